Context: an optimization exercise on an open-source flow, tuned for small area and a short achievable clock period. The choices shown serve that exercise and are no tape-out recipe. At most, simulation tests tie the RTL to the original design; equivalence was not proved. Runs are listed by start time; runs that overlapped did not see each other's results, and the first one shown may already differ from the original design. Not every run is shown, and edits may drop behaviour that the tests do not exercise. No functional check of the RTL was part of runs 2, 4, 8, 9, 11 to 14, 17, 20 and 30.

**config.mk**
```make
export PLATFORM = sky130hd
export DESIGN_NAME = image_enhance
export DESIGN_NICKNAME = image_enhance
export VERILOG_FILES = /design/flow/design.v
export SDC_FILE = /design/flow/constraint.sdc
export NUM_CORES = 4
export LEC_CHECK = 0
export CAP_MARGIN = 20
export CORE_MARGIN = 2
export CORE_UTILIZATION = 30
export SLEW_MARGIN = 20
```
**constraint.sdc**
```tcl
create_clock -name core_clock -period 20.0 [get_ports {clk}]
set_input_delay 4.0000 -clock core_clock [delete_from_list [all_inputs] [get_ports {clk}]]
set_output_delay 4.0000 -clock core_clock [all_outputs]
set_load 0.01 [all_outputs]
```
**design.v**
```verilog
module sharpening(
    input reset,
    input clk,
    input stall,
    input  [80:0] img_flat,  
    input  [71:0] fil_flat,  
    output logic signed [20:0] out  
);
    logic signed [8:0] img[8:0];  
    logic signed [7:0] fil[0:2][0:2];
    genvar k;
    generate
        for (k = 0; k < 9; k = k + 1) begin : g_unpack
            assign img[k] = img_flat[9*k +: 9];
            assign fil[k/3][k%3] = fil_flat[8*k +: 8];
        end
    endgenerate
    logic signed [16:0] temp[0:8];   
    always_ff @(posedge clk) begin
       if(reset) out<=0;
       else begin
       if(stall) out<=out;
       else begin
        temp[0] = (fil[0][0]) * img[0];
        temp[1] = (fil[0][1]) * img[1];
        temp[2] = (fil[0][2]) * img[2];
        temp[3] = (fil[1][0]) * img[3];
        temp[4] = (fil[1][1]) * img[4];
        temp[5] = (fil[1][2]) * img[5];
        temp[6] = (fil[2][0]) * img[6];
        temp[7] = (fil[2][1]) * img[7];
        temp[8] = (fil[2][2]) * img[8];
        out <= temp[0] + temp[1] + temp[2] + temp[3] + temp[4] + temp[5] + temp[6] + temp[7] + temp[8];
        end
        end
    end
endmodule
`timescale 1ns / 1ps
module addition(
    input reset,
    input [8:0] img,
    input stall,
    input clk,
    input signed [20:0] sharpened_image,
    output logic signed [20:0] out);
    always_ff@(posedge clk)begin
    if (reset) out<=0;
    else begin
    if(stall) out<=out;
    else begin
    out<=sharpened_image+img;
    end
    end
    end
endmodule
`timescale 1ns / 1ps
parameter norm_width = 21;
module Normalization(A, out, clk ,reset,stall);
    input clk;
    input reset;
    input stall;
    input logic signed  [norm_width:0]A;
    output logic signed [norm_width+8:0]out;  
    localparam integer signed max=1530;
    localparam integer signed min=-510;
    logic signed [norm_width+8:0]temp;
    logic signed [norm_width+8:0]temp_out;
    always_ff@(posedge clk)begin
        if(reset) temp<=0;
        else begin
        if(stall) temp<=temp;
        else begin
            temp <= 255*(A - min); 
            end  
        end 
    end
    always_ff@(posedge clk)begin
        if(reset) temp_out<=0;
        else begin
        if(stall) temp_out<=temp_out;
        else temp_out <= temp /(max-min);
        end
    end
    assign   out = temp_out;
endmodule
module image_enhance (
    input  logic        clk,
    input  logic        reset,
    input  logic        stall,
    input  logic [80:0] img,       
    input  logic [71:0] fil,       
    input  logic [8:0]  add_img,   
    output logic [29:0] out        
);
    logic signed [20:0] sharpened_image;
    logic signed [20:0] addition_out;
    logic signed [29:0] normalized_img;
    sharpening ar1(reset, clk, stall, img, fil, sharpened_image);
    addition ad1(reset, add_img, stall, clk, sharpened_image, addition_out);
    Normalization nr1({addition_out[20], addition_out}, normalized_img, clk, reset, stall);
    assign out = normalized_img;
endmodule
```
**run.sh**
```bash
#!/bin/bash
# synth_recipe.tcl (not shown) runs the flow's synth.tcl, then flattens the netlist and writes it again
# the make line also repeats each setting of config.mk as NAME=value (left out here)
make -C /OpenROAD-flow-scripts/flow DESIGN_CONFIG=/design/flow/config.mk WORK_HOME=/design/flow/orfs CLKGATE_MAP_FILE= SYNTH_SCRIPT=/design/flow/synth_recipe.tcl finish
```
==> notes.md, run 1 <==
sequential area share after synthesis 4.80%; first-pass GRT wire length 184000 um; DRT antenna net count 0; DP Wirelength 99500 um; Register Area 0.00204 mm2; Max Fclk 0.0585 GHz; Critical Path AT 17.34 ns; die span in x 380 um; asr flop ratio synth 0%; crit path max fanout 11; #FFs+latches synth 102; Slew @ Worst Pin 0.935 ns; share of post-route cells with drive strength above 1 2.06%; Netlist Area Pre-Place 0.0425 mm2; root buf cell clkbuf_16; Max Cap Viol 0; TritonRoute pass-1 iters 6; # setup viols final 0; DR vias/cell 4.71; setup_tns 0 ns; fillcell total 14695; First DRT Iteration DRCs 2038; Max-Slew Margin vs Limit 35.9%; Worst setup SP type flip-flop; CP delay by family, top compound AO/OA/AOI/OAI gates; crit end category flip-flop; CP max-delay cell nor4b_1; Cells after Synth 4757; fraction of synthesized area in multiplexers 0.892%; Setup Buffers After CTS 0; Non-Filler Instances 6775; PostCTS Resize Cnt 0; Synth Area per Inst 8.94 um2; Simple-Gate Fraction of Synth Area 15.5%; IO Port Bufs 194; CTS Hold Bufs 0; die area 0.145 mm2; RSZ-0062 raised after global routing false; Most common cell on crit path a21oi_1; final hold vios 0; CTS Buf Count 9; antenna violations before repair 42; Slew Limit Fails 0; Compound-Gate Fraction of Synth Area 9.76%; H-tree depth 3; status complete, no violations; slowest stage delay, CP 0.79 ns; CP Class flip-flop to flip-flop; Area growth, synth to finish 10.1%; CTS max path bufs 2; Remaining DRCs 0; Hold WC Path Type flip-flop to flip-flop; Clock Latency Late Sink 0.39 ns; final WL 110000 um; Multi-input gate area 0.0357 mm2; Post-Synth XOR/XNOR Area 4.32%; Cell variety after synth 118; syn_nets 6179; wire length per cell 16.3 um; Crit path required time 20.23 ns; Cells after DPL 6736; grt ovf 0; Final min period 17.11 ns; Worst-path clk slew 0.09 ns; fin nets 6279; Post-Synth Adder-Cell Area 53.6%; CTS tree built; die height 380 um; period utilisation layout 85.5%; largest family of logic cells by synthesized area adder cells; WP buf/inv 0; Ports 195; Vias 31890; pin count of the biggest net entering global routing 69; YS warnings 6; core area 0.141 mm2; Row Count 138; Post-synth EDFFs 0; top_reg_cell synth dfxtp_1; gpl congestion 0.942; Setup Skew 0.0146 ns; vias in the first global route 34192; Clock Sinks 102; Initial Util 30.1%; Total GRT Usage 15.7%
## path summary, 6_finish.rpt
| kind | from | depth (start not counted) | end | slack, ns |
|---|---|---|---|---|
| worst max register to register | nr1.temp[8] | 49 | nr1.temp_out[18] | 2.89 |
| worst min register to register | nr1.temp_out[27] | 1 | nr1.temp_out[27] | 0.45 |
| worst min-delay path | nr1.temp_out[27] | 1 | nr1.temp_out[27] | 0.45 |
| worst max-delay path | nr1.temp[8] | 49 | nr1.temp_out[18] | 2.89 |
## synthesized netlist by cell type (all sizes together), types with 19 or more instances
| cell | count | share of area [%] |
|---|---|---|
| nor3 | 48 | 0.58 |
| a211oi | 27 | 0.53 |
| o31ai | 27 | 0.55 |
| o21bai | 38 | 0.67 |
| o211ai | 27 | 0.49 |
| nand2b | 72 | 1.1 |
| nand2 | 493 | 4.4 |
| and2 | 279 | 4.1 |
| o21ai | 81 | 0.97 |
| a21o | 37 | 0.65 |
| ha | 317 | 9.3 |
| xor2 | 67 | 1.4 |
| fa | 940 | 44 |
| nand4 | 28 | 0.45 |
| clkbuf | 90 | 0.79 |
| a21oi | 193 | 2.3 |
| nor2 | 183 | 1.6 |
| or3 | 20 | 0.29 |
| nand3 | 45 | 0.54 |
| or4 | 22 | 0.40 |
| and3 | 23 | 0.35 |
| buf | 22 | 0.25 |
| nor4 | 24 | 0.54 |
| or2 | 19 | 0.28 |
| inv | 1144 | 10 |
| xnor2 | 140 | 2.9 |
| mux2i | 26 | 0.67 |
| dfxtp | 102 | 4.8 |
## placed cells by master (no fill, tap or decap), types with 9 or more instances in the layout
cell type        count
nand3_1             44
a21o_1              37
xnor2_1            140
or4_1               21
nor2b_1             18
and2_1             278
a21oi_1            190
xor2_1              67
o22ai_1             10
nor3_1              47
or2_2               12
o21ai_1             13
nand2b_1            72
and3_1              22
clkdlybuf4s50_1    192
o211ai_1            26
a211o_1             11
a31oi_1             13
o21bai_1            38
o211a_1             11
dfxtp_1            101
o21a_1              14
mux2i_1             24
a211oi_1            24
clkbuf_16            9
o31ai_1             24
or3_1               20
nor4_1              18
ha_1               317
o21ai_0             66
buf_4                9
fa_1               940
inv_1             1144
nand2_1            492
nand4_1             27
diode_2             23
nor2_1             182
## area by class of cell
type	count	area share, %
multi-input combinational	3396	76.3
inverter	1147	9.20
tap	1890	5.05
sequential	102	4.37
timing repair buffer	201	4.25
clock buffer	9	0.481
clock inverter	7	0.182
antenna	23	0.123
## metal layers
metal | up-vias | share of wire, % | track usage [%] | wire length, um
met1 | 16044 | 42 | 20.0 | 46400
met3 | 164 | 4.1 | 1.58 | 4580
li1 | 14898 | - | - | -
met5 | - | 0.17 | 0 | 193
met2 | 754 | 51 | 27.9 | 55900
met4 | 30 | 3.0 | 4.85 | 3370
## state kept, by name (all words and copies together) (netlist names)
signal	flops
nr1.temp	30
nr1.temp_out	30
ad1.out	21
ar1.out	21
## cell families (layout without fill, tap and decap cells)
family,count (synthesis),count (layout)
AOI/OAI and AO/OA,595,595
xor gates and xnor gates,208,208
adders and majority gates,1257,1257
buffers and inverters,1259,1364
DFF,102,102
muxes,33,33
other,0,23
and+or+nand+nor,1303,1303
## through the flow
step	worst slack (ns)	instance area [um2]	util [%]	hold WS (ns)
3_3_place_gp	3.19	46400	32.9	0.435
5_1_grt	1.52	46800	33.2	0.488
3_5_place_dp	3.16	46400	32.9	0.439
6_report	2.89	46800	33.2	0.453
2_1_floorplan	4.90	42500	-	0.445
4_1_cts	3.14	46700	33.1	0.456
Power of run 1 is not shown: default switching activity piles up to over one toggle a cycle in this logic, so the estimate is an artifact.
--- run 2: outline of the changes from run 1 ---
design.v: 102 -> 3931 lines; modules unchanged: 0
  image_enhance: edited, 17 -> 3931 lines, shown in part
  removed: sharpening, addition, Normalization
  code outside the modules changed too, not shown
==> module image_enhance, changes in run 2, first 74 of 3942 lines <==
@@ -2,16 +2,3930 @@
     input  logic        clk,
     input  logic        reset,
     input  logic        stall,
-    input  logic [80:0] img,       
-    input  logic [71:0] fil,       
-    input  logic [8:0]  add_img,   
-    output logic [29:0] out        
+    input  logic [80:0] img,
+    input  logic [71:0] fil,
+    input  logic [8:0]  add_img,
+    output logic [29:0] out
 );
-    logic signed [20:0] sharpened_image;
-    logic signed [20:0] addition_out;
-    logic signed [29:0] normalized_img;
-    sharpening ar1(reset, clk, stall, img, fil, sharpened_image);
-    addition ad1(reset, add_img, stall, clk, sharpened_image, addition_out);
-    Normalization nr1({addition_out[20], addition_out}, normalized_img, clk, reset, stall);
-    assign out = normalized_img;
+    logic [80:0] g_r;
+    logic [71:0] f_r;
+    logic        v1;
+    always_ff @(posedge clk) begin
+        if (!stall) begin
+            g_r <= img;
+            f_r <= fil;
+        end
+    end
+    always_ff @(posedge clk) begin
+        if (reset) v1 <= 1'b0;
+        else if (!stall) v1 <= 1'b1;
+    end
+    logic pp1;
+    logic pp2;
+    logic pp3;
+    logic pp4;
+    logic pp5;
+    logic pp6;
+    logic pp7;
+    logic pp8;
+    logic pp9;
+    logic pp10;
+    logic pp11;
+    logic pp12;
+    logic pp13;
+    logic pp14;
+    logic pp15;
+    logic pp16;
+    logic pp17;
+    logic pp18;
+    logic pp19;
+    logic pp20;
+    logic pp21;
+    logic pp22;
+    logic pp23;
+    logic pp24;
+    logic pp25;
+    logic pp26;
+    logic pp27;
+    logic pp28;
+    logic pp29;
+    logic pp30;
+    logic pp31;
+    logic pp32;
+    logic pp33;
+    logic pp34;
+    logic pp35;
+    logic pp36;
+    logic pp37;
+    logic pp38;
+    logic pp39;
+    logic pp40;
+    logic pp41;
==> notes.md, run 2 <==
CP Capture Point cs_r[32]; root buf cell clkbuf_16; Remaining DRCs 0 (unchanged); asr flop ratio synth 0% (unchanged); syn_nets 3477 (-44%); max reg flops 81; Max Cap Viol 0 (unchanged); DR vias/cell 4.60 (-2.3%); largest family of logic cells by synthesized area adder cells; Hold WC Path Type flip-flop to flip-flop; Critical path origin f_r[4]; share of post-route cells with drive strength above 1 2.25% (+0.20 points); top_reg_cell synth edfxtp_1; Max-Slew Margin vs Limit 34.0% (-1.9 points); fillcell total 9126 (-38%); Setup Skew 0.0146 ns (-0.0000151 ns); grt ovf 0 (unchanged); RSZ-0062 raised after global routing false; Largest regs g_r: 81 flops, f_r: 72 flops, cs_r: 40 flops; IO Port Bufs 194 (unchanged); CTS max path bufs 3 (+1); #FFs+latches synth 238 (+130%); top cells by area, synth fa_1 (45%), edfxtp_1 (17%), inv_1 (8.6%); Critical Path, Cell by Cell and2_1 -> fa_1 -> fa_1 -> inv_1 -> fa_1 -> fa_1 -> fa_1 -> fa_1 -> inv_1 -> fa_1 -> inv_1 -> fa_1 -> fa_1 -> fa_1 -> nor2_1 -> a21oi_1 -> nor2_1; CP max-delay cell fa_1; fraction of synthesized area in multiplexers 0.692% (-0.20 points); Slew Limit Fails 0 (unchanged); top-area cell type share of the netlist area 45.2% (+0.95 points); flop2flop setup slack 13.80 ns (+10.91 ns); DP Wirelength 73700 um (-26%); Netlist Area Pre-Place 0.0275 mm2 (-35%); sequential area share after synthesis 22.9% (+18 points); crit end category flip-flop; period utilisation layout 31.0% (-55 points); Post-synth EDFFs 153 (+153); fin util 34.5% (+1.3 points); core area 0.0912 mm2 (-35%); most common cell after layout, fill and taps aside inv_1; WP depth 17 (-65%); Final min period 6.20 ns (-10.91 ns); Cells after DPL 3932 (-42%); Area growth, synth to finish 14.5%; Synth Area per Inst 10.5 um2 (+17%); Synth area leader fa_1; die span in x 307 um (-19%); top post-synthesis cells by count inv_1 (629), fa_1 (621), nand2_1 (376), and2_1 (310), edfxtp_1 (153); Most flops, register g_r; Max Fclk 0.161 GHz (+180%); Simple-Gate Fraction of Synth Area 14.6% (-0.89 points); hold_sp xh_r[11]; Compound-Gate Fraction of Synth Area 3.10% (-6.7 points); most frequent cell after synthesis inv_1; die area 0.0941 mm2 (-35%); first-pass GRT wire length 130000 um (-29%); Cells after Synth 2630 (-45%); die height 307 um (-19%); Most common cell on crit path fa_1; Post-Synth XOR/XNOR Area 0.796% (-3.5 points); WP buf/inv 3 (+3); Crit path required time 20.44 ns (+0.21 ns); Post-Synth Adder-Cell Area 48.0% (-5.6 points); crit path max fanout 9 (-2); antenna violations before repair 5 (-88%); slowest stage delay, CP 0.56 ns (-0.23 ns); PostCTS Resize Cnt 0 (unchanged); Ports 195 (unchanged); gpl congestion 0.967 (+2.6%); Initial Util 30.1% (about the same); R2R depth 17 (-65%); final WL 87900 um (-20%); status complete, no violations; CTS Buf Count 28 (+19); Critical Path AT 6.64 ns (-10.70 ns); CP delay by family, top adder cells; CTS Hold Bufs 0 (unchanged); TritonRoute pass-1 iters 6 (unchanged); Worst-path clk slew 0.06 ns (-0.03 ns); Total GRT Usage 19.0% (+3.3 points); Non-Filler Instances 3984 (-41%); Cell variety after synth 57 (-52%); R2R Path End cs_r[32]; Row Count 111 (-20%); CTS tree built; Clock Sinks 238 (+130%); setup_tns 0 ns (unchanged); Worst setup SP type flip-flop; RR Startpoint f_r[4]; CP Class flip-flop to flip-flop; Clock Latency Late Sink 0.60 ns (+0.21 ns); vias in the first global route 19553 (-43%); Setup Buffers After CTS 0 (unchanged); fin nets 3623 (-42%); H-tree depth 1 (-2); YS warnings 1 (-5); First DRT Iteration DRCs 1611 (-21%); Vias 18317 (-43%); final hold vios 0 (unchanged); Slew @ Worst Pin 0.988 ns (+0.0525 ns); wire length per cell 22.1 um (+35%); most frequent cells in the layout inv_1 (629), fa_1 (621), nand2_1 (376); # setup viols final 0 (unchanged); pin count of the biggest net entering global routing 76 (+10%); DRT antenna net count 0 (unchanged)
run 2: worst min path at each step:
stage	to	slack [ns]	cells after the start
2_1_floorplan	xh_r[11]	0.43	2
3_3_place_gp	xh_r[11]	0.44	2
3_5_place_dp	xh_r[11]	0.44	2
4_1_cts	xh_r[11]	0.45	2
5_1_grt	xh_r[11]	0.46	2
6_report	xh_r[11]	0.44	2
run 2: cell families (layout without fill, tap and decap cells):
kind of cell    count (synthesis)  in the layout
xor+xnor                       25             25
mux                            19             19
other cells                     0              1
flops                         238            238
fa+ha+maj                     682            682
compound gates                122            122
buf+inv                       713            880
simple gates                  831            831
run 2: cell type report:
cell class / instances / area (um2) / share of cell area, %
flip-flops and latches: 238 / 6300 / 20.0
inverters: 630 / 2370 / 7.54
multi-input cells: 1679 / 18500 / 58.6
well taps: 1186 / 1480 / 4.71
clock inverters: 13 / 116 / 0.370
clock buffers: 38 / 779 / 2.48
diodes: 1 / 2.50 / 0.00795
repair buffers: 199 / 1970 / 6.26
run 2: per-stage QoR:
step	area [um2]	setup slack [ns]	hold slack, ns
final	31500	13.80	0.443
after global routing	31500	13.55	0.463
after CTS	31500	13.79	0.447
after detailed placement	30600	13.57	0.438
after global placement	30600	13.58	0.435
after floorplan	27500	10.67	0.425
run 2: tightest hold or removal path, delay by kind of cell, from the launching register on:
family	cells	cell delay, ns
AND/OR/NAND/NOR	1	0.05
flip-flops	1	0.31
AO/OA/AOI/OAI	1	0.05
run 2: routing by layer:
layer	track usage, %	share of wire [%]	wire length (um)	vias to the layer above
li1	-	-	-	8000
met1	24.0	39	34500	9466
met2	31.8	48	42600	695
met3	4.10	7.4	6520	154
met4	7.51	4.8	4180	2
met5	0	0.013	11	-
Power of run 2 is left out for the same reason.
==> run 3, diff against run 2 <==
--- a/design.v
+++ b/design.v
@@ -9,17 +9,13 @@
 );
     logic [80:0] g_r;
     logic [71:0] f_r;
-    logic        v1;
+    logic        v1;      
     always_ff @(posedge clk) begin
         if (!stall) begin
             g_r <= img;
             f_r <= fil;
         end
     end
-    always_ff @(posedge clk) begin
-        if (reset) v1 <= 1'b0;
-        else if (!stall) v1 <= 1'b1;
-    end
     logic pp1;
     logic pp2;
     logic pp3;
@@ -1958,6 +1954,42 @@
     logic c1936;
     logic s1937;
     logic c1938;
+    logic s1939;
+    logic c1940;
+    logic s1941;
+    logic c1942;
+    logic s1943;
+    logic c1944;
+    logic s1945;
+    logic c1946;
+    logic s1947;
+    logic c1948;
+    logic s1949;
+    logic c1950;
+    logic s1951;
+    logic c1952;
+    logic s1953;
+    logic c1954;
+    logic s1955;
+    logic c1956;
+    logic s1957;
+    logic c1958;
+    logic s1959;
+    logic c1960;
+    logic s1961;
+    logic c1962;
+    logic s1963;
+    logic c1964;
+    logic s1965;
+    logic c1966;
+    logic s1967;
+    logic c1968;
+    logic s1969;
+    logic c1970;
+    logic s1971;
+    logic c1972;
+    logic s1973;
+    logic c1974;
     assign pp1 = f_r[0] & g_r[0];
     assign pp2 = f_r[0] & g_r[1];
     assign pp3 = f_r[0] & g_r[2];
@@ -3820,104 +3852,137 @@
     assign c1860 = (1'b1 & c1692) | (c1788 & (1'b1 ^ c1692));
     assign s1861 = c1790 ^ c1792;
     assign c1862 = c1790 & c1792;
-    assign s1863 = pp577 ^ s1693;
-    assign c1864 = pp577 & s1693;
-    assign s1865 = s1701 ^ c1794 ^ s1795;
-    assign c1866 = (s1701 & c1794) | (s1795 & (s1701 ^ c1794));
-    assign s1867 = c1796 ^ c1798 ^ s1799;
-    assign c1868 = (c1796 & c1798) | (s1799 & (c1796 ^ c1798));
-    assign s1869 = c1800 ^ c1802 ^ s1803;
-    assign c1870 = (c1800 & c1802) | (s1803 & (c1800 ^ c1802));
-    assign s1871 = c1804 ^ c1806 ^ s1807;
-    assign c1872 = (c1804 & c1806) | (s1807 & (c1804 ^ c1806));
-    assign s1873 = c1808 ^ c1810 ^ s1811;
-    assign c1874 = (c1808 & c1810) | (s1811 & (c1808 ^ c1810));
-    assign s1875 = c1812 ^ c1814 ^ s1815;
-    assign c1876 = (c1812 & c1814) | (s1815 & (c1812 ^ c1814));
-    assign s1877 = c1816 ^ c1818 ^ s1819;
-    assign c1878 = (c1816 & c1818) | (s1819 & (c1816 ^ c1818));
-    assign s1879 = c1820 ^ c1822 ^ s1823;
-    assign c1880 = (c1820 & c1822) | (s1823 & (c1820 ^ c1822));
-    assign s1881 = c1824 ^ c1826 ^ s1827;
-    assign c1882 = (c1824 & c1826) | (s1827 & (c1824 ^ c1826));
-    assign s1883 = c1828 ^ c1830 ^ s1831;
-    assign c1884 = (c1828 & c1830) | (s1831 & (c1828 ^ c1830));
-    assign s1885 = c1832 ^ c1834 ^ s1835;
-    assign c1886 = (c1832 & c1834) | (s1835 & (c1832 ^ c1834));
-    assign s1887 = c1836 ^ c1838 ^ s1839;
-    assign c1888 = (c1836 & c1838) | (s1839 & (c1836 ^ c1838));
-    assign s1889 = c1840 ^ c1842 ^ s1843;
-    assign c1890 = (c1840 & c1842) | (s1843 & (c1840 ^ c1842));
-    assign s1891 = c1844 ^ c1846 ^ s1847;
-    assign c1892 = (c1844 & c1846) | (s1847 & (c1844 ^ c1846));
-    assign s1893 = c1848 ^ c1850 ^ s1851;
-    assign c1894 = (c1848 & c1850) | (s1851 & (c1848 ^ c1850));
-    assign s1895 = c1852 ^ c1854 ^ s1855;
-    assign c1896 = (c1852 & c1854) | (s1855 & (c1852 ^ c1854));
-    assign s1897 = c1856 ^ c1858 ^ s1859;
-    assign c1898 = (c1856 & c1858) | (s1859 & (c1856 ^ c1858));
-    assign s1899 = 1'b1 ^ c1860;
-    assign c1900 = 1'b1 & c1860;
-    assign s1901 = s1695 ^ s1793;
-    assign c1902 = s1695 & s1793;
-    assign s1903 = s1797 ^ c1864 ^ s1865;
-    assign c1904 = (s1797 & c1864) | (s1865 & (s1797 ^ c1864));
-    assign s1905 = s1801 ^ c1866 ^ s1867;
-    assign c1906 = (s1801 & c1866) | (s1867 & (s1801 ^ c1866));
-    assign s1907 = s1805 ^ c1868 ^ s1869;
-    assign c1908 = (s1805 & c1868) | (s1869 & (s1805 ^ c1868));
-    assign s1909 = s1809 ^ c1870 ^ s1871;
-    assign c1910 = (s1809 & c1870) | (s1871 & (s1809 ^ c1870));
-    assign s1911 = s1813 ^ c1872 ^ s1873;
-    assign c1912 = (s1813 & c1872) | (s1873 & (s1813 ^ c1872));
-    assign s1913 = s1817 ^ c1874 ^ s1875;
-    assign c1914 = (s1817 & c1874) | (s1875 & (s1817 ^ c1874));
-    assign s1915 = s1821 ^ c1876 ^ s1877;
-    assign c1916 = (s1821 & c1876) | (s1877 & (s1821 ^ c1876));
-    assign s1917 = s1825 ^ c1878 ^ s1879;
-    assign c1918 = (s1825 & c1878) | (s1879 & (s1825 ^ c1878));
-    assign s1919 = s1829 ^ c1880 ^ s1881;
-    assign c1920 = (s1829 & c1880) | (s1881 & (s1829 ^ c1880));
-    assign s1921 = s1833 ^ c1882 ^ s1883;
-    assign c1922 = (s1833 & c1882) | (s1883 & (s1833 ^ c1882));
-    assign s1923 = s1837 ^ c1884 ^ s1885;
-    assign c1924 = (s1837 & c1884) | (s1885 & (s1837 ^ c1884));
-    assign s1925 = s1841 ^ c1886 ^ s1887;
-    assign c1926 = (s1841 & c1886) | (s1887 & (s1841 ^ c1886));
-    assign s1927 = s1845 ^ c1888 ^ s1889;
-    assign c1928 = (s1845 & c1888) | (s1889 & (s1845 ^ c1888));
-    assign s1929 = s1849 ^ c1890 ^ s1891;
-    assign c1930 = (s1849 & c1890) | (s1891 & (s1849 ^ c1890));
-    assign s1931 = s1853 ^ c1892 ^ s1893;
-    assign c1932 = (s1853 & c1892) | (s1893 & (s1853 ^ c1892));
-    assign s1933 = s1857 ^ c1894 ^ s1895;
-    assign c1934 = (s1857 & c1894) | (s1895 & (s1857 ^ c1894));
-    assign s1935 = s1861 ^ c1896 ^ s1897;
-    assign c1936 = (s1861 & c1896) | (s1897 & (s1861 ^ c1896));
-    assign s1937 = c1862 ^ c1898 ^ s1899;
-    assign c1938 = (c1862 & c1898) | (s1899 & (c1862 ^ c1898));
-    logic [39:0] cs_r;
+    logic [74:0] cs_r;
     logic [8:0] a_r;
-    logic [39:0] cs_d;
-    assign cs_d = v1 ? {c1900, s1937, s1935, s1933, s1931, s1929, s1927, s1925, s1923, s1921, s1919, s1917, s1915, s1913, s1911, s1909, s1907, s1905, s1903, s1863, c1938, c1936, c1934, c1932, c1930, c1928, c1926, c1924, c1922, c1920, c1918, c1916, c1914, c1912, c1910, c1908, c1906, c1904, c1902, s1901} : 40'd510;
+    logic       s2;       
+    logic       d2;       
     always_ff @(posedge clk) begin
-        if (reset) begin
-            cs_r <= 40'd510;
-            a_r <= 9'd0;
-        end else if (!stall) begin
-            cs_r <= cs_d;
+        if (!stall) begin
+            cs_r <= {1'b1, c1862, c1860, s1861, s1859, c1858, c1856, s1857, s1855, c1854, c1852, s1853, s1851, c1850, c1848, s1849, s1847, c1846, c1844, s1845, s1843, c1842, c1840, s1841, s1839, c1838, c1836, s1837, s1835, c1834, c1832, s1833, s1831, c1830, c1828, s1829, s1827, c1826, c1824, s1825, s1823, c1822, c1820, s1821, s1819, c1818, c1816, s1817, s1815, c1814, c1812, s1813, s1811, c1810, c1808, s1809, s1807, c1806, c1804, s1805, s1803, c1802, c1800, s1801, s1799, c1798, c1796, s1701, s1797, s1795, c1794, s1695, s1693, pp577, s1793};
             a_r <= add_img;
         end
     end
-    logic [19:0] x;
-    assign x = 20'({cs_r[19], cs_r[18], cs_r[17], cs_r[16], cs_r[15], cs_r[14], cs_r[13], cs_r[12], cs_r[11], cs_r[10], cs_r[9], cs_r[8], cs_r[7], cs_r[6], cs_r[5], cs_r[4], cs_r[3], cs_r[2], cs_r[1], cs_r[0]}) + 20'({cs_r[39], cs_r[38], cs_r[37], cs_r[36], cs_r[35], cs_r[34], cs_r[33], cs_r[32], cs_r[31], cs_r[30], cs_r[29], cs_r[28], cs_r[27], cs_r[26], cs_r[25], cs_r[24], cs_r[23], cs_r[22], cs_r[21], cs_r[20]}) + 20'(a_r);
+    assign s1863 = cs_r[0] ^ cs_r[1];
+    assign c1864 = cs_r[0] & cs_r[1];
+    assign s1865 = cs_r[4] ^ cs_r[5] ^ cs_r[6];
+    assign c1866 = (cs_r[4] & cs_r[5]) | (cs_r[6] & (cs_r[4] ^ cs_r[5]));
+    assign s1867 = cs_r[8] ^ cs_r[9] ^ cs_r[10];
+    assign c1868 = (cs_r[8] & cs_r[9]) | (cs_r[10] & (cs_r[8] ^ cs_r[9]));
+    assign s1869 = cs_r[12] ^ cs_r[13] ^ cs_r[14];
+    assign c1870 = (cs_r[12] & cs_r[13]) | (cs_r[14] & (cs_r[12] ^ cs_r[13]));
+    assign s1871 = cs_r[16] ^ cs_r[17] ^ cs_r[18];
+    assign c1872 = (cs_r[16] & cs_r[17]) | (cs_r[18] & (cs_r[16] ^ cs_r[17]));
+    assign s1873 = cs_r[20] ^ cs_r[21] ^ cs_r[22];
+    assign c1874 = (cs_r[20] & cs_r[21]) | (cs_r[22] & (cs_r[20] ^ cs_r[21]));
+    assign s1875 = cs_r[24] ^ cs_r[25] ^ cs_r[26];
+    assign c1876 = (cs_r[24] & cs_r[25]) | (cs_r[26] & (cs_r[24] ^ cs_r[25]));
+    assign s1877 = cs_r[28] ^ cs_r[29] ^ cs_r[30];
+    assign c1878 = (cs_r[28] & cs_r[29]) | (cs_r[30] & (cs_r[28] ^ cs_r[29]));
+    assign s1879 = cs_r[32] ^ cs_r[33] ^ cs_r[34];
+    assign c1880 = (cs_r[32] & cs_r[33]) | (cs_r[34] & (cs_r[32] ^ cs_r[33]));
+    assign s1881 = cs_r[36] ^ cs_r[37];
+    assign c1882 = cs_r[36] & cs_r[37];
+    assign s1883 = cs_r[40] ^ cs_r[41];
+    assign c1884 = cs_r[40] & cs_r[41];
+    assign s1885 = cs_r[44] ^ cs_r[45];
+    assign c1886 = cs_r[44] & cs_r[45];
+    assign s1887 = cs_r[48] ^ cs_r[49];
+    assign c1888 = cs_r[48] & cs_r[49];
+    assign s1889 = cs_r[52] ^ cs_r[53];
+    assign c1890 = cs_r[52] & cs_r[53];
+    assign s1891 = cs_r[56] ^ cs_r[57];
+    assign c1892 = cs_r[56] & cs_r[57];
+    assign s1893 = cs_r[60] ^ cs_r[61];
+    assign c1894 = cs_r[60] & cs_r[61];
+    assign s1895 = cs_r[64] ^ cs_r[65];
+    assign c1896 = cs_r[64] & cs_r[65];
+    assign s1897 = cs_r[68] ^ cs_r[69];
+    assign c1898 = cs_r[68] & cs_r[69];
+    assign s1899 = cs_r[2] ^ cs_r[3];
+    assign c1900 = cs_r[2] & cs_r[3];
+    assign s1901 = cs_r[7] ^ a_r[1] ^ c1864;
+    assign c1902 = (cs_r[7] & a_r[1]) | (c1864 & (cs_r[7] ^ a_r[1]));
+    assign s1903 = cs_r[11] ^ a_r[2] ^ c1866;
+    assign c1904 = (cs_r[11] & a_r[2]) | (c1866 & (cs_r[11] ^ a_r[2]));
+    assign s1905 = cs_r[15] ^ a_r[3] ^ c1868;
+    assign c1906 = (cs_r[15] & a_r[3]) | (c1868 & (cs_r[15] ^ a_r[3]));
+    assign s1907 = cs_r[19] ^ a_r[4] ^ c1870;
+    assign c1908 = (cs_r[19] & a_r[4]) | (c1870 & (cs_r[19] ^ a_r[4]));
+    assign s1909 = cs_r[23] ^ a_r[5] ^ c1872;
+    assign c1910 = (cs_r[23] & a_r[5]) | (c1872 & (cs_r[23] ^ a_r[5]));
+    assign s1911 = cs_r[27] ^ a_r[6] ^ c1874;
+    assign c1912 = (cs_r[27] & a_r[6]) | (c1874 & (cs_r[27] ^ a_r[6]));
+    assign s1913 = cs_r[31] ^ a_r[7] ^ c1876;
+    assign c1914 = (cs_r[31] & a_r[7]) | (c1876 & (cs_r[31] ^ a_r[7]));
+    assign s1915 = cs_r[35] ^ a_r[8] ^ c1878;
+    assign c1916 = (cs_r[35] & a_r[8]) | (c1878 & (cs_r[35] ^ a_r[8]));
+    assign s1917 = cs_r[38] ^ cs_r[39] ^ c1880;
+    assign c1918 = (cs_r[38] & cs_r[39]) | (c1880 & (cs_r[38] ^ cs_r[39]));
+    assign s1919 = cs_r[42] ^ cs_r[43] ^ c1882;
+    assign c1920 = (cs_r[42] & cs_r[43]) | (c1882 & (cs_r[42] ^ cs_r[43]));
+    assign s1921 = cs_r[46] ^ cs_r[47] ^ c1884;
+    assign c1922 = (cs_r[46] & cs_r[47]) | (c1884 & (cs_r[46] ^ cs_r[47]));
+    assign s1923 = cs_r[50] ^ cs_r[51] ^ c1886;
+    assign c1924 = (cs_r[50] & cs_r[51]) | (c1886 & (cs_r[50] ^ cs_r[51]));
+    assign s1925 = cs_r[54] ^ cs_r[55] ^ c1888;
+    assign c1926 = (cs_r[54] & cs_r[55]) | (c1888 & (cs_r[54] ^ cs_r[55]));
+    assign s1927 = cs_r[58] ^ cs_r[59] ^ c1890;
+    assign c1928 = (cs_r[58] & cs_r[59]) | (c1890 & (cs_r[58] ^ cs_r[59]));
+    assign s1929 = cs_r[62] ^ cs_r[63] ^ c1892;
+    assign c1930 = (cs_r[62] & cs_r[63]) | (c1892 & (cs_r[62] ^ cs_r[63]));
+    assign s1931 = cs_r[66] ^ cs_r[67] ^ c1894;
+    assign c1932 = (cs_r[66] & cs_r[67]) | (c1894 & (cs_r[66] ^ cs_r[67]));
+    assign s1933 = cs_r[70] ^ cs_r[71] ^ c1896;
+    assign c1934 = (cs_r[70] & cs_r[71]) | (c1896 & (cs_r[70] ^ cs_r[71]));
+    assign s1935 = cs_r[72] ^ cs_r[73] ^ cs_r[74];
+    assign c1936 = (cs_r[72] & cs_r[73]) | (cs_r[74] & (cs_r[72] ^ cs_r[73]));
+    assign s1937 = a_r[0] ^ s1863;
+    assign c1938 = a_r[0] & s1863;
+    assign s1939 = s1865 ^ c1900 ^ s1901;
+    assign c1940 = (s1865 & c1900) | (s1901 & (s1865 ^ c1900));
+    assign s1941 = s1867 ^ c1902 ^ s1903;
+    assign c1942 = (s1867 & c1902) | (s1903 & (s1867 ^ c1902));
+    assign s1943 = s1869 ^ c1904 ^ s1905;
+    assign c1944 = (s1869 & c1904) | (s1905 & (s1869 ^ c1904));
+    assign s1945 = s1871 ^ c1906 ^ s1907;
+    assign c1946 = (s1871 & c1906) | (s1907 & (s1871 ^ c1906));
+    assign s1947 = s1873 ^ c1908 ^ s1909;
+    assign c1948 = (s1873 & c1908) | (s1909 & (s1873 ^ c1908));
+    assign s1949 = s1875 ^ c1910 ^ s1911;
+    assign c1950 = (s1875 & c1910) | (s1911 & (s1875 ^ c1910));
+    assign s1951 = s1877 ^ c1912 ^ s1913;
+    assign c1952 = (s1877 & c1912) | (s1913 & (s1877 ^ c1912));
+    assign s1953 = s1879 ^ c1914 ^ s1915;
+    assign c1954 = (s1879 & c1914) | (s1915 & (s1879 ^ c1914));
+    assign s1955 = s1881 ^ c1916 ^ s1917;
+    assign c1956 = (s1881 & c1916) | (s1917 & (s1881 ^ c1916));
+    assign s1957 = s1883 ^ c1918 ^ s1919;
+    assign c1958 = (s1883 & c1918) | (s1919 & (s1883 ^ c1918));
+    assign s1959 = s1885 ^ c1920 ^ s1921;
+    assign c1960 = (s1885 & c1920) | (s1921 & (s1885 ^ c1920));
+    assign s1961 = s1887 ^ c1922 ^ s1923;
+    assign c1962 = (s1887 & c1922) | (s1923 & (s1887 ^ c1922));
+    assign s1963 = s1889 ^ c1924 ^ s1925;
+    assign c1964 = (s1889 & c1924) | (s1925 & (s1889 ^ c1924));
+    assign s1965 = s1891 ^ c1926 ^ s1927;
+    assign c1966 = (s1891 & c1926) | (s1927 & (s1891 ^ c1926));
+    assign s1967 = s1893 ^ c1928 ^ s1929;
+    assign c1968 = (s1893 & c1928) | (s1929 & (s1893 ^ c1928));
+    assign s1969 = s1895 ^ c1930 ^ s1931;
+    assign c1970 = (s1895 & c1930) | (s1931 & (s1895 ^ c1930));
+    assign s1971 = s1897 ^ c1932 ^ s1933;
+    assign c1972 = (s1897 & c1932) | (s1933 & (s1897 ^ c1932));
+    assign s1973 = c1898 ^ c1934 ^ s1935;
+    assign c1974 = (c1898 & c1934) | (s1935 & (c1898 ^ c1934));
+    logic [19:0] x1, x0, x;
+    assign x1 = {c1974, c1972, c1970, c1968, c1966, c1964, c1962, c1960, c1958, c1956, c1954, c1952, c1950, c1948, c1946, c1944, c1942, c1940, c1938, s1937} + {c1936, s1973, s1971, s1969, s1967, s1965, s1963, s1961, s1959, s1957, s1955, s1953, s1951, s1949, s1947, s1945, s1943, s1941, s1939, s1899};
+    assign x0 = 20'd510 + 20'(d2 ? a_r : 9'd0);
+    assign x = (s2 & d2) ? x1 : x0;
     logic [16:0] xh_r;
     logic        xn_r;
+    logic        d3;      
     always_ff @(posedge clk) begin
-        if (reset) begin
-            xh_r <= 17'd0;
-            xn_r <= 1'b0;
-        end else if (!stall) begin
+        if (!stall) begin
             xh_r <= x[19:3];
             xn_r <= x[19] & (|x[2:0]);
         end
@@ -3925,7 +3990,20 @@
     logic signed [16:0] o_r;
     always_ff @(posedge clk) begin
         if (reset) o_r <= 17'd0;
-        else if (!stall) o_r <= xh_r + {16'd0, xn_r};
+        else if (!stall) o_r <= d3 ? xh_r + {16'd0, xn_r} : 17'd0;
     end
     assign out = {{13{o_r[16]}}, o_r};
+    always_ff @(posedge clk) begin
+        if (reset) begin
+            v1 <= 1'b0;
+            s2 <= 1'b0;
+            d2 <= 1'b0;
+            d3 <= 1'b0;
+        end else if (!stall) begin
+            v1 <= 1'b1;
+            s2 <= v1;
+            d2 <= 1'b1;
+            d3 <= 1'b1;
+        end
+    end
 endmodule
==> notes.md, run 3 <==
status complete, no violations; met3 GRT Util 3.61% (-0.49 points); Post-Synth XOR/XNOR Area 0.903% (+0.11 points); gr busiest metal met2; flop2flop setup slack 14.74 ns (+0.94 ns); WHS Endpoint o_r[15]; Post-synth EDFFs 254 (+66%); cell count of the worst hold path 2 (unchanged); Vias 17578 (-4.0%); WP buf/inv 5 (+2); Remaining DRCs 0 (unchanged); hold_sp o_r[15]; setup_tns 0 ns (unchanged); antenna cell count 0 (-1); largest family of logic cells by synthesized area adder cells; Slew @ Worst Pin 1.03 ns (+0.0457 ns); Worst-path clk slew 0.05 ns (about the same); Critical Path, Cell by Cell clkdlybuf4s50_1 -> buf_4 -> inv_8 -> buf_4 -> buf_4; Max Cap Viol 0 (unchanged); gpl congestion 0.905 (-6.3%); crit end category flip-flop; RSZ-0062 raised after global routing false; most common cell after layout, fill and taps aside fa_1; root buf cell clkbuf_16; Critical Path AT 7.17 ns (+0.53 ns); Crit path required time 20.18 ns (-0.26 ns); CTS Hold Bufs 0 (unchanged); Largest regs g_r: 81 flops, cs_r: 74 flops, f_r: 72 flops; period utilisation layout 35.0% (+4.0 points); fraction of synthesized area in multiplexers 0.254% (-0.44 points); asr flop ratio synth 0% (unchanged); final WL 85200 um (-3.0%); First DRT Iteration DRCs 1176 (-27%); # setup viols final 0 (unchanged); Synth Area per Inst 11.7 um2 (+12%); Area growth, synth to finish 15.5%; most frequent cell after synthesis fa_1; IO Port Bufs 194 (unchanged); Hold WC Path Type flip-flop to flip-flop; Ports 195 (unchanged); Cell variety after synth 48 (-16%); final hold vios 0 (unchanged); top-area cell type share of the netlist area 44.1% (-1.1 points); slowest stage delay, CP 0.90 ns (+0.34 ns); Synth area leader fa_1; Compound-Gate Fraction of Synth Area 1.93% (-1.2 points); top_reg_cell synth edfxtp_1; CTS tree built; grt ovf 0 (unchanged); DRT antenna net count 0 (unchanged); vias in the first global route 19640 (+0.44%); YS warnings 1 (unchanged); CP Class primary input to flip-flop; first-pass GRT wire length 126000 um (-2.7%); DR vias/cell 4.56 (-0.80%); core area 0.0932 mm2 (+2.1%); Max-Slew Margin vs Limit 31.1% (-2.9 points); Setup Skew 0.0124 ns (-0.00223 ns); CTS max path bufs 3 (unchanged); Total GRT Usage 18.4% (-0.62 points); most frequent cells in the layout fa_1 (620), inv_1 (493), and2_1 (360); sequential area share after synthesis 28.5% (+5.6 points); die span in x 310 um (+1.1%); TritonRoute pass-1 iters 5 (-1); Cells after Synth 2402 (-8.7%); Post-Synth Adder-Cell Area 47.0% (-1.0 points); Initial Util 30.2% (+0.051 points); share of post-route cells with drive strength above 1 2.38% (+0.13 points); Clock Latency Late Sink 0.56 ns (-0.04 ns); Final min period 6.99 ns (+0.792 ns); Slew Limit Fails 0 (unchanged); PostCTS Resize Cnt 0 (unchanged); top post-synthesis cells by count fa_1 (620), inv_1 (494), and2_1 (360), nand2_1 (325), edfxtp_1 (254); Netlist Area Pre-Place 0.0281 mm2 (+2.3%); pin count of the biggest net entering global routing 114 (+50%); CP delay by family, top buffers and inverters; syn_nets 3251 (-6.5%); fin nets 3425 (-5.5%); antenna violations before repair 4 (-1); crit path max fanout 113 (+104); wire length per cell 22.1 um (+0.24%); Setup Buffers After CTS 0 (unchanged); die height 310 um (+1.1%); met1 Usage GRT 22.6% (-1.4 points); Most common cell on crit path buf_4; Row Count 112 (+0.90%); Worst setup SP type primary input; CP max-delay cell buf_4; met2 Usage GRT 31.7% (-0.17 points); H-tree depth 2 (+1); RR Startpoint g_r[26]; max reg flops 81 (unchanged); R2R depth 12 (-5); die area 0.0962 mm2 (+2.3%); WP depth 5 (-12); Most flops, register g_r; #FFs+latches synth 273 (+15%); Max Fclk 0.143 GHz (-11%); R2R Path End cs_r[47]; Clock Sinks 273 (+15%); Simple-Gate Fraction of Synth Area 13.9% (-0.67 points); CTS Buf Count 35 (+25%); top cells by area, synth fa_1 (44%), edfxtp_1 (27%), and2_1 (8.0%); DP Wirelength 71800 um (-2.6%)
==> run 3: metrics by stage <==
step	cells	area, um2	util (%)	hold WS (ns)	setup WS, ns
after floorplan	2402	28100	-	0.486	10.29
after global placement	3793	31400	33.7	0.460	12.46
after detailed placement	3793	31400	33.7	0.458	12.43
after CTS	3854	32500	34.9	0.464	13.03
after global routing	3854	32500	34.9	0.491	12.79
final	3854	32500	34.9	0.462	13.01
==> run 3: cell type report <==
type / count / area (um2)
timing repair buffer: 197 / 1960
clock buffer: 40 / 895
inverter: 494 / 1860
multi-input combinational: 1575 / 18000
clock inverter: 21 / 201
tap: 1254 / 1570
fill: 9234 / 60700
sequential: 273 / 8010
==> run 3: kinds of logic after synthesis <==
kind of cell	after synthesis
xor gates and xnor gates	29
and+or+nand+nor	772
AOI/OAI and AO/OA	83
DFF	273
adders and majority gates	684
buffers and inverters	554
muxes	7
==> run 3: per-layer routing <==
layer,share of wire [%],vias to the layer above
met2,50,725
met5,0.015,-
met3,7.5,160
li1,-,7551
met1,38,9140
met4,4.7,2
==> run 3: worst max path at each step <==
| stage | start | endpoint | slack, ns |
|---|---|---|---|
| 6_report | stall | g_r[32] | 13.01 |
| 5_1_grt | stall | g_r[35] | 12.79 |
| 4_1_cts | stall | g_r[35] | 13.03 |
| 3_5_place_dp | stall | g_r[35] | 12.43 |
| 3_3_place_gp | stall | g_r[35] | 12.46 |
| 2_1_floorplan | stall | o_r[0] | 10.29 |
==> run 3: worst min-delay path, stage by stage (launching register included) <==
cell and delay (ns):
dfxtp_1 0.31, nand2_1 0.06, a21oi_1 0.05
Power of run 3 is left out for the same reason.
==> run 4, diff against run 3 <==
--- a/design.v
+++ b/design.v
@@ -1988,8 +1988,6 @@
     logic c1970;
     logic s1971;
     logic c1972;
-    logic s1973;
-    logic c1974;
     assign pp1 = f_r[0] & g_r[0];
     assign pp2 = f_r[0] & g_r[1];
     assign pp3 = f_r[0] & g_r[2];
@@ -3782,200 +3780,198 @@
     assign c1790 = (c1576 & c1684) | (c1686 & (c1576 ^ c1684));
     assign s1791 = c1688 ^ c1690 ^ s1691;
     assign c1792 = (c1688 & c1690) | (s1691 & (c1688 ^ c1690));
-    assign s1793 = pp361 ^ pp433 ^ pp505;
-    assign c1794 = (pp361 & pp433) | (pp505 & (pp361 ^ pp433));
-    assign s1795 = s1579 ^ c1694 ^ c1696;
-    assign c1796 = (s1579 & c1694) | (c1696 & (s1579 ^ c1694));
-    assign s1797 = s1697 ^ s1699;
-    assign c1798 = s1697 & s1699;
-    assign s1799 = c1698 ^ c1700 ^ c1702;
-    assign c1800 = (c1698 & c1700) | (c1702 & (c1698 ^ c1700));
-    assign s1801 = s1703 ^ s1705 ^ s1707;
-    assign c1802 = (s1703 & s1705) | (s1707 & (s1703 ^ s1705));
-    assign s1803 = c1704 ^ c1706 ^ c1708;
-    assign c1804 = (c1704 & c1706) | (c1708 & (c1704 ^ c1706));
-    assign s1805 = s1709 ^ s1711 ^ s1713;
-    assign c1806 = (s1709 & s1711) | (s1713 & (s1709 ^ s1711));
-    assign s1807 = c1710 ^ c1712 ^ c1714;
-    assign c1808 = (c1710 & c1712) | (c1714 & (c1710 ^ c1712));
-    assign s1809 = s1715 ^ s1717 ^ s1719;
-    assign c1810 = (s1715 & s1717) | (s1719 & (s1715 ^ s1717));
-    assign s1811 = c1716 ^ c1718 ^ c1720;
-    assign c1812 = (c1716 & c1718) | (c1720 & (c1716 ^ c1718));
-    assign s1813 = s1721 ^ s1723 ^ s1725;
-    assign c1814 = (s1721 & s1723) | (s1725 & (s1721 ^ s1723));
-    assign s1815 = c1722 ^ c1724 ^ c1726;
-    assign c1816 = (c1722 & c1724) | (c1726 & (c1722 ^ c1724));
-    assign s1817 = s1727 ^ s1729 ^ s1731;
-    assign c1818 = (s1727 & s1729) | (s1731 & (s1727 ^ s1729));
-    assign s1819 = c1728 ^ c1730 ^ c1732;
-    assign c1820 = (c1728 & c1730) | (c1732 & (c1728 ^ c1730));
-    assign s1821 = s1733 ^ s1735 ^ s1737;
-    assign c1822 = (s1733 & s1735) | (s1737 & (s1733 ^ s1735));
-    assign s1823 = c1734 ^ c1736 ^ c1738;
-    assign c1824 = (c1734 & c1736) | (c1738 & (c1734 ^ c1736));
-    assign s1825 = s1739 ^ s1741 ^ s1743;
-    assign c1826 = (s1739 & s1741) | (s1743 & (s1739 ^ s1741));
-    assign s1827 = c1740 ^ c1742 ^ c1744;
-    assign c1828 = (c1740 & c1742) | (c1744 & (c1740 ^ c1742));
-    assign s1829 = s1745 ^ s1747 ^ s1749;
-    assign c1830 = (s1745 & s1747) | (s1749 & (s1745 ^ s1747));
-    assign s1831 = c1746 ^ c1748 ^ c1750;
-    assign c1832 = (c1746 & c1748) | (c1750 & (c1746 ^ c1748));
-    assign s1833 = s1751 ^ s1753 ^ s1755;
-    assign c1834 = (s1751 & s1753) | (s1755 & (s1751 ^ s1753));
-    assign s1835 = c1752 ^ c1754 ^ c1756;
-    assign c1836 = (c1752 & c1754) | (c1756 & (c1752 ^ c1754));
-    assign s1837 = s1757 ^ s1759 ^ s1761;
-    assign c1838 = (s1757 & s1759) | (s1761 & (s1757 ^ s1759));
-    assign s1839 = c1758 ^ c1760 ^ c1762;
-    assign c1840 = (c1758 & c1760) | (c1762 & (c1758 ^ c1760));
-    assign s1841 = s1763 ^ s1765 ^ s1767;
-    assign c1842 = (s1763 & s1765) | (s1767 & (s1763 ^ s1765));
-    assign s1843 = c1764 ^ c1766 ^ c1768;
-    assign c1844 = (c1764 & c1766) | (c1768 & (c1764 ^ c1766));
-    assign s1845 = s1769 ^ s1771 ^ s1773;
-    assign c1846 = (s1769 & s1771) | (s1773 & (s1769 ^ s1771));
-    assign s1847 = c1770 ^ c1772 ^ c1774;
-    assign c1848 = (c1770 & c1772) | (c1774 & (c1770 ^ c1772));
-    assign s1849 = s1775 ^ s1777 ^ s1779;
-    assign c1850 = (s1775 & s1777) | (s1779 & (s1775 ^ s1777));
-    assign s1851 = c1776 ^ c1778 ^ c1780;
-    assign c1852 = (c1776 & c1778) | (c1780 & (c1776 ^ c1778));
-    assign s1853 = s1781 ^ s1783 ^ s1785;
-    assign c1854 = (s1781 & s1783) | (s1785 & (s1781 ^ s1783));
-    assign s1855 = c1782 ^ c1784 ^ c1786;
-    assign c1856 = (c1782 & c1784) | (c1786 & (c1782 ^ c1784));
-    assign s1857 = s1787 ^ s1789 ^ s1791;
-    assign c1858 = (s1787 & s1789) | (s1791 & (s1787 ^ s1789));
-    assign s1859 = 1'b1 ^ c1692 ^ c1788;
-    assign c1860 = (1'b1 & c1692) | (c1788 & (1'b1 ^ c1692));
-    assign s1861 = c1790 ^ c1792;
-    assign c1862 = c1790 & c1792;
-    logic [74:0] cs_r;
+    logic [107:0] cs_r;
     logic [8:0] a_r;
     logic       s2;       
     logic       d2;       
     always_ff @(posedge clk) begin
         if (!stall) begin
-            cs_r <= {1'b1, c1862, c1860, s1861, s1859, c1858, c1856, s1857, s1855, c1854, c1852, s1853, s1851, c1850, c1848, s1849, s1847, c1846, c1844, s1845, s1843, c1842, c1840, s1841, s1839, c1838, c1836, s1837, s1835, c1834, c1832, s1833, s1831, c1830, c1828, s1829, s1827, c1826, c1824, s1825, s1823, c1822, c1820, s1821, s1819, c1818, c1816, s1817, s1815, c1814, c1812, s1813, s1811, c1810, c1808, s1809, s1807, c1806, c1804, s1805, s1803, c1802, c1800, s1801, s1799, c1798, c1796, s1701, s1797, s1795, c1794, s1695, s1693, pp577, s1793};
+            cs_r <= {1'b1, c1692, 1'b1, c1792, c1790, c1788, s1791, s1789, s1787, c1786, c1784, c1782, s1785, s1783, s1781, c1780, c1778, c1776, s1779, s1777, s1775, c1774, c1772, c1770, s1773, s1771, s1769, c1768, c1766, c1764, s1767, s1765, s1763, c1762, c1760, c1758, s1761, s1759, s1757, c1756, c1754, c1752, s1755, s1753, s1751, c1750, c1748, c1746, s1749, s1747, s1745, c1744, c1742, c1740, s1743, s1741, s1739, c1738, c1736, c1734, s1737, s1735, s1733, c1732, c1730, c1728, s1731, s1729, s1727, c1726, c1724, c1722, s1725, s1723, s1721, c1720, c1718, c1716, s1719, s1717, s1715, c1714, c1712, c1710, s1713, s1711, s1709, c1708, c1706, c1704, s1707, s1705, s1703, c1702, c1700, c1698, s1579, s1701, s1699, s1697, c1696, c1694, pp577, pp505, pp433, pp361, s1695, s1693};
             a_r <= add_img;
         end
     end
-    assign s1863 = cs_r[0] ^ cs_r[1];
-    assign c1864 = cs_r[0] & cs_r[1];
-    assign s1865 = cs_r[4] ^ cs_r[5] ^ cs_r[6];
-    assign c1866 = (cs_r[4] & cs_r[5]) | (cs_r[6] & (cs_r[4] ^ cs_r[5]));
-    assign s1867 = cs_r[8] ^ cs_r[9] ^ cs_r[10];
-    assign c1868 = (cs_r[8] & cs_r[9]) | (cs_r[10] & (cs_r[8] ^ cs_r[9]));
-    assign s1869 = cs_r[12] ^ cs_r[13] ^ cs_r[14];
-    assign c1870 = (cs_r[12] & cs_r[13]) | (cs_r[14] & (cs_r[12] ^ cs_r[13]));
-    assign s1871 = cs_r[16] ^ cs_r[17] ^ cs_r[18];
-    assign c1872 = (cs_r[16] & cs_r[17]) | (cs_r[18] & (cs_r[16] ^ cs_r[17]));
-    assign s1873 = cs_r[20] ^ cs_r[21] ^ cs_r[22];
-    assign c1874 = (cs_r[20] & cs_r[21]) | (cs_r[22] & (cs_r[20] ^ cs_r[21]));
-    assign s1875 = cs_r[24] ^ cs_r[25] ^ cs_r[26];
-    assign c1876 = (cs_r[24] & cs_r[25]) | (cs_r[26] & (cs_r[24] ^ cs_r[25]));
-    assign s1877 = cs_r[28] ^ cs_r[29] ^ cs_r[30];
-    assign c1878 = (cs_r[28] & cs_r[29]) | (cs_r[30] & (cs_r[28] ^ cs_r[29]));
-    assign s1879 = cs_r[32] ^ cs_r[33] ^ cs_r[34];
-    assign c1880 = (cs_r[32] & cs_r[33]) | (cs_r[34] & (cs_r[32] ^ cs_r[33]));
-    assign s1881 = cs_r[36] ^ cs_r[37];
-    assign c1882 = cs_r[36] & cs_r[37];
-    assign s1883 = cs_r[40] ^ cs_r[41];
-    assign c1884 = cs_r[40] & cs_r[41];
-    assign s1885 = cs_r[44] ^ cs_r[45];
-    assign c1886 = cs_r[44] & cs_r[45];
-    assign s1887 = cs_r[48] ^ cs_r[49];
-    assign c1888 = cs_r[48] & cs_r[49];
-    assign s1889 = cs_r[52] ^ cs_r[53];
-    assign c1890 = cs_r[52] & cs_r[53];
-    assign s1891 = cs_r[56] ^ cs_r[57];
-    assign c1892 = cs_r[56] & cs_r[57];
-    assign s1893 = cs_r[60] ^ cs_r[61];
-    assign c1894 = cs_r[60] & cs_r[61];
-    assign s1895 = cs_r[64] ^ cs_r[65];
-    assign c1896 = cs_r[64] & cs_r[65];
-    assign s1897 = cs_r[68] ^ cs_r[69];
-    assign c1898 = cs_r[68] & cs_r[69];
-    assign s1899 = cs_r[2] ^ cs_r[3];
-    assign c1900 = cs_r[2] & cs_r[3];
-    assign s1901 = cs_r[7] ^ a_r[1] ^ c1864;
-    assign c1902 = (cs_r[7] & a_r[1]) | (c1864 & (cs_r[7] ^ a_r[1]));
-    assign s1903 = cs_r[11] ^ a_r[2] ^ c1866;
-    assign c1904 = (cs_r[11] & a_r[2]) | (c1866 & (cs_r[11] ^ a_r[2]));
-    assign s1905 = cs_r[15] ^ a_r[3] ^ c1868;
-    assign c1906 = (cs_r[15] & a_r[3]) | (c1868 & (cs_r[15] ^ a_r[3]));
-    assign s1907 = cs_r[19] ^ a_r[4] ^ c1870;
-    assign c1908 = (cs_r[19] & a_r[4]) | (c1870 & (cs_r[19] ^ a_r[4]));
-    assign s1909 = cs_r[23] ^ a_r[5] ^ c1872;
-    assign c1910 = (cs_r[23] & a_r[5]) | (c1872 & (cs_r[23] ^ a_r[5]));
-    assign s1911 = cs_r[27] ^ a_r[6] ^ c1874;
-    assign c1912 = (cs_r[27] & a_r[6]) | (c1874 & (cs_r[27] ^ a_r[6]));
-    assign s1913 = cs_r[31] ^ a_r[7] ^ c1876;
-    assign c1914 = (cs_r[31] & a_r[7]) | (c1876 & (cs_r[31] ^ a_r[7]));
-    assign s1915 = cs_r[35] ^ a_r[8] ^ c1878;
-    assign c1916 = (cs_r[35] & a_r[8]) | (c1878 & (cs_r[35] ^ a_r[8]));
-    assign s1917 = cs_r[38] ^ cs_r[39] ^ c1880;
-    assign c1918 = (cs_r[38] & cs_r[39]) | (c1880 & (cs_r[38] ^ cs_r[39]));
-    assign s1919 = cs_r[42] ^ cs_r[43] ^ c1882;
-    assign c1920 = (cs_r[42] & cs_r[43]) | (c1882 & (cs_r[42] ^ cs_r[43]));
-    assign s1921 = cs_r[46] ^ cs_r[47] ^ c1884;
-    assign c1922 = (cs_r[46] & cs_r[47]) | (c1884 & (cs_r[46] ^ cs_r[47]));
-    assign s1923 = cs_r[50] ^ cs_r[51] ^ c1886;
-    assign c1924 = (cs_r[50] & cs_r[51]) | (c1886 & (cs_r[50] ^ cs_r[51]));
-    assign s1925 = cs_r[54] ^ cs_r[55] ^ c1888;
-    assign c1926 = (cs_r[54] & cs_r[55]) | (c1888 & (cs_r[54] ^ cs_r[55]));
-    assign s1927 = cs_r[58] ^ cs_r[59] ^ c1890;
-    assign c1928 = (cs_r[58] & cs_r[59]) | (c1890 & (cs_r[58] ^ cs_r[59]));
-    assign s1929 = cs_r[62] ^ cs_r[63] ^ c1892;
-    assign c1930 = (cs_r[62] & cs_r[63]) | (c1892 & (cs_r[62] ^ cs_r[63]));
-    assign s1931 = cs_r[66] ^ cs_r[67] ^ c1894;
-    assign c1932 = (cs_r[66] & cs_r[67]) | (c1894 & (cs_r[66] ^ cs_r[67]));
-    assign s1933 = cs_r[70] ^ cs_r[71] ^ c1896;
-    assign c1934 = (cs_r[70] & cs_r[71]) | (c1896 & (cs_r[70] ^ cs_r[71]));
-    assign s1935 = cs_r[72] ^ cs_r[73] ^ cs_r[74];
-    assign c1936 = (cs_r[72] & cs_r[73]) | (cs_r[74] & (cs_r[72] ^ cs_r[73]));
-    assign s1937 = a_r[0] ^ s1863;
-    assign c1938 = a_r[0] & s1863;
-    assign s1939 = s1865 ^ c1900 ^ s1901;
-    assign c1940 = (s1865 & c1900) | (s1901 & (s1865 ^ c1900));
-    assign s1941 = s1867 ^ c1902 ^ s1903;
-    assign c1942 = (s1867 & c1902) | (s1903 & (s1867 ^ c1902));
-    assign s1943 = s1869 ^ c1904 ^ s1905;
-    assign c1944 = (s1869 & c1904) | (s1905 & (s1869 ^ c1904));
-    assign s1945 = s1871 ^ c1906 ^ s1907;
-    assign c1946 = (s1871 & c1906) | (s1907 & (s1871 ^ c1906));
-    assign s1947 = s1873 ^ c1908 ^ s1909;
-    assign c1948 = (s1873 & c1908) | (s1909 & (s1873 ^ c1908));
-    assign s1949 = s1875 ^ c1910 ^ s1911;
-    assign c1950 = (s1875 & c1910) | (s1911 & (s1875 ^ c1910));
-    assign s1951 = s1877 ^ c1912 ^ s1913;
-    assign c1952 = (s1877 & c1912) | (s1913 & (s1877 ^ c1912));
-    assign s1953 = s1879 ^ c1914 ^ s1915;
-    assign c1954 = (s1879 & c1914) | (s1915 & (s1879 ^ c1914));
-    assign s1955 = s1881 ^ c1916 ^ s1917;
-    assign c1956 = (s1881 & c1916) | (s1917 & (s1881 ^ c1916));
-    assign s1957 = s1883 ^ c1918 ^ s1919;
-    assign c1958 = (s1883 & c1918) | (s1919 & (s1883 ^ c1918));
-    assign s1959 = s1885 ^ c1920 ^ s1921;
-    assign c1960 = (s1885 & c1920) | (s1921 & (s1885 ^ c1920));
-    assign s1961 = s1887 ^ c1922 ^ s1923;
-    assign c1962 = (s1887 & c1922) | (s1923 & (s1887 ^ c1922));
-    assign s1963 = s1889 ^ c1924 ^ s1925;
-    assign c1964 = (s1889 & c1924) | (s1925 & (s1889 ^ c1924));
-    assign s1965 = s1891 ^ c1926 ^ s1927;
-    assign c1966 = (s1891 & c1926) | (s1927 & (s1891 ^ c1926));
-    assign s1967 = s1893 ^ c1928 ^ s1929;
-    assign c1968 = (s1893 & c1928) | (s1929 & (s1893 ^ c1928));
+    assign s1793 = cs_r[0] ^ cs_r[1];
+    assign c1794 = cs_r[0] & cs_r[1];
+    assign s1795 = cs_r[6] ^ cs_r[7] ^ cs_r[8];
+    assign c1796 = (cs_r[6] & cs_r[7]) | (cs_r[8] & (cs_r[6] ^ cs_r[7]));
+    assign s1797 = cs_r[12] ^ cs_r[13] ^ cs_r[14];
+    assign c1798 = (cs_r[12] & cs_r[13]) | (cs_r[14] & (cs_r[12] ^ cs_r[13]));
+    assign s1799 = cs_r[18] ^ cs_r[19] ^ cs_r[20];
+    assign c1800 = (cs_r[18] & cs_r[19]) | (cs_r[20] & (cs_r[18] ^ cs_r[19]));
+    assign s1801 = cs_r[24] ^ cs_r[25] ^ cs_r[26];
+    assign c1802 = (cs_r[24] & cs_r[25]) | (cs_r[26] & (cs_r[24] ^ cs_r[25]));
+    assign s1803 = cs_r[30] ^ cs_r[31] ^ cs_r[32];
+    assign c1804 = (cs_r[30] & cs_r[31]) | (cs_r[32] & (cs_r[30] ^ cs_r[31]));
+    assign s1805 = cs_r[36] ^ cs_r[37] ^ cs_r[38];
+    assign c1806 = (cs_r[36] & cs_r[37]) | (cs_r[38] & (cs_r[36] ^ cs_r[37]));
+    assign s1807 = cs_r[42] ^ cs_r[43] ^ cs_r[44];
+    assign c1808 = (cs_r[42] & cs_r[43]) | (cs_r[44] & (cs_r[42] ^ cs_r[43]));
+    assign s1809 = cs_r[48] ^ cs_r[49] ^ cs_r[50];
+    assign c1810 = (cs_r[48] & cs_r[49]) | (cs_r[50] & (cs_r[48] ^ cs_r[49]));
+    assign s1811 = cs_r[54] ^ cs_r[55];
+    assign c1812 = cs_r[54] & cs_r[55];
+    assign s1813 = cs_r[60] ^ cs_r[61];
+    assign c1814 = cs_r[60] & cs_r[61];
+    assign s1815 = cs_r[66] ^ cs_r[67];
+    assign c1816 = cs_r[66] & cs_r[67];
+    assign s1817 = cs_r[72] ^ cs_r[73];
+    assign c1818 = cs_r[72] & cs_r[73];
+    assign s1819 = cs_r[78] ^ cs_r[79];
+    assign c1820 = cs_r[78] & cs_r[79];
+    assign s1821 = cs_r[84] ^ cs_r[85];
+    assign c1822 = cs_r[84] & cs_r[85];
+    assign s1823 = cs_r[90] ^ cs_r[91];
+    assign c1824 = cs_r[90] & cs_r[91];
+    assign s1825 = cs_r[96] ^ cs_r[97];
+    assign c1826 = cs_r[96] & cs_r[97];
+    assign s1827 = cs_r[2] ^ cs_r[3] ^ cs_r[4];
+    assign c1828 = (cs_r[2] & cs_r[3]) | (cs_r[4] & (cs_r[2] ^ cs_r[3]));
+    assign s1829 = cs_r[9] ^ cs_r[10] ^ cs_r[11];
+    assign c1830 = (cs_r[9] & cs_r[10]) | (cs_r[11] & (cs_r[9] ^ cs_r[10]));
+    assign s1831 = a_r[1] ^ c1794;
+    assign c1832 = a_r[1] & c1794;
+    assign s1833 = cs_r[15] ^ cs_r[16] ^ cs_r[17];
+    assign c1834 = (cs_r[15] & cs_r[16]) | (cs_r[17] & (cs_r[15] ^ cs_r[16]));
+    assign s1835 = a_r[2] ^ c1796 ^ s1797;
+    assign c1836 = (a_r[2] & c1796) | (s1797 & (a_r[2] ^ c1796));
+    assign s1837 = cs_r[21] ^ cs_r[22] ^ cs_r[23];
+    assign c1838 = (cs_r[21] & cs_r[22]) | (cs_r[23] & (cs_r[21] ^ cs_r[22]));
+    assign s1839 = a_r[3] ^ c1798 ^ s1799;
+    assign c1840 = (a_r[3] & c1798) | (s1799 & (a_r[3] ^ c1798));
+    assign s1841 = cs_r[27] ^ cs_r[28] ^ cs_r[29];
+    assign c1842 = (cs_r[27] & cs_r[28]) | (cs_r[29] & (cs_r[27] ^ cs_r[28]));
+    assign s1843 = a_r[4] ^ c1800 ^ s1801;
+    assign c1844 = (a_r[4] & c1800) | (s1801 & (a_r[4] ^ c1800));
+    assign s1845 = cs_r[33] ^ cs_r[34] ^ cs_r[35];
+    assign c1846 = (cs_r[33] & cs_r[34]) | (cs_r[35] & (cs_r[33] ^ cs_r[34]));
+    assign s1847 = a_r[5] ^ c1802 ^ s1803;
+    assign c1848 = (a_r[5] & c1802) | (s1803 & (a_r[5] ^ c1802));
+    assign s1849 = cs_r[39] ^ cs_r[40] ^ cs_r[41];
+    assign c1850 = (cs_r[39] & cs_r[40]) | (cs_r[41] & (cs_r[39] ^ cs_r[40]));
+    assign s1851 = a_r[6] ^ c1804 ^ s1805;
+    assign c1852 = (a_r[6] & c1804) | (s1805 & (a_r[6] ^ c1804));
+    assign s1853 = cs_r[45] ^ cs_r[46] ^ cs_r[47];
+    assign c1854 = (cs_r[45] & cs_r[46]) | (cs_r[47] & (cs_r[45] ^ cs_r[46]));
+    assign s1855 = a_r[7] ^ c1806 ^ s1807;
+    assign c1856 = (a_r[7] & c1806) | (s1807 & (a_r[7] ^ c1806));
+    assign s1857 = cs_r[51] ^ cs_r[52] ^ cs_r[53];
+    assign c1858 = (cs_r[51] & cs_r[52]) | (cs_r[53] & (cs_r[51] ^ cs_r[52]));
+    assign s1859 = a_r[8] ^ c1808 ^ s1809;
+    assign c1860 = (a_r[8] & c1808) | (s1809 & (a_r[8] ^ c1808));
+    assign s1861 = cs_r[56] ^ cs_r[57] ^ cs_r[58];
+    assign c1862 = (cs_r[56] & cs_r[57]) | (cs_r[58] & (cs_r[56] ^ cs_r[57]));
+    assign s1863 = cs_r[59] ^ c1810 ^ s1811;
+    assign c1864 = (cs_r[59] & c1810) | (s1811 & (cs_r[59] ^ c1810));
+    assign s1865 = cs_r[62] ^ cs_r[63] ^ cs_r[64];
+    assign c1866 = (cs_r[62] & cs_r[63]) | (cs_r[64] & (cs_r[62] ^ cs_r[63]));
+    assign s1867 = cs_r[65] ^ c1812 ^ s1813;
+    assign c1868 = (cs_r[65] & c1812) | (s1813 & (cs_r[65] ^ c1812));
+    assign s1869 = cs_r[68] ^ cs_r[69] ^ cs_r[70];
+    assign c1870 = (cs_r[68] & cs_r[69]) | (cs_r[70] & (cs_r[68] ^ cs_r[69]));
+    assign s1871 = cs_r[71] ^ c1814 ^ s1815;
+    assign c1872 = (cs_r[71] & c1814) | (s1815 & (cs_r[71] ^ c1814));
+    assign s1873 = cs_r[74] ^ cs_r[75] ^ cs_r[76];
+    assign c1874 = (cs_r[74] & cs_r[75]) | (cs_r[76] & (cs_r[74] ^ cs_r[75]));
+    assign s1875 = cs_r[77] ^ c1816 ^ s1817;
+    assign c1876 = (cs_r[77] & c1816) | (s1817 & (cs_r[77] ^ c1816));
+    assign s1877 = cs_r[80] ^ cs_r[81] ^ cs_r[82];
+    assign c1878 = (cs_r[80] & cs_r[81]) | (cs_r[82] & (cs_r[80] ^ cs_r[81]));
+    assign s1879 = cs_r[83] ^ c1818 ^ s1819;
+    assign c1880 = (cs_r[83] & c1818) | (s1819 & (cs_r[83] ^ c1818));
+    assign s1881 = cs_r[86] ^ cs_r[87] ^ cs_r[88];
+    assign c1882 = (cs_r[86] & cs_r[87]) | (cs_r[88] & (cs_r[86] ^ cs_r[87]));
+    assign s1883 = cs_r[89] ^ c1820 ^ s1821;
+    assign c1884 = (cs_r[89] & c1820) | (s1821 & (cs_r[89] ^ c1820));
+    assign s1885 = cs_r[92] ^ cs_r[93] ^ cs_r[94];
+    assign c1886 = (cs_r[92] & cs_r[93]) | (cs_r[94] & (cs_r[92] ^ cs_r[93]));
+    assign s1887 = cs_r[95] ^ c1822 ^ s1823;
+    assign c1888 = (cs_r[95] & c1822) | (s1823 & (cs_r[95] ^ c1822));
+    assign s1889 = cs_r[98] ^ cs_r[99] ^ cs_r[100];
+    assign c1890 = (cs_r[98] & cs_r[99]) | (cs_r[100] & (cs_r[98] ^ cs_r[99]));
+    assign s1891 = cs_r[101] ^ c1824 ^ s1825;
+    assign c1892 = (cs_r[101] & c1824) | (s1825 & (cs_r[101] ^ c1824));
+    assign s1893 = cs_r[102] ^ cs_r[103] ^ cs_r[104];
+    assign c1894 = (cs_r[102] & cs_r[103]) | (cs_r[104] & (cs_r[102] ^ cs_r[103]));
+    assign s1895 = cs_r[105] ^ cs_r[106] ^ c1826;
+    assign c1896 = (cs_r[105] & cs_r[106]) | (c1826 & (cs_r[105] ^ cs_r[106]));
+    assign s1897 = cs_r[5] ^ a_r[0];
+    assign c1898 = cs_r[5] & a_r[0];
+    assign s1899 = s1795 ^ c1828 ^ s1829;
+    assign c1900 = (s1795 & c1828) | (s1829 & (s1795 ^ c1828));
+    assign s1901 = c1830 ^ c1832 ^ s1833;
+    assign c1902 = (c1830 & c1832) | (s1833 & (c1830 ^ c1832));
+    assign s1903 = c1834 ^ c1836 ^ s1837;
+    assign c1904 = (c1834 & c1836) | (s1837 & (c1834 ^ c1836));
+    assign s1905 = c1838 ^ c1840 ^ s1841;
+    assign c1906 = (c1838 & c1840) | (s1841 & (c1838 ^ c1840));
+    assign s1907 = c1842 ^ c1844 ^ s1845;
+    assign c1908 = (c1842 & c1844) | (s1845 & (c1842 ^ c1844));
+    assign s1909 = c1846 ^ c1848 ^ s1849;
+    assign c1910 = (c1846 & c1848) | (s1849 & (c1846 ^ c1848));
+    assign s1911 = c1850 ^ c1852 ^ s1853;
+    assign c1912 = (c1850 & c1852) | (s1853 & (c1850 ^ c1852));
+    assign s1913 = c1854 ^ c1856 ^ s1857;
+    assign c1914 = (c1854 & c1856) | (s1857 & (c1854 ^ c1856));
+    assign s1915 = c1858 ^ c1860 ^ s1861;
+    assign c1916 = (c1858 & c1860) | (s1861 & (c1858 ^ c1860));
+    assign s1917 = c1862 ^ c1864 ^ s1865;
+    assign c1918 = (c1862 & c1864) | (s1865 & (c1862 ^ c1864));
+    assign s1919 = c1866 ^ c1868 ^ s1869;
+    assign c1920 = (c1866 & c1868) | (s1869 & (c1866 ^ c1868));
+    assign s1921 = c1870 ^ c1872 ^ s1873;
+    assign c1922 = (c1870 & c1872) | (s1873 & (c1870 ^ c1872));
+    assign s1923 = c1874 ^ c1876 ^ s1877;
+    assign c1924 = (c1874 & c1876) | (s1877 & (c1874 ^ c1876));
+    assign s1925 = c1878 ^ c1880 ^ s1881;
+    assign c1926 = (c1878 & c1880) | (s1881 & (c1878 ^ c1880));
+    assign s1927 = c1882 ^ c1884 ^ s1885;
+    assign c1928 = (c1882 & c1884) | (s1885 & (c1882 ^ c1884));
+    assign s1929 = c1886 ^ c1888 ^ s1889;
+    assign c1930 = (c1886 & c1888) | (s1889 & (c1886 ^ c1888));
+    assign s1931 = c1890 ^ c1892 ^ s1893;
+    assign c1932 = (c1890 & c1892) | (s1893 & (c1890 ^ c1892));
+    assign s1933 = cs_r[107] ^ c1894;
+    assign c1934 = cs_r[107] & c1894;
+    assign s1935 = s1793 ^ s1827;
+    assign c1936 = s1793 & s1827;
+    assign s1937 = s1831 ^ c1898 ^ s1899;
+    assign c1938 = (s1831 & c1898) | (s1899 & (s1831 ^ c1898));
+    assign s1939 = s1835 ^ c1900 ^ s1901;
+    assign c1940 = (s1835 & c1900) | (s1901 & (s1835 ^ c1900));
+    assign s1941 = s1839 ^ c1902 ^ s1903;
+    assign c1942 = (s1839 & c1902) | (s1903 & (s1839 ^ c1902));
+    assign s1943 = s1843 ^ c1904 ^ s1905;
+    assign c1944 = (s1843 & c1904) | (s1905 & (s1843 ^ c1904));
+    assign s1945 = s1847 ^ c1906 ^ s1907;
+    assign c1946 = (s1847 & c1906) | (s1907 & (s1847 ^ c1906));
+    assign s1947 = s1851 ^ c1908 ^ s1909;
+    assign c1948 = (s1851 & c1908) | (s1909 & (s1851 ^ c1908));
+    assign s1949 = s1855 ^ c1910 ^ s1911;
+    assign c1950 = (s1855 & c1910) | (s1911 & (s1855 ^ c1910));
+    assign s1951 = s1859 ^ c1912 ^ s1913;
+    assign c1952 = (s1859 & c1912) | (s1913 & (s1859 ^ c1912));
+    assign s1953 = s1863 ^ c1914 ^ s1915;
+    assign c1954 = (s1863 & c1914) | (s1915 & (s1863 ^ c1914));
+    assign s1955 = s1867 ^ c1916 ^ s1917;
+    assign c1956 = (s1867 & c1916) | (s1917 & (s1867 ^ c1916));
+    assign s1957 = s1871 ^ c1918 ^ s1919;
+    assign c1958 = (s1871 & c1918) | (s1919 & (s1871 ^ c1918));
+    assign s1959 = s1875 ^ c1920 ^ s1921;
+    assign c1960 = (s1875 & c1920) | (s1921 & (s1875 ^ c1920));
+    assign s1961 = s1879 ^ c1922 ^ s1923;
+    assign c1962 = (s1879 & c1922) | (s1923 & (s1879 ^ c1922));
+    assign s1963 = s1883 ^ c1924 ^ s1925;
+    assign c1964 = (s1883 & c1924) | (s1925 & (s1883 ^ c1924));
+    assign s1965 = s1887 ^ c1926 ^ s1927;
+    assign c1966 = (s1887 & c1926) | (s1927 & (s1887 ^ c1926));
+    assign s1967 = s1891 ^ c1928 ^ s1929;
+    assign c1968 = (s1891 & c1928) | (s1929 & (s1891 ^ c1928));
     assign s1969 = s1895 ^ c1930 ^ s1931;
     assign c1970 = (s1895 & c1930) | (s1931 & (s1895 ^ c1930));
-    assign s1971 = s1897 ^ c1932 ^ s1933;
-    assign c1972 = (s1897 & c1932) | (s1933 & (s1897 ^ c1932));
-    assign s1973 = c1898 ^ c1934 ^ s1935;
-    assign c1974 = (c1898 & c1934) | (s1935 & (c1898 ^ c1934));
+    assign s1971 = c1896 ^ c1932 ^ s1933;
+    assign c1972 = (c1896 & c1932) | (s1933 & (c1896 ^ c1932));
     logic [19:0] x1, x0, x;
-    assign x1 = {c1974, c1972, c1970, c1968, c1966, c1964, c1962, c1960, c1958, c1956, c1954, c1952, c1950, c1948, c1946, c1944, c1942, c1940, c1938, s1937} + {c1936, s1973, s1971, s1969, s1967, s1965, s1963, s1961, s1959, s1957, s1955, s1953, s1951, s1949, s1947, s1945, s1943, s1941, s1939, s1899};
+    assign x1 = {c1972, c1970, c1968, c1966, c1964, c1962, c1960, c1958, c1956, c1954, c1952, c1950, c1948, c1946, c1944, c1942, c1940, c1938, c1936, s1935} + {c1934, s1971, s1969, s1967, s1965, s1963, s1961, s1959, s1957, s1955, s1953, s1951, s1949, s1947, s1945, s1943, s1941, s1939, s1937, s1897};
     assign x0 = 20'd510 + 20'(d2 ? a_r : 9'd0);
     assign x = (s2 & d2) ? x1 : x0;
     logic [16:0] xh_r;
==> notes.md, run 4 <==
Row Count 115 (+2.7%); syn_nets 3352 (+3.1%); top cells by area, synth fa_1 (42%), edfxtp_1 (29%), and2_1 (10%); Max Cap Viol 0 (unchanged); Cells after Synth 2505 (+4.3%); Final min period 6.57 ns (-0.422 ns); TritonRoute pass-1 iters 5 (unchanged); Clock Latency Late Sink 0.57 ns (about the same); Post-synth EDFFs 286 (+13%); crit end category flip-flop; IO Port Bufs 194 (unchanged); CTS Buf Count 36 (+2.9%); Total GRT Usage 19.2% (+0.76 points); status complete, no violations; Netlist Area Pre-Place 0.0296 mm2 (+5.1%); Placed Area 0.0330 mm2 (+5.1%); Remaining DRCs 0 (unchanged); #FFs+latches synth 305 (+12%); CTS max path bufs 3 (unchanged); max reg flops 106 (+31%); root buf cell clkbuf_16; setup_tns 0 ns (unchanged); period utilisation layout 32.9% (-2.1 points); Most flops, register cs_r; die height 318 um (+2.5%); Crit path required time 20.19 ns (about the same); Area growth, synth to finish 15.5% (about the same); Ports 195 (unchanged); Compound-Gate Fraction of Synth Area 1.65% (-0.28 points); most frequent cells in the layout fa_1 (621), inv_1 (616), and2_1 (473); wire length per cell 23.3 um (+5.6%); Post-Synth Adder-Cell Area 44.6% (-2.4 points); sequential area share after synthesis 30.3% (+1.9 points); DR vias/cell 4.48 (-1.8%); Max-Slew Margin vs Limit 37.7% (+6.5 points); core area 0.0980 mm2 (+5.1%); Worst setup SP type primary input; crit path max fanout 73 (-35%); First DRT Iteration DRCs 1300 (+11%); die area 0.101 mm2 (+5.1%); Post-Synth XOR/XNOR Area 1.07% (+0.16 points); largest family of logic cells by synthesized area adder cells; Initial Util 30.2% (about the same); final hold vios 0 (unchanged); YS warnings 1 (unchanged); top-area cell type share of the netlist area 42.0% (-2.1 points); fraction of synthesized area in multiplexers 0.0338% (-0.22 points); top_reg_cell synth edfxtp_1; CTS Hold Bufs 0 (unchanged); first-pass GRT wire length 138000 um (+9.1%); Critical Path AT 6.76 ns (-0.41 ns); asr flop ratio synth 0% (unchanged); antenna cell count 0 (unchanged); post-route cell area 0.0342 mm2 (+5.2%); top post-synthesis cells by count fa_1 (621), inv_1 (617), and2_1 (473), edfxtp_1 (286), nand2_1 (212); H-tree depth 2 (unchanged); Setup Buffers After CTS 0 (unchanged); Worst-path clk slew 0.06 ns (about the same); Synth Area per Inst 11.8 um2 (+0.81%); share of post-route cells with drive strength above 1 2.05% (-0.33 points); Synth area leader fa_1; most frequent cell after synthesis fa_1; vias in the first global route 20149 (+2.6%); Vias 17989 (+2.3%); CP Class primary input to flip-flop; # setup viols final 0 (unchanged); Max Fclk 0.152 GHz (+6.4%); Setup Skew 0.0177 ns (+0.00531 ns); die span in x 318 um (+2.5%); Hold WC Path Type flip-flop to flip-flop; Largest regs cs_r: 106 flops, g_r: 81 flops, f_r: 72 flops; RSZ-0062 raised after global routing false; DRT antenna net count 0 (unchanged); grt ovf 0 (unchanged); Clock Sinks 305 (+12%); Slew Limit Fails 0 (unchanged); CTS tree built; Simple-Gate Fraction of Synth Area 13.9% (+0.028 points); Cell variety after synth 43 (-10%); most common cell after layout, fill and taps aside fa_1; PostCTS Resize Cnt 0 (unchanged); gpl congestion 0.965 (+6.6%); Slew @ Worst Pin 0.935 ns (-0.0982 ns); fin nets 3557 (+3.9%); DP Wirelength 78600 um (+9.5%); pin count of the biggest net entering global routing 74 (-35%); final WL 93800 um (+10%); antenna violations before repair 4 (unchanged)
## run 4: cell types whose count changed in the layout (fill, tap and decap cells not counted), moves of 5 or more
cell / change
nand3_1: -7
clkinv_2: -5
a21oi_1: -7
nor2_1: +5
mux2i_1: -5
inv_1: +123
edfxtp_1: +32
and2_1: +113
nand2_1: -113
o21ai_0: -5
## run 4: logic make-up (layout without fill, tap and decap cells)
kind of cell    count (synthesis)  count (layout)
simple gates                  760             760
fa+ha+maj                     682             682
buf+inv                       648             874
flops                         305             305
compound gates                 73              73
xor+xnor                       36              36
mux                             1               1
## run 4: final cells by class
class | instances | area (um2)
clock buffers | 43 | 927
clock inverters | 16 | 240
fillers | 9768 | 63800
inverters | 617 | 2320
multi-input cells | 1552 | 18100
flip-flops and latches | 305 | 8970
well taps | 1287 | 1610
repair buffers | 198 | 1970
## run 4: worst max-delay path, stage by stage
cell and delay [ns]:
clkdlybuf4s50_1 0.41, buf_4 0.22, inv_8 0.36, buf_4 0.80, buf_4 0.82
## run 4: metal layers
| metal | up-vias | part of all wire, % | global-route usage (%) |
|---|---|---|---|
| li1 | 7828 | - | - |
| met1 | 9387 | 40 | 24.1 |
| met2 | 636 | 47 | 31.6 |
| met3 | 138 | 7.8 | 4.27 |
| met4 | 0 | 5.0 | 8.55 |
| met5 | - | 0 | 0 |
## run 4: final timing paths
kind / endpoint / slack (ns) / startpoint / cells past startpoint
setup reg to reg: cs_r[71] / 15.23 / f_r[3] / 10
hold / removal: o_r[15] / 0.47 / o_r[15] / 2
setup / recovery: f_r[25] / 13.43 / stall / 5
hold reg to reg: o_r[15] / 0.47 / o_r[15] / 2
## run 4: stage by stage
stage                     worst slack [ns]  util (%)  cells  hold slack (ns)
after floorplan                       9.28         -   2505            0.472
after global placement               12.79      33.7   3959            0.452
after detailed placement             12.79      33.7   3959            0.460
after CTS                            13.38      34.9   4018            0.466
after global routing                 13.18      34.9   4018            0.494
final                                13.43      34.9   4018            0.465
Power of run 4 is left out for the same reason.
==> run 5, diff against run 4 <==
==> design.v: back to that of run 3 <==
--- a/config.mk
+++ b/config.mk
@@ -5,7 +5,7 @@
 export SDC_FILE = /design/flow/constraint.sdc
 export NUM_CORES = 4
 export LEC_CHECK = 0
-export CAP_MARGIN = 20
+export CAP_MARGIN = 50
 export CORE_MARGIN = 2
 export CORE_UTILIZATION = 30
-export SLEW_MARGIN = 20
+export SLEW_MARGIN = 80
==> notes.md, run 5 <==
status complete, no violations; Cell variety after synth 48 (+12%); fin nets 3705 (+4.2%); first-pass GRT wire length 132000 um (-4.4%); final hold vios 0 (unchanged); fillcell total 9012 (-7.7%); CTS tree built; IO Port Bufs 194 (unchanged); Clock Sinks 273 (-10%); Placed Area 0.0339 mm2 (+2.7%); Synth Area per Inst 11.7 um2 (-0.81%); DR vias/cell 4.52 (+0.90%); YS warnings 1 (unchanged); CP Class primary input to flip-flop; Setup Buffers After CTS 0 (unchanged); share of post-route cells with drive strength above 1 12.4% (+10 points); syn_nets 3251 (-3.0%); RSZ-0062 raised after global routing false; CTS Buf Count 34 (-5.6%); # setup viols final 0 (unchanged); Most flops, register g_r; cell count of the worst hold path 2 (unchanged); most common cell after layout, fill and taps aside fa_1; Max Cap Viol 0 (unchanged); CP max-delay cell clkdlybuf4s50_1; WHS Endpoint o_r[14]; gr busiest metal met2; top post-synthesis cells by count fa_1 (620), inv_1 (494), and2_1 (360), nand2_1 (325), edfxtp_1 (254); Max-Slew Margin vs Limit 80.0% (+42 points); Ports 195 (unchanged); top-area cell type share of the netlist area 44.1% (+2.1 points); Total GRT Usage 18.9% (-0.26 points); Remaining DRCs 0 (unchanged); Worst setup SP type primary input; antenna cell count 0 (unchanged); grt ovf 0 (unchanged); die span in x 310 um (-2.4%); Post-synth EDFFs 254 (-11%); CTS max path bufs 3 (unchanged); Crit path required time 20.26 ns (+0.07 ns); DRT antenna net count 0 (unchanged); DP Wirelength 76500 um (-2.6%); top_reg_cell synth edfxtp_1; Final min period 5.79 ns (-0.778 ns); met2 Usage GRT 32.6% (+1.0 points); Initial Util 30.2% (about the same); slowest stage delay, CP 0.44 ns (-0.38 ns); gpl congestion 0.905 (-6.2%); Slew @ Worst Pin 0.299 ns (-0.636 ns); Largest regs g_r: 81 flops, cs_r: 74 flops, f_r: 72 flops; wire length per cell 21.0 um (-9.9%); Critical path origin stall; period utilisation layout 29.0% (-3.9 points); Area growth, synth to finish 24.5%; hold_sp o_r[14]; CTS Hold Bufs 0 (unchanged); die height 310 um (-2.4%); Setup Skew 0.0273 ns (+0.00958 ns); Register Area 0.00802 mm2 (-11%); Slew Limit Fails 0 (unchanged); top cells by area, synth fa_1 (44%), edfxtp_1 (27%), and2_1 (8.0%); PostCTS Resize Cnt 0 (unchanged); Clock Latency Late Sink 0.57 ns (about the same); Max Fclk 0.173 GHz (+13%); TritonRoute pass-1 iters 5 (unchanged); Multi-input gate area 0.0181 mm2 (about the same); flop2flop setup slack 14.54 ns (-0.69 ns); #FFs+latches synth 273 (-10%); Critical Path, Cell by Cell clkdlybuf4s50_1 -> buf_6 -> inv_16 -> buf_12 -> buf_8 -> buf_8 -> buf_12 -> buf_12; Cells after Synth 2402 (-4.1%); core area 0.0932 mm2 (-4.9%); Netlist Area Pre-Place 0.0281 mm2 (-4.9%); pin count of the biggest net entering global routing 45 (-39%); die area 0.0962 mm2 (-4.8%); antenna violations before repair 1 (-3); Synth area leader fa_1; Worst-path clk slew 0.05 ns (about the same); Critical Path AT 6.05 ns (-0.71 ns); met1 Usage GRT 23.7% (-0.48 points); max reg flops 81 (-24%); Vias 18675 (+3.8%); crit end category flip-flop; crit path max fanout 36 (-51%); vias in the first global route 21107 (+4.8%); sequential area share after synthesis 28.5% (-1.9 points); First DRT Iteration DRCs 1429 (+9.9%); Hold WC Path Type flip-flop to flip-flop; final WL 87000 um (-7.3%); met3 GRT Util 2.81% (-1.5 points); most frequent cell after synthesis fa_1; post-route cell area 0.0350 mm2 (+2.5%); most frequent cells in the layout fa_1 (618), inv_1 (493), and2_1 (359); R2R depth 14 (+4); Row Count 112 (-2.6%); root buf cell clkbuf_16; H-tree depth 2 (unchanged); R2R Path End cs_r[47]; Most common cell on crit path buf_12; setup_tns 0 ns (unchanged); RR Startpoint f_r[5]; asr flop ratio synth 0% (unchanged)
run 5: critical path: cells and delay by family:
kind | cells | cell delay [ns]
buf+inv | 8 | 1.94
run 5: worst max path at each step:
stage	endpoint	slack [ns]	depth (start not counted)
finish	g_r[35]	14.21	8
global placement	g_r[35]	12.46	5
CTS	f_r[21]	14.22	8
floorplan	o_r[0]	10.29	4
detailed placement	g_r[35]	13.64	8
global route	g_r[7]	14.11	8
run 5: per-layer routing:
metal | wire length [um] | up-vias
met2 | 43300 | 759
met3 | 5740 | 166
met1 | 33700 | 9632
met5 | 0 | -
met4 | 4160 | 0
li1 | - | 8118
run 5: layout make-up:
| cell class | instances | share of cell area [%] |
|---|---|---|
| Inverter | 494 | 5.34 |
| Sequential cell | 273 | 22.9 |
| Timing Repair Buffer | 478 | 12.5 |
| Tap cell | 1254 | 4.48 |
| Clock buffer | 44 | 2.54 |
| Multi-Input combinational cell | 1575 | 51.7 |
| Clock inverter | 16 | 0.518 |
run 5: logic make-up after synthesis:
| kind of cell | after synthesis | synth area share, % |
|---|---|---|
| AOI/OAI and AO/OA | 83 | 1.93 |
| and+or+nand+nor | 772 | 13.9 |
| muxes | 7 | 0.254 |
| DFF | 273 | 28.5 |
| xor gates and xnor gates | 29 | 0.903 |
| adders and majority gates | 684 | 47.0 |
| buffers and inverters | 554 | 7.58 |
run 5: stage by stage:
step	cells	util, %	setup slack, ns	hold slack (ns)
3_5_place_dp	4072	36.4	13.64	0.459
2_1_floorplan	2402	-	10.29	0.486
6_report	4134	37.6	14.21	0.469
3_3_place_gp	3793	33.7	12.46	0.460
4_1_cts	4132	37.5	14.22	0.473
5_1_grt	4134	37.6	14.11	0.493
Power of run 5 is left out for the same reason.
==> run 6, diff against run 5 <==
==> flow/run.sh (new file) <==
#!/bin/bash
# Layout flow: the standard synthesis, then a netlist pass that removes
# inverters around the full-adder cells (flow/invopt.py), then the standard
# ORFS flow from floorplan to finish with the settings in flow/settings.txt.
set -euo pipefail
R=orfs/results/sky130hd/image_enhance/base
bash standard.sh synth > synth.log 2>&1
python3 flow/invopt.py $R/1_2_yosys.v $R/1_2_yosys_invopt.v > invopt.log 2>&1
cp $R/1_2_yosys.v $R/1_2_yosys_orig.v
cp $R/1_2_yosys_invopt.v $R/1_2_yosys.v
rm -f $R/1_synth.odb $R/1_synth.sdc
mapfile -t EXTRA < flow/settings.txt
bash standard.sh "${EXTRA[@]}" finish > finish.log 2>&1
==> flow/invopt.py (new file) <==
#!/usr/bin/env python3
"""Remove inverters around full-adder cells in a mapped sky130hd netlist.

A full adder is self-dual: FA(~a,~b,~c) = (~sum, ~cout).  Each fa cell may
therefore be "flipped" (fed the complements of its inputs, giving the
complements of its outputs) without changing the function.  This picks a
flip for every fa cell, greedily, to minimise the inverters needed, then
rebuilds the inverters: at most one per driven signal.

Usage: invopt.py IN.v OUT.v
"""
import re, sys
from collections import defaultdict

src = open(sys.argv[1]).read()
OUTP = {"X", "Y", "Q", "Q_N", "SUM", "COUT", "HI", "LO", "GCLK"}
inst_re = re.compile(r'^(\s*)(sky130_fd_sc_hd__\w+)\s+(\S+)\s*\((.*?)\);\n', re.S | re.M)
pin_re = re.compile(r'\.(\w+)\(\s*((?:\\\S+\s)|[^()\s]+(?:\[\d+\])?)\s*\)')

cells = []
pieces = []
last = 0
for m in inst_re.finditer(src):
    pieces.append(src[last:m.start()])
    pins = [(p, n.strip()) for p, n in pin_re.findall(m.group(4))]
    cells.append({"type": m.group(2), "name": m.group(3), "pins": pins, "ind": m.group(1)})
    pieces.append(len(cells) - 1)
    last = m.end()
pieces.append(src[last:])

# special nets: ports and anything in assign statements stay as they are
header_text = "".join(p for p in pieces if isinstance(p, str))
special = set()
for m in re.finditer(r'^\s*(input|output|inout)\s+(\[[^\]]*\]\s*)?(\S+?)\s*;', header_text, re.M):
    special.add(m.group(3))
for m in re.finditer(r'^\s*assign\s+(.*?);', header_text, re.M | re.S):
    for t in re.findall(r'\\\S+|[A-Za-z_][\w$]*', m.group(1)):
        special.add(t)

def base(n):
    n = n.strip()
    if n.startswith("\\"):
        return n
    return re.sub(r'\[\d+\]$', '', n)

def is_special(n):
    return n in special or base(n) in special

driver = {}
loads = defaultdict(list)
for i, c in enumerate(cells):
    for p, n in c["pins"]:
        if p in OUTP:
            driver[n] = (i, p)
        else:
            loads[n].append((i, p))

def is_inv(c):
    return re.match(r'sky130_fd_sc_hd__(clk)?inv_\d+$', c["type"]) is not None

def is_fa(c):
    return re.match(r'sky130_fd_sc_hd__fa_\d+$', c["type"]) is not None

# root of each net through inverter chains
def root_of(n):
    par = 0
    seen = 0
    while n in driver and is_inv(cells[driver[n][0]]) and seen < 100:
        ci = driver[n][0]
        n = dict(cells[ci]["pins"])["A"]
        par ^= 1
        seen += 1
    return n, par

# build trees: root -> list of (cell, pin, parity), frozen flag
trees = {}
inv_cells = set()
for i, c in enumerate(cells):
    if is_inv(c):
        inv_cells.add(i)
netroot = {}
allnets = set(driver) | set(loads)
for n in allnets:
    netroot[n] = root_of(n)
for n, (r, par) in netroot.items():
    t = trees.setdefault(r, {"loads": [], "frozen": False, "nets": []})
    t["nets"].append((n, par))
    if is_special(n) and (n != r):
        t["frozen"] = True
    for (ci, p) in loads[n]:
        if ci in inv_cells:
            continue
        t["loads"].append((ci, p, par))
# a special root net itself is fine (it keeps its value if its driver is fixed)
for r, t in trees.items():
    if is_special(r):
        t["special_root"] = True

flip = defaultdict(int)
fixed = set()
for r, t in trees.items():
    if t["frozen"] or t.get("special_root"):
        if r in driver:
            fixed.add(driver[r][0])
        if t["frozen"]:
            for (ci, p, par) in t["loads"]:
                fixed.add(ci)
# output-inverting swaps for simple gates: type -> (other type, old pin, new pin, area delta)
AREA = {"and2_1": 6.256, "nand2_1": 3.7536, "or2_1": 6.256, "nor2_1": 3.7536,
        "xor2_1": 8.7584, "xnor2_1": 8.7584, "and3_1": 6.256, "nand3_1": 5.0048,
        "or3_1": 6.256, "nor3_1": 5.0048, "a21oi_1": 5.0048, "a21o_1": 7.5072,
        "o21ai_0": 5.0048, "o21a_1": 7.5072, "and4_1": 8.7584, "nand4_1": 6.256,
        "a22oi_1": 7.5072, "a22o_1": 8.7584, "o22ai_1": 6.256, "o22a_1": 8.7584,
        "a31oi_1": 6.256, "a31o_1": 8.7584}
PAIRS = [("and2_1", "nand2_1"), ("or2_1", "nor2_1"), ("xor2_1", "xnor2_1"),
         ("and3_1", "nand3_1"), ("or3_1", "nor3_1"), ("a21o_1", "a21oi_1"),
         ("o21a_1", "o21ai_0"), ("and4_1", "nand4_1"), ("a22o_1", "a22oi_1"),
         ("o22a_1", "o22ai_1"), ("a31o_1", "a31oi_1")]
SWAP = {}
for a, b in PAIRS:
    SWAP["sky130_fd_sc_hd__" + a] = "sky130_fd_sc_hd__" + b
    SWAP["sky130_fd_sc_hd__" + b] = "sky130_fd_sc_hd__" + a
def outpin(t):
    n = t[len("sky130_fd_sc_hd__"):]
    return "X" if n.split("_")[0] in ("and2", "or2", "and3", "or3", "a21o", "o21a", "and4", "a22o", "o22a", "a31o") else "Y"
def swap_delta(c):
    a = AREA[c["type"][len("sky130_fd_sc_hd__"):]]
    b = AREA[SWAP[c["type"]][len("sky130_fd_sc_hd__"):]]
    return b - a
flippable = [i for i, c in enumerate(cells) if (is_fa(c) or c["type"] in SWAP) and i not in fixed]
flipset = set(flippable)
isfa = {i: is_fa(cells[i]) for i in flippable}
INV = 3.7536

def drv_cell(r):
    return driver[r][0] if r in driver else None

def tree_cost(r):
    t = trees[r]
    if t["frozen"]:
        return 0
    dc = drv_cell(r)
    pd = flip[dc] if dc is not None else 0
    need = False
    for (ci, p, par) in t["loads"]:
        if par ^ pd ^ (flip[ci] if (ci in flipset and isfa[ci]) else 0):
            need = True
            break
    return INV if need else 0

def own(ci):
    return 0 if isfa[ci] or not flip[ci] else swap_delta(cells[ci])

cell_roots = defaultdict(set)
for r, t in trees.items():
    dc = drv_cell(r)
    if dc is not None:
        cell_roots[dc].add(r)
    for (ci, p, par) in t["loads"]:
        cell_roots[ci].add(r)

import random, math
random.seed(1)
def total():
    return sum(tree_cost(r) for r in trees) + sum(own(c) for c in flippable)
def delta_flip(ci):
    rs = cell_roots[ci]
    c0 = sum(tree_cost(r) for r in rs) + own(ci)
    flip[ci] ^= 1
    c1 = sum(tree_cost(r) for r in rs) + own(ci)
    flip[ci] ^= 1
    return c1 - c0
before = total()
best = before
bestflip = dict(flip)
T = 4.0
steps = 200 * len(flippable)
for s_ in range(steps):
    ci = random.choice(flippable)
    dl = delta_flip(ci)
    if dl < 0 or (T > 0.01 and random.random() < math.exp(-dl / T)):
        flip[ci] ^= 1
    T = 4.0 * (1 - s_ / steps)
changed = True
passes = 0
while changed and passes < 50:
    changed = False
    passes += 1
    for ci in flippable:
        if delta_flip(ci) < 0:
            flip[ci] ^= 1
            changed = True
after = total()
print(f"inverters: {len(inv_cells)} cells; cost {before:.1f} -> {after:.1f}; "
      f"flipped {sum(flip[c] for c in flippable)} of {len(flippable)} cells, {passes} passes",
      file=sys.stderr)

# rebuild
remove = set()
for r, t in trees.items():
    if t["frozen"]:
        continue
    for (n, par) in t["nets"]:
        if n in driver and driver[n][0] in inv_cells:
            remove.add(driver[n][0])
new_cells = []
new_wires = []
k = 0
for r, t in trees.items():
    if t["frozen"]:
        continue
    dc = drv_cell(r)
    pd = flip[dc] if dc is not None else 0
    invnet = None
    for (ci, p, par) in t["loads"]:
        needinv = par ^ pd ^ (flip[ci] if (ci in flipset and isfa[ci]) else 0)
        target = r
        if needinv:
            if invnet is None:
                k += 1
                invnet = f"_invopt_n{k}_"
                new_wires.append(invnet)
                new_cells.append({"type": "sky130_fd_sc_hd__inv_1", "name": f"_invopt_{k}_",
                                  "pins": [("A", r), ("Y", invnet)], "ind": "  "})
            target = invnet
        c = cells[ci]
        c["pins"] = [(pp, target if pp == p else nn) for (pp, nn) in c["pins"]]

for ci in flippable:
    if flip[ci] and not isfa[ci]:
        c = cells[ci]
        op, nt = outpin(c["type"]), SWAP[c["type"]]
        np_ = outpin(nt)
        c["type"] = nt
        c["pins"] = [((np_ if pp == op else pp), nn) for (pp, nn) in c["pins"]]

def fmt_net(n):
    return n + " " if n.startswith("\\") else n

def fmt(c):
    pins = ",\n".join(f"    .{p}({fmt_net(n)})" for p, n in c["pins"])
    return f"{c['ind']}{c['type']} {c['name']} (\n{pins}\n  );\n"

used = set()
for i, c in enumerate(cells):
    if i in remove:
        continue
    for p, n in c["pins"]:
        used.add(n)
for c in new_cells:
    for p, n in c["pins"]:
        used.add(n)

out = []
for p in pieces:
    if isinstance(p, str):
        # drop declarations of wires that are no longer used
        def keep(m):
            n = m.group(1)
            if n in used or is_special(n) or n.startswith("["):
                return m.group(0)
            return ""
        p = re.sub(r'^\s*wire\s+(\\\S+|[\w$]+)\s*;\n', keep, p, flags=re.M)
        out.append(p)
    elif p not in remove:
        out.append(fmt(cells[p]))
text = "".join(out)
decl = "".join(f"  wire {w};\n" for w in new_wires)
newc = "".join(fmt(c) for c in new_cells)
i = text.rfind("endmodule")
text = text[:i] + newc + text[i:]
m = re.search(r'^\s*wire\s', text, re.M)
text = text[:m.start()] + "\n" + decl + text[m.start():]
open(sys.argv[2], "w").write(text)
print(f"removed {len(remove)} inverters, added {len(new_cells)}", file=sys.stderr)
==> flow/settings.txt (new file) <==
SETUP_SLACK_MARGIN=14.5
BUFFER_PORTS_ARGS=-buffer_cell sky130_fd_sc_hd__buf_4
==> standard.sh (new file) <==
#!/bin/bash
# synth_recipe.tcl (not shown) runs the flow's synth.tcl, then flattens the netlist and writes it again
# the make line also repeats each setting of config.mk as NAME=value (left out here)
make -C /OpenROAD-flow-scripts/flow DESIGN_CONFIG=/design/flow/config.mk WORK_HOME=/design/flow/orfs CLKGATE_MAP_FILE= SYNTH_SCRIPT=/design/flow/synth_recipe.tcl "${@:-finish}"
--- a/config.mk
+++ b/config.mk
@@ -5,7 +5,7 @@
 export SDC_FILE = /design/flow/constraint.sdc
 export NUM_CORES = 4
 export LEC_CHECK = 0
-export CAP_MARGIN = 50
+export CAP_MARGIN = 20
 export CORE_MARGIN = 2
 export CORE_UTILIZATION = 30
-export SLEW_MARGIN = 80
+export SLEW_MARGIN = 20
removed: run.sh
==> notes.md, run 6 <==
# setup viols final 0 (unchanged); Slew @ Worst Pin 0.998 ns (+0.699 ns); Row Count 108 (-3.6%); root buf cell clkbuf_16; Crit path required time 20.27 ns (about the same); grt ovf 0 (unchanged); die area 0.0899 mm2 (-6.6%); crit end category flip-flop; Vias 16612 (-11%); met1 Usage GRT 24.6% (+0.96 points); Area growth, synth to finish 13.8%; Netlist Area Pre-Place 0.0262 mm2 (-6.7%); Remaining DRCs 0 (unchanged); IO Port Bufs 194 (unchanged); YS warnings 1 (unchanged); die height 300 um (-3.4%); Max Fclk 0.189 GHz (+9.4%); core area 0.0868 mm2 (-6.9%); CTS max path bufs 3 (unchanged); fin util 34.4% (-3.2 points); Worst-path clk slew 0.06 ns (about the same); TritonRoute pass-1 iters 5 (unchanged); DRT antenna net count 0 (unchanged); vias in the first global route 17715 (-16%); Cells after Synth 2037 (-15%); gr busiest metal met2; Critical path origin stall; Setup Buffers After CTS 0 (unchanged); CTS Hold Bufs 0 (unchanged); period utilisation layout 26.5% (-2.5 points); fillcell total 8591 (-4.7%); gpl congestion 1.02 (+13%); Critical Path AT 5.57 ns (-0.48 ns); RR Startpoint f_r[3]; Synth Area per Inst 12.9 um2 (+10%); met3 GRT Util 4.13% (+1.3 points); R2R depth 10 (-4); R2R Path End cs_r[43]; hold_sp o_r[14]; Slew Limit Fails 0 (unchanged); Setup WS post-layout 14.70 ns (+0.496 ns); crit path max fanout 78 (+120%); Initial Util 30.3% (+0.069 points); CP Capture Point f_r[17]; max reg flops 81 (unchanged); CP Class primary input to flip-flop; antenna violations before repair 2 (+1); most common cell after layout, fill and taps aside fa_1; Max Cap Viol 0 (unchanged); status complete, no violations; final WL 82600 um (-5.1%); Max-Slew Margin vs Limit 33.4% (-47 points); Final min period 5.30 ns (-0.496 ns); Hold WC Path Type flip-flop to flip-flop; antenna cell count 0 (unchanged); Worst setup SP type primary input; CTS tree built; met2 Usage GRT 29.2% (-3.4 points); syn_nets 2886 (-11%); most frequent cells in the layout fa_1 (620), nand2_1 (530), edfxtp_1 (254); share of post-route cells with drive strength above 1 11.2% (-1.1 points); Setup Skew 0.0467 ns (+0.0194 ns); Most flops, register g_r; Largest regs g_r: 81 flops, cs_r: 74 flops, f_r: 72 flops; H-tree depth 1 (-1); First DRT Iteration DRCs 1575 (+10%); flop2flop setup slack 14.87 ns (+0.33 ns); fin nets 3057 (-17%); pin count of the biggest net entering global routing 79 (+76%); Ports 195 (unchanged); wire length per cell 24.4 um (+16%); Min Hold Slack 0.479 ns (+0.00988 ns); RSZ-0062 raised after global routing false; DP Wirelength 68800 um (-10%); DP Worst Slack 12.98 ns (-0.658 ns); DR vias/cell 4.90 (+8.6%); Clock Latency Late Sink 0.64 ns (+0.07 ns); die span in x 300 um (-3.4%); Total GRT Usage 18.5% (-0.39 points); CTS Buf Count 31 (-8.8%); first-pass GRT wire length 121000 um (-8.4%); Clock Sinks 273 (unchanged); setup_tns 0 ns (unchanged); final hold vios 0 (unchanged)
==> run 6: what timing repair did <==
| item | 4_1_cts | 5_1_grt |
|---|---|---|
| gates cloned | 1 | 0 |
| gates resized for setup | 3 | 4 |
| endpoints found under the setup margin | 77 | 77 |
==> run 6: area by class of cell <==
| class | instances | area (um2) | area share [%] |
|---|---|---|---|
| clock buffer | 34 | 787 | 2.63 |
| clock inverter | 23 | 160 | 0.536 |
| inverter | 129 | 488 | 1.63 |
| multi-input combinational | 1575 | 17500 | 58.5 |
| sequential | 273 | 8010 | 26.8 |
| tap | 1155 | 1450 | 4.84 |
| timing repair buffer | 197 | 1500 | 5.02 |
| timing repair inverter | 1 | 5.00 | 0.0168 |
==> run 6: critical path, stage by stage <==
cell and delay (ns):
buf_4 0.20, clkinvlp_4 0.36, buf_12 0.40, buf_8 0.43
==> run 6: how the worst min path moves through the flow <==
stage,to,slack [ns],cells past startpoint
finish,o_r[14],0.48,2
global route,o_r[14],0.50,2
global placement,o_r[14],0.49,2
detailed placement,o_r[14],0.47,2
floorplan,o_r[13],0.49,2
CTS,o_r[14],0.48,2
==> run 6: per-layer routing <==
| metal | share of wire [%] | up-vias |
|---|---|---|
| met5 | 0.012 | - |
| met3 | 9.7 | 176 |
| li1 | - | 6809 |
| met1 | 39 | 8702 |
| met2 | 46 | 923 |
| met4 | 5.2 | 2 |
==> run 6: stage by stage <==
step / cell area [um2] / cells
finish: 29900 / 3387
global route: 29900 / 3387
CTS: 29900 / 3387
detailed placement: 28900 / 3329
global placement: 28900 / 3329
floorplan: 26300 / 2037
Power of run 6 is left out for the same reason.
==> run 7, diff against run 6 <==
==> flow/settings.txt (replaced) <==
SETUP_SLACK_MARGIN=15.3
BUFFER_PORTS_ARGS=-buffer_cell sky130_fd_sc_hd__buf_1
==> notes.md, run 7 <==
Critical path origin o_r[16]; IO Port Bufs 194 (unchanged); fillcell total 8475 (-1.4%); slowest stage delay, CP 0.41 ns (-0.02 ns); met3 WL 8000 um (+0.46%); die area 0.0899 mm2 (unchanged); CTS tree built; Total GRT Usage 19.7% (+1.2 points); DP Wirelength 69600 um (+1.3%); Final min period 5.14 ns (-0.162 ns); TritonRoute pass-1 iters 6 (+1); Initial Util 30.3% (unchanged); Worst-path clk slew 0.06 ns (about the same); Most flops, register g_r; Ports 195 (unchanged); Synth Area per Inst 12.9 um2 (unchanged); die span in x 300 um (unchanged); Cells after DPL 3330 (+0.030%); hold_sp o_r[14]; DR vias/cell 4.91 (+0.16%); final hold vios 0 (unchanged); antenna violations before repair 7 (+5); period utilisation layout 25.7% (-0.81 points); gpl congestion 0.967 (-5.5%); core area 0.0868 mm2 (unchanged); Routed met2 length 40600 um (+6.5%); first-pass GRT wire length 128000 um (+5.5%); Non-Filler Instances 3556 (+5.0%); # setup viols final 0 (unchanged); most frequent cells in the layout fa_1 (530), nand2_1 (520), edfxtp_1 (254); Clock Sinks 273 (unchanged); H-tree depth 2 (+1); Vias 17468 (+5.2%); CP max-delay cell dfxtp_4; Worst setup SP type flip-flop; die height 300 um (unchanged); RSZ-0062 raised after global routing true; RR Startpoint f_r[5]; crit end category primary output; R2R Path End cs_r[43]; max reg flops 81 (unchanged); Critical Path AT 1.14 ns (-4.43 ns); Netlist Area Pre-Place 0.0262 mm2 (unchanged); Setup Skew 0.0416 ns (-0.00508 ns); Remaining DRCs 0 (unchanged); antenna cell count 0 (unchanged); grt ovf 0 (unchanged); Cells after Synth 2037 (unchanged); most common cell after layout, fill and taps aside fa_1; Slew @ Worst Pin 0.862 ns (-0.136 ns); share of post-route cells with drive strength above 1 16.0% (+4.7 points); Largest regs g_r: 81 flops, cs_r: 74 flops, f_r: 72 flops; First DRT Iteration DRCs 1952 (+24%); Row Count 108 (unchanged); Hold WC Path Type flip-flop to flip-flop; cell count of the worst hold path 2 (unchanged); Clock Latency Late Sink 0.59 ns (-0.05 ns); status complete, no violations; CTS Buf Count 34 (+9.7%); Crit path required time 16.00 ns (-4.27 ns); WHS Endpoint o_r[14]; WP depth 1 (-3); fin nets 3226 (+5.5%); crit path max fanout 15 (-81%); top layer reached by signal wires met5; CTS max path bufs 3 (unchanged); Slew Limit Fails 0 (unchanged); Multi-input gate area 0.0178 mm2 (+1.6%); Critical Path, Cell by Cell buf_2; WP buf/inv 1 (-3); CTS Hold Bufs 0 (unchanged); root buf cell clkbuf_16; Register Area 0.00803 mm2 (+0.28%); Max Fclk 0.195 GHz (+3.2%); Max Cap Viol 0 (unchanged); CP Class flip-flop to primary output; M1 wire length 34300 um (+6.7%); pin count of the biggest net entering global routing 82 (+3.8%); vias in the first global route 18712 (+5.6%); DRT antenna net count 0 (unchanged); R2R depth 10 (unchanged); YS warnings 1 (unchanged); flop2flop setup slack 15.15 ns (+0.28 ns); final WL 87900 um (+6.4%); setup_tns 0 ns (unchanged); wire length per cell 24.7 um (+1.4%); CP delay by family, top flip-flops; Max-Slew Margin vs Limit 42.5% (+9.1 points); syn_nets 2886 (unchanged); Area growth, synth to finish 19.4%
==> run 7: changes by cell type in the layout (fill, tap and decap cells not counted), sizes merged <==
cell,change
bufbuf,+3
buf,+161
clkinv,-11
bufinv,+4
clkbuf,+8
clkinvlp,+4
==> run 7: worst max-delay path by stage <==
stage,endpoint
final,out[23]
after global routing,out[26]
after CTS,out[23]
after detailed placement,f_r[17]
after global placement,f_r[17]
after floorplan,o_r[0]
==> run 7: per-layer routing <==
metal  vias to the layer above  GRT usage, %
met3                       206          4.44
li1                       7156             -
met2                       960          31.2
met5                         -         0.212
met4                         6          9.30
met1                      9140          25.7
==> run 7: repair_timing <==
action / 4_1_cts / 5_1_grt
setup buffers: 128 / 29
pin swaps: 38 / 50
gates resized for setup: 139 / 61
gates cloned: 7 / 2
setup endpoints to repair: 316 / 152
==> run 7: layout make-up <==
| class | instances | area share (%) |
|---|---|---|
| Clock inverter | 20 | 1.00 |
| Timing Repair Buffer | 363 | 7.74 |
| Timing Repair inverter | 1 | 0.0240 |
| Clock buffer | 40 | 2.79 |
| Multi-Input combinational cell | 1575 | 56.7 |
| Sequential cell | 273 | 25.6 |
| Inverter | 129 | 1.56 |
| Tap cell | 1155 | 4.61 |
==> run 7: metrics by stage <==
step	util (%)	cell area, um2	hold WS (ns)	setup WS (ns)
after floorplan	-	26300	0.490	11.70
after global placement	32.5	28200	0.478	13.02
after detailed placement	32.5	28200	0.482	12.93
after CTS	35.6	30900	0.490	14.84
after global routing	36.1	31300	0.509	14.81
final	36.1	31300	0.485	14.86
==> run 7: worst reg2reg max path: cells and delay by family, from the launching register on <==
kind                     cells  cell delay (ns)
AND/OR/NAND/NOR              1             0.13
flip-flops                   1             0.49
buffers and inverters        1             0.04
adder cells (fa/ha/maj)      8             3.95
Power of run 7 is left out for the same reason.
==> run 8, diff against run 7 <==
--- a/design.v
+++ b/design.v
@@ -3988,11 +3988,17 @@
         end
     end
     logic signed [16:0] o_r;
+    logic               o_s;
     always_ff @(posedge clk) begin
-        if (reset) o_r <= 17'd0;
-        else if (!stall) o_r <= d3 ? xh_r + {16'd0, xn_r} : 17'd0;
+        if (reset) begin
+            o_r <= 17'd0;
+            o_s <= 1'b0;
+        end else if (!stall) begin
+            o_r <= d3 ? xh_r + {16'd0, xn_r} : 17'd0;
+            o_s <= d3 & xh_r[16] & ~(xn_r & (&xh_r[15:0]));
+        end
     end
-    assign out = {{13{o_r[16]}}, o_r};
+    assign out = {{7{o_s}}, {7{o_r[16]}}, o_r[15:0]};
     always_ff @(posedge clk) begin
         if (reset) begin
             v1 <= 1'b0;
==> flow/settings.txt (replaced) <==
SETUP_SLACK_MARGIN=15.0
BUFFER_PORTS_ARGS=-buffer_cell sky130_fd_sc_hd__buf_1
==> notes.md, run 8 <==
Vias 17210 (-1.5%); root buf cell clkbuf_16; core area 0.0870 mm2 (+0.31%); fin nets 3179 (-1.5%); CTS tree built; Crit path required time 16.00 ns (about the same); TritonRoute pass-1 iters 5 (-1); Synth Area per Inst 12.8 um2 (-0.42%); slowest stage delay, CP 0.42 ns (about the same); Largest regs g_r: 81 flops, cs_r: 74 flops, f_r: 72 flops; final hold vios 0 (unchanged); die height 301 um (+0.35%); Remaining DRCs 0 (unchanged); Clock Sinks 274 (+0.37%); first-pass GRT wire length 128000 um (+0.57%); Slew @ Worst Pin 0.741 ns (-0.121 ns); DRT antenna net count 0 (unchanged); Worst-path clk slew 0.06 ns (about the same); DP Wirelength 72700 um (+4.4%); Hold WC Path Type flip-flop to flip-flop; CTS max path bufs 3 (unchanged); Max-Slew Margin vs Limit 50.4% (+7.9 points); vias in the first global route 18444 (-1.4%); setup_tns 0 ns (unchanged); final WL 88600 um (+0.80%); die area 0.0905 mm2 (+0.69%); period utilisation layout 25.8% (+0.12 points); First DRT Iteration DRCs 1663 (-15%); die span in x 301 um (+0.35%); syn_nets 2909 (+0.80%); YS warnings 1 (unchanged); Critical Path AT 1.16 ns (+0.02 ns); Worst setup SP type flip-flop; # setup viols final 0 (unchanged); fillcell total 8650 (+2.1%); Row Count 108 (unchanged); Setup Skew 0.0322 ns (-0.00934 ns); Initial Util 30.4% (+0.12 points); antenna violations before repair 3 (-4); CP max-delay cell dfxtp_4; Area growth, synth to finish 15.4%; share of post-route cells with drive strength above 1 9.81% (-6.2 points); pin count of the biggest net entering global routing 75 (-8.5%); H-tree depth 1 (-1); Slew Limit Fails 0 (unchanged); gpl congestion 0.951 (-1.7%); Most flops, register g_r; crit end category primary output; Cells after Synth 2060 (+1.1%); WP buf/inv 1 (unchanged); CTS Buf Count 31 (-8.8%); wire length per cell 25.2 um (+2.1%); max reg flops 81 (unchanged); IO Port Bufs 194 (unchanged); Critical Path, Cell by Cell buf_6; Final min period 5.16 ns (+0.0232 ns); Ports 195 (unchanged); status complete, no violations; Clock Latency Late Sink 0.64 ns (+0.05 ns); Netlist Area Pre-Place 0.0264 mm2 (+0.70%); Max Cap Viol 0 (unchanged); grt ovf 0 (unchanged); most frequent cells in the layout fa_1 (610), nand2_1 (536), edfxtp_1 (254); CP delay by family, top flip-flops; Max Fclk 0.194 GHz (-0.45%); most common cell after layout, fill and taps aside fa_1; Total GRT Usage 19.8% (+0.14 points); RSZ-0062 raised after global routing true; Register Area 0.00806 mm2 (+0.30%); crit path max fanout 8 (-7); Multi-input gate area 0.0176 mm2 (-0.61%); DR vias/cell 4.90 (-0.21%); CP Class flip-flop to primary output
==> run 8: timing repair <==
item | 4_1_cts | 5_1_grt
cloned | 3 | 0
endpoints found under the setup margin | 303 | 172
buffers inserted | 52 | 42
gates resized for setup | 88 | 15
endpoints found under the hold margin | 0 | 0
hold buffers | 0 | 0
pin swaps | 0 | 2
==> run 8: worst register-to-register path: cells and delay by family (launching register included) <==
kind | cells | cell delay, ns
adder cells (fa/ha/maj) | 7 | 3.71
buffers and inverters | 1 | 0.07
AND/OR/NAND/NOR | 1 | 0.15
flip-flops | 1 | 0.73
==> run 8: per-stage QoR <==
stage / hold slack (ns) / setup slack [ns] / cell area [um2] / instances / util (%)
detailed placement: 0.447 / 12.55 / 28400 / 3355 / 32.6
CTS: 0.463 / 14.82 / 30100 / 3468 / 34.6
floorplan: 0.479 / 11.55 / 26500 / 2060 / -
global route: 0.485 / 14.79 / 30500 / 3510 / 35.0
finish: 0.458 / 14.84 / 30500 / 3511 / 35.0
global placement: 0.453 / 12.62 / 28400 / 3355 / 32.6
==> run 8: worst paths after layout <==
kind / from / to / slack (ns) / cells after the start
worst min-delay path: o_r[13] / o_r[13] / 0.46 / 2
worst min register to register: o_r[13] / o_r[13] / 0.46 / 2
worst max register to register: f_r[34] / cs_r[35] / 15.05 / 9
worst max-delay path: o_s / out[28] / 14.84 / 1
==> run 8: area by class of cell <==
cell class / instances / share of cell area, %
Inverter: 137 / 1.70
Clock buffer: 34 / 2.58
Timing Repair inverter: 2 / 0.0410
Clock inverter: 24 / 0.862
Antenna cell: 1 / 0.00820
Timing Repair Buffer: 292 / 5.80
Sequential cell: 274 / 26.4
Multi-Input combinational cell: 1592 / 57.9
Tap cell: 1155 / 4.74
==> run 8: per-layer routing <==
| layer | vias to the layer above | global-route usage [%] | share of wire, % |
|---|---|---|---|
| li1 | 7089 | - | - |
| met1 | 9084 | 27.2 | 41 |
| met2 | 888 | 30.2 | 45 |
| met3 | 149 | 4.47 | 9.1 |
| met4 | 0 | 8.58 | 4.9 |
| met5 | - | 0 | 0 |
Power of run 8 is left out for the same reason.
==> run 9, diff against run 8 <==
--- a/config.mk
+++ b/config.mk
@@ -7,5 +7,6 @@
 export LEC_CHECK = 0
 export CAP_MARGIN = 20
 export CORE_MARGIN = 2
-export CORE_UTILIZATION = 30
+export CORE_UTILIZATION = 50
+export CTS_BUF_LIST = sky130_fd_sc_hd__clkbuf_8 sky130_fd_sc_hd__clkbuf_4
 export SLEW_MARGIN = 20
==> notes.md, run 9 <==
status complete, no violations; antenna violations before repair 1 (-2); Max-Slew Margin vs Limit 51.3% (+0.83 points); Clock Latency Late Sink 0.67 ns (+0.03 ns); # setup viols final 0 (unchanged); Clock Sinks 274 (unchanged); Vias 17170 (-0.23%); YS warnings 1 (unchanged); Synth Area per Inst 12.8 um2 (unchanged); Area growth, synth to finish 12.4%; Slew Limit Fails 0 (unchanged); Hold WC Path Type flip-flop to flip-flop; slowest stage delay, CP 0.39 ns (-0.03 ns); CP delay by family, top flip-flops; Setup Skew 0.0618 ns (+0.0295 ns); vias in the first global route 18566 (+0.66%); Critical Path AT 1.20 ns (+0.04 ns); Cells after Synth 2060 (unchanged); setup_tns 0 ns (unchanged); DRT antenna net count 0 (unchanged); Most flops, register g_r; Crit path required time 16.00 ns (about the same); CTS tree built; first-pass GRT wire length 117000 um (-8.7%); CTS Buf Count 48 (+55%); fillcell total 4425 (-49%); Multi-input gate area 0.0176 mm2 (about the same); RSZ-0062 raised after global routing true; Netlist Area Pre-Place 0.0264 mm2 (unchanged); die height 234 um (-22%); share of post-route cells with drive strength above 1 9.74% (-0.073 points); CP max-delay cell dfxtp_4; final WL 80400 um (-9.2%); Slew @ Worst Pin 0.731 ns (-0.00966 ns); IO Port Bufs 194 (unchanged); Remaining DRCs 0 (unchanged); most common cell after layout, fill and taps aside fa_1; DP Worst Slack 12.80 ns (+0.246 ns); die span in x 234 um (-22%); CTS max path bufs 3 (unchanged); crit path max fanout 8 (unchanged); Max Cap Viol 0 (unchanged); final hold vios 0 (unchanged); Worst setup SP type flip-flop; wire length per cell 26.4 um (+4.8%); Final min period 5.20 ns (+0.0435 ns); most frequent cells in the layout fa_1 (613), nand2_1 (532), edfxtp_1 (254); fin nets 3162 (-0.53%); period utilisation layout 26.0% (+0.22 points); Min Hold Slack 0.463 ns (+0.00487 ns); flop2flop setup slack 15.07 ns (+0.02 ns); Largest regs g_r: 81 flops, cs_r: 74 flops, f_r: 72 flops; DP Wirelength 66800 um (-8.2%); root buf cell clkbuf_8; Register Area 0.00806 mm2 (unchanged); CTS Hold Bufs 0 (unchanged); gpl congestion 0.979 (+3.0%); Critical Path, Cell by Cell buf_2; Row Count 84 (-22%); Worst-path clk slew 0.07 ns (about the same); die area 0.0547 mm2 (-40%); core area 0.0524 mm2 (-40%); grt ovf 0 (unchanged); max reg flops 81 (unchanged); pin count of the biggest net entering global routing 74 (-1.3%); TritonRoute pass-1 iters 6 (+1); Setup WS post-layout 14.80 ns (-0.0435 ns); Total GRT Usage 30.6% (+11 points); DR vias/cell 5.65 (+15%); Initial Util 50.4% (+20 points); First DRT Iteration DRCs 1497 (-10%); H-tree depth 2 (+1); Ports 195 (unchanged); crit end category primary output; fin util 56.6% (+22 points); Max Fclk 0.192 GHz (-0.83%); WP buf/inv 1 (unchanged); syn_nets 2909 (unchanged); CP Class flip-flop to primary output
## run 9: final cells by class
cell class              instances  share of cell area [%]
multi-input cells            1592                    59.4
flip-flops and latches        274                    27.1
repair buffers                259                    4.92
well taps                     688                    2.90
clock buffers                  57                    2.45
inverters                     137                    1.74
clock inverters                32                    1.42
repair inverters                1                  0.0169
diodes                          1                 0.00843
## run 9: stage by stage
step / std cells / area, um2
2_1_floorplan: 2060 / 26500
4_1_cts: 2999 / 29400
5_1_grt: 3040 / 29700
3_3_place_gp: 2888 / 27800
6_report: 3041 / 29700
3_5_place_dp: 2888 / 27800
## run 9: layer usage
layer / wire (um) / GRT usage, % / up-vias
met5: 0 / 0 / -
met4: 4160 / 14.0 / 0
met3: 7930 / 8.07 / 175
met2: 37900 / 47.7 / 914
met1: 30500 / 40.5 / 9026
li1: - / - / 7055
## run 9: final timing paths
check,endpoint,startpoint,cells past startpoint
worst max-delay path,out[23],o_s,1
worst min-delay path,o_r[13],o_r[13],2
worst min register to register,o_r[13],o_r[13],2
worst max register to register,cs_r[31],f_r[25],9
## run 9: tightest hold or removal path, cell delays in order (launching register included)
cell and delay [ns]:
dfxtp_2 0.33, nand2_1 0.04, o21ai_0 0.05
## run 9: repair_timing
| item | CTS | global route |
|---|---|---|
| setup buffers | 19 | 41 |
| endpoints found under the setup margin | 277 | 134 |
| resized for setup | 80 | 15 |
| gates cloned | 3 | 0 |
Power of run 9 is left out for the same reason.
==> run 10, diff against run 9 <==
--- a/design.v
+++ b/design.v
@@ -3988,17 +3988,11 @@
         end
     end
     logic signed [16:0] o_r;
-    logic               o_s;
     always_ff @(posedge clk) begin
-        if (reset) begin
-            o_r <= 17'd0;
-            o_s <= 1'b0;
-        end else if (!stall) begin
-            o_r <= d3 ? xh_r + {16'd0, xn_r} : 17'd0;
-            o_s <= d3 & xh_r[16] & ~(xn_r & (&xh_r[15:0]));
-        end
+        if (reset) o_r <= 17'd0;
+        else if (!stall) o_r <= d3 ? xh_r + {16'd0, xn_r} : 17'd0;
     end
-    assign out = {{7{o_s}}, {7{o_r[16]}}, o_r[15:0]};
+    assign out = {{13{o_r[16]}}, o_r};
     always_ff @(posedge clk) begin
         if (reset) begin
             v1 <= 1'b0;
--- a/config.mk
+++ b/config.mk
@@ -7,6 +7,5 @@
 export LEC_CHECK = 0
 export CAP_MARGIN = 20
 export CORE_MARGIN = 2
-export CORE_UTILIZATION = 50
-export CTS_BUF_LIST = sky130_fd_sc_hd__clkbuf_8 sky130_fd_sc_hd__clkbuf_4
+export CORE_UTILIZATION = 30
 export SLEW_MARGIN = 20
==> notes.md, run 10 <==
CTS Hold Bufs 0 (unchanged); die height 300 um (+28%); TritonRoute pass-1 iters 7 (+1); fin util 34.9% (-22 points); RSZ-0062 raised after global routing true; pin count of the biggest net entering global routing 75 (+1.4%); Setup Skew 0.0494 ns (-0.0123 ns); grt ovf 0 (unchanged); max reg flops 81 (unchanged); IO Port Bufs 194 (unchanged); Cells after DPL 3330 (+15%); Worst-path clk slew 0.06 ns (about the same); Max Fclk 0.194 GHz (+0.95%); crit end category primary output; syn_nets 2886 (-0.79%); vias in the first global route 18289 (-1.5%); Non-Filler Instances 3486 (+15%); Area growth, synth to finish 15.2%; Total GRT Usage 19.1% (-11 points); final hold vios 0 (unchanged); Most flops, register g_r; most common cell after layout, fill and taps aside fa_1; DP Wirelength 69400 um (+3.9%); H-tree depth 1 (-1); CTS tree built; WHS Endpoint o_r[13]; most frequent cells in the layout fa_1 (610), nand2_1 (526), edfxtp_1 (254); CP max-delay cell dfxtp_4; status complete, no violations; R2R depth 10 (+1); slowest stage delay, CP 0.40 ns (about the same); DP Worst Slack 12.77 ns (-0.0291 ns); Crit path required time 16.00 ns (about the same); RR Startpoint g_r[17]; period utilisation layout 25.8% (-0.24 points); Ports 195 (unchanged); Setup WS post-layout 14.85 ns (+0.0489 ns); Max Cap Viol 0 (unchanged); Critical Path, Cell by Cell buf_2; Worst setup SP type flip-flop; Critical Path AT 1.15 ns (-0.05 ns); setup_tns 0 ns (unchanged); core area 0.0868 mm2 (+65%); Netlist Area Pre-Place 0.0262 mm2 (-0.70%); first-pass GRT wire length 124000 um (+5.4%); Clock Sinks 273 (-0.36%); Remaining DRCs 0 (unchanged); die span in x 300 um (+28%); DR vias/cell 4.83 (-15%); cell count of the worst hold path 2 (unchanged); Final min period 5.15 ns (-0.0489 ns); Slew @ Worst Pin 0.847 ns (+0.116 ns); Synth Area per Inst 12.9 um2 (+0.43%); die area 0.0899 mm2 (+64%); wire length per cell 24.4 um (-7.9%); crit path max fanout 15 (+7); root buf cell clkbuf_16; First DRT Iteration DRCs 1660 (+11%); flop2flop setup slack 15.04 ns (-0.03 ns); YS warnings 1 (unchanged); DRT antenna net count 0 (unchanged); WP buf/inv 1 (unchanged); Slew Limit Fails 0 (unchanged); CTS max path bufs 3 (unchanged); antenna violations before repair 2 (+1); Initial Util 30.3% (-20 points); CTS Buf Count 31 (-35%); hold_sp o_r[13]; CP Class flip-flop to primary output; Row Count 108 (+29%); Hold WC Path Type flip-flop to flip-flop; R2R Path End cs_r[47]; Clock Latency Late Sink 0.65 ns (-0.02 ns); Largest regs g_r: 81 flops, cs_r: 74 flops, f_r: 72 flops; fin nets 3153 (-0.28%); CP delay by family, top flip-flops; gpl congestion 0.993 (+1.5%); Max-Slew Margin vs Limit 43.5% (-7.7 points); final WL 84900 um (+5.6%); # setup viols final 0 (unchanged); Cells after Synth 2037 (-1.1%); share of post-route cells with drive strength above 1 9.53% (-0.20 points); Vias 16826 (-2.0%)
## run 10: cell type report
type                       count  area (um2)
inverter                     129         488
timing repair buffer         292        1670
timing repair inverter         2        12.5
clock buffer                  38         853
clock inverter                20         223
sequential                   273        8030
tap                         1155        1450
fill                        8554       56500
multi-input combinational   1575       17500
antenna                        2        5.00
## run 10: worst max-delay path by stage
stage                        from  endpoint  slack, ns  depth (start not counted)
final                     o_r[16]   out[20]      14.85                          1
after global routing      o_r[16]   out[24]      14.76                          1
after CTS                 o_r[16]   out[22]      14.80                          1
after detailed placement    stall    g_r[9]      12.77                          5
after global placement      stall   f_r[16]      12.83                          5
after floorplan             stall    o_r[0]      11.70                          4
## run 10: layer usage
| metal | vias to the layer above | GRT usage [%] | part of all wire, % |
|---|---|---|---|
| li1 | 7012 | - | - |
| met2 | 839 | 30.2 | 46 |
| met3 | 174 | 5.63 | 10 |
| met5 | - | 0 | 0 |
| met4 | 0 | 8.85 | 5.7 |
| met1 | 8801 | 24.1 | 38 |
## run 10: stage by stage
step / cell area, um2 / hold slack, ns
2_1_floorplan: 26300 / 0.490
3_3_place_gp: 28200 / 0.479
3_5_place_dp: 28200 / 0.478
4_1_cts: 29900 / 0.487
5_1_grt: 30200 / 0.512
6_report: 30200 / 0.488
## run 10: repair_timing
action                                  4_1_cts  5_1_grt
gates cloned                                  3        0
pin swaps                                     0        8
endpoints found under the hold margin         0        0
gates resized for setup                      74       14
endpoints found under the setup margin      298      112
buffers inserted                             57       36
Power of run 10 is left out for the same reason.
==> run 11, diff against run 10 <==
--- a/design.v
+++ b/design.v
@@ -3988,11 +3988,17 @@
         end
     end
     logic signed [16:0] o_r;
+    logic               o_s;
     always_ff @(posedge clk) begin
-        if (reset) o_r <= 17'd0;
-        else if (!stall) o_r <= d3 ? xh_r + {16'd0, xn_r} : 17'd0;
+        if (reset) begin
+            o_r <= 17'd0;
+            o_s <= 1'b0;
+        end else if (!stall) begin
+            o_r <= d3 ? xh_r + {16'd0, xn_r} : 17'd0;
+            o_s <= d3 & xh_r[16] & ~(xn_r & (&xh_r[15:0]));
+        end
     end
-    assign out = {{13{o_r[16]}}, o_r};
+    assign out = {{7{o_s}}, {7{o_r[16]}}, o_r[15:0]};
     always_ff @(posedge clk) begin
         if (reset) begin
             v1 <= 1'b0;
--- a/flow/run.sh
+++ b/flow/run.sh
@@ -1,6 +1,6 @@
 #!/bin/bash
 # Layout flow: the standard synthesis, then a netlist pass that removes
-# inverters around the full-adder cells (flow/invopt.py), then the standard
+# inverters around the full-adder cells (flow/invopt.py: cell polarities chosen so fewer inverters are needed), then the standard
 # ORFS flow from floorplan to finish with the settings in flow/settings.txt.
 set -euo pipefail
 R=orfs/results/sky130hd/image_enhance/base
==> flow/invopt.py (replaced) <==
#!/usr/bin/env python3
"""Remove inverters around adder cells in a mapped sky130hd netlist.

The netlist's logic is kept; only the polarity in which signals are carried
changes:
  * fa cells are self-dual, FA(~a,~b,~c) = (~sum, ~cout), so each may work
    on complemented inputs and give complemented outputs;
  * 2-input AND/OR-type gates (and2, nand2, or2, nor2 and their b-variants)
    and xor2/xnor2 take their inputs in either polarity and give their output
    in either polarity, by choice of cell;
  * ha cells are split into an xor gate and an AND-type gate when that helps.
Every other cell, and every port, keeps the polarity it has.  The choice is
made by simulated annealing on total cell area, then every inverter is
rebuilt: at most one per driven signal.

Usage: invopt2.py IN.v OUT.v
"""
import re, sys, random, math, os
from collections import defaultdict

src = open(sys.argv[1]).read()
OUTP = {"X", "Y", "Q", "Q_N", "SUM", "COUT", "HI", "LO", "GCLK"}
PFX = "sky130_fd_sc_hd__"
inst_re = re.compile(r'^(\s*)(sky130_fd_sc_hd__\w+)\s+(\S+)\s*\((.*?)\);\n', re.S | re.M)
pin_re = re.compile(r'\.(\w+)\(\s*((?:\\\S+\s)|[^()\s]+)\s*\)')

cells, pieces, last = [], [], 0
for m in inst_re.finditer(src):
    pieces.append(src[last:m.start()])
    pins = [(p, n.strip()) for p, n in pin_re.findall(m.group(4))]
    cells.append({"type": m.group(2), "name": m.group(3), "pins": pins, "ind": m.group(1)})
    pieces.append(len(cells) - 1)
    last = m.end()
pieces.append(src[last:])

header_text = "".join(p for p in pieces if isinstance(p, str))
special = set()
for m in re.finditer(r'^\s*(input|output|inout)\s+(\[[^\]]*\]\s*)?(\S+?)\s*;', header_text, re.M):
    special.add(m.group(3))
for m in re.finditer(r'^\s*assign\s+(.*?);', header_text, re.M | re.S):
    for t in re.findall(r'\\\S+|[A-Za-z_][\w$]*', m.group(1)):
        special.add(t)

def base(n):
    return n if n.startswith("\\") else re.sub(r'\[\d+\]$', '', n)

def is_special(n):
    return n in special or base(n) in special or "'" in n

driver, loads = {}, defaultdict(list)
for i, c in enumerate(cells):
    for p, n in c["pins"]:
        if p in OUTP:
            driver[n] = (i, p)
        else:
            loads[n].append((i, p))

def kind_of(t):
    if not t.startswith(PFX):
        return None
    return t[len(PFX):]

INVRE = re.compile(r'(clk)?inv_\d+$')
inv_cells = {i for i, c in enumerate(cells) if INVRE.match(kind_of(c["type"]))}

# AND-type cells: name -> (pinA, pinB, out, ia, ib, io): out = AND(A^ia, B^ib) ^ io
ANDT = {
    "and2_1": ("A", "B", "X", 0, 0, 0), "and2_0": ("A", "B", "X", 0, 0, 0),
    "nand2_1": ("A", "B", "Y", 0, 0, 1),
    "or2_1": ("A", "B", "X", 1, 1, 1), "or2_0": ("A", "B", "X", 1, 1, 1),
    "nor2_1": ("A", "B", "Y", 1, 1, 0),
    "and2b_1": ("A_N", "B", "X", 1, 0, 0),
    "nand2b_1": ("A_N", "B", "Y", 1, 0, 1),
    "or2b_1": ("A", "B_N", "X", 1, 0, 1),
    "nor2b_1": ("A", "B_N", "Y", 1, 0, 0),
}
XORT = {"xor2_1": ("A", "B", "X", 0), "xnor2_1": ("A", "B", "Y", 1)}
A = {"and2": 6.256, "nand2": 3.7536, "nor2": 3.7536, "or2": 6.256,
     "nor2b": 6.256, "nand2b": 6.256, "xor2": 8.7584, "ha": 12.512}
INV = 3.7536

def root_of(n):
    par, k = 0, 0
    while n in driver and driver[n][0] in inv_cells and k < 100:
        n = dict(cells[driver[n][0]]["pins"])["A"]
        par ^= 1
        k += 1
    return n, par

netroot = {n: root_of(n) for n in set(driver) | set(loads)}
trees = {}
for n, (r, par) in netroot.items():
    t = trees.setdefault(r, {"nets": [], "loads": [], "frozen": False})
    t["nets"].append((n, par))
    if is_special(n) and n != r:
        t["frozen"] = True
    for (ci, p) in loads[n]:
        if ci not in inv_cells:
            t["loads"].append((ci, p, par))

# node kinds
kind = {}
for i, c in enumerate(cells):
    k = kind_of(c["type"])
    if i in inv_cells:
        kind[i] = "inv"
    elif re.match(r'fa_1$', k):
        kind[i] = "fa"
    elif k == "ha_1":
        kind[i] = "ha"
    elif k in ANDT:
        kind[i] = "and"
    elif k in XORT:
        kind[i] = "xor"
    else:
        kind[i] = "fixed"

# cells touching frozen trees or driving special roots are fixed
for r, t in trees.items():
    if t["frozen"] or is_special(r):
        if r in driver:
            kind[driver[r][0]] = "fixed" if kind[driver[r][0]] != "inv" else "inv"
        if t["frozen"]:
            for (ci, p, par) in t["loads"]:
                kind[ci] = "fixed"

# per node: input literals (root, lp) and output roots
pinmap = {i: dict(c["pins"]) for i, c in enumerate(cells)}
node_in = {}
for i, c in enumerate(cells):
    k = kind[i]
    if k in ("and", "xor", "ha"):
        pm = pinmap[i]
        if k == "and":
            pa, pb, po, ia, ib, io = ANDT[kind_of(c["type"])]
        elif k == "xor":
            pa, pb, po, io = XORT[kind_of(c["type"])]
            ia = ib = 0
        else:
            pa, pb, ia, ib, io = "A", "B", 0, 0, 0
        ra, par_a = netroot[pm[pa]]
        rb, par_b = netroot[pm[pb]]
        node_in[i] = (ra, par_a ^ ia, rb, par_b ^ ib, io)

# variables: fa -> [f]; and/xor -> [o]; ha -> [o_s, o_c]
pol = defaultdict(int)       # (cell, outpin) -> output polarity
def outpol(r):
    if r not in driver:
        return 0
    ci, p = driver[r]
    return pol[(ci, p)]

def and_cell(pa, pb, oo):
    if pa == pb:
        return {(0, 0): "and2", (0, 1): "nand2", (1, 0): "nor2", (1, 1): "or2"}[(pa, oo)]
    return "nand2b" if oo else "nor2b"

def node_cost(i):
    k = kind[i]
    if k not in ("and", "xor", "ha"):
        return 0.0
    ra, la, rb, lb, io = node_in[i]
    pa, pb = la ^ outpol(ra), lb ^ outpol(rb)
    if k == "and":
        oo = io ^ pol[(i, ANDT[kind_of(cells[i]["type"])][2])]
        return A[and_cell(pa, pb, oo)]
    if k == "xor":
        return A["xor2"]
    os_, oc = pol[(i, "SUM")], pol[(i, "COUT")]
    if pa == 0 and pb == 0 and os_ == 0 and oc == 0:
        return A["ha"]
    return A["xor2"] + A[and_cell(pa, pb, oc)]

def load_need(ci, p, par, pd):
    """1 if this load pin needs the complement of the root net."""
    k = kind[ci]
    if k in ("and", "xor", "ha"):
        return 0
    if k == "fa":
        return par ^ pd ^ pol[(ci, "SUM")]
    return par ^ pd

def root_cost(r):
    t = trees[r]
    if t["frozen"]:
        return 0.0
    pd = outpol(r)
    for (ci, p, par) in t["loads"]:
        if load_need(ci, p, par, pd):
            return INV
    return 0.0

# variables
var_cells = [i for i in range(len(cells)) if kind[i] in ("fa", "and", "xor", "ha")]
out_roots = defaultdict(set)
in_roots = defaultdict(set)
for r, t in trees.items():
    if r in driver:
        out_roots[driver[r][0]].add(r)
    for (ci, p, par) in t["loads"]:
        in_roots[ci].add(r)
abs_loads = defaultdict(set)     # root -> absorbing nodes loading it
for r, t in trees.items():
    for (ci, p, par) in t["loads"]:
        if kind[ci] in ("and", "xor", "ha"):
            abs_loads[r].add(ci)

def flip_var(i, which):
    k = kind[i]
    if k == "fa":
        pol[(i, "SUM")] ^= 1
        pol[(i, "COUT")] ^= 1
    elif k in ("and", "xor"):
        o = ANDT[kind_of(cells[i]["type"])][2] if k == "and" else XORT[kind_of(cells[i]["type"])][2]
        pol[(i, o)] ^= 1
    else:
        pol[(i, "SUM" if which == 0 else "COUT")] ^= 1

def affected(i):
    rs = set(out_roots[i]) | set(in_roots[i])
    ns = {i}
    for r in out_roots[i]:
        ns |= abs_loads[r]
    return rs, ns

aff_cache = {i: affected(i) for i in var_cells}

def local(i):
    rs, ns = aff_cache[i]
    return sum(root_cost(r) for r in rs) + sum(node_cost(n) for n in ns)

def total():
    return sum(root_cost(r) for r in trees) + sum(node_cost(n) for n in range(len(cells)))

moves = [(i, 0) for i in var_cells] + [(i, 1) for i in var_cells if kind[i] == "ha"]
random.seed(1)
before = total() + INV * 0
inv_before = len(inv_cells) * INV
T0 = float(os.environ.get("T0", "4.0"))
steps = int(os.environ.get("SA", "300")) * len(moves)
for s_ in range(steps):
    i, w = moves[random.randrange(len(moves))]
    c0 = local(i)
    flip_var(i, w)
    dl = local(i) - c0
    T = T0 * (1 - s_ / steps)
    if not (dl < 0 or (T > 0.01 and random.random() < math.exp(-dl / T))):
        flip_var(i, w)
changed, passes = True, 0
while changed and passes < 50:
    changed, passes = False, passes + 1
    for (i, w) in moves:
        c0 = local(i)
        flip_var(i, w)
        if local(i) - c0 < -1e-9:
            changed = True
        else:
            flip_var(i, w)
after = total()
print(f"cost (gate area of the flexible cells + inverters): {before:.1f} -> {after:.1f}", file=sys.stderr)

# ---- rebuild ----
remove = set()
for r, t in trees.items():
    if not t["frozen"]:
        for (n, par) in t["nets"]:
            if n in driver and driver[n][0] in inv_cells:
                remove.add(driver[n][0])
new_cells, new_wires = [], []
cnt = [0]
invnet = {}
def get_inv(r):
    if r not in invnet:
        cnt[0] += 1
        n = f"_invopt_n{cnt[0]}_"
        new_wires.append(n)
        new_cells.append({"type": PFX + "inv_1", "name": f"_invopt_{cnt[0]}_",
                          "pins": [("A", r), ("Y", n)], "ind": "  "})
        invnet[r] = n
    return invnet[r]

# reconnect fixed and fa loads
for r, t in trees.items():
    if t["frozen"]:
        continue
    pd = outpol(r)
    for (ci, p, par) in t["loads"]:
        if kind[ci] in ("and", "xor", "ha"):
            continue
        tgt = get_inv(r) if load_need(ci, p, par, pd) else r
        cells[ci]["pins"] = [(pp, tgt if pp == p else nn) for (pp, nn) in cells[ci]["pins"]]

AND_PINS = {"and2": ("A", "B", "X"), "nand2": ("A", "B", "Y"), "nor2": ("A", "B", "Y"),
            "or2": ("A", "B", "X")}
def make_and(pa, pb, oo, ra, rb, outnet):
    t = and_cell(pa, pb, oo)
    if t in AND_PINS:
        a, b, o = AND_PINS[t]
        return PFX + t + "_1", [(a, ra), (b, rb), (o, outnet)]
    # mixed: inverted-literal input goes to A_N (nand2b) / A (nor2b)
    inv_in, true_in = (ra, rb) if pa else (rb, ra)
    if t == "nand2b":
        return PFX + "nand2b_1", [("A_N", inv_in), ("B", true_in), ("Y", outnet)]
    return PFX + "nor2b_1", [("A", inv_in), ("B_N", true_in), ("Y", outnet)]

def make_xor(pa, pb, want_func_inv, ra, rb, outnet):
    # pins see a^pa, b^pb; output must be a^b^want_func_inv
    if pa ^ pb ^ want_func_inv:
        return PFX + "xnor2_1", [("A", ra), ("B", rb), ("Y", outnet)]
    return PFX + "xor2_1", [("A", ra), ("B", rb), ("X", outnet)]

hx = [0]
for i in var_cells:
    k = kind[i]
    if k not in ("and", "xor", "ha"):
        continue
    c = cells[i]
    ra, la, rb, lb, io = node_in[i]
    pa, pb = la ^ outpol(ra), lb ^ outpol(rb)
    pm = pinmap[i]
    if k == "and":
        o = ANDT[kind_of(c["type"])][2]
        c["type"], c["pins"] = make_and(pa, pb, io ^ pol[(i, o)], ra, rb, pm[o])
    elif k == "xor":
        o = XORT[kind_of(c["type"])][2]
        c["type"], c["pins"] = make_xor(pa, pb, io ^ pol[(i, o)], ra, rb, pm[o])
    else:
        os_, oc = pol[(i, "SUM")], pol[(i, "COUT")]
        if pa == 0 and pb == 0 and os_ == 0 and oc == 0:
            c["pins"] = [("A", ra), ("B", rb), ("COUT", pm["COUT"]), ("SUM", pm["SUM"])]
        else:
            hx[0] += 1
            t1, p1 = make_xor(pa, pb, os_, ra, rb, pm["SUM"])
            new_cells.append({"type": t1, "name": f"_haxor_{hx[0]}_", "pins": p1, "ind": "  "})
            c["type"], c["pins"] = make_and(pa, pb, oc, ra, rb, pm["COUT"])

def fmt_net(n):
    return n + " " if n.startswith("\\") else n

def fmt(c):
    pins = ",\n".join(f"    .{p}({fmt_net(n)})" for p, n in c["pins"])
    return f"{c['ind']}{c['type']} {c['name']} (\n{pins}\n  );\n"

used = set()
for i, c in enumerate(cells):
    if i not in remove:
        used.update(n for p, n in c["pins"])
for c in new_cells:
    used.update(n for p, n in c["pins"])

out = []
for p in pieces:
    if isinstance(p, str):
        def keep(m):
            n = m.group(1)
            return m.group(0) if (n in used or is_special(n)) else ""
        out.append(re.sub(r'^\s*wire\s+(\\\S+|[\w$]+)\s*;\n', keep, p, flags=re.M))
    elif p not in remove:
        out.append(fmt(cells[p]))
text = "".join(out)
i = text.rfind("endmodule")
text = text[:i] + "".join(fmt(c) for c in new_cells) + text[i:]
m = re.search(r'^\s*wire\s', text, re.M)
text = text[:m.start()] + "\n" + "".join(f"  wire {w};\n" for w in new_wires) + text[m.start():]
open(sys.argv[2], "w").write(text)
from collections import Counter
print(f"removed {len(remove)} inverters, added {sum(1 for c in new_cells if 'inv_1' in c['type'])}, "
      f"split {hx[0]} half adders", file=sys.stderr)
==> notes.md, run 11 <==
status complete, no violations; WP buf/inv 1 (unchanged); die span in x 299 um (-0.10%); Clock Sinks 274 (+0.37%); setup_tns 0 ns (unchanged); hold_sp o_r[12]; RSZ-0062 raised after global routing true; H-tree depth 1 (unchanged); Row Count 108 (unchanged); Remaining DRCs 0 (unchanged); Worst setup SP type flip-flop; final WL 82700 um (-2.6%); TritonRoute pass-1 iters 5 (-2); syn_nets 2858 (-0.97%); IO Port Bufs 194 (unchanged); Area growth, synth to finish 14.9%; cell count of the worst hold path 2 (unchanged); Critical Path, Cell by Cell buf_2; CTS Hold Bufs 0 (unchanged); YS warnings 1 (unchanged); Vias 16765 (-0.36%); Slew @ Worst Pin 0.718 ns (-0.130 ns); DR vias/cell 4.84 (+0.27%); Worst-path clk slew 0.06 ns (about the same); wire length per cell 23.9 um (-2.0%); R2R depth 11 (+1); grt ovf 0 (unchanged); share of post-route cells with drive strength above 1 9.74% (+0.21 points); Non-Filler Instances 3464 (-0.63%); antenna cell count 0 (-2); flop2flop setup slack 15.06 ns (+0.02 ns); period utilisation layout 25.6% (-0.16 points); most common cell after layout, fill and taps aside fa_1; CP max-delay cell dfxtp_4; Most flops, register g_r; most frequent cells in the layout fa_1 (598), nand2_1 (574), edfxtp_1 (254); RR Startpoint g_r[11]; gpl congestion 0.936 (-5.8%); Max Cap Viol 0 (unchanged); CTS Buf Count 31 (unchanged); WHS Endpoint o_r[12]; root buf cell clkbuf_16; Hold WC Path Type flip-flop to flip-flop; Critical Path AT 1.12 ns (-0.03 ns); first-pass GRT wire length 122000 um (-1.1%); Total GRT Usage 18.7% (-0.44 points); Netlist Area Pre-Place 0.0262 mm2 (-0.20%); DRT antenna net count 0 (unchanged); max reg flops 81 (unchanged); Setup Skew 0.0423 ns (-0.00716 ns); Placed Area 0.0281 mm2 (-0.13%); Cells after Synth 2032 (-0.25%); Cells after DPL 3327 (-0.090%); Max-Slew Margin vs Limit 52.1% (+8.5 points); First DRT Iteration DRCs 1391 (-16%); core area 0.0866 mm2 (-0.16%); final hold vios 0 (unchanged); fillcell total 8480 (-0.87%); die area 0.0897 mm2 (-0.20%); pin count of the biggest net entering global routing 89 (+19%); Final min period 5.12 ns (-0.0314 ns); Max Fclk 0.195 GHz (+0.61%); CP delay by family, top flip-flops; Synth Area per Inst 12.9 um2 (about the same); Clock Latency Late Sink 0.62 ns (-0.03 ns); DP Wirelength 68400 um (-1.4%); slowest stage delay, CP 0.39 ns (about the same); Crit path required time 16.00 ns (about the same); CTS tree built; post-route cell area 0.0301 mm2 (-0.47%); CTS max path bufs 3 (unchanged); CP Class flip-flop to primary output; Slew Limit Fails 0 (unchanged); Initial Util 30.2% (about the same); fin nets 3113 (-1.3%); Ports 195 (unchanged); vias in the first global route 18658 (+2.0%); # setup viols final 0 (unchanged); crit path max fanout 8 (-7); Largest regs g_r: 81 flops, cs_r: 74 flops, f_r: 72 flops; die height 299 um (-0.10%); antenna violations before repair 2 (unchanged); crit end category primary output; R2R Path End cs_r[43]
[run 11: cell count changes in the layout (fill, tap and decap cells not counted), sizes merged, moves of 9 or more]
cell	before	now
inv	133	86
nand2	530	576
and2	156	115
ha	64	41
buf	291	275
or2	0	14
xnor2	15	29
xor2	14	24
nor2	36	45
[run 11: repair_timing]
action / in CTS / in global routing
endpoints found under the setup margin: 121 / 122
gates resized for setup: 76 / 25
hold endpoints to repair: 0 / 0
pin swaps: 3 / 14
cloned: 1 / 1
setup buffers: 54 / 26
[run 11: cell type report]
type,instances,area (um2),share of cell area [%]
clock buffers,37,798,2.65
clock inverters,18,216,0.719
inverters,86,327,1.08
multi-input cells,1615,17600,58.6
flip-flops and latches,274,8060,26.8
well taps,1155,1450,4.80
repair buffers,279,1620,5.37
[run 11: metrics by stage]
stage	hold slack, ns	utilization, %	worst slack (ns)
global route	0.465	34.7	14.83
floorplan	0.470	-	11.56
global placement	0.441	32.5	13.55
CTS	0.454	34.4	14.87
finish	0.451	34.7	14.88
detailed placement	0.442	32.5	13.53
[run 11: worst max-delay path by stage]
stage	startpoint	endpoint	slack (ns)	cells past startpoint
floorplan	stall	o_r[0]	11.56	5
global placement	stall	g_r[15]	13.55	5
detailed placement	stall	f_r[13]	13.53	5
CTS	o_r[16]	out[16]	14.87	1
global route	o_s	out[24]	14.83	1
finish	o_s	out[24]	14.88	1
[run 11: per-layer routing]
layer,share of wire (%),global-route usage (%),vias to the layer above,wire length [um]
met4,3.9,6.11,2,3240
met1,39,23.6,8804,32200
met2,49,32.0,760,40800
met3,7.7,3.77,193,6360
li1,-,-,7006,-
met5,0.017,0,-,14
Power of run 11 is not shown: the default activity estimate is doubtful for this run.
==> run 12, diff against run 11 <==
--- a/config.mk
+++ b/config.mk
@@ -8,4 +8,5 @@
 export CAP_MARGIN = 20
 export CORE_MARGIN = 2
 export CORE_UTILIZATION = 30
+export CTS_BUF_LIST = sky130_fd_sc_hd__clkbuf_8
 export SLEW_MARGIN = 20
==> notes.md, run 12 <==
status complete, no violations; WHS Endpoint o_r[14]; most common cell after layout, fill and taps aside fa_1; CTS Hold Bufs 0 (unchanged); fin nets 3126 (+0.42%); setup_tns 0 ns (unchanged); cell count of the worst hold path 2 (unchanged); vias in the first global route 18558 (-0.54%); gpl congestion 0.917 (-2.1%); Setup Skew 0.0369 ns (-0.00534 ns); root buf cell clkbuf_8; final hold vios 0 (unchanged); final WL 84100 um (+1.8%); die span in x 299 um (unchanged); # setup viols final 0 (unchanged); R2R depth 11 (unchanged); Max-Slew Margin vs Limit 49.6% (-2.5 points); max reg flops 81 (unchanged); die height 299 um (unchanged); CP Class flip-flop to primary output; Critical Path, Cell by Cell buf_2; antenna violations before repair 1 (-1); WP buf/inv 1 (unchanged); Vias 17095 (+2.0%); Cells after Synth 2032 (unchanged); Remaining DRCs 0 (unchanged); first-pass GRT wire length 124000 um (+1.3%); DR vias/cell 4.89 (+0.98%); RR Startpoint f_r[7]; core area 0.0866 mm2 (unchanged); Ports 195 (unchanged); TritonRoute pass-1 iters 5 (unchanged); hold_sp o_r[14]; IO Port Bufs 194 (unchanged); Clock Latency Late Sink 0.67 ns (+0.05 ns); pin count of the biggest net entering global routing 83 (-6.7%); die area 0.0897 mm2 (unchanged); YS warnings 1 (unchanged); DP Wirelength 68800 um (+0.66%); CP max-delay cell dfxtp_4; slowest stage delay, CP 0.38 ns (about the same); Slew Limit Fails 0 (unchanged); Most flops, register g_r; CP delay by family, top flip-flops; Synth Area per Inst 12.9 um2 (unchanged); CTS max path bufs 3 (unchanged); syn_nets 2858 (unchanged); Max Fclk 0.193 GHz (-1.2%); WP depth 1 (unchanged); H-tree depth 2 (+1); antenna cell count 0 (unchanged); First DRT Iteration DRCs 1428 (+2.7%); Max Cap Viol 0 (unchanged); Total GRT Usage 19.0% (+0.39 points); CTS Buf Count 51 (+65%); Critical Path AT 1.19 ns (+0.07 ns); Worst-path clk slew 0.06 ns (about the same); Netlist Area Pre-Place 0.0262 mm2 (unchanged); Crit path required time 16.00 ns (about the same); Hold WC Path Type flip-flop to flip-flop; Clock Sinks 274 (unchanged); Final min period 5.19 ns (+0.0648 ns); Area growth, synth to finish 15.0% (about the same); wire length per cell 24.0 um (+0.79%); share of post-route cells with drive strength above 1 10.2% (+0.46 points); Initial Util 30.2% (unchanged); RSZ-0062 raised after global routing true; R2R Path End cs_r[55]; flop2flop setup slack 15.05 ns (about the same); crit end category primary output; Slew @ Worst Pin 0.755 ns (+0.0372 ns); Largest regs g_r: 81 flops, cs_r: 74 flops, f_r: 72 flops; most frequent cells in the layout fa_1 (605), nand2_1 (572), edfxtp_1 (254); Worst setup SP type flip-flop; grt ovf 0 (unchanged); Row Count 108 (unchanged); crit path max fanout 8 (unchanged); CTS tree built; period utilisation layout 25.9% (+0.32 points); DRT antenna net count 0 (unchanged)
## run 12: per-stage QoR
| stage | hold slack [ns] | instances | utilization (%) | area [um2] | setup WS [ns] |
|---|---|---|---|---|---|
| 2_1_floorplan | 0.470 | 2032 | - | 26200 | 11.56 |
| 3_5_place_dp | 0.442 | 3326 | 32.5 | 28100 | 13.07 |
| 4_1_cts | 0.455 | 3466 | 34.4 | 29800 | 14.76 |
| 6_report | 0.454 | 3498 | 34.8 | 30100 | 14.81 |
| 5_1_grt | 0.477 | 3498 | 34.8 | 30100 | 14.75 |
| 3_3_place_gp | 0.436 | 3326 | 32.5 | 28100 | 13.12 |
## run 12: metal layers
layer	track usage (%)	part of all wire, %
met3	3.85	7.8
met4	5.74	3.3
met1	24.3	39
met2	32.7	50
met5	0	0
## run 12: area by class of cell
type,count,area (um2)
Sequential cell,274,8060
Multi-Input combinational cell,1615,17600
Clock buffer,53,729
Tap cell,1155,1450
Clock inverter,43,347
Timing Repair Buffer,272,1600
Fill cell,8543,56500
Inverter,86,327
## run 12: repair_timing
| item | CTS | global route |
|---|---|---|
| setup buffers | 41 | 32 |
| gates resized for setup | 76 | 19 |
| hold endpoints to repair | 0 | 0 |
| endpoints found under the setup margin | 278 | 43 |
| pin swaps | 0 | 2 |
| cloned | 3 | 0 |
## run 12: worst max path at each step
| stage | startpoint | end | slack [ns] |
|---|---|---|---|
| finish | o_r[16] | out[21] | 14.81 |
| global placement | stall | f_r[26] | 13.12 |
| CTS | o_r[16] | out[16] | 14.76 |
| floorplan | stall | o_r[0] | 11.56 |
| detailed placement | stall | f_r[26] | 13.07 |
| global route | o_s | out[27] | 14.75 |
Power of run 12 is not shown: the default activity estimate is doubtful for this run.
==> run 13, diff against run 12 <==
--- a/design.v
+++ b/design.v
@@ -3980,25 +3980,29 @@
     assign x = (s2 & d2) ? x1 : x0;
     logic [16:0] xh_r;
     logic        xn_r;
+    logic        on_r;    
     logic        d3;      
     always_ff @(posedge clk) begin
         if (!stall) begin
             xh_r <= x[19:3];
             xn_r <= x[19] & (|x[2:0]);
+            on_r <= x[19] & ~((&x[18:3]) & (|x[2:0]));
         end
     end
     logic signed [16:0] o_r;
-    logic               o_s;
+    logic               o_s, o_t;
     always_ff @(posedge clk) begin
         if (reset) begin
             o_r <= 17'd0;
             o_s <= 1'b0;
+            o_t <= 1'b0;
         end else if (!stall) begin
             o_r <= d3 ? xh_r + {16'd0, xn_r} : 17'd0;
             o_s <= d3 & xh_r[16] & ~(xn_r & (&xh_r[15:0]));
+            o_t <= d3 & on_r;
         end
     end
-    assign out = {{7{o_s}}, {7{o_r[16]}}, o_r[15:0]};
+    assign out = {{4{o_t}}, {5{o_s}}, {5{o_r[16]}}, o_r[15:0]};
     always_ff @(posedge clk) begin
         if (reset) begin
             v1 <= 1'b0;
--- a/config.mk
+++ b/config.mk
@@ -8,5 +8,4 @@
 export CAP_MARGIN = 20
 export CORE_MARGIN = 2
 export CORE_UTILIZATION = 30
-export CTS_BUF_LIST = sky130_fd_sc_hd__clkbuf_8
 export SLEW_MARGIN = 20
==> notes.md, run 13 <==
vias in the first global route 18776 (+1.2%); status complete, no violations; IO Port Bufs 194 (unchanged); core area 0.0869 mm2 (+0.31%); met2 Usage GRT 30.3% (-2.4 points); Synth Area per Inst 12.9 um2 (+0.43%); pin count of the biggest net entering global routing 74 (-11%); Netlist Area Pre-Place 0.0263 mm2 (+0.43%); R2R depth 9 (-2); Vias 17291 (+1.1%); Slew @ Worst Pin 0.887 ns (+0.132 ns); grt ovf 0 (unchanged); Max-Slew Margin vs Limit 40.9% (-8.7 points); Ports 195 (unchanged); CTS tree built; antenna violations before repair 1 (unchanged); die span in x 300 um (+0.21%); CTS max path bufs 3 (unchanged); R2R Path End cs_r[47]; cell count of the worst hold path 2 (unchanged); RSZ-0062 raised after global routing true; die area 0.0901 mm2 (+0.42%); setup_tns 0 ns (unchanged); CP Class flip-flop to primary output; Max Cap Viol 0 (unchanged); slowest stage delay, CP 0.37 ns (about the same); Critical Path AT 1.11 ns (-0.08 ns); Area growth, synth to finish 16.0%; die height 300 um (+0.21%); met1 Usage GRT 25.3% (+1.0 points); Cells after Synth 2032 (unchanged); Clock Sinks 276 (+0.73%); final hold vios 0 (unchanged); H-tree depth 2 (unchanged); # setup viols final 0 (unchanged); period utilisation layout 25.5% (-0.40 points); Most flops, register g_r; Final min period 5.11 ns (-0.0797 ns); gpl congestion 0.933 (+1.8%); WHS Endpoint o_r[1]; Initial Util 30.3% (+0.036 points); CTS Buf Count 34 (-33%); Critical Path, Cell by Cell buf_2; CTS Hold Bufs 0 (unchanged); antenna cell count 0 (unchanged); met3 GRT Util 4.21% (+0.36 points); Largest regs g_r: 81 flops, cs_r: 74 flops, f_r: 72 flops; crit path max fanout 5 (-3); first-pass GRT wire length 124000 um (about the same); TritonRoute pass-1 iters 5 (unchanged); Row Count 108 (unchanged); gr busiest metal met2; Max Fclk 0.196 GHz (+1.6%); CP max-delay cell dfxtp_4; final WL 83700 um (-0.54%); syn_nets 2856 (-0.070%); most frequent cells in the layout fa_1 (611), nand2_1 (564), edfxtp_1 (255); First DRT Iteration DRCs 1546 (+8.3%); YS warnings 1 (unchanged); Slew Limit Fails 0 (unchanged); Clock Latency Late Sink 0.60 ns (-0.07 ns); share of post-route cells with drive strength above 1 9.49% (-0.71 points); Hold WC Path Type flip-flop to flip-flop; hold_sp o_r[1]; fillcell total 8542 (-0.012%); Crit path required time 16.00 ns (about the same); CP delay by family, top flip-flops; RR Startpoint g_r[58]; flop2flop setup slack 15.04 ns (about the same); wire length per cell 23.9 um (-0.43%); Setup Skew 0.0376 ns (+0.000702 ns); max reg flops 81 (unchanged); Total GRT Usage 18.9% (-0.098 points); DR vias/cell 4.95 (+1.3%); Worst setup SP type flip-flop; fin nets 3138 (+0.38%); WP buf/inv 1 (unchanged); DRT antenna net count 0 (unchanged); Remaining DRCs 0 (unchanged); root buf cell clkbuf_16; crit end category primary output; Worst-path clk slew 0.06 ns (about the same); DP Wirelength 67300 um (-2.2%); most common cell after layout, fill and taps aside fa_1
run 13: layout make-up:
type | count | area [um2] | share of cell area, %
timing repair buffer | 290 | 1830 | 5.98
clock buffer | 38 | 866 | 2.84
tap | 1155 | 1450 | 4.73
sequential | 276 | 8110 | 26.6
multi-input combinational | 1621 | 17700 | 57.9
clock inverter | 23 | 245 | 0.803
inverter | 91 | 345 | 1.13
run 13: through the flow:
| step | instances | utilization, % | setup slack, ns | instance area [um2] | hold WS (ns) |
|---|---|---|---|---|---|
| floorplan | 2032 | - | 11.72 | 26300 | 0.525 |
| global placement | 3342 | 32.6 | 13.00 | 28300 | 0.483 |
| detailed placement | 3342 | 32.6 | 12.94 | 28300 | 0.479 |
| CTS | 3455 | 34.7 | 14.86 | 30100 | 0.494 |
| global route | 3494 | 35.1 | 14.86 | 30500 | 0.551 |
| finish | 3494 | 35.1 | 14.89 | 30500 | 0.495 |
run 13: worst max path at each step:
stage                from  cells after the start  endpoint  slack [ns]
floorplan           stall                      4    o_r[0]       11.72
global placement    stall                      6    g_r[7]       13.00
detailed placement  stall                      6   f_r[13]       12.94
CTS                   o_t                      1   out[27]       14.86
global route          o_t                      1   out[29]       14.86
finish                o_t                      1   out[27]       14.89
run 13: repair_timing:
item | in CTS | in global routing
setup endpoints to repair | 232 | 152
pin swaps | 0 | 9
cloned | 3 | 0
setup buffers | 49 | 39
resized for setup | 92 | 14
run 13: per-layer routing:
metal / vias to the layer above / part of all wire [%] / wire (um)
li1: 7115 / - / -
met1: 9009 / 38 / 31800
met2: 976 / 48 / 39900
met3: 189 / 10 / 8640
met4: 2 / 4.0 / 3310
met5: - / 0.019 / 16
Power of run 13 is not shown: default switching activity piles up to over one toggle a cycle in this logic, so the estimate is an artifact.
==> run 14: too many edits to list; what changed since run 13 <==
design.v: 4019 -> 3923 lines; modules unchanged: 0
  image_enhance: edited, 4019 -> 3923 lines, shown in part
==> module image_enhance as of run 14, first 103 of 3923 lines <==
module image_enhance (
    input  logic        clk,
    input  logic        reset,
    input  logic        stall,
    input  logic [80:0] img,
    input  logic [71:0] fil,
    input  logic [8:0]  add_img,
    output logic [29:0] out
);
    logic [80:0] g_r;
    logic [71:0] f_r;
    logic        v1;      
    always_ff @(posedge clk) begin
        if (!stall) begin
            g_r <= img;
            f_r <= fil;
        end
    end
    logic pp1;
    logic pp2;
    logic pp3;
    logic pp4;
    logic pp5;
    logic pp6;
    logic pp7;
    logic pp8;
    logic pp9;
    logic pp10;
    logic pp11;
    logic pp12;
    logic pp13;
    logic pp14;
    logic pp15;
    logic pp16;
    logic pp17;
    logic pp18;
    logic pp19;
    logic pp20;
    logic pp21;
    logic pp22;
    logic pp23;
    logic pp24;
    logic pp25;
    logic pp26;
    logic pp27;
    logic pp28;
    logic pp29;
    logic pp30;
    logic pp31;
    logic pp32;
    logic pp33;
    logic pp34;
    logic pp35;
    logic pp36;
    logic pp37;
    logic pp38;
    logic pp39;
    logic pp40;
    logic pp41;
    logic pp42;
    logic pp43;
    logic pp44;
    logic pp45;
    logic pp46;
    logic pp47;
    logic pp48;
    logic pp49;
    logic pp50;
    logic pp51;
    logic pp52;
    logic pp53;
    logic pp54;
    logic pp55;
    logic pp56;
    logic pp57;
    logic pp58;
    logic pp59;
    logic pp60;
    logic pp61;
    logic pp62;
    logic pp63;
    logic pp64;
    logic pp65;
    logic pp66;
    logic pp67;
    logic pp68;
    logic pp69;
    logic pp70;
    logic pp71;
    logic pp72;
    logic pp73;
    logic pp74;
    logic pp75;
    logic pp76;
    logic pp77;
    logic pp78;
    logic pp79;
    logic pp80;
    logic pp81;
    logic pp82;
    logic pp83;
    logic pp84;
    logic pp85;
==> notes.md, run 14 <==
YS warnings 1 (unchanged); Cells after Synth 1960 (-3.5%); Clock Sinks 247 (-11%); Max-Slew Margin vs Limit 43.6% (+2.7 points); Worst-path clk slew 0.06 ns (about the same); Clock Latency Late Sink 0.59 ns (about the same); crit path max fanout 6 (+1); gpl congestion 0.951 (+1.9%); CP max-delay cell dfxtp_4; fillcell total 7943 (-7.0%); RSZ-0062 raised after global routing true; grt ovf 0 (unchanged); first-pass GRT wire length 126000 um (+2.1%); antenna violations before repair 3 (+2); DP Worst Slack 13.39 ns (+0.454 ns); CTS Buf Count 28 (-18%); fin nets 3204 (+2.1%); share of post-route cells with drive strength above 1 24.4% (+15 points); crit end category primary output; Slew @ Worst Pin 0.846 ns (-0.0407 ns); slowest stage delay, CP 0.38 ns (about the same); Setup WS post-layout 14.90 ns (+0.0115 ns); DP Wirelength 69600 um (+3.5%); CTS tree built; wire length per cell 25.0 um (+4.6%); Hold WC Path Type flip-flop to flip-flop; Synth Area per Inst 12.8 um2 (-1.5%); H-tree depth 1 (-1); final WL 87200 um (+4.2%); cell count of the worst hold path 2 (unchanged); core area 0.0822 mm2 (-5.3%); CP delay by family, top flip-flops; Multi-input gate area 0.0175 mm2 (-1.2%); pin count of the biggest net entering global routing 73 (-1.4%); post-route cell area 0.0309 mm2 (+1.4%); Max Fclk 0.196 GHz (+0.23%); Crit path required time 16.00 ns (about the same); # setup viols final 0 (unchanged); Setup Skew 0.0235 ns (-0.0141 ns); TritonRoute pass-1 iters 5 (unchanged); Netlist Area Pre-Place 0.0250 mm2 (-5.0%); Critical Path, Cell by Cell buf_2; vias in the first global route 18848 (+0.38%); most frequent cells in the layout nand2_1 (549), fa_1 (484), buf_4 (265); Register Area 0.00724 mm2 (-11%); WP depth 1 (unchanged); max reg flops 81 (unchanged); Row Count 105 (-2.8%); status complete, no violations; most common cell after layout, fill and taps aside nand2_1; root buf cell clkbuf_16; CP Class flip-flop to primary output; Final min period 5.10 ns (-0.0115 ns); Worst setup SP type flip-flop; Vias 17084 (-1.2%); Initial Util 30.4% (+0.12 points); Placed Area 0.0266 mm2 (-6.0%); Ports 195 (unchanged); Area growth, synth to finish 23.8%; Max Cap Viol 0 (unchanged); period utilisation layout 25.5% (-0.057 points); CTS max path bufs 3 (unchanged); WP buf/inv 1 (unchanged); Total GRT Usage 20.6% (+1.6 points); First DRT Iteration DRCs 1886 (+22%); Largest regs g_r: 81 flops, f_r: 72 flops, cs_r: 45 flops; Remaining DRCs 0 (unchanged); Most flops, register g_r; antenna cell count 0 (unchanged); DRT antenna net count 0 (unchanged); Critical Path AT 1.10 ns (about the same); R2R depth 10 (+1); die height 293 um (-2.5%); DR vias/cell 4.91 (-0.80%); die area 0.0857 mm2 (-4.9%); final hold vios 0 (unchanged); Slew Limit Fails 0 (unchanged); syn_nets 2776 (-2.8%); IO Port Bufs 194 (unchanged); die span in x 293 um (-2.5%); setup_tns 0 ns (unchanged); flop2flop setup slack 14.99 ns (-0.05 ns)
run 14: worst paths after layout:
check	startpoint	end
worst max-delay path	o_s	out[23]
worst min-delay path	o_r[1]	o_r[1]
worst max register to register	g_r[63]	cs_r[24]
worst min register to register	o_r[1]	o_r[1]
run 14: final cells by class:
class	count	share of cell area, %
sequential	247	23.4
multi-input combinational	1531	56.5
clock inverter	19	0.675
timing repair buffer	512	12.0
tap	1070	4.33
inverter	67	0.825
timing repair inverter	1	0.0162
clock buffer	33	2.33
run 14: timing repair:
item                       CTS  global route
buffers inserted           268            45
setup endpoints to repair  265           165
pin swaps                   60            78
gates resized for setup    185            96
hold buffers                 0             0
cloned                       1             1
run 14: layer usage:
metal | up-vias | part of all wire [%] | GRT usage, %
li1 | 7035 | - | -
met1 | 9046 | 40 | 27.4
met2 | 846 | 47 | 33.6
met3 | 155 | 7.6 | 3.04
met4 | 2 | 5.4 | 9.06
met5 | - | 0.015 | 0
run 14: through the flow:
stage / instances / hold slack, ns / util, %
4_1_cts: 3434 / 0.500 / 36.8
3_3_place_gp: 3113 / 0.481 / 32.3
2_1_floorplan: 1960 / 0.525 / -
3_5_place_dp: 3113 / 0.484 / 32.3
6_report: 3480 / 0.520 / 37.6
5_1_grt: 3480 / 0.545 / 37.6
Power of run 14 is left out for the same reason.
## Run 15: large edit since run 14, in outline
design.v: 3923 -> 3923 lines; modules unchanged: 0
  image_enhance: edited, 3923 -> 3923 lines, shown in part
==> module image_enhance as of run 15, first 103 of 3923 lines <==
module image_enhance (
    input  logic        clk,
    input  logic        reset,
    input  logic        stall,
    input  logic [80:0] img,
    input  logic [71:0] fil,
    input  logic [8:0]  add_img,
    output logic [29:0] out
);
    logic [80:0] g_r;
    logic [71:0] f_r;
    logic        v1;      
    always_ff @(posedge clk) begin
        if (!stall) begin
            g_r <= img;
            f_r <= fil;
        end
    end
    logic pp1;
    logic pp2;
    logic pp3;
    logic pp4;
    logic pp5;
    logic pp6;
    logic pp7;
    logic pp8;
    logic pp9;
    logic pp10;
    logic pp11;
    logic pp12;
    logic pp13;
    logic pp14;
    logic pp15;
    logic pp16;
    logic pp17;
    logic pp18;
    logic pp19;
    logic pp20;
    logic pp21;
    logic pp22;
    logic pp23;
    logic pp24;
    logic pp25;
    logic pp26;
    logic pp27;
    logic pp28;
    logic pp29;
    logic pp30;
    logic pp31;
    logic pp32;
    logic pp33;
    logic pp34;
    logic pp35;
    logic pp36;
    logic pp37;
    logic pp38;
    logic pp39;
    logic pp40;
    logic pp41;
    logic pp42;
    logic pp43;
    logic pp44;
    logic pp45;
    logic pp46;
    logic pp47;
    logic pp48;
    logic pp49;
    logic pp50;
    logic pp51;
    logic pp52;
    logic pp53;
    logic pp54;
    logic pp55;
    logic pp56;
    logic pp57;
    logic pp58;
    logic pp59;
    logic pp60;
    logic pp61;
    logic pp62;
    logic pp63;
    logic pp64;
    logic pp65;
    logic pp66;
    logic pp67;
    logic pp68;
    logic pp69;
    logic pp70;
    logic pp71;
    logic pp72;
    logic pp73;
    logic pp74;
    logic pp75;
    logic pp76;
    logic pp77;
    logic pp78;
    logic pp79;
    logic pp80;
    logic pp81;
    logic pp82;
    logic pp83;
    logic pp84;
    logic pp85;
==> notes.md, run 15 <==
status complete, no violations; crit end category primary output; fin nets 2914 (-9.1%); Hold WC Path Type flip-flop to flip-flop; met3 GRT Util 3.29% (+0.26 points); IO Port Bufs 194 (unchanged); First DRT Iteration DRCs 1667 (-12%); grt ovf 0 (unchanged); Vias 15913 (-6.9%); Slew Limit Fails 0 (unchanged); pin count of the biggest net entering global routing 75 (+2.7%); Total GRT Usage 19.7% (-0.87 points); Most flops, register g_r; Netlist Area Pre-Place 0.0249 mm2 (-0.29%); DRT antenna net count 0 (unchanged); Worst setup SP type flip-flop; # setup viols final 0 (unchanged); Ports 195 (unchanged); Cells after DPL 3122 (+0.29%); antenna violations before repair 0 (-3); setup_tns 0 ns (unchanged); wire length per cell 25.9 um (+3.4%); hold_sp o_r[2]; Clock Latency Late Sink 0.60 ns (about the same); core area 0.0821 mm2 (-0.16%); Setup Skew 0.0233 ns (-0.000210 ns); met1 Usage GRT 25.3% (-2.1 points); TritonRoute pass-1 iters 5 (unchanged); Max Fclk 0.196 GHz (about the same); slowest stage delay, CP 0.40 ns (+0.02 ns); most frequent cells in the layout fa_1 (627), nand2_1 (564), edfxtp_1 (238); root buf cell clkbuf_16; Area growth, synth to finish 13.4%; Remaining DRCs 0 (unchanged); syn_nets 2701 (-2.7%); CTS tree built; Synth Area per Inst 13.2 um2 (+3.6%); Max Cap Viol 0 (unchanged); DP Wirelength 69500 um (-0.17%); WP buf/inv 1 (unchanged); Slew @ Worst Pin 0.979 ns (+0.132 ns); gr busiest metal met2; Initial Util 30.4% (-0.040 points); CTS Hold Bufs 0 (unchanged); DR vias/cell 4.98 (+1.5%); Cells after Synth 1886 (-3.8%); Crit path required time 16.00 ns (about the same); die height 292 um (-0.14%); CP max-delay cell dfxtp_4; CTS Buf Count 30 (+7.1%); Row Count 105 (unchanged); antenna cell count 0 (unchanged); H-tree depth 1 (unchanged); Worst-path clk slew 0.07 ns (about the same); CTS max path bufs 3 (unchanged); vias in the first global route 17912 (-5.0%); max reg flops 81 (unchanged); crit path max fanout 6 (unchanged); Max-Slew Margin vs Limit 34.3% (-9.3 points); CP Class flip-flop to primary output; Non-Filler Instances 3193 (-8.2%); RSZ-0062 raised after global routing true; Largest regs g_r: 81 flops, f_r: 72 flops, cs_r: 57 flops; die area 0.0854 mm2 (-0.29%); first-pass GRT wire length 122000 um (-3.6%); Critical Path AT 1.10 ns (about the same); Critical Path, Cell by Cell buf_6; Final min period 5.10 ns (+0.00290 ns); met2 Usage GRT 33.6% (+0.051 points); Critical path origin o_s; Clock Sinks 259 (+4.9%); period utilisation layout 25.5% (about the same); most common cell after layout, fill and taps aside fa_1; gpl congestion 0.934 (-1.7%); CP delay by family, top flip-flops; die span in x 292 um (-0.14%); final hold vios 0 (unchanged); RR Startpoint f_r[66]; share of post-route cells with drive strength above 1 6.22% (-18 points); fillcell total 7939 (-0.050%); final WL 82700 um (-5.1%); YS warnings 1 (unchanged)
-- run 15: cell type report --
| type | instances | area [um2] | area share [%] |
|---|---|---|---|
| Tap cell | 1070 | 1340 | 4.74 |
| Multi-Input combinational cell | 1520 | 16900 | 59.8 |
| Timing Repair inverter | 1 | 7.51 | 0.0266 |
| Inverter | 75 | 285 | 1.01 |
| Sequential cell | 259 | 7600 | 26.9 |
| Clock inverter | 26 | 246 | 0.872 |
| Clock buffer | 30 | 751 | 2.66 |
| Timing Repair Buffer | 212 | 1140 | 4.02 |
-- run 15: worst paths after layout --
kind | endpoint | slack, ns | cells past startpoint
setup / recovery | out[24] | 14.90 | 1
hold / removal | o_r[2] | 0.53 | 2
setup reg to reg | cs_r[10] | 15.10 | 9
hold reg to reg | o_r[2] | 0.53 | 2
-- run 15: what timing repair did --
action,4_1_cts,5_1_grt
setup endpoints to repair,257,121
gates resized for setup,92,3
gates cloned,1,1
setup buffers,10,3
-- run 15: through the flow --
stage | cell area (um2) | worst slack (ns) | hold slack (ns) | util [%]
floorplan | 25000 | 11.94 | 0.455 | -
global placement | 26900 | 13.23 | 0.509 | 32.7
detailed placement | 26900 | 13.06 | 0.506 | 32.7
CTS | 28200 | 14.86 | 0.530 | 34.4
global route | 28300 | 14.85 | 0.565 | 34.4
finish | 28300 | 14.90 | 0.528 | 34.4
-- run 15: per-layer routing --
| layer | wire [um] | share of wire, % |
|---|---|---|
| met4 | 3650 | 4.4 |
| met3 | 6070 | 7.3 |
| met1 | 31700 | 38 |
| met2 | 41300 | 50 |
| met5 | 0 | 0 |
Power of run 15 is not shown: the default activity estimate is doubtful for this run.
==> run 16, diff against run 15 <==
--- a/design.v
+++ b/design.v
@@ -2706,8 +2706,8 @@
     assign c762 = (s747 & s749) | (s751 & (s747 ^ s749));
     assign s763 = s753 ^ c708 ^ c710;
     assign c764 = (s753 & c708) | (c710 & (s753 ^ c708));
-    assign s765 = c712 ^ s755 ^ s757;
-    assign c766 = (c712 & s755) | (s757 & (c712 ^ s755));
+    assign s765 = s755 ^ c712 ^ s757;
+    assign c766 = (s755 & c712) | (s757 & (s755 ^ c712));
     assign s767 = s759 ^ s761 ^ c714;
     assign c768 = (s759 & s761) | (c714 & (s759 ^ s761));
     assign s769 = s763 ^ s765 ^ c716;
@@ -2772,14 +2772,14 @@
     assign c828 = (s809 & s811) | (s813 & (s809 ^ s811));
     assign s829 = s815 ^ s817 ^ c756;
     assign c830 = (s815 & s817) | (c756 & (s815 ^ s817));
-    assign s831 = c758 ^ c760 ^ c762;
-    assign c832 = (c758 & c760) | (c762 & (c758 ^ c760));
-    assign s833 = s819 ^ s821 ^ s823;
-    assign c834 = (s819 & s821) | (s823 & (s819 ^ s821));
+    assign s831 = c758 ^ c760 ^ s819;
+    assign c832 = (c758 & c760) | (s819 & (c758 ^ c760));
+    assign s833 = c762 ^ s821 ^ s823;
+    assign c834 = (c762 & s821) | (s823 & (c762 ^ s821));
     assign s835 = s825 ^ s827 ^ c764;
     assign c836 = (s825 & s827) | (c764 & (s825 ^ s827));
-    assign s837 = c766 ^ s829 ^ s831;
-    assign c838 = (c766 & s829) | (s831 & (c766 ^ s829));
+    assign s837 = s829 ^ c766 ^ s831;
+    assign c838 = (s829 & c766) | (s831 & (s829 ^ c766));
     assign s839 = s833 ^ c768 ^ s835;
     assign c840 = (s833 & c768) | (s835 & (s833 ^ c768));
     assign s841 = s837 ^ c770 ^ s839;
@@ -2858,8 +2858,8 @@
     assign c914 = (s895 & s897) | (s899 & (s895 ^ s897));
     assign s915 = c820 ^ c822 ^ c824;
     assign c916 = (c820 & c822) | (c824 & (c820 ^ c822));
-    assign s917 = c826 ^ c828 ^ s901;
-    assign c918 = (c826 & c828) | (s901 & (c826 ^ c828));
+    assign s917 = c826 ^ s901 ^ c828;
+    assign c918 = (c826 & s901) | (c828 & (c826 ^ s901));
     assign s919 = s903 ^ s905 ^ s907;
     assign c920 = (s903 & s905) | (s907 & (s903 ^ s905));
     assign s921 = s909 ^ s911 ^ s913;
@@ -2960,18 +2960,18 @@
     assign c1016 = (s997 & c902) | (c904 & (s997 ^ c902));
     assign s1017 = c906 ^ c908 ^ c910;
     assign c1018 = (c906 & c908) | (c910 & (c906 ^ c908));
-    assign s1019 = c912 ^ c914 ^ s999;
-    assign c1020 = (c912 & c914) | (s999 & (c912 ^ c914));
-    assign s1021 = s1001 ^ s1003 ^ s1005;
-    assign c1022 = (s1001 & s1003) | (s1005 & (s1001 ^ s1003));
+    assign s1019 = s999 ^ s1001 ^ c912;
+    assign c1020 = (s999 & s1001) | (c912 & (s999 ^ s1001));
+    assign s1021 = c914 ^ s1003 ^ s1005;
+    assign c1022 = (c914 & s1003) | (s1005 & (c914 ^ s1003));
     assign s1023 = s1007 ^ s1009 ^ s1011;
     assign c1024 = (s1007 & s1009) | (s1011 & (s1007 ^ s1009));
     assign s1025 = s1013 ^ c916 ^ c918;
     assign c1026 = (s1013 & c916) | (c918 & (s1013 ^ c916));
-    assign s1027 = c920 ^ c922 ^ s1015;
-    assign c1028 = (c920 & c922) | (s1015 & (c920 ^ c922));
-    assign s1029 = s1017 ^ s1019 ^ s1021;
-    assign c1030 = (s1017 & s1019) | (s1021 & (s1017 ^ s1019));
+    assign s1027 = c920 ^ s1015 ^ s1017;
+    assign c1028 = (c920 & s1015) | (s1017 & (c920 ^ s1015));
+    assign s1029 = c922 ^ s1019 ^ s1021;
+    assign c1030 = (c922 & s1019) | (s1021 & (c922 ^ s1019));
     assign s1031 = s1023 ^ c924 ^ c926;
     assign c1032 = (s1023 & c924) | (c926 & (s1023 ^ c924));
     assign s1033 = s1025 ^ s1027 ^ s1029;
@@ -3078,28 +3078,28 @@
     assign c1134 = (s1113 & c1000) | (c1002 & (s1113 ^ c1000));
     assign s1135 = c1004 ^ c1006 ^ c1008;
     assign c1136 = (c1004 & c1006) | (c1008 & (c1004 ^ c1006));
-    assign s1137 = c1010 ^ c1012 ^ c1014;
-    assign c1138 = (c1010 & c1012) | (c1014 & (c1010 ^ c1012));
-    assign s1139 = s1115 ^ s1117 ^ s1119;
-    assign c1140 = (s1115 & s1117) | (s1119 & (s1115 ^ s1117));
+    assign s1137 = c1010 ^ s1115 ^ s1117;
+    assign c1138 = (c1010 & s1115) | (s1117 & (c1010 ^ s1115));
+    assign s1139 = c1012 ^ c1014 ^ s1119;
+    assign c1140 = (c1012 & c1014) | (s1119 & (c1012 ^ c1014));
     assign s1141 = s1121 ^ s1123 ^ s1125;
     assign c1142 = (s1121 & s1123) | (s1125 & (s1121 ^ s1123));
     assign s1143 = s1127 ^ s1129 ^ s1131;
     assign c1144 = (s1127 & s1129) | (s1131 & (s1127 ^ s1129));
-    assign s1145 = c1016 ^ c1018 ^ c1020;
-    assign c1146 = (c1016 & c1018) | (c1020 & (c1016 ^ c1018));
-    assign s1147 = c1022 ^ c1024 ^ s1133;
-    assign c1148 = (c1022 & c1024) | (s1133 & (c1022 ^ c1024));
-    assign s1149 = s1135 ^ s1137 ^ s1139;
-    assign c1150 = (s1135 & s1137) | (s1139 & (s1135 ^ s1137));
+    assign s1145 = c1016 ^ c1018 ^ s1133;
+    assign c1146 = (c1016 & c1018) | (s1133 & (c1016 ^ c1018));
+    assign s1147 = c1020 ^ c1022 ^ s1135;
+    assign c1148 = (c1020 & c1022) | (s1135 & (c1020 ^ c1022));
+    assign s1149 = s1137 ^ c1024 ^ s1139;
+    assign c1150 = (s1137 & c1024) | (s1139 & (s1137 ^ c1024));
     assign s1151 = s1141 ^ s1143 ^ c1026;
     assign c1152 = (s1141 & s1143) | (c1026 & (s1141 ^ s1143));
-    assign s1153 = c1028 ^ c1030 ^ s1145;
-    assign c1154 = (c1028 & c1030) | (s1145 & (c1028 ^ c1030));
+    assign s1153 = c1028 ^ s1145 ^ c1030;
+    assign c1154 = (c1028 & s1145) | (c1030 & (c1028 ^ s1145));
     assign s1155 = s1147 ^ s1149 ^ c1032;
     assign c1156 = (s1147 & s1149) | (c1032 & (s1147 ^ s1149));
-    assign s1157 = c1034 ^ s1151 ^ s1153;
-    assign c1158 = (c1034 & s1151) | (s1153 & (c1034 ^ s1151));
+    assign s1157 = s1151 ^ c1034 ^ s1153;
+    assign c1158 = (s1151 & c1034) | (s1153 & (s1151 ^ c1034));
     assign s1159 = pp9 ^ pp17 ^ pp25;
     assign c1160 = (pp9 & pp17) | (pp25 & (pp9 ^ pp17));
     assign s1161 = pp33 ^ pp41 ^ pp49;
@@ -3204,28 +3204,28 @@
     assign c1260 = (s1235 & s1237) | (c1116 & (s1235 ^ s1237));
     assign s1261 = c1118 ^ c1120 ^ c1122;
     assign c1262 = (c1118 & c1120) | (c1122 & (c1118 ^ c1120));
-    assign s1263 = c1124 ^ c1126 ^ c1128;
-    assign c1264 = (c1124 & c1126) | (c1128 & (c1124 ^ c1126));
-    assign s1265 = c1130 ^ c1132 ^ s1239;
-    assign c1266 = (c1130 & c1132) | (s1239 & (c1130 ^ c1132));
-    assign s1267 = s1241 ^ s1243 ^ s1245;
-    assign c1268 = (s1241 & s1243) | (s1245 & (s1241 ^ s1243));
+    assign s1263 = c1124 ^ c1126 ^ s1239;
+    assign c1264 = (c1124 & c1126) | (s1239 & (c1124 ^ c1126));
+    assign s1265 = s1241 ^ c1128 ^ c1130;
+    assign c1266 = (s1241 & c1128) | (c1130 & (s1241 ^ c1128));
+    assign s1267 = c1132 ^ s1243 ^ s1245;
+    assign c1268 = (c1132 & s1243) | (s1245 & (c1132 ^ s1243));
     assign s1269 = s1247 ^ s1249 ^ s1251;
     assign c1270 = (s1247 & s1249) | (s1251 & (s1247 ^ s1249));
     assign s1271 = s1253 ^ s1255 ^ s1257;
     assign c1272 = (s1253 & s1255) | (s1257 & (s1253 ^ s1255));
     assign s1273 = c1134 ^ c1136 ^ c1138;
     assign c1274 = (c1134 & c1136) | (c1138 & (c1134 ^ c1136));
-    assign s1275 = c1140 ^ c1142 ^ c1144;
-    assign c1276 = (c1140 & c1142) | (c1144 & (c1140 ^ c1142));
-    assign s1277 = s1259 ^ s1261 ^ s1263;
-    assign c1278 = (s1259 & s1261) | (s1263 & (s1259 ^ s1261));
+    assign s1275 = s1259 ^ c1140 ^ c1142;
+    assign c1276 = (s1259 & c1140) | (c1142 & (s1259 ^ c1140));
+    assign s1277 = s1261 ^ s1263 ^ c1144;
+    assign c1278 = (s1261 & s1263) | (c1144 & (s1261 ^ s1263));
     assign s1279 = s1265 ^ s1267 ^ s1269;
     assign c1280 = (s1265 & s1267) | (s1269 & (s1265 ^ s1267));
     assign s1281 = s1271 ^ c1146 ^ c1148;
     assign c1282 = (s1271 & c1146) | (c1148 & (s1271 ^ c1146));
-    assign s1283 = c1150 ^ s1273 ^ s1275;
-    assign c1284 = (c1150 & s1273) | (s1275 & (c1150 ^ s1273));
+    assign s1283 = s1273 ^ c1150 ^ s1275;
+    assign c1284 = (s1273 & c1150) | (s1275 & (s1273 ^ c1150));
     assign s1285 = s1277 ^ s1279 ^ c1152;
     assign c1286 = (s1277 & s1279) | (c1152 & (s1277 ^ s1279));
     assign s1287 = c1154 ^ s1281 ^ s1283;
@@ -3328,558 +3328,558 @@
     assign c1384 = (c1242 & c1244) | (c1246 & (c1242 ^ c1244));
     assign s1385 = c1248 ^ c1250 ^ c1252;
     assign c1386 = (c1248 & c1250) | (c1252 & (c1248 ^ c1250));
-    assign s1387 = c1254 ^ c1256 ^ c1258;
-    assign c1388 = (c1254 & c1256) | (c1258 & (c1254 ^ c1256));
-    assign s1389 = s1361 ^ s1363 ^ s1365;
-    assign c1390 = (s1361 & s1363) | (s1365 & (s1361 ^ s1363));
+    assign s1387 = c1254 ^ s1361 ^ s1363;
+    assign c1388 = (c1254 & s1361) | (s1363 & (c1254 ^ s1361));
+    assign s1389 = s1365 ^ c1256 ^ c1258;
+    assign c1390 = (s1365 & c1256) | (c1258 & (s1365 ^ c1256));
     assign s1391 = s1367 ^ s1369 ^ s1371;
     assign c1392 = (s1367 & s1369) | (s1371 & (s1367 ^ s1369));
     assign s1393 = s1373 ^ s1375 ^ s1377;
     assign c1394 = (s1373 & s1375) | (s1377 & (s1373 ^ s1375));
     assign s1395 = s1379 ^ c1260 ^ c1262;
     assign c1396 = (s1379 & c1260) | (c1262 & (s1379 ^ c1260));
-    assign s1397 = c1264 ^ c1266 ^ c1268;
-    assign c1398 = (c1264 & c1266) | (c1268 & (c1264 ^ c1266));
-    assign s1399 = c1270 ^ c1272 ^ s1381;
-    assign c1400 = (c1270 & c1272) | (s1381 & (c1270 ^ c1272));
-    assign s1401 = s1383 ^ s1385 ^ s1387;
-    assign c1402 = (s1383 & s1385) | (s1387 & (s1383 ^ s1385));
+    assign s1397 = c1264 ^ s1381 ^ c1266;
+    assign c1398 = (c1264 & s1381) | (c1266 & (c1264 ^ s1381));
+    assign s1399 = c1268 ^ c1270 ^ s1383;
+    assign c1400 = (c1268 & c1270) | (s1383 & (c1268 ^ c1270));
+    assign s1401 = s1385 ^ s1387 ^ c1272;
+    assign c1402 = (s1385 & s1387) | (c1272 & (s1385 ^ s1387));
     assign s1403 = s1389 ^ s1391 ^ s1393;
     assign c1404 = (s1389 & s1391) | (s1393 & (s1389 ^ s1391));
-    assign s1405 = c1274 ^ c1276 ^ c1278;
-    assign c1406 = (c1274 & c1276) | (c1278 & (c1274 ^ c1276));
-    assign s1407 = c1280 ^ s1395 ^ s1397;
-    assign c1408 = (c1280 & s1395) | (s1397 & (c1280 ^ s1395));
+    assign s1405 = c1274 ^ c1276 ^ s1395;
+    assign c1406 = (c1274 & c1276) | (s1395 & (c1274 ^ c1276));
+    assign s1407 = c1278 ^ c1280 ^ s1397;
+    assign c1408 = (c1278 & c1280) | (s1397 & (c1278 ^ c1280));
     assign s1409 = s1399 ^ s1401 ^ s1403;
     assign c1410 = (s1399 & s1401) | (s1403 & (s1399 ^ s1401));
     assign s1411 = c1282 ^ c1284 ^ s1405;
     assign c1412 = (c1282 & c1284) | (s1405 & (c1282 ^ c1284));
-    assign s1413 = pp27 ^ pp35 ^ pp43;
-    assign c1414 = (pp27 & pp35) | (pp43 & (pp27 ^ pp35));
-    assign s1415 = pp51 ^ pp59 ^ pp67;
-    assign c1416 = (pp51 & pp59) | (pp67 & (pp51 ^ pp59));
-    assign s1417 = pp99 ^ pp107 ^ pp115;
-    assign c1418 = (pp99 & pp107) | (pp115 & (pp99 ^ pp107));
-    assign s1419 = pp123 ^ pp131 ^ pp139;
-    assign c1420 = (pp123 & pp131) | (pp139 & (pp123 ^ pp131));
-    assign s1421 = pp171 ^ pp179 ^ pp187;
-    assign c1422 = (pp171 & pp179) | (pp187 & (pp171 ^ pp179));
-    assign s1423 = pp195 ^ pp203 ^ pp211;
-    assign c1424 = (pp195 & pp203) | (pp211 & (pp195 ^ pp203));
-    assign s1425 = pp243 ^ pp251 ^ pp259;
-    assign c1426 = (pp243 & pp251) | (pp259 & (pp243 ^ pp251));
-    assign s1427 = pp267 ^ pp275 ^ pp283;
-    assign c1428 = (pp267 & pp275) | (pp283 & (pp267 ^ pp275));
-    assign s1429 = pp315 ^ pp323 ^ pp331;
-    assign c1430 = (pp315 & pp323) | (pp331 & (pp315 ^ pp323));
-    assign s1431 = pp339 ^ pp347 ^ pp355;
-    assign c1432 = (pp339 & pp347) | (pp355 & (pp339 ^ pp347));
-    assign s1433 = pp387 ^ pp395 ^ pp403;
-    assign c1434 = (pp387 & pp395) | (pp403 & (pp387 ^ pp395));
-    assign s1435 = pp411 ^ pp419 ^ pp427;
-    assign c1436 = (pp411 & pp419) | (pp427 & (pp411 ^ pp419));
-    assign s1437 = pp459 ^ pp467 ^ pp475;
-    assign c1438 = (pp459 & pp467) | (pp475 & (pp459 ^ pp467));
-    assign s1439 = pp483 ^ pp491 ^ pp499;
-    assign c1440 = (pp483 & pp491) | (pp499 & (pp483 ^ pp491));
-    assign s1441 = pp531 ^ pp539 ^ pp547;
-    assign c1442 = (pp531 & pp539) | (pp547 & (pp531 ^ pp539));
-    assign s1443 = pp555 ^ pp563 ^ pp571;
-    assign c1444 = (pp555 & pp563) | (pp571 & (pp555 ^ pp563));
-    assign s1445 = pp603 ^ pp611 ^ pp619;
-    assign c1446 = (pp603 & pp611) | (pp619 & (pp603 ^ pp611));
-    assign s1447 = pp627 ^ pp635 ^ pp643;
-    assign c1448 = (pp627 & pp635) | (pp643 & (pp627 ^ pp635));
-    assign s1449 = 1'b1 ^ c1290 ^ c1292;
-    assign c1450 = (1'b1 & c1290) | (c1292 & (1'b1 ^ c1290));
-    assign s1451 = c1294 ^ c1296 ^ c1298;
-    assign c1452 = (c1294 & c1296) | (c1298 & (c1294 ^ c1296));
-    assign s1453 = c1300 ^ c1302 ^ c1304;
-    assign c1454 = (c1300 & c1302) | (c1304 & (c1300 ^ c1302));
-    assign s1455 = c1306 ^ c1308 ^ c1310;
-    assign c1456 = (c1306 & c1308) | (c1310 & (c1306 ^ c1308));
-    assign s1457 = c1312 ^ c1314 ^ c1316;
-    assign c1458 = (c1312 & c1314) | (c1316 & (c1312 ^ c1314));
-    assign s1459 = c1318 ^ c1320 ^ c1322;
-    assign c1460 = (c1318 & c1320) | (c1322 & (c1318 ^ c1320));
-    assign s1461 = c1324 ^ c1326 ^ c1328;
-    assign c1462 = (c1324 & c1326) | (c1328 & (c1324 ^ c1326));
-    assign s1463 = c1330 ^ s1413 ^ s1415;
-    assign c1464 = (c1330 & s1413) | (s1415 & (c1330 ^ s1413));
-    assign s1465 = s1417 ^ s1419 ^ s1421;
-    assign c1466 = (s1417 & s1419) | (s1421 & (s1417 ^ s1419));
-    assign s1467 = s1423 ^ s1425 ^ s1427;
-    assign c1468 = (s1423 & s1425) | (s1427 & (s1423 ^ s1425));
-    assign s1469 = s1429 ^ s1431 ^ s1433;
-    assign c1470 = (s1429 & s1431) | (s1433 & (s1429 ^ s1431));
-    assign s1471 = s1435 ^ s1437 ^ s1439;
-    assign c1472 = (s1435 & s1437) | (s1439 & (s1435 ^ s1437));
-    assign s1473 = s1441 ^ s1443 ^ s1445;
-    assign c1474 = (s1441 & s1443) | (s1445 & (s1441 ^ s1443));
-    assign s1475 = s1447 ^ c1332 ^ c1334;
-    assign c1476 = (s1447 & c1332) | (c1334 & (s1447 ^ c1332));
-    assign s1477 = c1336 ^ c1338 ^ c1340;
-    assign c1478 = (c1336 & c1338) | (c1340 & (c1336 ^ c1338));
-    assign s1479 = c1342 ^ c1344 ^ c1346;
-    assign c1480 = (c1342 & c1344) | (c1346 & (c1342 ^ c1344));
-    assign s1481 = c1348 ^ c1350 ^ c1352;
-    assign c1482 = (c1348 & c1350) | (c1352 & (c1348 ^ c1350));
-    assign s1483 = c1354 ^ c1356 ^ c1358;
-    assign c1484 = (c1354 & c1356) | (c1358 & (c1354 ^ c1356));
-    assign s1485 = c1360 ^ s1449 ^ s1451;
-    assign c1486 = (c1360 & s1449) | (s1451 & (c1360 ^ s1449));
-    assign s1487 = s1453 ^ s1455 ^ s1457;
-    assign c1488 = (s1453 & s1455) | (s1457 & (s1453 ^ s1455));
-    assign s1489 = s1459 ^ s1461 ^ s1463;
-    assign c1490 = (s1459 & s1461) | (s1463 & (s1459 ^ s1461));
-    assign s1491 = s1465 ^ s1467 ^ s1469;
-    assign c1492 = (s1465 & s1467) | (s1469 & (s1465 ^ s1467));
-    assign s1493 = s1471 ^ s1473 ^ c1362;
-    assign c1494 = (s1471 & s1473) | (c1362 & (s1471 ^ s1473));
-    assign s1495 = c1364 ^ c1366 ^ c1368;
-    assign c1496 = (c1364 & c1366) | (c1368 & (c1364 ^ c1366));
-    assign s1497 = c1370 ^ c1372 ^ c1374;
-    assign c1498 = (c1370 & c1372) | (c1374 & (c1370 ^ c1372));
-    assign s1499 = c1376 ^ c1378 ^ c1380;
-    assign c1500 = (c1376 & c1378) | (c1380 & (c1376 ^ c1378));
-    assign s1501 = s1475 ^ s1477 ^ s1479;
-    assign c1502 = (s1475 & s1477) | (s1479 & (s1475 ^ s1477));
-    assign s1503 = s1481 ^ s1483 ^ s1485;
-    assign c1504 = (s1481 & s1483) | (s1485 & (s1481 ^ s1483));
-    assign s1505 = s1487 ^ s1489 ^ s1491;
-    assign c1506 = (s1487 & s1489) | (s1491 & (s1487 ^ s1489));
-    assign s1507 = c1382 ^ c1384 ^ c1386;
-    assign c1508 = (c1382 & c1384) | (c1386 & (c1382 ^ c1384));
-    assign s1509 = c1388 ^ c1390 ^ c1392;
-    assign c1510 = (c1388 & c1390) | (c1392 & (c1388 ^ c1390));
-    assign s1511 = c1394 ^ s1493 ^ s1495;
-    assign c1512 = (c1394 & s1493) | (s1495 & (c1394 ^ s1493));
-    assign s1513 = s1497 ^ s1499 ^ s1501;
-    assign c1514 = (s1497 & s1499) | (s1501 & (s1497 ^ s1499));
-    assign s1515 = s1503 ^ s1505 ^ c1396;
-    assign c1516 = (s1503 & s1505) | (c1396 & (s1503 ^ s1505));
-    assign s1517 = c1398 ^ c1400 ^ c1402;
-    assign c1518 = (c1398 & c1400) | (c1402 & (c1398 ^ c1400));
-    assign s1519 = c1404 ^ s1507 ^ s1509;
-    assign c1520 = (c1404 & s1507) | (s1509 & (c1404 ^ s1507));
-    assign s1521 = s1511 ^ s1513 ^ c1406;
-    assign c1522 = (s1511 & s1513) | (c1406 & (s1511 ^ s1513));
-    assign s1523 = c1408 ^ c1410 ^ s1515;
-    assign c1524 = (c1408 & c1410) | (s1515 & (c1408 ^ c1410));
-    assign s1525 = pp36 ^ pp44 ^ pp52;
-    assign c1526 = (pp36 & pp44) | (pp52 & (pp36 ^ pp44));
-    assign s1527 = pp60 ^ pp68 ^ pp108;
-    assign c1528 = (pp60 & pp68) | (pp108 & (pp60 ^ pp68));
-    assign s1529 = pp116 ^ pp124 ^ pp132;
-    assign c1530 = (pp116 & pp124) | (pp132 & (pp116 ^ pp124));
-    assign s1531 = pp140 ^ pp180 ^ pp188;
-    assign c1532 = (pp140 & pp180) | (pp188 & (pp140 ^ pp180));
-    assign s1533 = pp196 ^ pp204 ^ pp212;
-    assign c1534 = (pp196 & pp204) | (pp212 & (pp196 ^ pp204));
-    assign s1535 = pp252 ^ pp260 ^ pp268;
-    assign c1536 = (pp252 & pp260) | (pp268 & (pp252 ^ pp260));
-    assign s1537 = pp276 ^ pp284 ^ pp324;
-    assign c1538 = (pp276 & pp284) | (pp324 & (pp276 ^ pp284));
-    assign s1539 = pp332 ^ pp340 ^ pp348;
-    assign c1540 = (pp332 & pp340) | (pp348 & (pp332 ^ pp340));
-    assign s1541 = pp356 ^ pp396 ^ pp404;
-    assign c1542 = (pp356 & pp396) | (pp404 & (pp356 ^ pp396));
-    assign s1543 = pp412 ^ pp420 ^ pp428;
-    assign c1544 = (pp412 & pp420) | (pp428 & (pp412 ^ pp420));
-    assign s1545 = pp468 ^ pp476 ^ pp484;
-    assign c1546 = (pp468 & pp476) | (pp484 & (pp468 ^ pp476));
-    assign s1547 = pp492 ^ pp500 ^ pp540;
-    assign c1548 = (pp492 & pp500) | (pp540 & (pp492 ^ pp500));
-    assign s1549 = pp548 ^ pp556 ^ pp564;
-    assign c1550 = (pp548 & pp556) | (pp564 & (pp548 ^ pp556));
-    assign s1551 = pp572 ^ pp612 ^ pp620;
-    assign c1552 = (pp572 & pp612) | (pp620 & (pp572 ^ pp612));
-    assign s1553 = pp628 ^ pp636 ^ pp644;
-    assign c1554 = (pp628 & pp636) | (pp644 & (pp628 ^ pp636));
-    assign s1555 = 1'b1 ^ c1414 ^ c1416;
-    assign c1556 = (1'b1 & c1414) | (c1416 & (1'b1 ^ c1414));
-    assign s1557 = c1418 ^ c1420 ^ c1422;
-    assign c1558 = (c1418 & c1420) | (c1422 & (c1418 ^ c1420));
-    assign s1559 = c1424 ^ c1426 ^ c1428;
-    assign c1560 = (c1424 & c1426) | (c1428 & (c1424 ^ c1426));
-    assign s1561 = c1430 ^ c1432 ^ c1434;
-    assign c1562 = (c1430 & c1432) | (c1434 & (c1430 ^ c1432));
-    assign s1563 = c1436 ^ c1438 ^ c1440;
-    assign c1564 = (c1436 & c1438) | (c1440 & (c1436 ^ c1438));
-    assign s1565 = c1442 ^ c1444 ^ c1446;
-    assign c1566 = (c1442 & c1444) | (c1446 & (c1442 ^ c1444));
-    assign s1567 = c1448 ^ s1525 ^ s1527;
-    assign c1568 = (c1448 & s1525) | (s1527 & (c1448 ^ s1525));
-    assign s1569 = s1529 ^ s1531 ^ s1533;
-    assign c1570 = (s1529 & s1531) | (s1533 & (s1529 ^ s1531));
-    assign s1571 = s1535 ^ s1537 ^ s1539;
-    assign c1572 = (s1535 & s1537) | (s1539 & (s1535 ^ s1537));
-    assign s1573 = s1541 ^ s1543 ^ s1545;
-    assign c1574 = (s1541 & s1543) | (s1545 & (s1541 ^ s1543));
-    assign s1575 = s1547 ^ s1549 ^ s1551;
-    assign c1576 = (s1547 & s1549) | (s1551 & (s1547 ^ s1549));
-    assign s1577 = s1553 ^ c1450 ^ c1452;
-    assign c1578 = (s1553 & c1450) | (c1452 & (s1553 ^ c1450));
-    assign s1579 = c1454 ^ c1456 ^ c1458;
-    assign c1580 = (c1454 & c1456) | (c1458 & (c1454 ^ c1456));
-    assign s1581 = c1460 ^ c1462 ^ c1464;
-    assign c1582 = (c1460 & c1462) | (c1464 & (c1460 ^ c1462));
-    assign s1583 = c1466 ^ c1468 ^ c1470;
-    assign c1584 = (c1466 & c1468) | (c1470 & (c1466 ^ c1468));
-    assign s1585 = c1472 ^ c1474 ^ s1555;
-    assign c1586 = (c1472 & c1474) | (s1555 & (c1472 ^ c1474));
-    assign s1587 = s1557 ^ s1559 ^ s1561;
-    assign c1588 = (s1557 & s1559) | (s1561 & (s1557 ^ s1559));
-    assign s1589 = s1563 ^ s1565 ^ s1567;
-    assign c1590 = (s1563 & s1565) | (s1567 & (s1563 ^ s1565));
-    assign s1591 = s1569 ^ s1571 ^ s1573;
-    assign c1592 = (s1569 & s1571) | (s1573 & (s1569 ^ s1571));
-    assign s1593 = s1575 ^ c1476 ^ c1478;
-    assign c1594 = (s1575 & c1476) | (c1478 & (s1575 ^ c1476));
-    assign s1595 = c1480 ^ c1482 ^ c1484;
-    assign c1596 = (c1480 & c1482) | (c1484 & (c1480 ^ c1482));
-    assign s1597 = c1486 ^ c1488 ^ c1490;
-    assign c1598 = (c1486 & c1488) | (c1490 & (c1486 ^ c1488));
-    assign s1599 = c1492 ^ s1577 ^ s1579;
-    assign c1600 = (c1492 & s1577) | (s1579 & (c1492 ^ s1577));
-    assign s1601 = s1581 ^ s1583 ^ s1585;
-    assign c1602 = (s1581 & s1583) | (s1585 & (s1581 ^ s1583));
-    assign s1603 = s1587 ^ s1589 ^ s1591;
-    assign c1604 = (s1587 & s1589) | (s1591 & (s1587 ^ s1589));
-    assign s1605 = c1494 ^ c1496 ^ c1498;
-    assign c1606 = (c1494 & c1496) | (c1498 & (c1494 ^ c1496));
-    assign s1607 = c1500 ^ c1502 ^ c1504;
-    assign c1608 = (c1500 & c1502) | (c1504 & (c1500 ^ c1502));
-    assign s1609 = c1506 ^ s1593 ^ s1595;
-    assign c1610 = (c1506 & s1593) | (s1595 & (c1506 ^ s1593));
-    assign s1611 = s1597 ^ s1599 ^ s1601;
-    assign c1612 = (s1597 & s1599) | (s1601 & (s1597 ^ s1599));
-    assign s1613 = s1603 ^ c1508 ^ c1510;
-    assign c1614 = (s1603 & c1508) | (c1510 & (s1603 ^ c1508));
-    assign s1615 = c1512 ^ c1514 ^ s1605;
-    assign c1616 = (c1512 & c1514) | (s1605 & (c1512 ^ c1514));
-    assign s1617 = s1607 ^ s1609 ^ s1611;
-    assign c1618 = (s1607 & s1609) | (s1611 & (s1607 ^ s1609));
-    assign s1619 = c1516 ^ c1518 ^ c1520;
-    assign c1620 = (c1516 & c1518) | (c1520 & (c1516 ^ c1518));
-    assign s1621 = s1613 ^ s1615 ^ s1617;
-    assign c1622 = (s1613 & s1615) | (s1617 & (s1613 ^ s1615));
-    assign s1623 = pp45 ^ pp53 ^ pp61;
-    assign c1624 = (pp45 & pp53) | (pp61 & (pp45 ^ pp53));
-    assign s1625 = pp69 ^ pp117 ^ pp125;
-    assign c1626 = (pp69 & pp117) | (pp125 & (pp69 ^ pp117));
-    assign s1627 = pp133 ^ pp141 ^ pp189;
-    assign c1628 = (pp133 & pp141) | (pp189 & (pp133 ^ pp141));
-    assign s1629 = pp197 ^ pp205 ^ pp213;
-    assign c1630 = (pp197 & pp205) | (pp213 & (pp197 ^ pp205));
-    assign s1631 = pp261 ^ pp269 ^ pp277;
-    assign c1632 = (pp261 & pp269) | (pp277 & (pp261 ^ pp269));
-    assign s1633 = pp285 ^ pp333 ^ pp341;
-    assign c1634 = (pp285 & pp333) | (pp341 & (pp285 ^ pp333));
-    assign s1635 = pp349 ^ pp357 ^ pp405;
-    assign c1636 = (pp349 & pp357) | (pp405 & (pp349 ^ pp357));
-    assign s1637 = pp413 ^ pp421 ^ pp429;
-    assign c1638 = (pp413 & pp421) | (pp429 & (pp413 ^ pp421));
-    assign s1639 = pp477 ^ pp485 ^ pp493;
-    assign c1640 = (pp477 & pp485) | (pp493 & (pp477 ^ pp485));
-    assign s1641 = pp501 ^ pp549 ^ pp557;
-    assign c1642 = (pp501 & pp549) | (pp557 & (pp501 ^ pp549));
-    assign s1643 = pp565 ^ pp573 ^ pp621;
-    assign c1644 = (pp565 & pp573) | (pp621 & (pp565 ^ pp573));
-    assign s1645 = pp629 ^ pp637 ^ pp645;
-    assign c1646 = (pp629 & pp637) | (pp645 & (pp629 ^ pp637));
-    assign s1647 = c1526 ^ c1528 ^ c1530;
-    assign c1648 = (c1526 & c1528) | (c1530 & (c1526 ^ c1528));
-    assign s1649 = c1532 ^ c1534 ^ c1536;
-    assign c1650 = (c1532 & c1534) | (c1536 & (c1532 ^ c1534));
-    assign s1651 = c1538 ^ c1540 ^ c1542;
-    assign c1652 = (c1538 & c1540) | (c1542 & (c1538 ^ c1540));
-    assign s1653 = c1544 ^ c1546 ^ c1548;
-    assign c1654 = (c1544 & c1546) | (c1548 & (c1544 ^ c1546));
-    assign s1655 = c1550 ^ c1552 ^ c1554;
-    assign c1656 = (c1550 & c1552) | (c1554 & (c1550 ^ c1552));
-    assign s1657 = s1623 ^ s1625 ^ s1627;
-    assign c1658 = (s1623 & s1625) | (s1627 & (s1623 ^ s1625));
-    assign s1659 = s1629 ^ s1631 ^ s1633;
-    assign c1660 = (s1629 & s1631) | (s1633 & (s1629 ^ s1631));
-    assign s1661 = s1635 ^ s1637 ^ s1639;
-    assign c1662 = (s1635 & s1637) | (s1639 & (s1635 ^ s1637));
-    assign s1663 = s1641 ^ s1643 ^ s1645;
-    assign c1664 = (s1641 & s1643) | (s1645 & (s1641 ^ s1643));
-    assign s1665 = c1556 ^ c1558 ^ c1560;
-    assign c1666 = (c1556 & c1558) | (c1560 & (c1556 ^ c1558));
-    assign s1667 = c1562 ^ c1564 ^ c1566;
-    assign c1668 = (c1562 & c1564) | (c1566 & (c1562 ^ c1564));
-    assign s1669 = c1568 ^ c1570 ^ c1572;
-    assign c1670 = (c1568 & c1570) | (c1572 & (c1568 ^ c1570));
-    assign s1671 = c1574 ^ c1576 ^ s1647;
-    assign c1672 = (c1574 & c1576) | (s1647 & (c1574 ^ c1576));
-    assign s1673 = s1649 ^ s1651 ^ s1653;
-    assign c1674 = (s1649 & s1651) | (s1653 & (s1649 ^ s1651));
-    assign s1675 = s1655 ^ s1657 ^ s1659;
-    assign c1676 = (s1655 & s1657) | (s1659 & (s1655 ^ s1657));
-    assign s1677 = s1661 ^ s1663 ^ c1578;
-    assign c1678 = (s1661 & s1663) | (c1578 & (s1661 ^ s1663));
-    assign s1679 = c1580 ^ c1582 ^ c1584;
-    assign c1680 = (c1580 & c1582) | (c1584 & (c1580 ^ c1582));
-    assign s1681 = c1586 ^ c1588 ^ c1590;
-    assign c1682 = (c1586 & c1588) | (c1590 & (c1586 ^ c1588));
-    assign s1683 = c1592 ^ s1665 ^ s1667;
-    assign c1684 = (c1592 & s1665) | (s1667 & (c1592 ^ s1665));
-    assign s1685 = s1669 ^ s1671 ^ s1673;
-    assign c1686 = (s1669 & s1671) | (s1673 & (s1669 ^ s1671));
-    assign s1687 = s1675 ^ c1594 ^ c1596;
-    assign c1688 = (s1675 & c1594) | (c1596 & (s1675 ^ c1594));
-    assign s1689 = c1598 ^ c1600 ^ c1602;
-    assign c1690 = (c1598 & c1600) | (c1602 & (c1598 ^ c1600));
-    assign s1691 = c1604 ^ s1677 ^ s1679;
-    assign c1692 = (c1604 & s1677) | (s1679 & (c1604 ^ s1677));
-    assign s1693 = s1681 ^ s1683 ^ s1685;
-    assign c1694 = (s1681 & s1683) | (s1685 & (s1681 ^ s1683));
-    assign s1695 = c1606 ^ c1608 ^ c1610;
-    assign c1696 = (c1606 & c1608) | (c1610 & (c1606 ^ c1608));
-    assign s1697 = c1612 ^ s1687 ^ s1689;
-    assign c1698 = (c1612 & s1687) | (s1689 & (c1612 ^ s1687));
-    assign s1699 = s1691 ^ s1693 ^ c1614;
-    assign c1700 = (s1691 & s1693) | (c1614 & (s1691 ^ s1693));
-    assign s1701 = c1616 ^ c1618 ^ s1695;
-    assign c1702 = (c1616 & c1618) | (s1695 & (c1616 ^ c1618));
-    assign s1703 = pp54 ^ pp62 ^ pp70;
-    assign c1704 = (pp54 & pp62) | (pp70 & (pp54 ^ pp62));
-    assign s1705 = pp126 ^ pp134 ^ pp142;
-    assign c1706 = (pp126 & pp134) | (pp142 & (pp126 ^ pp134));
-    assign s1707 = pp198 ^ pp206 ^ pp214;
-    assign c1708 = (pp198 & pp206) | (pp214 & (pp198 ^ pp206));
-    assign s1709 = pp270 ^ pp278 ^ pp286;
-    assign c1710 = (pp270 & pp278) | (pp286 & (pp270 ^ pp278));
-    assign s1711 = pp342 ^ pp350 ^ pp358;
-    assign c1712 = (pp342 & pp350) | (pp358 & (pp342 ^ pp350));
-    assign s1713 = pp414 ^ pp422 ^ pp430;
-    assign c1714 = (pp414 & pp422) | (pp430 & (pp414 ^ pp422));
-    assign s1715 = pp486 ^ pp494 ^ pp502;
-    assign c1716 = (pp486 & pp494) | (pp502 & (pp486 ^ pp494));
-    assign s1717 = pp558 ^ pp566 ^ pp574;
-    assign c1718 = (pp558 & pp566) | (pp574 & (pp558 ^ pp566));
-    assign s1719 = pp630 ^ pp638 ^ pp646;
-    assign c1720 = (pp630 & pp638) | (pp646 & (pp630 ^ pp638));
-    assign s1721 = c1624 ^ c1626 ^ c1628;
-    assign c1722 = (c1624 & c1626) | (c1628 & (c1624 ^ c1626));
-    assign s1723 = c1630 ^ c1632 ^ c1634;
-    assign c1724 = (c1630 & c1632) | (c1634 & (c1630 ^ c1632));
-    assign s1725 = c1636 ^ c1638 ^ c1640;
-    assign c1726 = (c1636 & c1638) | (c1640 & (c1636 ^ c1638));
-    assign s1727 = c1642 ^ c1644 ^ c1646;
-    assign c1728 = (c1642 & c1644) | (c1646 & (c1642 ^ c1644));
-    assign s1729 = s1703 ^ s1705 ^ s1707;
-    assign c1730 = (s1703 & s1705) | (s1707 & (s1703 ^ s1705));
-    assign s1731 = s1709 ^ s1711 ^ s1713;
-    assign c1732 = (s1709 & s1711) | (s1713 & (s1709 ^ s1711));
-    assign s1733 = s1715 ^ s1717 ^ s1719;
-    assign c1734 = (s1715 & s1717) | (s1719 & (s1715 ^ s1717));
-    assign s1735 = c1648 ^ c1650 ^ c1652;
-    assign c1736 = (c1648 & c1650) | (c1652 & (c1648 ^ c1650));
-    assign s1737 = c1654 ^ c1656 ^ c1658;
-    assign c1738 = (c1654 & c1656) | (c1658 & (c1654 ^ c1656));
-    assign s1739 = c1660 ^ c1662 ^ c1664;
-    assign c1740 = (c1660 & c1662) | (c1664 & (c1660 ^ c1662));
-    assign s1741 = s1721 ^ s1723 ^ s1725;
-    assign c1742 = (s1721 & s1723) | (s1725 & (s1721 ^ s1723));
-    assign s1743 = s1727 ^ s1729 ^ s1731;
-    assign c1744 = (s1727 & s1729) | (s1731 & (s1727 ^ s1729));
-    assign s1745 = s1733 ^ c1666 ^ c1668;
-    assign c1746 = (s1733 & c1666) | (c1668 & (s1733 ^ c1666));
-    assign s1747 = c1670 ^ c1672 ^ c1674;
-    assign c1748 = (c1670 & c1672) | (c1674 & (c1670 ^ c1672));
-    assign s1749 = c1676 ^ s1735 ^ s1737;
-    assign c1750 = (c1676 & s1735) | (s1737 & (c1676 ^ s1735));
-    assign s1751 = s1739 ^ s1741 ^ s1743;
-    assign c1752 = (s1739 & s1741) | (s1743 & (s1739 ^ s1741));
-    assign s1753 = c1678 ^ c1680 ^ c1682;
-    assign c1754 = (c1678 & c1680) | (c1682 & (c1678 ^ c1680));
-    assign s1755 = c1684 ^ c1686 ^ s1745;
-    assign c1756 = (c1684 & c1686) | (s1745 & (c1684 ^ c1686));
-    assign s1757 = s1747 ^ s1749 ^ s1751;
-    assign c1758 = (s1747 & s1749) | (s1751 & (s1747 ^ s1749));
-    assign s1759 = c1688 ^ c1690 ^ c1692;
-    assign c1760 = (c1688 & c1690) | (c1692 & (c1688 ^ c1690));
-    assign s1761 = c1694 ^ s1753 ^ s1755;
-    assign c1762 = (c1694 & s1753) | (s1755 & (c1694 ^ s1753));
-    assign s1763 = s1757 ^ c1696 ^ c1698;
-    assign c1764 = (s1757 & c1696) | (c1698 & (s1757 ^ c1696));
-    assign s1765 = pp63 ^ pp71 ^ pp135;
-    assign c1766 = (pp63 & pp71) | (pp135 & (pp63 ^ pp71));
-    assign s1767 = pp143 ^ pp207 ^ pp215;
-    assign c1768 = (pp143 & pp207) | (pp215 & (pp143 ^ pp207));
-    assign s1769 = pp279 ^ pp287 ^ pp351;
-    assign c1770 = (pp279 & pp287) | (pp351 & (pp279 ^ pp287));
-    assign s1771 = pp359 ^ pp423 ^ pp431;
-    assign c1772 = (pp359 & pp423) | (pp431 & (pp359 ^ pp423));
-    assign s1773 = pp495 ^ pp503 ^ pp567;
-    assign c1774 = (pp495 & pp503) | (pp567 & (pp495 ^ pp503));
-    assign s1775 = pp575 ^ pp639 ^ pp647;
-    assign c1776 = (pp575 & pp639) | (pp647 & (pp575 ^ pp639));
-    assign s1777 = c1704 ^ c1706 ^ c1708;
-    assign c1778 = (c1704 & c1706) | (c1708 & (c1704 ^ c1706));
-    assign s1779 = c1710 ^ c1712 ^ c1714;
-    assign c1780 = (c1710 & c1712) | (c1714 & (c1710 ^ c1712));
-    assign s1781 = c1716 ^ c1718 ^ c1720;
-    assign c1782 = (c1716 & c1718) | (c1720 & (c1716 ^ c1718));
-    assign s1783 = s1765 ^ s1767 ^ s1769;
-    assign c1784 = (s1765 & s1767) | (s1769 & (s1765 ^ s1767));
-    assign s1785 = s1771 ^ s1773 ^ s1775;
-    assign c1786 = (s1771 & s1773) | (s1775 & (s1771 ^ s1773));
-    assign s1787 = c1722 ^ c1724 ^ c1726;
-    assign c1788 = (c1722 & c1724) | (c1726 & (c1722 ^ c1724));
-    assign s1789 = c1728 ^ c1730 ^ c1732;
-    assign c1790 = (c1728 & c1730) | (c1732 & (c1728 ^ c1730));
-    assign s1791 = c1734 ^ s1777 ^ s1779;
-    assign c1792 = (c1734 & s1777) | (s1779 & (c1734 ^ s1777));
-    assign s1793 = s1781 ^ s1783 ^ s1785;
-    assign c1794 = (s1781 & s1783) | (s1785 & (s1781 ^ s1783));
-    assign s1795 = c1736 ^ c1738 ^ c1740;
-    assign c1796 = (c1736 & c1738) | (c1740 & (c1736 ^ c1738));
-    assign s1797 = c1742 ^ c1744 ^ s1787;
-    assign c1798 = (c1742 & c1744) | (s1787 & (c1742 ^ c1744));
-    assign s1799 = s1789 ^ s1791 ^ s1793;
-    assign c1800 = (s1789 & s1791) | (s1793 & (s1789 ^ s1791));
-    assign s1801 = c1746 ^ c1748 ^ c1750;
-    assign c1802 = (c1746 & c1748) | (c1750 & (c1746 ^ c1748));
-    assign s1803 = c1752 ^ s1795 ^ s1797;
-    assign c1804 = (c1752 & s1795) | (s1797 & (c1752 ^ s1795));
-    assign s1805 = s1799 ^ c1754 ^ c1756;
-    assign c1806 = (s1799 & c1754) | (c1756 & (s1799 ^ c1754));
-    assign s1807 = c1758 ^ s1801 ^ s1803;
-    assign c1808 = (c1758 & s1801) | (s1803 & (c1758 ^ s1801));
-    assign s1809 = c1760 ^ c1762 ^ s1805;
-    assign c1810 = (c1760 & c1762) | (s1805 & (c1760 ^ c1762));
-    assign s1811 = pp72 ^ pp144 ^ pp216;
-    assign c1812 = (pp72 & pp144) | (pp216 & (pp72 ^ pp144));
-    assign s1813 = pp288 ^ pp360 ^ pp432;
-    assign c1814 = (pp288 & pp360) | (pp432 & (pp288 ^ pp360));
-    assign s1815 = pp504 ^ pp576 ^ pp648;
-    assign c1816 = (pp504 & pp576) | (pp648 & (pp504 ^ pp576));
-    assign s1817 = c1766 ^ c1768 ^ c1770;
-    assign c1818 = (c1766 & c1768) | (c1770 & (c1766 ^ c1768));
-    assign s1819 = c1772 ^ c1774 ^ c1776;
-    assign c1820 = (c1772 & c1774) | (c1776 & (c1772 ^ c1774));
-    assign s1821 = s1811 ^ s1813 ^ s1815;
-    assign c1822 = (s1811 & s1813) | (s1815 & (s1811 ^ s1813));
-    assign s1823 = c1778 ^ c1780 ^ c1782;
-    assign c1824 = (c1778 & c1780) | (c1782 & (c1778 ^ c1780));
-    assign s1825 = c1784 ^ c1786 ^ s1817;
-    assign c1826 = (c1784 & c1786) | (s1817 & (c1784 ^ c1786));
-    assign s1827 = s1819 ^ s1821 ^ c1788;
-    assign c1828 = (s1819 & s1821) | (c1788 & (s1819 ^ s1821));
-    assign s1829 = c1790 ^ c1792 ^ c1794;
-    assign c1830 = (c1790 & c1792) | (c1794 & (c1790 ^ c1792));
-    assign s1831 = s1823 ^ s1825 ^ c1796;
-    assign c1832 = (s1823 & s1825) | (c1796 & (s1823 ^ s1825));
-    assign s1833 = c1798 ^ c1800 ^ s1827;
-    assign c1834 = (c1798 & c1800) | (s1827 & (c1798 ^ c1800));
-    assign s1835 = s1829 ^ c1802 ^ c1804;
-    assign c1836 = (s1829 & c1802) | (c1804 & (s1829 ^ c1802));
-    assign s1837 = s1831 ^ s1833 ^ c1806;
-    assign c1838 = (s1831 & s1833) | (c1806 & (s1831 ^ s1833));
-    assign s1839 = 1'b1 ^ c1812 ^ c1814;
-    assign c1840 = (1'b1 & c1812) | (c1814 & (1'b1 ^ c1812));
-    assign s1841 = c1816 ^ c1818 ^ c1820;
-    assign c1842 = (c1816 & c1818) | (c1820 & (c1816 ^ c1818));
-    assign s1843 = c1822 ^ s1839 ^ c1824;
-    assign c1844 = (c1822 & s1839) | (c1824 & (c1822 ^ s1839));
-    assign s1845 = c1826 ^ s1841 ^ c1828;
-    assign c1846 = (c1826 & s1841) | (c1828 & (c1826 ^ s1841));
-    assign s1847 = c1830 ^ s1843 ^ c1832;
-    assign c1848 = (c1830 & s1843) | (c1832 & (c1830 ^ s1843));
-    assign s1849 = c1834 ^ s1845 ^ c1836;
-    assign c1850 = (c1834 & s1845) | (c1836 & (c1834 ^ s1845));
-    assign s1851 = 1'b1 ^ c1840 ^ c1842;
-    assign c1852 = (1'b1 & c1840) | (c1842 & (1'b1 ^ c1840));
-    assign s1853 = c1844 ^ s1851 ^ c1846;
-    assign c1854 = (c1844 & s1851) | (c1846 & (c1844 ^ s1851));
-    assign s1855 = 1'b1 ^ c1852 ^ c1854;
-    assign c1856 = (1'b1 & c1852) | (c1854 & (1'b1 ^ c1852));
-    logic [56:0] cs_r;
+    assign s1413 = s1407 ^ c1286 ^ s1409;
+    assign c1414 = (s1407 & c1286) | (s1409 & (s1407 ^ c1286));
+    assign s1415 = pp27 ^ pp35 ^ pp43;
+    assign c1416 = (pp27 & pp35) | (pp43 & (pp27 ^ pp35));
+    assign s1417 = pp51 ^ pp59 ^ pp67;
+    assign c1418 = (pp51 & pp59) | (pp67 & (pp51 ^ pp59));
+    assign s1419 = pp99 ^ pp107 ^ pp115;
+    assign c1420 = (pp99 & pp107) | (pp115 & (pp99 ^ pp107));
+    assign s1421 = pp123 ^ pp131 ^ pp139;
+    assign c1422 = (pp123 & pp131) | (pp139 & (pp123 ^ pp131));
+    assign s1423 = pp171 ^ pp179 ^ pp187;
+    assign c1424 = (pp171 & pp179) | (pp187 & (pp171 ^ pp179));
+    assign s1425 = pp195 ^ pp203 ^ pp211;
+    assign c1426 = (pp195 & pp203) | (pp211 & (pp195 ^ pp203));
+    assign s1427 = pp243 ^ pp251 ^ pp259;
+    assign c1428 = (pp243 & pp251) | (pp259 & (pp243 ^ pp251));
+    assign s1429 = pp267 ^ pp275 ^ pp283;
+    assign c1430 = (pp267 & pp275) | (pp283 & (pp267 ^ pp275));
+    assign s1431 = pp315 ^ pp323 ^ pp331;
+    assign c1432 = (pp315 & pp323) | (pp331 & (pp315 ^ pp323));
+    assign s1433 = pp339 ^ pp347 ^ pp355;
+    assign c1434 = (pp339 & pp347) | (pp355 & (pp339 ^ pp347));
+    assign s1435 = pp387 ^ pp395 ^ pp403;
+    assign c1436 = (pp387 & pp395) | (pp403 & (pp387 ^ pp395));
+    assign s1437 = pp411 ^ pp419 ^ pp427;
+    assign c1438 = (pp411 & pp419) | (pp427 & (pp411 ^ pp419));
+    assign s1439 = pp459 ^ pp467 ^ pp475;
+    assign c1440 = (pp459 & pp467) | (pp475 & (pp459 ^ pp467));
+    assign s1441 = pp483 ^ pp491 ^ pp499;
+    assign c1442 = (pp483 & pp491) | (pp499 & (pp483 ^ pp491));
+    assign s1443 = pp531 ^ pp539 ^ pp547;
+    assign c1444 = (pp531 & pp539) | (pp547 & (pp531 ^ pp539));
+    assign s1445 = pp555 ^ pp563 ^ pp571;
+    assign c1446 = (pp555 & pp563) | (pp571 & (pp555 ^ pp563));
+    assign s1447 = pp603 ^ pp611 ^ pp619;
+    assign c1448 = (pp603 & pp611) | (pp619 & (pp603 ^ pp611));
+    assign s1449 = pp627 ^ pp635 ^ pp643;
+    assign c1450 = (pp627 & pp635) | (pp643 & (pp627 ^ pp635));
+    assign s1451 = 1'b1 ^ c1290 ^ c1292;
+    assign c1452 = (1'b1 & c1290) | (c1292 & (1'b1 ^ c1290));
+    assign s1453 = c1294 ^ c1296 ^ c1298;
+    assign c1454 = (c1294 & c1296) | (c1298 & (c1294 ^ c1296));
+    assign s1455 = c1300 ^ c1302 ^ c1304;
+    assign c1456 = (c1300 & c1302) | (c1304 & (c1300 ^ c1302));
+    assign s1457 = c1306 ^ c1308 ^ c1310;
+    assign c1458 = (c1306 & c1308) | (c1310 & (c1306 ^ c1308));
+    assign s1459 = c1312 ^ c1314 ^ c1316;
+    assign c1460 = (c1312 & c1314) | (c1316 & (c1312 ^ c1314));
+    assign s1461 = c1318 ^ c1320 ^ c1322;
+    assign c1462 = (c1318 & c1320) | (c1322 & (c1318 ^ c1320));
+    assign s1463 = c1324 ^ c1326 ^ c1328;
+    assign c1464 = (c1324 & c1326) | (c1328 & (c1324 ^ c1326));
+    assign s1465 = c1330 ^ s1415 ^ s1417;
+    assign c1466 = (c1330 & s1415) | (s1417 & (c1330 ^ s1415));
+    assign s1467 = s1419 ^ s1421 ^ s1423;
+    assign c1468 = (s1419 & s1421) | (s1423 & (s1419 ^ s1421));
+    assign s1469 = s1425 ^ s1427 ^ s1429;
+    assign c1470 = (s1425 & s1427) | (s1429 & (s1425 ^ s1427));
+    assign s1471 = s1431 ^ s1433 ^ s1435;
+    assign c1472 = (s1431 & s1433) | (s1435 & (s1431 ^ s1433));
+    assign s1473 = s1437 ^ s1439 ^ s1441;
+    assign c1474 = (s1437 & s1439) | (s1441 & (s1437 ^ s1439));
+    assign s1475 = s1443 ^ s1445 ^ s1447;
+    assign c1476 = (s1443 & s1445) | (s1447 & (s1443 ^ s1445));
+    assign s1477 = s1449 ^ c1332 ^ c1334;
+    assign c1478 = (s1449 & c1332) | (c1334 & (s1449 ^ c1332));
+    assign s1479 = c1336 ^ c1338 ^ c1340;
+    assign c1480 = (c1336 & c1338) | (c1340 & (c1336 ^ c1338));
+    assign s1481 = c1342 ^ c1344 ^ c1346;
+    assign c1482 = (c1342 & c1344) | (c1346 & (c1342 ^ c1344));
+    assign s1483 = c1348 ^ c1350 ^ c1352;
+    assign c1484 = (c1348 & c1350) | (c1352 & (c1348 ^ c1350));
+    assign s1485 = c1354 ^ c1356 ^ c1358;
+    assign c1486 = (c1354 & c1356) | (c1358 & (c1354 ^ c1356));
+    assign s1487 = c1360 ^ s1451 ^ s1453;
+    assign c1488 = (c1360 & s1451) | (s1453 & (c1360 ^ s1451));
+    assign s1489 = s1455 ^ s1457 ^ s1459;
+    assign c1490 = (s1455 & s1457) | (s1459 & (s1455 ^ s1457));
+    assign s1491 = s1461 ^ s1463 ^ s1465;
+    assign c1492 = (s1461 & s1463) | (s1465 & (s1461 ^ s1463));
+    assign s1493 = s1467 ^ s1469 ^ s1471;
+    assign c1494 = (s1467 & s1469) | (s1471 & (s1467 ^ s1469));
+    assign s1495 = s1473 ^ s1475 ^ c1362;
+    assign c1496 = (s1473 & s1475) | (c1362 & (s1473 ^ s1475));
+    assign s1497 = c1364 ^ c1366 ^ c1368;
+    assign c1498 = (c1364 & c1366) | (c1368 & (c1364 ^ c1366));
+    assign s1499 = c1370 ^ c1372 ^ c1374;
+    assign c1500 = (c1370 & c1372) | (c1374 & (c1370 ^ c1372));
+    assign s1501 = c1376 ^ s1477 ^ s1479;
+    assign c1502 = (c1376 & s1477) | (s1479 & (c1376 ^ s1477));
+    assign s1503 = s1481 ^ c1378 ^ c1380;
+    assign c1504 = (s1481 & c1378) | (c1380 & (s1481 ^ c1378));
+    assign s1505 = s1483 ^ s1485 ^ s1487;
+    assign c1506 = (s1483 & s1485) | (s1487 & (s1483 ^ s1485));
+    assign s1507 = s1489 ^ s1491 ^ s1493;
+    assign c1508 = (s1489 & s1491) | (s1493 & (s1489 ^ s1491));
+    assign s1509 = c1382 ^ c1384 ^ c1386;
+    assign c1510 = (c1382 & c1384) | (c1386 & (c1382 ^ c1384));
+    assign s1511 = c1388 ^ s1495 ^ c1390;
+    assign c1512 = (c1388 & s1495) | (c1390 & (c1388 ^ s1495));
+    assign s1513 = c1392 ^ s1497 ^ s1499;
+    assign c1514 = (c1392 & s1497) | (s1499 & (c1392 ^ s1497));
+    assign s1515 = s1501 ^ c1394 ^ s1503;
+    assign c1516 = (s1501 & c1394) | (s1503 & (s1501 ^ c1394));
+    assign s1517 = s1505 ^ s1507 ^ c1396;
+    assign c1518 = (s1505 & s1507) | (c1396 & (s1505 ^ s1507));
+    assign s1519 = c1398 ^ c1400 ^ s1509;
+    assign c1520 = (c1398 & c1400) | (s1509 & (c1398 ^ c1400));
+    assign s1521 = c1402 ^ s1511 ^ s1513;
+    assign c1522 = (c1402 & s1511) | (s1513 & (c1402 ^ s1511));
+    assign s1523 = c1404 ^ s1515 ^ c1406;
+    assign c1524 = (c1404 & s1515) | (c1406 & (c1404 ^ s1515));
+    assign s1525 = s1517 ^ c1408 ^ s1519;
+    assign c1526 = (s1517 & c1408) | (s1519 & (s1517 ^ c1408));
+    assign s1527 = pp36 ^ pp44 ^ pp52;
+    assign c1528 = (pp36 & pp44) | (pp52 & (pp36 ^ pp44));
+    assign s1529 = pp60 ^ pp68 ^ pp108;
+    assign c1530 = (pp60 & pp68) | (pp108 & (pp60 ^ pp68));
+    assign s1531 = pp116 ^ pp124 ^ pp132;
+    assign c1532 = (pp116 & pp124) | (pp132 & (pp116 ^ pp124));
+    assign s1533 = pp140 ^ pp180 ^ pp188;
+    assign c1534 = (pp140 & pp180) | (pp188 & (pp140 ^ pp180));
+    assign s1535 = pp196 ^ pp204 ^ pp212;
+    assign c1536 = (pp196 & pp204) | (pp212 & (pp196 ^ pp204));
+    assign s1537 = pp252 ^ pp260 ^ pp268;
+    assign c1538 = (pp252 & pp260) | (pp268 & (pp252 ^ pp260));
+    assign s1539 = pp276 ^ pp284 ^ pp324;
+    assign c1540 = (pp276 & pp284) | (pp324 & (pp276 ^ pp284));
+    assign s1541 = pp332 ^ pp340 ^ pp348;
+    assign c1542 = (pp332 & pp340) | (pp348 & (pp332 ^ pp340));
+    assign s1543 = pp356 ^ pp396 ^ pp404;
+    assign c1544 = (pp356 & pp396) | (pp404 & (pp356 ^ pp396));
+    assign s1545 = pp412 ^ pp420 ^ pp428;
+    assign c1546 = (pp412 & pp420) | (pp428 & (pp412 ^ pp420));
+    assign s1547 = pp468 ^ pp476 ^ pp484;
+    assign c1548 = (pp468 & pp476) | (pp484 & (pp468 ^ pp476));
+    assign s1549 = pp492 ^ pp500 ^ pp540;
+    assign c1550 = (pp492 & pp500) | (pp540 & (pp492 ^ pp500));
+    assign s1551 = pp548 ^ pp556 ^ pp564;
+    assign c1552 = (pp548 & pp556) | (pp564 & (pp548 ^ pp556));
+    assign s1553 = pp572 ^ pp612 ^ pp620;
+    assign c1554 = (pp572 & pp612) | (pp620 & (pp572 ^ pp612));
+    assign s1555 = pp628 ^ pp636 ^ pp644;
+    assign c1556 = (pp628 & pp636) | (pp644 & (pp628 ^ pp636));
+    assign s1557 = 1'b1 ^ c1416 ^ c1418;
+    assign c1558 = (1'b1 & c1416) | (c1418 & (1'b1 ^ c1416));
+    assign s1559 = c1420 ^ c1422 ^ c1424;
+    assign c1560 = (c1420 & c1422) | (c1424 & (c1420 ^ c1422));
+    assign s1561 = c1426 ^ c1428 ^ c1430;
+    assign c1562 = (c1426 & c1428) | (c1430 & (c1426 ^ c1428));
+    assign s1563 = c1432 ^ c1434 ^ c1436;
+    assign c1564 = (c1432 & c1434) | (c1436 & (c1432 ^ c1434));
+    assign s1565 = c1438 ^ c1440 ^ c1442;
+    assign c1566 = (c1438 & c1440) | (c1442 & (c1438 ^ c1440));
+    assign s1567 = c1444 ^ c1446 ^ c1448;
+    assign c1568 = (c1444 & c1446) | (c1448 & (c1444 ^ c1446));
+    assign s1569 = c1450 ^ s1527 ^ s1529;
+    assign c1570 = (c1450 & s1527) | (s1529 & (c1450 ^ s1527));
+    assign s1571 = s1531 ^ s1533 ^ s1535;
+    assign c1572 = (s1531 & s1533) | (s1535 & (s1531 ^ s1533));
+    assign s1573 = s1537 ^ s1539 ^ s1541;
+    assign c1574 = (s1537 & s1539) | (s1541 & (s1537 ^ s1539));
+    assign s1575 = s1543 ^ s1545 ^ s1547;
+    assign c1576 = (s1543 & s1545) | (s1547 & (s1543 ^ s1545));
+    assign s1577 = s1549 ^ s1551 ^ s1553;
+    assign c1578 = (s1549 & s1551) | (s1553 & (s1549 ^ s1551));
+    assign s1579 = s1555 ^ c1452 ^ c1454;
+    assign c1580 = (s1555 & c1452) | (c1454 & (s1555 ^ c1452));
+    assign s1581 = c1456 ^ c1458 ^ c1460;
+    assign c1582 = (c1456 & c1458) | (c1460 & (c1456 ^ c1458));
+    assign s1583 = c1462 ^ c1464 ^ c1466;
+    assign c1584 = (c1462 & c1464) | (c1466 & (c1462 ^ c1464));
+    assign s1585 = c1468 ^ c1470 ^ c1472;
+    assign c1586 = (c1468 & c1470) | (c1472 & (c1468 ^ c1470));
+    assign s1587 = c1474 ^ c1476 ^ s1557;
+    assign c1588 = (c1474 & c1476) | (s1557 & (c1474 ^ c1476));
+    assign s1589 = s1559 ^ s1561 ^ s1563;
+    assign c1590 = (s1559 & s1561) | (s1563 & (s1559 ^ s1561));
+    assign s1591 = s1565 ^ s1567 ^ s1569;
+    assign c1592 = (s1565 & s1567) | (s1569 & (s1565 ^ s1567));
+    assign s1593 = s1571 ^ s1573 ^ s1575;
+    assign c1594 = (s1571 & s1573) | (s1575 & (s1571 ^ s1573));
+    assign s1595 = s1577 ^ c1478 ^ c1480;
+    assign c1596 = (s1577 & c1478) | (c1480 & (s1577 ^ c1478));
+    assign s1597 = c1482 ^ c1484 ^ c1486;
+    assign c1598 = (c1482 & c1484) | (c1486 & (c1482 ^ c1484));
+    assign s1599 = c1488 ^ c1490 ^ s1579;
+    assign c1600 = (c1488 & c1490) | (s1579 & (c1488 ^ c1490));
+    assign s1601 = s1581 ^ c1492 ^ c1494;
+    assign c1602 = (s1581 & c1492) | (c1494 & (s1581 ^ c1492));
+    assign s1603 = s1583 ^ s1585 ^ s1587;
+    assign c1604 = (s1583 & s1585) | (s1587 & (s1583 ^ s1585));
+    assign s1605 = s1589 ^ s1591 ^ s1593;
+    assign c1606 = (s1589 & s1591) | (s1593 & (s1589 ^ s1591));
+    assign s1607 = c1496 ^ c1498 ^ c1500;
+    assign c1608 = (c1496 & c1498) | (c1500 & (c1496 ^ c1498));
+    assign s1609 = c1502 ^ s1595 ^ c1504;
+    assign c1610 = (c1502 & s1595) | (c1504 & (c1502 ^ s1595));
+    assign s1611 = c1506 ^ s1597 ^ s1599;
+    assign c1612 = (c1506 & s1597) | (s1599 & (c1506 ^ s1597));
+    assign s1613 = c1508 ^ s1601 ^ s1603;
+    assign c1614 = (c1508 & s1601) | (s1603 & (c1508 ^ s1601));
+    assign s1615 = s1605 ^ c1510 ^ c1512;
+    assign c1616 = (s1605 & c1510) | (c1512 & (s1605 ^ c1510));
+    assign s1617 = c1514 ^ s1607 ^ c1516;
+    assign c1618 = (c1514 & s1607) | (c1516 & (c1514 ^ s1607));
+    assign s1619 = s1609 ^ s1611 ^ s1613;
+    assign c1620 = (s1609 & s1611) | (s1613 & (s1609 ^ s1611));
+    assign s1621 = c1518 ^ c1520 ^ c1522;
+    assign c1622 = (c1518 & c1520) | (c1522 & (c1518 ^ c1520));
+    assign s1623 = s1615 ^ s1617 ^ s1619;
+    assign c1624 = (s1615 & s1617) | (s1619 & (s1615 ^ s1617));
+    assign s1625 = pp45 ^ pp53 ^ pp61;
+    assign c1626 = (pp45 & pp53) | (pp61 & (pp45 ^ pp53));
+    assign s1627 = pp69 ^ pp117 ^ pp125;
+    assign c1628 = (pp69 & pp117) | (pp125 & (pp69 ^ pp117));
+    assign s1629 = pp133 ^ pp141 ^ pp189;
+    assign c1630 = (pp133 & pp141) | (pp189 & (pp133 ^ pp141));
+    assign s1631 = pp197 ^ pp205 ^ pp213;
+    assign c1632 = (pp197 & pp205) | (pp213 & (pp197 ^ pp205));
+    assign s1633 = pp261 ^ pp269 ^ pp277;
+    assign c1634 = (pp261 & pp269) | (pp277 & (pp261 ^ pp269));
+    assign s1635 = pp285 ^ pp333 ^ pp341;
+    assign c1636 = (pp285 & pp333) | (pp341 & (pp285 ^ pp333));
+    assign s1637 = pp349 ^ pp357 ^ pp405;
+    assign c1638 = (pp349 & pp357) | (pp405 & (pp349 ^ pp357));
+    assign s1639 = pp413 ^ pp421 ^ pp429;
+    assign c1640 = (pp413 & pp421) | (pp429 & (pp413 ^ pp421));
+    assign s1641 = pp477 ^ pp485 ^ pp493;
+    assign c1642 = (pp477 & pp485) | (pp493 & (pp477 ^ pp485));
+    assign s1643 = pp501 ^ pp549 ^ pp557;
+    assign c1644 = (pp501 & pp549) | (pp557 & (pp501 ^ pp549));
+    assign s1645 = pp565 ^ pp573 ^ pp621;
+    assign c1646 = (pp565 & pp573) | (pp621 & (pp565 ^ pp573));
+    assign s1647 = pp629 ^ pp637 ^ pp645;
+    assign c1648 = (pp629 & pp637) | (pp645 & (pp629 ^ pp637));
+    assign s1649 = c1528 ^ c1530 ^ c1532;
+    assign c1650 = (c1528 & c1530) | (c1532 & (c1528 ^ c1530));
+    assign s1651 = c1534 ^ c1536 ^ c1538;
+    assign c1652 = (c1534 & c1536) | (c1538 & (c1534 ^ c1536));
+    assign s1653 = c1540 ^ c1542 ^ c1544;
+    assign c1654 = (c1540 & c1542) | (c1544 & (c1540 ^ c1542));
+    assign s1655 = c1546 ^ c1548 ^ c1550;
+    assign c1656 = (c1546 & c1548) | (c1550 & (c1546 ^ c1548));
+    assign s1657 = c1552 ^ c1554 ^ c1556;
+    assign c1658 = (c1552 & c1554) | (c1556 & (c1552 ^ c1554));
+    assign s1659 = s1625 ^ s1627 ^ s1629;
+    assign c1660 = (s1625 & s1627) | (s1629 & (s1625 ^ s1627));
+    assign s1661 = s1631 ^ s1633 ^ s1635;
+    assign c1662 = (s1631 & s1633) | (s1635 & (s1631 ^ s1633));
+    assign s1663 = s1637 ^ s1639 ^ s1641;
+    assign c1664 = (s1637 & s1639) | (s1641 & (s1637 ^ s1639));
+    assign s1665 = s1643 ^ s1645 ^ s1647;
+    assign c1666 = (s1643 & s1645) | (s1647 & (s1643 ^ s1645));
+    assign s1667 = c1558 ^ c1560 ^ c1562;
+    assign c1668 = (c1558 & c1560) | (c1562 & (c1558 ^ c1560));
+    assign s1669 = c1564 ^ c1566 ^ c1568;
+    assign c1670 = (c1564 & c1566) | (c1568 & (c1564 ^ c1566));
+    assign s1671 = c1570 ^ c1572 ^ c1574;
+    assign c1672 = (c1570 & c1572) | (c1574 & (c1570 ^ c1572));
+    assign s1673 = c1576 ^ c1578 ^ s1649;
+    assign c1674 = (c1576 & c1578) | (s1649 & (c1576 ^ c1578));
+    assign s1675 = s1651 ^ s1653 ^ s1655;
+    assign c1676 = (s1651 & s1653) | (s1655 & (s1651 ^ s1653));
+    assign s1677 = s1657 ^ s1659 ^ s1661;
+    assign c1678 = (s1657 & s1659) | (s1661 & (s1657 ^ s1659));
+    assign s1679 = s1663 ^ s1665 ^ c1580;
+    assign c1680 = (s1663 & s1665) | (c1580 & (s1663 ^ s1665));
+    assign s1681 = c1582 ^ c1584 ^ c1586;
+    assign c1682 = (c1582 & c1584) | (c1586 & (c1582 ^ c1584));
+    assign s1683 = c1588 ^ c1590 ^ s1667;
+    assign c1684 = (c1588 & c1590) | (s1667 & (c1588 ^ c1590));
+    assign s1685 = s1669 ^ c1592 ^ c1594;
+    assign c1686 = (s1669 & c1592) | (c1594 & (s1669 ^ c1592));
+    assign s1687 = s1671 ^ s1673 ^ s1675;
+    assign c1688 = (s1671 & s1673) | (s1675 & (s1671 ^ s1673));
+    assign s1689 = s1677 ^ c1596 ^ c1598;
+    assign c1690 = (s1677 & c1596) | (c1598 & (s1677 ^ c1596));
+    assign s1691 = c1600 ^ s1679 ^ c1602;
+    assign c1692 = (c1600 & s1679) | (c1602 & (c1600 ^ s1679));
+    assign s1693 = c1604 ^ s1681 ^ s1683;
+    assign c1694 = (c1604 & s1681) | (s1683 & (c1604 ^ s1681));
+    assign s1695 = c1606 ^ s1685 ^ s1687;
+    assign c1696 = (c1606 & s1685) | (s1687 & (c1606 ^ s1685));
+    assign s1697 = c1608 ^ c1610 ^ c1612;
+    assign c1698 = (c1608 & c1610) | (c1612 & (c1608 ^ c1610));
+    assign s1699 = s1689 ^ c1614 ^ s1691;
+    assign c1700 = (s1689 & c1614) | (s1691 & (s1689 ^ c1614));
+    assign s1701 = s1693 ^ s1695 ^ c1616;
+    assign c1702 = (s1693 & s1695) | (c1616 & (s1693 ^ s1695));
+    assign s1703 = c1618 ^ s1697 ^ c1620;
+    assign c1704 = (c1618 & s1697) | (c1620 & (c1618 ^ s1697));
+    assign s1705 = pp54 ^ pp62 ^ pp70;
+    assign c1706 = (pp54 & pp62) | (pp70 & (pp54 ^ pp62));
+    assign s1707 = pp126 ^ pp134 ^ pp142;
+    assign c1708 = (pp126 & pp134) | (pp142 & (pp126 ^ pp134));
+    assign s1709 = pp198 ^ pp206 ^ pp214;
+    assign c1710 = (pp198 & pp206) | (pp214 & (pp198 ^ pp206));
+    assign s1711 = pp270 ^ pp278 ^ pp286;
+    assign c1712 = (pp270 & pp278) | (pp286 & (pp270 ^ pp278));
+    assign s1713 = pp342 ^ pp350 ^ pp358;
+    assign c1714 = (pp342 & pp350) | (pp358 & (pp342 ^ pp350));
+    assign s1715 = pp414 ^ pp422 ^ pp430;
+    assign c1716 = (pp414 & pp422) | (pp430 & (pp414 ^ pp422));
+    assign s1717 = pp486 ^ pp494 ^ pp502;
+    assign c1718 = (pp486 & pp494) | (pp502 & (pp486 ^ pp494));
+    assign s1719 = pp558 ^ pp566 ^ pp574;
+    assign c1720 = (pp558 & pp566) | (pp574 & (pp558 ^ pp566));
+    assign s1721 = pp630 ^ pp638 ^ pp646;
+    assign c1722 = (pp630 & pp638) | (pp646 & (pp630 ^ pp638));
+    assign s1723 = c1626 ^ c1628 ^ c1630;
+    assign c1724 = (c1626 & c1628) | (c1630 & (c1626 ^ c1628));
+    assign s1725 = c1632 ^ c1634 ^ c1636;
+    assign c1726 = (c1632 & c1634) | (c1636 & (c1632 ^ c1634));
+    assign s1727 = c1638 ^ c1640 ^ c1642;
+    assign c1728 = (c1638 & c1640) | (c1642 & (c1638 ^ c1640));
+    assign s1729 = c1644 ^ c1646 ^ c1648;
+    assign c1730 = (c1644 & c1646) | (c1648 & (c1644 ^ c1646));
+    assign s1731 = s1705 ^ s1707 ^ s1709;
+    assign c1732 = (s1705 & s1707) | (s1709 & (s1705 ^ s1707));
+    assign s1733 = s1711 ^ s1713 ^ s1715;
+    assign c1734 = (s1711 & s1713) | (s1715 & (s1711 ^ s1713));
+    assign s1735 = s1717 ^ s1719 ^ s1721;
+    assign c1736 = (s1717 & s1719) | (s1721 & (s1717 ^ s1719));
+    assign s1737 = c1650 ^ c1652 ^ c1654;
+    assign c1738 = (c1650 & c1652) | (c1654 & (c1650 ^ c1652));
+    assign s1739 = c1656 ^ c1658 ^ c1660;
+    assign c1740 = (c1656 & c1658) | (c1660 & (c1656 ^ c1658));
+    assign s1741 = c1662 ^ c1664 ^ c1666;
+    assign c1742 = (c1662 & c1664) | (c1666 & (c1662 ^ c1664));
+    assign s1743 = s1723 ^ s1725 ^ s1727;
+    assign c1744 = (s1723 & s1725) | (s1727 & (s1723 ^ s1725));
+    assign s1745 = s1729 ^ s1731 ^ s1733;
+    assign c1746 = (s1729 & s1731) | (s1733 & (s1729 ^ s1731));
+    assign s1747 = s1735 ^ c1668 ^ c1670;
+    assign c1748 = (s1735 & c1668) | (c1670 & (s1735 ^ c1668));
+    assign s1749 = c1672 ^ c1674 ^ c1676;
+    assign c1750 = (c1672 & c1674) | (c1676 & (c1672 ^ c1674));
+    assign s1751 = s1737 ^ c1678 ^ s1739;
+    assign c1752 = (s1737 & c1678) | (s1739 & (s1737 ^ c1678));
+    assign s1753 = s1741 ^ s1743 ^ s1745;
+    assign c1754 = (s1741 & s1743) | (s1745 & (s1741 ^ s1743));
+    assign s1755 = c1680 ^ c1682 ^ c1684;
+    assign c1756 = (c1680 & c1682) | (c1684 & (c1680 ^ c1682));
+    assign s1757 = s1747 ^ c1686 ^ c1688;
+    assign c1758 = (s1747 & c1686) | (c1688 & (s1747 ^ c1686));
+    assign s1759 = s1749 ^ s1751 ^ s1753;
+    assign c1760 = (s1749 & s1751) | (s1753 & (s1749 ^ s1751));
+    assign s1761 = c1690 ^ c1692 ^ c1694;
+    assign c1762 = (c1690 & c1692) | (c1694 & (c1690 ^ c1692));
+    assign s1763 = s1755 ^ c1696 ^ s1757;
+    assign c1764 = (s1755 & c1696) | (s1757 & (s1755 ^ c1696));
+    assign s1765 = s1759 ^ c1698 ^ c1700;
+    assign c1766 = (s1759 & c1698) | (c1700 & (s1759 ^ c1698));
+    assign s1767 = s1761 ^ s1763 ^ c1702;
+    assign c1768 = (s1761 & s1763) | (c1702 & (s1761 ^ s1763));
+    assign s1769 = pp63 ^ pp71 ^ pp135;
+    assign c1770 = (pp63 & pp71) | (pp135 & (pp63 ^ pp71));
+    assign s1771 = pp143 ^ pp207 ^ pp215;
+    assign c1772 = (pp143 & pp207) | (pp215 & (pp143 ^ pp207));
+    assign s1773 = pp279 ^ pp287 ^ pp351;
+    assign c1774 = (pp279 & pp287) | (pp351 & (pp279 ^ pp287));
+    assign s1775 = pp359 ^ pp423 ^ pp431;
+    assign c1776 = (pp359 & pp423) | (pp431 & (pp359 ^ pp423));
+    assign s1777 = pp495 ^ pp503 ^ pp567;
+    assign c1778 = (pp495 & pp503) | (pp567 & (pp495 ^ pp503));
+    assign s1779 = pp575 ^ pp639 ^ pp647;
+    assign c1780 = (pp575 & pp639) | (pp647 & (pp575 ^ pp639));
+    assign s1781 = c1706 ^ c1708 ^ c1710;
+    assign c1782 = (c1706 & c1708) | (c1710 & (c1706 ^ c1708));
+    assign s1783 = c1712 ^ c1714 ^ c1716;
+    assign c1784 = (c1712 & c1714) | (c1716 & (c1712 ^ c1714));
+    assign s1785 = c1718 ^ c1720 ^ c1722;
+    assign c1786 = (c1718 & c1720) | (c1722 & (c1718 ^ c1720));
+    assign s1787 = s1769 ^ s1771 ^ s1773;
+    assign c1788 = (s1769 & s1771) | (s1773 & (s1769 ^ s1771));
+    assign s1789 = s1775 ^ s1777 ^ s1779;
+    assign c1790 = (s1775 & s1777) | (s1779 & (s1775 ^ s1777));
+    assign s1791 = c1724 ^ c1726 ^ c1728;
+    assign c1792 = (c1724 & c1726) | (c1728 & (c1724 ^ c1726));
+    assign s1793 = c1730 ^ c1732 ^ c1734;
+    assign c1794 = (c1730 & c1732) | (c1734 & (c1730 ^ c1732));
+    assign s1795 = c1736 ^ s1781 ^ s1783;
+    assign c1796 = (c1736 & s1781) | (s1783 & (c1736 ^ s1781));
+    assign s1797 = s1785 ^ s1787 ^ s1789;
+    assign c1798 = (s1785 & s1787) | (s1789 & (s1785 ^ s1787));
+    assign s1799 = c1738 ^ c1740 ^ c1742;
+    assign c1800 = (c1738 & c1740) | (c1742 & (c1738 ^ c1740));
+    assign s1801 = c1744 ^ s1791 ^ c1746;
+    assign c1802 = (c1744 & s1791) | (c1746 & (c1744 ^ s1791));
+    assign s1803 = s1793 ^ s1795 ^ s1797;
+    assign c1804 = (s1793 & s1795) | (s1797 & (s1793 ^ s1795));
+    assign s1805 = c1748 ^ c1750 ^ c1752;
+    assign c1806 = (c1748 & c1750) | (c1752 & (c1748 ^ c1750));
+    assign s1807 = s1799 ^ c1754 ^ s1801;
+    assign c1808 = (s1799 & c1754) | (s1801 & (s1799 ^ c1754));
+    assign s1809 = s1803 ^ c1756 ^ c1758;
+    assign c1810 = (s1803 & c1756) | (c1758 & (s1803 ^ c1756));
+    assign s1811 = s1805 ^ c1760 ^ s1807;
+    assign c1812 = (s1805 & c1760) | (s1807 & (s1805 ^ c1760));
+    assign s1813 = c1762 ^ c1764 ^ s1809;
+    assign c1814 = (c1762 & c1764) | (s1809 & (c1762 ^ c1764));
+    assign s1815 = pp72 ^ pp144 ^ pp216;
+    assign c1816 = (pp72 & pp144) | (pp216 & (pp72 ^ pp144));
+    assign s1817 = pp288 ^ pp360 ^ pp432;
+    assign c1818 = (pp288 & pp360) | (pp432 & (pp288 ^ pp360));
+    assign s1819 = pp504 ^ pp576 ^ pp648;
+    assign c1820 = (pp504 & pp576) | (pp648 & (pp504 ^ pp576));
+    assign s1821 = c1770 ^ c1772 ^ c1774;
+    assign c1822 = (c1770 & c1772) | (c1774 & (c1770 ^ c1772));
+    assign s1823 = c1776 ^ c1778 ^ c1780;
+    assign c1824 = (c1776 & c1778) | (c1780 & (c1776 ^ c1778));
+    assign s1825 = s1815 ^ s1817 ^ s1819;
+    assign c1826 = (s1815 & s1817) | (s1819 & (s1815 ^ s1817));
+    assign s1827 = c1782 ^ c1784 ^ c1786;
+    assign c1828 = (c1782 & c1784) | (c1786 & (c1782 ^ c1784));
+    assign s1829 = c1788 ^ c1790 ^ s1821;
+    assign c1830 = (c1788 & c1790) | (s1821 & (c1788 ^ c1790));
+    assign s1831 = s1823 ^ s1825 ^ c1792;
+    assign c1832 = (s1823 & s1825) | (c1792 & (s1823 ^ s1825));
+    assign s1833 = c1794 ^ c1796 ^ s1827;
+    assign c1834 = (c1794 & c1796) | (s1827 & (c1794 ^ c1796));
+    assign s1835 = c1798 ^ s1829 ^ c1800;
+    assign c1836 = (c1798 & s1829) | (c1800 & (c1798 ^ s1829));
+    assign s1837 = s1831 ^ c1802 ^ s1833;
+    assign c1838 = (s1831 & c1802) | (s1833 & (s1831 ^ c1802));
+    assign s1839 = c1804 ^ c1806 ^ s1835;
+    assign c1840 = (c1804 & c1806) | (s1835 & (c1804 ^ c1806));
+    assign s1841 = c1808 ^ s1837 ^ c1810;
+    assign c1842 = (c1808 & s1837) | (c1810 & (c1808 ^ s1837));
+    assign s1843 = 1'b1 ^ c1816 ^ c1818;
+    assign c1844 = (1'b1 & c1816) | (c1818 & (1'b1 ^ c1816));
+    assign s1845 = c1820 ^ c1822 ^ c1824;
+    assign c1846 = (c1820 & c1822) | (c1824 & (c1820 ^ c1822));
+    assign s1847 = c1826 ^ s1843 ^ c1828;
+    assign c1848 = (c1826 & s1843) | (c1828 & (c1826 ^ s1843));
+    assign s1849 = c1830 ^ s1845 ^ c1832;
+    assign c1850 = (c1830 & s1845) | (c1832 & (c1830 ^ s1845));
+    assign s1851 = c1834 ^ s1847 ^ c1836;
+    assign c1852 = (c1834 & s1847) | (c1836 & (c1834 ^ s1847));
+    assign s1853 = s1849 ^ c1838 ^ c1840;
+    assign c1854 = (s1849 & c1838) | (c1840 & (s1849 ^ c1838));
+    assign s1855 = 1'b1 ^ c1844 ^ c1846;
+    assign c1856 = (1'b1 & c1844) | (c1846 & (1'b1 ^ c1844));
+    assign s1857 = c1848 ^ s1855 ^ c1850;
+    assign c1858 = (c1848 & s1855) | (c1850 & (c1848 ^ s1855));
+    assign s1859 = c1852 ^ s1857 ^ c1854;
+    assign c1860 = (c1852 & s1857) | (c1854 & (c1852 ^ s1857));
+    assign s1861 = 1'b1 ^ c1856 ^ c1858;
+    assign c1862 = (1'b1 & c1856) | (c1858 & (1'b1 ^ c1856));
+    logic [53:0] cs_r;
     logic [8:0] a_r;
     logic       s2;       
     logic       d2;       
     always_ff @(posedge clk) begin
         if (!stall) begin
-            cs_r <= {c1856, s1855, c1850, s1853, c1848, s1849, c1838, s1847, s1837, c1810, s1835, c1808, s1809, c1764, s1807, s1763, c1702, c1700, s1761, s1759, s1701, s1699, c1622, c1620, s1697, s1621, s1619, c1524, c1522, s1523, s1521, c1412, s1519, s1517, s1411, c1288, c1286, s1409, s1407, s1287, s1285, c1158, c1156, s1157, s1155, c1036, s1035, c930, s929, c842, s927, s841, s769, s767, s715, s677, s655};
+            cs_r <= {c1862, c1860, s1861, s1859, s1853, c1842, s1851, s1841, c1814, c1812, s1839, c1768, s1813, c1766, s1811, s1767, s1765, c1704, s1703, c1624, s1701, c1622, s1699, s1623, s1621, c1526, c1524, c1414, s1525, s1523, c1412, c1410, s1521, s1413, s1411, c1288, s1287, c1158, s1285, c1156, s1157, c1036, s1155, s1035, c930, s929, c842, s927, s841, s769, s767, s715, s677, s655};
             a_r <= add_img;
         end
     end
-    assign s1857 = cs_r[3] ^ cs_r[4] ^ a_r[3];
-    assign c1858 = (cs_r[3] & cs_r[4]) | (a_r[3] & (cs_r[3] ^ cs_r[4]));
-    assign s1859 = cs_r[5] ^ a_r[4] ^ c1858;
-    assign c1860 = (cs_r[5] & a_r[4]) | (c1858 & (cs_r[5] ^ a_r[4]));
-    assign s1861 = cs_r[6] ^ cs_r[7] ^ cs_r[8];
-    assign c1862 = (cs_r[6] & cs_r[7]) | (cs_r[8] & (cs_r[6] ^ cs_r[7]));
-    assign s1863 = a_r[5] ^ s1861 ^ c1860;
-    assign c1864 = (a_r[5] & s1861) | (c1860 & (a_r[5] ^ s1861));
-    assign s1865 = cs_r[9] ^ cs_r[10] ^ a_r[6];
-    assign c1866 = (cs_r[9] & cs_r[10]) | (a_r[6] & (cs_r[9] ^ cs_r[10]));
-    assign s1867 = c1862 ^ s1865 ^ c1864;
-    assign c1868 = (c1862 & s1865) | (c1864 & (c1862 ^ s1865));
-    assign s1869 = cs_r[11] ^ cs_r[12] ^ cs_r[13];
-    assign c1870 = (cs_r[11] & cs_r[12]) | (cs_r[13] & (cs_r[11] ^ cs_r[12]));
-    assign s1871 = a_r[7] ^ c1866 ^ s1869;
-    assign c1872 = (a_r[7] & c1866) | (s1869 & (a_r[7] ^ c1866));
-    assign s1873 = cs_r[14] ^ cs_r[15] ^ cs_r[16];
-    assign c1874 = (cs_r[14] & cs_r[15]) | (cs_r[16] & (cs_r[14] ^ cs_r[15]));
-    assign s1875 = cs_r[17] ^ a_r[8] ^ c1870;
-    assign c1876 = (cs_r[17] & a_r[8]) | (c1870 & (cs_r[17] ^ a_r[8]));
-    assign s1877 = s1873 ^ c1872 ^ s1875;
-    assign c1878 = (s1873 & c1872) | (s1875 & (s1873 ^ c1872));
-    assign s1879 = cs_r[18] ^ cs_r[19] ^ cs_r[20];
-    assign c1880 = (cs_r[18] & cs_r[19]) | (cs_r[20] & (cs_r[18] ^ cs_r[19]));
-    assign s1881 = cs_r[21] ^ cs_r[22] ^ c1874;
-    assign c1882 = (cs_r[21] & cs_r[22]) | (c1874 & (cs_r[21] ^ cs_r[22]));
-    assign s1883 = s1879 ^ c1876 ^ s1881;
-    assign c1884 = (s1879 & c1876) | (s1881 & (s1879 ^ c1876));
-    assign s1885 = cs_r[23] ^ cs_r[24] ^ cs_r[25];
-    assign c1886 = (cs_r[23] & cs_r[24]) | (cs_r[25] & (cs_r[23] ^ cs_r[24]));
-    assign s1887 = cs_r[26] ^ cs_r[27] ^ c1880;
-    assign c1888 = (cs_r[26] & cs_r[27]) | (c1880 & (cs_r[26] ^ cs_r[27]));
-    assign s1889 = s1885 ^ c1882 ^ s1887;
-    assign c1890 = (s1885 & c1882) | (s1887 & (s1885 ^ c1882));
-    assign s1891 = cs_r[28] ^ cs_r[29] ^ cs_r[30];
-    assign c1892 = (cs_r[28] & cs_r[29]) | (cs_r[30] & (cs_r[28] ^ cs_r[29]));
-    assign s1893 = cs_r[31] ^ c1886 ^ s1891;
-    assign c1894 = (cs_r[31] & c1886) | (s1891 & (cs_r[31] ^ c1886));
-    assign s1895 = c1888 ^ s1893 ^ c1890;
-    assign c1896 = (c1888 & s1893) | (c1890 & (c1888 ^ s1893));
-    assign s1897 = cs_r[32] ^ cs_r[33] ^ cs_r[34];
-    assign c1898 = (cs_r[32] & cs_r[33]) | (cs_r[34] & (cs_r[32] ^ cs_r[33]));
-    assign s1899 = cs_r[35] ^ cs_r[36] ^ c1892;
-    assign c1900 = (cs_r[35] & cs_r[36]) | (c1892 & (cs_r[35] ^ cs_r[36]));
-    assign s1901 = s1897 ^ c1894 ^ s1899;
-    assign c1902 = (s1897 & c1894) | (s1899 & (s1897 ^ c1894));
-    assign s1903 = cs_r[37] ^ cs_r[38] ^ cs_r[39];
-    assign c1904 = (cs_r[37] & cs_r[38]) | (cs_r[39] & (cs_r[37] ^ cs_r[38]));
-    assign s1905 = cs_r[40] ^ cs_r[41] ^ c1898;
-    assign c1906 = (cs_r[40] & cs_r[41]) | (c1898 & (cs_r[40] ^ cs_r[41]));
-    assign s1907 = s1903 ^ c1900 ^ s1905;
-    assign c1908 = (s1903 & c1900) | (s1905 & (s1903 ^ c1900));
-    assign s1909 = cs_r[42] ^ cs_r[43] ^ cs_r[44];
-    assign c1910 = (cs_r[42] & cs_r[43]) | (cs_r[44] & (cs_r[42] ^ cs_r[43]));
-    assign s1911 = c1904 ^ s1909 ^ c1906;
-    assign c1912 = (c1904 & s1909) | (c1906 & (c1904 ^ s1909));
-    assign s1913 = cs_r[45] ^ cs_r[46] ^ cs_r[47];
-    assign c1914 = (cs_r[45] & cs_r[46]) | (cs_r[47] & (cs_r[45] ^ cs_r[46]));
-    assign s1915 = cs_r[48] ^ c1910 ^ s1913;
-    assign c1916 = (cs_r[48] & c1910) | (s1913 & (cs_r[48] ^ c1910));
-    assign s1917 = cs_r[49] ^ cs_r[50] ^ cs_r[51];
-    assign c1918 = (cs_r[49] & cs_r[50]) | (cs_r[51] & (cs_r[49] ^ cs_r[50]));
-    assign s1919 = c1914 ^ s1917 ^ c1916;
-    assign c1920 = (c1914 & s1917) | (c1916 & (c1914 ^ s1917));
-    assign s1921 = cs_r[52] ^ cs_r[53] ^ cs_r[54];
-    assign c1922 = (cs_r[52] & cs_r[53]) | (cs_r[54] & (cs_r[52] ^ cs_r[53]));
-    assign s1923 = c1918 ^ s1921 ^ c1920;
-    assign c1924 = (c1918 & s1921) | (c1920 & (c1918 ^ s1921));
-    assign s1925 = cs_r[55] ^ c1922 ^ c1924;
-    assign c1926 = (cs_r[55] & c1922) | (c1924 & (cs_r[55] ^ c1922));
+    assign s1863 = cs_r[3] ^ cs_r[4] ^ a_r[3];
+    assign c1864 = (cs_r[3] & cs_r[4]) | (a_r[3] & (cs_r[3] ^ cs_r[4]));
+    assign s1865 = cs_r[5] ^ a_r[4] ^ c1864;
+    assign c1866 = (cs_r[5] & a_r[4]) | (c1864 & (cs_r[5] ^ a_r[4]));
+    assign s1867 = cs_r[6] ^ cs_r[7] ^ cs_r[8];
+    assign c1868 = (cs_r[6] & cs_r[7]) | (cs_r[8] & (cs_r[6] ^ cs_r[7]));
+    assign s1869 = a_r[5] ^ s1867 ^ c1866;
+    assign c1870 = (a_r[5] & s1867) | (c1866 & (a_r[5] ^ s1867));
+    assign s1871 = cs_r[9] ^ cs_r[10] ^ a_r[6];
+    assign c1872 = (cs_r[9] & cs_r[10]) | (a_r[6] & (cs_r[9] ^ cs_r[10]));
+    assign s1873 = c1868 ^ s1871 ^ c1870;
+    assign c1874 = (c1868 & s1871) | (c1870 & (c1868 ^ s1871));
+    assign s1875 = cs_r[11] ^ cs_r[12] ^ cs_r[13];
+    assign c1876 = (cs_r[11] & cs_r[12]) | (cs_r[13] & (cs_r[11] ^ cs_r[12]));
+    assign s1877 = a_r[7] ^ c1872 ^ s1875;
+    assign c1878 = (a_r[7] & c1872) | (s1875 & (a_r[7] ^ c1872));
+    assign s1879 = cs_r[14] ^ cs_r[15] ^ cs_r[16];
+    assign c1880 = (cs_r[14] & cs_r[15]) | (cs_r[16] & (cs_r[14] ^ cs_r[15]));
+    assign s1881 = cs_r[17] ^ a_r[8] ^ c1876;
+    assign c1882 = (cs_r[17] & a_r[8]) | (c1876 & (cs_r[17] ^ a_r[8]));
+    assign s1883 = s1879 ^ c1878 ^ s1881;
+    assign c1884 = (s1879 & c1878) | (s1881 & (s1879 ^ c1878));
+    assign s1885 = cs_r[18] ^ cs_r[19] ^ cs_r[20];
+    assign c1886 = (cs_r[18] & cs_r[19]) | (cs_r[20] & (cs_r[18] ^ cs_r[19]));
+    assign s1887 = c1880 ^ s1885 ^ c1882;
+    assign c1888 = (c1880 & s1885) | (c1882 & (c1880 ^ s1885));
+    assign s1889 = cs_r[21] ^ cs_r[22] ^ cs_r[23];
+    assign c1890 = (cs_r[21] & cs_r[22]) | (cs_r[23] & (cs_r[21] ^ cs_r[22]));
+    assign s1891 = cs_r[24] ^ cs_r[25] ^ cs_r[26];
+    assign c1892 = (cs_r[24] & cs_r[25]) | (cs_r[26] & (cs_r[24] ^ cs_r[25]));
+    assign s1893 = c1886 ^ s1889 ^ s1891;
+    assign c1894 = (c1886 & s1889) | (s1891 & (c1886 ^ s1889));
+    assign s1895 = cs_r[27] ^ cs_r[28] ^ cs_r[29];
+    assign c1896 = (cs_r[27] & cs_r[28]) | (cs_r[29] & (cs_r[27] ^ cs_r[28]));
+    assign s1897 = cs_r[30] ^ c1890 ^ c1892;
+    assign c1898 = (cs_r[30] & c1890) | (c1892 & (cs_r[30] ^ c1890));
+    assign s1899 = s1895 ^ c1894 ^ s1897;
+    assign c1900 = (s1895 & c1894) | (s1897 & (s1895 ^ c1894));
+    assign s1901 = cs_r[31] ^ cs_r[32] ^ cs_r[33];
+    assign c1902 = (cs_r[31] & cs_r[32]) | (cs_r[33] & (cs_r[31] ^ cs_r[32]));
+    assign s1903 = cs_r[34] ^ cs_r[35] ^ c1896;
+    assign c1904 = (cs_r[34] & cs_r[35]) | (c1896 & (cs_r[34] ^ cs_r[35]));
+    assign s1905 = s1901 ^ c1898 ^ s1903;
+    assign c1906 = (s1901 & c1898) | (s1903 & (s1901 ^ c1898));
+    assign s1907 = cs_r[36] ^ cs_r[37] ^ cs_r[38];
+    assign c1908 = (cs_r[36] & cs_r[37]) | (cs_r[38] & (cs_r[36] ^ cs_r[37]));
+    assign s1909 = c1902 ^ s1907 ^ c1904;
+    assign c1910 = (c1902 & s1907) | (c1904 & (c1902 ^ s1907));
+    assign s1911 = cs_r[39] ^ cs_r[40] ^ cs_r[41];
+    assign c1912 = (cs_r[39] & cs_r[40]) | (cs_r[41] & (cs_r[39] ^ cs_r[40]));
+    assign s1913 = cs_r[42] ^ c1908 ^ s1911;
+    assign c1914 = (cs_r[42] & c1908) | (s1911 & (cs_r[42] ^ c1908));
+    assign s1915 = cs_r[43] ^ cs_r[44] ^ cs_r[45];
+    assign c1916 = (cs_r[43] & cs_r[44]) | (cs_r[45] & (cs_r[43] ^ cs_r[44]));
+    assign s1917 = cs_r[46] ^ c1912 ^ s1915;
+    assign c1918 = (cs_r[46] & c1912) | (s1915 & (cs_r[46] ^ c1912));
+    assign s1919 = cs_r[47] ^ cs_r[48] ^ cs_r[49];
+    assign c1920 = (cs_r[47] & cs_r[48]) | (cs_r[49] & (cs_r[47] ^ cs_r[48]));
+    assign s1921 = c1916 ^ s1919 ^ c1918;
+    assign c1922 = (c1916 & s1919) | (c1918 & (c1916 ^ s1919));
+    assign s1923 = cs_r[50] ^ c1920 ^ c1922;
+    assign c1924 = (cs_r[50] & c1920) | (c1922 & (cs_r[50] ^ c1920));
+    assign s1925 = cs_r[51] ^ cs_r[52] ^ c1924;
+    assign c1926 = (cs_r[51] & cs_r[52]) | (c1924 & (cs_r[51] ^ cs_r[52]));
     logic [19:0] x1, x0, x;
-    assign x1 = {cs_r[56], s1925, s1923, s1919, s1915, c1908, c1902, s1901, s1895, c1884, c1878, s1877, s1871, s1867, s1863, s1859, s1857, cs_r[2], cs_r[1], cs_r[0]} + {c1926, 1'b0, 1'b0, 1'b0, c1912, s1911, s1907, c1896, 1'b0, s1889, s1883, 1'b0, c1868, 1'b0, 1'b0, 1'b0, 1'b0, a_r[2], a_r[1], a_r[0]};
+    assign x1 = {cs_r[53], s1925, s1923, s1921, c1914, s1913, c1906, c1900, s1899, s1893, c1884, s1883, s1877, s1873, s1869, s1865, s1863, cs_r[2], cs_r[1], cs_r[0]} + {c1926, 1'b0, 1'b0, 1'b0, s1917, c1910, s1909, s1905, 1'b0, c1888, s1887, 1'b0, c1874, 1'b0, 1'b0, 1'b0, 1'b0, a_r[2], a_r[1], a_r[0]};
     assign x0 = 20'd510 + 20'(d2 ? a_r : 9'd0);
     assign x = (s2 & d2) ? x1 : x0;
     logic [16:0] xh_r;
--- a/flow/invopt.py
+++ b/flow/invopt.py
@@ -334,6 +334,54 @@
             new_cells.append({"type": t1, "name": f"_haxor_{hx[0]}_", "pins": p1, "ind": "  "})
             c["type"], c["pins"] = make_and(pa, pb, oc, ra, rb, pm["COUT"])
 
+# ---- full-adder input order: latest-arriving input on CIN ----
+# (fa_1 is fastest from CIN, then B, then A; the inputs are interchangeable)
+allc = [c for i, c in enumerate(cells) if i not in remove] + new_cells
+drv2 = {}
+for c in allc:
+    for p, n in c["pins"]:
+        if p in OUTP:
+            drv2[n] = c
+SEQ = re.compile(r'(e?dfx|dfr|dfs|sdf|dlx|dlr)')
+arr = {}
+def arrival(n, depth=0):
+    if n in arr:
+        return arr[n]
+    c = drv2.get(n)
+    if c is None or SEQ.match(kind_of(c["type"]) or "") or depth > 400:
+        arr[n] = 0.0
+        return 0.0
+    ins = [(p, nn) for p, nn in c["pins"] if p not in OUTP]
+    k = kind_of(c["type"])
+    if k.startswith("fa_"):
+        tin = {p: arrival(nn, depth + 1) for p, nn in ins}
+        outp = [p for p, nn in c["pins"] if nn == n][0]
+        if outp == "SUM":
+            t = max(tin["A"] + 0.55, tin["B"] + 0.53, tin["CIN"] + 0.49)
+        else:
+            t = max(tin["A"] + 0.45, tin["B"] + 0.43, tin["CIN"] + 0.39)
+    else:
+        d = 0.06 if "inv" in k else 0.2
+        t = max([arrival(nn, depth + 1) for p, nn in ins] or [0.0]) + d
+    arr[n] = t
+    return t
+sys.setrecursionlimit(100000)
+# topological order over fa cells: process by increasing input arrival
+fas = [c for c in allc if kind_of(c["type"]).startswith("fa_")]
+def fa_in_arr(c):
+    return max(arrival(nn) for p, nn in c["pins"] if p not in OUTP)
+nperm = 0
+for c in sorted(fas, key=fa_in_arr):
+    pm = dict(c["pins"])
+    ins = sorted([pm["A"], pm["B"], pm["CIN"]], key=arrival)
+    if [pm["A"], pm["B"], pm["CIN"]] != ins:
+        nperm += 1
+        c["pins"] = [("A", ins[0]), ("B", ins[1]), ("CIN", ins[2]),
+                     ("COUT", pm["COUT"]), ("SUM", pm["SUM"])]
+        # outputs of this cell change: forget arrivals downstream
+        arr.clear()
+print(f"reordered the inputs of {nperm} of {len(fas)} full adders", file=sys.stderr)
+
 def fmt_net(n):
     return n + " " if n.startswith("\\") else n
 
==> notes.md, run 16 <==
Clock Sinks 256 (-1.2%); final hold vios 0 (unchanged); CTS Hold Bufs 0 (unchanged); grt ovf 0 (unchanged); most common cell after layout, fill and taps aside fa_1; TritonRoute pass-1 iters 5 (unchanged); Largest regs g_r: 81 flops, f_r: 72 flops, cs_r: 54 flops; period utilisation layout 25.5% (about the same); Worst setup SP type flip-flop; Row Count 105 (unchanged); crit path max fanout 5 (-1); Synth Area per Inst 13.2 um2 (-0.14%); CP delay by family, top flip-flops; die area 0.0854 mm2 (about the same); Total GRT Usage 19.3% (-0.40 points); Setup Skew 0.0260 ns (+0.00275 ns); CTS max path bufs 3 (unchanged); Max Cap Viol 0 (unchanged); fin nets 2909 (-0.17%); Initial Util 30.3% (about the same); Max Fclk 0.196 GHz (about the same); met2 Usage GRT 33.4% (-0.27 points); Hold WC Path Type flip-flop to flip-flop; crit end category primary output; gpl congestion 0.951 (+1.8%); H-tree depth 1 (unchanged); DR vias/cell 5.01 (+0.55%); Critical Path, Cell by Cell buf_6; antenna violations before repair 0 (unchanged); met1 Usage GRT 24.1% (-1.2 points); Area growth, synth to finish 13.4% (about the same); post-route cell area 0.0283 mm2 (about the same); fillcell total 7987 (+0.60%); RSZ-0062 raised after global routing true; met3 GRT Util 3.61% (+0.32 points); status complete, no violations; Cells after Synth 1888 (+0.11%); vias in the first global route 17915 (+0.017%); Worst-path clk slew 0.06 ns (about the same); Final min period 5.09 ns (-0.00460 ns); Most flops, register g_r; WP buf/inv 1 (unchanged); share of post-route cells with drive strength above 1 6.09% (-0.13 points); antenna cell count 0 (unchanged); die span in x 292 um (about the same); Slew Limit Fails 0 (unchanged); die height 292 um (about the same); Crit path required time 16.00 ns (about the same); CTS Buf Count 30 (unchanged); IO Port Bufs 194 (unchanged); final WL 81100 um (-1.9%); DRT antenna net count 0 (unchanged); pin count of the biggest net entering global routing 77 (+2.7%); Netlist Area Pre-Place 0.0249 mm2 (about the same); First DRT Iteration DRCs 1531 (-8.2%); slowest stage delay, CP 0.40 ns (about the same); Clock Latency Late Sink 0.59 ns (about the same); Ports 195 (unchanged); Max-Slew Margin vs Limit 39.8% (+5.5 points); CTS tree built; first-pass GRT wire length 119000 um (-1.9%); setup_tns 0 ns (unchanged); max reg flops 81 (unchanged); # setup viols final 0 (unchanged); root buf cell clkbuf_16; wire length per cell 25.4 um (-1.8%); CP max-delay cell dfxtp_4; Placed Area 0.0268 mm2 (about the same); CP Class flip-flop to primary output; Slew @ Worst Pin 0.904 ns (-0.0751 ns); Critical Path AT 1.09 ns (about the same); YS warnings 1 (unchanged); Remaining DRCs 0 (unchanged); Vias 15981 (+0.43%); DP Wirelength 68400 um (-1.6%); syn_nets 2702 (+0.037%); gr busiest metal met2; core area 0.0821 mm2 (unchanged); most frequent cells in the layout fa_1 (627), nand2_1 (557), edfxtp_1 (235)
## run 16: per-stage QoR
step                      worst slack, ns  utilization [%]  hold WS, ns  cells
final                               14.91             34.4        0.521   3189
after global routing                14.86             34.4        0.556   3189
after CTS                           14.86             34.3        0.526   3183
after detailed placement            13.26             32.7        0.493   3117
after global placement              13.38             32.7        0.497   3117
after floorplan                     12.01                -        0.525   1888
## run 16: path summary, 6_finish.rpt
path / cells past startpoint / startpoint / end / slack, ns
hold / removal: 2 / o_r[4] / o_r[4] / 0.52
hold reg to reg: 2 / o_r[4] / o_r[4] / 0.52
setup reg to reg: 10 / f_r[7] / cs_r[38] / 15.09
setup / recovery: 1 / o_t / out[28] / 14.91
## run 16: per-layer routing
metal	vias to the layer above	part of all wire, %
met3	163	8.0
met5	-	0
met2	848	50
met4	0	4.7
met1	8500	37
li1	6470	-
## run 16: repair_timing
item,CTS,global route
hold endpoints to repair,0,0
resized for setup,89,3
endpoints found under the setup margin,254,177
buffers inserted,10,5
cloned,0,1
## run 16: layout make-up
type | instances | area [um2] | area share, %
Timing Repair Buffer | 214 | 1160 | 4.09
Tap cell | 1070 | 1340 | 4.74
Clock buffer | 35 | 791 | 2.80
Multi-Input combinational cell | 1525 | 17000 | 60.1
Inverter | 68 | 259 | 0.917
Clock inverter | 21 | 209 | 0.739
Sequential cell | 256 | 7510 | 26.6
## run 16: worst min-delay path, cell delays in order (launching register included)
cell and delay, ns:
dfxtp_2 0.33, a22oi_1 0.08, nor2_1 0.08
Power of run 16 is not shown: the default activity estimate is doubtful for this run.
## Run 17: large edit since run 16, in outline
design.v: 3923 -> 3923 lines; modules unchanged: 0
  image_enhance: edited, 3923 -> 3923 lines, shown in part
==> module image_enhance as of run 17, first 103 of 3923 lines <==
module image_enhance (
    input  logic        clk,
    input  logic        reset,
    input  logic        stall,
    input  logic [80:0] img,
    input  logic [71:0] fil,
    input  logic [8:0]  add_img,
    output logic [29:0] out
);
    logic [80:0] g_r;
    logic [71:0] f_r;
    logic        v1;      
    always_ff @(posedge clk) begin
        if (!stall) begin
            g_r <= img;
            f_r <= fil;
        end
    end
    logic pp1;
    logic pp2;
    logic pp3;
    logic pp4;
    logic pp5;
    logic pp6;
    logic pp7;
    logic pp8;
    logic pp9;
    logic pp10;
    logic pp11;
    logic pp12;
    logic pp13;
    logic pp14;
    logic pp15;
    logic pp16;
    logic pp17;
    logic pp18;
    logic pp19;
    logic pp20;
    logic pp21;
    logic pp22;
    logic pp23;
    logic pp24;
    logic pp25;
    logic pp26;
    logic pp27;
    logic pp28;
    logic pp29;
    logic pp30;
    logic pp31;
    logic pp32;
    logic pp33;
    logic pp34;
    logic pp35;
    logic pp36;
    logic pp37;
    logic pp38;
    logic pp39;
    logic pp40;
    logic pp41;
    logic pp42;
    logic pp43;
    logic pp44;
    logic pp45;
    logic pp46;
    logic pp47;
    logic pp48;
    logic pp49;
    logic pp50;
    logic pp51;
    logic pp52;
    logic pp53;
    logic pp54;
    logic pp55;
    logic pp56;
    logic pp57;
    logic pp58;
    logic pp59;
    logic pp60;
    logic pp61;
    logic pp62;
    logic pp63;
    logic pp64;
    logic pp65;
    logic pp66;
    logic pp67;
    logic pp68;
    logic pp69;
    logic pp70;
    logic pp71;
    logic pp72;
    logic pp73;
    logic pp74;
    logic pp75;
    logic pp76;
    logic pp77;
    logic pp78;
    logic pp79;
    logic pp80;
    logic pp81;
    logic pp82;
    logic pp83;
    logic pp84;
    logic pp85;
==> notes.md, run 17 <==
Final min period 5.10 ns (+0.00960 ns); antenna violations before repair 2 (+2); Worst setup SP type flip-flop; slowest stage delay, CP 0.38 ns (-0.02 ns); DP Wirelength 68800 um (+0.50%); CTS max path bufs 3 (unchanged); final WL 84300 um (+3.9%); Remaining DRCs 0 (unchanged); Max Cap Viol 0 (unchanged); WP buf/inv 1 (unchanged); grt ovf 0 (unchanged); Ports 195 (unchanged); period utilisation layout 25.5% (+0.048 points); Row Count 105 (unchanged); DR vias/cell 4.99 (-0.42%); Synth Area per Inst 12.8 um2 (-2.7%); WHS Endpoint o_r[6]; gpl congestion 0.969 (+1.9%); YS warnings 1 (unchanged); Largest regs g_r: 81 flops, f_r: 72 flops, cs_r: 49 flops; CP Class flip-flop to primary output; CP delay by family, top flip-flops; die span in x 293 um (+0.20%); RSZ-0062 raised after global routing true; antenna cell count 0 (unchanged); final hold vios 0 (unchanged); hold_sp o_r[6]; Critical path origin o_r[16]; R2R depth 11 (+1); Critical Path AT 1.10 ns (about the same); Total GRT Usage 19.8% (+0.49 points); flop2flop setup slack 15.04 ns (-0.05 ns); Critical Path, Cell by Cell buf_2; die area 0.0857 mm2 (+0.40%); First DRT Iteration DRCs 1557 (+1.7%); post-route cell area 0.0296 mm2 (+4.7%); Slew Limit Fails 0 (unchanged); fin nets 3076 (+5.7%); pin count of the biggest net entering global routing 74 (-3.9%); Setup WS post-layout 14.90 ns (-0.00960 ns); CTS Buf Count 28 (-6.7%); Cells after Synth 1949 (+3.2%); first-pass GRT wire length 122000 um (+2.2%); Max-Slew Margin vs Limit 44.2% (+4.4 points); Initial Util 30.4% (about the same); cell count of the worst hold path 2 (unchanged); Crit path required time 16.00 ns (about the same); crit path max fanout 6 (+1); Most flops, register g_r; most frequent cells in the layout fa_1 (598), nand2_1 (551), edfxtp_1 (230); H-tree depth 1 (unchanged); Placed Area 0.0267 mm2 (-0.55%); Area growth, synth to finish 18.2%; Slew @ Worst Pin 0.837 ns (-0.0665 ns); syn_nets 2762 (+2.2%); Vias 16742 (+4.8%); root buf cell clkbuf_16; vias in the first global route 17946 (+0.17%); Setup Skew 0.0254 ns (-0.000622 ns); IO Port Bufs 194 (unchanged); most common cell after layout, fill and taps aside fa_1; TritonRoute pass-1 iters 7 (+2); setup_tns 0 ns (unchanged); wire length per cell 25.1 um (-1.2%); die height 293 um (+0.20%); Clock Latency Late Sink 0.61 ns (+0.02 ns); Netlist Area Pre-Place 0.0250 mm2 (+0.41%); Max Fclk 0.196 GHz (-0.19%); # setup viols final 0 (unchanged); R2R Path End cs_r[31]; crit end category primary output; CTS tree built; DRT antenna net count 0 (unchanged); status complete, no violations; DP Worst Slack 12.47 ns (-0.790 ns); core area 0.0824 mm2 (+0.32%); Hold WC Path Type flip-flop to flip-flop; share of post-route cells with drive strength above 1 14.3% (+8.2 points); Worst-path clk slew 0.06 ns (about the same); Clock Sinks 251 (-2.0%); RR Startpoint f_r[35]; fin util 35.9% (+1.5 points); max reg flops 81 (unchanged); CP max-delay cell dfxtp_4
==> run 17: layout make-up <==
class	count	area [um2]
fillers	7912	52800
repair inverters	2	12.5
inverters	69	263
multi-input cells	1528	17100
flip-flops and latches	251	7360
clock inverters	19	228
clock buffers	33	719
repair buffers	383	2570
well taps	1070	1340
==> run 17: per-layer routing <==
| layer | GRT usage, % | vias up | wire length (um) |
|---|---|---|---|
| met5 | 0 | - | 8 |
| li1 | - | 6788 | - |
| met3 | 3.57 | 154 | 6920 |
| met4 | 6.88 | 2 | 3750 |
| met1 | 26.6 | 8876 | 33500 |
| met2 | 32.3 | 922 | 40100 |
==> run 17: timing repair <==
item                                    CTS  global route
buffers inserted                         70           115
hold buffers                              0             0
endpoints found under the setup margin  282            38
pin swaps                                 1             6
gates cloned                              2             0
gates resized for setup                  92            38
==> run 17: worst max path at each step <==
stage / slack, ns / cells past startpoint / end
finish: 14.90 / 1 / out[16]
global route: 14.86 / 1 / out[23]
CTS: 14.87 / 1 / out[25]
detailed placement: 12.47 / 4 / f_r[24]
global placement: 12.70 / 4 / f_r[25]
floorplan: 12.09 / 4 / o_r[0]
==> run 17: worst register-to-register path: stages, from the launching register on <==
cell      delay [ns]
edfxtp_1        0.57
buf_4           0.18
nand2_1         0.06
fa_1            0.48
fa_1            0.65
fa_1            0.50
fa_1            0.40
fa_1            0.41
fa_2            0.43
fa_1            0.42
fa_1            0.56
inv_1           0.06
==> run 17: per-stage QoR <==
stage                     hold WS, ns  cells
after CTS                       0.507   3239
after floorplan                 0.525   1949
after global routing            0.527   3355
final                           0.513   3355
after detailed placement        0.502   3115
after global placement          0.494   3115
Power of run 17 is not shown: default switching activity piles up to over one toggle a cycle in this logic, so the estimate is an artifact.
==> run 18, diff against run 17 <==
==> design.v: back to that of run 16 <==
--- a/config.mk
+++ b/config.mk
@@ -7,5 +7,5 @@
 export LEC_CHECK = 0
 export CAP_MARGIN = 20
 export CORE_MARGIN = 2
-export CORE_UTILIZATION = 30
+export CORE_UTILIZATION = 55
 export SLEW_MARGIN = 20
==> notes.md, run 18 <==
root buf cell clkbuf_16; grt ovf 0 (unchanged); period utilisation layout 25.4% (-0.097 points); Worst setup SP type flip-flop; top layer reached by signal wires met4; CP delay by family, top flip-flops; wire length per cell 26.3 um (+4.8%); Critical Path, Cell by Cell buf_6; cell count of the worst hold path 2 (unchanged); fillcell total 3540 (-55%); status complete, no violations; most common cell after layout, fill and taps aside fa_1; final hold vios 0 (unchanged); share of post-route cells with drive strength above 1 5.86% (-8.4 points); Worst-path clk slew 0.06 ns (about the same); DRT antenna net count 0 (unchanged); vias in the first global route 17502 (-2.5%); die area 0.0470 mm2 (-45%); # setup viols final 0 (unchanged); setup_tns 0 ns (unchanged); final WL 71400 um (-15%); Remaining DRCs 0 (unchanged); hold_sp o_r[1]; Crit path required time 16.00 ns (about the same); DR vias/cell 5.89 (+18%); R2R depth 10 (-1); Synth Area per Inst 13.2 um2 (+2.8%); IO Port Bufs 194 (unchanged); antenna cell count 0 (unchanged); Multi-input gate area 0.0170 mm2 (-0.50%); Min Hold Slack 0.494 ns (-0.0192 ns); Cells after Synth 1888 (-3.1%); Setup Skew 0.0215 ns (-0.00393 ns); M1 wire length 27000 um (-20%); slowest stage delay, CP 0.39 ns (about the same); flop2flop setup slack 15.12 ns (+0.08 ns); Initial Util 56.0% (+26 points); WP depth 1 (unchanged); core area 0.0445 mm2 (-46%); first-pass GRT wire length 108000 um (-11%); Ports 195 (unchanged); Hold WC Path Type flip-flop to flip-flop; H-tree depth 1 (unchanged); WP buf/inv 1 (unchanged); met3 WL 6710 um (-3.1%); Row Count 77 (-27%); YS warnings 1 (unchanged); Most flops, register g_r; max reg flops 81 (unchanged); Register Area 0.00751 mm2 (+2.0%); pin count of the biggest net entering global routing 43 (-42%); Critical Path AT 1.08 ns (-0.02 ns); CTS max path bufs 3 (unchanged); CP max-delay cell dfxtp_4; Slew @ Worst Pin 0.899 ns (+0.0619 ns); Max-Slew Margin vs Limit 40.1% (-4.1 points); syn_nets 2702 (-2.2%); CP Class flip-flop to primary output; crit end category primary output; die height 217 um (-26%); RR Startpoint f_r[71]; Routed met2 length 34000 um (-15%); Clock Latency Late Sink 0.58 ns (-0.03 ns); CTS Hold Bufs 0 (unchanged); Area growth, synth to finish 11.0%; die span in x 217 um (-26%); WHS Endpoint o_r[1]; R2R Path End cs_r[38]; antenna violations before repair 0 (-2); Final min period 5.08 ns (-0.0195 ns); Max Fclk 0.197 GHz (+0.38%); TritonRoute pass-1 iters 6 (-1); gpl congestion 0.948 (-2.1%); fin nets 2911 (-5.4%); Largest regs g_r: 81 flops, f_r: 72 flops, cs_r: 54 flops; Vias 15946 (-4.8%); Critical path origin o_r[16]; RSZ-0062 raised after global routing true; most frequent cells in the layout fa_1 (627), nand2_1 (557), edfxtp_1 (235); Clock Sinks 256 (+2.0%); First DRT Iteration DRCs 1679 (+7.8%); Slew Limit Fails 0 (unchanged); DP Wirelength 60200 um (-12%); Max Cap Viol 0 (unchanged); Netlist Area Pre-Place 0.0249 mm2 (-0.41%); CTS Buf Count 29 (+3.6%); Total GRT Usage 32.0% (+12 points); CTS tree built; crit path max fanout 6 (unchanged)
[run 18: changes by cell type in the layout (fill, tap and decap cells not counted), moves of 4 or more]
cell      previous run  this run
and2_4               6         0
a21oi_1             13        17
and2_1             115       111
fa_1               598       627
edfxtp_1           230       235
buf_12              17         3
nand2_1            551       557
fa_2                29         0
buf_4              170        14
nor3_1              11         5
xor2_1              22        17
or3_1                6         2
[run 18: per-layer routing]
layer,track usage (%),up-vias
met2,50.0,961
met5,0,-
met4,14.1,0
li1,-,6472
met3,5.65,155
met1,44.7,8358
[run 18: stage by stage]
step | std cells | setup WS [ns] | util [%] | instance area, um2
2_1_floorplan | 1888 | 12.01 | - | 24900
3_3_place_gp | 2639 | 13.29 | 58.9 | 26200
6_report | 2709 | 14.92 | 62.1 | 27700
5_1_grt | 2709 | 14.88 | 62.1 | 27700
4_1_cts | 2695 | 14.88 | 61.8 | 27500
3_5_place_dp | 2639 | 13.17 | 58.9 | 26200
[run 18: worst max path at each step]
stage | to | slack, ns
finish | out[20] | 14.92
global placement | f_r[18] | 13.29
CTS | out[22] | 14.88
detailed placement | f_r[12] | 13.17
global route | out[18] | 14.88
floorplan | o_r[0] | 12.01
[run 18: layout make-up]
type	instances	area share, %
multi-input combinational	1525	61.5
sequential	256	27.2
timing repair buffer	217	4.64
clock buffer	35	2.71
tap	592	2.68
inverter	68	0.937
clock inverter	16	0.403
[run 18: timing repair]
item / CTS / global route
cloned: 3 / 0
resized for setup: 95 / 3
setup buffers: 2 / 14
endpoints found under the setup margin: 284 / 114
Power of run 18 is left out for the same reason.
==> run 19, diff against run 18 <==
--- a/config.mk
+++ b/config.mk
@@ -8,4 +8,6 @@
 export CAP_MARGIN = 20
 export CORE_MARGIN = 2
 export CORE_UTILIZATION = 55
+export CTS_CLUSTER_DIAMETER = 80
+export CTS_CLUSTER_SIZE = 30
 export SLEW_MARGIN = 20
==> notes.md, run 19 <==
cell count of the worst hold path 2 (unchanged); vias in the first global route 17444 (-0.33%); period utilisation layout 25.5% (+0.056 points); crit path max fanout 6 (unchanged); CTS Buf Count 18 (-38%); antenna violations before repair 0 (unchanged); R2R Path End cs_r[38]; Clock Sinks 256 (unchanged); WP buf/inv 1 (unchanged); RSZ-0062 raised after global routing true; CTS tree built; Remaining DRCs 0 (unchanged); Slew Limit Fails 0 (unchanged); fin nets 2892 (-0.65%); CP Class flip-flop to primary output; Final min period 5.09 ns (+0.0112 ns); DRT antenna net count 0 (unchanged); Slew @ Worst Pin 0.888 ns (-0.0106 ns); Netlist Area Pre-Place 0.0249 mm2 (unchanged); die area 0.0470 mm2 (unchanged); pin count of the biggest net entering global routing 74 (+72%); root buf cell clkbuf_16; first-pass GRT wire length 109000 um (+0.97%); # setup viols final 0 (unchanged); grt ovf 0 (unchanged); Setup Skew 0.0242 ns (+0.00272 ns); gpl congestion 0.955 (+0.67%); CTS Hold Bufs 0 (unchanged); TritonRoute pass-1 iters 5 (-1); Worst-path clk slew 0.09 ns (+0.03 ns); Initial Util 56.0% (unchanged); Clock Latency Late Sink 0.56 ns (-0.02 ns); Max-Slew Margin vs Limit 40.8% (+0.71 points); Critical Path, Cell by Cell buf_6; Hold WC Path Type flip-flop to flip-flop; Register Area 0.00751 mm2 (unchanged); R2R depth 10 (unchanged); most frequent cells in the layout fa_1 (627), nand2_1 (557), edfxtp_1 (235); crit end category primary output; die height 217 um (unchanged); syn_nets 2702 (unchanged); Crit path required time 16.00 ns (about the same); most common cell after layout, fill and taps aside fa_1; Total GRT Usage 32.3% (+0.31 points); hold_sp o_r[1]; Multi-input gate area 0.0170 mm2 (about the same); Cells after Synth 1888 (unchanged); H-tree depth 1 (unchanged); WHS Endpoint o_r[1]; DP Wirelength 60800 um (+0.87%); YS warnings 1 (unchanged); final hold vios 0 (unchanged); flop2flop setup slack 15.11 ns (about the same); Row Count 77 (unchanged); Largest regs g_r: 81 flops, f_r: 72 flops, cs_r: 54 flops; IO Port Bufs 194 (unchanged); CTS max path bufs 3 (unchanged); CP delay by family, top flip-flops; Max Cap Viol 0 (unchanged); Most flops, register g_r; slowest stage delay, CP 0.41 ns (+0.02 ns); final WL 71700 um (+0.45%); DR vias/cell 5.92 (+0.51%); die span in x 217 um (unchanged); Critical Path AT 1.09 ns (about the same); First DRT Iteration DRCs 1453 (-13%); wire length per cell 26.7 um (+1.5%); share of post-route cells with drive strength above 1 5.22% (-0.64 points); Vias 15867 (-0.50%); CP max-delay cell dfxtp_4; status complete, no violations; Area growth, synth to finish 9.86%; Max Fclk 0.196 GHz (-0.22%); core area 0.0445 mm2 (unchanged); RR Startpoint f_r[7]; Synth Area per Inst 13.2 um2 (unchanged); setup_tns 0 ns (unchanged); antenna cell count 0 (unchanged); max reg flops 81 (unchanged); Ports 195 (unchanged); fillcell total 3614 (+2.1%); Worst setup SP type flip-flop
==> run 19: how the worst max path moves through the flow <==
stage / slack (ns) / depth (start not counted) / endpoint / from
2_1_floorplan: 12.01 / 4 / o_r[0] / stall
3_3_place_gp: 13.27 / 4 / f_r[26] / stall
3_5_place_dp: 13.17 / 4 / g_r[29] / stall
4_1_cts: 14.89 / 1 / out[17] / o_r[16]
5_1_grt: 14.86 / 1 / out[17] / o_r[16]
6_report: 14.91 / 1 / out[17] / o_r[16]
==> run 19: timing repair <==
| action | in CTS | in global routing |
|---|---|---|
| resized for setup | 98 | 4 |
| hold endpoints to repair | 0 | 0 |
| setup buffers | 3 | 6 |
| setup endpoints to repair | 284 | 124 |
| pin swaps | 0 | 0 |
| gates cloned | 2 | 0 |
==> run 19: stage by stage <==
stage | cell area (um2) | instances | utilization, % | setup slack [ns] | hold slack (ns)
after global routing | 27400 | 2682 | 61.5 | 14.86 | 0.531
after floorplan | 24900 | 1888 | - | 12.01 | 0.525
after detailed placement | 26200 | 2639 | 58.9 | 13.17 | 0.483
final | 27400 | 2682 | 61.5 | 14.91 | 0.504
after global placement | 26200 | 2639 | 58.9 | 13.27 | 0.477
after CTS | 27300 | 2676 | 61.3 | 14.89 | 0.505
==> run 19: layer usage <==
metal  vias to the layer above  wire [um]  GRT usage, %
met5                         -          0             0
met4                         0       4050          14.8
met3                       161       6890          5.38
met2                       909      34100          50.0
met1                      8369      26600          45.6
li1                       6428          -             -
==> run 19: layout make-up <==
cell class                      count  area share, %
Timing Repair Buffer              209           4.40
Tap cell                          592           2.71
Inverter                           68          0.946
Multi-Input combinational cell   1525           62.1
Clock inverter                     14          0.745
Clock buffer                       18           1.65
Sequential cell                   256           27.4
Power of run 19 is left out for the same reason.
==> run 20, diff against run 19 <==
==> design.v: back to that of run 17 <==
==> flow/settings.txt (replaced) <==
SETUP_SLACK_MARGIN=14.9
BUFFER_PORTS_ARGS=-buffer_cell sky130_fd_sc_hd__buf_1
==> notes.md, run 20 <==
# setup viols final 0 (unchanged); R2R Path End cs_r[23]; Slew @ Worst Pin 1.01 ns (+0.122 ns); CP Class flip-flop to primary output; Worst setup SP type flip-flop; Largest regs g_r: 81 flops, f_r: 72 flops, cs_r: 49 flops; flop2flop setup slack 14.95 ns (-0.16 ns); max reg flops 81 (unchanged); Critical Path AT 1.10 ns (about the same); Critical Path, Cell by Cell buf_6; Synth Area per Inst 12.8 um2 (-2.7%); fin nets 2891 (-0.035%); die area 0.0472 mm2 (+0.40%); syn_nets 2762 (+2.2%); CTS max path bufs 3 (unchanged); antenna cell count 0 (unchanged); Remaining DRCs 0 (unchanged); hold_sp o_r[0]; slowest stage delay, CP 0.43 ns (+0.02 ns); Setup WS post-layout 14.90 ns (-0.00240 ns); share of post-route cells with drive strength above 1 4.07% (-1.1 points); CP max-delay cell dfxtp_4; RR Startpoint f_r[68]; setup_tns 0 ns (unchanged); antenna violations before repair 0 (unchanged); most common cell after layout, fill and taps aside fa_1; final WL 71400 um (-0.40%); DR vias/cell 5.85 (-1.1%); crit end category primary output; Slew Limit Fails 0 (unchanged); wire length per cell 26.6 um (-0.63%); WP buf/inv 1 (unchanged); gpl congestion 0.921 (-3.5%); Crit path required time 16.00 ns (about the same); Netlist Area Pre-Place 0.0250 mm2 (+0.41%); Hold WC Path Type flip-flop to flip-flop; Row Count 78 (+1.3%); Most flops, register g_r; Max Cap Viol 0 (unchanged); IO Port Bufs 194 (unchanged); Max-Slew Margin vs Limit 32.5% (-8.2 points); R2R depth 10 (unchanged); RSZ-0062 raised after global routing true; H-tree depth 1 (unchanged); core area 0.0452 mm2 (+1.5%); Vias 15734 (-0.84%); First DRT Iteration DRCs 1592 (+9.6%); Setup Skew 0.0355 ns (+0.0113 ns); YS warnings 1 (unchanged); period utilisation layout 25.5% (about the same); Max Fclk 0.196 GHz (about the same); cell count of the worst hold path 2 (unchanged); Cells after Synth 1949 (+3.2%); die span in x 217 um (+0.20%); CTS tree built; Initial Util 55.4% (-0.61 points); die height 217 um (+0.20%); first-pass GRT wire length 107000 um (-1.5%); final hold vios 0 (unchanged); Worst-path clk slew 0.11 ns (+0.02 ns); CP delay by family, top flip-flops; Clock Sinks 251 (-2.0%); crit path max fanout 6 (unchanged); DP Worst Slack 13.22 ns (+0.0551 ns); Ports 195 (unchanged); Clock Latency Late Sink 0.56 ns (about the same); DP Wirelength 60900 um (+0.30%); vias in the first global route 17373 (-0.41%); TritonRoute pass-1 iters 5 (unchanged); status complete, no violations; Total GRT Usage 31.9% (-0.36 points); root buf cell clkbuf_16; pin count of the biggest net entering global routing 77 (+4.1%); grt ovf 0 (unchanged); Final min period 5.10 ns (+0.00240 ns); DRT antenna net count 0 (unchanged); most frequent cells in the layout fa_1 (627), nand2_1 (551), edfxtp_1 (230); CTS Buf Count 16 (-2); Area growth, synth to finish 8.23%; WHS Endpoint o_r[0]
## run 20: worst max-delay path by stage
stage	start	to	slack, ns	depth (start not counted)
floorplan	stall	o_r[0]	12.09	4
global placement	stall	g_r[14]	13.30	4
detailed placement	stall	f_r[14]	13.22	4
CTS	o_s	out[22]	14.89	1
global route	o_s	out[23]	14.87	1
finish	o_s	out[23]	14.90	1
## run 20: through the flow
step | util, % | std cells | hold slack, ns | instance area (um2)
6_report | 59.9 | 2688 | 0.505 | 27100
5_1_grt | 59.9 | 2688 | 0.537 | 27100
4_1_cts | 59.5 | 2675 | 0.512 | 26900
3_5_place_dp | 57.7 | 2645 | 0.484 | 26100
3_3_place_gp | 57.7 | 2645 | 0.496 | 26100
2_1_floorplan | - | 1949 | 0.525 | 25000
## run 20: metal layers
layer / global-route usage, % / routed length, um / share of wire [%]
met1: 43.3 / 26800 / 38
met2: 52.3 / 35300 / 49
met3: 4.05 / 5430 / 7.6
met4: 14.5 / 3880 / 5.4
met5: 0 / 0 / 0
## run 20: cell type report
type                            instances  area [um2]
Inverter                               69         263
Multi-Input combinational cell       1528       17000
Timing Repair Buffer                  212        1130
Fill cell                            3714       18100
Clock inverter                         11         169
Tap cell                              600         751
Sequential cell                       251        7340
Clock buffer                           17         425
## run 20: timing repair
item | CTS | global route
gates resized for setup | 38 | 15
hold buffers | 0 | 0
endpoints found under the setup margin | 264 | 25
buffers inserted | 0 | 13
gates cloned | 2 | 0
## run 20: tightest hold or removal path: stages (launching register included)
cell and delay, ns:
dfxtp_1 0.34, a21oi_1 0.07, nor2_1 0.07
Power of run 20 is left out for the same reason.
==> run 21, diff against run 20 <==
==> design.v: back to that of run 16 <==
==> flow/settings.txt (replaced) <==
SETUP_SLACK_MARGIN=14.7
BUFFER_PORTS_ARGS=-buffer_cell sky130_fd_sc_hd__buf_1
==> notes.md, run 21 <==
Row Count 77 (-1.3%); CP Class primary input to flip-flop; First DRT Iteration DRCs 1446 (-9.2%); crit end category flip-flop; first-pass GRT wire length 106000 um (-1.2%); pin count of the biggest net entering global routing 86 (+12%); DP Wirelength 60200 um (-1.1%); Netlist Area Pre-Place 0.0249 mm2 (-0.41%); WHS Endpoint o_r[1]; Worst setup SP type primary input; flop2flop setup slack 15.02 ns (+0.07 ns); root buf cell clkbuf_16; antenna violations before repair 0 (unchanged); top layer reached by signal wires met4; period utilisation layout 26.1% (+0.60 points); RSZ-0062 raised after global routing false; fin nets 2883 (-0.28%); Max-Slew Margin vs Limit 41.4% (+8.9 points); CTS tree built; die area 0.0470 mm2 (-0.40%); die height 217 um (-0.20%); gpl congestion 0.960 (+4.3%); Max Fclk 0.192 GHz (-2.3%); Worst-path clk slew 0.09 ns (-0.02 ns); Cells after DPL 2639 (-0.23%); Cells after Synth 1888 (-3.1%); Crit path required time 20.25 ns (+4.25 ns); antenna cell count 0 (unchanged); YS warnings 1 (unchanged); Vias 15718 (-0.10%); # setup viols final 0 (unchanged); Final min period 5.22 ns (+0.121 ns); setup_tns 0 ns (unchanged); Multi-input gate area 0.0170 mm2 (about the same); R2R Path End cs_r[20]; Area growth, synth to finish 8.48%; Clock Latency Late Sink 0.58 ns (+0.02 ns); Slew @ Worst Pin 0.879 ns (-0.131 ns); CTS max path bufs 3 (unchanged); hold_sp o_r[1]; vias in the first global route 17195 (-1.0%); most common cell after layout, fill and taps aside fa_1; most frequent cells in the layout fa_1 (627), nand2_1 (557), edfxtp_1 (235); post-route cell area 0.0270 mm2 (-0.18%); Setup Skew 0.0485 ns (+0.0130 ns); Placed Area 0.0262 mm2 (+0.52%); max reg flops 81 (unchanged); final WL 70600 um (-1.1%); IO Port Bufs 194 (unchanged); CTS Buf Count 19 (+3); Hold WC Path Type flip-flop to flip-flop; fillcell total 3638 (-2.0%); met3 WL 6050 um (+11%); crit path max fanout 72 (+66); Initial Util 56.0% (+0.61 points); R2R depth 10 (unchanged); DRT antenna net count 0 (unchanged); Largest regs g_r: 81 flops, f_r: 72 flops, cs_r: 54 flops; RR Startpoint f_r[67]; Remaining DRCs 0 (unchanged); Register Area 0.00748 mm2 (+1.9%); Routed met2 length 33800 um (-4.3%); grt ovf 0 (unchanged); TritonRoute pass-1 iters 5 (unchanged); Critical Path AT 5.46 ns (+4.36 ns); Most flops, register g_r; Max Cap Viol 0 (unchanged); core area 0.0445 mm2 (-1.5%); syn_nets 2702 (-2.2%); DR vias/cell 5.88 (+0.42%); Non-Filler Instances 2674 (-0.52%); Ports 195 (unchanged); status complete, no violations; wire length per cell 26.4 um (-0.56%); M1 wire length 27000 um (+0.51%); H-tree depth 1 (unchanged); Slew Limit Fails 0 (unchanged); Total GRT Usage 31.5% (-0.43 points); share of post-route cells with drive strength above 1 2.50% (-1.6 points); cell count of the worst hold path 2 (unchanged); Clock Sinks 256 (+2.0%); die span in x 217 um (-0.20%); final hold vios 0 (unchanged); Synth Area per Inst 13.2 um2 (+2.8%)
[run 21: changes by cell type in the layout (fill, tap and decap cells not counted), moves of 6 or more]
cell	previous run	this run
nand2_1	551	557
buf_6	7	0
buf_12	7	0
and2_1	121	111
clkbuf_2	11	1
nor3_1	11	5
buf_2	6	0
buf_1	170	193
[run 21: area by class of cell]
class                           instances  share of cell area (%)
Timing Repair Buffer                  199                    3.15
Inverter                               68                   0.958
Sequential cell                       256                    27.7
Clock inverter                         14                   0.847
Multi-Input combinational cell       1525                    62.9
Clock buffer                           20                    1.78
Tap cell                              592                    2.74
[run 21: routing by layer]
layer / global-route usage, % / up-vias
met1: 44.6 / 8292
met2: 49.4 / 860
li1: - / 6402
met5: 0 / -
met3: 4.53 / 164
met4: 14.0 / 0
[run 21: repair_timing]
action / CTS / global route
hold buffers: 0 / 0
setup buffers: 0 / 0
endpoints found under the setup margin: 158 / 155
resized for setup: 11 / 3
cloned: 0 / 1
pin swaps: 0 / 0
[run 21: worst max-delay path: stages]
cell,delay (ns)
clkdlybuf4s15_2,0.52
clkinvlp_4,0.32
buf_16,0.27
buf_16,0.24
[run 21: per-stage QoR]
| step | hold slack [ns] | setup slack, ns | utilization, % |
|---|---|---|---|
| after global routing | 0.531 | 14.70 | 60.7 |
| after floorplan | 0.525 | 12.01 | - |
| final | 0.497 | 14.78 | 60.7 |
| after CTS | 0.500 | 14.74 | 60.6 |
| after detailed placement | 0.477 | 13.15 | 58.9 |
| after global placement | 0.481 | 13.25 | 58.9 |
[run 21: worst max path at each step]
stage,to,depth (start not counted),from
floorplan,o_r[0],4,stall
global placement,f_r[26],4,stall
detailed placement,f_r[18],4,stall
CTS,g_r[29],4,stall
global route,f_r[16],4,stall
finish,g_r[5],4,stall
Power of run 21 is left out for the same reason.
==> run 22, diff against run 21 <==
==> flow/settings.txt (replaced) <==
SETUP_SLACK_MARGIN=14.9
BUFFER_PORTS_ARGS=-buffer_cell sky130_fd_sc_hd__buf_1
==> notes.md, run 22 <==
CTS tree built; Worst setup SP type flip-flop; core area 0.0445 mm2 (unchanged); CTS max path bufs 3 (unchanged); antenna cell count 0 (unchanged); fillcell total 3627 (-0.30%); crit end category primary output; crit path max fanout 2 (-97%); Initial Util 56.0% (unchanged); Max-Slew Margin vs Limit 41.3% (-0.093 points); vias in the first global route 17345 (+0.87%); antenna violations before repair 0 (unchanged); First DRT Iteration DRCs 1589 (+9.9%); WP buf/inv 1 (-3); H-tree depth 1 (unchanged); Slew @ Worst Pin 0.880 ns (+0.00140 ns); Clock Latency Late Sink 0.56 ns (-0.02 ns); first-pass GRT wire length 108000 um (+1.4%); Setup Buffers After CTS 0 (unchanged); Hold WC Path Type flip-flop to flip-flop; Total GRT Usage 31.7% (+0.23 points); R2R Path End cs_r[38]; # setup viols final 0 (unchanged); CP Class flip-flop to primary output; die height 217 um (unchanged); status complete, no violations; RR Startpoint f_r[66]; DP Wirelength 60300 um (+0.16%); IO Port Bufs 194 (unchanged); final hold vios 0 (unchanged); Row Count 77 (unchanged); Clock Sinks 256 (unchanged); WHS Endpoint o_r[1]; die area 0.0470 mm2 (unchanged); most frequent cells in the layout fa_1 (627), nand2_1 (557), edfxtp_1 (235); max reg flops 81 (unchanged); final WL 70600 um (about the same); grt ovf 0 (unchanged); root buf cell clkbuf_16; Critical Path, Cell by Cell buf_2; CTS Hold Bufs 0 (unchanged); share of post-route cells with drive strength above 1 3.56% (+1.1 points); Netlist Area Pre-Place 0.0249 mm2 (unchanged); Final min period 5.07 ns (-0.148 ns); slowest stage delay, CP 0.38 ns (-0.14 ns); die span in x 217 um (unchanged); Synth Area per Inst 13.2 um2 (unchanged); YS warnings 1 (unchanged); TritonRoute pass-1 iters 5 (unchanged); R2R depth 10 (unchanged); setup_tns 0 ns (unchanged); CP max-delay cell dfxtp_1; Slew Limit Fails 0 (unchanged); CTS Buf Count 18 (-1); DRT antenna net count 0 (unchanged); Critical Path AT 1.07 ns (-4.39 ns); fin util 60.7% (about the same); flop2flop setup slack 15.10 ns (+0.08 ns); syn_nets 2702 (unchanged); Cells after Synth 1888 (unchanged); Max Fclk 0.197 GHz (+2.9%); Crit path required time 16.00 ns (-4.25 ns); CP delay by family, top flip-flops; most common cell after layout, fill and taps aside fa_1; Area growth, synth to finish 8.47% (about the same); Ports 195 (unchanged); Worst-path clk slew 0.08 ns (about the same); period utilisation layout 25.4% (-0.74 points); Vias 15859 (+0.90%); fin nets 2883 (unchanged); DR vias/cell 5.93 (+0.93%); Remaining DRCs 0 (unchanged); Setup Skew 0.0369 ns (-0.0115 ns); RSZ-0062 raised after global routing false; pin count of the biggest net entering global routing 74 (-14%); gpl congestion 0.957 (-0.34%); Max Cap Viol 0 (unchanged); Largest regs g_r: 81 flops, f_r: 72 flops, cs_r: 54 flops; wire length per cell 26.4 um (about the same); cell count of the worst hold path 2 (unchanged); hold_sp o_r[1]; Most flops, register g_r
## run 22: cell count changes in the layout (fill, tap and decap cells not counted), moves of 2 or more
cell	previous run	this run
buf_1	193	173
clkbuf_2	1	5
dfxtp_2	0	3
inv_8	2	0
inv_16	3	1
clkinv_1	0	2
bufbuf_16	0	2
dfxtp_4	0	2
buf_2	0	15
dfxtp_1	21	16
## run 22: metrics by stage
| step | hold WS [ns] | area, um2 | std cells | worst slack [ns] |
|---|---|---|---|---|
| 6_report | 0.505 | 27000 | 2673 | 14.93 |
| 5_1_grt | 0.546 | 27000 | 2673 | 14.90 |
| 4_1_cts | 0.504 | 27000 | 2673 | 14.90 |
| 3_5_place_dp | 0.483 | 26200 | 2639 | 13.14 |
| 3_3_place_gp | 0.480 | 26200 | 2639 | 13.24 |
| 2_1_floorplan | 0.525 | 24900 | 1888 | 12.01 |
## run 22: layer usage
layer	track usage, %	vias to the layer above	wire length, um
met5	0	-	0
met2	50.5	912	34000
met1	45.1	8398	26700
met3	4.72	137	6620
met4	11.8	0	3250
li1	-	6412	-
## run 22: timing repair
item / in CTS / in global routing
setup endpoints to repair: 272 / 100
cloned: 2 / 0
pin swaps: 0 / 0
gates resized for setup: 34 / 11
## run 22: final cells by class
cell class	instances	area, um2	area share, %
Clock buffer	20	479	1.77
Clock inverter	12	149	0.551
Inverter	68	259	0.958
Multi-Input combinational cell	1525	17000	62.9
Sequential cell	256	7490	27.7
Tap cell	592	741	2.74
Timing Repair Buffer	200	912	3.37
## run 22: worst max path at each step
| stage | start | to | slack (ns) | cells after the start |
|---|---|---|---|---|
| 2_1_floorplan | stall | o_r[0] | 12.01 | 4 |
| 3_3_place_gp | stall | g_r[29] | 13.24 | 4 |
| 3_5_place_dp | stall | f_r[18] | 13.14 | 4 |
| 4_1_cts | o_r[16] | out[18] | 14.90 | 1 |
| 5_1_grt | o_s | out[22] | 14.90 | 1 |
| 6_report | o_r[2] | out[2] | 14.93 | 1 |
Power of run 22 is left out for the same reason.
==> run 23, diff against run 22 <==
--- a/config.mk
+++ b/config.mk
@@ -7,7 +7,7 @@
 export LEC_CHECK = 0
 export CAP_MARGIN = 20
 export CORE_MARGIN = 2
-export CORE_UTILIZATION = 55
+export CORE_UTILIZATION = 70
 export CTS_CLUSTER_DIAMETER = 80
 export CTS_CLUSTER_SIZE = 30
 export SLEW_MARGIN = 20
==> notes.md, run 23 <==
root buf cell clkbuf_16; DP Worst Slack 13.14 ns (-0.00780 ns); setup_tns 0 ns (unchanged); Clock Sinks 256 (unchanged); slowest stage delay, CP 0.38 ns (about the same); Initial Util 70.6% (+15 points); status complete, no violations; final hold vios 0 (unchanged); CP max-delay cell dfxtp_2; WP buf/inv 1 (unchanged); # setup viols final 0 (unchanged); Max Cap Viol 0 (unchanged); DRT antenna net count 0 (unchanged); Largest regs g_r: 81 flops, f_r: 72 flops, cs_r: 54 flops; antenna violations before repair 0 (unchanged); First DRT Iteration DRCs 1713 (+7.8%); Worst setup SP type flip-flop; RR Startpoint f_r[66]; max reg flops 81 (unchanged); Total GRT Usage 39.4% (+7.7 points); TritonRoute pass-1 iters 5 (unchanged); H-tree depth 1 (unchanged); Max-Slew Margin vs Limit 43.2% (+1.9 points); die height 193 um (-11%); most common cell after layout, fill and taps aside fa_1; Crit path required time 16.00 ns (about the same); CTS Hold Bufs 0 (unchanged); Setup Skew 0.0314 ns (-0.00553 ns); Slew Limit Fails 0 (unchanged); Hold WC Path Type flip-flop to flip-flop; wire length per cell 26.7 um (+1.2%); antenna cell count 0 (unchanged); met3 WL 7870 um (+19%); Final min period 5.07 ns (+0.000100 ns); Critical Path AT 1.07 ns (about the same); pin count of the biggest net entering global routing 83 (+12%); period utilisation layout 25.4% (about the same); CTS Buf Count 17 (-1); Max Fclk 0.197 GHz (about the same); M1 wire length 23100 um (-13%); top layer reached by signal wires met4; CTS max path bufs 3 (unchanged); CP delay by family, top flip-flops; YS warnings 1 (unchanged); hold_sp o_r[1]; Synth Area per Inst 13.2 um2 (unchanged); most frequent cells in the layout fa_1 (627), nand2_1 (557), edfxtp_1 (235); grt ovf 0 (unchanged); Row Count 69 (-10%); die area 0.0371 mm2 (-21%); Area growth, synth to finish 7.36%; Routed met2 length 31700 um (-6.8%); Most flops, register g_r; crit end category primary output; IO Port Bufs 194 (unchanged); Clock Latency Late Sink 0.54 ns (-0.02 ns); Critical path origin o_t; syn_nets 2702 (unchanged); die span in x 193 um (-11%); Netlist Area Pre-Place 0.0249 mm2 (unchanged); Ports 195 (unchanged); Worst-path clk slew 0.10 ns (+0.02 ns); Slew @ Worst Pin 0.851 ns (-0.0291 ns); CP Class flip-flop to primary output; DP Wirelength 57400 um (-4.9%); core area 0.0353 mm2 (-21%); Setup WS post-layout 14.93 ns (-0.000100 ns); Cells after Synth 1888 (unchanged); first-pass GRT wire length 103000 um (-4.0%); Vias 16153 (+1.9%); gpl congestion 0.991 (+3.6%); DR vias/cell 6.36 (+7.2%); CTS tree built; Critical Path, Cell by Cell buf_1; fin nets 2884 (+0.035%); RSZ-0062 raised after global routing false; share of post-route cells with drive strength above 1 2.84% (-0.72 points); Remaining DRCs 0 (unchanged); vias in the first global route 17775 (+2.5%); crit path max fanout 5 (+3); final WL 67900 um (-3.8%)
run 23: cell types whose count changed in the layout (fill, tap and decap cells not counted), moves of 3 or more:
cell    before  now
buf_1      173  187
buf_2       15    1
buf_16       3    0
buf_4        1    4
inv_16       1    4
run 23: layer usage:
layer,track usage [%],vias to the layer above
met5,0,-
met4,24.6,0
met3,8.42,237
met2,59.5,1257
met1,53.4,8251
li1,-,6408
run 23: through the flow:
stage                     hold slack [ns]  std cells  utilization [%]  instance area (um2)
after floorplan                     0.525       1888                -                24900
after global placement              0.469       2508             73.8                26100
after detailed placement            0.476       2508             73.8                26100
after CTS                           0.500       2540             75.7                26700
after global routing                0.557       2540             75.8                26800
final                               0.496       2540             75.8                26800
run 23: layout make-up:
cell class / count / area, um2
Clock inverter: 10 / 171
Timing Repair inverter: 1 / 7.51
Multi-Input combinational cell: 1525 / 17000
Sequential cell: 256 / 7480
Inverter: 68 / 259
Clock buffer: 18 / 429
Fill cell: 2286 / 8560
Timing Repair Buffer: 201 / 818
Tap cell: 461 / 577
run 23: worst reg2reg max path: stages (launching register included):
cell      delay [ns]
edfxtp_1        0.79
nand2_1         0.18
fa_1            0.50
fa_1            0.46
fa_1            0.51
fa_1            0.47
fa_1            0.41
fa_1            0.42
fa_1            0.40
fa_1            0.51
inv_1           0.04
run 23: worst paths after layout:
path	end	slack (ns)	cells past startpoint
setup / recovery	out[27]	14.93	1
hold / removal	o_r[1]	0.50	2
setup reg to reg	cs_r[38]	15.10	10
hold reg to reg	o_r[1]	0.50	2
run 23: what timing repair did:
item,in CTS,in global routing
gates cloned,1,0
pin swaps,0,0
resized for setup,11,9
buffers inserted,3,0
endpoints found under the hold margin,0,0
endpoints found under the setup margin,220,33
Power of run 23 is left out for the same reason.
==> run 24, diff against run 23 <==
==> flow/run.sh (replaced) <==
#!/bin/bash
# Layout flow:
#  1. the standard synthesis (standard.sh synth), unchanged;
#  2. flow/invopt.py on its netlist: picks the polarity in which each
#     full adder and 2-input AND/OR/XOR gate works, so that fewer inverters
#     are needed, and puts each full adder's latest input on its fastest pin
#     (the logic and the registers are left as they are);
#  3. the standard ORFS flow from floorplan to finish, with the make settings
#     in flow/settings.txt, one per line: ports buffered with buf_1, and
#     timing repair asked for 14.9 ns of setup slack (a 5.1 ns period), at
#     the design's clock period and constraints.
# Each step's output goes to its own log file in the work folder.
set -euo pipefail
R=orfs/results/sky130hd/image_enhance/base
bash standard.sh synth > synth.log 2>&1
python3 flow/invopt.py $R/1_2_yosys.v $R/1_2_yosys_invopt.v > invopt.log 2>&1
cp $R/1_2_yosys.v $R/1_2_yosys_orig.v
cp $R/1_2_yosys_invopt.v $R/1_2_yosys.v
rm -f $R/1_synth.odb $R/1_synth.sdc
mapfile -t EXTRA < flow/settings.txt
bash standard.sh "${EXTRA[@]}" finish > finish.log 2>&1
==> notes.md, run 24 <==
RR Startpoint f_r[66]; Hold WC Path Type flip-flop to flip-flop; Final min period 5.09 ns (+0.0170 ns); First DRT Iteration DRCs 1693 (-1.2%); Clock Latency Late Sink 0.55 ns (about the same); setup_tns 0 ns (unchanged); WP buf/inv 1 (unchanged); max reg flops 81 (unchanged); Critical Path AT 1.09 ns (+0.02 ns); core area 0.0353 mm2 (unchanged); Max Cap Viol 0 (unchanged); Synth Area per Inst 13.2 um2 (unchanged); CTS tree built; Critical path origin o_r[15]; wire length per cell 26.7 um (-0.16%); Max Fclk 0.197 GHz (-0.33%); Total GRT Usage 39.4% (-0.085 points); most frequent cells in the layout fa_1 (627), nand2_1 (557), edfxtp_1 (235); CP Class flip-flop to primary output; pin count of the biggest net entering global routing 84 (+1.2%); R2R Path End cs_r[38]; die height 193 um (unchanged); final WL 67700 um (-0.24%); antenna cell count 0 (unchanged); period utilisation layout 25.4% (+0.085 points); fillcell total 2334 (+2.1%); crit path max fanout 2 (-3); Largest regs g_r: 81 flops, f_r: 72 flops, cs_r: 54 flops; Ports 195 (unchanged); status complete, no violations; Initial Util 70.6% (unchanged); hold_sp o_r[0]; most common cell after layout, fill and taps aside fa_1; CP delay by family, top flip-flops; Slew Limit Fails 0 (unchanged); # setup viols final 0 (unchanged); final hold vios 0 (unchanged); crit end category primary output; antenna violations before repair 0 (unchanged); YS warnings 1 (unchanged); Area growth, synth to finish 7.54%; grt ovf 0 (unchanged); Worst setup SP type flip-flop; CTS max path bufs 3 (unchanged); Vias 16096 (-0.35%); Crit path required time 16.00 ns (about the same); fin nets 2880 (-0.14%); H-tree depth 1 (unchanged); DRT antenna net count 0 (unchanged); RSZ-0062 raised after global routing true; root buf cell clkbuf_16; DP Wirelength 57200 um (-0.22%); DR vias/cell 6.34 (-0.27%); IO Port Bufs 194 (unchanged); die area 0.0371 mm2 (unchanged); CP Capture Point out[15]; Cells after Synth 1888 (unchanged); Clock Sinks 256 (unchanged); Worst-path clk slew 0.10 ns (about the same); WP depth 1 (unchanged); TritonRoute pass-1 iters 6 (+1); share of post-route cells with drive strength above 1 3.08% (+0.24 points); R2R depth 10 (unchanged); CP max-delay cell dfxtp_1; Row Count 69 (unchanged); first-pass GRT wire length 104000 um (+0.36%); gpl congestion 0.987 (-0.40%); Setup Skew 0.0238 ns (-0.00760 ns); CTS Buf Count 17 (unchanged); syn_nets 2702 (unchanged); slowest stage delay, CP 0.38 ns (about the same); die span in x 193 um (unchanged); Remaining DRCs 0 (unchanged); Most flops, register g_r; flop2flop setup slack 15.06 ns (-0.04 ns); Critical Path, Cell by Cell clkbuf_2; Slew @ Worst Pin 1.09 ns (+0.239 ns); vias in the first global route 17589 (-1.0%); Netlist Area Pre-Place 0.0249 mm2 (unchanged); Max-Slew Margin vs Limit 26.4% (-17 points)
-- run 24: stage by stage --
step	util [%]	worst slack, ns	cell area [um2]	hold slack, ns	cells
global route	75.9	14.86	26800	0.534	2538
finish	75.9	14.91	26800	0.499	2538
detailed placement	73.8	13.51	26100	0.481	2508
global placement	73.8	13.63	26100	0.472	2508
CTS	75.7	14.90	26700	0.505	2538
floorplan	-	12.01	24900	0.525	1888
-- run 24: repair_timing --
item / in CTS / in global routing
gates resized for setup: 24 / 17
hold buffers: 0 / 0
pin swaps: 0 / 0
endpoints found under the setup margin: 180 / 151
setup buffers: 0 / 0
-- run 24: worst min path at each step --
| stage | end | cells after the start |
|---|---|---|
| floorplan | o_r[0] | 2 |
| global placement | o_r[1] | 2 |
| detailed placement | o_r[0] | 2 |
| CTS | o_r[0] | 2 |
| global route | o_r[0] | 2 |
| finish | o_r[0] | 2 |
-- run 24: layout make-up --
| cell class | instances | area, um2 | share of cell area, % |
|---|---|---|---|
| clock buffer | 17 | 425 | 1.59 |
| tap | 461 | 577 | 2.15 |
| timing repair buffer | 198 | 872 | 3.25 |
| inverter | 68 | 259 | 0.966 |
| clock inverter | 13 | 174 | 0.649 |
| multi-input combinational | 1525 | 17000 | 63.4 |
| sequential | 256 | 7490 | 27.9 |
-- run 24: per-layer routing --
| layer | vias to the layer above | GRT usage [%] | wire [um] |
|---|---|---|---|
| li1 | 6394 | - | - |
| met1 | 8298 | 54.4 | 23600 |
| met2 | 1162 | 59.6 | 31800 |
| met3 | 242 | 7.67 | 7510 |
| met4 | 0 | 22.8 | 4880 |
| met5 | - | 0 | 0 |
Power of run 24 is left out for the same reason.
==> run 25, diff against run 24 <==
==> flow/settings.txt (replaced) <==
SETUP_SLACK_MARGIN=14.95
BUFFER_PORTS_ARGS=-buffer_cell sky130_fd_sc_hd__buf_1
==> notes.md, run 25 <==
fin util 76.5% (+0.65 points); TritonRoute pass-1 iters 6 (unchanged); hold_sp o_r[1]; Area growth, synth to finish 8.46%; root buf cell clkbuf_16; Critical Path AT 1.07 ns (-0.02 ns); Vias 16246 (+0.93%); die span in x 193 um (unchanged); # setup viols final 0 (unchanged); CTS Hold Bufs 0 (unchanged); RR Startpoint f_r[65]; vias in the first global route 17668 (+0.45%); CP delay by family, top flip-flops; Largest regs g_r: 81 flops, f_r: 72 flops, cs_r: 54 flops; antenna violations before repair 0 (unchanged); Clock Sinks 256 (unchanged); Worst-path clk slew 0.10 ns (about the same); most common cell after layout, fill and taps aside fa_1; crit end category primary output; Critical path origin o_t; Critical Path, Cell by Cell buf_6; Crit path required time 16.00 ns (about the same); YS warnings 1 (unchanged); die area 0.0371 mm2 (unchanged); crit path max fanout 5 (+3); most frequent cells in the layout fa_1 (627), nand2_1 (557), edfxtp_1 (235); First DRT Iteration DRCs 1636 (-3.4%); pin count of the biggest net entering global routing 80 (-4.8%); CP Class flip-flop to primary output; IO Port Bufs 194 (unchanged); Setup Skew 0.0320 ns (+0.00820 ns); core area 0.0353 mm2 (unchanged); Hold WC Path Type flip-flop to flip-flop; Initial Util 70.6% (unchanged); DRT antenna net count 0 (unchanged); final WL 68300 um (+0.90%); Total GRT Usage 39.5% (+0.11 points); RSZ-0062 raised after global routing true; CTS max path bufs 3 (unchanged); syn_nets 2702 (unchanged); DR vias/cell 6.39 (+0.81%); Slew @ Worst Pin 0.900 ns (-0.190 ns); WP buf/inv 1 (unchanged); grt ovf 0 (unchanged); gpl congestion 0.968 (-2.0%); max reg flops 81 (unchanged); Max Cap Viol 0 (unchanged); Netlist Area Pre-Place 0.0249 mm2 (unchanged); DP Wirelength 57200 um (about the same); Max-Slew Margin vs Limit 40.0% (+14 points); H-tree depth 1 (unchanged); Clock Latency Late Sink 0.55 ns (about the same); CTS tree built; Worst setup SP type flip-flop; Ports 195 (unchanged); Slew Limit Fails 0 (unchanged); Final min period 5.07 ns (-0.0147 ns); Remaining DRCs 0 (unchanged); CP max-delay cell dfxtp_4; share of post-route cells with drive strength above 1 4.52% (+1.4 points); antenna cell count 0 (unchanged); die height 193 um (unchanged); Max Fclk 0.197 GHz (+0.29%); Cells after Synth 1888 (unchanged); setup_tns 0 ns (unchanged); Synth Area per Inst 13.2 um2 (unchanged); period utilisation layout 25.4% (-0.074 points); status complete, no violations; first-pass GRT wire length 104000 um (about the same); Row Count 69 (unchanged); fin nets 2884 (+0.14%); CTS Buf Count 18 (+1); wire length per cell 26.9 um (+0.78%); slowest stage delay, CP 0.41 ns (+0.03 ns); Min Hold Slack 0.504 ns (+0.00481 ns); final hold vios 0 (unchanged); fillcell total 2285 (-2.1%); Most flops, register g_r
-- run 25: tightest hold or removal path, stage by stage, from the launching register on --
cell and delay [ns]:
dfxtp_1 0.34, a21oi_1 0.07, nor2_1 0.07
-- run 25: final cells by class --
class / count / area, um2 / area share (%)
Timing Repair Buffer: 201 / 997 / 3.69
Clock inverter: 11 / 204 / 0.755
Multi-Input combinational cell: 1525 / 17000 / 63.0
Sequential cell: 256 / 7500 / 27.7
Clock buffer: 19 / 475 / 1.76
Tap cell: 461 / 577 / 2.13
Inverter: 68 / 259 / 0.958
-- run 25: layer usage --
layer	up-vias	wire length, um	global-route usage (%)
met1	8281	23100	53.8
met3	279	8300	8.17
met2	1279	31600	59.5
met4	0	5320	24.2
met5	-	0	0
li1	6407	-	-
-- run 25: repair_timing --
item / in CTS / in global routing
gates cloned: 1 / 0
buffers inserted: 2 / 0
setup endpoints to repair: 253 / 27
resized for setup: 61 / 13
-- run 25: final timing paths --
check / end / slack, ns / cells past startpoint
worst min register to register: o_r[1] / 0.50 / 2
worst max register to register: cs_r[38] / 15.10 / 10
worst max-delay path: out[29] / 14.93 / 1
worst min-delay path: o_r[1] / 0.50 / 2
-- run 25: per-stage QoR --
step / area [um2] / setup WS, ns / std cells
final: 27000 / 14.93 / 2541
after global routing: 27000 / 14.91 / 2541
after CTS: 27000 / 14.92 / 2541
after detailed placement: 26100 / 13.34 / 2508
after global placement: 26100 / 13.40 / 2508
after floorplan: 24900 / 12.01 / 1888
Power of run 25 is left out for the same reason.
==> run 26, diff against run 25 <==
==> flow/settings.txt (replaced) <==
SETUP_SLACK_MARGIN=14.9
BUFFER_PORTS_ARGS=-buffer_cell sky130_fd_sc_hd__buf_1
--- a/config.mk
+++ b/config.mk
@@ -7,7 +7,7 @@
 export LEC_CHECK = 0
 export CAP_MARGIN = 20
 export CORE_MARGIN = 2
-export CORE_UTILIZATION = 70
+export CORE_UTILIZATION = 80
 export CTS_CLUSTER_DIAMETER = 80
 export CTS_CLUSTER_SIZE = 30
 export SLEW_MARGIN = 20
==> notes.md, run 26 <==
Cells after DPL 2442 (-2.6%); IO Port Bufs 194 (unchanged); R2R depth 13 (+3); Worst setup SP type flip-flop; Total GRT Usage 49.2% (+9.7 points); Worst-path clk slew 0.11 ns (about the same); Most flops, register g_r; pin count of the biggest net entering global routing 87 (+8.8%); slowest stage delay, CP 0.39 ns (-0.02 ns); Largest regs g_r: 81 flops, f_r: 72 flops, cs_r: 54 flops; DR vias/cell 7.10 (+11%); H-tree depth 1 (unchanged); CTS max path bufs 3 (unchanged); CTS Hold Bufs 0 (unchanged); hold_sp o_r[1]; Critical Path, Cell by Cell buf_1; Max Fclk 0.196 GHz (-0.35%); root buf cell clkbuf_16; flop2flop setup slack 14.99 ns (-0.11 ns); RSZ-0062 raised after global routing true; CP delay by family, top flip-flops; status complete, no violations; post-route cell area 0.0266 mm2 (-1.5%); die height 180 um (-6.3%); fin nets 2880 (-0.14%); grt ovf 0 (unchanged); max reg flops 81 (unchanged); Hold WC Path Type flip-flop to flip-flop; Row Count 64 (-7.2%); CP Capture Point out[27]; DRT antenna net count 0 (unchanged); vias in the first global route 19860 (+12%); Critical path origin o_t; Clock Sinks 256 (unchanged); antenna violations before repair 0 (unchanged); RR Startpoint a_r[3]; Vias 17553 (+8.0%); Remaining DRCs 0 (unchanged); # setup viols final 0 (unchanged); syn_nets 2702 (unchanged); Critical Path AT 1.09 ns (+0.02 ns); Non-Filler Instances 2471 (-2.8%); Area growth, synth to finish 6.78%; R2R Path End on_r; Final min period 5.09 ns (+0.0178 ns); period utilisation layout 25.5% (+0.089 points); First DRT Iteration DRCs 2454 (+50%); Slew Limit Fails 0 (unchanged); CP Class flip-flop to primary output; Crit path required time 16.00 ns (about the same); most common cell after layout, fill and taps aside fa_1; Cells after Synth 1888 (unchanged); TritonRoute pass-1 iters 6 (unchanged); WP buf/inv 1 (unchanged); Placed Area 0.0260 mm2 (-0.34%); final WL 75400 um (+10%); Initial Util 81.3% (+11 points); setup_tns 0 ns (unchanged); CP max-delay cell dfxtp_2; crit end category primary output; CTS tree built; CTS Buf Count 14 (-4); first-pass GRT wire length 115000 um (+11%); most frequent cells in the layout fa_1 (627), nand2_1 (557), edfxtp_1 (235); Clock Latency Late Sink 0.54 ns (about the same); die area 0.0326 mm2 (-12%); Netlist Area Pre-Place 0.0249 mm2 (unchanged); die span in x 180 um (-6.3%); wire length per cell 30.5 um (+13%); Max Cap Viol 0 (unchanged); crit path max fanout 5 (unchanged); YS warnings 1 (unchanged); Slew @ Worst Pin 0.987 ns (+0.0868 ns); Ports 195 (unchanged); Max-Slew Margin vs Limit 34.2% (-5.8 points); Synth Area per Inst 13.2 um2 (unchanged); final hold vios 0 (unchanged); gpl congestion 0.994 (+2.7%); WP depth 1 (unchanged); core area 0.0307 mm2 (-13%); DP Wirelength 60900 um (+6.6%); share of post-route cells with drive strength above 1 2.60% (-1.9 points); Setup Skew 0.0313 ns (-0.000723 ns)
[run 26: stage by stage]
step	setup slack, ns	hold slack (ns)	util (%)
6_report	14.91	0.513	86.8
5_1_grt	14.89	0.534	86.8
4_1_cts	14.90	0.516	86.6
3_5_place_dp	13.14	0.492	84.7
3_3_place_gp	13.37	0.476	84.7
2_1_floorplan	12.01	0.525	-
[run 26: per-layer routing]
metal,track usage (%),part of all wire [%],vias to the layer above
met2,72.3,46,1981
met5,0,0,-
met3,13.3,14,530
met4,40.9,11,0
met1,62.4,29,8641
li1,-,-,6401
[run 26: worst min-delay path by stage]
stage	end	slack (ns)	cells past startpoint
after floorplan	o_r[0]	0.52	2
after global placement	o_r[1]	0.48	2
after detailed placement	o_r[1]	0.49	2
after CTS	o_r[1]	0.52	2
after global routing	o_r[1]	0.53	2
final	o_r[1]	0.51	2
[run 26: layout make-up]
type / instances / area [um2]
Fill cell: 1303 / 4060
Timing Repair Buffer: 201 / 877
Multi-Input combinational cell: 1525 / 17000
Inverter: 68 / 259
Clock inverter: 6 / 88.8
Sequential cell: 256 / 7480
Clock buffer: 18 / 387
Tap cell: 396 / 495
Antenna cell: 1 / 2.50
[run 26: timing repair]
action | CTS | global route
setup endpoints to repair | 270 | 121
gates resized for setup | 21 | 10
buffers inserted | 0 | 3
gates cloned | 1 | 0
[run 26: tightest hold or removal path, cell delays in order (launching register included)]
cell     delay, ns
dfxtp_1       0.34
a21oi_1       0.07
nor2_1        0.07
Power of run 26 is left out for the same reason.
==> run 27, diff against run 26 <==
--- a/config.mk
+++ b/config.mk
@@ -7,7 +7,8 @@
 export LEC_CHECK = 0
 export CAP_MARGIN = 20
 export CORE_MARGIN = 2
-export CORE_UTILIZATION = 80
+export CORE_UTILIZATION = 70
 export CTS_CLUSTER_DIAMETER = 80
 export CTS_CLUSTER_SIZE = 30
+export GPL_TIMING_DRIVEN = 1
 export SLEW_MARGIN = 20
==> notes.md, run 27 <==
status complete, no violations; CP Class flip-flop to primary output; H-tree depth 1 (unchanged); Max Fclk 0.197 GHz (+0.37%); Final min period 5.07 ns (-0.0189 ns); Critical Path, Cell by Cell buf_1; Multi-input gate area 0.0170 mm2 (about the same); setup_tns 0 ns (unchanged); Critical path origin o_r[16]; Total GRT Usage 40.0% (-9.2 points); Max Cap Viol 0 (unchanged); Area growth, synth to finish 7.29%; Remaining DRCs 0 (unchanged); crit end category primary output; core area 0.0353 mm2 (+15%); Vias 16286 (-7.2%); slowest stage delay, CP 0.38 ns (about the same); CP delay by family, top flip-flops; crit path max fanout 6 (+1); final hold vios 0 (unchanged); RSZ-0062 raised after global routing true; Critical Path AT 1.07 ns (-0.02 ns); Initial Util 70.6% (-11 points); first-pass GRT wire length 105000 um (-8.4%); WP buf/inv 1 (unchanged); CP max-delay cell dfxtp_2; hold_sp o_r[1]; CTS Buf Count 17 (+3); DP Wirelength 58000 um (-4.8%); wire length per cell 27.4 um (-10%); Slew @ Worst Pin 1.26 ns (+0.270 ns); DR vias/cell 6.40 (-9.8%); grt ovf 0 (unchanged); die height 193 um (+6.8%); YS warnings 1 (unchanged); RR Startpoint g_r[76]; Setup Skew 0.0422 ns (+0.0109 ns); antenna violations before repair 1 (+1); share of post-route cells with drive strength above 1 2.93% (+0.33 points); CTS max path bufs 3 (unchanged); IO Port Bufs 194 (unchanged); Most flops, register g_r; most common cell after layout, fill and taps aside fa_1; syn_nets 2702 (unchanged); final WL 69600 um (-7.7%); TritonRoute pass-1 iters 5 (-1); vias in the first global route 17776 (-10%); most frequent cells in the layout fa_1 (627), nand2_1 (557), edfxtp_1 (235); die area 0.0371 mm2 (+14%); fillcell total 2293 (+76%); Clock Latency Late Sink 0.55 ns (about the same); Ports 195 (unchanged); Synth Area per Inst 13.2 um2 (unchanged); Slew Limit Fails 0 (unchanged); Hold WC Path Type flip-flop to flip-flop; die span in x 193 um (+6.8%); CTS tree built; Cells after Synth 1888 (unchanged); Row Count 69 (+7.8%); Netlist Area Pre-Place 0.0249 mm2 (unchanged); root buf cell clkbuf_16; period utilisation layout 25.4% (-0.094 points); Worst setup SP type flip-flop; pin count of the biggest net entering global routing 83 (-4.6%); Largest regs g_r: 81 flops, f_r: 72 flops, cs_r: 54 flops; # setup viols final 0 (unchanged); Register Area 0.00748 mm2 (about the same); Max-Slew Margin vs Limit 15.1% (-19 points); max reg flops 81 (unchanged); DRT antenna net count 0 (unchanged); gpl congestion 0.983 (-1.1%); First DRT Iteration DRCs 1754 (-29%); Worst-path clk slew 0.09 ns (-0.02 ns); Crit path required time 16.00 ns (about the same); Clock Sinks 256 (unchanged); fin nets 2884 (+0.14%)
==> run 27: repair_timing <==
action	CTS	global route
buffers inserted	2	0
setup endpoints to repair	228	33
hold buffers	0	0
gates resized for setup	16	6
cloned	1	1
==> run 27: final cells by class <==
class	count	share of cell area, %
multi-input cells	1525	63.6
flip-flops and latches	256	28.0
repair buffers	201	3.16
well taps	461	2.16
clock buffers	20	1.65
inverters	68	0.969
clock inverters	10	0.459
repair inverters	1	0.0187
diodes	1	0.00936
==> run 27: metal layers <==
metal,GRT usage (%),share of wire (%)
met1,54.5,34
met2,60.8,47
met3,8.31,12
met4,23.6,7.3
met5,0,0
==> run 27: through the flow <==
step / hold slack, ns / util (%) / instances / instance area (um2) / setup WS, ns
floorplan: 0.525 / - / 1888 / 24900 / 12.01
global placement: 0.467 / 73.8 / 2508 / 26100 / 13.42
detailed placement: 0.476 / 73.8 / 2508 / 26100 / 13.31
CTS: 0.497 / 75.6 / 2541 / 26700 / 14.90
global route: 0.555 / 75.7 / 2542 / 26700 / 14.88
finish: 0.497 / 75.7 / 2543 / 26700 / 14.93
==> run 27: worst paths after layout <==
path                                  to  slack (ns)  cells after the start
worst max-delay path             out[18]       14.93                      1
worst min-delay path              o_r[1]        0.50                      2
worst max register to register  cs_r[38]       15.07                     10
worst min register to register    o_r[1]        0.50                      2
Power of run 27 is left out for the same reason.
==> run 28, diff against run 27 <==
==> run.sh (new file) <==
#!/bin/bash
# synth_recipe.tcl (not shown) runs the flow's synth.tcl, then flattens the netlist and writes it again
# the make line also repeats each setting of config.mk as NAME=value (left out here)
make -C /OpenROAD-flow-scripts/flow DESIGN_CONFIG=/design/flow/config.mk WORK_HOME=/design/flow/orfs CLKGATE_MAP_FILE= SYNTH_SCRIPT=/design/flow/synth_recipe.tcl finish
removed: flow/run.sh
removed: flow/invopt.py
removed: flow/settings.txt
removed: standard.sh
==> notes.md, run 28 <==
Max Cap Viol 0 (unchanged); Clock Latency Late Sink 0.56 ns (about the same); first-pass GRT wire length 120000 um (+14%); Cell variety after synth 55; Final min period 6.48 ns (+1.41 ns); asr flop ratio synth 0%; DRT antenna net count 0 (unchanged); Clock Sinks 256 (unchanged); grt ovf 0 (unchanged); fin nets 3336 (+16%); H-tree depth 1 (unchanged); Initial Util 70.8% (+0.26 points); root buf cell clkbuf_16; Min Hold Slack 0.492 ns (-0.00407 ns); Slew Limit Fails 0 (unchanged); antenna cell count 0 (-1); #FFs+latches synth 256; CTS tree built; PostCTS Resize Cnt 0 (-16); WHS Endpoint o_r[1]; cell count of the worst hold path 2 (unchanged); Netlist Area Pre-Place 0.0274 mm2 (+9.9%); Worst-path clk slew 0.10 ns (about the same); Total GRT Usage 41.1% (+1.1 points); antenna violations before repair 0 (-1); most frequent cell after synthesis fa_1; flop2flop setup slack 15.05 ns (-0.02 ns); wire length per cell 25.7 um (-6.2%); CTS Hold Bufs 0 (unchanged); gpl congestion 1.00 (+1.6%); die height 202 um (+4.7%); Setup Skew 0.0381 ns (-0.00404 ns); most common cell after layout, fill and taps aside fa_1; period utilisation layout 32.4% (+7.1 points); Critical Path AT 6.68 ns (+5.61 ns); CP Class primary input to flip-flop; sequential area share after synthesis 27.3%; CTS max path bufs 3 (unchanged); Post-synth EDFFs 235; RSZ-0062 raised after global routing false; crit end category flip-flop; Max Fclk 0.154 GHz (-22%); vias in the first global route 20253 (+14%); Area growth, synth to finish 11.0%; Most flops, register g_r; DP Wirelength 65100 um (+12%); final hold vios 0 (unchanged); Slew @ Worst Pin 1.01 ns (-0.251 ns); R2R depth 11 (+1); Row Count 72 (+4.3%); Max-Slew Margin vs Limit 32.7% (+18 points); top-area cell type share of the netlist area 45.8%; core area 0.0386 mm2 (+9.5%); setup_tns 0 ns (unchanged); # setup viols final 0 (unchanged); IO Port Bufs 194 (unchanged); TritonRoute pass-1 iters 5 (unchanged); share of post-route cells with drive strength above 1 1.74% (-1.2 points); Non-Filler Instances 3047 (+20%); max reg flops 81 (unchanged); pin count of the biggest net entering global routing 93 (+12%); Ports 195 (unchanged); most frequent cells in the layout fa_1 (627), inv_1 (524), and2_1 (410); Largest regs g_r: 81 flops, f_r: 72 flops, cs_r: 54 flops; final WL 78200 um (+12%); RR Startpoint f_r[26]; top_reg_cell synth edfxtp_1; status complete, no violations; top post-synthesis cells by count fa_1 (627), inv_1 (525), and2_1 (410), nand2_1 (257), edfxtp_1 (235); Cells after DPL 3017 (+20%); die area 0.0407 mm2 (+9.7%); Synth area leader fa_1; Setup Buffers After CTS 0 (-2); Remaining DRCs 0 (unchanged); die span in x 202 um (+4.7%); R2R Path End cs_r[20]; Crit path required time 20.19 ns (+4.19 ns); Cells after Synth 2342 (+24%); Hold WC Path Type flip-flop to flip-flop; Vias 18031 (+11%); DR vias/cell 5.92 (-7.6%); YS warnings 1 (unchanged); Synth Area per Inst 11.7 um2 (-11%); hold_sp o_r[1]; Worst setup SP type primary input; syn_nets 3160 (+17%); First DRT Iteration DRCs 1608 (-8.3%); CTS Buf Count 17 (unchanged); top cells by area, synth fa_1 (46%), edfxtp_1 (26%), and2_1 (9.4%); crit path max fanout 92 (+86)
run 28: cell types whose count changed in the layout (fill, tap and decap cells not counted), sizes merged, moves of 6 or more:
cell           previous run  this run
inv                      74       529
buf                     198         2
clkbuf                   23        17
nand2                   557       257
and2                    111       410
clkdlybuf4s50             0       194
run 28: kinds of logic (layout without fill, tap and decap cells):
kind of cell / after synthesis / in the layout / share of synthesized area (%)
multiplexers: 1 / 1 / 0.0366
buffers and inverters: 565 / 752 / 7.92
AND/OR/NAND/NOR: 764 / 764 / 14.8
XOR/XNOR: 31 / 31 / 0.992
adder cells (fa/ha/maj): 653 / 653 / 47.0
AO/OA/AOI/OAI: 72 / 72 / 1.86
flip-flops: 256 / 256 / 27.3
run 28: worst max path at each step:
stage | cells past startpoint | slack [ns] | from | endpoint
after floorplan | 4 | 10.73 | stall | o_r[0]
after global placement | 3 | 13.14 | stall | f_r[43]
after detailed placement | 3 | 13.01 | stall | g_r[48]
after CTS | 3 | 13.59 | stall | f_r[60]
after global routing | 3 | 13.36 | stall | f_r[49]
final | 3 | 13.52 | stall | g_r[48]
run 28: area by class of cell:
class,instances,area [um2]
Clock inverter,13,154
Inverter,526,1980
Tap cell,518,648
Sequential cell,256,7480
Clock buffer,17,425
Timing Repair Buffer,196,1960
Multi-Input combinational cell,1521,17700
Fill cell,2346,8270
run 28: worst max-delay path, cell delays in order:
cell and delay [ns]:
clkdlybuf4s50_1 0.94, inv_8 0.73, buf_4 0.83
run 28: per-layer routing:
metal	global-route usage (%)	share of wire, %	wire (um)
met5	0	0	0
met4	28.5	9.3	7260
met3	7.08	9.6	7510
met2	65.5	47	36900
met1	52.4	34	26600
run 28: metrics by stage:
step | utilization, % | worst slack [ns] | instance area (um2)
CTS | 78.6 | 13.59 | 30400
global placement | 77.1 | 13.14 | 29800
global route | 78.6 | 13.36 | 30400
detailed placement | 77.1 | 13.01 | 29800
finish | 78.6 | 13.52 | 30400
floorplan | - | 10.73 | 27400
Power of run 28 is not shown: the default activity estimate is doubtful for this run.
==> run 29, diff against run 28 <==
==> flow/run.sh (new file) <==
#!/bin/bash
# Layout flow:
#  1. the standard synthesis (standard.sh synth), unchanged;
#  2. flow/invopt.py on its netlist: picks the polarity in which each
#     full adder and 2-input AND/OR/XOR gate works, so that fewer inverters
#     are needed, and puts each full adder's latest input on its fastest pin
#     (the logic and the registers are left as they are);
#  3. the standard ORFS flow from floorplan to finish, with the make settings
#     in flow/settings.txt, one per line: ports buffered with buf_1.
# Each step's output goes to its own log file in the work folder.
set -euo pipefail
R=orfs/results/sky130hd/image_enhance/base
bash standard.sh synth > synth.log 2>&1
python3 flow/invopt.py $R/1_2_yosys.v $R/1_2_yosys_invopt.v > invopt.log 2>&1
cp $R/1_2_yosys.v $R/1_2_yosys_orig.v
cp $R/1_2_yosys_invopt.v $R/1_2_yosys.v
rm -f $R/1_synth.odb $R/1_synth.sdc
mapfile -t EXTRA < flow/settings.txt
bash standard.sh "${EXTRA[@]}" finish > finish.log 2>&1
==> flow/invopt.py: back to that of run 16 <==
==> flow/settings.txt (new file) <==
BUFFER_PORTS_ARGS=-buffer_cell sky130_fd_sc_hd__buf_1
==> standard.sh (new file) <==
#!/bin/bash
# synth_recipe.tcl (not shown) runs the flow's synth.tcl, then flattens the netlist and writes it again
# the make line also repeats each setting of config.mk as NAME=value (left out here)
make -C /OpenROAD-flow-scripts/flow DESIGN_CONFIG=/design/flow/config.mk WORK_HOME=/design/flow/orfs CLKGATE_MAP_FILE= SYNTH_SCRIPT=/design/flow/synth_recipe.tcl "${@:-finish}"
removed: run.sh
==> notes.md, run 29 <==
final WL 69400 um (-11%); wire length per cell 27.4 um (+6.6%); CP Class primary input to flip-flop; most frequent cells in the layout fa_1 (627), nand2_1 (557), edfxtp_1 (235); # setup viols final 0 (unchanged); Clock Latency Late Sink 0.54 ns (-0.02 ns); most common cell after layout, fill and taps aside fa_1; slowest stage delay, CP 0.90 ns (-0.04 ns); YS warnings 1 (unchanged); R2R Path End on_r; WHS Endpoint o_r[1]; PostCTS Resize Cnt 0 (unchanged); Max Cap Viol 0 (unchanged); root buf cell clkbuf_16; DR vias/cell 6.41 (+8.4%); Most flops, register g_r; Final min period 5.57 ns (-0.912 ns); TritonRoute pass-1 iters 5 (unchanged); Setup Buffers After CTS 0 (unchanged); Worst setup SP type primary input; setup_tns 0 ns (unchanged); final hold vios 0 (unchanged); vias in the first global route 18273 (-9.8%); max reg flops 81 (unchanged); Critical Path AT 5.72 ns (-0.96 ns); Setup Skew 0.0239 ns (-0.0143 ns); Multi-input gate area 0.0170 mm2 (-4.2%); crit end category flip-flop; CP delay by family, top buffers and inverters; RSZ-0062 raised after global routing false; Total GRT Usage 40.3% (-0.82 points); Most common cell on crit path buf_4; CTS tree built; met3 WL 7890 um (+5.1%); Initial Util 70.6% (-0.26 points); CTS Hold Bufs 0 (unchanged); Crit path required time 20.15 ns (-0.04 ns); CTS max path bufs 3 (unchanged); Row Count 69 (-4.2%); R2R depth 12 (+1); IO Port Bufs 194 (unchanged); crit path max fanout 85 (-7.6%); pin count of the biggest net entering global routing 86 (-7.5%); Max-Slew Margin vs Limit 24.0% (-8.7 points); CP max-delay cell buf_4; CTS Buf Count 16 (-1); status complete, no violations; core area 0.0353 mm2 (-8.6%); Area growth, synth to finish 6.91%; DP Wirelength 58600 um (-10%); Hold WC Path Type flip-flop to flip-flop; Register Area 0.00748 mm2 (unchanged); Slew @ Worst Pin 1.12 ns (+0.119 ns); first-pass GRT wire length 106000 um (-12%); Largest regs g_r: 81 flops, f_r: 72 flops, cs_r: 54 flops; First DRT Iteration DRCs 1697 (+5.5%); WP buf/inv 4 (+1); Routed met2 length 32200 um (-13%); Vias 16260 (-9.8%); Clock Sinks 256 (unchanged); fin nets 2878 (-14%); Netlist Area Pre-Place 0.0249 mm2 (-9.0%); antenna violations before repair 0 (unchanged); top layer reached by signal wires met4; Remaining DRCs 0 (unchanged); cell count of the worst hold path 2 (unchanged); syn_nets 2702 (-14%); die span in x 193 um (-4.5%); Slew Limit Fails 0 (unchanged); Max Fclk 0.179 GHz (+16%); share of post-route cells with drive strength above 1 1.93% (+0.19 points); gpl congestion 0.973 (-2.6%); die area 0.0371 mm2 (-8.8%); M1 wire length 23500 um (-11%); fillcell total 2255 (-3.9%); period utilisation layout 27.9% (-4.6 points); Critical Path, Cell by Cell buf_1 -> buf_4 -> inv_8 -> buf_4; Synth Area per Inst 13.2 um2 (+13%); Cells after Synth 1888 (-19%); antenna cell count 0 (unchanged); Worst-path clk slew 0.10 ns (about the same); DRT antenna net count 0 (unchanged); Ports 195 (unchanged); Critical path origin stall; hold_sp o_r[1]; H-tree depth 1 (unchanged); RR Startpoint a_r[3]; flop2flop setup slack 14.94 ns (-0.11 ns); grt ovf 0 (unchanged); die height 193 um (-4.5%)
-- run 29: changes by cell type in the layout (fill, tap and decap cells not counted), sizes merged, moves of 4 or more --
cell,change
clkdlybuf4s50,-194
ha,-4
nand2,+300
buf,+195
clkinv,-7
and2,-299
inv,-453
-- run 29: routing by layer --
| layer | global-route usage [%] | vias up |
|---|---|---|
| met5 | 0 | - |
| met4 | 26.4 | 0 |
| met3 | 9.64 | 269 |
| met2 | 60.8 | 1253 |
| met1 | 53.3 | 8344 |
| li1 | - | 6394 |
-- run 29: worst max-delay path by stage --
| stage | end | slack (ns) | depth (start not counted) |
|---|---|---|---|
| 2_1_floorplan | o_r[0] | 10.73 | 4 |
| 3_3_place_gp | f_r[24] | 14.01 | 4 |
| 3_5_place_dp | f_r[24] | 13.90 | 4 |
| 4_1_cts | f_r[24] | 14.48 | 4 |
| 5_1_grt | f_r[24] | 14.36 | 4 |
| 6_report | f_r[24] | 14.43 | 4 |
-- run 29: layout make-up --
cell class,instances,area share [%]
Tap cell,461,2.17
Clock inverter,9,0.559
Timing Repair Buffer,197,2.82
Multi-Input combinational cell,1525,63.8
Clock buffer,19,1.62
Sequential cell,256,28.1
Inverter,68,0.986
-- run 29: per-stage QoR --
step / cells / utilization [%] / hold slack, ns / setup WS [ns] / instance area (um2)
detailed placement: 2507 / 73.8 / 0.486 / 13.90 / 26100
global placement: 2507 / 73.8 / 0.470 / 14.01 / 26100
global route: 2535 / 75.5 / 0.547 / 14.36 / 26600
floorplan: 1888 / - / 0.525 / 10.73 / 24900
finish: 2535 / 75.5 / 0.509 / 14.43 / 26600
CTS: 2535 / 75.5 / 0.508 / 14.48 / 26600
-- run 29: worst reg2reg max path, delay by kind of cell, from the launching register on --
kind | cells | cell delay, ns
buffers and inverters | 1 | 0.08
flip-flops | 1 | 0.50
AND/OR/NAND/NOR | 4 | 1.26
adder cells (fa/ha/maj) | 4 | 1.71
AO/OA/AOI/OAI | 3 | 1.27
Power of run 29 is not shown: default switching activity piles up to over one toggle a cycle in this logic, so the estimate is an artifact.
==> run 30, diff against run 29 <==
--- a/design.v
+++ b/design.v
@@ -3906,7 +3906,7 @@
             o_t <= d3 & on_r;
         end
     end
-    assign out = {{4{o_t}}, {5{o_s}}, {5{o_r[16]}}, o_r[15:0]};
+    assign out = {{5{o_t}}, {5{o_s}}, {4{o_r[16]}}, o_r[15:0]};
     always_ff @(posedge clk) begin
         if (reset) begin
             v1 <= 1'b0;
--- a/flow/run.sh
+++ b/flow/run.sh
@@ -6,7 +6,9 @@
 #     are needed, and puts each full adder's latest input on its fastest pin
 #     (the logic and the registers are left as they are);
 #  3. the standard ORFS flow from floorplan to finish, with the make settings
-#     in flow/settings.txt, one per line: ports buffered with buf_1.
+#     in flow/settings.txt, one per line: ports buffered with buf_1, and
+#     timing repair asked for 14.9 ns of setup slack (a 5.1 ns period), at
+#     the design's clock period and constraints.
 # Each step's output goes to its own log file in the work folder.
 set -euo pipefail
 R=orfs/results/sky130hd/image_enhance/base
==> flow/settings.txt (replaced) <==
SETUP_SLACK_MARGIN=14.9
BUFFER_PORTS_ARGS=-buffer_cell sky130_fd_sc_hd__buf_1
==> notes.md, run 30 <==
status complete, no violations; CTS tree built; Clock Latency Late Sink 0.55 ns (about the same); Slew @ Worst Pin 0.895 ns (-0.230 ns); share of post-route cells with drive strength above 1 3.41% (+1.5 points); slowest stage delay, CP 0.39 ns (-0.51 ns); CP Class flip-flop to primary output; RSZ-0062 raised after global routing true; pin count of the biggest net entering global routing 79 (-8.1%); Register Area 0.00748 mm2 (+0.10%); Row Count 69 (unchanged); root buf cell clkbuf_16; Multi-input gate area 0.0170 mm2 (about the same); core area 0.0353 mm2 (unchanged); Max Cap Viol 0 (unchanged); final WL 68000 um (-2.0%); setup_tns 0 ns (unchanged); Vias 16149 (-0.68%); Crit path required time 16.00 ns (-4.15 ns); crit end category primary output; met3 WL 7820 um (-0.96%); Routed met2 length 31400 um (-2.5%); Final min period 5.08 ns (-0.493 ns); most common cell after layout, fill and taps aside fa_1; DR vias/cell 6.35 (-0.96%); CTS Hold Bufs 0 (unchanged); Setup WS post-layout 14.92 ns (+0.493 ns); CP max-delay cell dfxtp_4; Setup Skew 0.0391 ns (+0.0152 ns); antenna violations before repair 0 (unchanged); grt ovf 0 (unchanged); crit path max fanout 6 (-93%); die area 0.0371 mm2 (unchanged); # setup viols final 0 (unchanged); Slew Limit Fails 0 (unchanged); most frequent cells in the layout fa_1 (627), nand2_1 (557), edfxtp_1 (235); Clock Sinks 256 (unchanged); max reg flops 81 (unchanged); Critical Path, Cell by Cell buf_2; Netlist Area Pre-Place 0.0249 mm2 (unchanged); die span in x 193 um (unchanged); first-pass GRT wire length 103000 um (-2.1%); Cells after Synth 1888 (unchanged); CTS max path bufs 3 (unchanged); wire length per cell 26.7 um (-2.3%); H-tree depth 1 (unchanged); Remaining DRCs 0 (unchanged); Synth Area per Inst 13.2 um2 (unchanged); Initial Util 70.6% (unchanged); antenna cell count 0 (unchanged); top layer reached by signal wires met4; DP Wirelength 57600 um (-1.6%); Worst-path clk slew 0.11 ns (about the same); DRT antenna net count 0 (unchanged); WP buf/inv 1 (-3); Max-Slew Margin vs Limit 40.4% (+16 points); syn_nets 2702 (unchanged); Most flops, register g_r; IO Port Bufs 194 (unchanged); M1 wire length 23600 um (+0.12%); Total GRT Usage 39.4% (-0.91 points); Critical Path AT 1.08 ns (-4.64 ns); fillcell total 2263 (+0.35%); CP delay by family, top flip-flops; YS warnings 1 (unchanged); CTS Buf Count 17 (+1); die height 193 um (unchanged); vias in the first global route 17810 (-2.5%); period utilisation layout 25.4% (-2.5 points); gpl congestion 0.969 (-0.42%); First DRT Iteration DRCs 1813 (+6.8%); Area growth, synth to finish 7.45%; fin nets 2884 (+0.21%); final hold vios 0 (unchanged); TritonRoute pass-1 iters 5 (unchanged); Ports 195 (unchanged); Max Fclk 0.197 GHz (+9.7%); DP Worst Slack 13.27 ns (-0.627 ns); Hold WC Path Type flip-flop to flip-flop; Largest regs g_r: 81 flops, f_r: 72 flops, cs_r: 54 flops; Worst setup SP type flip-flop
==> run 30: routing by layer <==
layer,vias up,global-route usage [%]
met5,-,0
met4,0,23.3
met3,266,8.60
met2,1207,60.0
met1,8271,53.1
li1,6405,-
==> run 30: repair_timing <==
item | in CTS | in global routing
buffers inserted | 2 | 0
gates cloned | 1 | 0
resized for setup | 18 | 16
setup endpoints to repair | 225 | 18
pin swaps | 0 | 0
==> run 30: metrics by stage <==
step	hold WS, ns	instances	instance area (um2)	utilization, %
4_1_cts	0.499	2541	26700	75.7
6_report	0.493	2542	26800	75.8
3_5_place_dp	0.474	2508	26100	73.8
2_1_floorplan	0.525	1888	24900	-
5_1_grt	0.551	2542	26800	75.8
3_3_place_gp	0.473	2508	26100	73.8
==> run 30: final cells by class <==
class	instances	share of cell area, %
clock buffer	19	1.62
clock inverter	11	0.598
inverter	68	0.967
multi-input combinational	1525	63.5
sequential	256	28.0
tap	461	2.15
timing repair buffer	201	3.17
timing repair inverter	1	0.0187
==> run 30: worst paths after layout <==
| kind | start | end | slack, ns | cells past startpoint |
|---|---|---|---|---|
| min | o_r[0] | o_r[0] | 0.49 | 2 |
| min reg2reg | o_r[0] | o_r[0] | 0.49 | 2 |
| max reg2reg | f_r[67] | cs_r[20] | 15.03 | 10 |
| max | o_t | out[28] | 14.92 | 1 |
Power of run 30 is left out for the same reason.

## re-timing with driven ports
How much do the figures lean on ideal ports? The routed layouts below were timed once more, with nothing changed but the port constraints. Step 1, drivers: a clkbuf_16 drives clk and a buf_2 each remaining input, both assumed. Step 2 also shifts input and output timing later by t, the mid clock arrival at the registers, as if the neighbouring blocks saw the same clock. Three values: ideal ports, drivers, drivers and shift; two values: the first two.
| run | shift t [ns] | setup slack, ns | hold WS [ns] | worst slew at a driven data input, ns |
|---|---|---|---|---|
| run 1 | 0.426 | 2.893 / 2.893 / 2.893 | 0.453 / 0.453 / 0.453 | 0.16 |
| run 2 | 0.655 | 13.799 / 13.799 / 13.511 | 0.443 / 0.443 / 0.443 | 0.07 |
| run 3 | 0.615 | 13.007 / 13.039 / 12.425 | 0.462 / 0.462 / 0.462 | 0.06 |
| run 4 | 0.626 | 13.429 / 13.460 / 12.834 | 0.465 / 0.465 / 0.465 | 0.06 |
| run 5 | 0.623 | 14.207 / 14.241 / 13.619 | 0.469 / 0.469 / 0.469 | 0.07 |
| run 6 | 0.682 | 14.703 / 14.692 / 14.064 | 0.479 / 0.479 / 0.479 | 0.09 |
| run 7 | 0.631 | 14.865 / 14.799 / 14.738 | 0.485 / 0.485 / 0.485 | 0.09 |
| run 8 | 0.686 | 14.842 / 14.776 / 14.398 | 0.458 / 0.458 / 0.458 | 0.08 |
| run 9 | 0.702 | 14.798 / 14.738 / 14.366 | 0.463 / 0.463 / 0.463 | 0.05 |
| run 10 | 0.685 | 14.847 / 14.783 / 14.404 | 0.488 / 0.488 / 0.488 | 0.13 |
| run 11 | 0.654 | 14.878 / 14.821 / 14.497 | 0.451 / 0.451 / 0.451 | 0.09 |
| run 12 | 0.706 | 14.814 / 14.755 / 14.314 | 0.454 / 0.454 / 0.454 | 0.08 |
| run 13 | 0.646 | 14.893 / 14.828 / 14.469 | 0.495 / 0.495 / 0.495 | 0.04 |
| run 14 | 0.645 | 14.905 / 14.839 / 14.475 | 0.520 / 0.520 / 0.520 | 0.07 |
| run 15 | 0.653 | 14.902 / 14.838 / 14.368 | 0.528 / 0.528 / 0.528 | 0.07 |
| run 16 | 0.646 | 14.907 / 14.842 / 14.448 | 0.521 / 0.521 / 0.521 | 0.07 |
| run 17 | 0.669 | 14.897 / 14.828 / 14.437 | 0.513 / 0.513 / 0.513 | 0.08 |
| run 18 | 0.633 | 14.917 / 14.857 / 14.541 | 0.494 / 0.494 / 0.494 | 0.05 |
| run 19 | 0.609 | 14.905 / 14.846 / 14.512 | 0.504 / 0.504 / 0.504 | 0.05 |
| run 20 | 0.599 | 14.903 / 14.844 / 14.430 | 0.505 / 0.505 / 0.505 | 0.07 |
| run 21 | 0.617 | 14.782 / 14.781 / 14.199 | 0.497 / 0.497 / 0.497 | 0.05 |
| run 22 | 0.609 | 14.930 / 14.867 / 14.472 | 0.505 / 0.505 / 0.505 | 0.05 |
| run 23 | 0.585 | 14.930 / 14.872 / 14.461 | 0.496 / 0.496 / 0.496 | 0.04 |
| run 24 | 0.599 | 14.913 / 14.853 / 14.388 | 0.499 / 0.499 / 0.499 | 0.06 |
| run 25 | 0.590 | 14.927 / 14.872 / 14.536 | 0.504 / 0.504 / 0.504 | 0.04 |
| run 26 | 0.577 | 14.910 / 14.855 / 14.430 | 0.513 / 0.513 / 0.513 | 0.06 |
| run 27 | 0.589 | 14.928 / 14.870 / 14.467 | 0.497 / 0.497 / 0.497 | 0.06 |
| run 28 | 0.603 | 13.516 / 13.554 / 12.951 | 0.492 / 0.492 / 0.492 | 0.06 |
| run 29 | 0.581 | 14.429 / 14.461 / 13.880 | 0.509 / 0.509 / 0.509 | 0.06 |
| run 30 | 0.589 | 14.921 / 14.865 / 14.452 | 0.493 / 0.493 / 0.493 | 0.08 |
After both steps setup and hold are still met in every run listed. For run 6, which loses most, drivers alone change the setup slack by -0.011 ns; drivers and shift together by -0.639 ns.
